This is an optimization exercise on Yosys and OpenROAD, whose aim is small area, a short achievable clock period and few clock cycles per item, not a production implementation. The RTL was checked by simulation tests, not by an equivalence proof against the original design. Runs are listed by start time; runs that overlapped did not see each other's results, and the first one shown may already differ from the original design. Not every run is shown, and edits may drop behaviour that the tests do not exercise.

## design/flow/config.mk

```make
export PLATFORM = sky130hd
export DESIGN_NAME = ysyx_041461_DIV
export DESIGN_NICKNAME = ysyx_041461_DIV
export VERILOG_FILES = /design/flow/design.v
export SDC_FILE = /design/flow/constraint.sdc
export NUM_CORES = 4
export LEC_CHECK = 0
export CAP_MARGIN = 20
export CORE_MARGIN = 2
export CORE_UTILIZATION = 40
export SLEW_MARGIN = 20
```

## design/flow/constraint.sdc

```tcl
create_clock -name core_clock -period 11.0 [get_ports {clk}]
set_input_delay 2.2000 -clock core_clock [delete_from_list [all_inputs] [get_ports {clk}]]
set_output_delay 2.2000 -clock core_clock [all_outputs]
set_load 0.01 [all_outputs]
```

## design/flow/design.v

```verilog
module ysyx_041461_DIV(
    input  wire   [0:0]  clk          ,
    input  wire   [0:0]  rst          ,
    input  wire   [0:0]  DIV_valid_in ,
    input  wire   [0:0]  DIV_signed   ,
    input  wire   [0:0]  DIV_divw     ,
    input  wire   [63:0] DIV_dividend ,
    input  wire   [63:0] DIV_divisor  ,
    output reg    [0:0]  DIV_valid_out,
    output reg    [63:0] DIV_quotient ,
    output reg    [63:0] DIV_remainder
);
reg  [0:0]  signed_buffer  ;   
reg  [0:0]  divw_buffer    ;     
reg  [63:0] dividend_buffer; 
reg  [63:0] divisor_buffer ;  
reg  [127:0] dividend;
reg  [64:0] divisor;
reg  [63:0] quotient;
wire [64:0] sub_out; 
reg  [63:0] dividend_w;
reg  [32:0] divisor_w;
reg  [31:0] quotient_w;
wire [32:0] subw_out;
reg  [63:0] quotient_out;
reg  [63:0] remainder_out;
reg  [0:0] quotient_positive;
reg  [0:0] remainder_positive;
reg  [6:0] state;
always@(posedge clk or posedge rst) begin
    if(rst == 1'b1) begin
        signed_buffer   <= 1'b0; 
        divw_buffer     <= 1'b0; 
        dividend_buffer <= 64'b0; 
        divisor_buffer  <= 64'b0; 
    end
    else begin
        if(state == 7'b0 && DIV_valid_in == 1'b1) begin
            signed_buffer   <= DIV_signed  ; 
            divw_buffer     <= DIV_divw    ; 
            dividend_buffer <= DIV_dividend; 
            divisor_buffer  <= DIV_divisor ; 
        end
        else begin
            signed_buffer   <= signed_buffer  ;
            divw_buffer     <= divw_buffer    ;
            dividend_buffer <= dividend_buffer;
            divisor_buffer  <= divisor_buffer ;
        end
    end
end
always@(*) begin
    if(signed_buffer == 1'b1) begin
        if(divisor_buffer[63:63] == 1'b1) begin
            divisor = {1'b0, ~divisor_buffer + 1'b1};
        end
        else begin
            divisor = {1'b0, divisor_buffer};
        end
    end
    else begin
        divisor = {1'b0, divisor_buffer};
    end
end
always@(*) begin
    if(signed_buffer == 1'b1) begin
        if(divisor_buffer[31:31] == 1'b1) begin
            divisor_w = {1'b0, ~divisor_buffer[31:0] + 1'b1};
        end
        else begin
            divisor_w = {1'b0, divisor_buffer[31:0]};
        end
    end
    else begin
        divisor_w = {1'b0, divisor_buffer[31:0]};
    end
end
assign sub_out = dividend[127:63] - divisor;
assign subw_out = dividend_w[63:31] - divisor_w;
always@(posedge clk or posedge rst) begin
    if(rst == 1'b1) begin
        dividend <= 128'b0;
    end
    else begin
        if(state == 7'b1) begin
            if(signed_buffer == 1'b1) begin
                if(dividend_buffer[63:63] == 1'b1) begin
                    dividend <= {64'b0, ~dividend_buffer + 1'b1};
                end
                else begin
                    dividend <= {64'b0, dividend_buffer};
                end
            end
            else begin
                dividend <= {64'b0, dividend_buffer};
            end
        end
        else begin
            if(sub_out[64:64] == 1'b1) begin
                dividend <= dividend << 1;
            end
            else begin
                dividend <= {sub_out, dividend[62:0]} << 1;
            end
        end
    end
end
always@(posedge clk or posedge rst) begin
    if(rst == 1'b1) begin
        quotient <= 64'b0;
    end
    else begin
        if(state == 7'b1) begin
            quotient <= 64'b0;
        end
        else begin
            if(sub_out[64:64] == 1'b1) begin
                quotient <= {quotient[63:1], 1'b0} << 1;
            end
            else begin
                quotient <= {quotient[63:1], 1'b1} << 1;
            end
        end
    end
end
always@(posedge clk or posedge rst) begin
    if(rst == 1'b1) begin
        dividend_w <= 64'b0;
    end
    else begin
        if(state == 7'b1) begin
            if(signed_buffer == 1'b1) begin
                if(dividend_buffer[31:31] == 1'b1) begin
                    dividend_w <= {32'b0, ~dividend_buffer[31:0] + 1'b1};
                end
                else begin
                    dividend_w <= {32'b0, dividend_buffer[31:0]};
                end
            end
            else begin
                dividend_w <= {32'b0, dividend_buffer[31:0]};
            end
        end
        else begin
            if(subw_out[32:32] == 1'b1) begin
                dividend_w <= dividend_w << 1;
            end
            else begin
                dividend_w <= {subw_out, dividend_w[30:0]} << 1;
            end
        end
    end
end
always@(posedge clk or posedge rst) begin
    if(rst == 1'b1) begin
        quotient_w <= 32'b0;
    end
    else begin
        if(state == 7'b1) begin
            quotient_w <= 32'b0;
        end
        else begin
            if(subw_out[32:32] == 1'b1) begin
                quotient_w <= {quotient_w[31:1], 1'b0} << 1;
            end
            else begin
                quotient_w <= {quotient_w[31:1], 1'b1} << 1;
            end
        end
    end
end
always@(*) begin
    if(divw_buffer == 1'b0) begin
        if(sub_out[64:64] == 1'b1) begin
            quotient_out = {quotient[63:1], 1'b0};
        end
        else begin
            quotient_out = {quotient[63:1], 1'b1};
        end
    end
    else begin
        if(subw_out[32:32] == 1'b1) begin
            quotient_out = {32'b0, quotient_w[31:1], 1'b0};
        end
        else begin
            quotient_out = {32'b0, quotient_w[31:1], 1'b1};
        end
    end
end
always@(*) begin
    if(divw_buffer == 1'b0) begin
        if(sub_out[64:64] == 1'b1) begin
            remainder_out = dividend[126:63];
        end
        else begin
            remainder_out = sub_out[63:0];
        end
    end
    else begin
        if(subw_out[32:32] == 1'b1) begin
            remainder_out = {32'b0, dividend_w[62:31]};
        end
        else begin
            remainder_out = {32'b0, subw_out[31:0]};
        end
    end
end
always@(*) begin
    if(signed_buffer == 1'b1) begin
        if(divw_buffer == 1'b0) begin
            quotient_positive = ~dividend_buffer[63:63] ^ divisor_buffer[63:63];
            remainder_positive = ~dividend_buffer[63:63];
        end
        else begin
            quotient_positive = ~dividend_buffer[31:31] ^ divisor_buffer[31:31];
            remainder_positive = ~dividend_buffer[31:31];
        end
    end
    else begin
        quotient_positive = 1'b1;
        remainder_positive = 1'b1;
    end
end
always@(*) begin
    if(quotient_positive == 1'b1) begin
        DIV_quotient = quotient_out;
    end
    else begin
        DIV_quotient = ~quotient_out + 1'b1;
    end
end
always@(*) begin
    if(remainder_positive == 1'b1) begin
        DIV_remainder = remainder_out;
    end
    else begin
        DIV_remainder = ~remainder_out + 1'b1;
    end
end
always@(*) begin
    if(state == 7'd33 && divw_buffer == 1'b1) begin
        DIV_valid_out = 1'b1;
    end
    else if(state == 7'd65) begin
        DIV_valid_out = 1'b1;
    end
    else begin
        DIV_valid_out = 1'b0;
    end
end
always@(posedge clk or posedge rst) begin
    if(rst == 1'b1) begin
        state <= 7'b0;
    end
    else begin
        if(state == 7'b0) begin
            if(DIV_valid_in == 1'b1) begin
                state <= state + 1'b1;
            end
            else begin
                state <= state;
            end
        end
        else if(state == 7'd33 && divw_buffer == 1'b1) begin
            state <= 7'b0;
        end
        else if(state == 7'd65) begin
            state <= 7'b0;
        end
        else begin
            state <= state + 1'b1;
        end
    end
end
endmodule
```

## design/flow/run.sh

```bash
#!/bin/bash
# synth_recipe.tcl (not shown) runs the flow's synth.tcl, then flattens the netlist and writes it again
# the make line also repeats each setting of config.mk as NAME=value (left out here)
make -C /OpenROAD-flow-scripts/flow DESIGN_CONFIG=/design/flow/config.mk WORK_HOME=/design/flow/orfs CLKGATE_MAP_FILE= SYNTH_SCRIPT=/design/flow/synth_recipe.tcl finish
```

==> impl_table.tex, run 1 <==
\begin{tabular}{lr}
\hline
Metric & Value \\
\hline
\multicolumn{2}{l}{\textbf{Run status}} \\
Result of the run & timing/DRC/antenna clean \\
\multicolumn{2}{l}{\textbf{Critical path}} \\
Type of the worst setup path & register to output port \\
Crit. End Element & output port \\
Arrival time at the worst endpoint & about 8.6 ns \\
Critical path buffers and inverters & 8 \\
Largest delay contributor family on the critical path & simple AND/OR/NAND/NOR gates \\
Worst-path cell with the longest stage delay & or4\_4 \\
CP Max Fanout & 40 \\
Required @ worst endpoint & 8.80 ns \\
Most common cell on crit path & buf\_4 \\
Critical path startpoint category & register \\
Crit path largest cell delay & 0.56 ns \\
\multicolumn{2}{l}{\textbf{Route}} \\
Total iterations of the first detailed-routing run & 6 \\
Average wire per standard cell & about 21 um \\
Violation count after the first detailed-routing iteration & around 2500 \\
Residual DRC & 0 \\
Remaining antenna violation count & 0 \\
Detailed-route vias per instance & 5.73 \\
Routed Wire Length & between 100000 and 150000 um \\
DR vias & $\sim$29000 \\
\multicolumn{2}{l}{\textbf{Floorplanning}} \\
IO Count & 262 \\
Height of the chip & around 280 um \\
DIE WIDTH & between 200 and 300 um \\
Die Area & between 70000 and 80000 sq um \\
Core area & between 70000 and 80000 sq um \\
Initial Utilization & approximately 40\% \\
Number of core rows & 101 \\
\multicolumn{2}{l}{\textbf{Logic synthesis}} \\
Mean Syn Cell Area & roughly 8.4 sq um \\
Mapped Nets & 3904 \\
Most common cell in the netlist & nor2\_1 \\
Xor and xnor area share after synthesis & 9.85\% \\
Share of the synthesized area in the top cell type & 34.3\% \\
Adder-Cell Fraction of Synth Area & under 10\% \\
Total standard cell area after synthesis & 30800 sq um \\
Number of warnings reported in the yosys synthesis log & 1 \\
Async set or reset register ratio after synthesis & 100\% \\
Cell types with the highest counts after synthesis & nor2\_1, dfrtp\_1, nand2\_1 \\
Synth unique cells & between 90 and 100 \\
Fraction of synthesized area in multiplexers & just under 9\% \\
Fraction of the yosys area taken by sequential cells & around a third \\
Synth area leader & dfrtp\_1 \\
Top cells by area in the synthesized netlist & dfrtp\_1, xnor2\_1, nor2\_1 \\
Area fraction in compound gates after synthesis & roughly 18\% \\
Number of synthesized register bits & between 400 and 500 \\
Main combinational cell family by area after synthesis & simple AND/OR/NAND/NOR gates \\
Syn Inst Count & approximately 3700 \\
Top FF cell, synth & dfrtp\_1 \\
Count of flip-flops with a built-in enable after synthesis & 0 \\
Synth Area in Simple Gates & a little over a fifth \\
\multicolumn{2}{l}{\textbf{CTS}} \\
CTS clk-pin slew, worst paths & 0.06 ns \\
CTS tree & done \\
Skew-Pair Late Insertion Delay & 0.65 ns \\
Number of hold-repair buffers added at the cts stage & 0 \\
Level count of the clock H-tree & 2 \\
Total clock sinks & about 420 \\
Total CTS buffers & 52 \\
Clock Root Buffer & clkbuf\_16 \\
CTS max path bufs & 3 \\
\multicolumn{2}{l}{\textbf{Layout}} \\
Share of layout cells above drive strength 1 & approximately 14\% \\
Utilization after layout & roughly 50\% \\
Synthesis-to-layout area growth & 23.3\% \\
Final layout net count & 4203 \\
\multicolumn{2}{l}{\textbf{Timing}} \\
Pin slew with the least headroom to its limit & approximately 1.0 ns \\
Worst slew margin & between 30 and 40\% \\
Final setup vio count & 0 \\
Final critical delay including setup and external delays & around 11 ns \\
Period utilization & a little over nine tenths \\
Clock Skews & between 0.04 and 0.05 ns \\
Smallest setup slack after layout & around 0.25 ns \\
Setup repair after global routing missed its margin & true \\
Total count of max-transition violations in the final report & 0 \\
Maximum clock frequency & around 93 MHz \\
Final-report hold violation count & 0 \\
Final-layout worst hold slack & a little over 0.4 ns \\
\multicolumn{2}{l}{\textbf{Global route}} \\
Pin count of the biggest net entering global routing & 175 \\
Global router's overall resource usage & 26.1\% \\
Initial antenna violation count & 4 \\
Global route total overflow & 0 \\
Vias in the first global route & between 20000 and 30000 \\
Global-route wire length before repair & roughly 160000 um \\
\multicolumn{2}{l}{\textbf{Placement}} \\
DP HPWL & $\sim$80000 um \\
RePlAce Congestion & 0.995 \\
Total of buffers placed on input and output ports & approximately 260 \\
Setup Slack @ Placement & -0.0420 ns \\
\multicolumn{2}{l}{\textbf{Job}} \\
Max Cap Violations & 0 \\
\multicolumn{2}{l}{\textbf{Min path}} \\
Worst min-delay path category & register to register \\
\hline
\end{tabular}
[through the flow]
step	TNS, ns	cells	cell area (sq um)
detailed placement	-0.0420	4910	35200
global placement	0	4910	35200
floorplan	0	3664	30800
CTS	-0.0119	5020	37400
global route	-0.538	5037	37900
finish	0	5037	37900
[layout make-up]
cell class	count	area, sq um
clock buffers	62	1410
fillers	7375	38100
flip-flops and latches	422	10600
inverters	53	203
multi-input cells	2976	19700
repair buffers	458	4160
clock inverters	35	597
well taps	1030	1290
diodes	1	2.50
[final timing paths]
| check | start | to | slack (ns) | cells past startpoint |
|---|---|---|---|---|
| min in group asynchronous | rst[0] | quotient[31]$_DFF_PP0_ | 2.11 | 3 |
| max in group asynchronous | rst[0] | divisor_buffer[49]$_DFFE_PP0P_ | 7.39 | 4 |
| worst min-delay path | dividend[56]$_DFF_PP0_ | dividend[57]$_DFF_PP0_ | 0.42 | 2 |
| worst max-delay path | divisor_buffer[2]$_DFFE_PP0P_ | DIV_remainder[60] | 0.25 | 33 |
| worst min register to register | dividend[56]$_DFF_PP0_ | dividend[57]$_DFF_PP0_ | 0.42 | 2 |
| worst max register to register | divisor_buffer[2]$_DFFE_PP0P_ | dividend[110]$_DFF_PP0_ | 4.20 | 29 |
[state kept, by name, indices dropped and copies added, names as in the netlist, 7 cells and up]
name and flops:
dividend 128, dividend_buffer 64, divisor_buffer 64, dividend_w 63
quotient 63, quotient_w 31, state 7
[worst min-delay path: cells and delay by family (launching register included)]
| kind | cells | cell delay, ns |
|---|---|---|
| flip-flops | 1 | 0.32 |
| AO/OA/AOI/OAI | 1 | 0.06 |
| AND/OR/NAND/NOR | 1 | 0.04 |
[cell families after synthesis]
group                    count (synthesis)
multiplexers                           254
flip-flops                             422
AND/OR/NAND/NOR                       1390
adder cells (fa/ha/maj)                107
AO/OA/AOI/OAI                          879
buffers and inverters                  266
XOR/XNOR                               346
[metal layers]
| metal | track usage [%] | vias to the layer above | part of all wire [%] | routed length (um) |
|---|---|---|---|---|
| met5 | 0 | - | 0.012 | 13 |
| met4 | 7.87 | 2 | 3.2 | 3390 |
| met3 | 5.29 | 179 | 7.6 | 8090 |
| met2 | 39.7 | 1085 | 43 | 46200 |
| met1 | 37.3 | 13900 | 46 | 48800 |
| li1 | - | 13600 | - | - |
[repair_timing]
action / in CTS / in global routing
resized for setup: 93 / 105
setup endpoints to repair: 71 / 89
pin swaps: 24 / 34
gates cloned: 0 / 1
setup buffers: 13 / 16
[cells in the final DEF (no fill, tap or decap), drive strengths merged, types with 64 or more instances in the layout]
| master | synthesis | routed |
|---|---|---|
| o21ai | 276 | 276 |
| clkdlybuf4s50 | 0 | 207 |
| nor2 | 444 | 444 |
| mux2i | 116 | 116 |
| nor3 | 124 | 124 |
| buf | 42 | 201 |
| clkbuf | 171 | 69 |
| nand2 | 380 | 380 |
| nand3 | 64 | 64 |
| mux2 | 138 | 138 |
| and2 | 112 | 112 |
| dfrtp | 422 | 422 |
| ha | 105 | 105 |
| xnor2 | 210 | 210 |
| xor2 | 136 | 136 |
| a21oi | 262 | 262 |
Testbench counts, summed over its fixed seeds: cycles 79,744, items 1,600.
Power of run 1 is not shown: the default activity estimate is doubtful for this run.
==> inputs of run 2 (changes only) <==
==> design/flow/design.v (replaced) <==
module ysyx_041461_DIV(
    input  wire   [0:0]  clk          ,
    input  wire   [0:0]  rst          ,
    input  wire   [0:0]  DIV_valid_in ,
    input  wire   [0:0]  DIV_signed   ,
    input  wire   [0:0]  DIV_divw     ,
    input  wire   [63:0] DIV_dividend ,
    input  wire   [63:0] DIV_divisor  ,
    output reg    [0:0]  DIV_valid_out,
    output wire   [63:0] DIV_quotient ,
    output wire   [63:0] DIV_remainder
);
localparam S_IDLE  = 3'd0;
localparam S_ABS   = 3'd1;
localparam S_LZ    = 3'd2;
localparam S_ALIGN = 3'd3;
localparam S_ITER  = 3'd4;
localparam S_FIX   = 3'd5;
localparam S_DONE  = 3'd6;
reg  [2:0]  state;
reg  [63:0] R;       
reg  [63:0] D;       
reg  [63:0] Q;       
reg  [5:0]  cnt;     
reg  [5:0]  al;      
reg         rneg;    
reg         dneg;    
assign DIV_quotient  = Q;
assign DIV_remainder = R;
wire        a_sb  = DIV_divw ? DIV_dividend[31] : DIV_dividend[63];
wire        b_sb  = DIV_divw ? DIV_divisor[31]  : DIV_divisor[63];
wire        a_neg = DIV_signed & a_sb;
wire        b_neg = DIV_signed & b_sb;
wire [63:0] a_ext = {DIV_divw ? {32{a_neg}} : DIV_dividend[63:32], DIV_dividend[31:0]};
wire [63:0] b_ext = {DIV_divw ? {32{b_neg}} : DIV_divisor[63:32],  DIV_divisor[31:0]};
function [6:0] lzc64(input [63:0] x);
    integer i;
    begin
        lzc64 = 7'd64;
        for (i = 0; i < 64; i = i + 1)
            if (x[i]) lzc64 = 7'd63 - i[6:0];
    end
endfunction
wire [6:0] lz_r = lzc64(R);
wire [6:0] lz_d = lzc64(D);
wire [7:0] sdiff = {1'b0, lz_d} - {1'b0, lz_r};
wire       d_zero = lz_d[6];
wire       no_iter = d_zero | sdiff[7];       
wire [64:0] t = {1'b0, R} - {1'b0, D};
wire        qbit = ~t[64];
wire        need_fix = rneg | (rneg ^ dneg);
wire [5:0]  step = (al[5:4] != 2'd0) ? 6'd16 : (al[3:2] != 2'd0) ? 6'd4 : 6'd1;
wire [5:0]  al_n = al - step;
always @(posedge clk or posedge rst) begin
    if (rst) begin
        state         <= S_IDLE;
        DIV_valid_out <= 1'b0;
    end
    else begin
        DIV_valid_out <= 1'b0;
        case (state)
            S_IDLE:  if (DIV_valid_in) state <= (a_neg | b_neg) ? S_ABS : S_LZ;
            S_ABS:   state <= S_LZ;
            S_LZ:    if (no_iter) begin
                         state <= need_fix ? S_FIX : S_DONE;
                         DIV_valid_out <= ~need_fix;
                     end
                     else state <= (sdiff[5:0] == 6'd0) ? S_ITER : S_ALIGN;
            S_ALIGN: if (al_n == 6'd0) state <= S_ITER;
            S_ITER:  if (cnt == 6'd0) begin
                         state <= need_fix ? S_FIX : S_DONE;
                         DIV_valid_out <= ~need_fix;
                     end
            S_FIX:   begin state <= S_DONE; DIV_valid_out <= 1'b1; end
            default: state <= S_IDLE;
        endcase
    end
end
always @(posedge clk) begin
    case (state)
        S_IDLE: begin
            R    <= a_ext;
            D    <= b_ext;
            rneg <= a_neg;
            dneg <= b_neg;
        end
        S_ABS: begin
            if (rneg) R <= -R;
            if (dneg) D <= -D;
        end
        S_LZ: begin
            Q   <= {64{d_zero}};
            cnt <= sdiff[5:0];
            al  <= sdiff[5:0];
        end
        S_ALIGN: begin
            D  <= (step == 6'd16) ? {D[47:0], 16'b0} :
                  (step == 6'd4)  ? {D[59:0], 4'b0}  : {D[62:0], 1'b0};
            al <= al_n;
        end
        S_ITER: begin
            if (qbit) R <= t[63:0];
            Q   <= {Q[62:0], qbit};
            D   <= {1'b0, D[63:1]};
            cnt <= cnt - 6'd1;
        end
        S_FIX: begin
            if (rneg)        R <= -R;
            if (rneg ^ dneg) Q <= -Q;
        end
        default: ;
    endcase
end
endmodule
==> run 2 against run 1 <==
Net effect: final cell count down 34%; first-iteration DRC count increased by 7.6%; clock skew shrank 0.027 ns; wire length down 24%; highest routed layer is now met4.
==> impl_table.tex, run 2 <==
\begin{tabular}{lr}
\hline
Metric & Value \\
\hline
\multicolumn{2}{l}{\textbf{Global route}} \\
GR met1 Demand/Resource & 42.5\% (+5.2 points) \\
Global router's overall resource usage & 29.3\% (+3.1 points) \\
Vias in the first global route & 19900 (-27\%) \\
Routing usage on met2 & 44.8\% (+5.1 points) \\
Global-route wire length before repair & 121000 um (-25\%) \\
Global-route layer with the greatest usage & met2 \\
Initial antenna violation count & 1 (-3) \\
Pin count of the biggest net entering global routing & 91 (-48\%) \\
GR Layer Usage met3 & 3.73\% (-1.6 points) \\
Global route total overflow & 0 (unchanged) \\
\multicolumn{2}{l}{\textbf{Timing}} \\
Pin slew with the least headroom to its limit & 1.15 ns (+0.118 ns) \\
Final critical delay including setup and external delays & 5.44 ns (-5.31 ns) \\
Period utilization & 49.4\% (-48 points) \\
Final-report hold violation count & 0 (unchanged) \\
Final setup TNS & 0 ns (unchanged) \\
Clock Skews & 0.0205 ns (-0.0274 ns) \\
Total count of max-transition violations in the final report & 0 (unchanged) \\
Setup repair after global routing missed its margin & false \\
Smallest setup slack after layout & 5.56 ns (+5.31 ns) \\
Maximum clock frequency & 184 MHz (+98\%) \\
Worst slew margin & 22.7\% (-8.4 points) \\
Final setup vio count & 0 (unchanged) \\
\multicolumn{2}{l}{\textbf{Placement}} \\
Setup Slack @ Placement & 5.67 ns (+5.72 ns) \\
Placed cell areas & 23200 sq um (-34\%) \\
Total of buffers placed on input and output ports & 261 (unchanged) \\
RePlAce Congestion & 0.973 (-2.2\%) \\
DP HPWL & 57600 um (-28\%) \\
\multicolumn{2}{l}{\textbf{CTS}} \\
Number of hold-repair buffers added at the cts stage & 0 (unchanged) \\
Total clock sinks & 210 (-50\%) \\
Cts repair resizes & 0 (-100\%) \\
Number of buffers added for setup after CTS & 0 (-13) \\
Level count of the clock H-tree & 1 (-1) \\
Skew-Pair Late Insertion Delay & 0.59 ns (-0.06 ns) \\
CTS clk-pin slew, worst paths & 0.06 ns (about the same) \\
CTS tree & done \\
CTS max path bufs & 3 (unchanged) \\
Clock Root Buffer & clkbuf\_16 \\
Total CTS buffers & 29 (-44\%) \\
\multicolumn{2}{l}{\textbf{Logic synthesis}} \\
Synth unique cells & 78 (-16\%) \\
Synth Area in Simple Gates & 17.9\% (-3.5 points) \\
Count of flip-flops with a built-in enable after synthesis & 206 (+206) \\
Top cells by area in the synthesized netlist & edfxtp\_1, a21oi\_1, xnor2\_1 \\
Total standard cell area after synthesis & 20200 sq um (-34\%) \\
Number of warnings reported in the yosys synthesis log & 1 (unchanged) \\
Fraction of the yosys area taken by sequential cells & 31.2\% (-3.2 points) \\
Share of the synthesized area in the top cell type & 30.7\% (-3.7 points) \\
Adder-Cell Fraction of Synth Area & 5.47\% (+1.1 points) \\
Mean Syn Cell Area & 8.15 sq um (-2.9\%) \\
Async set or reset register ratio after synthesis & 1.90\% (-98 points) \\
Cell types with the highest counts after synthesis & a21oi\_1, o21ai\_0, edfxtp\_1 \\
Xor and xnor area share after synthesis & 8.81\% (-1.0 points) \\
Most common cell in the netlist & a21oi\_1 \\
Top FF cell, synth & edfxtp\_1 \\
Area fraction in compound gates after synthesis & 28.0\% (+10 points) \\
Syn Inst Count & 2476 (-32\%) \\
Mapped Nets & 2696 (-31\%) \\
Main combinational cell family by area after synthesis & compound AO/OA/AOI/OAI gates \\
Synth area leader & edfxtp\_1 \\
Fraction of synthesized area in multiplexers & 2.98\% (-5.8 points) \\
Number of synthesized register bits & 210 (-50\%) \\
\multicolumn{2}{l}{\textbf{Critical path}} \\
List of cells traversed by the critical path & inv\_1 > ha\_1 > inv\_1 > ha\_1 > nand2b\_1 > a211oi\_1 > o311ai\_0 > a31oi\_1 > o311ai\_0 > a21boi\_0 > o311ai\_0 > a31oi\_1 > o2111ai\_1 > a311oi\_1 > ha\_1 > a21oi\_1 > o21ai\_0 > a21o\_1 > a21o\_1 > xnor2\_1 > and3\_1 > inv\_1 > o21ba\_2 > a221o\_1 \\
Launch point of the worst reg-to-reg path & D[1]\$\_DFFE\_PP\_ \\
Required @ worst endpoint & 11.45 ns (+2.65 ns) \\
Crit path largest cell delay & 0.47 ns (-0.09 ns) \\
Type of the worst setup path & register to register \\
Flop-to-flop setup slack & 5.56 ns (+1.36 ns) \\
Termination of the worst setup path & state[1]\$\_DFFE\_PP0P\_ \\
Arrival time at the worst endpoint & 5.89 ns (-2.66 ns) \\
Number of cell instances on the worst register-to-register path & 24 (-17\%) \\
Worst-path cell with the longest stage delay & edfxtp\_1 \\
Launch point of the critical path & D[1]\$\_DFFE\_PP\_ \\
CP Max Fanout & 6 (-85\%) \\
Crit. End Element & register \\
Reg2reg end & state[1]\$\_DFFE\_PP0P\_ \\
Critical path startpoint category & register \\
\multicolumn{2}{l}{\textbf{Route}} \\
Average wire per standard cell & 24.3 um (+15\%) \\
Detailed-route vias per instance & 6.39 (+11\%) \\
Remaining antenna violation count & 0 (unchanged) \\
Residual DRC & 0 (unchanged) \\
Violation count after the first detailed-routing iteration & 2703 (+7.6\%) \\
Total iterations of the first detailed-routing run & 6 (unchanged) \\
Routed Wire Length & 80400 um (-24\%) \\
DR vias & 21200 (-27\%) \\
\multicolumn{2}{l}{\textbf{Layout}} \\
Cell area after layout & 24100 sq um (-36\%) \\
Most frequent standard cell in the layout excluding fill and tap cells & clkdlybuf4s50\_1 \\
Commonest cells after routing, fill and taps aside & clkdlybuf4s50\_1, a21oi\_1, o21ai\_0 \\
Filler Cell Count & 4941 (-33\%) \\
Biggest registers after layout & D: 64 flops, Q: 64 flops, R: 64 flops \\
Final layout net count & 2841 (-32\%) \\
Synthesis-to-layout area growth & 19.7\% \\
Combined area of the multi-input logic cells & 12800 sq um (-35\%) \\
Storage cell area & 6290 sq um (-40\%) \\
Share of layout cells above drive strength 1 & 4.32\% (-9.7 points) \\
\multicolumn{2}{l}{\textbf{Run status}} \\
Result of the run & timing/DRC/antenna clean \\
\multicolumn{2}{l}{\textbf{Job}} \\
Max Cap Violations & 0 (unchanged) \\
\multicolumn{2}{l}{\textbf{Min path}} \\
Worst min-delay path category & register to register \\
\multicolumn{2}{l}{\textbf{Floorplanning}} \\
Die Area & 52300 sq um (-34\%) \\
Initial Utilization & 40.4\% (-0.058 points) \\
Core area & 50000 sq um (-34\%) \\
Height of the chip & 229 um (-19\%) \\
DIE WIDTH & 229 um (-19\%) \\
Number of core rows & 82 (-19\%) \\
IO Count & 262 (unchanged) \\
\hline
\end{tabular}
[run 2: final cells by class]
type,instances,share of cell area [%]
Inverter,129,2.01
Clock inverter,15,0.627
Sequential cell,210,26.0
Tap cell,672,3.48
Clock buffer,36,3.11
Timing Repair Buffer,288,11.7
Multi-Input combinational cell,1963,53.1
Antenna cell,1,0.0104
[run 2: critical path: cells and delay by family (launching register included)]
| family | cells | cell delay (ns) |
|---|---|---|
| and+or+nand+nor | 2 | 0.31 |
| buffers and inverters | 3 | 0.34 |
| adders and majority gates | 3 | 0.72 |
| xor gates and xnor gates | 1 | 0.25 |
| AOI/OAI and AO/OA | 15 | 3.23 |
| DFF | 1 | 0.47 |
[run 2: worst min-delay path by stage]
stage | from | end | cells past startpoint
3_5_place_dp | cnt[0]$_DFFE_PP_ | cnt[0]$_DFFE_PP_ | 1
2_1_floorplan | cnt[0]$_DFFE_PP_ | cnt[0]$_DFFE_PP_ | 1
3_3_place_gp | cnt[0]$_DFFE_PP_ | cnt[0]$_DFFE_PP_ | 1
5_1_grt | cnt[0]$_DFFE_PP_ | cnt[0]$_DFFE_PP_ | 1
4_1_cts | cnt[0]$_DFFE_PP_ | cnt[0]$_DFFE_PP_ | 1
6_report | cnt[0]$_DFFE_PP_ | cnt[0]$_DFFE_PP_ | 1
[run 2: through the flow]
stage	cells	hold WS (ns)	util (%)
floorplan	2476	0.575	-
finish	3314	0.612	48.3
global route	3314	0.623	48.3
detailed placement	3262	0.609	46.5
global placement	3262	0.612	46.5
CTS	3313	0.617	48.3
[run 2: logic make-up (layout without fill, tap and decap cells)]
logic type | count (synthesis) | after routing
AOI/OAI and AO/OA | 876 | 876
xor gates and xnor gates | 203 | 203
adders and majority gates | 87 | 87
buffers and inverters | 303 | 468
DFF | 210 | 210
muxes | 60 | 60
other | 0 | 1
and+or+nand+nor | 737 | 737
[run 2: metal layers]
layer / up-vias / share of wire [%]
met5: - / 0
met4: 0 / 3.1
met3: 152 / 9.0
met2: 1158 / 44
met1: 10200 / 44
li1: 9674 / -
Testbench counts for the RTL of run 2, summed over its fixed seeds: cycles 19,898, items 1,600.
Power of run 2 is not shown: the default activity estimate is doubtful for this run.
==> inputs of run 3 (changes only) <==
--- a/design/flow/config.mk
+++ b/design/flow/config.mk
@@ -7,2 +7,3 @@
 export LEC_CHECK = 0
+export ABC_CLOCK_PERIOD_IN_PS = 3000
 export CAP_MARGIN = 20
@@ -10,2 +11,3 @@
 export CORE_UTILIZATION = 40
+export SETUP_SLACK_MARGIN = 5
 export SLEW_MARGIN = 20
==> run 3 against run 2 <==
Net effect: global-route usage down 0.071 points; flip-flop and latch count unchanged; first-iteration DRC count down 4.4%; sequential share of layout area hardly changed; register-to-register slack worse by 0.21 ns; die area unchanged; final area is essentially flat; non-clock buffer count up 1; maximum frequency fell by 3.7%; final cell count about the same; setup slack worse by 0.21 ns; critical path type unchanged; critical endpoint is now R[5]$_DFFE_PP_; highest routed layer unchanged.
==> impl_table.tex, run 3 <==
\begin{tabular}{lr}
\hline
Metric & Value \\
\hline
\multicolumn{2}{l}{\textbf{Run status}} \\
Result of the run & timing/DRC/antenna clean \\
\multicolumn{2}{l}{\textbf{Timing}} \\
Worst slew margin & 23.3\% (+0.61 points) \\
Maximum clock frequency & 177 MHz (-3.7\%) \\
Final critical delay including setup and external delays & 5.64 ns (+0.207 ns) \\
Final setup vio count & 0 (unchanged) \\
Clock Skews & 0.0152 ns (-0.00532 ns) \\
Setup repair after global routing missed its margin & false \\
Final setup TNS & 0 ns (unchanged) \\
Pin slew with the least headroom to its limit & 1.15 ns (-0.00156 ns) \\
Period utilization & 51.3\% (+1.9 points) \\
Final-report hold violation count & 0 (unchanged) \\
Total count of max-transition violations in the final report & 0 (unchanged) \\
\multicolumn{2}{l}{\textbf{Job}} \\
Max Cap Violations & 0 (unchanged) \\
\multicolumn{2}{l}{\textbf{Placement}} \\
DP HPWL & 57900 um (+0.46\%) \\
RePlAce Congestion & 0.952 (-2.2\%) \\
Total of buffers placed on input and output ports & 261 (unchanged) \\
\multicolumn{2}{l}{\textbf{Global route}} \\
Pin count of the biggest net entering global routing & 91 (unchanged) \\
Vias in the first global route & 19900 (+0.14\%) \\
Global-route wire length before repair & 121000 um (about the same) \\
Global router's overall resource usage & 29.2\% (-0.071 points) \\
Initial antenna violation count & 1 (unchanged) \\
Global route total overflow & 0 (unchanged) \\
\multicolumn{2}{l}{\textbf{Route}} \\
Average wire per standard cell & 24.0 um (-0.91\%) \\
Detailed-route vias per instance & 6.37 (-0.22\%) \\
Total iterations of the first detailed-routing run & 8 (+2) \\
Total met2 wirelength after detailed routing & 34300 um (-3.5\%) \\
Remaining antenna violation count & 0 (unchanged) \\
Met1 wire length & 34700 um (-1.0\%) \\
Met3 layer wire length in the routed design & 7620 um (+5.3\%) \\
Top routing layer in use & met4 \\
Residual DRC & 0 (unchanged) \\
DR vias & 21100 (-0.16\%) \\
Violation count after the first detailed-routing iteration & 2585 (-4.4\%) \\
Routed Wire Length & 79700 um (-0.85\%) \\
\multicolumn{2}{l}{\textbf{Logic synthesis}} \\
Synth unique cells & 78 (unchanged) \\
Most common cell in the netlist & a21oi\_1 \\
Top FF cell, synth & edfxtp\_1 \\
Synth area leader & edfxtp\_1 \\
Cell types with the highest counts after synthesis & a21oi\_1, o21ai\_0, edfxtp\_1 \\
Mean Syn Cell Area & 8.15 sq um (unchanged) \\
Fraction of the yosys area taken by sequential cells & 31.2\% (unchanged) \\
Top cells by area in the synthesized netlist & edfxtp\_1, a21oi\_1, xnor2\_1 \\
Number of warnings reported in the yosys synthesis log & 1 (unchanged) \\
Async set or reset register ratio after synthesis & 1.90\% (unchanged) \\
Count of flip-flops with a built-in enable after synthesis & 206 (unchanged) \\
Total standard cell area after synthesis & 20200 sq um (unchanged) \\
Syn Inst Count & 2476 (unchanged) \\
Mapped Nets & 2696 (unchanged) \\
Number of synthesized register bits & 210 (unchanged) \\
Share of the synthesized area in the top cell type & 30.7\% (unchanged) \\
\multicolumn{2}{l}{\textbf{Layout}} \\
Biggest registers after layout & D: 64 flops, Q: 64 flops, R: 64 flops \\
Most frequent standard cell in the layout excluding fill and tap cells & clkdlybuf4s50\_1 \\
Synthesis-to-layout area growth & 19.7\% (about the same) \\
Share of layout cells above drive strength 1 & 4.20\% (-0.12 points) \\
Commonest cells after routing, fill and taps aside & clkdlybuf4s50\_1, a21oi\_1, o21ai\_0 \\
Final layout net count & 2842 (+0.035\%) \\
\multicolumn{2}{l}{\textbf{Critical path}} \\
Arrival time at the worst endpoint & 5.85 ns (-0.04 ns) \\
Number of cell instances on the worst register-to-register path & 14 (-42\%) \\
Required @ worst endpoint & 11.20 ns (-0.25 ns) \\
Reg2reg end & R[5]\$\_DFFE\_PP\_ \\
CP Max Fanout & 64 (+58) \\
Launch point of the worst reg-to-reg path & D[0]\$\_DFFE\_PP\_ \\
Type of the worst setup path & register to register \\
Flop-to-flop setup slack & 5.36 ns (-0.21 ns) \\
Crit. End Element & register \\
Critical path startpoint category & register \\
\multicolumn{2}{l}{\textbf{Floorplanning}} \\
IO Count & 262 (unchanged) \\
Number of core rows & 82 (unchanged) \\
Initial Utilization & 40.4\% (unchanged) \\
DIE WIDTH & 229 um (unchanged) \\
Core area & 50000 sq um (unchanged) \\
Height of the chip & 229 um (unchanged) \\
Die Area & 52300 sq um (unchanged) \\
\multicolumn{2}{l}{\textbf{Min path}} \\
Worst min-delay path category & register to register \\
Hold path startpoint & cnt[0]\$\_DFFE\_PP\_ \\
Hold endpoint & cnt[0]\$\_DFFE\_PP\_ \\
Hold Path Cell Cnt & 1 (unchanged) \\
\multicolumn{2}{l}{\textbf{CTS}} \\
Skew-Pair Late Insertion Delay & 0.60 ns (about the same) \\
Total clock sinks & 210 (unchanged) \\
Number of hold-repair buffers added at the cts stage & 0 (unchanged) \\
Number of buffers added for setup after CTS & 0 (unchanged) \\
CTS max path bufs & 3 (unchanged) \\
Total CTS buffers & 29 (unchanged) \\
CTS clk-pin slew, worst paths & 0.06 ns (about the same) \\
Level count of the clock H-tree & 1 (unchanged) \\
Cts repair resizes & 0 (unchanged) \\
Clock Root Buffer & clkbuf\_16 \\
CTS tree & done \\
\hline
\end{tabular}
## run 3: cell counts after synthesis
No cell type changed its count.
## run 3: logic make-up after synthesis
logic type / after synthesis / synth area share, %
multiplexers: 60 / 2.98
AND/OR/NAND/NOR: 737 / 17.9
flip-flops: 210 / 31.2
adder cells (fa/ha/maj): 87 / 5.47
buffers and inverters: 303 / 5.70
XOR/XNOR: 203 / 8.81
AO/OA/AOI/OAI: 876 / 28.0
## run 3: worst max-delay path, cell delays in order, from the launching register on
cell,delay [ns]
edfxtp_1,0.52
ha_1,0.22
inv_1,0.05
fa_1,0.43
a211oi_1,0.24
nor2_1,0.12
o41ai_1,0.84
a311oi_1,0.37
o21ai_0,0.43
a41oi_1,0.32
a221oi_1,0.43
o21ai_0,0.30
a31oi_1,0.40
o21ai_4,0.09
buf_4,0.38
## run 3: per-stage QoR
stage	cells	instance area [sq um]	util (%)	hold slack [ns]	setup slack [ns]
after floorplan	2476	20200	-	0.575	5.02
after global placement	3260	23200	46.5	0.612	5.73
after detailed placement	3261	23200	46.5	0.616	5.50
after CTS	3313	24100	48.3	0.624	5.49
after global routing	3316	24100	48.3	0.670	5.03
final	3316	24100	48.3	0.625	5.36
## run 3: routing by layer
layer | vias up | track usage (%)
met1 | 10200 | 41.8
met4 | 0 | 10.3
li1 | 9642 | -
met3 | 189 | 4.95
met5 | - | 0
met2 | 1131 | 44.2
## run 3: cell type report
type	instances	area [sq um]
inverter	129	484
clock inverter	15	149
timing repair buffer	289	2820
tap	672	841
antenna	1	2.50
sequential	210	6290
multi-input combinational	1963	12800
clock buffer	37	756
fill	4897	25800
## run 3: how the worst max path moves through the flow
stage | from | cells past startpoint | slack, ns | end
final | D[0]$_DFFE_PP_ | 14 | 5.36 | R[5]$_DFFE_PP_
after global routing | D[0]$_DFFE_PP_ | 14 | 5.03 | R[1]$_DFFE_PP_
after CTS | D[0]$_DFFE_PP_ | 14 | 5.49 | R[7]$_DFFE_PP_
after detailed placement | D[0]$_DFFE_PP_ | 14 | 5.50 | R[1]$_DFFE_PP_
after global placement | D[1]$_DFFE_PP_ | 24 | 5.73 | state[0]$_DFFE_PP0P_
after floorplan | state[1]$_DFFE_PP0P_ | 4 | 5.02 | D[0]$_DFFE_PP_
Power of run 3 is not shown: the default activity estimate is doubtful for this run.
==> inputs of run 4 (changes only) <==
--- a/design/flow/design.v
+++ b/design/flow/design.v
@@ -17,6 +17,7 @@
 localparam S_ITER  = 3'd4;
-localparam S_FIX   = 3'd5;
-localparam S_DONE  = 3'd6;
+localparam S_CORR  = 3'd5;
+localparam S_FIX   = 3'd6;
+localparam S_DONE  = 3'd7;
 reg  [2:0]  state;
-reg  [63:0] R;       
+reg  [64:0] R;       
 reg  [63:0] D;       
@@ -28,3 +29,3 @@
 assign DIV_quotient  = Q;
-assign DIV_remainder = R;
+assign DIV_remainder = R[63:0];
 wire        a_sb  = DIV_divw ? DIV_dividend[31] : DIV_dividend[63];
@@ -35,12 +36,42 @@
 wire [63:0] b_ext = {DIV_divw ? {32{b_neg}} : DIV_divisor[63:32],  DIV_divisor[31:0]};
-function [6:0] lzc64(input [63:0] x);
-    integer i;
+function [2:0] lz4(input [3:0] x);
+    lz4 = x[3] ? 3'd0 : x[2] ? 3'd1 : x[1] ? 3'd2 : x[0] ? 3'd3 : 3'd4;
+endfunction
+function [4:0] lz16(input [15:0] x);
+    reg [2:0] a, b, c, d;
     begin
-        lzc64 = 7'd64;
-        for (i = 0; i < 64; i = i + 1)
-            if (x[i]) lzc64 = 7'd63 - i[6:0];
+        a = lz4(x[15:12]); b = lz4(x[11:8]); c = lz4(x[7:4]); d = lz4(x[3:0]);
+        lz16 = !a[2] ? {3'd0, a[1:0]} : !b[2] ? {3'd1, b[1:0]} :
+               !c[2] ? {3'd2, c[1:0]} : !d[2] ? {3'd3, d[1:0]} : 5'd16;
     end
 endfunction
-wire [6:0] lz_r = lzc64(R);
-wire [6:0] lz_d = lzc64(D);
+function [6:0] lz64(input [63:0] x);
+    reg [4:0] a, b, c, d;
+    begin
+        a = lz16(x[63:48]); b = lz16(x[47:32]); c = lz16(x[31:16]); d = lz16(x[15:0]);
+        lz64 = !a[4] ? {3'd0, a[3:0]} : !b[4] ? {3'd1, b[3:0]} :
+               !c[4] ? {3'd2, c[3:0]} : !d[4] ? {3'd3, d[3:0]} : 7'd64;
+    end
+endfunction
+function [64:0] add65(input [64:0] a, input [64:0] b, input cin);
+    reg [64:0] g, p, G, P;
+    integer i, l, j;
+    begin
+        g = a & b;
+        p = a ^ b;
+        G = g;
+        P = p;
+        G[0] = g[0] | (p[0] & cin);
+        for (l = 0; l < 7; l = l + 1)
+            for (i = 0; i < 65; i = i + 1)
+                if ((i >> l) & 1) begin
+                    j = ((i >> l) << l) - 1;
+                    G[i] = G[i] | (P[i] & G[j]);
+                    P[i] = P[i] & P[j];
+                end
+        add65 = p ^ {G[63:0], cin};
+    end
+endfunction
+wire [6:0] lz_r = lz64(R[63:0]);
+wire [6:0] lz_d = lz64(D);
 wire [7:0] sdiff = {1'b0, lz_d} - {1'b0, lz_r};
@@ -48,5 +79,5 @@
 wire       no_iter = d_zero | sdiff[7];       
-wire [64:0] t = {1'b0, R} - {1'b0, D};
-wire        qbit = ~t[64];
-wire        need_fix = rneg | (rneg ^ dneg);
+wire        sub = ~R[64];
+wire [64:0] sum = add65(R, {1'b0, D} ^ {65{sub}}, sub);
+wire        need_fix = rneg | dneg;
 wire [5:0]  step = (al[5:4] != 2'd0) ? 6'd16 : (al[3:2] != 2'd0) ? 6'd4 : 6'd1;
@@ -70,2 +101,9 @@
             S_ITER:  if (cnt == 6'd0) begin
+                         if (sum[64]) state <= S_CORR;
+                         else begin
+                             state <= need_fix ? S_FIX : S_DONE;
+                             DIV_valid_out <= ~need_fix;
+                         end
+                     end
+            S_CORR:  begin
                          state <= need_fix ? S_FIX : S_DONE;
@@ -81,3 +119,3 @@
         S_IDLE: begin
-            R    <= a_ext;
+            R    <= {1'b0, a_ext};
             D    <= b_ext;
@@ -87,3 +125,3 @@
         S_ABS: begin
-            if (rneg) R <= -R;
+            if (rneg) R <= {1'b0, -R[63:0]};
             if (dneg) D <= -D;
@@ -101,9 +139,12 @@
         S_ITER: begin
-            if (qbit) R <= t[63:0];
-            Q   <= {Q[62:0], qbit};
-            D   <= {1'b0, D[63:1]};
+            R   <= sum;
+            Q   <= {Q[62:0], ~sum[64]};
+            if (cnt != 6'd0) D <= {1'b0, D[63:1]};
             cnt <= cnt - 6'd1;
         end
+        S_CORR: begin
+            R   <= sum;
+        end
         S_FIX: begin
-            if (rneg)        R <= -R;
+            if (rneg)        R <= {1'b0, -R[63:0]};
             if (rneg ^ dneg) Q <= -Q;
--- a/design/flow/config.mk
+++ b/design/flow/config.mk
@@ -7,3 +7,2 @@
 export LEC_CHECK = 0
-export ABC_CLOCK_PERIOD_IN_PS = 3000
 export CAP_MARGIN = 20
@@ -11,3 +10,2 @@
 export CORE_UTILIZATION = 40
-export SETUP_SLACK_MARGIN = 5
 export SLEW_MARGIN = 20
==> run 4 against run 3 <==
Net effect: synthesized cell count rose by 3.7%; wire length up 1.3%; global-route usage decreased by 0.15 points; non-clock buffer count up 4; largest cell class unchanged; utilization fell by 1.1 points; flip-flop and latch count increased by 1; final area grew 0.64%; die area increased by 3.1%; hold slack improved by 0.0079 ns; area after synthesis is 3.1% higher.
==> impl_table.tex, run 4 <==
\begin{tabular}{lr}
\hline
Metric & Value \\
\hline
\multicolumn{2}{l}{\textbf{Critical path}} \\
Critical path buffers and inverters & 1 (-1) \\
Worst-path cell with the longest stage delay & a31oi\_1 \\
Crit. End Element & register \\
List of cells traversed by the critical path & buf\_4 > o21ai\_0 > fa\_1 > a211oi\_1 > o211ai\_1 > a32oi\_1 > a21oi\_1 > nor3\_2 > o2111ai\_1 > a31oi\_1 > o221ai\_1 > a21o\_1 \\
Levels on crit path & 12 (-2) \\
CP Max Fanout & 64 (unchanged) \\
Termination of the worst setup path & state[1]\$\_DFFE\_PP0P\_ \\
Reg2reg end & state[1]\$\_DFFE\_PP0P\_ \\
Required @ worst endpoint & 11.48 ns (+0.28 ns) \\
Arrival time at the worst endpoint & 5.74 ns (-0.11 ns) \\
Flop-to-flop setup slack & 5.74 ns (+0.39 ns) \\
Number of cell instances on the worst register-to-register path & 12 (-2) \\
Launch point of the worst reg-to-reg path & R[64]\$\_DFFE\_PP\_ \\
Launch point of the critical path & R[64]\$\_DFFE\_PP\_ \\
Crit path largest cell delay & 0.83 ns (about the same) \\
Largest delay contributor family on the critical path & compound AO/OA/AOI/OAI gates \\
Critical path startpoint category & register \\
Type of the worst setup path & register to register \\
\multicolumn{2}{l}{\textbf{Layout}} \\
Max reg flops & 65 \\
Share of layout cells above drive strength 1 & 4.74\% (+0.54 points) \\
Register containing the most flip-flops in the final layout & R \\
Most frequent standard cell in the layout excluding fill and tap cells & clkdlybuf4s50\_1 \\
Final layout net count & 2858 (+0.56\%) \\
Commonest cells after routing, fill and taps aside & clkdlybuf4s50\_1, o21ai\_0, a21oi\_1 \\
Biggest registers after layout & R: 65 flops, D: 64 flops, Q: 64 flops \\
Synthesis-to-layout area growth & 16.8\% \\
\multicolumn{2}{l}{\textbf{CTS}} \\
Skew-Pair Late Insertion Delay & 0.59 ns (about the same) \\
CTS clk-pin slew, worst paths & 0.06 ns (about the same) \\
Level count of the clock H-tree & 1 (unchanged) \\
Number of hold-repair buffers added at the cts stage & 0 (unchanged) \\
Total clock sinks & 211 (+0.48\%) \\
Total CTS buffers & 28 (-3.4\%) \\
Cts repair resizes & 0 (unchanged) \\
Number of buffers added for setup after CTS & 0 (unchanged) \\
Clock Root Buffer & clkbuf\_16 \\
CTS tree & done \\
CTS max path bufs & 3 (unchanged) \\
\multicolumn{2}{l}{\textbf{Placement}} \\
RePlAce Congestion & 0.941 (-1.1\%) \\
Total of buffers placed on input and output ports & 261 (unchanged) \\
DP HPWL & 56600 um (-2.2\%) \\
\multicolumn{2}{l}{\textbf{Floorplanning}} \\
DIE WIDTH & 232 um (+1.5\%) \\
Die Area & 53900 sq um (+3.1\%) \\
Number of core rows & 83 (+1.2\%) \\
Core area & 51400 sq um (+2.9\%) \\
IO Count & 262 (unchanged) \\
Initial Utilization & 40.5\% (+0.10 points) \\
Height of the chip & 232 um (+1.5\%) \\
\multicolumn{2}{l}{\textbf{Logic synthesis}} \\
Most common cell in the netlist & o21ai\_0 \\
Syn Inst Count & 2567 (+3.7\%) \\
Number of warnings reported in the yosys synthesis log & 1 (unchanged) \\
Top cells by area in the synthesized netlist & edfxtp\_1, xnor2\_1, o21ai\_0 \\
Count of flip-flops with a built-in enable after synthesis & 207 (+0.49\%) \\
Synth area leader & edfxtp\_1 \\
Top FF cell, synth & edfxtp\_1 \\
Number of synthesized register bits & 211 (+0.48\%) \\
Async set or reset register ratio after synthesis & 1.90\% (-0.0090 points) \\
Mean Syn Cell Area & 8.11 sq um (-0.51\%) \\
Share of the synthesized area in the top cell type & 29.9\% (-0.79 points) \\
Mapped Nets & 2790 (+3.5\%) \\
Fraction of the yosys area taken by sequential cells & 30.3\% (-0.81 points) \\
Cell types with the highest counts after synthesis & o21ai\_0, a21oi\_1, nand2\_1 \\
Total standard cell area after synthesis & 20800 sq um (+3.1\%) \\
Synth unique cells & 81 (+3.8\%) \\
\multicolumn{2}{l}{\textbf{Timing}} \\
Final-report hold violation count & 0 (unchanged) \\
Setup repair after global routing missed its margin & false \\
Maximum clock frequency & 190 MHz (+7.4\%) \\
Pin slew with the least headroom to its limit & 1.07 ns (-0.0750 ns) \\
Final critical delay including setup and external delays & 5.26 ns (-0.387 ns) \\
Final setup vio count & 0 (unchanged) \\
Final setup TNS & 0 ns (unchanged) \\
Clock Skews & 0.0183 ns (+0.00314 ns) \\
Worst slew margin & 28.1\% (+4.8 points) \\
Total count of max-transition violations in the final report & 0 (unchanged) \\
Period utilization & 47.8\% (-3.5 points) \\
\multicolumn{2}{l}{\textbf{Global route}} \\
Pin count of the biggest net entering global routing & 72 (-21\%) \\
Global-route wire length before repair & 123000 um (+1.7\%) \\
Global route total overflow & 0 (unchanged) \\
Vias in the first global route & 20300 (+1.8\%) \\
Global router's overall resource usage & 29.0\% (-0.15 points) \\
Initial antenna violation count & 4 (+3) \\
\multicolumn{2}{l}{\textbf{Route}} \\
Average wire per standard cell & 24.2 um (+0.56\%) \\
Remaining antenna violation count & 0 (unchanged) \\
Met1 wire length & 33700 um (-2.9\%) \\
Total iterations of the first detailed-routing run & 8 (unchanged) \\
Detailed-route vias per instance & 6.29 (-1.3\%) \\
Routed Wire Length & 80700 um (+1.3\%) \\
Met3 layer wire length in the routed design & 7670 um (+0.56\%) \\
Total met2 wirelength after detailed routing & 36800 um (+7.3\%) \\
Violation count after the first detailed-routing iteration & 2325 (-10\%) \\
Residual DRC & 0 (unchanged) \\
DR vias & 21000 (-0.62\%) \\
Top routing layer in use & met5 \\
\multicolumn{2}{l}{\textbf{Job}} \\
Max Cap Violations & 0 (unchanged) \\
\multicolumn{2}{l}{\textbf{Min path}} \\
Worst min-delay path category & register to register \\
\multicolumn{2}{l}{\textbf{Run status}} \\
Result of the run & timing/DRC/antenna clean \\
\hline
\end{tabular}
run 4: how the worst min path moves through the flow:
stage / slack [ns] / endpoint / from / cells after the start
after global routing: 0.67 / cnt[0]$_DFFE_PP_ / cnt[0]$_DFFE_PP_ / 1
after CTS: 0.64 / cnt[0]$_DFFE_PP_ / cnt[0]$_DFFE_PP_ / 1
after global placement: 0.61 / cnt[0]$_DFFE_PP_ / cnt[0]$_DFFE_PP_ / 1
after detailed placement: 0.63 / cnt[0]$_DFFE_PP_ / cnt[0]$_DFFE_PP_ / 1
final: 0.63 / cnt[0]$_DFFE_PP_ / cnt[0]$_DFFE_PP_ / 1
after floorplan: 0.56 / state[2]$_DFFE_PP0P_ / cnt[5]$_DFFE_PP_ / 2
run 4: cell type report:
cell class | count | area (sq um)
diodes | 2 | 5.00
fillers | 5016 | 27100
clock buffers | 41 | 821
well taps | 680 | 851
clock inverters | 11 | 104
repair buffers | 293 | 2850
flip-flops and latches | 211 | 6320
multi-input cells | 2034 | 13100
inverters | 67 | 251
run 4: cells by family after synthesis:
family	Yosys count	synth area share, %
compound gates	857	25.6
simple gates	781	18.3
buf+inv	322	7.06
xor+xnor	272	11.4
flops	211	30.3
fa+ha+maj	90	5.66
mux	34	1.64
run 4: routing by layer:
metal,up-vias,GRT usage (%)
li1,9619,-
met2,1181,46.5
met5,-,0
met1,10000,39.7
met4,8,8.87
met3,160,5.29
run 4: through the flow:
step	cells	setup slack [ns]	instance area, sq um	hold WS, ns	utilization, %
final	3339	5.74	24300	0.633	47.3
after global routing	3337	5.44	24300	0.670	47.3
after CTS	3337	5.80	24300	0.638	47.3
after detailed placement	3285	5.81	23400	0.628	45.5
after global placement	3285	5.93	23400	0.608	45.5
after floorplan	2567	4.62	20800	0.561	-
run 4: worst register-to-register path: cells and delay by family, from the launching register on:
family                     cells  cell delay [ns]
AOI/OAI and AO/OA              9             2.94
buffers and inverters          1             0.79
adders and majority gates      1             0.50
DFF                            1             0.32
and+or+nand+nor                1             0.58
Testbench counts for the RTL of run 4, summed over its fixed seeds: cycles 20,287, items 1,600.
Power of run 4 is not shown: the default activity estimate is doubtful for this run.
==> inputs of run 5 (changes only) <==
--- a/design/flow/design.v
+++ b/design/flow/design.v
@@ -25,3 +25,2 @@
 reg  [5:0]  cnt;     
-reg  [5:0]  al;      
 reg         rneg;    
@@ -74,10 +73,13 @@
 endfunction
+wire       need_fix = rneg | dneg;
 wire [6:0] lz_r = lz64(R[63:0]);
 wire [6:0] lz_d = lz64(D);
-wire [7:0] sdiff = {1'b0, lz_d} - {1'b0, lz_r};
+wire [5:0] sdiff = lz_d[5:0] - lz_r[5:0];
 wire       d_zero = lz_d[6];
-wire       no_iter = d_zero | sdiff[7];       
+wire       no_iter = d_zero | (lz_d < lz_r);   
+wire       s_zero = lz_d == lz_r;
+wire       do_lz = (state == S_LZ) | ((state == S_ABS) & ~need_fix);
 wire        sub = ~R[64];
 wire [64:0] sum = add65(R, {1'b0, D} ^ {65{sub}}, sub);
-wire        need_fix = rneg | dneg;
+wire [5:0]  al   = Q[5:0];
 wire [5:0]  step = (al[5:4] != 2'd0) ? 6'd16 : (al[3:2] != 2'd0) ? 6'd4 : 6'd1;
@@ -92,5 +94,6 @@
         case (state)
-            S_IDLE:  if (DIV_valid_in) state <= (a_neg | b_neg) ? S_ABS : S_LZ;
-            S_ABS:   state <= S_LZ;
-            S_LZ:    if (no_iter) begin
+            S_IDLE:  if (DIV_valid_in) state <= S_ABS;
+            S_ABS,
+            S_LZ:    if (state == S_ABS && need_fix) state <= S_LZ;
+                     else if (no_iter) begin
                          state <= need_fix ? S_FIX : S_DONE;
@@ -98,3 +101,3 @@
                      end
-                     else state <= (sdiff[5:0] == 6'd0) ? S_ITER : S_ALIGN;
+                     else state <= s_zero ? S_ITER : S_ALIGN;
             S_ALIGN: if (al_n == 6'd0) state <= S_ITER;
@@ -124,10 +127,12 @@
         end
-        S_ABS: begin
-            if (rneg) R <= {1'b0, -R[63:0]};
-            if (dneg) D <= -D;
-        end
+        S_ABS,
         S_LZ: begin
-            Q   <= {64{d_zero}};
-            cnt <= sdiff[5:0];
-            al  <= sdiff[5:0];
+            if (do_lz) begin
+                Q   <= {{58{d_zero}}, d_zero ? 6'h3f : no_iter ? 6'h00 : sdiff};
+                cnt <= sdiff;
+            end
+            else begin
+                if (rneg) R <= {1'b0, -R[63:0]};
+                if (dneg) D <= -D;
+            end
         end
@@ -136,3 +141,3 @@
                   (step == 6'd4)  ? {D[59:0], 4'b0}  : {D[62:0], 1'b0};
-            al <= al_n;
+            Q[5:0] <= al_n;
         end
--- a/design/flow/config.mk
+++ b/design/flow/config.mk
@@ -7,5 +7,6 @@
 export LEC_CHECK = 0
-export CAP_MARGIN = 20
+export CAP_MARGIN = 60
 export CORE_MARGIN = 2
 export CORE_UTILIZATION = 40
-export SLEW_MARGIN = 20
+export SETUP_SLACK_MARGIN = 5
+export SLEW_MARGIN = 60
==> run 5 against run 4 <==
Net effect: sequential share of layout area fell by 1.6 points; synthesized cell count up 2.7%; flip-flop and latch count shrank 6; utilization increased by 0.56 points; wire length is 2.3% higher; setup slack gained 0.30 ns; maximum frequency grew 6.0%.
==> impl_table.tex, run 5 <==
\begin{tabular}{lr}
\hline
Metric & Value \\
\hline
\multicolumn{2}{l}{\textbf{Layout}} \\
Count of placed standard cells in the final layout, fillers left out & 3423 (+2.5\%) \\
Filler Cell Count & 5072 (+1.1\%) \\
Max reg flops & 65 (unchanged) \\
ANT cells & 0 (-2) \\
Storage cell area & 6140 sq um (-2.8\%) \\
Register containing the most flip-flops in the final layout & R \\
Commonest cells after routing, fill and taps aside & a21oi\_1, clkdlybuf4s50\_1, o21ai\_0 \\
Biggest registers after layout & R: 65 flops, D: 64 flops, Q: 64 flops \\
Most frequent standard cell in the layout excluding fill and tap cells & a21oi\_1 \\
Final layout net count & 2937 (+2.8\%) \\
Share of layout cells above drive strength 1 & 7.57\% (+2.8 points) \\
Combined area of the multi-input logic cells & 13900 sq um (+6.2\%) \\
Synthesis-to-layout area growth & 18.1\% \\
\multicolumn{2}{l}{\textbf{Route}} \\
Detailed-route vias per instance & 6.31 (+0.36\%) \\
Violation count after the first detailed-routing iteration & 2471 (+6.3\%) \\
DR vias & 21600 (+2.9\%) \\
Routed Wire Length & 82600 um (+2.3\%) \\
Remaining antenna violation count & 0 (unchanged) \\
Average wire per standard cell & 24.1 um (-0.19\%) \\
Residual DRC & 0 (unchanged) \\
Total iterations of the first detailed-routing run & 7 (-1) \\
\multicolumn{2}{l}{\textbf{CTS}} \\
CTS clk-pin slew, worst paths & 0.06 ns (about the same) \\
Cts repair resizes & 0 (unchanged) \\
Number of hold-repair buffers added at the cts stage & 0 (unchanged) \\
Number of buffers added for setup after CTS & 0 (unchanged) \\
CTS max path bufs & 3 (unchanged) \\
Skew-Pair Late Insertion Delay & 0.59 ns (about the same) \\
Total CTS buffers & 28 (unchanged) \\
CTS tree & done \\
Clock Root Buffer & clkbuf\_16 \\
Level count of the clock H-tree & 1 (unchanged) \\
Total clock sinks & 205 (-2.8\%) \\
\multicolumn{2}{l}{\textbf{Logic synthesis}} \\
Synth Area in Simple Gates & 19.3\% (+1.0 points) \\
Synth area leader & edfxtp\_1 \\
Async set or reset register ratio after synthesis & 1.95\% (+0.055 points) \\
Fraction of the yosys area taken by sequential cells & 28.8\% (-1.6 points) \\
Number of warnings reported in the yosys synthesis log & 1 (unchanged) \\
Syn Inst Count & 2637 (+2.7\%) \\
Mean Syn Cell Area & 8.09 sq um (-0.26\%) \\
Xor and xnor area share after synthesis & 11.0\% (-0.44 points) \\
Share of the synthesized area in the top cell type & 28.3\% (-1.6 points) \\
Adder-Cell Fraction of Synth Area & 5.53\% (-0.14 points) \\
Top cells by area in the synthesized netlist & edfxtp\_1, xnor2\_1, a21oi\_1 \\
Mapped Nets & 2860 (+2.5\%) \\
Total standard cell area after synthesis & 21300 sq um (+2.5\%) \\
Main combinational cell family by area after synthesis & compound AO/OA/AOI/OAI gates \\
Most common cell in the netlist & a21oi\_1 \\
Count of flip-flops with a built-in enable after synthesis & 201 (-2.9\%) \\
Top FF cell, synth & edfxtp\_1 \\
Area fraction in compound gates after synthesis & 26.5\% (+0.98 points) \\
Number of synthesized register bits & 205 (-2.8\%) \\
Cell types with the highest counts after synthesis & a21oi\_1, o21ai\_0, nand2\_1 \\
Synth unique cells & 90 (+11\%) \\
Fraction of synthesized area in multiplexers & 1.55\% (-0.092 points) \\
\multicolumn{2}{l}{\textbf{Placement}} \\
Total of buffers placed on input and output ports & 261 (unchanged) \\
RePlAce Congestion & 0.970 (+3.1\%) \\
Total placed cells including tap cells & 3367 (+2.5\%) \\
DP HPWL & 58900 um (+4.0\%) \\
\multicolumn{2}{l}{\textbf{Critical path}} \\
Crit path largest cell delay & 0.56 ns (-0.27 ns) \\
Required @ worst endpoint & 11.33 ns (-0.15 ns) \\
Critical path startpoint category & register \\
CP Max Fanout & 33 (-48\%) \\
List of cells traversed by the critical path & buf\_4 > buf\_6 > buf\_12 > xnor2\_1 > ha\_1 > a21oi\_1 > o21ai\_0 > a221o\_1 > a221oi\_1 > buf\_1 > o22ai\_1 > o21bai\_1 > a2111oi\_0 > nor3\_2 > buf\_2 > buf\_2 > a221o\_1 \\
Arrival time at the worst endpoint & 5.29 ns (-0.45 ns) \\
Crit. End Element & register \\
Worst-path cell with the longest stage delay & a2111oi\_0 \\
Type of the worst setup path & register to register \\
\multicolumn{2}{l}{\textbf{Floorplanning}} \\
Core area & 52700 sq um (+2.4\%) \\
Initial Utilization & 40.5\% (about the same) \\
IO Count & 262 (unchanged) \\
DIE WIDTH & 235 um (+1.2\%) \\
Height of the chip & 235 um (+1.2\%) \\
Die Area & 55200 sq um (+2.4\%) \\
Number of core rows & 84 (+1.2\%) \\
\multicolumn{2}{l}{\textbf{Timing}} \\
Final setup TNS & 0 ns (unchanged) \\
Pin slew with the least headroom to its limit & 0.631 ns (-0.443 ns) \\
Final critical delay including setup and external delays & 4.96 ns (-0.297 ns) \\
Final-report hold violation count & 0 (unchanged) \\
Total count of max-transition violations in the final report & 0 (unchanged) \\
Setup repair after global routing missed its margin & false \\
Final setup vio count & 0 (unchanged) \\
Period utilization & 45.1\% (-2.7 points) \\
Clock Skews & 0.0135 ns (-0.00481 ns) \\
Worst slew margin & 58.0\% (+30 points) \\
Maximum clock frequency & 202 MHz (+6.0\%) \\
\multicolumn{2}{l}{\textbf{Global route}} \\
Global-route wire length before repair & 126000 um (+2.8\%) \\
Pin count of the biggest net entering global routing & 72 (unchanged) \\
Initial antenna violation count & 3 (-1) \\
Vias in the first global route & 20400 (+0.87\%) \\
Global route total overflow & 0 (unchanged) \\
Global router's overall resource usage & 28.6\% (-0.43 points) \\
\multicolumn{2}{l}{\textbf{Min path}} \\
Worst min-delay path category & register to register \\
\multicolumn{2}{l}{\textbf{Job}} \\
Max Cap Violations & 0 (unchanged) \\
\multicolumn{2}{l}{\textbf{Run status}} \\
Result of the run & timing/DRC/antenna clean \\
\hline
\end{tabular}
-- run 5: worst max-delay path: cells and delay by family, from the launching register on --
kind            cells  cell delay, ns
buf+inv             6            1.47
fa+ha+maj           1            0.31
compound gates      8            2.33
flops               1            0.32
simple gates        1            0.09
xor+xnor            1            0.15
-- run 5: worst paths after layout --
path / startpoint / to / slack [ns] / cells after the start
max: R[64]$_DFFE_PP_ / Q[0]$_DFFE_PP_ / 6.04 / 17
min: Q[62]$_DFFE_PP_ / Q[63]$_DFFE_PP_ / 0.64 / 2
max reg2reg: R[64]$_DFFE_PP_ / Q[0]$_DFFE_PP_ / 6.04 / 17
min reg2reg: Q[62]$_DFFE_PP_ / Q[63]$_DFFE_PP_ / 0.64 / 2
max in group asynchronous: rst[0] / state[0]$_DFFE_PP0P_ / 9.01 / 2
min in group asynchronous: rst[0] / state[2]$_DFFE_PP0P_ / 1.80 / 2
-- run 5: cell families after synthesis --
kind of cell / count (synthesis)
mux: 31
simple gates: 810
flops: 205
xor+xnor: 268
buf+inv: 336
fa+ha+maj: 90
compound gates: 897
-- run 5: final cells by class --
| type | instances | area share [%] |
|---|---|---|
| repair buffers | 318 | 12.5 |
| flip-flops and latches | 205 | 24.4 |
| clock buffers | 36 | 2.90 |
| clock inverters | 15 | 0.601 |
| well taps | 688 | 3.42 |
| inverters | 65 | 0.979 |
| multi-input cells | 2096 | 55.2 |
-- run 5: through the flow --
| stage | instance area [sq um] | hold WS (ns) | worst slack (ns) | utilization (%) |
|---|---|---|---|---|
| final | 25200 | 0.641 | 6.04 | 47.8 |
| after global routing | 25200 | 0.679 | 5.80 | 47.8 |
| after CTS | 25100 | 0.645 | 5.93 | 47.6 |
| after detailed placement | 24200 | 0.630 | 5.95 | 46.0 |
| after global placement | 23800 | 0.627 | 5.78 | 45.2 |
| after floorplan | 21300 | 0.642 | 5.36 | - |
-- run 5: per-layer routing --
layer	vias up	track usage [%]	part of all wire (%)	routed length, um
met5	-	0	0.033	27
met2	1151	45.2	45	37200
met3	177	4.88	8.8	7240
met1	10300	39.5	43	35100
met4	4	9.65	3.6	2970
li1	9941	-	-	-
Testbench counts for the RTL of run 5, summed over its fixed seeds: cycles 20,287, items 1,600.
Power of run 5 is not shown: the default activity estimate is doubtful for this run.
==> inputs of run 6 (changes only) <==
--- a/design/flow/config.mk
+++ b/design/flow/config.mk
@@ -7,3 +7,3 @@
 export LEC_CHECK = 0
-export CAP_MARGIN = 60
+export CAP_MARGIN = 85
 export CORE_MARGIN = 2
@@ -11,2 +11,2 @@
 export SETUP_SLACK_MARGIN = 5
-export SLEW_MARGIN = 60
+export SLEW_MARGIN = 85
==> run 6 against run 5 <==
Net effect: still clean; global-route usage rose by 3.0 points; maximum frequency fell by 21%; wire length rose by 19%; clock skew rose by 0.019 ns; hold slack got worse by 0.050 ns; via count rose by 22%; flip-flop and latch count did not move; count of clock-buffer cells in the layout rose by 1; die area did not move; final cell count rose by 26%; non-clock buffer count rose by 874; final area rose by 38%; critical endpoint unchanged; highest routed layer unchanged.
==> impl_table.tex, run 6 <==
\begin{tabular}{lr}
\hline
Metric & Value \\
\hline
\multicolumn{2}{l}{\textbf{Run status}} \\
Result of the run & timing/DRC/antenna clean \\
\multicolumn{2}{l}{\textbf{Route}} \\
DR vias & 26400 (+22\%) \\
Total iterations of the first detailed-routing run & 7 (unchanged) \\
Routed Wire Length & 98000 um (+19\%) \\
Residual DRC & 0 (unchanged) \\
Violation count after the first detailed-routing iteration & 3249 (+31\%) \\
Detailed-route vias per instance & 6.13 (-2.8\%) \\
Remaining antenna violation count & 0 (unchanged) \\
Average wire per standard cell & 22.8 um (-5.6\%) \\
\multicolumn{2}{l}{\textbf{Logic synthesis}} \\
Synth Area in Simple Gates & 19.3\% (unchanged) \\
Fraction of synthesized area in multiplexers & 1.55\% (unchanged) \\
Top cells by area in the synthesized netlist & edfxtp\_1, xnor2\_1, a21oi\_1 \\
Share of the synthesized area in the top cell type & 28.3\% (unchanged) \\
Top FF cell, synth & edfxtp\_1 \\
Synth area leader & edfxtp\_1 \\
Adder-Cell Fraction of Synth Area & 5.53\% (unchanged) \\
Most common cell in the netlist & a21oi\_1 \\
Area fraction in compound gates after synthesis & 26.5\% (unchanged) \\
Syn Inst Count & 2637 (unchanged) \\
Number of synthesized register bits & 205 (unchanged) \\
Main combinational cell family by area after synthesis & compound AO/OA/AOI/OAI gates \\
Total standard cell area after synthesis & 21300 sq um (unchanged) \\
Xor and xnor area share after synthesis & 11.0\% (unchanged) \\
Mean Syn Cell Area & 8.09 sq um (unchanged) \\
Number of warnings reported in the yosys synthesis log & 1 (unchanged) \\
Mapped Nets & 2860 (unchanged) \\
Fraction of the yosys area taken by sequential cells & 28.8\% (unchanged) \\
Count of flip-flops with a built-in enable after synthesis & 201 (unchanged) \\
Async set or reset register ratio after synthesis & 1.95\% (unchanged) \\
Synth unique cells & 90 (unchanged) \\
Cell types with the highest counts after synthesis & a21oi\_1, o21ai\_0, nand2\_1 \\
\multicolumn{2}{l}{\textbf{CTS}} \\
Clock Root Buffer & clkbuf\_16 \\
CTS tree & done \\
Total CTS buffers & 29 (+3.6\%) \\
CTS clk-pin slew, worst paths & 0.06 ns (about the same) \\
Skew-Pair Late Insertion Delay & 0.62 ns (+0.03 ns) \\
Level count of the clock H-tree & 1 (unchanged) \\
CTS max path bufs & 3 (unchanged) \\
Total clock sinks & 205 (unchanged) \\
\multicolumn{2}{l}{\textbf{Critical path}} \\
Arrival time at the worst endpoint & 6.59 ns (+1.30 ns) \\
Crit. End Element & register \\
Required @ worst endpoint & 11.34 ns (about the same) \\
Critical path startpoint category & register \\
Worst-path cell with the longest stage delay & clkdlybuf4s50\_1 \\
Type of the worst setup path & register to register \\
Most common cell on crit path & clkbuf\_2 \\
CP Max Fanout & 4 (-88\%) \\
Crit path largest cell delay & 0.47 ns (-0.09 ns) \\
Number of cell instances on the worst register-to-register path & 37 (+20) \\
\multicolumn{2}{l}{\textbf{Floorplanning}} \\
Die Area & 55200 sq um (unchanged) \\
Height of the chip & 235 um (unchanged) \\
IO Count & 262 (unchanged) \\
Number of core rows & 84 (unchanged) \\
Initial Utilization & 40.5\% (unchanged) \\
Core area & 52700 sq um (unchanged) \\
DIE WIDTH & 235 um (unchanged) \\
\multicolumn{2}{l}{\textbf{Layout}} \\
Synthesis-to-layout area growth & 63.4\% \\
Most frequent standard cell in the layout excluding fill and tap cells & clkdlybuf4s50\_1 \\
Biggest registers after layout & R: 65 flops, D: 64 flops, Q: 64 flops \\
Max reg flops & 65 (unchanged) \\
Commonest cells after routing, fill and taps aside & clkdlybuf4s50\_1, buf\_1, a21oi\_1 \\
Final layout net count & 3812 (+30\%) \\
Cell area after layout & 34800 sq um (+38\%) \\
Register containing the most flip-flops in the final layout & R \\
Share of layout cells above drive strength 1 & 32.1\% (+25 points) \\
Utilization after layout & 66.2\% (+18 points) \\
\multicolumn{2}{l}{\textbf{Global route}} \\
Vias in the first global route & 25000 (+22\%) \\
Global-route wire length before repair & 141000 um (+12\%) \\
Initial antenna violation count & 2 (-1) \\
Pin count of the biggest net entering global routing & 31 (-57\%) \\
Global router's overall resource usage & 31.6\% (+3.0 points) \\
Global route total overflow & 0 (unchanged) \\
\multicolumn{2}{l}{\textbf{Timing}} \\
Maximum clock frequency & 160 MHz (-21\%) \\
Period utilization & 56.8\% (+12 points) \\
Final setup TNS & 0 ns (unchanged) \\
Clock Skews & 0.0324 ns (+0.0189 ns) \\
Final critical delay including setup and external delays & 6.25 ns (+1.29 ns) \\
Final setup vio count & 0 (unchanged) \\
Setup repair after global routing missed its margin & true \\
Worst slew margin & 74.6\% (+17 points) \\
Smallest setup slack after layout & 4.75 ns (-1.29 ns) \\
Pin slew with the least headroom to its limit & 0.376 ns (-0.254 ns) \\
Final-report hold violation count & 0 (unchanged) \\
Total count of max-transition violations in the final report & 0 (unchanged) \\
\multicolumn{2}{l}{\textbf{Placement}} \\
Total of buffers placed on input and output ports & 261 (unchanged) \\
Placed cell areas & 30800 sq um (+27\%) \\
Setup Slack @ Placement & 2.95 ns (-3.00 ns) \\
DP HPWL & 71300 um (+21\%) \\
RePlAce Congestion & 0.970 (unchanged) \\
\multicolumn{2}{l}{\textbf{Min path}} \\
Hold Path Cell Cnt & 2 (unchanged) \\
Worst min-delay path category & register to register \\
\multicolumn{2}{l}{\textbf{Job}} \\
Max Cap Violations & 0 (unchanged) \\
\hline
\end{tabular}
## run 6: cell counts after synthesis
Identical to the previous run, type by type.
## run 6: logic make-up (layout without fill, tap and decap cells)
group | Yosys count | in the layout
AO/OA/AOI/OAI | 897 | 897
AND/OR/NAND/NOR | 810 | 810
buffers and inverters | 336 | 1311
XOR/XNOR | 268 | 268
flip-flops | 205 | 205
adder cells (fa/ha/maj) | 90 | 90
multiplexers | 31 | 31
other | 0 | 1
## run 6: worst max-delay path, delay by kind of cell (launching register included)
family | cells | cell delay [ns]
buffers and inverters | 26 | 3.44
AO/OA/AOI/OAI | 8 | 1.73
flip-flops | 1 | 0.43
adder cells (fa/ha/maj) | 1 | 0.22
XOR/XNOR | 1 | 0.12
AND/OR/NAND/NOR | 1 | 0.04
## run 6: worst paths after layout
kind | start | to | slack [ns]
hold reg to reg | Q[16]$_DFFE_PP_ | Q[17]$_DFFE_PP_ | 0.59
min in group asynchronous | rst[0] | DIV_valid_out$_DFF_PP0_ | 1.78
setup / recovery | R[64]$_DFFE_PP_ | Q[0]$_DFFE_PP_ | 4.75
hold / removal | Q[16]$_DFFE_PP_ | Q[17]$_DFFE_PP_ | 0.59
setup reg to reg | R[64]$_DFFE_PP_ | Q[0]$_DFFE_PP_ | 4.75
max in group asynchronous | rst[0] | state[0]$_DFFE_PP0P_ | 9.05
## run 6: through the flow
stage	hold slack, ns	instances
detailed placement	0.578	4087
finish	0.591	4301
global placement	0.627	3351
CTS	0.588	4165
global route	0.650	4301
floorplan	0.642	2637
## run 6: timing repair
item	CTS	global route
gates resized for setup	71	113
pin swaps	20	31
setup endpoints to repair	16	52
gates cloned	1	0
hold buffers	0	0
buffers inserted	23	44
## run 6: layout make-up
class | count | area, sq um
clock buffers | 37 | 756
inverters | 65 | 256
repair buffers | 1192 | 9160
well taps | 688 | 861
flip-flops and latches | 205 | 6140
multi-input cells | 2096 | 17500
fillers | 4058 | 17800
diodes | 1 | 2.50
clock inverters | 17 | 183
## run 6: layer usage
metal	part of all wire, %	vias up	global-route usage, %
met5	0.011	-	0
met4	6.2	2	13.2
met3	9.6	462	5.53
met2	46	1656	52.3
met1	38	12600	40.6
li1	-	11700	-
Power of run 6 is not shown: the default activity estimate is doubtful for this run.
==> inputs of run 7 (changes only) <==
--- a/design/flow/design.v
+++ b/design/flow/design.v
@@ -78,3 +78,2 @@
 wire       d_zero = lz_d[6];
-wire       no_iter = d_zero | (lz_d < lz_r);   
 wire       s_zero = lz_d == lz_r;
@@ -83,5 +82,6 @@
 wire [64:0] sum = add65(R, {1'b0, D} ^ {65{sub}}, sub);
-wire [5:0]  al   = Q[5:0];
-wire [5:0]  step = (al[5:4] != 2'd0) ? 6'd16 : (al[3:2] != 2'd0) ? 6'd4 : 6'd1;
-wire [5:0]  al_n = al - step;
+wire        no_iter = d_zero | sum[64];         
+wire [5:0]  step = (cnt[5:4] != 2'd0) ? 6'd16 : (cnt[3:2] != 2'd0) ? 6'd4 : 6'd1;
+wire        al_last = cnt == step;
+wire [5:0]  shifted = Q[5:0] + step;
 always @(posedge clk or posedge rst) begin
@@ -102,3 +102,3 @@
                      else state <= s_zero ? S_ITER : S_ALIGN;
-            S_ALIGN: if (al_n == 6'd0) state <= S_ITER;
+            S_ALIGN: if (al_last) state <= S_ITER;
             S_ITER:  if (cnt == 6'd0) begin
@@ -130,3 +130,3 @@
             if (do_lz) begin
-                Q   <= {{58{d_zero}}, d_zero ? 6'h3f : no_iter ? 6'h00 : sdiff};
+                Q   <= {64{d_zero}};
                 cnt <= sdiff;
@@ -141,3 +141,4 @@
                   (step == 6'd4)  ? {D[59:0], 4'b0}  : {D[62:0], 1'b0};
-            Q[5:0] <= al_n;
+            Q[5:0] <= al_last ? 6'd0 : shifted;
+            cnt    <= al_last ? shifted : cnt - step;
         end
--- a/design/flow/config.mk
+++ b/design/flow/config.mk
@@ -7,3 +7,3 @@
 export LEC_CHECK = 0
-export CAP_MARGIN = 85
+export CAP_MARGIN = 60
 export CORE_MARGIN = 2
@@ -11,2 +11,2 @@
 export SETUP_SLACK_MARGIN = 5
-export SLEW_MARGIN = 85
+export SLEW_MARGIN = 60
==> run 7 against run 6 <==
Net effect: critical path depth shrank 23; still clean on timing, DRC and antenna; non-clock buffer count shrank 886; critical path type unchanged; count of clock-buffer cells in the layout shrank 8; maximum frequency grew 33%; critical endpoint is now state[2]$_DFFE_PP0P_; register-to-register slack gained 1.5 ns; utilization shrank 18 points; clock skew grew 0.0032 ns; hold slack gained 0.064 ns.
==> impl_table.tex, run 7 <==
\begin{tabular}{lr}
\hline
Metric & Value \\
\hline
\multicolumn{2}{l}{\textbf{Floorplanning}} \\
DIE WIDTH & 233 um (-0.87\%) \\
Number of core rows & 83 (-1.2\%) \\
Initial Utilization & 40.7\% (+0.17 points) \\
Die Area & 54200 sq um (-1.7\%) \\
Core area & 51500 sq um (-2.2\%) \\
Height of the chip & 233 um (-0.87\%) \\
IO Count & 262 (unchanged) \\
\multicolumn{2}{l}{\textbf{CTS}} \\
CTS max path bufs & 3 (unchanged) \\
Cts repair resizes & 0 (-100\%) \\
Total clock sinks & 205 (unchanged) \\
Number of hold-repair buffers added at the cts stage & 0 (unchanged) \\
Level count of the clock H-tree & 1 (unchanged) \\
Total CTS buffers & 28 (-3.4\%) \\
Skew-Pair Late Insertion Delay & 0.60 ns (-0.02 ns) \\
CTS clk-pin slew, worst paths & 0.06 ns (about the same) \\
Number of buffers added for setup after CTS & 0 (-100\%) \\
Clock Root Buffer & clkbuf\_16 \\
CTS tree & done \\
\multicolumn{2}{l}{\textbf{Critical path}} \\
Largest delay contributor family on the critical path & compound AO/OA/AOI/OAI gates \\
Required @ worst endpoint & 11.45 ns (+0.11 ns) \\
Crit path largest cell delay & 0.58 ns (+0.11 ns) \\
List of cells traversed by the critical path & buf\_8 > buf\_16 > xnor2\_1 > ha\_1 > o211a\_1 > a21oi\_1 > o31a\_1 > a2111oi\_4 > nor2\_1 > or4\_1 > a31o\_2 > nand2b\_1 > a2111oi\_0 > nor3\_1 \\
Launch point of the worst reg-to-reg path & R[64]\$\_DFFE\_PP\_ \\
Flop-to-flop setup slack & 6.30 ns (+1.55 ns) \\
Arrival time at the worst endpoint & 5.16 ns (-1.43 ns) \\
Launch point of the critical path & R[64]\$\_DFFE\_PP\_ \\
CP Max Fanout & 42 (+38) \\
Worst-path cell with the longest stage delay & or4\_1 \\
Crit. End Element & register \\
Critical path startpoint category & register \\
Critical path buffers and inverters & 2 (-92\%) \\
Type of the worst setup path & register to register \\
\multicolumn{2}{l}{\textbf{Global route}} \\
Global router's overall resource usage & 28.5\% (-3.1 points) \\
Pin count of the biggest net entering global routing & 80 (+160\%) \\
Global route total overflow & 0 (unchanged) \\
Global-route wire length before repair & 121000 um (-14\%) \\
Initial antenna violation count & 0 (-2) \\
Vias in the first global route & 19800 (-21\%) \\
\multicolumn{2}{l}{\textbf{Layout}} \\
ANT cells & 0 (-1) \\
Register containing the most flip-flops in the final layout & R \\
Commonest cells after routing, fill and taps aside & clkdlybuf4s50\_1, a21oi\_1, nand2\_1 \\
Synthesis-to-layout area growth & 18.9\% \\
Biggest registers after layout & R: 65 flops, D: 64 flops, Q: 64 flops \\
Share of layout cells above drive strength 1 & 6.71\% (-25 points) \\
Max reg flops & 65 (unchanged) \\
Utilization after layout & 48.4\% (-18 points) \\
Final layout net count & 2888 (-24\%) \\
Most frequent standard cell in the layout excluding fill and tap cells & clkdlybuf4s50\_1 \\
\multicolumn{2}{l}{\textbf{Run status}} \\
Result of the run & timing/DRC/antenna clean \\
\multicolumn{2}{l}{\textbf{Logic synthesis}} \\
Mean Syn Cell Area & 8.09 sq um (about the same) \\
Cell types with the highest counts after synthesis & a21oi\_1, nand2\_1, o21ai\_0 \\
Synth area leader & edfxtp\_1 \\
Total standard cell area after synthesis & 20900 sq um (-1.8\%) \\
Syn Inst Count & 2589 (-1.8\%) \\
Number of synthesized register bits & 205 (unchanged) \\
Top cells by area in the synthesized netlist & edfxtp\_1, xnor2\_1, a21oi\_1 \\
Share of the synthesized area in the top cell type & 28.8\% (+0.51 points) \\
Top FF cell, synth & edfxtp\_1 \\
Fraction of the yosys area taken by sequential cells & 29.3\% (+0.52 points) \\
Mapped Nets & 2814 (-1.6\%) \\
Number of warnings reported in the yosys synthesis log & 1 (unchanged) \\
Synth unique cells & 86 (-4.4\%) \\
Count of flip-flops with a built-in enable after synthesis & 201 (unchanged) \\
Async set or reset register ratio after synthesis & 1.95\% (unchanged) \\
Most common cell in the netlist & a21oi\_1 \\
\multicolumn{2}{l}{\textbf{Timing}} \\
Final setup vio count & 0 (unchanged) \\
Final critical delay including setup and external delays & 4.70 ns (-1.55 ns) \\
Smallest setup slack after layout & 6.30 ns (+1.55 ns) \\
Pin slew with the least headroom to its limit & 0.624 ns (+0.247 ns) \\
Period utilization & 42.7\% (-14 points) \\
Maximum clock frequency & 213 MHz (+33\%) \\
Clock Skews & 0.0356 ns (+0.00325 ns) \\
Worst slew margin & 58.0\% (-17 points) \\
Final-layout worst hold slack & 0.655 ns (+0.0641 ns) \\
Final-report hold violation count & 0 (unchanged) \\
Setup repair after global routing missed its margin & false \\
Final setup TNS & 0 ns (unchanged) \\
Total count of max-transition violations in the final report & 0 (unchanged) \\
\multicolumn{2}{l}{\textbf{Route}} \\
Residual DRC & 0 (unchanged) \\
DR vias & 21200 (-20\%) \\
Routed Wire Length & 80500 um (-18\%) \\
Remaining antenna violation count & 0 (unchanged) \\
Total iterations of the first detailed-routing run & 6 (-1) \\
Detailed-route vias per instance & 6.29 (+2.5\%) \\
Violation count after the first detailed-routing iteration & 2582 (-21\%) \\
Average wire per standard cell & 23.9 um (+5.1\%) \\
\multicolumn{2}{l}{\textbf{Placement}} \\
RePlAce Congestion & 0.948 (-2.2\%) \\
Setup Slack @ Placement & 6.35 ns (+3.41 ns) \\
DP HPWL & 56600 um (-21\%) \\
Total of buffers placed on input and output ports & 261 (unchanged) \\
\multicolumn{2}{l}{\textbf{Min path}} \\
Worst min-delay path category & register to register \\
Hold path startpoint & Q[6]\$\_DFFE\_PP\_ \\
\multicolumn{2}{l}{\textbf{Job}} \\
Max Cap Violations & 0 (unchanged) \\
\hline
\end{tabular}
## run 7: changes by cell type after synthesis, moves of 8 or more
cell / before / now
a22o_1: 5 / 16
o221ai_1: 10 / 21
a211oi_1: 28 / 10
nand3_1: 69 / 85
nand2b_1: 23 / 15
mux2i_1: 15 / 30
o21ai_0: 229 / 215
nand2_1: 224 / 242
buf_2: 16 / 5
a21oi_1: 271 / 248
nor3_1: 88 / 69
## run 7: final cells by class
cell class | count | area (sq um)
clock inverters | 21 | 274
flip-flops and latches | 205 | 6140
repair buffers | 306 | 3070
inverters | 71 | 268
fillers | 5039 | 26600
clock buffers | 29 | 704
well taps | 680 | 851
multi-input cells | 2051 | 13600
## run 7: final timing paths
check,endpoint,depth (start not counted)
hold reg to reg,Q[7]$_DFFE_PP_,1
setup / recovery,state[2]$_DFFE_PP0P_,14
max in group asynchronous,state[0]$_DFFE_PP0P_,2
hold / removal,Q[7]$_DFFE_PP_,1
setup reg to reg,state[2]$_DFFE_PP0P_,14
min in group asynchronous,state[0]$_DFFE_PP0P_,2
## run 7: logic make-up (layout without fill, tap and decap cells)
logic type,after synthesis,in the layout,synth area share [%]
buffers and inverters,333,427,7.14
multiplexers,44,44,2.19
XOR/XNOR,277,277,11.6
AND/OR/NAND/NOR,789,789,18.1
flip-flops,205,205,29.3
adder cells (fa/ha/maj),92,92,5.75
AO/OA/AOI/OAI,849,849,26.0
## run 7: stage by stage
stage	instances	area, sq um
global placement	3301	23500
floorplan	2589	20900
finish	3363	24900
global route	3363	24900
detailed placement	3301	23700
CTS	3351	24700
## run 7: worst reg2reg max path: cells and delay by family (launching register included)
kind / cells / cell delay, ns
AOI/OAI and AO/OA: 6 / 2.06
xor gates and xnor gates: 1 / 0.20
adders and majority gates: 1 / 0.35
buffers and inverters: 2 / 0.52
DFF: 1 / 0.35
and+or+nand+nor: 4 / 1.10
## run 7: layer usage
layer | vias to the layer above | GRT usage [%] | routed length [um]
li1 | 9716 | - | -
met1 | 10200 | 40.7 | 35200
met2 | 1051 | 44.8 | 36500
met4 | 0 | 8.68 | 2490
met3 | 150 | 3.59 | 6380
met5 | - | 0 | 0
Testbench counts for the RTL of run 7, summed over its fixed seeds: cycles 20,075, items 1,600.
Power of run 7 is not shown: the default activity estimate is doubtful for this run.
==> inputs of run 8 (changes only) <==
--- a/design/flow/config.mk
+++ b/design/flow/config.mk
@@ -9,3 +9,3 @@
 export CORE_MARGIN = 2
-export CORE_UTILIZATION = 40
+export CORE_UTILIZATION = 60
 export SETUP_SLACK_MARGIN = 5
==> run 8 against run 7 <==
Net effect: final cell count fell by 6.6%; setup slack got worse by 0.021 ns; clock skew fell by 0.017 ns; via count rose by 2.0%; sequential share of layout area rose by 0.56 points; non-clock buffer count rose by 5; utilization rose by 22 points; first-iteration DRC count rose by 13%; register-to-register slack got worse by 0.02 ns; final area fell by 2.3%; area after synthesis did not move; maximum frequency fell by 0.44%; critical endpoint is now cnt[5]$_DFFE_PP_; largest cell class unchanged.
==> impl_table.tex, run 8 <==
\begin{tabular}{lr}
\hline
Metric & Value \\
\hline
\multicolumn{2}{l}{\textbf{Run status}} \\
Result of the run & timing/DRC/antenna clean \\
\multicolumn{2}{l}{\textbf{Timing}} \\
Clock Skews & 0.0185 ns (-0.0171 ns) \\
Pin slew with the least headroom to its limit & 0.654 ns (+0.0307 ns) \\
Total count of max-transition violations in the final report & 0 (unchanged) \\
Final setup TNS & 0 ns (unchanged) \\
Final critical delay including setup and external delays & 4.72 ns (+0.0207 ns) \\
Final-report hold violation count & 0 (unchanged) \\
Setup repair after global routing missed its margin & false \\
Final setup vio count & 0 (unchanged) \\
Worst slew margin & 55.9\% (-2.1 points) \\
Period utilization & 42.9\% (+0.19 points) \\
Maximum clock frequency & 212 MHz (-0.44\%) \\
\multicolumn{2}{l}{\textbf{Logic synthesis}} \\
Number of synthesized register bits & 205 (unchanged) \\
Number of warnings reported in the yosys synthesis log & 1 (unchanged) \\
Async set or reset register ratio after synthesis & 1.95\% (unchanged) \\
Share of the synthesized area in the top cell type & 28.8\% (unchanged) \\
Mapped Nets & 2814 (unchanged) \\
Total standard cell area after synthesis & 20900 sq um (unchanged) \\
Fraction of the yosys area taken by sequential cells & 29.3\% (unchanged) \\
Cell types with the highest counts after synthesis & a21oi\_1, nand2\_1, o21ai\_0 \\
Top cells by area in the synthesized netlist & edfxtp\_1, xnor2\_1, a21oi\_1 \\
Synth unique cells & 86 (unchanged) \\
Count of flip-flops with a built-in enable after synthesis & 201 (unchanged) \\
Mean Syn Cell Area & 8.09 sq um (unchanged) \\
Synth area leader & edfxtp\_1 \\
Syn Inst Count & 2589 (unchanged) \\
Most common cell in the netlist & a21oi\_1 \\
Top FF cell, synth & edfxtp\_1 \\
\multicolumn{2}{l}{\textbf{Layout}} \\
Final layout net count & 2891 (+0.10\%) \\
Most frequent standard cell in the layout excluding fill and tap cells & clkdlybuf4s50\_1 \\
Commonest cells after routing, fill and taps aside & clkdlybuf4s50\_1, a21oi\_1, nand2\_1 \\
Filler Cell Count & 2850 (-43\%) \\
Max reg flops & 65 (unchanged) \\
Share of layout cells above drive strength 1 & 6.33\% (-0.38 points) \\
Register containing the most flip-flops in the final layout & R \\
Cell area after layout & 24300 sq um (-2.3\%) \\
Synthesis-to-layout area growth & 16.2\% \\
Biggest registers after layout & R: 65 flops, D: 64 flops, Q: 64 flops \\
\multicolumn{2}{l}{\textbf{Critical path}} \\
Required @ worst endpoint & 11.30 ns (-0.15 ns) \\
Crit path largest cell delay & 0.69 ns (+0.11 ns) \\
Type of the worst setup path & register to register \\
Worst-path cell with the longest stage delay & or4\_1 \\
Arrival time at the worst endpoint & 5.02 ns (-0.14 ns) \\
Crit. End Element & register \\
List of cells traversed by the critical path & or4\_1 > or2\_2 > nor3\_1 > nor3\_1 > a31oi\_1 > o32ai\_1 > a22o\_1 > ha\_1 > nor2b\_1 > o21ai\_0 > nand2b\_1 > a21o\_1 > a21oi\_1 > xnor2\_1 > o21ai\_0 \\
CP Max Fanout & 10 (-76\%) \\
Critical path startpoint category & register \\
\multicolumn{2}{l}{\textbf{Floorplanning}} \\
Core area & 34500 sq um (-33\%) \\
Number of core rows & 68 (-18\%) \\
Height of the chip & 191 um (-18\%) \\
IO Count & 262 (unchanged) \\
Die Area & 36400 sq um (-33\%) \\
Initial Utilization & 60.8\% (+20 points) \\
DIE WIDTH & 191 um (-18\%) \\
\multicolumn{2}{l}{\textbf{Route}} \\
Average wire per standard cell & 23.3 um (-2.8\%) \\
Residual DRC & 0 (unchanged) \\
Detailed-route vias per instance & 6.87 (+9.3\%) \\
DR vias & 21600 (+2.0\%) \\
Remaining antenna violation count & 0 (unchanged) \\
Total iterations of the first detailed-routing run & 6 (unchanged) \\
Violation count after the first detailed-routing iteration & 2928 (+13\%) \\
Routed Wire Length & 73100 um (-9.2\%) \\
\multicolumn{2}{l}{\textbf{Job}} \\
Max Cap Violations & 0 (unchanged) \\
\multicolumn{2}{l}{\textbf{Placement}} \\
RePlAce Congestion & 0.981 (+3.4\%) \\
DP HPWL & 50700 um (-10\%) \\
Total of buffers placed on input and output ports & 261 (unchanged) \\
Placed cell areas & 23500 sq um (-1.1\%) \\
\multicolumn{2}{l}{\textbf{CTS}} \\
CTS tree & done \\
Total CTS buffers & 26 (-7.1\%) \\
CTS clk-pin slew, worst paths & 0.06 ns (about the same) \\
Cts repair resizes & 0 (unchanged) \\
Number of hold-repair buffers added at the cts stage & 0 (unchanged) \\
CTS max path bufs & 3 (unchanged) \\
Level count of the clock H-tree & 1 (unchanged) \\
Clock Root Buffer & clkbuf\_16 \\
Skew-Pair Late Insertion Delay & 0.57 ns (-0.03 ns) \\
Number of buffers added for setup after CTS & 0 (unchanged) \\
Total clock sinks & 205 (unchanged) \\
\multicolumn{2}{l}{\textbf{Global route}} \\
Global-route wire length before repair & 112000 um (-7.9\%) \\
Global router's overall resource usage & 38.7\% (+10 points) \\
Pin count of the biggest net entering global routing & 74 (-7.5\%) \\
Global route total overflow & 0 (unchanged) \\
Vias in the first global route & 19900 (+0.87\%) \\
Initial antenna violation count & 3 (+3) \\
\multicolumn{2}{l}{\textbf{Min path}} \\
Worst min-delay path category & register to register \\
\hline
\end{tabular}
## run 8: cell type report
type,instances,area [sq um],share of cell area (%)
tap,455,569,2.34
inverter,71,268,1.10
clock inverter,13,70.1,0.288
timing repair buffer,311,3060,12.6
multi-input combinational,2051,13600,55.7
clock buffer,33,677,2.78
sequential,205,6140,25.2
antenna,1,2.50,0.0103
## run 8: worst paths after layout
check,start,to,slack [ns],cells past startpoint
worst max-delay path,D[7]$_DFFE_PP_,cnt[5]$_DFFE_PP_,6.28,15
worst min-delay path,Q[54]$_DFFE_PP_,Q[55]$_DFFE_PP_,0.65,2
worst max register to register,D[7]$_DFFE_PP_,cnt[5]$_DFFE_PP_,6.28,15
worst min register to register,Q[54]$_DFFE_PP_,Q[55]$_DFFE_PP_,0.65,2
max in group asynchronous,rst[0],state[1]$_DFFE_PP0P_,8.92,2
min in group asynchronous,rst[0],state[0]$_DFFE_PP0P_,1.86,2
## run 8: stage by stage
stage,hold WS (ns),setup slack [ns],utilization [%],cells
floorplan,0.646,5.59,-,2589
global placement,0.617,5.95,67.4,3076
detailed placement,0.628,6.43,68.1,3085
CTS,0.646,6.42,70.2,3131
global route,0.685,6.17,70.6,3140
finish,0.648,6.28,70.6,3140
## run 8: cells by family after synthesis
group                      count (synthesis)  share of synthesized area [%]
and+or+nand+nor                          789                           18.1
muxes                                     44                           2.19
DFF                                      205                           29.3
buffers and inverters                    333                           7.14
xor gates and xnor gates                 277                           11.6
adders and majority gates                 92                           5.75
AOI/OAI and AO/OA                        849                           26.0
## run 8: worst max-delay path, delay by kind of cell, from the launching register on
kind | cells | cell delay (ns)
DFF | 1 | 0.62
AOI/OAI and AO/OA | 7 | 1.35
and+or+nand+nor | 6 | 1.98
xor gates and xnor gates | 1 | 0.15
adders and majority gates | 1 | 0.32
## run 8: routing by layer
metal  routed length, um  vias up  global-route usage, %
met5                  27        -                      0
met4                2720        4                   14.6
met3                9170      228                   7.53
met2               32700     1504                   60.6
met1               28400    10100                   52.7
li1                    -     9706                      -
Power of run 8 is not shown: the default activity estimate is doubtful for this run.
==> inputs of run 9 (changes only) <==
==> design/flow/design.v (replaced) <==
module ysyx_041461_DIV(
    input  wire   [0:0]  clk          ,
    input  wire   [0:0]  rst          ,
    input  wire   [0:0]  DIV_valid_in ,
    input  wire   [0:0]  DIV_signed   ,
    input  wire   [0:0]  DIV_divw     ,
    input  wire   [63:0] DIV_dividend ,
    input  wire   [63:0] DIV_divisor  ,
    output reg    [0:0]  DIV_valid_out,
    output wire   [63:0] DIV_quotient ,
    output wire   [63:0] DIV_remainder
);
reg         s_idle, s_abs, s_lz, s_align, s_iter, s_corr, s_fix;
reg  [63:0] R;       
reg         sg_a;    
reg         sg_b;    
reg  [63:0] D;       
reg  [63:0] Q;       
reg  [5:0]  cnt;     
reg         rneg;    
reg         dneg;    
assign DIV_quotient  = Q;
assign DIV_remainder = R;
wire        a_sb  = DIV_divw ? DIV_dividend[31] : DIV_dividend[63];
wire        b_sb  = DIV_divw ? DIV_divisor[31]  : DIV_divisor[63];
wire        a_neg = DIV_signed & a_sb;
wire        b_neg = DIV_signed & b_sb;
wire [63:0] a_ext = {DIV_divw ? {32{a_neg}} : DIV_dividend[63:32], DIV_dividend[31:0]};
wire [63:0] b_ext = {DIV_divw ? {32{b_neg}} : DIV_divisor[63:32],  DIV_divisor[31:0]};
function [2:0] lz4(input [3:0] x);
    lz4 = x[3] ? 3'd0 : x[2] ? 3'd1 : x[1] ? 3'd2 : x[0] ? 3'd3 : 3'd4;
endfunction
function [4:0] lz16(input [15:0] x);
    reg [2:0] a, b, c, d;
    begin
        a = lz4(x[15:12]); b = lz4(x[11:8]); c = lz4(x[7:4]); d = lz4(x[3:0]);
        lz16 = !a[2] ? {3'd0, a[1:0]} : !b[2] ? {3'd1, b[1:0]} :
               !c[2] ? {3'd2, c[1:0]} : !d[2] ? {3'd3, d[1:0]} : 5'd16;
    end
endfunction
function [6:0] lz64(input [63:0] x);
    reg [4:0] a, b, c, d;
    begin
        a = lz16(x[63:48]); b = lz16(x[47:32]); c = lz16(x[31:16]); d = lz16(x[15:0]);
        lz64 = !a[4] ? {3'd0, a[3:0]} : !b[4] ? {3'd1, b[3:0]} :
               !c[4] ? {3'd2, c[3:0]} : !d[4] ? {3'd3, d[3:0]} : 7'd64;
    end
endfunction
function [64:0] add65(input [64:0] a, input [64:0] b, input cin);
    reg [64:0] g, p, G, P;
    integer i, l, j;
    begin
        g = a & b;
        p = a ^ b;
        G = g;
        P = p;
        G[0] = g[0] | (p[0] & cin);
        for (l = 0; l < 7; l = l + 1)
            for (i = 0; i < 65; i = i + 1)
                if ((i >> l) & 1) begin
                    j = ((i >> l) << l) - 1;
                    G[i] = G[i] | (P[i] & G[j]);
                    P[i] = P[i] & P[j];
                end
        add65 = p ^ {G[63:0], cin};
    end
endfunction
wire       need_fix = rneg | dneg;
wire [6:0] lz_r = lz64(R);
wire [6:0] lz_d = lz64(D);
wire [5:0] sdiff = lz_d[5:0] - lz_r[5:0];
wire       d_zero = lz_d[6];
wire       s_zero = lz_d == lz_r;
wire       do_lz = s_lz | (s_abs & ~need_fix);
wire [64:0] sum = add65({sg_b, R},
                        {1'b0, D} ^ {{33{~sg_b}}, {32{~sg_a}}}, ~sg_a);
wire        neg = sum[64];
wire        no_iter = d_zero | neg;              
wire        last = cnt == 6'd0;
wire [5:0]  step = (cnt[5:4] != 2'd0) ? 6'd16 : (cnt[3:2] != 2'd0) ? 6'd4 : 6'd1;
wire        al_last = cnt == step;
wire [5:0]  shifted = Q[5:0] + step;
wire        fin = (do_lz & no_iter) | (s_iter & last & ~neg) | s_corr;
always @(posedge clk or posedge rst) begin
    if (rst) begin
        s_idle        <= 1'b1;
        s_abs         <= 1'b0;
        s_lz          <= 1'b0;
        s_align       <= 1'b0;
        s_iter        <= 1'b0;
        s_corr        <= 1'b0;
        s_fix         <= 1'b0;
        DIV_valid_out <= 1'b0;
    end
    else begin
        s_idle        <= (s_idle & ~DIV_valid_in) | DIV_valid_out;
        s_abs         <= s_idle & DIV_valid_in;
        s_lz          <= s_abs & need_fix;
        s_align       <= (do_lz & ~no_iter & ~s_zero) | (s_align & ~al_last);
        s_iter        <= (do_lz & ~no_iter & s_zero) | (s_align & al_last) | (s_iter & ~last);
        s_corr        <= s_iter & last & neg;
        s_fix         <= fin & need_fix;
        DIV_valid_out <= (fin & ~need_fix) | s_fix;
    end
end
always @(posedge clk) begin
    sg_a <= s_iter & neg;
    sg_b <= (s_iter | s_corr) & neg;
    if (s_idle) begin
        R    <= a_ext;
        D    <= b_ext;
        rneg <= a_neg;
        dneg <= b_neg;
    end
    else if (s_abs | s_lz) begin
        if (do_lz) begin
            Q   <= {64{d_zero}};
            cnt <= sdiff;
        end
        else begin
            if (rneg) R <= -R;
            if (dneg) D <= -D;
        end
    end
    else if (s_align) begin
        D  <= (step == 6'd16) ? {D[47:0], 16'b0} :
              (step == 6'd4)  ? {D[59:0], 4'b0}  : {D[62:0], 1'b0};
        Q[5:0] <= al_last ? 6'd0 : shifted;
        cnt    <= al_last ? shifted : cnt - step;
    end
    else if (s_iter) begin
        R   <= sum[63:0];
        Q   <= {Q[62:0], ~neg};
        if (!last) D <= {1'b0, D[63:1]};
        cnt <= cnt - 6'd1;
    end
    else if (s_corr) begin
        R   <= sum[63:0];
    end
    else if (s_fix) begin
        if (rneg)        R <= -R;
        if (rneg ^ dneg) Q <= -Q;
    end
end
endmodule
--- a/design/flow/config.mk
+++ b/design/flow/config.mk
@@ -9,3 +9,3 @@
 export CORE_MARGIN = 2
-export CORE_UTILIZATION = 60
+export CORE_UTILIZATION = 40
 export SETUP_SLACK_MARGIN = 5
==> run 9 against run 8 <==
Net effect: still clean; sequential share of layout area decreased by 0.92 points; die area increased by 53%; first-iteration DRC count down 23%; hold slack got worse by 0.10 ns; count of clock-buffer cells in the layout up 7; final cell count is 13% higher; register-to-register slack lost 0.05 ns; flip-flop and latch count grew 5; critical endpoint is now s_align$_DFF_PP0_; highest routed layer unchanged.
==> impl_table.tex, run 9 <==
\begin{tabular}{lr}
\hline
Metric & Value \\
\hline
\multicolumn{2}{l}{\textbf{Run status}} \\
Result of the run & timing/DRC/antenna clean \\
\multicolumn{2}{l}{\textbf{Logic synthesis}} \\
Xor and xnor area share after synthesis & 9.46\% (-2.1 points) \\
Area fraction in compound gates after synthesis & 24.9\% (-1.0 points) \\
Most common cell in the netlist & a21oi\_1 \\
Top cells by area in the synthesized netlist & edfxtp\_1, a21oi\_1, xnor2\_1 \\
Mapped Nets & 2938 (+4.4\%) \\
Total standard cell area after synthesis & 21500 sq um (+2.6\%) \\
Synth Area in Simple Gates & 20.3\% (+2.2 points) \\
Count of flip-flops with a built-in enable after synthesis & 200 (-0.50\%) \\
Synth unique cells & 94 (+9.3\%) \\
Number of warnings reported in the yosys synthesis log & 1 (unchanged) \\
Fraction of the yosys area taken by sequential cells & 29.1\% (-0.22 points) \\
Mean Syn Cell Area & 7.92 sq um (-2.1\%) \\
Syn Inst Count & 2713 (+4.8\%) \\
Share of the synthesized area in the top cell type & 28.0\% (-0.86 points) \\
Main combinational cell family by area after synthesis & compound AO/OA/AOI/OAI gates \\
Async set or reset register ratio after synthesis & 3.81\% (+1.9 points) \\
Top FF cell, synth & edfxtp\_1 \\
Number of synthesized register bits & 210 (+2.4\%) \\
Fraction of synthesized area in multiplexers & 4.44\% (+2.3 points) \\
Synth area leader & edfxtp\_1 \\
Cell types with the highest counts after synthesis & a21oi\_1, nor2\_1, nand2\_1 \\
Adder-Cell Fraction of Synth Area & 5.60\% (-0.14 points) \\
\multicolumn{2}{l}{\textbf{Critical path}} \\
Type of the worst setup path & register to register \\
Crit. End Element & register \\
Worst-path cell with the longest stage delay & edfxtp\_1 \\
CP Max Fanout & 8 (-2) \\
Launch point of the worst reg-to-reg path & D[0]\$\_DFFE\_PP\_ \\
Critical path buffers and inverters & 1 (+1) \\
List of cells traversed by the critical path & inv\_1 > mux2\_2 > fa\_1 > nand2b\_1 > a211oi\_1 > o2111ai\_1 > a21oi\_2 > o2111ai\_1 > a21oi\_1 > o2111ai\_2 > o21bai\_1 > a21oi\_1 > o41ai\_1 \\
Flop-to-flop setup slack & 6.23 ns (-0.05 ns) \\
Number of cell instances on the worst register-to-register path & 13 (-2) \\
Reg2reg end & s\_align\$\_DFF\_PP0\_ \\
Required @ worst endpoint & 11.45 ns (+0.15 ns) \\
Largest delay contributor family on the critical path & compound AO/OA/AOI/OAI gates \\
Critical path startpoint category & register \\
Arrival time at the worst endpoint & 5.22 ns (+0.20 ns) \\
Crit path largest cell delay & 0.56 ns (-0.13 ns) \\
\multicolumn{2}{l}{\textbf{Min path}} \\
Hold endpoint & DIV\_valid\_out\$\_DFF\_PP0\_ \\
Worst min-delay path category & register to register \\
Hold Path Cell Cnt & 1 (-1) \\
Hold path startpoint & s\_fix\$\_DFF\_PP0\_ \\
\multicolumn{2}{l}{\textbf{Floorplanning}} \\
Number of core rows & 84 (+24\%) \\
Core area & 52900 sq um (+53\%) \\
Initial Utilization & 40.6\% (-20 points) \\
Height of the chip & 236 um (+24\%) \\
Die Area & 55600 sq um (+53\%) \\
DIE WIDTH & 236 um (+24\%) \\
IO Count & 262 (unchanged) \\
\multicolumn{2}{l}{\textbf{Layout}} \\
Utilization after layout & 48.7\% (-22 points) \\
Storage cell area & 6260 sq um (+2.0\%) \\
Most frequent standard cell in the layout excluding fill and tap cells & a21oi\_1 \\
Filler Cell Count & 5152 (+81\%) \\
Cell area after layout & 25800 sq um (+5.8\%) \\
Synthesis-to-layout area growth & 19.9\% \\
Share of layout cells above drive strength 1 & 6.58\% (+0.24 points) \\
ANT cells & 0 (-1) \\
Combined area of the multi-input logic cells & 14100 sq um (+4.0\%) \\
Biggest registers after layout & D: 64 flops, Q: 64 flops, R: 64 flops \\
Commonest cells after routing, fill and taps aside & a21oi\_1, nor2\_1, clkdlybuf4s50\_1 \\
Final layout net count & 3060 (+5.8\%) \\
\multicolumn{2}{l}{\textbf{Timing}} \\
Final critical delay including setup and external delays & 4.77 ns (+0.0462 ns) \\
Maximum clock frequency & 210 MHz (-0.97\%) \\
Period utilization & 43.4\% (+0.42 points) \\
Final setup vio count & 0 (unchanged) \\
Setup repair after global routing missed its margin & false \\
Final setup TNS & 0 ns (unchanged) \\
Pin slew with the least headroom to its limit & 0.594 ns (-0.0604 ns) \\
Total count of max-transition violations in the final report & 0 (unchanged) \\
Clock Skews & 0.0316 ns (+0.0131 ns) \\
Final-report hold violation count & 0 (unchanged) \\
Worst slew margin & 60.4\% (+4.5 points) \\
\multicolumn{2}{l}{\textbf{Placement}} \\
Total of buffers placed on input and output ports & 261 (unchanged) \\
Placed cell areas & 24700 sq um (+5.2\%) \\
RePlAce Congestion & 0.954 (-2.7\%) \\
DP HPWL & 57200 um (+13\%) \\
\multicolumn{2}{l}{\textbf{Route}} \\
Total iterations of the first detailed-routing run & 6 (unchanged) \\
Detailed-route vias per instance & 6.11 (-11\%) \\
Residual DRC & 0 (unchanged) \\
Remaining antenna violation count & 0 (unchanged) \\
Average wire per standard cell & 22.4 um (-3.7\%) \\
Violation count after the first detailed-routing iteration & 2255 (-23\%) \\
DR vias & 21700 (+0.34\%) \\
Routed Wire Length & 79400 um (+8.7\%) \\
\multicolumn{2}{l}{\textbf{Global route}} \\
GR met1 Demand/Resource & 36.6\% (-16 points) \\
Global-route layer with the greatest usage & met2 \\
Initial antenna violation count & 2 (-1) \\
Global-route wire length before repair & 123000 um (+11\%) \\
GR Layer Usage met3 & 3.94\% (-3.6 points) \\
Vias in the first global route & 21000 (+5.2\%) \\
Routing usage on met2 & 45.7\% (-15 points) \\
Pin count of the biggest net entering global routing & 95 (+28\%) \\
Global route total overflow & 0 (unchanged) \\
Global router's overall resource usage & 27.5\% (-11 points) \\
\multicolumn{2}{l}{\textbf{CTS}} \\
Level count of the clock H-tree & 1 (unchanged) \\
CTS clk-pin slew, worst paths & 0.06 ns (about the same) \\
Number of hold-repair buffers added at the cts stage & 0 (unchanged) \\
Clock Root Buffer & clkbuf\_16 \\
Number of buffers added for setup after CTS & 0 (unchanged) \\
Skew-Pair Late Insertion Delay & 0.59 ns (+0.02 ns) \\
CTS tree & done \\
Cts repair resizes & 0 (unchanged) \\
Total CTS buffers & 29 (+12\%) \\
Total clock sinks & 210 (+2.4\%) \\
CTS max path bufs & 3 (unchanged) \\
\multicolumn{2}{l}{\textbf{Job}} \\
Max Cap Violations & 0 (unchanged) \\
\hline
\end{tabular}
==> run 9: cell count changes after synthesis, moves of 24 or more <==
| cell | previous run | this run |
|---|---|---|
| inv_1 | 69 | 121 |
| xnor2_1 | 183 | 152 |
| mux2i_1 | 30 | 83 |
| a22oi_1 | 36 | 6 |
| a21oi_1 | 248 | 333 |
| buf_4 | 64 | 4 |
| o31ai_1 | 17 | 41 |
| a211oi_1 | 10 | 72 |
| o211ai_1 | 70 | 34 |
| nor2_1 | 200 | 310 |
| nand3_1 | 85 | 33 |
| o21ai_0 | 215 | 145 |
==> run 9: cell type report <==
cell class / instances / share of cell area [%]
clock buffer: 40 / 3.05
clock inverter: 14 / 0.461
sequential: 210 / 24.3
tap: 688 / 3.34
multi-input combinational: 2161 / 54.7
timing repair buffer: 309 / 12.3
inverter: 124 / 1.81
==> run 9: logic make-up after synthesis <==
| family | Yosys count |
|---|---|
| and+or+nand+nor | 886 |
| AOI/OAI and AO/OA | 857 |
| buffers and inverters | 342 |
| xor gates and xnor gates | 232 |
| DFF | 210 |
| muxes | 94 |
| adders and majority gates | 92 |
==> run 9: per-layer routing <==
layer / up-vias / part of all wire, %
li1: 10100 / -
met1: 10400 / 43
met2: 934 / 47
met3: 160 / 7.0
met4: 2 / 3.6
met5: - / 0.016
==> run 9: metrics by stage <==
stage / worst slack (ns) / std cells / hold WS [ns]
detailed placement: 6.31 / 3484 / 0.533
CTS: 6.26 / 3538 / 0.551
global route: 5.99 / 3546 / 0.567
floorplan: 5.10 / 2713 / 0.473
finish: 6.23 / 3546 / 0.548
global placement: 6.38 / 3469 / 0.508
==> run 9: worst max-delay path by stage <==
stage	start	endpoint	slack [ns]	cells after the start
floorplan	s_lz$_DFF_PP0_	Q[10]$_DFFE_PP_	5.10	6
global placement	R[0]$_DFFE_PP_	cnt[5]$_DFFE_PP_	6.38	21
detailed placement	D[0]$_DFFE_PP_	s_align$_DFF_PP0_	6.31	13
CTS	D[0]$_DFFE_PP_	s_align$_DFF_PP0_	6.26	13
global route	D[0]$_DFFE_PP_	s_align$_DFF_PP0_	5.99	13
finish	D[0]$_DFFE_PP_	s_align$_DFF_PP0_	6.23	13
Testbench counts for the RTL of run 9, summed over its fixed seeds: cycles 20,075, items 1,600.
Power of run 9 is not shown: the default activity estimate is doubtful for this run.
==> inputs of run 10 (changes only) <==
==> design/flow/design.v (replaced) <==
module ysyx_041461_DIV(
    input  wire   [0:0]  clk          ,
    input  wire   [0:0]  rst          ,
    input  wire   [0:0]  DIV_valid_in ,
    input  wire   [0:0]  DIV_signed   ,
    input  wire   [0:0]  DIV_divw     ,
    input  wire   [63:0] DIV_dividend ,
    input  wire   [63:0] DIV_divisor  ,
    output reg    [0:0]  DIV_valid_out,
    output wire   [63:0] DIV_quotient ,
    output wire   [63:0] DIV_remainder
);
localparam S_IDLE  = 3'd0;
localparam S_ABS   = 3'd1;
localparam S_LZ    = 3'd2;
localparam S_ALIGN = 3'd3;
localparam S_ITER  = 3'd4;
localparam S_CORR  = 3'd5;
localparam S_FIX   = 3'd6;
localparam S_DONE  = 3'd7;
reg  [2:0]  state;
reg  [64:0] R;       
reg  [63:0] D;       
reg  [63:0] Q;       
reg  [5:0]  cnt;     
reg         rneg;    
reg         dneg;    
reg         qfin;    
assign DIV_quotient  = Q;
assign DIV_remainder = R[63:0];
wire        a_sb  = DIV_divw ? DIV_dividend[31] : DIV_dividend[63];
wire        b_sb  = DIV_divw ? DIV_divisor[31]  : DIV_divisor[63];
wire        a_neg = DIV_signed & a_sb;
wire        b_neg = DIV_signed & b_sb;
wire [63:0] a_ext = {DIV_divw ? {32{a_neg}} : DIV_dividend[63:32], DIV_dividend[31:0]};
wire [63:0] b_ext = {DIV_divw ? {32{b_neg}} : DIV_divisor[63:32],  DIV_divisor[31:0]};
function [2:0] lz4(input [3:0] x);
    lz4 = x[3] ? 3'd0 : x[2] ? 3'd1 : x[1] ? 3'd2 : x[0] ? 3'd3 : 3'd4;
endfunction
function [4:0] lz16(input [15:0] x);
    reg [2:0] a, b, c, d;
    begin
        a = lz4(x[15:12]); b = lz4(x[11:8]); c = lz4(x[7:4]); d = lz4(x[3:0]);
        lz16 = !a[2] ? {3'd0, a[1:0]} : !b[2] ? {3'd1, b[1:0]} :
               !c[2] ? {3'd2, c[1:0]} : !d[2] ? {3'd3, d[1:0]} : 5'd16;
    end
endfunction
function [6:0] lz64(input [63:0] x);
    reg [4:0] a, b, c, d;
    begin
        a = lz16(x[63:48]); b = lz16(x[47:32]); c = lz16(x[31:16]); d = lz16(x[15:0]);
        lz64 = !a[4] ? {3'd0, a[3:0]} : !b[4] ? {3'd1, b[3:0]} :
               !c[4] ? {3'd2, c[3:0]} : !d[4] ? {3'd3, d[3:0]} : 7'd64;
    end
endfunction
function [64:0] add65(input [64:0] a, input [64:0] b, input cin);
    reg [64:0] g, p, G, P;
    integer i, l, j;
    begin
        g = a & b;
        p = a ^ b;
        G = g;
        P = p;
        G[0] = g[0] | (p[0] & cin);
        for (l = 0; l < 7; l = l + 1)
            for (i = 0; i < 65; i = i + 1)
                if ((i >> l) & 1) begin
                    j = ((i >> l) << l) - 1;
                    G[i] = G[i] | (P[i] & G[j]);
                    P[i] = P[i] & P[j];
                end
        add65 = p ^ {G[63:0], cin};
    end
endfunction
wire       need_fix = rneg | dneg;
wire [6:0] lz_r = lz64(R[63:0]);
wire [6:0] lz_d = lz64(D);
wire       d_zero = lz_d[6];
wire       do_lz = (state == S_LZ) | ((state == S_ABS) & ~need_fix);
wire        sub = ~R[64];
wire [64:0] sum = add65(R, {1'b0, D} ^ {65{sub}}, sub);
wire        no_iter = d_zero | sum[64];         
wire        qneg = rneg ^ dneg;
wire [5:0]  al = cnt - Q[5:0];
wire [5:0]  step = (al[5:4] != 2'd0) ? 6'd16 : (al[3:2] != 2'd0) ? 6'd4 :
                   (al[1:0] != 2'd0) ? 6'd1 : 6'd0;
wire        al_last = al == step;
wire [5:0]  shifted = Q[11:6] + step;
always @(posedge clk or posedge rst) begin
    if (rst) begin
        state         <= S_IDLE;
        DIV_valid_out <= 1'b0;
    end
    else begin
        DIV_valid_out <= 1'b0;
        case (state)
            S_IDLE:  if (DIV_valid_in) state <= S_ABS;
            S_ABS,
            S_LZ:    if (state == S_ABS && need_fix) state <= S_LZ;
                     else if (no_iter) begin
                         state <= rneg ? S_FIX : S_DONE;
                         DIV_valid_out <= ~rneg;
                     end
                     else state <= S_ALIGN;
            S_ALIGN: if (al_last) state <= S_ITER;
            S_ITER:  if (cnt == 6'd0) begin
                         if (sum[64]) state <= S_CORR;
                         else begin
                             state <= need_fix ? S_FIX : S_DONE;
                             DIV_valid_out <= ~need_fix;
                         end
                     end
            S_CORR:  begin
                         state <= need_fix ? S_FIX : S_DONE;
                         DIV_valid_out <= ~need_fix;
                     end
            S_FIX:   begin state <= S_DONE; DIV_valid_out <= 1'b1; end
            default: state <= S_IDLE;
        endcase
    end
end
always @(posedge clk) begin
    case (state)
        S_IDLE: begin
            R    <= {1'b0, a_ext};
            D    <= b_ext;
            rneg <= a_neg;
            dneg <= b_neg;
        end
        S_ABS,
        S_LZ: begin
            if (do_lz) begin
                Q   <= no_iter ? {{63{d_zero & ~qneg}}, d_zero} : {58'd0, lz_r[5:0]};
                cnt <= lz_d[5:0];
                qfin <= no_iter;
            end
            else begin
                if (rneg) R <= {1'b0, -R[63:0]};
                if (dneg) D <= -D;
            end
        end
        S_ALIGN: begin
            if (step != 6'd0)
                D <= (step == 6'd16) ? {D[47:0], 16'b0} :
                     (step == 6'd4)  ? {D[59:0], 4'b0}  : {D[62:0], 1'b0};
            Q[11:6] <= shifted;
            cnt     <= cnt - step;
            if (al_last) begin
                Q   <= 64'd0;
                cnt <= shifted;
            end
        end
        S_ITER: begin
            R   <= sum;
            Q   <= {Q[62:0], ~sum[64]};
            if (cnt != 6'd0) D <= {1'b0, D[63:1]};
            cnt <= cnt - 6'd1;
        end
        S_CORR: begin
            R   <= sum;
        end
        S_FIX: begin
            if (rneg)        R <= {1'b0, -R[63:0]};
            if (qneg & ~qfin) Q <= -Q;
        end
        default: ;
    endcase
end
endmodule
--- a/design/flow/config.mk
+++ b/design/flow/config.mk
@@ -9,3 +9,3 @@
 export CORE_MARGIN = 2
-export CORE_UTILIZATION = 40
+export CORE_UTILIZATION = 60
 export SETUP_SLACK_MARGIN = 5
==> run 10 against run 9 <==
Net effect: maximum frequency shrank 2.6%; wire length is 3.0% lower; clock skew is 0.0093 ns lower; flip-flop and latch count decreased by 4.
==> impl_table.tex, run 10 <==
\begin{tabular}{lr}
\hline
Metric & Value \\
\hline
\multicolumn{2}{l}{\textbf{Run status}} \\
Result of the run & timing/DRC/antenna clean \\
\multicolumn{2}{l}{\textbf{Critical path}} \\
Type of the worst setup path & register to register \\
Launch point of the worst reg-to-reg path & Q[1]\$\_DFFE\_PP\_ \\
Worst-path cell with the longest stage delay & edfxtp\_1 \\
CP Max Fanout & 83 (+75) \\
Launch point of the critical path & Q[1]\$\_DFFE\_PP\_ \\
Levels on crit path & 18 (+5) \\
Critical path startpoint category & register \\
Crit path largest cell delay & 0.49 ns (-0.07 ns) \\
Most common cell on crit path & o21ai\_0 \\
List of cells traversed by the critical path & inv\_1 > ha\_1 > nor2b\_1 > o21ai\_0 > a21oi\_1 > o21a\_1 > or3\_1 > a21oi\_4 > buf\_4 > clkbuf\_8 > o21ai\_0 > ha\_1 > a21oi\_1 > nand2b\_1 > a21oi\_1 > xor2\_1 > o21ai\_0 > o21ai\_0 \\
Critical path buffers and inverters & 3 (+2) \\
Number of cell instances on the worst register-to-register path & 18 (+5) \\
Arrival time at the worst endpoint & 5.21 ns (about the same) \\
Crit. End Element & register \\
Required @ worst endpoint & 11.32 ns (-0.13 ns) \\
Largest delay contributor family on the critical path & compound AO/OA/AOI/OAI gates \\
\multicolumn{2}{l}{\textbf{Logic synthesis}} \\
Main combinational cell family by area after synthesis & compound AO/OA/AOI/OAI gates \\
Number of warnings reported in the yosys synthesis log & 1 (unchanged) \\
Xor and xnor area share after synthesis & 11.4\% (+2.0 points) \\
Fraction of synthesized area in multiplexers & 3.19\% (-1.3 points) \\
Mean Syn Cell Area & 8.20 sq um (+3.6\%) \\
Count of flip-flops with a built-in enable after synthesis & 202 (+1.0\%) \\
Synth Area in Simple Gates & 19.8\% (-0.52 points) \\
Synth unique cells & 93 (-1.1\%) \\
Area fraction in compound gates after synthesis & 23.0\% (-2.0 points) \\
Syn Inst Count & 2646 (-2.5\%) \\
Number of synthesized register bits & 206 (-1.9\%) \\
Total standard cell area after synthesis & 21700 sq um (+1.0\%) \\
Adder-Cell Fraction of Synth Area & 6.12\% (+0.52 points) \\
Share of the synthesized area in the top cell type & 27.9\% (about the same) \\
Mapped Nets & 2873 (-2.2\%) \\
Top cells by area in the synthesized netlist & edfxtp\_1, xnor2\_1, ha\_1 \\
Most common cell in the netlist & nand2\_1 \\
Fraction of the yosys area taken by sequential cells & 28.4\% (-0.67 points) \\
Synth area leader & edfxtp\_1 \\
Async set or reset register ratio after synthesis & 1.94\% (-1.9 points) \\
Cell types with the highest counts after synthesis & nand2\_1, a21oi\_1, edfxtp\_1 \\
Top FF cell, synth & edfxtp\_1 \\
\multicolumn{2}{l}{\textbf{CTS}} \\
CTS max path bufs & 3 (unchanged) \\
Cts repair resizes & 0 (unchanged) \\
Number of hold-repair buffers added at the cts stage & 0 (unchanged) \\
CTS clk-pin slew, worst paths & 0.06 ns (about the same) \\
Skew-Pair Late Insertion Delay & 0.60 ns (about the same) \\
Number of buffers added for setup after CTS & 0 (unchanged) \\
Level count of the clock H-tree & 1 (unchanged) \\
Clock Root Buffer & clkbuf\_16 \\
CTS tree & done \\
Total clock sinks & 206 (-1.9\%) \\
Total CTS buffers & 26 (-10\%) \\
\multicolumn{2}{l}{\textbf{Min path}} \\
Worst min-delay path category & register to register \\
Hold Path Cell Cnt & 2 (+1) \\
Hold path startpoint & Q[31]\$\_DFFE\_PP\_ \\
\multicolumn{2}{l}{\textbf{Layout}} \\
Final layout net count & 2949 (-3.6\%) \\
Filler Cell Count & 2897 (-44\%) \\
Max reg flops & 65 \\
Cell area after layout & 25000 sq um (-3.0\%) \\
Commonest cells after routing, fill and taps aside & nand2\_1, clkdlybuf4s50\_1, a21oi\_1 \\
Share of layout cells above drive strength 1 & 6.97\% (+0.39 points) \\
ANT cells & 0 (unchanged) \\
Combined area of the multi-input logic cells & 14100 sq um (-0.28\%) \\
Synthesis-to-layout area growth & 15.2\% \\
Most frequent standard cell in the layout excluding fill and tap cells & nand2\_1 \\
Storage cell area & 6170 sq um (-1.5\%) \\
Count of placed standard cells in the final layout, fillers left out & 3201 (-9.7\%) \\
Biggest registers after layout & R: 65 flops, D: 64 flops, Q: 64 flops \\
Register containing the most flip-flops in the final layout & R \\
\multicolumn{2}{l}{\textbf{Route}} \\
Detailed-route vias per instance & 6.87 (+13\%) \\
Average wire per standard cell & 24.1 um (+7.5\%) \\
Violation count after the first detailed-routing iteration & 2613 (+16\%) \\
Remaining antenna violation count & 0 (unchanged) \\
Residual DRC & 0 (unchanged) \\
Routed Wire Length & 77000 um (-3.0\%) \\
Total iterations of the first detailed-routing run & 6 (unchanged) \\
DR vias & 22000 (+1.6\%) \\
\multicolumn{2}{l}{\textbf{Timing}} \\
Period utilization & 44.5\% (+1.1 points) \\
Setup repair after global routing missed its margin & false \\
Clock Skews & 0.0224 ns (-0.00926 ns) \\
Final-report hold violation count & 0 (unchanged) \\
Maximum clock frequency & 204 MHz (-2.6\%) \\
Total count of max-transition violations in the final report & 0 (unchanged) \\
Final setup TNS & 0 ns (unchanged) \\
Final setup vio count & 0 (unchanged) \\
Worst slew margin & 57.3\% (-3.1 points) \\
Final critical delay including setup and external delays & 4.90 ns (+0.126 ns) \\
Smallest setup slack after layout & 6.10 ns (-0.126 ns) \\
Pin slew with the least headroom to its limit & 0.636 ns (+0.0416 ns) \\
\multicolumn{2}{l}{\textbf{Placement}} \\
Setup Slack @ Placement & 6.22 ns (-0.0890 ns) \\
RePlAce Congestion & 0.977 (+2.5\%) \\
Total placed cells including tap cells & 3146 (-9.7\%) \\
DP HPWL & 54000 um (-5.6\%) \\
Placed cell areas & 24100 sq um (-2.5\%) \\
Total of buffers placed on input and output ports & 261 (unchanged) \\
\multicolumn{2}{l}{\textbf{Job}} \\
Max Cap Violations & 0 (unchanged) \\
\multicolumn{2}{l}{\textbf{Global route}} \\
Global-route wire length before repair & 118000 um (-4.0\%) \\
Vias in the first global route & 20800 (-0.75\%) \\
Global router's overall resource usage & 39.1\% (+12 points) \\
Global route total overflow & 0 (unchanged) \\
Initial antenna violation count & 1 (-1) \\
Pin count of the biggest net entering global routing & 84 (-12\%) \\
\multicolumn{2}{l}{\textbf{Floorplanning}} \\
Initial Utilization & 61.0\% (+20 points) \\
Die Area & 37700 sq um (-32\%) \\
Core area & 35600 sq um (-33\%) \\
Height of the chip & 194 um (-18\%) \\
DIE WIDTH & 194 um (-18\%) \\
IO Count & 262 (unchanged) \\
Number of core rows & 69 (-18\%) \\
\hline
\end{tabular}
[run 10: changes by cell type in the layout (fill, tap and decap cells not counted), sizes merged, moves of 26 or more]
cell	delta
a22oi	+28
o221ai	+35
o21ai	+38
xor2	+26
a21oi	-121
inv	-38
a211oi	-51
nor2	-118
[run 10: logic make-up (layout without fill, tap and decap cells)]
group                    after synthesis  in the layout
AND/OR/NAND/NOR                      844            844
AO/OA/AOI/OAI                        787            787
adder cells (fa/ha/maj)              104            104
XOR/XNOR                             283            283
multiplexers                          69             69
buffers and inverters                353            447
flip-flops                           206            206
[run 10: stage by stage]
| stage | hold slack (ns) | utilization (%) |
|---|---|---|
| after floorplan | 0.606 | - |
| after global placement | 0.632 | 67.0 |
| after detailed placement | 0.646 | 67.6 |
| after CTS | 0.661 | 69.8 |
| after global routing | 0.696 | 70.3 |
| final | 0.666 | 70.3 |
[run 10: cell type report]
type | instances | area share [%]
inverters | 85 | 1.28
clock buffers | 30 | 2.66
well taps | 461 | 2.31
repair buffers | 316 | 12.4
flip-flops and latches | 206 | 24.7
clock inverters | 16 | 0.465
multi-input cells | 2087 | 56.2
[run 10: worst paths after layout]
kind | to | slack, ns
worst min-delay path | Q[32]$_DFFE_PP_ | 0.67
max in group asynchronous | state[2]$_DFFE_PP0P_ | 8.93
min in group asynchronous | state[1]$_DFFE_PP0P_ | 1.91
worst min register to register | Q[32]$_DFFE_PP_ | 0.67
worst max-delay path | cnt[5]$_DFFE_PP_ | 6.10
worst max register to register | cnt[5]$_DFFE_PP_ | 6.10
[run 10: tightest hold or removal path: stages (launching register included)]
cell	delay [ns]
edfxtp_1	0.40
a21oi_1	0.08
o21ai_0	0.07
[run 10: metal layers]
layer | up-vias | wire [um] | track usage, %
met5 | - | 0 | 0
met1 | 10300 | 29200 | 50.1
met3 | 295 | 8260 | 7.03
met4 | 0 | 4480 | 20.0
li1 | 9880 | - | -
met2 | 1488 | 35100 | 63.3
Testbench counts for the RTL of run 10, summed over its fixed seeds: cycles 20,085, items 1,600.
Power of run 10 is not shown: the default activity estimate is doubtful for this run.
==> inputs of run 11 (changes only) <==
--- a/design/flow/design.v
+++ b/design/flow/design.v
@@ -77,3 +77,5 @@
 wire [6:0] lz_d = lz64(D);
+wire [5:0] sdiff = lz_d[5:0] - lz_r[5:0];
 wire       d_zero = lz_d[6];
+wire       s_zero = lz_d == lz_r;
 wire       do_lz = (state == S_LZ) | ((state == S_ABS) & ~need_fix);
@@ -83,7 +85,5 @@
 wire        qneg = rneg ^ dneg;
-wire [5:0]  al = cnt - Q[5:0];
-wire [5:0]  step = (al[5:4] != 2'd0) ? 6'd16 : (al[3:2] != 2'd0) ? 6'd4 :
-                   (al[1:0] != 2'd0) ? 6'd1 : 6'd0;
-wire        al_last = al == step;
-wire [5:0]  shifted = Q[11:6] + step;
+wire [5:0]  step = (cnt[5:4] != 2'd0) ? 6'd16 : (cnt[3:2] != 2'd0) ? 6'd4 : 6'd1;
+wire        al_last = cnt == step;
+wire [5:0]  shifted = Q[5:0] + step;
 always @(posedge clk or posedge rst) begin
@@ -103,3 +103,3 @@
                      end
-                     else state <= S_ALIGN;
+                     else state <= s_zero ? S_ITER : S_ALIGN;
             S_ALIGN: if (al_last) state <= S_ITER;
@@ -132,4 +132,4 @@
             if (do_lz) begin
-                Q   <= no_iter ? {{63{d_zero & ~qneg}}, d_zero} : {58'd0, lz_r[5:0]};
-                cnt <= lz_d[5:0];
+                Q    <= {{63{d_zero & ~qneg}}, d_zero};
+                cnt  <= sdiff;
                 qfin <= no_iter;
@@ -142,11 +142,6 @@
         S_ALIGN: begin
-            if (step != 6'd0)
-                D <= (step == 6'd16) ? {D[47:0], 16'b0} :
-                     (step == 6'd4)  ? {D[59:0], 4'b0}  : {D[62:0], 1'b0};
-            Q[11:6] <= shifted;
-            cnt     <= cnt - step;
-            if (al_last) begin
-                Q   <= 64'd0;
-                cnt <= shifted;
-            end
+            D  <= (step == 6'd16) ? {D[47:0], 16'b0} :
+                  (step == 6'd4)  ? {D[59:0], 4'b0}  : {D[62:0], 1'b0};
+            Q[5:0] <= al_last ? 6'd0 : shifted;
+            cnt    <= al_last ? shifted : cnt - step;
         end
==> run 11 against run 10 <==
Net effect: maximum frequency is 9.1% lower; final cell count is 1.4% lower; critical path type unchanged; still clean; largest cell class unchanged; critical endpoint unchanged; first-iteration DRC count is 17% higher; count of clock-buffer cells in the layout is 10 higher.
==> impl_table.tex, run 11 <==
\begin{tabular}{lr}
\hline
Metric & Value \\
\hline
\multicolumn{2}{l}{\textbf{Critical path}} \\
Worst-path cell with the longest stage delay & a2111oi\_1 \\
Crit. End Element & register \\
Arrival time at the worst endpoint & 5.67 ns (+0.46 ns) \\
Number of cell instances on the worst register-to-register path & 20 (+2) \\
CP Max Fanout & 7 (-92\%) \\
Crit path largest cell delay & 0.63 ns (+0.14 ns) \\
Type of the worst setup path & register to register \\
List of cells traversed by the critical path & inv\_1 > ha\_1 > ha\_1 > or4\_1 > a211oi\_1 > o31ai\_1 > a2111oi\_1 > nor2\_1 > o32a\_1 > o21ai\_1 > inv\_1 > ha\_1 > nor2b\_1 > o21ai\_0 > nand2b\_1 > a21o\_1 > a21oi\_1 > xor2\_1 > xnor2\_1 > o21ai\_0 \\
Critical path startpoint category & register \\
Required @ worst endpoint & 11.29 ns (-0.03 ns) \\
Most common cell on crit path & ha\_1 \\
\multicolumn{2}{l}{\textbf{Global route}} \\
Global-route wire length before repair & 111000 um (-6.4\%) \\
Initial antenna violation count & 0 (-1) \\
Vias in the first global route & 19900 (-4.3\%) \\
Pin count of the biggest net entering global routing & 79 (-6.0\%) \\
Global route total overflow & 0 (unchanged) \\
Global router's overall resource usage & 37.8\% (-1.3 points) \\
\multicolumn{2}{l}{\textbf{Layout}} \\
Share of layout cells above drive strength 1 & 5.81\% (-1.2 points) \\
Cell area after layout & 24500 sq um (-1.9\%) \\
Register containing the most flip-flops in the final layout & R \\
Max reg flops & 65 (unchanged) \\
Synthesis-to-layout area growth & 16.0\% \\
Count of placed standard cells in the final layout, fillers left out & 3156 (-1.4\%) \\
Filler Cell Count & 2844 (-1.8\%) \\
Final layout net count & 2908 (-1.4\%) \\
Most frequent standard cell in the layout excluding fill and tap cells & a21oi\_1 \\
ANT cells & 0 (unchanged) \\
Commonest cells after routing, fill and taps aside & a21oi\_1, clkdlybuf4s50\_1, nand2\_1 \\
Biggest registers after layout & R: 65 flops, D: 64 flops, Q: 64 flops \\
\multicolumn{2}{l}{\textbf{Floorplanning}} \\
DIE WIDTH & 192 um (-1.3\%) \\
Initial Utilization & 61.1\% (+0.061 points) \\
Number of core rows & 68 (-1.4\%) \\
Die Area & 36800 sq um (-2.5\%) \\
Height of the chip & 192 um (-1.3\%) \\
IO Count & 262 (unchanged) \\
Core area & 34600 sq um (-2.6\%) \\
\multicolumn{2}{l}{\textbf{CTS}} \\
Clock Root Buffer & clkbuf\_16 \\
Number of hold-repair buffers added at the cts stage & 0 (unchanged) \\
Total clock sinks & 206 (unchanged) \\
CTS max path bufs & 3 (unchanged) \\
CTS tree & done \\
Cts repair resizes & 0 (unchanged) \\
CTS clk-pin slew, worst paths & 0.06 ns (about the same) \\
Level count of the clock H-tree & 1 (unchanged) \\
Skew-Pair Late Insertion Delay & 0.57 ns (-0.03 ns) \\
Total CTS buffers & 27 (+3.8\%) \\
Number of buffers added for setup after CTS & 0 (unchanged) \\
\multicolumn{2}{l}{\textbf{Route}} \\
Total iterations of the first detailed-routing run & 7 (+1) \\
Remaining antenna violation count & 0 (unchanged) \\
Routed Wire Length & 72200 um (-6.2\%) \\
Violation count after the first detailed-routing iteration & 3062 (+17\%) \\
DR vias & 21600 (-2.0\%) \\
Average wire per standard cell & 22.9 um (-4.9\%) \\
Residual DRC & 0 (unchanged) \\
Detailed-route vias per instance & 6.83 (-0.60\%) \\
\multicolumn{2}{l}{\textbf{Timing}} \\
Final critical delay including setup and external delays & 5.38 ns (+0.490 ns) \\
Clock Skews & 0.0180 ns (-0.00438 ns) \\
Period utilization & 49.0\% (+4.5 points) \\
Worst slew margin & 57.6\% (+0.34 points) \\
Pin slew with the least headroom to its limit & 0.631 ns (-0.00446 ns) \\
Final setup TNS & 0 ns (unchanged) \\
Final-report hold violation count & 0 (unchanged) \\
Setup repair after global routing missed its margin & false \\
Maximum clock frequency & 186 MHz (-9.1\%) \\
Total count of max-transition violations in the final report & 0 (unchanged) \\
Final setup vio count & 0 (unchanged) \\
Smallest setup slack after layout & 5.62 ns (-0.490 ns) \\
\multicolumn{2}{l}{\textbf{Min path}} \\
Worst min-delay path category & register to register \\
Hold Path Cell Cnt & 2 (unchanged) \\
\multicolumn{2}{l}{\textbf{Logic synthesis}} \\
Synth area leader & edfxtp\_1 \\
Total standard cell area after synthesis & 21200 sq um (-2.5\%) \\
Share of the synthesized area in the top cell type & 28.7\% (+0.73 points) \\
Async set or reset register ratio after synthesis & 1.94\% (unchanged) \\
Mean Syn Cell Area & 8.07 sq um (-1.6\%) \\
Number of warnings reported in the yosys synthesis log & 1 (unchanged) \\
Top FF cell, synth & edfxtp\_1 \\
Top cells by area in the synthesized netlist & edfxtp\_1, xnor2\_1, a21oi\_1 \\
Fraction of the yosys area taken by sequential cells & 29.1\% (+0.74 points) \\
Count of flip-flops with a built-in enable after synthesis & 202 (unchanged) \\
Most common cell in the netlist & a21oi\_1 \\
Cell types with the highest counts after synthesis & a21oi\_1, nand2\_1, nor2\_1 \\
Number of synthesized register bits & 206 (unchanged) \\
Mapped Nets & 2845 (-0.97\%) \\
Syn Inst Count & 2620 (-0.98\%) \\
Synth unique cells & 84 (-9.7\%) \\
\multicolumn{2}{l}{\textbf{Job}} \\
Max Cap Violations & 0 (unchanged) \\
\multicolumn{2}{l}{\textbf{Placement}} \\
RePlAce Congestion & 1.02 (+4.6\%) \\
Placed cell areas & 23600 sq um (-1.7\%) \\
Setup Slack @ Placement & 5.87 ns (-0.356 ns) \\
Total placed cells including tap cells & 3106 (-1.3\%) \\
Total of buffers placed on input and output ports & 261 (unchanged) \\
DP HPWL & 50300 um (-6.8\%) \\
\multicolumn{2}{l}{\textbf{Run status}} \\
Result of the run & timing/DRC/antenna clean \\
\hline
\end{tabular}
run 11: routing by layer:
metal	share of wire (%)	global-route usage (%)	wire, um
met1	40	52.3	28700
met2	44	57.0	31500
met3	12	8.19	8970
met4	4.2	16.2	3040
met5	0	0	0
run 11: final cells by class:
| type | count | area (sq um) | share of cell area (%) |
|---|---|---|---|
| multi-input combinational | 2070 | 13700 | 55.8 |
| timing repair buffer | 304 | 3030 | 12.3 |
| inverter | 74 | 279 | 1.14 |
| clock buffer | 40 | 744 | 3.03 |
| clock inverter | 7 | 41.3 | 0.168 |
| tap | 455 | 569 | 2.32 |
| sequential | 206 | 6170 | 25.2 |
run 11: kinds of logic after synthesis:
group	after synthesis	share of synthesized area (%)
flip-flops	206	29.1
multiplexers	63	3.03
adder cells (fa/ha/maj)	92	5.69
AO/OA/AOI/OAI	844	25.3
XOR/XNOR	279	11.6
AND/OR/NAND/NOR	792	18.0
buffers and inverters	344	7.28
run 11: worst paths after layout:
path                                        end                  from  slack, ns
setup / recovery               cnt[5]$_DFFE_PP_        R[0]$_DFFE_PP_       5.62
hold / removal                  D[31]$_DFFE_PP_  state[1]$_DFFE_PP0P_       0.66
setup reg to reg               cnt[5]$_DFFE_PP_        R[0]$_DFFE_PP_       5.62
hold reg to reg                 D[31]$_DFFE_PP_  state[1]$_DFFE_PP0P_       0.66
max in group asynchronous  state[2]$_DFFE_PP0P_                rst[0]       8.97
min in group asynchronous  state[0]$_DFFE_PP0P_                rst[0]       1.83
run 11: critical path, delay by kind of cell (launching register included):
family,cells,cell delay [ns]
compound gates,9,2.39
simple gates,4,0.86
fa+ha+maj,3,0.84
flops,1,0.47
xor+xnor,2,0.33
buf+inv,2,0.22
run 11: stage by stage:
| stage | hold WS (ns) | utilization (%) |
|---|---|---|
| after global routing | 0.670 | 70.9 |
| after CTS | 0.652 | 70.6 |
| after detailed placement | 0.644 | 68.3 |
| after global placement | 0.604 | 67.6 |
| after floorplan | 0.631 | - |
| final | 0.658 | 70.9 |
Testbench counts for the RTL of run 11, summed over its fixed seeds: cycles 19,976, items 1,600.
Power of run 11 is not shown: the default activity estimate is doubtful for this run.
==> inputs of run 12 (changes only) <==
--- a/design/flow/design.v
+++ b/design/flow/design.v
@@ -27,3 +27,3 @@
 reg         dneg;    
-reg         qfin;    
+reg         w32;     
 assign DIV_quotient  = Q;
@@ -34,4 +34,4 @@
 wire        b_neg = DIV_signed & b_sb;
-wire [63:0] a_ext = {DIV_divw ? {32{a_neg}} : DIV_dividend[63:32], DIV_dividend[31:0]};
-wire [63:0] b_ext = {DIV_divw ? {32{b_neg}} : DIV_divisor[63:32],  DIV_divisor[31:0]};
+wire [63:0] a_ext = {DIV_dividend[63:32] & {32{~DIV_divw}}, DIV_dividend[31:0]};
+wire [63:0] b_ext = {DIV_divisor[63:32]  & {32{~DIV_divw}}, DIV_divisor[31:0]};
 function [2:0] lz4(input [3:0] x);
@@ -84,3 +84,2 @@
 wire        no_iter = d_zero | sum[64];         
-wire        qneg = rneg ^ dneg;
 wire [5:0]  step = (cnt[5:4] != 2'd0) ? 6'd16 : (cnt[3:2] != 2'd0) ? 6'd4 : 6'd1;
@@ -100,4 +99,4 @@
                      else if (no_iter) begin
-                         state <= rneg ? S_FIX : S_DONE;
-                         DIV_valid_out <= ~rneg;
+                         state <= need_fix ? S_FIX : S_DONE;
+                         DIV_valid_out <= ~need_fix;
                      end
@@ -128,2 +127,3 @@
             dneg <= b_neg;
+            w32  <= DIV_divw;
         end
@@ -132,9 +132,8 @@
             if (do_lz) begin
-                Q    <= {{63{d_zero & ~qneg}}, d_zero};
-                cnt  <= sdiff;
-                qfin <= no_iter;
+                Q   <= {64{d_zero}};
+                cnt <= sdiff;
             end
             else begin
-                if (rneg) R <= {1'b0, -R[63:0]};
-                if (dneg) D <= -D;
+                if (rneg) R <= {1'b0, -{R[63:32] | {32{w32}}, R[31:0]}};
+                if (dneg) D <= -{D[63:32] | {32{w32}}, D[31:0]};
             end
@@ -158,3 +157,3 @@
             if (rneg)        R <= {1'b0, -R[63:0]};
-            if (qneg & ~qfin) Q <= -Q;
+            if (rneg ^ dneg) Q <= -Q;
         end
==> run 12 against run 11 <==
Net effect: final cell count down 4.7%; first-iteration DRC count down 8.5%; sequential share of layout area up 0.36 points; register-to-register slack better by 0.58 ns; hold slack better by 0.0086 ns; synthesized cell count down 6.0%; global-route usage up 0.81 points; utilization up 0.86 points; clock skew down 0.0040 ns; flip-flop and latch count unchanged; via count down 2.5%; non-clock buffer count up 1; still clean on timing, DRC and antenna; critical path type unchanged.
==> impl_table.tex, run 12 <==
\begin{tabular}{lr}
\hline
Metric & Value \\
\hline
\multicolumn{2}{l}{\textbf{Run status}} \\
Result of the run & timing/DRC/antenna clean \\
\multicolumn{2}{l}{\textbf{Logic synthesis}} \\
Synth area leader & edfxtp\_1 \\
Top cells by area in the synthesized netlist & edfxtp\_1, xnor2\_1, ha\_1 \\
Number of warnings reported in the yosys synthesis log & 1 (unchanged) \\
Total standard cell area after synthesis & 20600 sq um (-2.4\%) \\
Synth unique cells & 79 (-6.0\%) \\
Syn Inst Count & 2464 (-6.0\%) \\
Share of the synthesized area in the top cell type & 29.4\% (+0.71 points) \\
Async set or reset register ratio after synthesis & 1.94\% (unchanged) \\
Mean Syn Cell Area & 8.38 sq um (+3.8\%) \\
Cell types with the highest counts after synthesis & nor2\_1, o21ai\_0, nand2\_1 \\
Fraction of the yosys area taken by sequential cells & 29.9\% (+0.72 points) \\
Mapped Nets & 2689 (-5.5\%) \\
Most common cell in the netlist & nor2\_1 \\
Top FF cell, synth & edfxtp\_1 \\
Count of flip-flops with a built-in enable after synthesis & 202 (unchanged) \\
Number of synthesized register bits & 206 (unchanged) \\
\multicolumn{2}{l}{\textbf{Placement}} \\
Total of buffers placed on input and output ports & 261 (unchanged) \\
DP HPWL & 50600 um (+0.61\%) \\
RePlAce Congestion & 0.991 (-3.1\%) \\
\multicolumn{2}{l}{\textbf{Timing}} \\
Final-report hold violation count & 0 (unchanged) \\
Final setup TNS & 0 ns (unchanged) \\
Pin slew with the least headroom to its limit & 0.665 ns (+0.0340 ns) \\
Setup repair after global routing missed its margin & false \\
Final critical delay including setup and external delays & 4.81 ns (-0.579 ns) \\
Period utilization & 43.7\% (-5.3 points) \\
Final setup vio count & 0 (unchanged) \\
Clock Skews & 0.0140 ns (-0.00399 ns) \\
Worst slew margin & 55.7\% (-1.9 points) \\
Maximum clock frequency & 208 MHz (+12\%) \\
Total count of max-transition violations in the final report & 0 (unchanged) \\
\multicolumn{2}{l}{\textbf{CTS}} \\
CTS tree & done \\
Total clock sinks & 206 (unchanged) \\
Number of hold-repair buffers added at the cts stage & 0 (unchanged) \\
Cts repair resizes & 0 (unchanged) \\
Skew-Pair Late Insertion Delay & 0.58 ns (about the same) \\
Level count of the clock H-tree & 1 (unchanged) \\
CTS max path bufs & 3 (unchanged) \\
Total CTS buffers & 27 (unchanged) \\
CTS clk-pin slew, worst paths & 0.07 ns (about the same) \\
Clock Root Buffer & clkbuf\_16 \\
Number of buffers added for setup after CTS & 0 (unchanged) \\
\multicolumn{2}{l}{\textbf{Route}} \\
Total iterations of the first detailed-routing run & 6 (-1) \\
Met3 layer wire length in the routed design & 8570 um (-4.4\%) \\
Top routing layer in use & met5 \\
Detailed-route vias per instance & 6.99 (+2.3\%) \\
Average wire per standard cell & 23.9 um (+4.5\%) \\
Total met2 wirelength after detailed routing & 32000 um (+1.4\%) \\
Routed Wire Length & 71900 um (-0.44\%) \\
DR vias & 21000 (-2.5\%) \\
Met1 wire length & 27100 um (-5.4\%) \\
Residual DRC & 0 (unchanged) \\
Remaining antenna violation count & 0 (unchanged) \\
Violation count after the first detailed-routing iteration & 2803 (-8.5\%) \\
\multicolumn{2}{l}{\textbf{Critical path}} \\
Type of the worst setup path & register to register \\
Crit. End Element & register \\
Critical path startpoint category & register \\
Required @ worst endpoint & 11.31 ns (+0.02 ns) \\
Arrival time at the worst endpoint & 5.11 ns (-0.56 ns) \\
CP Max Fanout & 9 (+2) \\
\multicolumn{2}{l}{\textbf{Layout}} \\
Most frequent standard cell in the layout excluding fill and tap cells & clkdlybuf4s50\_1 \\
Share of layout cells above drive strength 1 & 6.37\% (+0.55 points) \\
Commonest cells after routing, fill and taps aside & clkdlybuf4s50\_1, nor2\_1, o21ai\_0 \\
ANT cells & 0 (unchanged) \\
Synthesis-to-layout area growth & 17.1\% \\
Final layout net count & 2764 (-5.0\%) \\
Register containing the most flip-flops in the final layout & R \\
Max reg flops & 65 (unchanged) \\
Biggest registers after layout & R: 65 flops, D: 64 flops, Q: 64 flops \\
Filler Cell Count & 2701 (-5.0\%) \\
\multicolumn{2}{l}{\textbf{Floorplanning}} \\
Die Area & 35900 sq um (-2.4\%) \\
DIE WIDTH & 189 um (-1.2\%) \\
Core area & 33700 sq um (-2.7\%) \\
Height of the chip & 189 um (-1.2\%) \\
Number of core rows & 67 (-1.5\%) \\
IO Count & 262 (unchanged) \\
Initial Utilization & 61.3\% (+0.17 points) \\
\multicolumn{2}{l}{\textbf{Job}} \\
Max Cap Violations & 0 (unchanged) \\
\multicolumn{2}{l}{\textbf{Min path}} \\
Worst min-delay path category & register to register \\
\multicolumn{2}{l}{\textbf{Global route}} \\
Global-route wire length before repair & 111000 um (about the same) \\
Global router's overall resource usage & 38.6\% (+0.81 points) \\
Vias in the first global route & 19800 (-0.59\%) \\
Pin count of the biggest net entering global routing & 66 (-16\%) \\
Global route total overflow & 0 (unchanged) \\
Initial antenna violation count & 1 (+1) \\
\hline
\end{tabular}
[run 12: cell families (layout without fill, tap and decap cells)]
kind of cell               count (synthesis)  in the layout  share of synthesized area (%)
muxes                                     28             28                           1.38
AOI/OAI and AO/OA                        768            768                           25.6
adders and majority gates                 92             92                           5.83
buffers and inverters                    328            424                           7.22
and+or+nand+nor                          773            773                           18.7
xor gates and xnor gates                 269            269                           11.4
DFF                                      206            206                           29.9
[run 12: worst max-delay path, cell delays in order (launching register included)]
cell and delay [ns]:
edfxtp_1 0.62, inv_1 0.15, ha_1 0.26, ha_1 0.22, nor4_1 0.17, nor3_1 0.07, nor3_1 0.26, nor3_1 0.08
o31ai_1 0.39, a32oi_1 0.28, o32ai_1 0.24, a22o_1 0.28, inv_1 0.06, ha_1 0.28, nor2b_1 0.14, o21ai_0 0.20
nand2b_1 0.14, a21o_1 0.19, a21oi_1 0.17, xnor2_1 0.17, o221ai_1 0.14
[run 12: area by class of cell]
type                       instances  area (sq um)  share of cell area (%)
inverter                          69           259                    1.07
tap                              448           561                    2.32
clock buffer                      37           733                    3.03
timing repair buffer             305          3030                    12.5
clock inverter                    13           158                   0.652
multi-input combinational       1930         13300                    54.9
sequential                       206          6170                    25.5
[run 12: per-layer routing]
layer  global-route usage, %  vias to the layer above
met4                    20.6                        2
met1                    51.2                     9844
met5                       0                        -
met2                    60.0                     1502
met3                    7.10                      289
li1                        -                     9389
[run 12: path summary, 6_finish.rpt]
check,start,slack (ns),cells after the start,endpoint
worst max register to register,R[0]$_DFFE_PP_,6.19,20,cnt[5]$_DFFE_PP_
worst min-delay path,Q[57]$_DFFE_PP_,0.67,2,Q[58]$_DFFE_PP_
max in group asynchronous,rst[0],8.92,2,state[2]$_DFFE_PP0P_
min in group asynchronous,rst[0],1.92,2,state[2]$_DFFE_PP0P_
worst max-delay path,R[0]$_DFFE_PP_,6.19,20,cnt[5]$_DFFE_PP_
worst min register to register,Q[57]$_DFFE_PP_,0.67,2,Q[58]$_DFFE_PP_
[run 12: metrics by stage]
step / util [%] / instances / area (sq um) / hold WS, ns / setup WS, ns
3_3_place_gp: 67.9 / 2942 / 22900 / 0.635 / 5.88
2_1_floorplan: - / 2464 / 20700 / 0.613 / 6.26
6_report: 71.7 / 3008 / 24200 / 0.667 / 6.19
3_5_place_dp: 68.7 / 2953 / 23100 / 0.650 / 6.35
4_1_cts: 71.3 / 3003 / 24000 / 0.671 / 6.33
5_1_grt: 71.7 / 3008 / 24200 / 0.692 / 5.96
Testbench counts for the RTL of run 12, summed over its fixed seeds: cycles 20,075, items 1,600.
Power of run 12 is not shown: the default activity estimate is doubtful for this run.
==> inputs of run 13 (changes only) <==
--- a/design/flow/design.v
+++ b/design/flow/design.v
@@ -84,3 +84,4 @@
 wire        no_iter = d_zero | sum[64];         
-wire [5:0]  step = (cnt[5:4] != 2'd0) ? 6'd16 : (cnt[3:2] != 2'd0) ? 6'd4 : 6'd1;
+wire [5:0]  step = (cnt >= 6'd23) ? 6'd23 : (cnt >= 6'd7) ? 6'd7 :
+                   (cnt >= 6'd3)  ? 6'd3  : 6'd1;
 wire        al_last = cnt == step;
@@ -141,4 +142,5 @@
         S_ALIGN: begin
-            D  <= (step == 6'd16) ? {D[47:0], 16'b0} :
-                  (step == 6'd4)  ? {D[59:0], 4'b0}  : {D[62:0], 1'b0};
+            D  <= (step == 6'd23) ? {D[40:0], 23'b0} :
+                  (step == 6'd7)  ? {D[56:0], 7'b0}  :
+                  (step == 6'd3)  ? {D[60:0], 3'b0}  : {D[62:0], 1'b0};
             Q[5:0] <= al_last ? 6'd0 : shifted;
==> run 13 against run 12 <==
Net effect: still clean on timing, DRC and antenna; utilization fell by 0.25 points; first-iteration DRC count up 21%; synthesized cell count is 5.0% higher; maximum frequency down 1.3%; flip-flop and latch count did not move; sequential share of layout area fell by 0.54 points; setup slack worse by 0.062 ns; global-route usage rose by 2.3 points; critical path type unchanged; critical endpoint is now state[2]$_DFFE_PP0P_.
==> impl_table.tex, run 13 <==
\begin{tabular}{lr}
\hline
Metric & Value \\
\hline
\multicolumn{2}{l}{\textbf{Critical path}} \\
Required @ worst endpoint & 11.46 ns (+0.15 ns) \\
Critical path startpoint category & register \\
Flop-to-flop setup slack & 6.13 ns (-0.06 ns) \\
List of cells traversed by the critical path & buf\_4 > clkbuf\_8 > o21ai\_0 > fa\_1 > a211o\_1 > a21oi\_1 > o2bb2ai\_1 > a32o\_1 > o211a\_1 > o2111ai\_1 > a41o\_1 > nor3\_1 > a311oi\_1 \\
Largest delay contributor family on the critical path & compound AO/OA/AOI/OAI gates \\
Arrival time at the worst endpoint & 5.33 ns (+0.22 ns) \\
CP Max Fanout & 52 (+43) \\
Crit. End Element & register \\
Launch point of the worst reg-to-reg path & R[64]\$\_DFFE\_PP\_ \\
Crit path largest cell delay & 0.53 ns (-0.09 ns) \\
Number of cell instances on the worst register-to-register path & 13 (-35\%) \\
Type of the worst setup path & register to register \\
Critical path buffers and inverters & 2 (unchanged) \\
Worst-path cell with the longest stage delay & edfxtp\_1 \\
Termination of the worst setup path & state[2]\$\_DFFE\_PP0P\_ \\
Reg2reg end & state[2]\$\_DFFE\_PP0P\_ \\
Launch point of the critical path & R[64]\$\_DFFE\_PP\_ \\
Levels on crit path & 13 (-35\%) \\
\multicolumn{2}{l}{\textbf{Logic synthesis}} \\
Area fraction in compound gates after synthesis & 26.3\% (+0.69 points) \\
Async set or reset register ratio after synthesis & 1.94\% (unchanged) \\
Mapped Nets & 2817 (+4.8\%) \\
Count of flip-flops with a built-in enable after synthesis & 202 (unchanged) \\
Syn Inst Count & 2588 (+5.0\%) \\
Synth Area in Simple Gates & 18.7\% (+0.036 points) \\
Fraction of synthesized area in multiplexers & 0.908\% (-0.47 points) \\
Share of the synthesized area in the top cell type & 28.8\% (-0.63 points) \\
Main combinational cell family by area after synthesis & compound AO/OA/AOI/OAI gates \\
Xor and xnor area share after synthesis & 11.7\% (+0.26 points) \\
Top cells by area in the synthesized netlist & edfxtp\_1, xnor2\_1, o21ai\_0 \\
Cell types with the highest counts after synthesis & nand2\_1, o21ai\_0, a21oi\_1 \\
Fraction of the yosys area taken by sequential cells & 29.2\% (-0.64 points) \\
Synth unique cells & 86 (+8.9\%) \\
Adder-Cell Fraction of Synth Area & 6.20\% (+0.37 points) \\
Top FF cell, synth & edfxtp\_1 \\
Synth area leader & edfxtp\_1 \\
Number of warnings reported in the yosys synthesis log & 1 (unchanged) \\
Most common cell in the netlist & nand2\_1 \\
Number of synthesized register bits & 206 (unchanged) \\
Mean Syn Cell Area & 8.15 sq um (-2.7\%) \\
Total standard cell area after synthesis & 21100 sq um (+2.2\%) \\
\multicolumn{2}{l}{\textbf{Timing}} \\
Final setup TNS & 0 ns (unchanged) \\
Pin slew with the least headroom to its limit & 0.604 ns (-0.0608 ns) \\
Final setup vio count & 0 (unchanged) \\
Maximum clock frequency & 205 MHz (-1.3\%) \\
Clock Skews & 0.0202 ns (+0.00616 ns) \\
Total count of max-transition violations in the final report & 0 (unchanged) \\
Period utilization & 44.3\% (+0.56 points) \\
Final critical delay including setup and external delays & 4.87 ns (+0.0617 ns) \\
Setup repair after global routing missed its margin & false \\
Final-layout worst hold slack & 0.668 ns (+0.00115 ns) \\
Worst slew margin & 59.4\% (+3.7 points) \\
Final-report hold violation count & 0 (unchanged) \\
\multicolumn{2}{l}{\textbf{Layout}} \\
Most frequent standard cell in the layout excluding fill and tap cells & clkdlybuf4s50\_1 \\
Max reg flops & 65 (unchanged) \\
Utilization after layout & 71.5\% (-0.25 points) \\
Count of placed standard cells in the final layout, fillers left out & 3155 (+4.9\%) \\
Share of layout cells above drive strength 1 & 6.22\% (-0.14 points) \\
Synthesis-to-layout area growth & 17.0\% (about the same) \\
ANT cells & 0 (unchanged) \\
Commonest cells after routing, fill and taps aside & clkdlybuf4s50\_1, nand2\_1, a21oi\_1 \\
Register containing the most flip-flops in the final layout & R \\
Biggest registers after layout & R: 65 flops, D: 64 flops, Q: 64 flops \\
Final layout net count & 2911 (+5.3\%) \\
Filler Cell Count & 2737 (+1.3\%) \\
\multicolumn{2}{l}{\textbf{Route}} \\
DR vias & 22300 (+6.0\%) \\
Residual DRC & 0 (unchanged) \\
Detailed-route vias per instance & 7.07 (+1.1\%) \\
Remaining antenna violation count & 0 (unchanged) \\
Violation count after the first detailed-routing iteration & 3384 (+21\%) \\
Routed Wire Length & 77500 um (+7.8\%) \\
Average wire per standard cell & 24.6 um (+2.8\%) \\
Total iterations of the first detailed-routing run & 8 (+2) \\
\multicolumn{2}{l}{\textbf{Floorplanning}} \\
IO Count & 262 (unchanged) \\
Die Area & 36700 sq um (+2.1\%) \\
Initial Utilization & 61.1\% (-0.20 points) \\
Core area & 34500 sq um (+2.5\%) \\
Height of the chip & 192 um (+1.1\%) \\
DIE WIDTH & 192 um (+1.1\%) \\
Number of core rows & 68 (+1.5\%) \\
\multicolumn{2}{l}{\textbf{Global route}} \\
Initial antenna violation count & 0 (-1) \\
Pin count of the biggest net entering global routing & 90 (+36\%) \\
Global route total overflow & 0 (unchanged) \\
Vias in the first global route & 21000 (+5.9\%) \\
Global-route wire length before repair & 118000 um (+6.7\%) \\
Global router's overall resource usage & 40.9\% (+2.3 points) \\
\multicolumn{2}{l}{\textbf{CTS}} \\
Clock Root Buffer & clkbuf\_16 \\
Cts repair resizes & 0 (unchanged) \\
Skew-Pair Late Insertion Delay & 0.57 ns (about the same) \\
CTS max path bufs & 3 (unchanged) \\
Total clock sinks & 206 (unchanged) \\
Level count of the clock H-tree & 1 (unchanged) \\
Number of buffers added for setup after CTS & 0 (unchanged) \\
Number of hold-repair buffers added at the cts stage & 0 (unchanged) \\
CTS tree & done \\
Total CTS buffers & 26 (-3.7\%) \\
CTS clk-pin slew, worst paths & 0.06 ns (about the same) \\
\multicolumn{2}{l}{\textbf{Job}} \\
Max Cap Violations & 0 (unchanged) \\
\multicolumn{2}{l}{\textbf{Placement}} \\
Total placed cells including tap cells & 3094 (+4.8\%) \\
Total of buffers placed on input and output ports & 261 (unchanged) \\
DP HPWL & 53600 um (+5.9\%) \\
RePlAce Congestion & 0.986 (-0.49\%) \\
\multicolumn{2}{l}{\textbf{Min path}} \\
Worst min-delay path category & register to register \\
\multicolumn{2}{l}{\textbf{Run status}} \\
Result of the run & timing/DRC/antenna clean \\
\hline
\end{tabular}
[run 13: cell count changes in the layout (fill, tap and decap cells not counted), moves of 28 or more]
cell / change
a21oi_1: +111
nand2_1: +41
o21ai_0: +28
a311oi_1: -45
a31oi_1: +29
a221o_1: -30
a221oi_1: +33
nor2_1: -37
[run 13: tightest hold or removal path: stages, from the launching register on]
cell,delay (ns)
edfxtp_1,0.41
a21oi_1,0.08
o21ai_0,0.07
[run 13: cell type report]
cell class | instances | area [sq um] | share of cell area (%)
multi-input combinational | 2060 | 13700 | 55.6
sequential | 206 | 6170 | 25.0
timing repair buffer | 323 | 3200 | 13.0
clock buffer | 36 | 688 | 2.79
tap | 455 | 569 | 2.31
inverter | 65 | 245 | 0.993
clock inverter | 10 | 85.1 | 0.345
[run 13: kinds of logic (layout without fill, tap and decap cells)]
| family | after synthesis | in the layout |
|---|---|---|
| buffers and inverters | 322 | 434 |
| flip-flops | 206 | 206 |
| multiplexers | 19 | 19 |
| AO/OA/AOI/OAI | 865 | 865 |
| XOR/XNOR | 281 | 281 |
| adder cells (fa/ha/maj) | 100 | 100 |
| AND/OR/NAND/NOR | 795 | 795 |
[run 13: routing by layer]
layer | track usage (%) | wire length (um) | vias to the layer above
li1 | - | - | 9830
met4 | 19.7 | 4290 | 2
met1 | 54.5 | 29100 | 10400
met2 | 62.0 | 33500 | 1710
met3 | 10.4 | 10600 | 359
met5 | 0 | 48 | -
[run 13: worst min path at each step]
stage / startpoint / to / depth (start not counted)
finish: Q[47]$_DFFE_PP_ / Q[48]$_DFFE_PP_ / 2
detailed placement: Q[47]$_DFFE_PP_ / Q[48]$_DFFE_PP_ / 2
global placement: Q[14]$_DFFE_PP_ / Q[15]$_DFFE_PP_ / 2
floorplan: Q[14]$_DFFE_PP_ / Q[15]$_DFFE_PP_ / 2
CTS: Q[47]$_DFFE_PP_ / Q[48]$_DFFE_PP_ / 2
global route: Q[47]$_DFFE_PP_ / Q[48]$_DFFE_PP_ / 2
[run 13: per-stage QoR]
| stage | setup slack [ns] | instance area (sq um) |
|---|---|---|
| floorplan | 5.11 | 21100 |
| global placement | 6.03 | 23400 |
| detailed placement | 6.18 | 23700 |
| CTS | 6.15 | 24500 |
| global route | 5.86 | 24700 |
| finish | 6.13 | 24700 |
Testbench counts for the RTL of run 13, summed over its fixed seeds: cycles 19,601, items 1,600.
Power of run 13 is not shown: the default activity estimate is doubtful for this run.
==> inputs of run 14 (changes only) <==
--- a/design/flow/design.v
+++ b/design/flow/design.v
@@ -84,4 +84,3 @@
 wire        no_iter = d_zero | sum[64];         
-wire [5:0]  step = (cnt >= 6'd23) ? 6'd23 : (cnt >= 6'd7) ? 6'd7 :
-                   (cnt >= 6'd3)  ? 6'd3  : 6'd1;
+wire [5:0]  step = (cnt[5:4] != 2'd0) ? 6'd16 : (cnt[3:2] != 2'd0) ? 6'd4 : 6'd1;
 wire        al_last = cnt == step;
@@ -142,5 +141,4 @@
         S_ALIGN: begin
-            D  <= (step == 6'd23) ? {D[40:0], 23'b0} :
-                  (step == 6'd7)  ? {D[56:0], 7'b0}  :
-                  (step == 6'd3)  ? {D[60:0], 3'b0}  : {D[62:0], 1'b0};
+            D  <= (step == 6'd16) ? {D[47:0], 16'b0} :
+                  (step == 6'd4)  ? {D[59:0], 4'b0}  : {D[62:0], 1'b0};
             Q[5:0] <= al_last ? 6'd0 : shifted;
--- a/design/flow/config.mk
+++ b/design/flow/config.mk
@@ -7,3 +7,3 @@
 export LEC_CHECK = 0
-export CAP_MARGIN = 60
+export CAP_MARGIN = 70
 export CORE_MARGIN = 2
@@ -11,2 +11,2 @@
 export SETUP_SLACK_MARGIN = 5
-export SLEW_MARGIN = 60
+export SLEW_MARGIN = 70
==> run 14 against run 13 <==
Net effect: count of clock-buffer cells in the layout down 9; largest cell class unchanged; die area down 2.1%; final cell count down 2.4%; first-iteration DRC count down 19%.
==> impl_table.tex, run 14 <==
\begin{tabular}{lr}
\hline
Metric & Value \\
\hline
\multicolumn{2}{l}{\textbf{Run status}} \\
Result of the run & timing/DRC/antenna clean \\
\multicolumn{2}{l}{\textbf{Layout}} \\
Register containing the most flip-flops in the final layout & R \\
Biggest registers after layout & R: 65 flops, D: 64 flops, Q: 64 flops \\
Synthesis-to-layout area growth & 20.8\% \\
Utilization after layout & 74.0\% (+2.5 points) \\
Final layout net count & 2836 (-2.6\%) \\
Most frequent standard cell in the layout excluding fill and tap cells & clkdlybuf4s50\_1 \\
Commonest cells after routing, fill and taps aside & clkdlybuf4s50\_1, nor2\_1, edfxtp\_1, o21ai\_0, nand2\_1 \\
Share of layout cells above drive strength 1 & 10.3\% (+4.1 points) \\
Max reg flops & 65 (unchanged) \\
Cell area after layout & 24900 sq um (+1.0\%) \\
Filler Cell Count & 2579 (-5.8\%) \\
ANT cells & 0 (unchanged) \\
\multicolumn{2}{l}{\textbf{CTS}} \\
Cts repair resizes & 0 (unchanged) \\
CTS tree & done \\
Total clock sinks & 206 (unchanged) \\
Number of buffers added for setup after CTS & 0 (unchanged) \\
Skew-Pair Late Insertion Delay & 0.57 ns (about the same) \\
Clock Root Buffer & clkbuf\_16 \\
Total CTS buffers & 26 (unchanged) \\
CTS clk-pin slew, worst paths & 0.07 ns (about the same) \\
Level count of the clock H-tree & 1 (unchanged) \\
CTS max path bufs & 3 (unchanged) \\
Number of hold-repair buffers added at the cts stage & 0 (unchanged) \\
\multicolumn{2}{l}{\textbf{Timing}} \\
Final critical delay including setup and external delays & 4.71 ns (-0.159 ns) \\
Clock Skews & 0.0180 ns (-0.00220 ns) \\
Total count of max-transition violations in the final report & 0 (unchanged) \\
Final setup TNS & 0 ns (unchanged) \\
Final setup vio count & 0 (unchanged) \\
Pin slew with the least headroom to its limit & 0.508 ns (-0.0963 ns) \\
Worst slew margin & 65.8\% (+6.5 points) \\
Final-layout worst hold slack & 0.674 ns (+0.00644 ns) \\
Final-report hold violation count & 0 (unchanged) \\
Maximum clock frequency & 212 MHz (+3.4\%) \\
Setup repair after global routing missed its margin & false \\
Period utilization & 42.8\% (-1.4 points) \\
\multicolumn{2}{l}{\textbf{Logic synthesis}} \\
Adder-Cell Fraction of Synth Area & 5.83\% (-0.37 points) \\
Top FF cell, synth & edfxtp\_1 \\
Main combinational cell family by area after synthesis & compound AO/OA/AOI/OAI gates \\
Total standard cell area after synthesis & 20600 sq um (-2.1\%) \\
Mapped Nets & 2689 (-4.5\%) \\
Xor and xnor area share after synthesis & 11.4\% (-0.26 points) \\
Most common cell in the netlist & nor2\_1 \\
Syn Inst Count & 2464 (-4.8\%) \\
Top cells by area in the synthesized netlist & edfxtp\_1, xnor2\_1, ha\_1 \\
Synth unique cells & 79 (-8.1\%) \\
Synth area leader & edfxtp\_1 \\
Number of warnings reported in the yosys synthesis log & 1 (unchanged) \\
Area fraction in compound gates after synthesis & 25.6\% (-0.69 points) \\
Fraction of synthesized area in multiplexers & 1.38\% (+0.47 points) \\
Async set or reset register ratio after synthesis & 1.94\% (unchanged) \\
Count of flip-flops with a built-in enable after synthesis & 202 (unchanged) \\
Mean Syn Cell Area & 8.38 sq um (+2.8\%) \\
Fraction of the yosys area taken by sequential cells & 29.9\% (+0.64 points) \\
Number of synthesized register bits & 206 (unchanged) \\
Share of the synthesized area in the top cell type & 29.4\% (+0.63 points) \\
Cell types with the highest counts after synthesis & nor2\_1, o21ai\_0, nand2\_1 \\
Synth Area in Simple Gates & 18.7\% (-0.036 points) \\
\multicolumn{2}{l}{\textbf{Critical path}} \\
Crit. End Element & register \\
Flop-to-flop setup slack & 6.29 ns (+0.16 ns) \\
Arrival time at the worst endpoint & 5.02 ns (-0.31 ns) \\
CP Max Fanout & 5 (-90\%) \\
Number of cell instances on the worst register-to-register path & 19 (+6) \\
Type of the worst setup path & register to register \\
Launch point of the worst reg-to-reg path & R[0]\$\_DFFE\_PP\_ \\
Required @ worst endpoint & 11.31 ns (-0.15 ns) \\
Reg2reg end & cnt[5]\$\_DFFE\_PP\_ \\
Critical path startpoint category & register \\
\multicolumn{2}{l}{\textbf{Placement}} \\
Placed cell areas & 23800 sq um (+0.26\%) \\
RePlAce Congestion & 0.991 (+0.50\%) \\
Total of buffers placed on input and output ports & 261 (unchanged) \\
DP HPWL & 52300 um (-2.5\%) \\
\multicolumn{2}{l}{\textbf{Min path}} \\
Hold endpoint & Q[32]\$\_DFFE\_PP\_ \\
Hold Path Cell Cnt & 1 (-1) \\
Worst min-delay path category & register to register \\
Hold path startpoint & Q[31]\$\_DFFE\_PP\_ \\
\multicolumn{2}{l}{\textbf{Global route}} \\
Initial antenna violation count & 0 (unchanged) \\
Vias in the first global route & 20100 (-4.1\%) \\
Global router's overall resource usage & 39.1\% (-1.8 points) \\
Global-route wire length before repair & 112000 um (-5.1\%) \\
Global route total overflow & 0 (unchanged) \\
Pin count of the biggest net entering global routing & 61 (-32\%) \\
\multicolumn{2}{l}{\textbf{Floorplanning}} \\
DIE WIDTH & 189 um (-1.0\%) \\
Core area & 33700 sq um (-2.4\%) \\
Height of the chip & 189 um (-1.0\%) \\
Initial Utilization & 61.3\% (+0.20 points) \\
Die Area & 35900 sq um (-2.1\%) \\
IO Count & 262 (unchanged) \\
Number of core rows & 67 (-1.5\%) \\
\multicolumn{2}{l}{\textbf{Route}} \\
Remaining antenna violation count & 0 (unchanged) \\
Detailed-route vias per instance & 6.96 (-1.5\%) \\
DR vias & 21400 (-3.8\%) \\
Routed Wire Length & 73600 um (-5.1\%) \\
Residual DRC & 0 (unchanged) \\
Total iterations of the first detailed-routing run & 9 (+1) \\
Violation count after the first detailed-routing iteration & 2757 (-19\%) \\
Average wire per standard cell & 23.9 um (-2.8\%) \\
\multicolumn{2}{l}{\textbf{Job}} \\
Max Cap Violations & 0 (unchanged) \\
\hline
\end{tabular}
-- run 14: cell count changes after synthesis, sizes merged, moves of 18 or more --
cell    delta
a221oi    -33
a31oi     -29
nor2      +39
o21ai     -24
a21oi    -112
a221o     +30
o211ai    +18
a311oi    +46
and3      -19
nand2     -40
-- run 14: kinds of logic after synthesis --
family                   count (synthesis)
XOR/XNOR                               269
flip-flops                             206
AND/OR/NAND/NOR                        773
adder cells (fa/ha/maj)                 92
buffers and inverters                  328
AO/OA/AOI/OAI                          768
multiplexers                            28
-- run 14: worst max path at each step --
stage	end	start	slack [ns]	cells past startpoint
after floorplan	R[0]$_DFFE_PP_	state[0]$_DFFE_PP0P_	6.26	5
after CTS	cnt[5]$_DFFE_PP_	R[0]$_DFFE_PP_	6.32	21
after global routing	cnt[5]$_DFFE_PP_	R[0]$_DFFE_PP_	6.17	19
after detailed placement	cnt[5]$_DFFE_PP_	R[0]$_DFFE_PP_	6.35	21
after global placement	R[50]$_DFFE_PP_	R[64]$_DFFE_PP_	5.88	12
final	cnt[5]$_DFFE_PP_	R[0]$_DFFE_PP_	6.29	19
-- run 14: per-stage QoR --
step,setup slack (ns),cells
after detailed placement,6.35,3012
after global placement,5.88,2942
after global routing,6.17,3079
final,6.29,3079
after floorplan,6.26,2464
after CTS,6.32,3060
-- run 14: layer usage --
| layer | track usage, % | vias up | routed length, um |
|---|---|---|---|
| li1 | - | 9527 | - |
| met1 | 51.9 | 10000 | 27800 |
| met2 | 62.0 | 1557 | 33000 |
| met3 | 6.51 | 314 | 8380 |
| met4 | 19.6 | 0 | 4420 |
| met5 | 0 | - | 0 |
-- run 14: final cells by class --
type / instances / area (sq um) / share of cell area (%)
flip-flops and latches: 206 / 6170 / 24.7
multi-input cells: 1930 / 13600 / 54.4
repair buffers: 378 / 3530 / 14.2
well taps: 448 / 561 / 2.25
clock buffers: 27 / 654 / 2.62
clock inverters: 21 / 190 / 0.763
inverters: 69 / 262 / 1.05
-- run 14: worst max-delay path: stages, from the launching register on --
cell and delay (ns):
edfxtp_1 0.48, buf_2 0.23, inv_1 0.12, ha_1 0.22, ha_1 0.22, nor2b_1 0.32, nand4_1 0.26, and2_1 0.31
a32oi_1 0.38, o32ai_1 0.20, a22o_1 0.32, inv_1 0.07, ha_1 0.24, nor2b_1 0.13, o21ai_0 0.16, nand2b_1 0.12
a21o_1 0.19, a21oi_1 0.17, xnor2_1 0.17, o221ai_1 0.13
Testbench counts for the RTL of run 14, summed over its fixed seeds: cycles 20,075, items 1,600.
Power of run 14 is not shown: the default activity estimate is doubtful for this run.
==> inputs of run 15 (changes only) <==
--- a/design/flow/config.mk
+++ b/design/flow/config.mk
@@ -7,6 +7,7 @@
 export LEC_CHECK = 0
-export CAP_MARGIN = 70
+export CAP_MARGIN = 60
 export CORE_MARGIN = 2
-export CORE_UTILIZATION = 60
+export CORE_UTILIZATION = 70
+export PLACE_DENSITY = 0.75
 export SETUP_SLACK_MARGIN = 5
-export SLEW_MARGIN = 70
+export SLEW_MARGIN = 60
==> run 15 against run 14 <==
Net effect: flip-flop and latch count did not move; count of clock-buffer cells in the layout rose by 4; global-route usage rose by 7.5 points; clock skew rose by 0.0090 ns; wire length rose by 2.2%; setup slack got worse by 0.10 ns; critical path type unchanged.
==> impl_table.tex, run 15 <==
\begin{tabular}{lr}
\hline
Metric & Value \\
\hline
\multicolumn{2}{l}{\textbf{Run status}} \\
Result of the run & timing/DRC/antenna clean \\
\multicolumn{2}{l}{\textbf{Route}} \\
Violation count after the first detailed-routing iteration & 4261 (+55\%) \\
Residual DRC & 0 (unchanged) \\
DR vias & 22400 (+4.3\%) \\
Routed Wire Length & 75200 um (+2.2\%) \\
Average wire per standard cell & 25.6 um (+7.1\%) \\
Remaining antenna violation count & 0 (unchanged) \\
Total iterations of the first detailed-routing run & 17 (+8) \\
Detailed-route vias per instance & 7.61 (+9.3\%) \\
\multicolumn{2}{l}{\textbf{Placement}} \\
DP HPWL & 50700 um (-3.1\%) \\
Total of buffers placed on input and output ports & 261 (unchanged) \\
RePlAce Congestion & 1.02 (+2.6\%) \\
\multicolumn{2}{l}{\textbf{Critical path}} \\
Arrival time at the worst endpoint & 5.10 ns (+0.08 ns) \\
List of cells traversed by the critical path & inv\_1 > ha\_1 > ha\_1 > nor4\_1 > nor3\_1 > nor3\_1 > nor3\_1 > o31ai\_1 > a32oi\_1 > o32ai\_1 > a22o\_1 > inv\_1 > ha\_1 > nor2b\_1 > o21ai\_0 > nand2b\_1 > a21o\_1 > a21oi\_1 > xnor2\_1 > o221ai\_1 \\
Required @ worst endpoint & 11.29 ns (-0.02 ns) \\
Number of cell instances on the worst register-to-register path & 20 (+1) \\
Type of the worst setup path & register to register \\
Critical path startpoint category & register \\
Worst-path cell with the longest stage delay & edfxtp\_1 \\
Crit path largest cell delay & 0.59 ns (+0.11 ns) \\
Crit. End Element & register \\
CP Max Fanout & 9 (+4) \\
\multicolumn{2}{l}{\textbf{Global route}} \\
GR Layer Usage met3 & 12.5\% (+6.0 points) \\
Initial antenna violation count & 0 (unchanged) \\
Pin count of the biggest net entering global routing & 95 (+56\%) \\
Vias in the first global route & 21200 (+5.5\%) \\
Routing usage on met2 & 73.5\% (+11 points) \\
GR met1 Demand/Resource & 57.7\% (+5.8 points) \\
Global-route layer with the greatest usage & met2 \\
Global route total overflow & 0 (unchanged) \\
Global router's overall resource usage & 46.6\% (+7.5 points) \\
Global-route wire length before repair & 116000 um (+3.0\%) \\
\multicolumn{2}{l}{\textbf{Timing}} \\
Clock Skews & 0.0270 ns (+0.00903 ns) \\
Maximum clock frequency & 208 MHz (-2.1\%) \\
Final-report hold violation count & 0 (unchanged) \\
Worst slew margin & 57.8\% (-8.0 points) \\
Final critical delay including setup and external delays & 4.81 ns (+0.102 ns) \\
Pin slew with the least headroom to its limit & 0.627 ns (+0.119 ns) \\
Total count of max-transition violations in the final report & 0 (unchanged) \\
Setup repair after global routing missed its margin & false \\
Period utilization & 43.7\% (+0.93 points) \\
Final setup vio count & 0 (unchanged) \\
Final setup TNS & 0 ns (unchanged) \\
\multicolumn{2}{l}{\textbf{Logic synthesis}} \\
Total standard cell area after synthesis & 20600 sq um (unchanged) \\
Syn Inst Count & 2464 (unchanged) \\
Most common cell in the netlist & nor2\_1 \\
Number of synthesized register bits & 206 (unchanged) \\
Top cells by area in the synthesized netlist & edfxtp\_1, xnor2\_1, ha\_1 \\
Number of warnings reported in the yosys synthesis log & 1 (unchanged) \\
Mapped Nets & 2689 (unchanged) \\
Synth unique cells & 79 (unchanged) \\
Mean Syn Cell Area & 8.38 sq um (unchanged) \\
Top FF cell, synth & edfxtp\_1 \\
Async set or reset register ratio after synthesis & 1.94\% (unchanged) \\
Cell types with the highest counts after synthesis & nor2\_1, o21ai\_0, nand2\_1 \\
Share of the synthesized area in the top cell type & 29.4\% (unchanged) \\
Synth area leader & edfxtp\_1 \\
Fraction of the yosys area taken by sequential cells & 29.9\% (unchanged) \\
Count of flip-flops with a built-in enable after synthesis & 202 (unchanged) \\
\multicolumn{2}{l}{\textbf{Floorplanning}} \\
IO Count & 262 (unchanged) \\
Initial Utilization & 71.5\% (+10 points) \\
Height of the chip & 176 um (-7.3\%) \\
Core area & 28900 sq um (-14\%) \\
DIE WIDTH & 176 um (-7.3\%) \\
Number of core rows & 62 (-7.5\%) \\
Die Area & 30900 sq um (-14\%) \\
\multicolumn{2}{l}{\textbf{CTS}} \\
Cts repair resizes & 0 (unchanged) \\
CTS tree & done \\
Total CTS buffers & 26 (unchanged) \\
Clock Root Buffer & clkbuf\_16 \\
Skew-Pair Late Insertion Delay & 0.57 ns (about the same) \\
Number of buffers added for setup after CTS & 0 (unchanged) \\
Total clock sinks & 206 (unchanged) \\
CTS max path bufs & 3 (unchanged) \\
Level count of the clock H-tree & 1 (unchanged) \\
CTS clk-pin slew, worst paths & 0.07 ns (about the same) \\
Number of hold-repair buffers added at the cts stage & 0 (unchanged) \\
\multicolumn{2}{l}{\textbf{Job}} \\
Max Cap Violations & 0 (unchanged) \\
\multicolumn{2}{l}{\textbf{Layout}} \\
Synthesis-to-layout area growth & 16.2\% \\
Share of layout cells above drive strength 1 & 6.15\% (-4.2 points) \\
Max reg flops & 65 (unchanged) \\
Commonest cells after routing, fill and taps aside & clkdlybuf4s50\_1, nor2\_1, o21ai\_0 \\
ANT cells & 0 (unchanged) \\
Register containing the most flip-flops in the final layout & R \\
Most frequent standard cell in the layout excluding fill and tap cells & clkdlybuf4s50\_1 \\
Final layout net count & 2760 (-2.7\%) \\
Biggest registers after layout & R: 65 flops, D: 64 flops, Q: 64 flops \\
\multicolumn{2}{l}{\textbf{Min path}} \\
Hold Path Cell Cnt & 2 (+1) \\
Worst min-delay path category & register to register \\
\hline
\end{tabular}
[run 15: changes by cell type in the layout (fill, tap and decap cells not counted), moves of 6 or more]
cell,previous run,this run
buf_4,34,25
buf_2,48,0
nor2_1,211,217
nor4_1,23,32
[run 15: logic make-up after synthesis]
group                    synth area share (%)
adder cells (fa/ha/maj)                  5.83
AND/OR/NAND/NOR                          18.7
XOR/XNOR                                 11.4
multiplexers                             1.38
buffers and inverters                    7.22
AO/OA/AOI/OAI                            25.6
flip-flops                               29.9
[run 15: final cells by class]
cell class                      count  area, sq um
Multi-Input combinational cell   1930        13300
Sequential cell                   206         6170
Fill cell                        1792         4860
Timing Repair Buffer              302         3090
Clock buffer                       31          669
Tap cell                          384          480
Inverter                           69          259
Clock inverter                     15         77.6
[run 15: worst max-delay path: cells and delay by family (launching register included)]
family	cells	cell delay, ns
buffers and inverters	2	0.23
AOI/OAI and AO/OA	8	1.96
and+or+nand+nor	6	0.78
xor gates and xnor gates	1	0.19
DFF	1	0.59
adders and majority gates	3	0.78
[run 15: final timing paths]
check	start	to	slack, ns
max	R[0]$_DFFE_PP_	cnt[5]$_DFFE_PP_	6.19
min	Q[57]$_DFFE_PP_	Q[58]$_DFFE_PP_	0.66
min reg2reg	Q[57]$_DFFE_PP_	Q[58]$_DFFE_PP_	0.66
max in group asynchronous	rst[0]	state[2]$_DFFE_PP0P_	8.89
min in group asynchronous	rst[0]	DIV_valid_out$_DFF_PP0_	1.93
max reg2reg	R[0]$_DFFE_PP_	cnt[5]$_DFFE_PP_	6.19
[run 15: metal layers]
layer	wire length, um	share of wire, %	up-vias
met1	25000	33	10100
met3	11400	15	589
met4	5900	7.8	0
li1	-	-	9387
met5	0	0	-
met2	32900	44	2295
[run 15: stage by stage]
stage          setup slack, ns  hold slack (ns)  std cells  utilization (%)  cell area, sq um
6_report                  6.19            0.659       2937             83.2             24000
5_1_grt                   5.87            0.700       2937             83.2             24000
2_1_floorplan             6.26            0.613       2464                -             20700
3_3_place_gp              6.38            0.633       2878             79.0             22800
4_1_cts                   6.32            0.653       2928             82.3             23800
3_5_place_dp              6.60            0.634       2882             79.8             23000
Power of run 15 is not shown: the default activity estimate is doubtful for this run.
==> inputs of run 16 (changes only) <==
--- a/design/flow/design.v
+++ b/design/flow/design.v
@@ -84,3 +84,4 @@
 wire        no_iter = d_zero | sum[64];         
-wire [5:0]  step = (cnt[5:4] != 2'd0) ? 6'd16 : (cnt[3:2] != 2'd0) ? 6'd4 : 6'd1;
+wire [5:0]  step = (cnt >= 6'd23) ? 6'd23 : (cnt >= 6'd7) ? 6'd7 :
+                   (cnt >= 6'd3)  ? 6'd3  : 6'd1;
 wire        al_last = cnt == step;
@@ -141,4 +142,5 @@
         S_ALIGN: begin
-            D  <= (step == 6'd16) ? {D[47:0], 16'b0} :
-                  (step == 6'd4)  ? {D[59:0], 4'b0}  : {D[62:0], 1'b0};
+            D  <= (step == 6'd23) ? {D[40:0], 23'b0} :
+                  (step == 6'd7)  ? {D[56:0], 7'b0}  :
+                  (step == 6'd3)  ? {D[60:0], 3'b0}  : {D[62:0], 1'b0};
             Q[5:0] <= al_last ? 6'd0 : shifted;
==> run 16 against run 15 <==
Net effect: still clean on timing, DRC and antenna; final area increased by 3.4%; die area is 2.1% higher; register-to-register slack lost 0.22 ns; synthesized cell count up 5.0%; wire length grew 14%; clock skew is 0.025 ns higher; global-route usage rose by 3.4 points; via count increased by 9.2%; maximum frequency shrank 4.4%; non-clock buffer count grew 25; critical endpoint unchanged.
==> impl_table.tex, run 16 <==
\begin{tabular}{lr}
\hline
Metric & Value \\
\hline
\multicolumn{2}{l}{\textbf{Timing}} \\
Final critical delay including setup and external delays & 5.04 ns (+0.224 ns) \\
Clock Skews & 0.0519 ns (+0.0249 ns) \\
Setup repair after global routing missed its margin & false \\
Pin slew with the least headroom to its limit & 0.780 ns (+0.153 ns) \\
Period utilization & 45.8\% (+2.0 points) \\
Final setup vio count & 0 (unchanged) \\
Final-report hold violation count & 0 (unchanged) \\
Total count of max-transition violations in the final report & 0 (unchanged) \\
Final setup TNS & 0 ns (unchanged) \\
Maximum clock frequency & 199 MHz (-4.4\%) \\
Worst slew margin & 47.5\% (-10 points) \\
\multicolumn{2}{l}{\textbf{Route}} \\
Remaining antenna violation count & 0 (unchanged) \\
Violation count after the first detailed-routing iteration & 5834 (+37\%) \\
Routed Wire Length & 85700 um (+14\%) \\
DR vias & 24400 (+9.2\%) \\
Residual DRC & 0 (unchanged) \\
Total iterations of the first detailed-routing run & 17 (unchanged) \\
Average wire per standard cell & 27.7 um (+8.2\%) \\
Detailed-route vias per instance & 7.89 (+3.7\%) \\
\multicolumn{2}{l}{\textbf{Logic synthesis}} \\
Share of the synthesized area in the top cell type & 28.8\% (-0.63 points) \\
Top cells by area in the synthesized netlist & edfxtp\_1, xnor2\_1, o21ai\_0 \\
Fraction of the yosys area taken by sequential cells & 29.2\% (-0.64 points) \\
Synth unique cells & 86 (+8.9\%) \\
Async set or reset register ratio after synthesis & 1.94\% (unchanged) \\
Mean Syn Cell Area & 8.15 sq um (-2.7\%) \\
Count of flip-flops with a built-in enable after synthesis & 202 (unchanged) \\
Synth area leader & edfxtp\_1 \\
Number of synthesized register bits & 206 (unchanged) \\
Mapped Nets & 2817 (+4.8\%) \\
Top FF cell, synth & edfxtp\_1 \\
Cell types with the highest counts after synthesis & nand2\_1, o21ai\_0, a21oi\_1 \\
Most common cell in the netlist & nand2\_1 \\
Syn Inst Count & 2588 (+5.0\%) \\
Total standard cell area after synthesis & 21100 sq um (+2.2\%) \\
Number of warnings reported in the yosys synthesis log & 1 (unchanged) \\
\multicolumn{2}{l}{\textbf{CTS}} \\
Number of hold-repair buffers added at the cts stage & 0 (unchanged) \\
Clock Root Buffer & clkbuf\_16 \\
CTS tree & done \\
CTS clk-pin slew, worst paths & 0.08 ns (about the same) \\
Total clock sinks & 206 (unchanged) \\
CTS max path bufs & 3 (unchanged) \\
Cts repair resizes & 0 (unchanged) \\
Number of buffers added for setup after CTS & 0 (unchanged) \\
Skew-Pair Late Insertion Delay & 0.61 ns (+0.04 ns) \\
Level count of the clock H-tree & 1 (unchanged) \\
Total CTS buffers & 25 (-3.8\%) \\
\multicolumn{2}{l}{\textbf{Critical path}} \\
CP Max Fanout & 8 (-1) \\
Arrival time at the worst endpoint & 5.38 ns (+0.28 ns) \\
Critical path buffers and inverters & 2 (unchanged) \\
Crit. End Element & register \\
Crit path largest cell delay & 0.50 ns (-0.09 ns) \\
Critical path startpoint category & register \\
Levels on crit path & 21 (+5.0\%) \\
Number of cell instances on the worst register-to-register path & 21 (+5.0\%) \\
Required @ worst endpoint & 11.35 ns (+0.06 ns) \\
Largest delay contributor family on the critical path & compound AO/OA/AOI/OAI gates \\
List of cells traversed by the critical path & inv\_1 > ha\_1 > ha\_1 > nor4\_1 > nor3\_1 > o31a\_1 > o31ai\_1 > a31oi\_1 > o2bb2ai\_1 > a22o\_1 > inv\_1 > ha\_1 > nor2b\_1 > o21ai\_0 > nand2b\_1 > a21o\_1 > a21oi\_1 > xnor2\_1 > a21oi\_1 > o22ai\_1 > a21oi\_1 \\
Type of the worst setup path & register to register \\
Worst-path cell with the longest stage delay & edfxtp\_1 \\
\multicolumn{2}{l}{\textbf{Placement}} \\
Placed cell areas & 23700 sq um (+2.8\%) \\
DP HPWL & 54600 um (+7.8\%) \\
RePlAce Congestion & 0.992 (-2.5\%) \\
Total of buffers placed on input and output ports & 261 (unchanged) \\
Total placed cells including tap cells & 3026 (+5.0\%) \\
\multicolumn{2}{l}{\textbf{Layout}} \\
Most frequent standard cell in the layout excluding fill and tap cells & clkdlybuf4s50\_1 \\
Cell area after layout & 24800 sq um (+3.4\%) \\
Synthesis-to-layout area growth & 17.6\% \\
ANT cells & 0 (unchanged) \\
Register containing the most flip-flops in the final layout & R \\
Commonest cells after routing, fill and taps aside & clkdlybuf4s50\_1, nand2\_1, a21oi\_1, o21ai\_0, edfxtp\_1 \\
Final layout net count & 2914 (+5.6\%) \\
Max reg flops & 65 (unchanged) \\
Share of layout cells above drive strength 1 & 6.88\% (+0.73 points) \\
Utilization after layout & 83.7\% (+0.56 points) \\
Biggest registers after layout & R: 65 flops, D: 64 flops, Q: 64 flops \\
Count of placed standard cells in the final layout, fillers left out & 3093 (+5.3\%) \\
\multicolumn{2}{l}{\textbf{Global route}} \\
Global router's overall resource usage & 50.0\% (+3.4 points) \\
Global-route wire length before repair & 125000 um (+7.8\%) \\
Pin count of the biggest net entering global routing & 90 (-5.3\%) \\
Initial antenna violation count & 2 (+2) \\
Vias in the first global route & 22600 (+6.6\%) \\
Global route total overflow & 0 (unchanged) \\
\multicolumn{2}{l}{\textbf{Job}} \\
Max Cap Violations & 0 (unchanged) \\
\multicolumn{2}{l}{\textbf{Min path}} \\
Hold Path Cell Cnt & 2 (unchanged) \\
Worst min-delay path category & register to register \\
\multicolumn{2}{l}{\textbf{Floorplanning}} \\
IO Count & 262 (unchanged) \\
Initial Utilization & 71.2\% (-0.37 points) \\
Die Area & 31500 sq um (+2.1\%) \\
DIE WIDTH & 178 um (+1.1\%) \\
Core area & 29600 sq um (+2.7\%) \\
Height of the chip & 178 um (+1.1\%) \\
Number of core rows & 63 (+1.6\%) \\
\multicolumn{2}{l}{\textbf{Run status}} \\
Result of the run & timing/DRC/antenna clean \\
\hline
\end{tabular}
## run 16: changes by cell type after synthesis, sizes merged, moves of 10 or more
cell / before / now
or3: 38 / 28
a311oi: 49 / 3
or4: 31 / 17
nand2: 203 / 243
and3: 7 / 26
nor2: 226 / 187
a221o: 56 / 26
o211ai: 30 / 12
a21oi: 124 / 236
a31oi: 10 / 39
a221oi: 43 / 76
o21ai: 214 / 238
o22ai: 5 / 18
## run 16: metal layers
layer / up-vias / part of all wire (%) / track usage (%)
li1: 9833 / - / -
met1: 10900 / 32 / 62.3
met2: 2795 / 42 / 75.8
met3: 887 / 17 / 15.1
met4: 4 / 9.7 / 31.2
met5: - / 0.053 / 0
## run 16: kinds of logic (layout without fill, tap and decap cells)
group           after synthesis  after routing  share of synthesized area (%)
compound gates              865            865                           26.3
simple gates                795            795                           18.7
buf+inv                     322            437                           6.98
xor+xnor                    281            281                           11.7
flops                       206            206                           29.2
fa+ha+maj                   100            100                           6.20
mux                          19             19                          0.908
## run 16: layout make-up
cell class,count,area [sq um]
clock inverters,16,166
well taps,390,488
fillers,1773,4820
clock buffers,29,641
flip-flops and latches,206,6170
inverters,65,246
multi-input cells,2060,13800
repair buffers,327,3310
## run 16: final timing paths
| kind | startpoint | to | slack [ns] |
|---|---|---|---|
| min | Q[47]$_DFFE_PP_ | Q[48]$_DFFE_PP_ | 0.69 |
| max | R[0]$_DFFE_PP_ | cnt[5]$_DFFE_PP_ | 5.97 |
| min reg2reg | Q[47]$_DFFE_PP_ | Q[48]$_DFFE_PP_ | 0.69 |
| min in group asynchronous | rst[0] | state[2]$_DFFE_PP0P_ | 1.83 |
| max in group asynchronous | rst[0] | state[1]$_DFFE_PP0P_ | 8.93 |
| max reg2reg | R[0]$_DFFE_PP_ | cnt[5]$_DFFE_PP_ | 5.97 |
## run 16: tightest hold or removal path, delay by kind of cell (launching register included)
kind / cells / cell delay, ns
AOI/OAI and AO/OA: 2 / 0.16
DFF: 1 / 0.41
## run 16: through the flow
stage,hold WS [ns],worst slack (ns)
final,0.687,5.97
after global placement,0.619,5.95
after CTS,0.672,6.16
after floorplan,0.662,5.11
after detailed placement,0.655,6.17
after global routing,0.715,5.58
Testbench counts for the RTL of run 16, summed over its fixed seeds: cycles 19,601, items 1,600.
Power of run 16 is not shown: the default activity estimate is doubtful for this run.
==> inputs of run 17 (changes only) <==
--- a/design/flow/design.v
+++ b/design/flow/design.v
@@ -27,2 +27,3 @@
 reg         dneg;    
+reg         qfin;    
 reg         w32;     
@@ -84,4 +85,3 @@
 wire        no_iter = d_zero | sum[64];         
-wire [5:0]  step = (cnt >= 6'd23) ? 6'd23 : (cnt >= 6'd7) ? 6'd7 :
-                   (cnt >= 6'd3)  ? 6'd3  : 6'd1;
+wire [5:0]  step = (cnt[5:4] != 2'd0) ? 6'd16 : (cnt[3:2] != 2'd0) ? 6'd4 : 6'd1;
 wire        al_last = cnt == step;
@@ -100,4 +100,4 @@
                      else if (no_iter) begin
-                         state <= need_fix ? S_FIX : S_DONE;
-                         DIV_valid_out <= ~need_fix;
+                         state <= rneg ? S_FIX : S_DONE;
+                         DIV_valid_out <= ~rneg;
                      end
@@ -133,4 +133,5 @@
             if (do_lz) begin
-                Q   <= {64{d_zero}};
-                cnt <= sdiff;
+                Q    <= {{63{d_zero & ~(rneg ^ dneg)}}, d_zero};
+                cnt  <= sdiff;
+                qfin <= no_iter;
             end
@@ -142,5 +143,4 @@
         S_ALIGN: begin
-            D  <= (step == 6'd23) ? {D[40:0], 23'b0} :
-                  (step == 6'd7)  ? {D[56:0], 7'b0}  :
-                  (step == 6'd3)  ? {D[60:0], 3'b0}  : {D[62:0], 1'b0};
+            D  <= (step == 6'd16) ? {D[47:0], 16'b0} :
+                  (step == 6'd4)  ? {D[59:0], 4'b0}  : {D[62:0], 1'b0};
             Q[5:0] <= al_last ? 6'd0 : shifted;
@@ -159,3 +159,3 @@
             if (rneg)        R <= {1'b0, -R[63:0]};
-            if (rneg ^ dneg) Q <= -Q;
+            if ((rneg ^ dneg) & ~qfin) Q <= -Q;
         end
==> run 17 against run 16 <==
Net effect: still clean on timing, DRC and antenna; register-to-register slack better by 0.14 ns; clock skew down 0.039 ns; non-clock buffer count down 30; via count down 12%; final cell count down 3.8%; flip-flop and latch count up 1; setup slack better by 0.14 ns; sequential share of layout area up 0.90 points; count of clock-buffer cells in the layout down 1; hold slack worse by 0.026 ns; synthesized cell count down 3.5%; area after synthesis down 1.5%; critical path type unchanged; highest routed layer is now met4.
==> impl_table.tex, run 17 <==
\begin{tabular}{lr}
\hline
Metric & Value \\
\hline
\multicolumn{2}{l}{\textbf{CTS}} \\
Number of hold-repair buffers added at the cts stage & 0 (unchanged) \\
Level count of the clock H-tree & 1 (unchanged) \\
Total clock sinks & 207 (+0.49\%) \\
Number of buffers added for setup after CTS & 0 (unchanged) \\
CTS max path bufs & 3 (unchanged) \\
Cts repair resizes & 0 (unchanged) \\
Skew-Pair Late Insertion Delay & 0.55 ns (-0.06 ns) \\
Clock Root Buffer & clkbuf\_16 \\
CTS clk-pin slew, worst paths & 0.06 ns (-0.02 ns) \\
CTS tree & done \\
Total CTS buffers & 25 (unchanged) \\
\multicolumn{2}{l}{\textbf{Layout}} \\
Final layout net count & 2794 (-4.1\%) \\
Storage cell area & 6200 sq um (+0.49\%) \\
Combined area of the multi-input logic cells & 13400 sq um (-3.0\%) \\
Share of layout cells above drive strength 1 & 6.38\% (-0.50 points) \\
Register containing the most flip-flops in the final layout & R \\
Synthesis-to-layout area growth & 15.9\% \\
Most frequent standard cell in the layout excluding fill and tap cells & clkdlybuf4s50\_1 \\
Filler Cell Count & 1909 (+7.7\%) \\
Max reg flops & 65 (unchanged) \\
Commonest cells after routing, fill and taps aside & clkdlybuf4s50\_1, o21ai\_0, nand2\_1 \\
Biggest registers after layout & R: 65 flops, D: 64 flops, Q: 64 flops \\
\multicolumn{2}{l}{\textbf{Floorplanning}} \\
Core area & 29400 sq um (-0.80\%) \\
Die Area & 31100 sq um (-1.5\%) \\
Number of core rows & 63 (unchanged) \\
Initial Utilization & 70.7\% (-0.52 points) \\
DIE WIDTH & 176 um (-0.74\%) \\
Height of the chip & 176 um (-0.74\%) \\
IO Count & 262 (unchanged) \\
\multicolumn{2}{l}{\textbf{Placement}} \\
DP HPWL & 47400 um (-13\%) \\
Total of buffers placed on input and output ports & 261 (unchanged) \\
RePlAce Congestion & 1.01 (+1.6\%) \\
\multicolumn{2}{l}{\textbf{Logic synthesis}} \\
Total standard cell area after synthesis & 20800 sq um (-1.5\%) \\
Syn Inst Count & 2497 (-3.5\%) \\
Mapped Nets & 2722 (-3.4\%) \\
Count of flip-flops with a built-in enable after synthesis & 203 (+0.50\%) \\
Share of the synthesized area in the top cell type & 29.3\% (+0.59 points) \\
Synth area leader & edfxtp\_1 \\
Synth unique cells & 86 (unchanged) \\
Number of warnings reported in the yosys synthesis log & 1 (unchanged) \\
Top cells by area in the synthesized netlist & edfxtp\_1, xnor2\_1, o21ai\_0 \\
Top FF cell, synth & edfxtp\_1 \\
Fraction of the yosys area taken by sequential cells & 29.8\% (+0.60 points) \\
Number of synthesized register bits & 207 (+0.49\%) \\
Async set or reset register ratio after synthesis & 1.93\% (-0.0094 points) \\
Most common cell in the netlist & o21ai\_0 \\
Mean Syn Cell Area & 8.32 sq um (+2.1\%) \\
Cell types with the highest counts after synthesis & o21ai\_0, nand2\_1, edfxtp\_1 \\
\multicolumn{2}{l}{\textbf{Critical path}} \\
Launch point of the worst reg-to-reg path & D[16]\$\_DFFE\_PP\_ \\
Arrival time at the worst endpoint & 5.16 ns (-0.22 ns) \\
CP Max Fanout & 11 (+3) \\
Required @ worst endpoint & 11.27 ns (-0.08 ns) \\
Crit path largest cell delay & 0.65 ns (+0.15 ns) \\
Crit. End Element & register \\
Type of the worst setup path & register to register \\
List of cells traversed by the critical path & nor4\_2 > nand3\_1 > nor2\_1 > nand2\_1 > nor4\_1 > a21oi\_1 > o32ai\_1 > a22o\_1 > ha\_1 > nor2b\_1 > o21ai\_0 > nand2b\_1 > a21o\_1 > a21oi\_1 > xnor2\_1 > nor2\_1 > a21oi\_1 > a21oi\_1 \\
Number of cell instances on the worst register-to-register path & 18 (-14\%) \\
Flop-to-flop setup slack & 6.11 ns (+0.14 ns) \\
Reg2reg end & cnt[5]\$\_DFFE\_PP\_ \\
Critical path startpoint category & register \\
Most common cell on crit path & a21oi\_1 \\
Worst-path cell with the longest stage delay & edfxtp\_1 \\
\multicolumn{2}{l}{\textbf{Min path}} \\
Hold endpoint & Q[52]\$\_DFFE\_PP\_ \\
Worst min-delay path category & register to register \\
Hold path startpoint & Q[51]\$\_DFFE\_PP\_ \\
Hold Path Cell Cnt & 2 (unchanged) \\
\multicolumn{2}{l}{\textbf{Global route}} \\
Global-route layer with the greatest usage & met2 \\
Vias in the first global route & 20000 (-12\%) \\
GR Layer Usage met3 & 7.41\% (-7.7 points) \\
Initial antenna violation count & 1 (-1) \\
Routing usage on met2 & 66.9\% (-8.9 points) \\
Global router's overall resource usage & 42.0\% (-8.0 points) \\
Global-route wire length before repair & 106000 um (-15\%) \\
GR met1 Demand/Resource & 55.9\% (-6.3 points) \\
Pin count of the biggest net entering global routing & 96 (+6.7\%) \\
Global route total overflow & 0 (unchanged) \\
\multicolumn{2}{l}{\textbf{Timing}} \\
Final critical delay including setup and external delays & 4.89 ns (-0.145 ns) \\
Setup repair after global routing missed its margin & false \\
Period utilization & 44.5\% (-1.3 points) \\
Final setup vio count & 0 (unchanged) \\
Final setup TNS & 0 ns (unchanged) \\
Clock Skews & 0.0129 ns (-0.0390 ns) \\
Final-report hold violation count & 0 (unchanged) \\
Worst slew margin & 59.8\% (+12 points) \\
Pin slew with the least headroom to its limit & 0.601 ns (-0.179 ns) \\
Total count of max-transition violations in the final report & 0 (unchanged) \\
Maximum clock frequency & 204 MHz (+3.0\%) \\
\multicolumn{2}{l}{\textbf{Job}} \\
Max Cap Violations & 0 (unchanged) \\
\multicolumn{2}{l}{\textbf{Route}} \\
Average wire per standard cell & 23.2 um (-16\%) \\
Residual DRC & 0 (unchanged) \\
Remaining antenna violation count & 0 (unchanged) \\
Total iterations of the first detailed-routing run & 11 (-6) \\
Routed Wire Length & 69000 um (-19\%) \\
Violation count after the first detailed-routing iteration & 3884 (-33\%) \\
Detailed-route vias per instance & 7.21 (-8.7\%) \\
DR vias & 21500 (-12\%) \\
\multicolumn{2}{l}{\textbf{Run status}} \\
Result of the run & timing/DRC/antenna clean \\
\hline
\end{tabular}
run 17: cell families after synthesis:
family	count (synthesis)	share of synthesized area [%]
DFF	207	29.8
buffers and inverters	326	7.17
and+or+nand+nor	783	19.0
adders and majority gates	92	5.79
muxes	70	3.40
AOI/OAI and AO/OA	746	23.3
xor gates and xnor gates	273	11.5
run 17: final cells by class:
class,count,area share [%]
Clock inverter,16,0.307
Clock buffer,28,2.65
Tap cell,390,2.03
Inverter,74,1.15
Timing Repair Buffer,297,12.5
Multi-Input combinational cell,1964,55.6
Antenna cell,1,0.0104
Sequential cell,207,25.7
run 17: layer usage:
layer,vias to the layer above,part of all wire [%]
met4,0,4.9
met1,9934,37
met2,1815,45
li1,9385,-
met5,-,0
met3,333,13
run 17: per-stage QoR:
stage	setup WS [ns]	cell area [sq um]	instances	utilization, %	hold WS (ns)
2_1_floorplan	6.34	20800	2497	-	0.653
3_3_place_gp	6.36	23000	2923	78.1	0.628
3_5_place_dp	6.34	23200	2928	79.0	0.630
4_1_cts	6.33	23900	2972	81.4	0.648
5_1_grt	5.85	24100	2977	81.9	0.701
6_report	6.11	24100	2977	81.9	0.661
run 17: worst max-delay path by stage:
| stage | start | endpoint | slack, ns | cells past startpoint |
|---|---|---|---|---|
| detailed placement | D[16]$_DFFE_PP_ | cnt[4]$_DFFE_PP_ | 6.34 | 14 |
| global placement | D[16]$_DFFE_PP_ | cnt[4]$_DFFE_PP_ | 6.36 | 14 |
| finish | D[16]$_DFFE_PP_ | cnt[5]$_DFFE_PP_ | 6.11 | 18 |
| global route | D[16]$_DFFE_PP_ | cnt[5]$_DFFE_PP_ | 5.85 | 18 |
| floorplan | state[1]$_DFFE_PP0P_ | D[0]$_DFFE_PP_ | 6.34 | 7 |
| CTS | D[16]$_DFFE_PP_ | cnt[4]$_DFFE_PP_ | 6.33 | 14 |
run 17: worst max-delay path: cells and delay by family (launching register included):
family,cells,cell delay (ns)
and+or+nand+nor,8,2.27
xor gates and xnor gates,1,0.17
AOI/OAI and AO/OA,8,1.27
adders and majority gates,1,0.24
DFF,1,0.65
Testbench counts for the RTL of run 17, summed over its fixed seeds: cycles 19,976, items 1,600.
Power of run 17 is not shown: the default activity estimate is doubtful for this run.
==> inputs of run 18 (changes only) <==
--- a/design/flow/design.v
+++ b/design/flow/design.v
@@ -85,3 +85,4 @@
 wire        no_iter = d_zero | sum[64];         
-wire [5:0]  step = (cnt[5:4] != 2'd0) ? 6'd16 : (cnt[3:2] != 2'd0) ? 6'd4 : 6'd1;
+wire [5:0]  step = (cnt[5:4] != 2'd0) ? 6'd16 : (cnt[3:2] != 2'd0) ? 6'd4 :
+                   (cnt[1:0] != 2'd0) ? 6'd1 : 6'd0;
 wire        al_last = cnt == step;
@@ -103,3 +104,3 @@
                      end
-                     else state <= s_zero ? S_ITER : S_ALIGN;
+                     else state <= S_ALIGN;
             S_ALIGN: if (al_last) state <= S_ITER;
@@ -143,4 +144,5 @@
         S_ALIGN: begin
-            D  <= (step == 6'd16) ? {D[47:0], 16'b0} :
-                  (step == 6'd4)  ? {D[59:0], 4'b0}  : {D[62:0], 1'b0};
+            if (step != 6'd0)
+                D <= (step == 6'd16) ? {D[47:0], 16'b0} :
+                     (step == 6'd4)  ? {D[59:0], 4'b0}  : {D[62:0], 1'b0};
             Q[5:0] <= al_last ? 6'd0 : shifted;
==> run 18 against run 17 <==
Net effect: still clean; synthesized cell count is 6.9% higher; via count is 11% higher; utilization is 0.84 points higher; sequential share of layout area is 0.45 points lower; flip-flop and latch count stayed put.
==> impl_table.tex, run 18 <==
\begin{tabular}{lr}
\hline
Metric & Value \\
\hline
\multicolumn{2}{l}{\textbf{Timing}} \\
Period utilization & 44.8\% (+0.37 points) \\
Final critical delay including setup and external delays & 4.93 ns (+0.0404 ns) \\
Final setup TNS & 0 ns (unchanged) \\
Worst slew margin & 57.6\% (-2.1 points) \\
Setup repair after global routing missed its margin & false \\
Pin slew with the least headroom to its limit & 0.636 ns (+0.0346 ns) \\
Maximum clock frequency & 203 MHz (-0.82\%) \\
Clock Skews & 0.0370 ns (+0.0241 ns) \\
Total count of max-transition violations in the final report & 0 (unchanged) \\
Final setup vio count & 0 (unchanged) \\
Final-report hold violation count & 0 (unchanged) \\
\multicolumn{2}{l}{\textbf{Route}} \\
Detailed-route vias per instance & 7.54 (+4.6\%) \\
DR vias & 23700 (+11\%) \\
Met1 wire length & 25800 um (+1.0\%) \\
Met3 layer wire length in the routed design & 12100 um (+34\%) \\
Total iterations of the first detailed-routing run & 12 (+1) \\
Violation count after the first detailed-routing iteration & 4915 (+27\%) \\
Total met2 wirelength after detailed routing & 34400 um (+11\%) \\
Top routing layer in use & met4 \\
Routed Wire Length & 78900 um (+14\%) \\
Residual DRC & 0 (unchanged) \\
Average wire per standard cell & 25.1 um (+8.2\%) \\
Remaining antenna violation count & 0 (unchanged) \\
\multicolumn{2}{l}{\textbf{Layout}} \\
Commonest cells after routing, fill and taps aside & nand2\_1, clkdlybuf4s50\_1, nor2\_1 \\
Filler Cell Count & 1824 (-4.5\%) \\
Share of layout cells above drive strength 1 & 6.24\% (-0.14 points) \\
Max reg flops & 65 (unchanged) \\
Most frequent standard cell in the layout excluding fill and tap cells & nand2\_1 \\
Biggest registers after layout & R: 65 flops, D: 64 flops, Q: 64 flops \\
Synthesis-to-layout area growth & 16.2\% \\
Final layout net count & 2960 (+5.9\%) \\
Register containing the most flip-flops in the final layout & R \\
\multicolumn{2}{l}{\textbf{CTS}} \\
Number of hold-repair buffers added at the cts stage & 0 (unchanged) \\
CTS tree & done \\
Cts repair resizes & 0 (unchanged) \\
Total CTS buffers & 26 (+4.0\%) \\
CTS clk-pin slew, worst paths & 0.07 ns (about the same) \\
Number of buffers added for setup after CTS & 0 (unchanged) \\
Skew-Pair Late Insertion Delay & 0.58 ns (+0.03 ns) \\
Level count of the clock H-tree & 1 (unchanged) \\
Clock Root Buffer & clkbuf\_16 \\
CTS max path bufs & 3 (unchanged) \\
Total clock sinks & 207 (unchanged) \\
\multicolumn{2}{l}{\textbf{Placement}} \\
RePlAce Congestion & 1.03 (+2.1\%) \\
Total of buffers placed on input and output ports & 261 (unchanged) \\
DP HPWL & 53600 um (+13\%) \\
\multicolumn{2}{l}{\textbf{Critical path}} \\
Critical path startpoint category & register \\
Worst-path cell with the longest stage delay & or4\_1 \\
Crit. End Element & register \\
Crit path largest cell delay & 0.68 ns (+0.03 ns) \\
Most common cell on crit path & a21oi\_1 \\
Arrival time at the worst endpoint & 5.25 ns (+0.09 ns) \\
Termination of the worst setup path & cnt[5]\$\_DFFE\_PP\_ \\
Launch point of the worst reg-to-reg path & R[26]\$\_DFFE\_PP\_ \\
List of cells traversed by the critical path & or4\_1 > nor2\_1 > and2\_1 > nand2b\_1 > nor3\_1 > a21oi\_1 > a2bb2oi\_1 > o32ai\_2 > inv\_1 > ha\_1 > nor2b\_1 > o21ai\_0 > nand2b\_1 > a21o\_1 > a21oi\_1 > xnor2\_1 > nor2\_1 > a21oi\_1 > a21oi\_1 \\
Required @ worst endpoint & 11.32 ns (+0.05 ns) \\
CP Max Fanout & 8 (-3) \\
Reg2reg end & cnt[5]\$\_DFFE\_PP\_ \\
Flop-to-flop setup slack & 6.07 ns (-0.04 ns) \\
Type of the worst setup path & register to register \\
Launch point of the critical path & R[26]\$\_DFFE\_PP\_ \\
Number of cell instances on the worst register-to-register path & 19 (+1) \\
\multicolumn{2}{l}{\textbf{Logic synthesis}} \\
Number of synthesized register bits & 207 (unchanged) \\
Synth area leader & edfxtp\_1 \\
Share of the synthesized area in the top cell type & 28.9\% (-0.44 points) \\
Mapped Nets & 2894 (+6.3\%) \\
Most common cell in the netlist & nand2\_1 \\
Synth unique cells & 77 (-10\%) \\
Cell types with the highest counts after synthesis & nand2\_1, nor2\_1, o21ai\_0 \\
Syn Inst Count & 2669 (+6.9\%) \\
Async set or reset register ratio after synthesis & 1.93\% (unchanged) \\
Number of warnings reported in the yosys synthesis log & 1 (unchanged) \\
Top cells by area in the synthesized netlist & edfxtp\_1, xnor2\_1, nand2\_1 \\
Top FF cell, synth & edfxtp\_1 \\
Count of flip-flops with a built-in enable after synthesis & 203 (unchanged) \\
Fraction of the yosys area taken by sequential cells & 29.4\% (-0.45 points) \\
Total standard cell area after synthesis & 21100 sq um (+1.5\%) \\
Mean Syn Cell Area & 7.90 sq um (-5.0\%) \\
\multicolumn{2}{l}{\textbf{Global route}} \\
Pin count of the biggest net entering global routing & 101 (+5.2\%) \\
Global-route wire length before repair & 119000 um (+13\%) \\
Initial antenna violation count & 1 (unchanged) \\
Vias in the first global route & 21800 (+9.2\%) \\
Global route total overflow & 0 (unchanged) \\
Global router's overall resource usage & 47.6\% (+5.5 points) \\
\multicolumn{2}{l}{\textbf{Floorplanning}} \\
Core area & 29600 sq um (+0.80\%) \\
IO Count & 262 (unchanged) \\
Height of the chip & 178 um (+0.74\%) \\
Initial Utilization & 71.2\% (+0.51 points) \\
Die Area & 31500 sq um (+1.5\%) \\
Number of core rows & 63 (unchanged) \\
DIE WIDTH & 178 um (+0.74\%) \\
\multicolumn{2}{l}{\textbf{Job}} \\
Max Cap Violations & 0 (unchanged) \\
\multicolumn{2}{l}{\textbf{Run status}} \\
Result of the run & timing/DRC/antenna clean \\
\multicolumn{2}{l}{\textbf{Min path}} \\
Worst min-delay path category & register to register \\
\hline
\end{tabular}
[run 18: cell types whose count changed after synthesis, moves of 15 or more]
cell and change:
clkbuf_1 +25, a21oi_1 -25, nand2_1 +138, or3_1 -19
xor2_1 -16, a221o_1 -15, nor4_1 +16, mux2i_1 -30
a31oi_1 +54, o21ai_0 -28, nor2_1 +64
[run 18: layout make-up]
class | instances | area, sq um | area share [%]
inverters | 65 | 244 | 0.995
diodes | 1 | 2.50 | 0.0102
multi-input cells | 2120 | 13700 | 55.7
well taps | 390 | 488 | 1.99
clock buffers | 27 | 654 | 2.67
flip-flops and latches | 207 | 6200 | 25.3
repair buffers | 315 | 3120 | 12.7
clock inverters | 21 | 136 | 0.556
[run 18: cell families (layout without fill, tap and decap cells)]
| family | count (synthesis) | count (layout) | share of synthesized area (%) |
|---|---|---|---|
| AND/OR/NAND/NOR | 988 | 988 | 22.1 |
| AO/OA/AOI/OAI | 748 | 748 | 23.2 |
| other | 0 | 1 | 0 |
| XOR/XNOR | 249 | 249 | 10.3 |
| buffers and inverters | 342 | 428 | 7.24 |
| flip-flops | 207 | 207 | 29.4 |
| multiplexers | 41 | 41 | 1.98 |
| adder cells (fa/ha/maj) | 94 | 94 | 5.80 |
[run 18: worst min-delay path by stage]
stage | startpoint | to | depth (start not counted)
after global placement | rneg$_DFFE_PP_ | DIV_valid_out$_DFF_PP0_ | 2
after floorplan | rneg$_DFFE_PP_ | DIV_valid_out$_DFF_PP0_ | 2
after CTS | rneg$_DFFE_PP_ | DIV_valid_out$_DFF_PP0_ | 2
after global routing | rneg$_DFFE_PP_ | DIV_valid_out$_DFF_PP0_ | 2
after detailed placement | rneg$_DFFE_PP_ | DIV_valid_out$_DFF_PP0_ | 2
final | rneg$_DFFE_PP_ | DIV_valid_out$_DFF_PP0_ | 2
[run 18: through the flow]
stage / utilization, % / instance area, sq um / setup slack [ns] / instances / hold slack (ns)
floorplan: - / 21100 / 6.15 / 2669 / 0.519
global placement: 78.3 / 23200 / 5.48 / 3075 / 0.530
detailed placement: 79.3 / 23500 / 6.28 / 3087 / 0.544
CTS: 82.0 / 24300 / 6.27 / 3135 / 0.558
global route: 82.7 / 24500 / 5.92 / 3145 / 0.617
finish: 82.7 / 24500 / 6.07 / 3146 / 0.584
[run 18: routing by layer]
layer,GRT usage (%),vias to the layer above
li1,-,9919
met1,58.7,10600
met2,73.9,2554
met3,11.1,618
met4,32.3,0
met5,0,-
[run 18: critical path, delay by kind of cell (launching register included)]
kind / cells / cell delay (ns)
AO/OA/AOI/OAI: 8 / 1.41
XOR/XNOR: 1 / 0.19
adder cells (fa/ha/maj): 1 / 0.27
buffers and inverters: 1 / 0.09
flip-flops: 1 / 0.54
AND/OR/NAND/NOR: 8 / 2.17
Testbench counts for the RTL of run 18, summed over its fixed seeds: cycles 20,085, items 1,600.
Power of run 18 is not shown: the default activity estimate is doubtful for this run.
==> inputs of run 19 (changes only) <==
==> design/flow/design.v: back to that of run 7 <==
==> run 19 against run 18 <==
Net effect: hold slack gained 0.071 ns; register-to-register slack gained 0.22 ns; area after synthesis shrank 0.69%; utilization shrank 0.57 points; final cell count shrank 2.6%; critical path type unchanged; final area shrank 0.95%; still clean; flip-flop and latch count shrank 2; via count shrank 5.1%; highest routed layer unchanged; synthesized cell count shrank 3.0%.
==> impl_table.tex, run 19 <==
\begin{tabular}{lr}
\hline
Metric & Value \\
\hline
\multicolumn{2}{l}{\textbf{Logic synthesis}} \\
Area fraction in compound gates after synthesis & 26.0\% (+2.8 points) \\
Most common cell in the netlist & a21oi\_1 \\
Top FF cell, synth & edfxtp\_1 \\
Cell types with the highest counts after synthesis & a21oi\_1, nand2\_1, o21ai\_0 \\
Synth Area in Simple Gates & 18.1\% (-4.0 points) \\
Fraction of synthesized area in multiplexers & 2.19\% (+0.21 points) \\
Async set or reset register ratio after synthesis & 1.95\% (+0.019 points) \\
Fraction of the yosys area taken by sequential cells & 29.3\% (-0.081 points) \\
Adder-Cell Fraction of Synth Area & 5.75\% (-0.055 points) \\
Synth unique cells & 86 (+12\%) \\
Top cells by area in the synthesized netlist & edfxtp\_1, xnor2\_1, a21oi\_1 \\
Count of flip-flops with a built-in enable after synthesis & 201 (-0.99\%) \\
Number of synthesized register bits & 205 (-0.97\%) \\
Main combinational cell family by area after synthesis & compound AO/OA/AOI/OAI gates \\
Synth area leader & edfxtp\_1 \\
Xor and xnor area share after synthesis & 11.6\% (+1.2 points) \\
Mean Syn Cell Area & 8.09 sq um (+2.4\%) \\
Share of the synthesized area in the top cell type & 28.8\% (-0.085 points) \\
Total standard cell area after synthesis & 20900 sq um (-0.69\%) \\
Number of warnings reported in the yosys synthesis log & 1 (unchanged) \\
Mapped Nets & 2814 (-2.8\%) \\
Syn Inst Count & 2589 (-3.0\%) \\
\multicolumn{2}{l}{\textbf{Timing}} \\
Final setup TNS & 0 ns (unchanged) \\
Setup repair after global routing missed its margin & false \\
Period utilization & 42.8\% (-2.0 points) \\
Final-report hold violation count & 0 (unchanged) \\
Final-layout worst hold slack & 0.655 ns (+0.0708 ns) \\
Final setup vio count & 0 (unchanged) \\
Total count of max-transition violations in the final report & 0 (unchanged) \\
Clock Skews & 0.0128 ns (-0.0241 ns) \\
Worst slew margin & 58.6\% (+0.96 points) \\
Pin slew with the least headroom to its limit & 0.615 ns (-0.0209 ns) \\
Final critical delay including setup and external delays & 4.71 ns (-0.221 ns) \\
Maximum clock frequency & 212 MHz (+4.7\%) \\
\multicolumn{2}{l}{\textbf{Route}} \\
Violation count after the first detailed-routing iteration & 3997 (-19\%) \\
DR vias & 22500 (-5.1\%) \\
Remaining antenna violation count & 0 (unchanged) \\
Routed Wire Length & 73500 um (-6.8\%) \\
Top routing layer in use & met4 \\
Total iterations of the first detailed-routing run & 6 (-6) \\
Residual DRC & 0 (unchanged) \\
Total met2 wirelength after detailed routing & 32600 um (-5.0\%) \\
Met3 layer wire length in the routed design & 11000 um (-9.2\%) \\
Detailed-route vias per instance & 7.35 (-2.5\%) \\
Average wire per standard cell & 24.0 um (-4.3\%) \\
Met1 wire length & 25700 um (-0.43\%) \\
\multicolumn{2}{l}{\textbf{Job}} \\
Max Cap Violations & 0 (unchanged) \\
\multicolumn{2}{l}{\textbf{CTS}} \\
CTS clk-pin slew, worst paths & 0.06 ns (about the same) \\
Total clock sinks & 205 (-0.97\%) \\
Cts repair resizes & 0 (unchanged) \\
Number of hold-repair buffers added at the cts stage & 0 (unchanged) \\
Level count of the clock H-tree & 1 (unchanged) \\
Number of buffers added for setup after CTS & 0 (unchanged) \\
CTS max path bufs & 3 (unchanged) \\
Total CTS buffers & 25 (-3.8\%) \\
Clock Root Buffer & clkbuf\_16 \\
CTS tree & done \\
Skew-Pair Late Insertion Delay & 0.55 ns (-0.03 ns) \\
\multicolumn{2}{l}{\textbf{Critical path}} \\
Flop-to-flop setup slack & 6.29 ns (+0.22 ns) \\
Arrival time at the worst endpoint & 4.99 ns (-0.26 ns) \\
Critical path startpoint category & register \\
Launch point of the worst reg-to-reg path & D[0]\$\_DFFE\_PP\_ \\
Reg2reg end & cnt[5]\$\_DFFE\_PP\_ \\
Type of the worst setup path & register to register \\
CP Max Fanout & 11 (+3) \\
Crit. End Element & register \\
Required @ worst endpoint & 11.28 ns (-0.04 ns) \\
Launch point of the critical path & D[0]\$\_DFFE\_PP\_ \\
Number of cell instances on the worst register-to-register path & 18 (-1) \\
\multicolumn{2}{l}{\textbf{Floorplanning}} \\
DIE WIDTH & 177 um (-0.34\%) \\
Number of core rows & 63 (unchanged) \\
Height of the chip & 177 um (-0.34\%) \\
Die Area & 31300 sq um (-0.67\%) \\
Core area & 29600 sq um (-0.27\%) \\
Initial Utilization & 70.9\% (-0.31 points) \\
IO Count & 262 (unchanged) \\
\multicolumn{2}{l}{\textbf{Global route}} \\
Global router's overall resource usage & 44.9\% (-2.6 points) \\
Vias in the first global route & 21200 (-2.8\%) \\
Initial antenna violation count & 0 (-1) \\
Pin count of the biggest net entering global routing & 87 (-14\%) \\
Global route total overflow & 0 (unchanged) \\
Global-route wire length before repair & 112000 um (-5.5\%) \\
\multicolumn{2}{l}{\textbf{Min path}} \\
Hold Path Cell Cnt & 2 (unchanged) \\
Worst min-delay path category & register to register \\
Hold endpoint & Q[44]\$\_DFFE\_PP\_ \\
Hold path startpoint & Q[43]\$\_DFFE\_PP\_ \\
\multicolumn{2}{l}{\textbf{Layout}} \\
Filler Cell Count & 1874 (+2.7\%) \\
Max reg flops & 65 (unchanged) \\
Combined area of the multi-input logic cells & 13600 sq um (-0.38\%) \\
Synthesis-to-layout area growth & 15.9\% \\
Register containing the most flip-flops in the final layout & R \\
Storage cell area & 6140 sq um (-0.95\%) \\
ANT cells & 0 (-1) \\
Final layout net count & 2882 (-2.6\%) \\
Commonest cells after routing, fill and taps aside & clkdlybuf4s50\_1, a21oi\_1, nand2\_1 \\
Most frequent standard cell in the layout excluding fill and tap cells & clkdlybuf4s50\_1 \\
Share of layout cells above drive strength 1 & 6.17\% (-0.073 points) \\
Biggest registers after layout & R: 65 flops, D: 64 flops, Q: 64 flops \\
\multicolumn{2}{l}{\textbf{Placement}} \\
RePlAce Congestion & 1.02 (-1.2\%) \\
DP HPWL & 50200 um (-6.3\%) \\
Total of buffers placed on input and output ports & 261 (unchanged) \\
\multicolumn{2}{l}{\textbf{Run status}} \\
Result of the run & timing/DRC/antenna clean \\
\hline
\end{tabular}
==> run 19: cell types whose count changed after synthesis, sizes merged, moves of 15 or more <==
cell / previous run / this run
a21oi: 129 / 248
a221oi: 34 / 19
a222oi: 39 / 18
a22oi: 61 / 36
a31oi: 65 / 12
and3: 29 / 13
clkbuf: 194 / 172
nand2: 358 / 244
nand2b: 30 / 15
nand3: 38 / 85
nor2: 250 / 201
o211ai: 28 / 70
o221ai: 3 / 21
==> run 19: metrics by stage <==
stage               instances  area [sq um]  utilization, %  worst slack, ns
floorplan                2589         20900               -             5.59
finish                   3064         24300            82.1             6.29
detailed placement       3016         23400            79.1             6.55
global placement         3009         23100            78.2             5.70
CTS                      3060         24100            81.6             6.51
global route             3064         24300            82.1             6.14
==> run 19: per-layer routing <==
metal | vias up | GRT usage, %
met2 | 2083 | 70.2
met3 | 425 | 10.9
li1 | 9709 | -
met1 | 10300 | 57.6
met5 | - | 0
met4 | 0 | 24.2
==> run 19: kinds of logic (layout without fill, tap and decap cells) <==
group / Yosys count / after routing
buffers and inverters: 333 / 418
muxes: 44 / 44
adders and majority gates: 92 / 92
and+or+nand+nor: 789 / 789
xor gates and xnor gates: 277 / 277
AOI/OAI and AO/OA: 849 / 849
DFF: 205 / 205
==> run 19: worst max-delay path: stages, from the launching register on <==
cell and delay [ns]:
edfxtp_1 0.74, inv_1 0.16, ha_1 0.25, ha_1 0.21, nor4_1 0.30, nor3_1 0.08, o31a_1 0.26, o31ai_1 0.45
a31oi_1 0.26, o32ai_1 0.20, a22o_1 0.25, ha_1 0.26, nor2b_1 0.13, o21ai_0 0.17, nand2b_1 0.11, a21o_1 0.19
a21oi_1 0.17, xnor2_1 0.16, o21ai_0 0.10
==> run 19: final cells by class <==
class / count / share of cell area (%)
Clock buffer: 32 / 2.69
Clock inverter: 12 / 0.443
Inverter: 71 / 1.10
Multi-Input combinational cell: 2051 / 56.1
Sequential cell: 205 / 25.3
Tap cell: 390 / 2.01
Timing Repair Buffer: 303 / 12.4
==> run 19: worst max path at each step <==
stage,to,cells after the start
6_report,cnt[5]$_DFFE_PP_,18
2_1_floorplan,R[0]$_DFFE_PP_,6
5_1_grt,cnt[5]$_DFFE_PP_,18
3_5_place_dp,cnt[5]$_DFFE_PP_,16
4_1_cts,cnt[4]$_DFFE_PP_,16
3_3_place_gp,D[53]$_DFFE_PP_,11
Testbench counts for the RTL of run 19, summed over its fixed seeds: cycles 20,075, items 1,600.
Power of run 19 is not shown: the default activity estimate is doubtful for this run.
==> inputs of run 20 (changes only) <==
--- a/design/flow/design.v
+++ b/design/flow/design.v
@@ -27,2 +27,3 @@
 reg         dneg;    
+reg         w32;     
 assign DIV_quotient  = Q;
@@ -33,4 +34,4 @@
 wire        b_neg = DIV_signed & b_sb;
-wire [63:0] a_ext = {DIV_divw ? {32{a_neg}} : DIV_dividend[63:32], DIV_dividend[31:0]};
-wire [63:0] b_ext = {DIV_divw ? {32{b_neg}} : DIV_divisor[63:32],  DIV_divisor[31:0]};
+wire [63:0] a_ext = {DIV_dividend[63:32] & {32{~DIV_divw}}, DIV_dividend[31:0]};
+wire [63:0] b_ext = {DIV_divisor[63:32]  & {32{~DIV_divw}}, DIV_divisor[31:0]};
 function [2:0] lz4(input [3:0] x);
@@ -126,2 +127,3 @@
             dneg <= b_neg;
+            w32  <= DIV_divw;
         end
@@ -134,4 +136,4 @@
             else begin
-                if (rneg) R <= {1'b0, -R[63:0]};
-                if (dneg) D <= -D;
+                if (rneg) R <= {1'b0, -{R[63:32] | {32{w32}}, R[31:0]}};
+                if (dneg) D <= -{D[63:32] | {32{w32}}, D[31:0]};
             end
--- a/design/flow/config.mk
+++ b/design/flow/config.mk
@@ -9,4 +9,4 @@
 export CORE_MARGIN = 2
-export CORE_UTILIZATION = 70
-export PLACE_DENSITY = 0.75
+export CORE_UTILIZATION = 65
+export PLACE_DENSITY = 0.7
 export SETUP_SLACK_MARGIN = 5
==> run 20 against run 19 <==
Net effect: sequential share of layout area increased by 0.23 points; synthesized cell count decreased by 4.8%; non-clock buffer count increased by 5; global-route usage decreased by 2.7 points.
==> impl_table.tex, run 20 <==
\begin{tabular}{lr}
\hline
Metric & Value \\
\hline
\multicolumn{2}{l}{\textbf{Global route}} \\
Global router's overall resource usage & 42.2\% (-2.7 points) \\
Pin count of the biggest net entering global routing & 66 (-24\%) \\
Vias in the first global route & 20100 (-5.3\%) \\
Global-route wire length before repair & 112000 um (-0.22\%) \\
Initial antenna violation count & 1 (+1) \\
Global route total overflow & 0 (unchanged) \\
\multicolumn{2}{l}{\textbf{Logic synthesis}} \\
Share of the synthesized area in the top cell type & 29.4\% (+0.56 points) \\
Total standard cell area after synthesis & 20600 sq um (-1.4\%) \\
Top FF cell, synth & edfxtp\_1 \\
Count of flip-flops with a built-in enable after synthesis & 202 (+0.50\%) \\
Fraction of the yosys area taken by sequential cells & 29.9\% (+0.57 points) \\
Top cells by area in the synthesized netlist & edfxtp\_1, xnor2\_1, ha\_1 \\
Mapped Nets & 2689 (-4.4\%) \\
Synth unique cells & 79 (-8.1\%) \\
Number of synthesized register bits & 206 (+0.49\%) \\
Synth area leader & edfxtp\_1 \\
Syn Inst Count & 2464 (-4.8\%) \\
Number of warnings reported in the yosys synthesis log & 1 (unchanged) \\
Async set or reset register ratio after synthesis & 1.94\% (-0.0095 points) \\
Mean Syn Cell Area & 8.38 sq um (+3.6\%) \\
Most common cell in the netlist & nor2\_1 \\
Cell types with the highest counts after synthesis & nor2\_1, o21ai\_0, nand2\_1 \\
\multicolumn{2}{l}{\textbf{Critical path}} \\
Number of cell instances on the worst register-to-register path & 19 (+1) \\
Crit. End Element & register \\
Critical path buffers and inverters & 1 (unchanged) \\
Reg2reg end & cnt[5]\$\_DFFE\_PP\_ \\
Type of the worst setup path & register to register \\
Crit path largest cell delay & 0.68 ns (-0.06 ns) \\
Launch point of the worst reg-to-reg path & D[0]\$\_DFFE\_PP\_ \\
Largest delay contributor family on the critical path & compound AO/OA/AOI/OAI gates \\
List of cells traversed by the critical path & inv\_1 > ha\_1 > ha\_1 > nor2b\_1 > nand2b\_1 > nand2\_1 > a31oi\_1 > o21ai\_0 > a21oi\_1 > o21ai\_0 > a21oi\_1 > a211oi\_1 > ha\_1 > o21ai\_0 > nand2b\_1 > a21o\_1 > a21oi\_1 > xnor2\_1 > o221ai\_1 \\
Levels on crit path & 19 (+1) \\
Flop-to-flop setup slack & 6.18 ns (-0.11 ns) \\
Required @ worst endpoint & 11.27 ns (about the same) \\
Worst-path cell with the longest stage delay & edfxtp\_1 \\
Arrival time at the worst endpoint & 5.09 ns (+0.10 ns) \\
CP Max Fanout & 12 (+1) \\
Critical path startpoint category & register \\
\multicolumn{2}{l}{\textbf{CTS}} \\
Number of hold-repair buffers added at the cts stage & 0 (unchanged) \\
Number of buffers added for setup after CTS & 0 (unchanged) \\
CTS max path bufs & 3 (unchanged) \\
CTS tree & done \\
CTS clk-pin slew, worst paths & 0.06 ns (about the same) \\
Total clock sinks & 206 (+0.49\%) \\
Cts repair resizes & 0 (unchanged) \\
Skew-Pair Late Insertion Delay & 0.57 ns (+0.02 ns) \\
Level count of the clock H-tree & 1 (unchanged) \\
Total CTS buffers & 26 (+4.0\%) \\
Clock Root Buffer & clkbuf\_16 \\
\multicolumn{2}{l}{\textbf{Timing}} \\
Final critical delay including setup and external delays & 4.82 ns (+0.114 ns) \\
Total count of max-transition violations in the final report & 0 (unchanged) \\
Maximum clock frequency & 207 MHz (-2.4\%) \\
Pin slew with the least headroom to its limit & 0.640 ns (+0.0252 ns) \\
Final setup TNS & 0 ns (unchanged) \\
Clock Skews & 0.0190 ns (+0.00617 ns) \\
Smallest setup slack after layout & 6.18 ns (-0.114 ns) \\
Worst slew margin & 57.3\% (-1.2 points) \\
Period utilization & 43.9\% (+1.0 points) \\
Final setup vio count & 0 (unchanged) \\
Setup repair after global routing missed its margin & false \\
Final-report hold violation count & 0 (unchanged) \\
\multicolumn{2}{l}{\textbf{Min path}} \\
Hold Path Cell Cnt & 2 (unchanged) \\
Hold endpoint & Q[63]\$\_DFFE\_PP\_ \\
Worst min-delay path category & register to register \\
Hold path startpoint & Q[62]\$\_DFFE\_PP\_ \\
\multicolumn{2}{l}{\textbf{Run status}} \\
Result of the run & timing/DRC/antenna clean \\
\multicolumn{2}{l}{\textbf{Layout}} \\
Most frequent standard cell in the layout excluding fill and tap cells & clkdlybuf4s50\_1 \\
Biggest registers after layout & R: 65 flops, D: 64 flops, Q: 64 flops \\
ANT cells & 0 (unchanged) \\
Share of layout cells above drive strength 1 & 6.45\% (+0.28 points) \\
Final layout net count & 2766 (-4.0\%) \\
Storage cell area & 6170 sq um (+0.41\%) \\
Filler Cell Count & 2271 (+21\%) \\
Register containing the most flip-flops in the final layout & R \\
Commonest cells after routing, fill and taps aside & clkdlybuf4s50\_1, nor2\_1, o21ai\_0 \\
Combined area of the multi-input logic cells & 13300 sq um (-2.6\%) \\
Synthesis-to-layout area growth & 17.0\% \\
Max reg flops & 65 (unchanged) \\
\multicolumn{2}{l}{\textbf{Placement}} \\
DP HPWL & 50600 um (+0.77\%) \\
Total of buffers placed on input and output ports & 261 (unchanged) \\
RePlAce Congestion & 1.04 (+1.8\%) \\
Setup Slack @ Placement & 6.51 ns (-0.0478 ns) \\
\multicolumn{2}{l}{\textbf{Floorplanning}} \\
Height of the chip & 182 um (+3.0\%) \\
IO Count & 262 (unchanged) \\
Core area & 31400 sq um (+6.2\%) \\
Number of core rows & 65 (+3.2\%) \\
Die Area & 33200 sq um (+6.0\%) \\
DIE WIDTH & 182 um (+3.0\%) \\
Initial Utilization & 65.8\% (-5.1 points) \\
\multicolumn{2}{l}{\textbf{Route}} \\
Average wire per standard cell & 24.7 um (+3.0\%) \\
Routed Wire Length & 73200 um (-0.49\%) \\
Residual DRC & 0 (unchanged) \\
DR vias & 21500 (-4.6\%) \\
Violation count after the first detailed-routing iteration & 3540 (-11\%) \\
Detailed-route vias per instance & 7.26 (-1.3\%) \\
Remaining antenna violation count & 0 (unchanged) \\
Total iterations of the first detailed-routing run & 10 (+4) \\
\multicolumn{2}{l}{\textbf{Job}} \\
Max Cap Violations & 0 (unchanged) \\
\hline
\end{tabular}
[run 20: cell types whose count changed after synthesis, sizes merged, moves of 13 or more]
cell,before,now
a21oi,248,124
nand3,85,37
a311oi,2,49
nand2,244,203
o211ai,70,30
a221o,19,56
nor2,201,226
a221oi,19,43
o22ai,23,5
or3,25,38
[run 20: metrics by stage]
stage	hold slack, ns	instance area [sq um]	utilization (%)	cells
detailed placement	0.635	23100	73.5	2908
global route	0.680	24200	77.0	2961
floorplan	0.613	20700	-	2464
finish	0.655	24200	77.0	2961
CTS	0.657	24000	76.5	2954
global placement	0.631	22800	72.7	2895
[run 20: tightest hold or removal path, stage by stage (launching register included)]
cell and delay [ns]:
edfxtp_1 0.40, a21oi_1 0.07, o21ai_0 0.08
[run 20: logic make-up after synthesis]
group	synth area share (%)
buffers and inverters	7.22
DFF	29.9
xor gates and xnor gates	11.4
AOI/OAI and AO/OA	25.6
adders and majority gates	5.83
muxes	1.38
and+or+nand+nor	18.7
[run 20: worst max-delay path by stage]
stage,start,end,slack [ns]
floorplan,state[0]$_DFFE_PP0P_,R[0]$_DFFE_PP_,6.26
global placement,R[64]$_DFFE_PP_,R[50]$_DFFE_PP_,5.89
detailed placement,R[0]$_DFFE_PP_,cnt[5]$_DFFE_PP_,6.51
CTS,R[0]$_DFFE_PP_,cnt[5]$_DFFE_PP_,6.39
global route,R[0]$_DFFE_PP_,cnt[5]$_DFFE_PP_,5.88
finish,D[0]$_DFFE_PP_,cnt[5]$_DFFE_PP_,6.18
[run 20: cell type report]
type / instances / share of cell area (%)
clock buffer: 30 / 2.84
clock inverter: 16 / 0.953
inverter: 69 / 1.07
multi-input combinational: 1930 / 54.9
sequential: 206 / 25.5
tap: 402 / 2.08
timing repair buffer: 308 / 12.6
[run 20: per-layer routing]
metal / GRT usage [%] / part of all wire (%)
met1: 55.7 / 37
met4: 22.5 / 6.2
met5: 0 / 0.015
met3: 7.58 / 12
met2: 66.3 / 45
Testbench counts for the RTL of run 20, summed over its fixed seeds: cycles 20,075, items 1,600.
Power of run 20 is not shown: the default activity estimate is doubtful for this run.
==> inputs of run 21 (changes only) <==
--- a/design/flow/config.mk
+++ b/design/flow/config.mk
@@ -7,7 +7,7 @@
 export LEC_CHECK = 0
-export CAP_MARGIN = 60
+export CAP_MARGIN = 50
 export CORE_MARGIN = 2
-export CORE_UTILIZATION = 65
-export PLACE_DENSITY = 0.7
+export CORE_UTILIZATION = 70
+export PLACE_DENSITY = 0.75
 export SETUP_SLACK_MARGIN = 5
-export SLEW_MARGIN = 60
+export SLEW_MARGIN = 50
==> run 21 against run 20 <==
Net effect: still clean; maximum frequency increased by 3.2%; first-iteration DRC count increased by 23%; global-route usage increased by 3.6 points; setup slack improved by 0.15 ns; final cell count decreased by 1.2%; critical path type unchanged.
==> impl_table.tex, run 21 <==
\begin{tabular}{lr}
\hline
Metric & Value \\
\hline
\multicolumn{2}{l}{\textbf{Route}} \\
Average wire per standard cell & 25.3 um (+2.4\%) \\
Routed Wire Length & 74000 um (+1.1\%) \\
Detailed-route vias per instance & 7.57 (+4.4\%) \\
Total iterations of the first detailed-routing run & 10 (unchanged) \\
Residual DRC & 0 (unchanged) \\
DR vias & 22100 (+3.1\%) \\
Remaining antenna violation count & 0 (unchanged) \\
Violation count after the first detailed-routing iteration & 4355 (+23\%) \\
\multicolumn{2}{l}{\textbf{Global route}} \\
Initial antenna violation count & 0 (-1) \\
Pin count of the biggest net entering global routing & 106 (+61\%) \\
Global-route wire length before repair & 114000 um (+1.2\%) \\
Vias in the first global route & 20800 (+3.7\%) \\
Global route total overflow & 0 (unchanged) \\
Global router's overall resource usage & 45.8\% (+3.6 points) \\
\multicolumn{2}{l}{\textbf{Job}} \\
Max Cap Violations & 0 (unchanged) \\
\multicolumn{2}{l}{\textbf{Layout}} \\
Max reg flops & 65 (unchanged) \\
Final layout net count & 2748 (-0.65\%) \\
Register containing the most flip-flops in the final layout & R \\
Combined area of the multi-input logic cells & 13100 sq um (-0.87\%) \\
ANT cells & 0 (unchanged) \\
Storage cell area & 6170 sq um (unchanged) \\
Synthesis-to-layout area growth & 14.6\% \\
Biggest registers after layout & R: 65 flops, D: 64 flops, Q: 64 flops \\
Share of layout cells above drive strength 1 & 5.00\% (-1.4 points) \\
Filler Cell Count & 1894 (-17\%) \\
Commonest cells after routing, fill and taps aside & clkdlybuf4s50\_1, nor2\_1, o21ai\_0 \\
Most frequent standard cell in the layout excluding fill and tap cells & clkdlybuf4s50\_1 \\
\multicolumn{2}{l}{\textbf{Timing}} \\
Setup repair after global routing missed its margin & false \\
Worst slew margin & 48.2\% (-9.2 points) \\
Final-report hold violation count & 0 (unchanged) \\
Final setup vio count & 0 (unchanged) \\
Final critical delay including setup and external delays & 4.67 ns (-0.151 ns) \\
Final setup TNS & 0 ns (unchanged) \\
Maximum clock frequency & 214 MHz (+3.2\%) \\
Total count of max-transition violations in the final report & 0 (unchanged) \\
Pin slew with the least headroom to its limit & 0.770 ns (+0.130 ns) \\
Period utilization & 42.5\% (-1.4 points) \\
Clock Skews & 0.0227 ns (+0.00368 ns) \\
\multicolumn{2}{l}{\textbf{Logic synthesis}} \\
Synth area leader & edfxtp\_1 \\
Mean Syn Cell Area & 8.38 sq um (unchanged) \\
Synth unique cells & 79 (unchanged) \\
Total standard cell area after synthesis & 20600 sq um (unchanged) \\
Count of flip-flops with a built-in enable after synthesis & 202 (unchanged) \\
Fraction of the yosys area taken by sequential cells & 29.9\% (unchanged) \\
Async set or reset register ratio after synthesis & 1.94\% (unchanged) \\
Top FF cell, synth & edfxtp\_1 \\
Top cells by area in the synthesized netlist & edfxtp\_1, xnor2\_1, ha\_1 \\
Most common cell in the netlist & nor2\_1 \\
Number of synthesized register bits & 206 (unchanged) \\
Share of the synthesized area in the top cell type & 29.4\% (unchanged) \\
Number of warnings reported in the yosys synthesis log & 1 (unchanged) \\
Syn Inst Count & 2464 (unchanged) \\
Cell types with the highest counts after synthesis & nor2\_1, o21ai\_0, nand2\_1 \\
Mapped Nets & 2689 (unchanged) \\
\multicolumn{2}{l}{\textbf{Critical path}} \\
Launch point of the critical path & R[0]\$\_DFFE\_PP\_ \\
Flop-to-flop setup slack & 6.33 ns (+0.15 ns) \\
Arrival time at the worst endpoint & 5.09 ns (about the same) \\
Required @ worst endpoint & 11.42 ns (+0.15 ns) \\
Reg2reg end & state[1]\$\_DFFE\_PP0P\_ \\
Type of the worst setup path & register to register \\
Crit. End Element & register \\
Number of cell instances on the worst register-to-register path & 17 (-2) \\
Critical path startpoint category & register \\
Launch point of the worst reg-to-reg path & R[0]\$\_DFFE\_PP\_ \\
CP Max Fanout & 9 (-3) \\
\multicolumn{2}{l}{\textbf{Floorplanning}} \\
Core area & 28900 sq um (-8.1\%) \\
Initial Utilization & 71.5\% (+5.8 points) \\
DIE WIDTH & 176 um (-3.6\%) \\
Height of the chip & 176 um (-3.6\%) \\
IO Count & 262 (unchanged) \\
Number of core rows & 62 (-4.6\%) \\
Die Area & 30900 sq um (-7.0\%) \\
\multicolumn{2}{l}{\textbf{CTS}} \\
Number of buffers added for setup after CTS & 0 (unchanged) \\
Total clock sinks & 206 (unchanged) \\
Total CTS buffers & 25 (-3.8\%) \\
Level count of the clock H-tree & 1 (unchanged) \\
Clock Root Buffer & clkbuf\_16 \\
CTS max path bufs & 3 (unchanged) \\
Number of hold-repair buffers added at the cts stage & 0 (unchanged) \\
Cts repair resizes & 0 (unchanged) \\
Skew-Pair Late Insertion Delay & 0.58 ns (about the same) \\
CTS tree & done \\
CTS clk-pin slew, worst paths & 0.06 ns (about the same) \\
\multicolumn{2}{l}{\textbf{Min path}} \\
Hold path startpoint & Q[31]\$\_DFFE\_PP\_ \\
Worst min-delay path category & register to register \\
Hold endpoint & Q[32]\$\_DFFE\_PP\_ \\
Hold Path Cell Cnt & 1 (-1) \\
\multicolumn{2}{l}{\textbf{Placement}} \\
DP HPWL & 49800 um (-1.5\%) \\
Total of buffers placed on input and output ports & 261 (unchanged) \\
RePlAce Congestion & 1.02 (-1.8\%) \\
\multicolumn{2}{l}{\textbf{Run status}} \\
Result of the run & timing/DRC/antenna clean \\
\hline
\end{tabular}
[run 21: cell counts after synthesis]
Identical to the previous run, type by type.
[run 21: worst max-delay path by stage]
| stage | end | slack (ns) | cells after the start |
|---|---|---|---|
| detailed placement | R[50]$_DFFE_PP_ | 6.52 | 12 |
| finish | state[1]$_DFFE_PP0P_ | 6.33 | 17 |
| global placement | R[35]$_DFFE_PP_ | 6.38 | 10 |
| global route | R[50]$_DFFE_PP_ | 6.18 | 12 |
| CTS | state[1]$_DFFE_PP0P_ | 6.50 | 12 |
| floorplan | R[0]$_DFFE_PP_ | 6.26 | 5 |
[run 21: metal layers]
metal	part of all wire [%]	wire [um]	track usage (%)
met1	34	25000	58.3
met2	44	32400	72.3
met3	15	11200	11.0
met4	7.2	5330	24.7
met5	0	0	0
[run 21: metrics by stage]
| stage | worst slack [ns] | util (%) | hold slack, ns | cells | area (sq um) |
|---|---|---|---|---|---|
| floorplan | 6.26 | - | 0.613 | 2464 | 20700 |
| global placement | 6.38 | 79.0 | 0.633 | 2878 | 22800 |
| finish | 6.33 | 82.0 | 0.667 | 2924 | 23700 |
| detailed placement | 6.52 | 79.2 | 0.635 | 2878 | 22900 |
| CTS | 6.50 | 81.7 | 0.673 | 2922 | 23600 |
| global route | 6.18 | 82.0 | 0.711 | 2924 | 23700 |
[run 21: cell families after synthesis]
| kind of cell | share of synthesized area (%) |
|---|---|
| AOI/OAI and AO/OA | 25.6 |
| xor gates and xnor gates | 11.4 |
| adders and majority gates | 5.83 |
| buffers and inverters | 7.22 |
| DFF | 29.9 |
| muxes | 1.38 |
| and+or+nand+nor | 18.7 |
[run 21: cell type report]
cell class	count	share of cell area, %
Timing Repair Buffer	291	12.2
Tap cell	384	2.03
Multi-Input combinational cell	1930	55.5
Clock buffer	36	2.86
Sequential cell	206	26.1
Inverter	69	1.09
Clock inverter	8	0.211
[run 21: critical path, cell delays in order, from the launching register on]
cell       delay (ns)
edfxtp_1         0.59
inv_1            0.16
ha_1             0.28
ha_1             0.22
nor2b_1          0.18
o21ai_0          0.20
a21oi_1          0.09
o21ai_0          0.34
a21oi_1          0.15
o21ai_0          0.32
a21oi_1          0.13
o31ai_1          0.26
nand3_1          0.19
ha_1             0.40
and3_1           0.19
o2111ai_1        0.25
o41ai_1          0.41
o221ai_1         0.17
Power of run 21 is not shown: the default activity estimate is doubtful for this run.
==> inputs of run 22 (changes only) <==
--- a/design/flow/design.v
+++ b/design/flow/design.v
@@ -28,2 +28,3 @@
 reg         w32;     
+reg         sgl;     
 assign DIV_quotient  = Q;
@@ -81,4 +82,5 @@
 wire       do_lz = (state == S_LZ) | ((state == S_ABS) & ~need_fix);
-wire        sub = ~R[64];
-wire [64:0] sum = add65(R, {1'b0, D} ^ {65{sub}}, sub);
+wire        sub  = ~R[64];
+wire        subl = ~sgl;
+wire [64:0] sum = add65(R, {1'b0, D} ^ {{33{sub}}, {32{subl}}}, subl);
 wire        no_iter = d_zero | sum[64];         
@@ -121,2 +123,3 @@
 always @(posedge clk) begin
+    sgl <= ((state == S_ITER) | (state == S_CORR)) & sum[64];
     case (state)
--- a/design/flow/config.mk
+++ b/design/flow/config.mk
@@ -7,3 +7,3 @@
 export LEC_CHECK = 0
-export CAP_MARGIN = 50
+export CAP_MARGIN = 60
 export CORE_MARGIN = 2
@@ -12,2 +12,2 @@
 export SETUP_SLACK_MARGIN = 5
-export SLEW_MARGIN = 50
+export SLEW_MARGIN = 60
==> run 22 against run 21 <==
Net effect: still clean; flip-flop and latch count is 1 higher; clock skew is 0.0044 ns lower; maximum frequency is 1.5% higher; sequential share of layout area is 0.51 points lower; non-clock buffer count is 8 higher; setup slack better by 0.068 ns; die area is 0.41% higher; hold slack better by 0.010 ns; largest cell class unchanged; highest routed layer unchanged.
==> impl_table.tex, run 22 <==
\begin{tabular}{lr}
\hline
Metric & Value \\
\hline
\multicolumn{2}{l}{\textbf{Run status}} \\
Result of the run & timing/DRC/antenna clean \\
\multicolumn{2}{l}{\textbf{Logic synthesis}} \\
Synth unique cells & 90 (+14\%) \\
Number of synthesized register bits & 207 (+0.49\%) \\
Count of flip-flops with a built-in enable after synthesis & 202 (unchanged) \\
Async set or reset register ratio after synthesis & 1.93\% (-0.0094 points) \\
Number of warnings reported in the yosys synthesis log & 1 (unchanged) \\
Top FF cell, synth & edfxtp\_1 \\
Most common cell in the netlist & o21ai\_0 \\
Synth area leader & edfxtp\_1 \\
Fraction of the yosys area taken by sequential cells & 29.8\% (about the same) \\
Total standard cell area after synthesis & 20700 sq um (+0.42\%) \\
Top cells by area in the synthesized netlist & edfxtp\_1, xnor2\_1, o21ai\_0 \\
Mapped Nets & 2691 (+0.074\%) \\
Share of the synthesized area in the top cell type & 29.3\% (-0.12 points) \\
Syn Inst Count & 2466 (+0.081\%) \\
Mean Syn Cell Area & 8.41 sq um (+0.34\%) \\
Cell types with the highest counts after synthesis & o21ai\_0, nand2\_1, edfxtp\_1 \\
\multicolumn{2}{l}{\textbf{Critical path}} \\
CP Max Fanout & 10 (+1) \\
Required @ worst endpoint & 11.32 ns (-0.10 ns) \\
Arrival time at the worst endpoint & 4.93 ns (-0.16 ns) \\
Crit. End Element & register \\
Critical path startpoint category & register \\
Type of the worst setup path & register to register \\
\multicolumn{2}{l}{\textbf{Timing}} \\
Pin slew with the least headroom to its limit & 0.645 ns (-0.125 ns) \\
Final setup TNS & 0 ns (unchanged) \\
Maximum clock frequency & 217 MHz (+1.5\%) \\
Final setup vio count & 0 (unchanged) \\
Final-report hold violation count & 0 (unchanged) \\
Worst slew margin & 56.6\% (+8.4 points) \\
Clock Skews & 0.0183 ns (-0.00435 ns) \\
Setup repair after global routing missed its margin & false \\
Period utilization & 41.9\% (-0.62 points) \\
Smallest setup slack after layout & 6.40 ns (+0.0684 ns) \\
Final critical delay including setup and external delays & 4.60 ns (-0.0684 ns) \\
Total count of max-transition violations in the final report & 0 (unchanged) \\
\multicolumn{2}{l}{\textbf{Floorplanning}} \\
IO Count & 262 (unchanged) \\
DIE WIDTH & 176 um (+0.20\%) \\
Number of core rows & 63 (+1.6\%) \\
Die Area & 31000 sq um (+0.41\%) \\
Core area & 29400 sq um (+1.9\%) \\
Height of the chip & 176 um (+0.20\%) \\
Initial Utilization & 70.5\% (-1.0 points) \\
\multicolumn{2}{l}{\textbf{Global route}} \\
Initial antenna violation count & 0 (unchanged) \\
Global-route wire length before repair & 111000 um (-2.5\%) \\
Global router's overall resource usage & 44.6\% (-1.2 points) \\
Pin count of the biggest net entering global routing & 94 (-11\%) \\
Global route total overflow & 0 (unchanged) \\
Vias in the first global route & 20500 (-1.6\%) \\
\multicolumn{2}{l}{\textbf{Layout}} \\
Count of placed standard cells in the final layout, fillers left out & 2956 (+1.1\%) \\
Share of layout cells above drive strength 1 & 6.47\% (+1.5 points) \\
Most frequent standard cell in the layout excluding fill and tap cells & clkdlybuf4s50\_1 \\
Synthesis-to-layout area growth & 16.8\% \\
Final layout net count & 2771 (+0.84\%) \\
Biggest registers after layout & R: 65 flops, D: 64 flops, Q: 64 flops \\
Register containing the most flip-flops in the final layout & R \\
Commonest cells after routing, fill and taps aside & clkdlybuf4s50\_1, o21ai\_0, nand2\_1 \\
Max reg flops & 65 (unchanged) \\
\multicolumn{2}{l}{\textbf{CTS}} \\
Level count of the clock H-tree & 1 (unchanged) \\
Number of hold-repair buffers added at the cts stage & 0 (unchanged) \\
Cts repair resizes & 0 (unchanged) \\
Total CTS buffers & 26 (+4.0\%) \\
CTS clk-pin slew, worst paths & 0.06 ns (about the same) \\
CTS max path bufs & 3 (unchanged) \\
Clock Root Buffer & clkbuf\_16 \\
CTS tree & done \\
Number of buffers added for setup after CTS & 0 (unchanged) \\
Total clock sinks & 207 (+0.49\%) \\
Skew-Pair Late Insertion Delay & 0.57 ns (about the same) \\
\multicolumn{2}{l}{\textbf{Route}} \\
DR vias & 21800 (-1.7\%) \\
Detailed-route vias per instance & 7.36 (-2.7\%) \\
Residual DRC & 0 (unchanged) \\
Remaining antenna violation count & 0 (unchanged) \\
Total iterations of the first detailed-routing run & 7 (-3) \\
Average wire per standard cell & 24.7 um (-2.2\%) \\
Violation count after the first detailed-routing iteration & 3577 (-18\%) \\
Routed Wire Length & 73100 um (-1.1\%) \\
\multicolumn{2}{l}{\textbf{Min path}} \\
Worst min-delay path category & register to register \\
\multicolumn{2}{l}{\textbf{Job}} \\
Max Cap Violations & 0 (unchanged) \\
\multicolumn{2}{l}{\textbf{Placement}} \\
Total placed cells including tap cells & 2904 (+0.90\%) \\
Total of buffers placed on input and output ports & 261 (unchanged) \\
Setup Slack @ Placement & 6.56 ns (+0.0362 ns) \\
DP HPWL & 49700 um (-0.29\%) \\
RePlAce Congestion & 1.00 (-1.4\%) \\
\hline
\end{tabular}
==> run 22: area by class of cell <==
class	instances	area [sq um]
multi-input combinational	1948	13400
sequential	207	6190
fill	1820	5190
timing repair buffer	299	2980
clock buffer	31	669
tap	390	488
clock inverter	16	293
inverter	64	240
antenna	1	2.50
==> run 22: worst paths after layout <==
check                           startpoint                   end  slack [ns]  cells after the start
setup / recovery           D[52]$_DFFE_PP_      cnt[4]$_DFFE_PP_        6.40                     14
hold / removal             Q[55]$_DFFE_PP_       Q[56]$_DFFE_PP_        0.68                      2
setup reg to reg           D[52]$_DFFE_PP_      cnt[4]$_DFFE_PP_        6.40                     14
hold reg to reg            Q[55]$_DFFE_PP_       Q[56]$_DFFE_PP_        0.68                      2
max in group asynchronous           rst[0]  state[2]$_DFFE_PP0P_        8.89                      2
min in group asynchronous           rst[0]  state[2]$_DFFE_PP0P_        1.92                      2
==> run 22: kinds of logic (layout without fill, tap and decap cells) <==
group	Yosys count	in the layout	share of synthesized area, %
AO/OA/AOI/OAI	736	736	23.3
XOR/XNOR	268	268	11.3
adder cells (fa/ha/maj)	92	92	5.81
buffers and inverters	311	410	7.01
flip-flops	207	207	29.8
multiplexers	72	72	3.50
other	0	1	0
AND/OR/NAND/NOR	780	780	19.2
==> run 22: critical path: stages (launching register included) <==
cell and delay, ns:
edfxtp_1 0.55, nor4_1 0.65, nand2b_1 0.31, nor2_1 0.38
nand2_1 0.19, or4_1 0.57, o221a_2 0.31, ha_1 0.23
fa_1 0.41, inv_1 0.07, a21o_1 0.11, a21oi_1 0.08
xor2_1 0.14, nor2_1 0.07, a211o_1 0.27
==> run 22: metrics by stage <==
stage          utilization [%]  cell area (sq um)  hold WS (ns)
2_1_floorplan                -              20700         0.661
3_3_place_gp              77.8              22900         0.631
3_5_place_dp              78.5              23100         0.651
4_1_cts                   81.8              24000         0.668
5_1_grt                   82.4              24200         0.687
6_report                  82.4              24200         0.677
==> run 22: metal layers <==
metal	up-vias	GRT usage (%)	share of wire, %
li1	9356	-	-
met1	10100	56.8	35
met2	1935	72.1	45
met3	414	7.95	14
met4	0	24.6	6.5
met5	-	0	0
Testbench counts for the RTL of run 22, summed over its fixed seeds: cycles 20,075, items 1,600.
Power of run 22 is not shown: the default activity estimate is doubtful for this run.
==> inputs of run 23 (changes only) <==
--- a/design/flow/config.mk
+++ b/design/flow/config.mk
@@ -7,3 +7,3 @@
 export LEC_CHECK = 0
-export CAP_MARGIN = 60
+export CAP_MARGIN = 50
 export CORE_MARGIN = 2
@@ -12,2 +12,2 @@
 export SETUP_SLACK_MARGIN = 5
-export SLEW_MARGIN = 60
+export SLEW_MARGIN = 50
==> run 23 against run 22 <==
Net effect: hold slack got worse by 0.0039 ns; flip-flop and latch count unchanged; count of clock-buffer cells in the layout up 2; via count fell by 0.53%; area after synthesis unchanged; first-iteration DRC count up 2.8%; clock skew shrank 0.0049 ns; die area stayed put; sequential share of layout area is 0.31 points higher; critical path depth unchanged; critical path type unchanged; largest cell class unchanged; highest routed layer unchanged.
==> impl_table.tex, run 23 <==
\begin{tabular}{lr}
\hline
Metric & Value \\
\hline
\multicolumn{2}{l}{\textbf{CTS}} \\
Total clock sinks & 207 (unchanged) \\
CTS max path bufs & 3 (unchanged) \\
Number of buffers added for setup after CTS & 0 (unchanged) \\
Level count of the clock H-tree & 1 (unchanged) \\
Cts repair resizes & 0 (unchanged) \\
Total CTS buffers & 26 (unchanged) \\
Number of hold-repair buffers added at the cts stage & 0 (unchanged) \\
Skew-Pair Late Insertion Delay & 0.57 ns (about the same) \\
CTS tree & done \\
Clock Root Buffer & clkbuf\_16 \\
CTS clk-pin slew, worst paths & 0.06 ns (about the same) \\
\multicolumn{2}{l}{\textbf{Floorplanning}} \\
Number of core rows & 63 (unchanged) \\
DIE WIDTH & 176 um (unchanged) \\
IO Count & 262 (unchanged) \\
Height of the chip & 176 um (unchanged) \\
Initial Utilization & 70.5\% (unchanged) \\
Core area & 29400 sq um (unchanged) \\
Die Area & 31000 sq um (unchanged) \\
\multicolumn{2}{l}{\textbf{Logic synthesis}} \\
Number of warnings reported in the yosys synthesis log & 1 (unchanged) \\
Count of flip-flops with a built-in enable after synthesis & 202 (unchanged) \\
Cell types with the highest counts after synthesis & o21ai\_0, nand2\_1, edfxtp\_1 \\
Top FF cell, synth & edfxtp\_1 \\
Syn Inst Count & 2466 (unchanged) \\
Share of the synthesized area in the top cell type & 29.3\% (unchanged) \\
Mapped Nets & 2691 (unchanged) \\
Async set or reset register ratio after synthesis & 1.93\% (unchanged) \\
Synth unique cells & 90 (unchanged) \\
Total standard cell area after synthesis & 20700 sq um (unchanged) \\
Mean Syn Cell Area & 8.41 sq um (unchanged) \\
Synth area leader & edfxtp\_1 \\
Top cells by area in the synthesized netlist & edfxtp\_1, xnor2\_1, o21ai\_0 \\
Fraction of the yosys area taken by sequential cells & 29.8\% (unchanged) \\
Most common cell in the netlist & o21ai\_0 \\
Number of synthesized register bits & 207 (unchanged) \\
\multicolumn{2}{l}{\textbf{Placement}} \\
Total of buffers placed on input and output ports & 261 (unchanged) \\
RePlAce Congestion & 1.00 (unchanged) \\
DP HPWL & 49200 um (-0.89\%) \\
\multicolumn{2}{l}{\textbf{Timing}} \\
Total count of max-transition violations in the final report & 0 (unchanged) \\
Final setup TNS & 0 ns (unchanged) \\
Final critical delay including setup and external delays & 4.57 ns (-0.0372 ns) \\
Final-report hold violation count & 0 (unchanged) \\
Period utilization & 41.5\% (-0.34 points) \\
Setup repair after global routing missed its margin & false \\
Maximum clock frequency & 219 MHz (+0.81\%) \\
Pin slew with the least headroom to its limit & 0.757 ns (+0.112 ns) \\
Final setup vio count & 0 (unchanged) \\
Clock Skews & 0.0135 ns (-0.00486 ns) \\
Worst slew margin & 49.1\% (-7.5 points) \\
\multicolumn{2}{l}{\textbf{Route}} \\
DR vias & 21700 (-0.53\%) \\
Violation count after the first detailed-routing iteration & 3677 (+2.8\%) \\
Residual DRC & 0 (unchanged) \\
Average wire per standard cell & 24.6 um (-0.69\%) \\
Remaining antenna violation count & 0 (unchanged) \\
Total iterations of the first detailed-routing run & 14 (+7) \\
Detailed-route vias per instance & 7.35 (-0.26\%) \\
Routed Wire Length & 72400 um (-0.96\%) \\
\multicolumn{2}{l}{\textbf{Critical path}} \\
Crit. End Element & register \\
Critical path startpoint category & register \\
CP Max Fanout & 11 (+1) \\
Type of the worst setup path & register to register \\
Required @ worst endpoint & 11.32 ns (about the same) \\
Number of cell instances on the worst register-to-register path & 14 (unchanged) \\
List of cells traversed by the critical path & nor4\_2 > nand2\_1 > nor3\_1 > nand2\_1 > or4\_1 > o221a\_2 > ha\_1 > fa\_1 > inv\_1 > a21o\_1 > a21oi\_1 > xor2\_1 > nor2\_1 > a211o\_1 \\
Most common cell on crit path & nand2\_1 \\
Arrival time at the worst endpoint & 4.89 ns (-0.04 ns) \\
Crit path largest cell delay & 0.63 ns (-0.02 ns) \\
Worst-path cell with the longest stage delay & nor4\_2 \\
\multicolumn{2}{l}{\textbf{Layout}} \\
Commonest cells after routing, fill and taps aside & clkdlybuf4s50\_1, o21ai\_0, nand2\_1 \\
ANT cells & 0 (-1) \\
Final layout net count & 2763 (-0.29\%) \\
Register containing the most flip-flops in the final layout & R \\
Max reg flops & 65 (unchanged) \\
Biggest registers after layout & R: 65 flops, D: 64 flops, Q: 64 flops \\
Share of layout cells above drive strength 1 & 5.43\% (-1.0 points) \\
Synthesis-to-layout area growth & 15.4\% \\
Most frequent standard cell in the layout excluding fill and tap cells & clkdlybuf4s50\_1 \\
\multicolumn{2}{l}{\textbf{Global route}} \\
Global route total overflow & 0 (unchanged) \\
Global router's overall resource usage & 44.6\% (about the same) \\
GR Layer Usage met3 & 9.56\% (+1.6 points) \\
Global-route wire length before repair & 110000 um (-0.23\%) \\
Initial antenna violation count & 0 (unchanged) \\
Global-route layer with the greatest usage & met2 \\
GR met1 Demand/Resource & 56.5\% (-0.25 points) \\
Vias in the first global route & 20400 (-0.40\%) \\
Routing usage on met2 & 70.4\% (-1.7 points) \\
Pin count of the biggest net entering global routing & 105 (+12\%) \\
\multicolumn{2}{l}{\textbf{Run status}} \\
Result of the run & timing/DRC/antenna clean \\
\multicolumn{2}{l}{\textbf{Min path}} \\
Worst min-delay path category & register to register \\
Hold Path Cell Cnt & 2 (unchanged) \\
\multicolumn{2}{l}{\textbf{Job}} \\
Max Cap Violations & 0 (unchanged) \\
\hline
\end{tabular}
## run 23: final timing paths
kind / from / to / slack [ns]
setup reg to reg: D[32]$_DFFE_PP_ / cnt[4]$_DFFE_PP_ / 6.43
setup / recovery: D[32]$_DFFE_PP_ / cnt[4]$_DFFE_PP_ / 6.43
hold / removal: Q[30]$_DFFE_PP_ / Q[31]$_DFFE_PP_ / 0.67
hold reg to reg: Q[30]$_DFFE_PP_ / Q[31]$_DFFE_PP_ / 0.67
max in group asynchronous: rst[0] / state[2]$_DFFE_PP0P_ / 8.88
min in group asynchronous: rst[0] / state[1]$_DFFE_PP0P_ / 1.92
## run 23: per-layer routing
layer	up-vias	routed length, um
met4	0	4910
li1	9335	-
met1	9954	24900
met3	412	10200
met5	-	0
met2	1953	32400
## run 23: kinds of logic after synthesis
| group | count (synthesis) | synth area share (%) |
|---|---|---|
| flops | 207 | 29.8 |
| mux | 72 | 3.50 |
| simple gates | 780 | 19.2 |
| xor+xnor | 268 | 11.3 |
| fa+ha+maj | 92 | 5.81 |
| compound gates | 736 | 23.3 |
| buf+inv | 311 | 7.01 |
## run 23: stage by stage
stage               hold WS (ns)  instances  setup slack [ns]  util (%)  area (sq um)
global route               0.686       2948              6.12      81.4         23900
finish                     0.674       2948              6.43      81.4         23900
detailed placement         0.653       2899              6.57      78.1         23000
CTS                        0.677       2947              6.58      81.2         23900
global placement           0.631       2899              6.56      77.8         22900
floorplan                  0.661       2466              6.50         -         20700
## run 23: final cells by class
type	count	area (sq um)
Clock buffer	33	677
Clock inverter	15	241
Multi-Input combinational cell	1948	13200
Timing Repair Buffer	291	2860
Tap cell	390	488
Fill cell	1875	5480
Inverter	64	240
Sequential cell	207	6190
## run 23: critical path, delay by kind of cell (launching register included)
family,cells,cell delay [ns]
fa+ha+maj,2,0.64
compound gates,4,0.77
simple gates,6,2.09
buf+inv,1,0.07
xor+xnor,1,0.14
flops,1,0.61
Power of run 23 is not shown: the default activity estimate is doubtful for this run.
==> inputs of run 24 (changes only) <==
--- a/design/flow/design.v
+++ b/design/flow/design.v
@@ -86,3 +86,4 @@
 wire        no_iter = d_zero | sum[64];         
-wire [5:0]  step = (cnt[5:4] != 2'd0) ? 6'd16 : (cnt[3:2] != 2'd0) ? 6'd4 : 6'd1;
+wire [5:0]  step = (cnt >= 6'd23) ? 6'd23 : (cnt >= 6'd7) ? 6'd7 :
+                   (cnt >= 6'd3)  ? 6'd3  : 6'd1;
 wire        al_last = cnt == step;
@@ -144,4 +145,5 @@
         S_ALIGN: begin
-            D  <= (step == 6'd16) ? {D[47:0], 16'b0} :
-                  (step == 6'd4)  ? {D[59:0], 4'b0}  : {D[62:0], 1'b0};
+            D  <= (step == 6'd23) ? {D[40:0], 23'b0} :
+                  (step == 6'd7)  ? {D[56:0], 7'b0}  :
+                  (step == 6'd3)  ? {D[60:0], 3'b0}  : {D[62:0], 1'b0};
             Q[5:0] <= al_last ? 6'd0 : shifted;
--- a/design/flow/config.mk
+++ b/design/flow/config.mk
@@ -7,3 +7,3 @@
 export LEC_CHECK = 0
-export CAP_MARGIN = 50
+export CAP_MARGIN = 60
 export CORE_MARGIN = 2
@@ -12,2 +12,2 @@
 export SETUP_SLACK_MARGIN = 5
-export SLEW_MARGIN = 50
+export SLEW_MARGIN = 60
==> run 24 against run 23 <==
Net effect: clock skew up 0.040 ns; non-clock buffer count up 7; area after synthesis down 0.51%; highest routed layer is now met5; utilization up 2.5 points; die area down 0.50%; final cell count down 0.20%.
==> impl_table.tex, run 24 <==
\begin{tabular}{lr}
\hline
Metric & Value \\
\hline
\multicolumn{2}{l}{\textbf{Floorplanning}} \\
Height of the chip & 176 um (-0.25\%) \\
Core area & 28900 sq um (-1.9\%) \\
Die Area & 30900 sq um (-0.50\%) \\
Number of core rows & 62 (-1.6\%) \\
Initial Utilization & 71.5\% (+0.96 points) \\
IO Count & 262 (unchanged) \\
DIE WIDTH & 176 um (-0.25\%) \\
\multicolumn{2}{l}{\textbf{Layout}} \\
Register containing the most flip-flops in the final layout & R \\
Max reg flops & 65 (unchanged) \\
Share of layout cells above drive strength 1 & 6.69\% (+1.3 points) \\
Filler Cell Count & 1712 (-8.7\%) \\
Final layout net count & 2767 (+0.14\%) \\
Biggest registers after layout & R: 65 flops, D: 64 flops, Q: 64 flops \\
Most frequent standard cell in the layout excluding fill and tap cells & clkdlybuf4s50\_1 \\
Commonest cells after routing, fill and taps aside & clkdlybuf4s50\_1, nand2\_1, edfxtp\_1 \\
Synthesis-to-layout area growth & 17.4\% \\
\multicolumn{2}{l}{\textbf{Critical path}} \\
Arrival time at the worst endpoint & 5.21 ns (+0.32 ns) \\
Crit path largest cell delay & 0.76 ns (+0.13 ns) \\
Launch point of the critical path & D[0]\$\_DFFE\_PP\_ \\
Critical path startpoint category & register \\
Largest delay contributor family on the critical path & compound AO/OA/AOI/OAI gates \\
CP Max Fanout & 13 (+2) \\
Levels on crit path & 19 (+5) \\
Type of the worst setup path & register to register \\
List of cells traversed by the critical path & inv\_1 > ha\_1 > ha\_1 > nor2b\_1 > o21ai\_0 > a21oi\_1 > o21ai\_0 > a21oi\_1 > o21ai\_0 > a31o\_2 > and3\_1 > ha\_1 > o21ai\_0 > nand2b\_1 > a21o\_1 > a21oi\_1 > xnor2\_1 > xnor2\_1 > o221ai\_1 \\
Crit. End Element & register \\
Most common cell on crit path & o21ai\_0 \\
Critical path buffers and inverters & 1 (unchanged) \\
Worst-path cell with the longest stage delay & o21ai\_0 \\
Number of cell instances on the worst register-to-register path & 19 (+5) \\
Launch point of the worst reg-to-reg path & D[0]\$\_DFFE\_PP\_ \\
Required @ worst endpoint & 11.27 ns (-0.05 ns) \\
\multicolumn{2}{l}{\textbf{Timing}} \\
Final critical delay including setup and external delays & 4.94 ns (+0.373 ns) \\
Final-report hold violation count & 0 (unchanged) \\
Clock Skews & 0.0530 ns (+0.0395 ns) \\
Final setup TNS & 0 ns (unchanged) \\
Maximum clock frequency & 202 MHz (-7.6\%) \\
Total count of max-transition violations in the final report & 0 (unchanged) \\
Period utilization & 44.9\% (+3.4 points) \\
Final setup vio count & 0 (unchanged) \\
Setup repair after global routing missed its margin & false \\
Pin slew with the least headroom to its limit & 0.935 ns (+0.178 ns) \\
Worst slew margin & 37.0\% (-12 points) \\
\multicolumn{2}{l}{\textbf{Route}} \\
Detailed-route vias per instance & 7.71 (+4.9\%) \\
Routed Wire Length & 78600 um (+8.5\%) \\
Remaining antenna violation count & 0 (unchanged) \\
Average wire per standard cell & 26.7 um (+8.7\%) \\
DR vias & 22700 (+4.7\%) \\
Total iterations of the first detailed-routing run & 14 (unchanged) \\
Residual DRC & 0 (unchanged) \\
Violation count after the first detailed-routing iteration & 5304 (+44\%) \\
\multicolumn{2}{l}{\textbf{Logic synthesis}} \\
Top FF cell, synth & edfxtp\_1 \\
Share of the synthesized area in the top cell type & 29.4\% (+0.15 points) \\
Async set or reset register ratio after synthesis & 1.93\% (unchanged) \\
Cell types with the highest counts after synthesis & nand2\_1, edfxtp\_1, o21ai\_0 \\
Synth area leader & edfxtp\_1 \\
Number of synthesized register bits & 207 (unchanged) \\
Top cells by area in the synthesized netlist & edfxtp\_1, xnor2\_1, ha\_1 \\
Count of flip-flops with a built-in enable after synthesis & 202 (unchanged) \\
Total standard cell area after synthesis & 20600 sq um (-0.51\%) \\
Synth unique cells & 78 (-13\%) \\
Fraction of the yosys area taken by sequential cells & 30.0\% (+0.15 points) \\
Mean Syn Cell Area & 8.35 sq um (-0.63\%) \\
Mapped Nets & 2698 (+0.26\%) \\
Syn Inst Count & 2469 (+0.12\%) \\
Most common cell in the netlist & nand2\_1 \\
Number of warnings reported in the yosys synthesis log & 1 (unchanged) \\
\multicolumn{2}{l}{\textbf{Global route}} \\
Pin count of the biggest net entering global routing & 94 (-10\%) \\
Global-route wire length before repair & 117000 um (+5.9\%) \\
Vias in the first global route & 20900 (+2.5\%) \\
Initial antenna violation count & 5 (+5) \\
Global route total overflow & 0 (unchanged) \\
Global router's overall resource usage & 47.8\% (+3.2 points) \\
\multicolumn{2}{l}{\textbf{Run status}} \\
Result of the run & timing/DRC/antenna clean \\
\multicolumn{2}{l}{\textbf{Min path}} \\
Hold path startpoint & Q[31]\$\_DFFE\_PP\_ \\
Hold Path Cell Cnt & 1 (-1) \\
Worst min-delay path category & register to register \\
\multicolumn{2}{l}{\textbf{CTS}} \\
Cts repair resizes & 0 (unchanged) \\
Total CTS buffers & 25 (-3.8\%) \\
Number of buffers added for setup after CTS & 0 (unchanged) \\
Clock Root Buffer & clkbuf\_16 \\
CTS clk-pin slew, worst paths & 0.06 ns (about the same) \\
CTS max path bufs & 3 (unchanged) \\
Total clock sinks & 207 (unchanged) \\
Skew-Pair Late Insertion Delay & 0.59 ns (+0.02 ns) \\
CTS tree & done \\
Level count of the clock H-tree & 1 (unchanged) \\
Number of hold-repair buffers added at the cts stage & 0 (unchanged) \\
\multicolumn{2}{l}{\textbf{Job}} \\
Max Cap Violations & 0 (unchanged) \\
\multicolumn{2}{l}{\textbf{Placement}} \\
DP HPWL & 52500 um (+6.6\%) \\
Total of buffers placed on input and output ports & 261 (unchanged) \\
RePlAce Congestion & 1.02 (+1.5\%) \\
\hline
\end{tabular}
[run 24: path summary, 6_finish.rpt]
| path | end | slack [ns] |
|---|---|---|
| setup / recovery | cnt[5]$_DFFE_PP_ | 6.06 |
| hold / removal | Q[32]$_DFFE_PP_ | 0.68 |
| setup reg to reg | cnt[5]$_DFFE_PP_ | 6.06 |
| hold reg to reg | Q[32]$_DFFE_PP_ | 0.68 |
| max in group asynchronous | state[1]$_DFFE_PP0P_ | 8.90 |
| min in group asynchronous | DIV_valid_out$_DFF_PP0_ | 1.94 |
[run 24: worst register-to-register path, cell delays in order (launching register included)]
cell and delay (ns):
edfxtp_1 0.64, inv_1 0.15, ha_1 0.28, ha_1 0.23, nor2b_1 0.17, o21ai_0 0.19, a21oi_1 0.08, o21ai_0 0.76
a21oi_1 0.18, o21ai_0 0.26, a31o_2 0.20, and3_1 0.20, ha_1 0.29, o21ai_0 0.11, nand2b_1 0.12, a21o_1 0.19
a21oi_1 0.17, xnor2_1 0.15, xnor2_1 0.14, o221ai_1 0.14
[run 24: cells by family (layout without fill, tap and decap cells)]
family          Yosys count  count (layout)  share of synthesized area (%)
simple gates            746             746                           17.6
mux                      18              18                          0.892
flops                   207             207                           30.0
xor+xnor                275             275                           11.7
compound gates          796             796                           26.3
buf+inv                 328             416                           7.21
fa+ha+maj                99              99                           6.30
other cells               0               1                              0
[run 24: layout make-up]
type / count / area, sq um / share of cell area (%)
multi-input cells: 1934 / 13300 / 55.1
inverters: 72 / 270 / 1.12
flip-flops and latches: 207 / 6190 / 25.5
diodes: 1 / 2.50 / 0.0103
clock inverters: 20 / 308 / 1.27
repair buffers: 298 / 3010 / 12.4
clock buffers: 26 / 629 / 2.60
well taps: 384 / 480 / 1.98
[run 24: layer usage]
layer	share of wire (%)	track usage [%]
met1	34	60.8
met2	42	73.8
met4	7.6	23.3
met5	0.13	0
met3	16	15.2
[run 24: stage by stage]
step	worst slack [ns]	instance area, sq um	hold WS (ns)	std cells	utilization (%)
floorplan	5.79	20600	0.637	2469	-
global route	5.91	24200	0.695	2941	83.9
finish	6.06	24200	0.677	2942	83.9
global placement	6.44	22800	0.636	2883	78.9
CTS	6.36	24000	0.669	2938	83.1
detailed placement	6.39	23100	0.653	2892	79.9
Testbench counts for the RTL of run 24, summed over its fixed seeds: cycles 19,601, items 1,600.
Power of run 24 is not shown: the default activity estimate is doubtful for this run.
==> inputs of run 25 (changes only) <==
--- a/design/flow/design.v
+++ b/design/flow/design.v
@@ -27,2 +27,3 @@
 reg         dneg;    
+reg         qfin;    
 reg         w32;     
@@ -86,4 +87,3 @@
 wire        no_iter = d_zero | sum[64];         
-wire [5:0]  step = (cnt >= 6'd23) ? 6'd23 : (cnt >= 6'd7) ? 6'd7 :
-                   (cnt >= 6'd3)  ? 6'd3  : 6'd1;
+wire [5:0]  step = (cnt[5:4] != 2'd0) ? 6'd16 : (cnt[3:2] != 2'd0) ? 6'd4 : 6'd1;
 wire        al_last = cnt == step;
@@ -102,4 +102,4 @@
                      else if (no_iter) begin
-                         state <= need_fix ? S_FIX : S_DONE;
-                         DIV_valid_out <= ~need_fix;
+                         state <= rneg ? S_FIX : S_DONE;
+                         DIV_valid_out <= ~rneg;
                      end
@@ -136,4 +136,5 @@
             if (do_lz) begin
-                Q   <= {64{d_zero}};
-                cnt <= sdiff;
+                Q    <= {{63{d_zero & ~(rneg ^ dneg)}}, d_zero};
+                cnt  <= sdiff;
+                qfin <= no_iter;
             end
@@ -145,5 +146,4 @@
         S_ALIGN: begin
-            D  <= (step == 6'd23) ? {D[40:0], 23'b0} :
-                  (step == 6'd7)  ? {D[56:0], 7'b0}  :
-                  (step == 6'd3)  ? {D[60:0], 3'b0}  : {D[62:0], 1'b0};
+            D  <= (step == 6'd16) ? {D[47:0], 16'b0} :
+                  (step == 6'd4)  ? {D[59:0], 4'b0}  : {D[62:0], 1'b0};
             Q[5:0] <= al_last ? 6'd0 : shifted;
@@ -162,3 +162,3 @@
             if (rneg)        R <= {1'b0, -R[63:0]};
-            if (rneg ^ dneg) Q <= -Q;
+            if ((rneg ^ dneg) & ~qfin) Q <= -Q;
         end
--- a/design/flow/config.mk
+++ b/design/flow/config.mk
@@ -7,3 +7,3 @@
 export LEC_CHECK = 0
-export CAP_MARGIN = 60
+export CAP_MARGIN = 50
 export CORE_MARGIN = 2
@@ -12,2 +12,2 @@
 export SETUP_SLACK_MARGIN = 5
-export SLEW_MARGIN = 60
+export SLEW_MARGIN = 50
==> run 25 against run 24 <==
Net effect: still clean on timing, DRC and antenna; count of clock-buffer cells in the layout rose by 9; critical path depth fell by 4; wire length rose by 4.3%; first-iteration DRC count fell by 14%; area after synthesis rose by 3.5%; critical path type unchanged; critical endpoint is now state[1]$_DFFE_PP0P_; largest cell class unchanged.
==> impl_table.tex, run 25 <==
\begin{tabular}{lr}
\hline
Metric & Value \\
\hline
\multicolumn{2}{l}{\textbf{Timing}} \\
Worst slew margin & 46.0\% (+9.0 points) \\
Clock Skews & 0.0277 ns (-0.0253 ns) \\
Final setup vio count & 0 (unchanged) \\
Final setup TNS & 0 ns (unchanged) \\
Pin slew with the least headroom to its limit & 0.807 ns (-0.128 ns) \\
Maximum clock frequency & 209 MHz (+3.4\%) \\
Total count of max-transition violations in the final report & 0 (unchanged) \\
Period utilization & 43.4\% (-1.5 points) \\
Final-report hold violation count & 0 (unchanged) \\
Final critical delay including setup and external delays & 4.78 ns (-0.165 ns) \\
Setup repair after global routing missed its margin & false \\
\multicolumn{2}{l}{\textbf{Logic synthesis}} \\
Mean Syn Cell Area & 8.23 sq um (-1.5\%) \\
Top cells by area in the synthesized netlist & edfxtp\_1, xnor2\_1, o21ai\_0 \\
Count of flip-flops with a built-in enable after synthesis & 203 (+0.50\%) \\
Synth unique cells & 95 (+22\%) \\
Top FF cell, synth & edfxtp\_1 \\
Synth area leader & edfxtp\_1 \\
Total standard cell area after synthesis & 21300 sq um (+3.5\%) \\
Syn Inst Count & 2594 (+5.1\%) \\
Cell types with the highest counts after synthesis & nand2\_1, o21ai\_0, nor2\_1 \\
Number of warnings reported in the yosys synthesis log & 1 (unchanged) \\
Most common cell in the netlist & nand2\_1 \\
Async set or reset register ratio after synthesis & 1.92\% (-0.0093 points) \\
Number of synthesized register bits & 208 (+0.48\%) \\
Mapped Nets & 2819 (+4.5\%) \\
Share of the synthesized area in the top cell type & 28.6\% (-0.85 points) \\
Fraction of the yosys area taken by sequential cells & 29.1\% (-0.87 points) \\
\multicolumn{2}{l}{\textbf{Layout}} \\
Final layout net count & 2877 (+4.0\%) \\
Most frequent standard cell in the layout excluding fill and tap cells & clkdlybuf4s50\_1 \\
Synthesis-to-layout area growth & 14.6\% \\
Biggest registers after layout & R: 65 flops, D: 64 flops, Q: 64 flops \\
Commonest cells after routing, fill and taps aside & clkdlybuf4s50\_1, nand2\_1, o21ai\_0 \\
Combined area of the multi-input logic cells & 13800 sq um (+3.7\%) \\
Share of layout cells above drive strength 1 & 5.73\% (-0.96 points) \\
Max reg flops & 65 (unchanged) \\
Filler Cell Count & 1919 (+12\%) \\
Storage cell area & 6220 sq um (+0.59\%) \\
Register containing the most flip-flops in the final layout & R \\
\multicolumn{2}{l}{\textbf{Floorplanning}} \\
Die Area & 31900 sq um (+3.4\%) \\
DIE WIDTH & 179 um (+1.7\%) \\
Number of core rows & 63 (+1.6\%) \\
Initial Utilization & 71.6\% (+0.17 points) \\
Height of the chip & 179 um (+1.7\%) \\
Core area & 29800 sq um (+3.3\%) \\
IO Count & 262 (unchanged) \\
\multicolumn{2}{l}{\textbf{Global route}} \\
Global-route wire length before repair & 123000 um (+4.7\%) \\
Pin count of the biggest net entering global routing & 92 (-2.1\%) \\
Vias in the first global route & 22200 (+6.1\%) \\
Global router's overall resource usage & 49.4\% (+1.6 points) \\
Global route total overflow & 0 (unchanged) \\
Initial antenna violation count & 1 (-4) \\
\multicolumn{2}{l}{\textbf{Critical path}} \\
Crit. End Element & register \\
CP Max Fanout & 12 (-1) \\
Type of the worst setup path & register to register \\
Required @ worst endpoint & 11.43 ns (+0.16 ns) \\
Arrival time at the worst endpoint & 5.21 ns (about the same) \\
Critical path startpoint category & register \\
\multicolumn{2}{l}{\textbf{Run status}} \\
Result of the run & timing/DRC/antenna clean \\
\multicolumn{2}{l}{\textbf{CTS}} \\
Total clock sinks & 208 (+0.48\%) \\
Level count of the clock H-tree & 1 (unchanged) \\
Cts repair resizes & 0 (unchanged) \\
Clock Root Buffer & clkbuf\_16 \\
Total CTS buffers & 26 (+4.0\%) \\
Number of hold-repair buffers added at the cts stage & 0 (unchanged) \\
CTS clk-pin slew, worst paths & 0.06 ns (about the same) \\
CTS tree & done \\
Number of buffers added for setup after CTS & 0 (unchanged) \\
CTS max path bufs & 3 (unchanged) \\
Skew-Pair Late Insertion Delay & 0.58 ns (about the same) \\
\multicolumn{2}{l}{\textbf{Placement}} \\
RePlAce Congestion & 1.05 (+3.0\%) \\
DP HPWL & 54900 um (+4.5\%) \\
Total of buffers placed on input and output ports & 261 (unchanged) \\
\multicolumn{2}{l}{\textbf{Job}} \\
Max Cap Violations & 0 (unchanged) \\
\multicolumn{2}{l}{\textbf{Route}} \\
Total iterations of the first detailed-routing run & 11 (-3) \\
Average wire per standard cell & 26.8 um (+0.23\%) \\
DR vias & 23600 (+4.1\%) \\
Routed Wire Length & 81900 um (+4.3\%) \\
Residual DRC & 0 (unchanged) \\
Violation count after the first detailed-routing iteration & 4556 (-14\%) \\
Remaining antenna violation count & 0 (unchanged) \\
Detailed-route vias per instance & 7.71 (about the same) \\
\multicolumn{2}{l}{\textbf{Min path}} \\
Worst min-delay path category & register to register \\
\hline
\end{tabular}
-- run 25: cell types whose count changed in the layout (fill, tap and decap cells not counted), sizes merged, moves of 31 or more --
cell    before  now
a21oi      164  132
a221o       55   11
a221oi      86   14
a22oi       41   72
mux2i       15   80
nand2      223  262
o21ai      200  253
-- run 25: cell families after synthesis --
family	share of synthesized area (%)
AND/OR/NAND/NOR	20.1
AO/OA/AOI/OAI	24.3
adder cells (fa/ha/maj)	5.64
flip-flops	29.1
multiplexers	3.96
buffers and inverters	7.05
XOR/XNOR	9.76
-- run 25: worst paths after layout --
check                                start  cells after the start  slack [ns]                    to
setup / recovery            D[0]$_DFFE_PP_                     15        6.22  state[1]$_DFFE_PP0P_
hold / removal             Q[60]$_DFFE_PP_                      2        0.68       Q[61]$_DFFE_PP_
setup reg to reg            D[0]$_DFFE_PP_                     15        6.22  state[1]$_DFFE_PP0P_
hold reg to reg            Q[60]$_DFFE_PP_                      2        0.68       Q[61]$_DFFE_PP_
max in group asynchronous           rst[0]                      2        8.86  state[2]$_DFFE_PP0P_
min in group asynchronous           rst[0]                      2        1.95  state[1]$_DFFE_PP0P_
-- run 25: through the flow --
stage	utilization (%)	instances	hold WS, ns	instance area [sq um]	setup slack [ns]
floorplan	-	2594	0.632	21400	6.45
global placement	78.8	3012	0.632	23500	6.37
detailed placement	79.1	3013	0.641	23600	6.51
CTS	81.8	3059	0.655	24400	6.48
global route	82.1	3060	0.739	24500	6.19
finish	82.1	3061	0.675	24500	6.22
-- run 25: layout make-up --
class                   count  share of cell area, %
multi-input cells        2055                   56.5
flip-flops and latches    208                   25.4
repair buffers            289                   11.7
clock buffers              35                   2.80
well taps                 390                   2.00
inverters                  72                   1.12
clock inverters            11                  0.445
diodes                      1                 0.0102
-- run 25: critical path, stage by stage, from the launching register on --
cell and delay [ns]:
edfxtp_1 0.60, inv_1 0.22, ha_1 0.22, ha_1 0.22, nor2b_1 0.23, nand2_1 0.20, o21ai_0 0.63, nor3_1 0.14
a21oi_1 0.27, o32ai_1 0.18, a22o_1 0.28, ha_1 0.30, nand3_1 0.07, nor3_1 0.41, a21oi_1 0.13, or4_1 0.55
-- run 25: layer usage --
layer	GRT usage, %	part of all wire (%)	vias up	wire length (um)
met2	76.3	43	2519	35400
met1	58.8	33	10700	26700
met4	37.2	8.9	2	7280
met3	13.3	15	638	12600
li1	-	-	9784	-
met5	0	0.016	-	13
Testbench counts for the RTL of run 25, summed over its fixed seeds: cycles 19,976, items 1,600.
Power of run 25 is not shown: the default activity estimate is doubtful for this run.
==> inputs of run 26 (changes only) <==
--- a/design/flow/design.v
+++ b/design/flow/design.v
@@ -27,3 +27,2 @@
 reg         dneg;    
-reg         qfin;    
 reg         w32;     
@@ -102,4 +101,4 @@
                      else if (no_iter) begin
-                         state <= rneg ? S_FIX : S_DONE;
-                         DIV_valid_out <= ~rneg;
+                         state <= need_fix ? S_FIX : S_DONE;
+                         DIV_valid_out <= ~need_fix;
                      end
@@ -136,5 +135,4 @@
             if (do_lz) begin
-                Q    <= {{63{d_zero & ~(rneg ^ dneg)}}, d_zero};
-                cnt  <= sdiff;
-                qfin <= no_iter;
+                Q   <= {64{d_zero}};
+                cnt <= sdiff;
             end
@@ -162,3 +160,3 @@
             if (rneg)        R <= {1'b0, -R[63:0]};
-            if ((rneg ^ dneg) & ~qfin) Q <= -Q;
+            if (rneg ^ dneg) Q <= -Q;
         end
--- a/design/flow/config.mk
+++ b/design/flow/config.mk
@@ -10,3 +10,3 @@
 export CORE_UTILIZATION = 70
-export PLACE_DENSITY = 0.75
+export PLACE_DENSITY = 0.8
 export SETUP_SLACK_MARGIN = 5
==> run 26 against run 25 <==
Net effect: global-route usage is 4.8 points lower; die area is 2.8% lower; wire length is 12% lower; final area is 2.2% lower; critical endpoint is now cnt[4]$_DFFE_PP_.
==> impl_table.tex, run 26 <==
\begin{tabular}{lr}
\hline
Metric & Value \\
\hline
\multicolumn{2}{l}{\textbf{Run status}} \\
Result of the run & timing/DRC/antenna clean \\
\multicolumn{2}{l}{\textbf{Global route}} \\
Global-route wire length before repair & 110000 um (-9.9\%) \\
Initial antenna violation count & 0 (-1) \\
Global router's overall resource usage & 44.6\% (-4.8 points) \\
Vias in the first global route & 20400 (-8.1\%) \\
Pin count of the biggest net entering global routing & 105 (+14\%) \\
Global route total overflow & 0 (unchanged) \\
\multicolumn{2}{l}{\textbf{Timing}} \\
Total count of max-transition violations in the final report & 0 (unchanged) \\
Final setup TNS & 0 ns (unchanged) \\
Maximum clock frequency & 219 MHz (+4.6\%) \\
Clock Skews & 0.0135 ns (-0.0142 ns) \\
Period utilization & 41.5\% (-1.9 points) \\
Final-report hold violation count & 0 (unchanged) \\
Worst slew margin & 49.1\% (+3.1 points) \\
Final critical delay including setup and external delays & 4.57 ns (-0.209 ns) \\
Final setup vio count & 0 (unchanged) \\
Setup repair after global routing missed its margin & false \\
Pin slew with the least headroom to its limit & 0.757 ns (-0.0498 ns) \\
\multicolumn{2}{l}{\textbf{Placement}} \\
DP HPWL & 49200 um (-10\%) \\
Total of buffers placed on input and output ports & 261 (unchanged) \\
RePlAce Congestion & 1.00 (-4.3\%) \\
Placed cell areas & 23000 sq um (-2.6\%) \\
\multicolumn{2}{l}{\textbf{Layout}} \\
Share of layout cells above drive strength 1 & 5.43\% (-0.30 points) \\
Register containing the most flip-flops in the final layout & R \\
Synthesis-to-layout area growth & 15.4\% \\
Most frequent standard cell in the layout excluding fill and tap cells & clkdlybuf4s50\_1 \\
Biggest registers after layout & R: 65 flops, D: 64 flops, Q: 64 flops \\
Max reg flops & 65 (unchanged) \\
Commonest cells after routing, fill and taps aside & clkdlybuf4s50\_1, o21ai\_0, nand2\_1 \\
Cell area after layout & 23900 sq um (-2.2\%) \\
ANT cells & 0 (-1) \\
Final layout net count & 2763 (-4.0\%) \\
\multicolumn{2}{l}{\textbf{Critical path}} \\
Worst-path cell with the longest stage delay & nor4\_2 \\
Termination of the worst setup path & cnt[4]\$\_DFFE\_PP\_ \\
List of cells traversed by the critical path & nor4\_2 > nand2\_1 > nor3\_1 > nand2\_1 > or4\_1 > o221a\_2 > ha\_1 > fa\_1 > inv\_1 > a21o\_1 > a21oi\_1 > xor2\_1 > nor2\_1 > a211o\_1 \\
Type of the worst setup path & register to register \\
Crit. End Element & register \\
Crit path largest cell delay & 0.63 ns (about the same) \\
Required @ worst endpoint & 11.32 ns (-0.11 ns) \\
Most common cell on crit path & nand2\_1 \\
Launch point of the worst reg-to-reg path & D[32]\$\_DFFE\_PP\_ \\
Launch point of the critical path & D[32]\$\_DFFE\_PP\_ \\
CP Max Fanout & 11 (-1) \\
Number of cell instances on the worst register-to-register path & 14 (-1) \\
Arrival time at the worst endpoint & 4.89 ns (-0.32 ns) \\
Reg2reg end & cnt[4]\$\_DFFE\_PP\_ \\
Flop-to-flop setup slack & 6.43 ns (+0.21 ns) \\
Critical path startpoint category & register \\
\multicolumn{2}{l}{\textbf{Logic synthesis}} \\
Total standard cell area after synthesis & 20700 sq um (-2.9\%) \\
Count of flip-flops with a built-in enable after synthesis & 202 (-0.49\%) \\
Fraction of the yosys area taken by sequential cells & 29.8\% (+0.72 points) \\
Most common cell in the netlist & o21ai\_0 \\
Syn Inst Count & 2466 (-4.9\%) \\
Share of the synthesized area in the top cell type & 29.3\% (+0.70 points) \\
Async set or reset register ratio after synthesis & 1.93\% (+0.0093 points) \\
Synth area leader & edfxtp\_1 \\
Mapped Nets & 2691 (-4.5\%) \\
Top cells by area in the synthesized netlist & edfxtp\_1, xnor2\_1, o21ai\_0 \\
Synth unique cells & 90 (-5.3\%) \\
Mean Syn Cell Area & 8.41 sq um (+2.2\%) \\
Number of warnings reported in the yosys synthesis log & 1 (unchanged) \\
Top FF cell, synth & edfxtp\_1 \\
Cell types with the highest counts after synthesis & o21ai\_0, nand2\_1, edfxtp\_1 \\
Number of synthesized register bits & 207 (-0.48\%) \\
\multicolumn{2}{l}{\textbf{Route}} \\
Violation count after the first detailed-routing iteration & 3677 (-19\%) \\
Remaining antenna violation count & 0 (unchanged) \\
Routed Wire Length & 72400 um (-12\%) \\
Residual DRC & 0 (unchanged) \\
Detailed-route vias per instance & 7.35 (-4.7\%) \\
Total met2 wirelength after detailed routing & 32400 um (-8.4\%) \\
Average wire per standard cell & 24.6 um (-8.2\%) \\
DR vias & 21700 (-8.2\%) \\
Met3 layer wire length in the routed design & 10200 um (-19\%) \\
Total iterations of the first detailed-routing run & 14 (+3) \\
Top routing layer in use & met4 \\
Met1 wire length & 24900 um (-6.5\%) \\
\multicolumn{2}{l}{\textbf{CTS}} \\
Level count of the clock H-tree & 1 (unchanged) \\
Skew-Pair Late Insertion Delay & 0.57 ns (about the same) \\
Total CTS buffers & 26 (unchanged) \\
Number of buffers added for setup after CTS & 0 (unchanged) \\
Total clock sinks & 207 (-0.48\%) \\
CTS max path bufs & 3 (unchanged) \\
Cts repair resizes & 0 (unchanged) \\
CTS tree & done \\
Number of hold-repair buffers added at the cts stage & 0 (unchanged) \\
CTS clk-pin slew, worst paths & 0.06 ns (about the same) \\
Clock Root Buffer & clkbuf\_16 \\
\multicolumn{2}{l}{\textbf{Floorplanning}} \\
Initial Utilization & 70.5\% (-1.1 points) \\
IO Count & 262 (unchanged) \\
Height of the chip & 176 um (-1.4\%) \\
Number of core rows & 63 (unchanged) \\
Core area & 29400 sq um (-1.3\%) \\
DIE WIDTH & 176 um (-1.4\%) \\
Die Area & 31000 sq um (-2.8\%) \\
\multicolumn{2}{l}{\textbf{Job}} \\
Max Cap Violations & 0 (unchanged) \\
\multicolumn{2}{l}{\textbf{Min path}} \\
Worst min-delay path category & register to register \\
Hold Path Cell Cnt & 2 (unchanged) \\
\hline
\end{tabular}
## run 26: cell count changes in the layout (fill, tap and decap cells not counted), moves of 12 or more
cell,change
xor2_1,+34
a22oi_1,-16
nand2_1,-33
nor4_1,+15
nor3_1,-19
a31oi_1,-14
mux2i_1,-12
nor2_1,-18
## run 26: cells by family after synthesis
group,share of synthesized area [%]
xor+xnor,11.3
flops,29.8
compound gates,23.3
simple gates,19.2
mux,3.50
fa+ha+maj,5.81
buf+inv,7.01
## run 26: worst min path at each step
stage	start	to	slack, ns
6_report	Q[30]$_DFFE_PP_	Q[31]$_DFFE_PP_	0.67
5_1_grt	Q[31]$_DFFE_PP_	Q[32]$_DFFE_PP_	0.69
4_1_cts	Q[30]$_DFFE_PP_	Q[31]$_DFFE_PP_	0.68
3_5_place_dp	Q[10]$_DFFE_PP_	Q[11]$_DFFE_PP_	0.65
3_3_place_gp	Q[57]$_DFFE_PP_	Q[58]$_DFFE_PP_	0.63
2_1_floorplan	Q[30]$_DFFE_PP_	Q[31]$_DFFE_PP_	0.66
## run 26: worst max-delay path: cells and delay by family (launching register included)
family	cells	cell delay, ns
DFF	1	0.61
xor gates and xnor gates	1	0.14
AOI/OAI and AO/OA	4	0.77
adders and majority gates	2	0.64
and+or+nand+nor	6	2.09
buffers and inverters	1	0.07
## run 26: per-stage QoR
step                std cells  setup WS [ns]  util (%)  hold slack [ns]
floorplan                2466           6.50         -            0.661
global placement         2899           6.56      77.8            0.631
detailed placement       2899           6.57      78.1            0.653
CTS                      2947           6.58      81.2            0.677
global route             2948           6.12      81.4            0.686
finish                   2948           6.43      81.4            0.674
## run 26: area by class of cell
class / count / area [sq um]
multi-input combinational: 1948 / 13200
sequential: 207 / 6190
fill: 1875 / 5480
timing repair buffer: 291 / 2860
clock buffer: 33 / 677
tap: 390 / 488
clock inverter: 15 / 241
inverter: 64 / 240
## run 26: layer usage
layer  GRT usage (%)  vias up
li1                -     9335
met1            56.5     9954
met2            70.4     1953
met3            9.56      412
met4            26.4        0
met5               0        -
Testbench counts for the RTL of run 26, summed over its fixed seeds: cycles 20,075, items 1,600.
Power of run 26 is not shown: the default activity estimate is doubtful for this run.
==> inputs of run 27 (changes only) <==
--- a/design/flow/config.mk
+++ b/design/flow/config.mk
@@ -7,7 +7,7 @@
 export LEC_CHECK = 0
-export CAP_MARGIN = 50
+export CAP_MARGIN = 40
 export CORE_MARGIN = 2
 export CORE_UTILIZATION = 70
-export PLACE_DENSITY = 0.8
+export PLACE_DENSITY = 0.75
 export SETUP_SLACK_MARGIN = 5
-export SLEW_MARGIN = 50
+export SLEW_MARGIN = 40
==> run 27 against run 26 <==
Net effect: global-route usage down 0.35 points; maximum frequency down 1.0%; critical endpoint is now cnt[5]$_DFFE_PP_; first-iteration DRC count down 5.2%; die area unchanged; highest routed layer unchanged; final cell count about the same; clock skew up 0.012 ns; count of clock-buffer cells in the layout up 1; hold slack worse by 0.0010 ns; critical path depth up 3.
==> impl_table.tex, run 27 <==
\begin{tabular}{lr}
\hline
Metric & Value \\
\hline
\multicolumn{2}{l}{\textbf{Min path}} \\
Worst min-delay path category & register to register \\
\multicolumn{2}{l}{\textbf{Logic synthesis}} \\
Share of the synthesized area in the top cell type & 29.3\% (unchanged) \\
Cell types with the highest counts after synthesis & o21ai\_0, nand2\_1, edfxtp\_1 \\
Number of warnings reported in the yosys synthesis log & 1 (unchanged) \\
Mean Syn Cell Area & 8.41 sq um (unchanged) \\
Top FF cell, synth & edfxtp\_1 \\
Synth unique cells & 90 (unchanged) \\
Async set or reset register ratio after synthesis & 1.93\% (unchanged) \\
Syn Inst Count & 2466 (unchanged) \\
Most common cell in the netlist & o21ai\_0 \\
Mapped Nets & 2691 (unchanged) \\
Synth area leader & edfxtp\_1 \\
Top cells by area in the synthesized netlist & edfxtp\_1, xnor2\_1, o21ai\_0 \\
Number of synthesized register bits & 207 (unchanged) \\
Total standard cell area after synthesis & 20700 sq um (unchanged) \\
Count of flip-flops with a built-in enable after synthesis & 202 (unchanged) \\
Fraction of the yosys area taken by sequential cells & 29.8\% (unchanged) \\
\multicolumn{2}{l}{\textbf{Route}} \\
Average wire per standard cell & 24.3 um (-0.96\%) \\
DR vias & 21500 (-0.62\%) \\
Violation count after the first detailed-routing iteration & 3486 (-5.2\%) \\
Detailed-route vias per instance & 7.30 (-0.65\%) \\
Residual DRC & 0 (unchanged) \\
Remaining antenna violation count & 0 (unchanged) \\
Routed Wire Length & 71700 um (-0.93\%) \\
Total iterations of the first detailed-routing run & 13 (-1) \\
\multicolumn{2}{l}{\textbf{Timing}} \\
Period utilization & 41.9\% (+0.43 points) \\
Final-report hold violation count & 0 (unchanged) \\
Final setup TNS & 0 ns (unchanged) \\
Maximum clock frequency & 217 MHz (-1.0\%) \\
Pin slew with the least headroom to its limit & 0.876 ns (+0.118 ns) \\
Clock Skews & 0.0253 ns (+0.0118 ns) \\
Setup repair after global routing missed its margin & false \\
Total count of max-transition violations in the final report & 0 (unchanged) \\
Final setup vio count & 0 (unchanged) \\
Final critical delay including setup and external delays & 4.61 ns (+0.0470 ns) \\
Worst slew margin & 41.1\% (-8.0 points) \\
\multicolumn{2}{l}{\textbf{Critical path}} \\
Critical path startpoint category & register \\
Crit. End Element & register \\
Arrival time at the worst endpoint & 4.89 ns (about the same) \\
Required @ worst endpoint & 11.27 ns (-0.05 ns) \\
CP Max Fanout & 8 (-3) \\
Type of the worst setup path & register to register \\
\multicolumn{2}{l}{\textbf{Job}} \\
Max Cap Violations & 0 (unchanged) \\
\multicolumn{2}{l}{\textbf{Global route}} \\
Pin count of the biggest net entering global routing & 105 (unchanged) \\
Global router's overall resource usage & 44.3\% (-0.35 points) \\
Global-route wire length before repair & 110000 um (-0.48\%) \\
Global route total overflow & 0 (unchanged) \\
Vias in the first global route & 20300 (-0.48\%) \\
Initial antenna violation count & 0 (unchanged) \\
\multicolumn{2}{l}{\textbf{Floorplanning}} \\
Initial Utilization & 70.5\% (unchanged) \\
Height of the chip & 176 um (unchanged) \\
Core area & 29400 sq um (unchanged) \\
Die Area & 31000 sq um (unchanged) \\
DIE WIDTH & 176 um (unchanged) \\
IO Count & 262 (unchanged) \\
Number of core rows & 63 (unchanged) \\
\multicolumn{2}{l}{\textbf{Placement}} \\
RePlAce Congestion & 1.00 (unchanged) \\
DP HPWL & 49200 um (about the same) \\
Total of buffers placed on input and output ports & 261 (unchanged) \\
\multicolumn{2}{l}{\textbf{CTS}} \\
CTS tree & done \\
Cts repair resizes & 0 (unchanged) \\
Number of buffers added for setup after CTS & 0 (unchanged) \\
CTS clk-pin slew, worst paths & 0.06 ns (about the same) \\
Clock Root Buffer & clkbuf\_16 \\
Total CTS buffers & 26 (unchanged) \\
Level count of the clock H-tree & 1 (unchanged) \\
CTS max path bufs & 3 (unchanged) \\
Number of hold-repair buffers added at the cts stage & 0 (unchanged) \\
Total clock sinks & 207 (unchanged) \\
Skew-Pair Late Insertion Delay & 0.56 ns (about the same) \\
\multicolumn{2}{l}{\textbf{Layout}} \\
Final layout net count & 2764 (+0.036\%) \\
Biggest registers after layout & R: 65 flops, D: 64 flops, Q: 64 flops \\
Register containing the most flip-flops in the final layout & R \\
Most frequent standard cell in the layout excluding fill and tap cells & clkdlybuf4s50\_1 \\
Synthesis-to-layout area growth & 15.4\% (about the same) \\
Share of layout cells above drive strength 1 & 5.24\% (-0.20 points) \\
ANT cells & 0 (unchanged) \\
Filler Cell Count & 1892 (+0.91\%) \\
Max reg flops & 65 (unchanged) \\
Commonest cells after routing, fill and taps aside & clkdlybuf4s50\_1, o21ai\_0, nand2\_1 \\
\multicolumn{2}{l}{\textbf{Run status}} \\
Result of the run & timing/DRC/antenna clean \\
\hline
\end{tabular}
-- run 27: cell counts after synthesis --
No cell type changed its count.
-- run 27: stage by stage --
stage	std cells	util (%)	hold slack (ns)	worst slack, ns	cell area (sq um)
CTS	2947	81.1	0.668	6.53	23900
floorplan	2466	-	0.661	6.50	20700
detailed placement	2899	78.0	0.653	6.58	22900
global placement	2899	77.8	0.631	6.56	22900
finish	2949	81.4	0.673	6.39	23900
global route	2949	81.4	0.686	6.24	23900
-- run 27: cell type report --
class                           instances  area (sq um)  share of cell area, %
Sequential cell                       207          6190                   25.9
Clock buffer                           34           702                   2.93
Inverter                               64           240                   1.00
Clock inverter                         14           224                  0.936
Tap cell                              390           488                   2.04
Multi-Input combinational cell       1948         13200                   55.1
Timing Repair Buffer                  292          2890                   12.1
-- run 27: kinds of logic after synthesis --
group / synth area share (%)
and+or+nand+nor: 19.2
adders and majority gates: 5.81
muxes: 3.50
DFF: 29.8
buffers and inverters: 7.01
AOI/OAI and AO/OA: 23.3
xor gates and xnor gates: 11.3
-- run 27: metal layers --
| metal | vias to the layer above | GRT usage (%) | share of wire [%] |
|---|---|---|---|
| met5 | - | 0 | 0 |
| li1 | 9335 | - | - |
| met3 | 371 | 8.44 | 13 |
| met4 | 0 | 25.3 | 6.7 |
| met2 | 1885 | 70.2 | 45 |
| met1 | 9929 | 56.8 | 35 |
-- run 27: path summary, 6_finish.rpt --
| path | slack, ns | to | cells after the start | start |
|---|---|---|---|---|
| hold reg to reg | 0.67 | Q[31]$_DFFE_PP_ | 2 | Q[30]$_DFFE_PP_ |
| min in group asynchronous | 1.91 | DIV_valid_out$_DFF_PP0_ | 2 | rst[0] |
| max in group asynchronous | 8.89 | state[2]$_DFFE_PP0P_ | 2 | rst[0] |
| setup / recovery | 6.39 | cnt[5]$_DFFE_PP_ | 17 | R[28]$_DFFE_PP_ |
| setup reg to reg | 6.39 | cnt[5]$_DFFE_PP_ | 17 | R[28]$_DFFE_PP_ |
| hold / removal | 0.67 | Q[31]$_DFFE_PP_ | 2 | Q[30]$_DFFE_PP_ |
-- run 27: critical path, cell delays in order (launching register included) --
cell and delay [ns]:
edfxtp_1 0.54, nor4_2 0.73, nand2_1 0.22, nor2_1 0.26, and2_1 0.28, nand2_1 0.08, nor2_1 0.16, a21oi_1 0.13
o32ai_1 0.26, a22oi_1 0.24, ha_1 0.36, nor2b_1 0.13, o21ai_0 0.17, nand2b_1 0.11, a21o_1 0.20, a21oi_1 0.20
xnor2_1 0.14, o21ai_0 0.11
Power of run 27 is not shown: the default activity estimate is doubtful for this run.
